Context: an optimization exercise on an open-source flow, tuned for small area and a short achievable clock period. The choices shown serve that exercise and are no tape-out recipe. Where RTL was checked, it was by simulation tests only, not by an equivalence proof against the original. Order is by start time. A run may have started before the one above it ended, and the first run may already hold edits. The series may have gaps, and a smaller design here may also do less where the tests do not look. Only the layout flow was run in runs 2 to 22, 24 to 26, 29 to 31, 36, 37, 39, 40, 43 to 56, 58, 76 to 78, 80, 83, 84 and 108; the RTL was not checked for function there. No driver is modelled on the clock port, so clocking that relies on it looks cheaper here than on a real chip. Power and IR drop assume default switching activity.

`design/flow/design.v`:
```
`timescale 1ns / 1ps
module top(
            input clk,input [15:0]x,y,
            output [31:0] Q_p
            );
 wire  [15:0]Q_x,Q_y;
 wire [31:0] p;
  RisingEdge_DFlipFlop_16 d_ff_x(x,clk,Q_x); 
  RisingEdge_DFlipFlop_16 d_ff_y(y,clk,Q_y);
  RisingEdge_DFlipFlop_32 d_ff_p(p,clk,Q_p);
 ROBA S_roba( Q_x,Q_y,p);
endmodule
module RisingEdge_DFlipFlop_16(D,clk,Q);
input [15:0]D;  
input clk;  
output reg [15:0]Q;  
always @(posedge clk) 
begin
 Q <= D; 
end 
endmodule 
module RisingEdge_DFlipFlop_32(D,clk,Q);
input [31:0]D;  
input clk;  
output reg [31:0]Q;  
always @(posedge clk) 
begin
 Q <= D; 
end 
endmodule
module ROBA(
    input [15:0] x,
    input [15:0] y,
    output [31:0] p
    );
wire [15:0] x_abs;
wire [15:0] y_abs;
wire x_sign;
wire y_sign;
assign x_sign = x[15];
assign y_sign = y[15];
sec_complement_w16 abs_X
        (
         .data_in(x),
         .sign(x[15]),
         .data_out(x_abs)
         );
sec_complement_w16 abs_Y
        (
         .data_in(y),
         .sign(y[15]),
         .data_out(y_abs)
         ); 
wire [15:0] x_round;
rounding_mod RoundX(x_abs,x_round);
wire [15:0] y_round;
rounding_mod RoundY(y_abs,y_round);
wire [3:0] x_enc;
PriorityEncoder_16 EncX(x_round,x_enc);
wire [3:0] y_enc;
PriorityEncoder_16 EncY(y_round,y_enc);
wire [31:0] xr_Y;
Barrel32L XRtimesY( y_abs, x_enc, xr_Y);
wire [31:0] yr_X;
Barrel32L YRtimesX( x_abs, y_enc, yr_X);
wire [31:0] yr_yx;
Barrel32L YRtimesXR( x_round, y_enc, yr_yx);
wire [31:0] P;
wire carry_out;
cpu_wb_cla_adder CLA(xr_Y, yr_X, 1'b0, P, carry_out);
wire [31:0] prod_abs;
wire [31:0] Z;
assign Z = yr_yx;
wire [31:0] tmp;
wire [31:0] tmp1;
wire [31:0] tmp2;
assign tmp = (P ^ Z);
assign tmp1 = (Z << 1);
assign tmp2 = (P & Z) << 1;
assign prod_abs = tmp & ((tmp1 ^ tmp) | tmp2);
wire prod_sign;
assign prod_sign = x_sign ^ y_sign;
wire zero_op;
assign zero_op = ~(|x) | ~(|y);
assign p =  zero_op ? 32'd0 : ((prod_sign ==1) ?  (~prod_abs) : prod_abs) ;
endmodule
module rounding_mod(
    input [15:0] data_in,
    output [15:0] data_out
);
    wire [15:0] tmp;
    genvar i;
    generate
    for (i=3; i<14; i=i+1) 
      begin
        assign tmp[i] = &(~data_in[15:i+1]);
        assign data_out[i] = ((~(data_in[i]) & data_in[i-1] & data_in[i-2]) | (data_in[i] & ~data_in[i-1])) & tmp[i];
      end
    endgenerate
    assign data_out[15] = (~data_in[15] & data_in[14] & data_in[13]) | (data_in[15] & ~data_in[14]);
    assign data_out[14] = ((~data_in[14] & data_in[13] & data_in[12]) | (data_in[14] & ~data_in[13])) & ~data_in[15];
    assign data_out[2] = data_in[2] & ~data_in[1] & (&(~data_in[15:3]));
    assign data_out[1] = data_in[1] & (&(~data_in[15:2]));
    assign data_out[0] = data_in[0] & (&(~data_in[15:1]));
endmodule
module PriorityEncoder_16(
    input [15:0] data_i,
    output reg [3:0] code_o
    );
	always @*
		case (data_i)
	 16'b0000000000000001 : code_o = 4'b0000;
         16'b0000000000000010 : code_o = 4'b0001;
         16'b0000000000000100 : code_o = 4'b0010;
         16'b0000000000001000 : code_o = 4'b0011;
         16'b0000000000010000 : code_o = 4'b0100;
         16'b0000000000100000 : code_o = 4'b0101;
         16'b0000000001000000 : code_o = 4'b0110;
         16'b0000000010000000 : code_o = 4'b0111;
         16'b0000000100000000 : code_o = 4'b1000;
         16'b0000001000000000 : code_o = 4'b1001;
         16'b0000010000000000 : code_o = 4'b1010;
         16'b0000100000000000 : code_o = 4'b1011;
         16'b0001000000000000 : code_o = 4'b1100;
         16'b0010000000000000 : code_o = 4'b1101;
         16'b0100000000000000 : code_o = 4'b1110;
         16'b1000000000000000 : code_o = 4'b1111;
	 default     : code_o = 4'b0000;
	        endcase
endmodule
module Barrel32L(
    input [15:0] data_i,
    input [3:0] shift_i,
    output reg [31:0] data_o
    );
   always @*
      case (shift_i)
         4'b0000: data_o = data_i;
         4'b0001: data_o = data_i << 1;
         4'b0010: data_o = data_i << 2;
         4'b0011: data_o = data_i << 3;
         4'b0100: data_o = data_i << 4;
         4'b0101: data_o = data_i << 5;
         4'b0110: data_o = data_i << 6;
         4'b0111: data_o = data_i << 7;
         4'b1000: data_o = data_i << 8;
         4'b1001: data_o = data_i << 9;
         4'b1010: data_o = data_i << 10;
         4'b1011: data_o = data_i << 11;
         4'b1100: data_o = data_i << 12;
         4'b1101: data_o = data_i << 13;
         4'b1110: data_o = data_i << 14;
         default: data_o = data_i << 15;
      endcase
endmodule
module sec_complement_w16 (          
    input [15:0] data_in,
    input sign,
    output [15:0] data_out
);
    wire [15:0] inverted_data;
    wire [15:0] sum;
    wire carry_out;
    assign inverted_data = sign ? ~data_in : data_in;
    assign {carry_out, sum} = inverted_data + sign;
    assign data_out = sum;
endmodule
module cpu_wb_cla_adder (in1, in2, carry_in, sum, carry_out);  
parameter DATA_WID = 32;
input [DATA_WID - 1:0] in1;
input [DATA_WID - 1:0] in2;
input carry_in;
output [DATA_WID - 1:0] sum;
output carry_out;
wire [DATA_WID - 1:0] gen;
wire [DATA_WID - 1:0] pro;
wire [DATA_WID:0] carry_tmp;
genvar j, i;
generate
 assign carry_tmp[0] = carry_in;
 for(j = 0; j < DATA_WID; j = j + 1) begin: carry_generator
 assign gen[j] = in1[j] & in2[j];
 assign pro[j] = in1[j] | in2[j];
 assign carry_tmp[j+1] = gen[j] | pro[j] & carry_tmp[j];
 end
 assign carry_out = carry_tmp[DATA_WID];
 for(i = 0; i < DATA_WID; i = i+1) begin: sum_without_carry
 assign sum[i] = in1[i] ^ in2[i] ^ carry_tmp[i];
 end 
endgenerate 
endmodule
```
`design/flow/run.sh`:
```
#!/bin/bash
# synth_recipe.tcl (not shown) runs the flow's synth.tcl, then flattens the netlist and writes it again
# the make line also repeats each setting of config.mk as NAME=value (left out here)
make -C /OpenROAD-flow-scripts/flow DESIGN_CONFIG=/design/flow/config.mk WORK_HOME=/design/flow/orfs CLKGATE_MAP_FILE= SYNTH_SCRIPT=/design/flow/synth_recipe.tcl finish
```
`design/flow/config.mk`:
```
export PLATFORM = sky130hd
export DESIGN_NAME = top
export DESIGN_NICKNAME = top
export VERILOG_FILES = /design/flow/design.v
export SDC_FILE = /design/flow/constraint.sdc
export NUM_CORES = 8
export LEC_CHECK = 0
export CAP_MARGIN = 20
export CORE_MARGIN = 2
export CORE_UTILIZATION = 40
export SLEW_MARGIN = 20
```
`design/flow/constraint.sdc`:
```
create_clock -name core_clock -period 14.0 [get_ports {clk}]
set_input_delay 2.8000 -clock core_clock [delete_from_list [all_inputs] [get_ports {clk}]]
set_output_delay 2.8000 -clock core_clock [all_outputs]
set_load 0.01 [all_outputs]
```
==> results.sh, run 1 <==
export IMPL_floorplan_core_area_mm2=0.02606
export IMPL_p_per_area_mw_per_mm2=91.15
export IMPL_area_sequential_mm2=0.001294
export IMPL_cpLargestDelayFamily="adder cells"
export IMPL_met1_usage=0.4566
export IMPL_crit_buf_inv=7
export IMPL_worst_setup_path_start_kind="flop"
export IMPL_drv_slew=0
export IMPL_layout_commonest_cell="o22ai_1"
export IMPL_crit_arrival_ns=13.76
export IMPL_dp_hpwl_um=35370
export IMPL_grt_usage=0.3602
export IMPL_grt_overflow=0
export IMPL_gp_congestion=1.032
export IMPL_multi_input_area_mm2=0.008782
export IMPL_post_place_ws_ns=0.3279
export IMPL_fin_util=0.4840
export IMPL_fmax_mhz=73.91
export IMPL_cts_root_buffer="clkbuf_16"
export IMPL_ys_flop_type="dfxtp_1"
export IMPL_grt_util_met2=0.5486
export IMPL_p_total_mw=1.150
export IMPL_layoutNonFillerInstCount=1799
export IMPL_wirelength_um=52170
export IMPL_initial_core_util=0.4083
export IMPL_crit_required_ns=14.23
export IMPL_critical_path_class="flop to flop"
export IMPL_cap_violations=0
export IMPL_final_cell_mix="186 x o22ai_1, 130 x buf_4, 91 x nor2_1, 64 x clkdlybuf4s50_1, 62 x a21oi_1"
export IMPL_clockBufferDepth=2
export IMPL_fin_ws_ns=0.4697
export IMPL_status="no timing/DRC/antenna violations"
export IMPL_slowest_delay_ns=0.49
export IMPL_wl_per_cell_um=29.00
export IMPL_seq_area_frac_synth=0.1204
export IMPL_slew_headroom=0.2686
export IMPL_cts_buffers_inserted=9
export IMPL_cts_sinks=64
export IMPL_synth_area_per_cell_um2=7.435
export IMPL_hold_viol=0
export IMPL_worstSetupEndpointType="flop"
export IMPL_fillCellCount=2578
export IMPL_rsz0062_at_grt="no"
export IMPL_tns_ns=0
export IMPL_die_x_um=167.1
export IMPL_critical_path_max_fanout=7
export IMPL_via_per_inst=7.479
export IMPL_fp_dieH_um=167.1
export IMPL_port_buffer_count=64
export IMPL_rows=59
export IMPL_post_route_period_util=0.9664
export IMPL_synth_warnings=4
export IMPL_hold_class="flop to flop"
export IMPL_async_flop_share=0
export IMPL_die_area_mm2=0.02792
export IMPL_netlist_instances=1431
export IMPL_layout_drive_gt1_share=0.1955
export IMPL_p_leak_nw=4.551
export IMPL_grt_busiest_layer="met2"
export IMPL_vias=13450
export IMPL_skew_ns=0.01046
export IMPL_placedCellCount=1779
export IMPL_drc=0
export IMPL_grt_pass1_vias=12620
export IMPL_holdBufCountCts=0
export IMPL_areaGrowthSynthToFinish_pct=18.55
export IMPL_grt_pass1_wl_um=78190
export IMPL_antenna_found_initial=1
export IMPL_drt_iter0_markers=2294
export IMPL_drtAntennaViolNets=0
export IMPL_ys_types=104
export IMPL_synth_edf_count=0
export IMPL_setup_violations=0
export IMPL_grt_max_degree=38
export IMPL_grt_util_met3=0.1112
export IMPL_cts_htree_levels=3
export IMPL_clk_pin_slew_ns=0.06
export IMPL_cpMostUsedCell="fa_2"
export IMPL_num_io_pins=65
export IMPL_fin_nets=1562
export IMPL_insertion_delay_ns=0.34
export IMPL_cp_slowest_cell="or4b_4"
export IMPL_firstDrtPassIters=7
export IMPL_tightest_slew_ns=1.092
export IMPL_ir_drop_mv=0.07851
export IMPL_final_min_clock_period_ns=13.53
export IMPL_syn_area_mm2=0.01064
export IMPL_cts_tree="yes"
export IMPL_synth_seq_cells=64
==> cells by family (layout without fill, tap and decap cells) <==
kind of cell | Yosys count | in the layout | share of synthesized area
buf+inv | 231 | 263 | 0.09338
fa+ha+maj | 68 | 68 | 0.1011
xor+xnor | 41 | 41 | 0.03587
mux | 26 | 26 | 0.02458
compound gates | 571 | 571 | 0.3940
flops | 64 | 64 | 0.1204
simple gates | 430 | 430 | 0.2306
other cells | 0 | 1 | 0
==> layer usage <==
metal  up-vias  wire length [um]
met4         0              3716
met2      1160             21840
li1       5723                 -
met1      6259             19680
met5         -                 0
met3       312              6929
==> sequential cells by signal (all words and copies together) (netlist names) <==
register  cells
d_ff_p.Q     32
d_ff_x.Q     16
d_ff_y.Q     16
==> layout make-up <==
class                   instances  area share
multi-input cells            1136      0.6963
repair buffers                197      0.1309
flip-flops and latches         64      0.1026
well taps                     335     0.03323
clock buffers                  12     0.02034
inverters                      53     0.01607
clock inverters                 1   0.0003968
diodes                          1   0.0001984
==> report_power, final <==
part | switching [mW] | total [mW] | internal [mW]
registers | 0.0224 | 0.247 | 0.224
logic | 0.396 | 0.694 | 0.298
clock network | 0.0828 | 0.209 | 0.126
total | 0.502 | 1.15 | 0.648
==> stage by stage <==
step / cell area [um^2] / hold WS (ns)
finish: 12610 / 0.8769
global route: 12610 / 0.9526
CTS: 12270 / 0.8626
detailed placement: 12010 / 0.8502
global placement: 12010 / 0.8695
floorplan: 10780 / 0.6754
==> cells in the mapped netlist (all sizes together), types with 6 or more instances <==
cell,number,area (um^2)
nand2b,27,171.4
or4,15,120.1
a221oi,33,289.0
xor2,21,198.9
o21ai,39,198.9
or2,11,68.81
nand3,36,185.2
o221ai,53,470.5
or3,16,100.1
nor3,49,271.5
o31ai,7,57.55
nor2b,10,62.56
nand2,57,216.5
dfxtp,64,1281
mux2i,25,250.2
and4,6,52.55
ha,38,475.5
and2,16,100.1
a21o,8,60.06
xnor2,20,182.7
o2111ai,11,96.34
nor2,94,365.3
nand4,20,143.9
and3,16,100.1
o22ai,188,1182
a21oi,64,320.3
a222oi,19,190.2
fa,30,600.6
a211oi,36,302.8
o211ai,11,87.58
a2111oi,13,138.9
inv,51,191.4
a22oi,21,157.7
buf,79,422.9
a21bo,6,60.06
clkbuf,99,371.6
nor3b,10,85.08
nor4,22,173.9
==> worst min-delay path, stage by stage (launching register included) <==
cell	delay, ns
dfxtp_1	0.32
inv_1	0.06
nand4_1	0.10
o41ai_1	0.07
buf_4	0.18
nor2_1	0.10
==> worst paths after layout <==
path / from / to / slack, ns / cells past startpoint
max: d_ff_y.Q[15]$_DFF_P_ / d_ff_p.Q[30]$_SDFF_PP0_ / 0.47 / 54
min: d_ff_x.Q[0]$_DFF_P_ / d_ff_p.Q[0]$_SDFF_PP0_ / 0.88 / 5
max reg2reg: d_ff_y.Q[15]$_DFF_P_ / d_ff_p.Q[30]$_SDFF_PP0_ / 0.47 / 54
min reg2reg: d_ff_x.Q[0]$_DFF_P_ / d_ff_p.Q[0]$_SDFF_PP0_ / 0.88 / 5
==> what timing repair did <==
| action | CTS | global route |
|---|---|---|
| resized for setup | 0 | 56 |
| endpoints found under the setup margin | 0 | 2 |
| buffers inserted | 0 | 6 |
==> run 2, diff against run 1 <==
==> design/flow/design.v (replaced) <==
`timescale 1ns / 1ps
module top (
    input         clk,
    input  [15:0] x,
    input  [15:0] y,
    output reg [31:0] Q_p
);
  wire        nzx = |x;
  wire        nzy = |y;
  wire [15:0] ax  = x[15] ? (~x + 16'd1) : x;
  wire [15:0] ay  = y[15] ? (~y + 16'd1) : y;
  reg  [15:0] ax_r, ay_r;
  reg         s_r;
  always @(posedge clk) begin
    ax_r <= nzy ? ax : 16'd0;
    ay_r <= nzx ? ay : 16'd0;
    s_r  <= (x[15] ^ y[15]) & nzx & nzy;
  end
  wire [3:0]  ex, ey;
  wire [15:0] dx;
  roba_round rx (.a(ax_r), .e(ex), .d(dx));
  roba_round ry (.a(ay_r), .e(ey), .d());
  wire [31:0] A = {16'd0, ay_r} << ex;
  wire [31:0] B = {{16{dx[15]}}, dx} << ey;
  wire [31:0] P = A + B;
  always @(posedge clk)
    Q_p <= P ^ {32{s_r}};
endmodule
module roba_round (
    input      [15:0] a,
    output reg [3:0]  e,
    output     [15:0] d
);
  wire [15:0] m;
  assign m[15] = 1'b0;
  genvar j;
  generate
    for (j = 0; j < 15; j = j + 1) begin : g_m
      assign m[j] = |a[15:j+1];
    end
  endgenerate
  wire [15:0] oh = a & ~m;            
  wire up = |(oh[15:2] & a[14:1]);    
  assign d = (a & m) | ({16{up}} & ~m);
  integer i;
  always @* begin
    e = 4'd0;
    for (i = 0; i < 16; i = i + 1)
      if (oh[i]) e = i;
    e = e + up;
  end
endmodule
==> results.sh, run 2 <==
export IMPL_topRoutingLayerUsed="met4"
export IMPL_p_per_area_mw_per_mm2=184.2
export IMPL_holdBufCountCts=0
export IMPL_p_comb_frac=0.645
export IMPL_fmax_mhz=150.2
export IMPL_dp_hpwl_um=13140
export IMPL_insertion_delay_ns=0.35
export IMPL_r2r_end="Q_p[31]$_DFF_P_"
export IMPL_clock_net_power_mw=0.221
export IMPL_cts_sinks=65
export IMPL_status="no timing/DRC/antenna violations"
export IMPL_largest_register_ffs=32
export IMPL_synth_seq_cells=65
export IMPL_via_per_inst=5.539
export IMPL_cpLargestDelayFamily="simple AND/OR/NAND/NOR gates"
export IMPL_grt_util_met2=0.3045
export IMPL_crit_start="ax_r[13]$_SDFF_PN0_"
export IMPL_cap_violations=0
export IMPL_clockBufferDepth=2
export IMPL_synth_most_common_cell="nor2_1"
export IMPL_drv_slew=0
export IMPL_p_switching_mw=0.5913
export IMPL_multi_input_area_mm2=0.004957
export IMPL_layout_drive_gt1_share=0.06328
export IMPL_grt_pass1_vias=5380
export IMPL_cts_resized=0
export IMPL_wl_per_cell_um=15.16
export IMPL_worst_setup_path_start_kind="flop"
export IMPL_drc=0
export IMPL_hold_viol=0
export IMPL_switching_share=0.4232
export IMPL_cts_root_buffer="clkbuf_16"
export IMPL_p_seq_mw=0.275
export IMPL_slowest_delay_ns=0.63
## run 2: logic make-up (layout without fill, tap and decap cells)
logic type	after synthesis	after routing	share of synthesized area
adder cells (fa/ha/maj)	38	38	0.07432
AND/OR/NAND/NOR	297	297	0.2278
buffers and inverters	66	108	0.03889
AO/OA/AOI/OAI	231	231	0.2357
flip-flops	65	65	0.2002
multiplexers	53	53	0.09665
XOR/XNOR	93	93	0.1265
## run 2: through the flow
step                      worst slack (ns)  hold slack (ns)  utilization
after floorplan                      8.522           0.7224            -
after global placement               7.530           0.9656       0.4587
after detailed placement             7.476           0.9547       0.4587
after CTS                            7.455           0.9780       0.4770
after global routing                 6.861            1.025       0.4775
final                                7.340           0.9339       0.4775
## run 2: area by class of cell
cell class | instances | area share
Tap cell | 216 | 0.03563
Sequential cell | 65 | 0.1717
Multi-Input combinational cell | 712 | 0.6536
Timing Repair Buffer | 69 | 0.08941
Clock buffer | 13 | 0.03299
Inverter | 23 | 0.01138
Clock inverter | 3 | 0.005279
--- run 3: outline of the changes from run 2 ---
design/flow/design.v: 52 -> 77 lines; modules unchanged: 0
  top: edited, 27 -> 27 lines, not shown
  roba_abs: new, 16 lines
  roba_round: edited, 24 -> 33 lines, shown in part
==> module roba_abs as of run 3 <==
module roba_abs (
    input  [15:0] v,
    output [15:0] a,
    output        nz
);
  wire [15:0] c;
  assign c[0] = 1'b0;
  genvar j;
  generate
    for (j = 1; j < 16; j = j + 1) begin : g_c
      assign c[j] = |v[j-1:0];
    end
  endgenerate
  assign a  = v ^ (c & {16{v[15]}});
  assign nz = c[15] | v[15];
endmodule
==> module roba_round, changes in run 3, first 34 of 37 lines <==
@@ -1,6 +1,6 @@
 module roba_round (
-    input      [15:0] a,
-    output reg [3:0]  e,
-    output     [15:0] d
+    input  [15:0] a,
+    output [3:0]  e,
+    output [15:0] d
 );
   wire [15:0] m;
@@ -15,10 +15,19 @@
   wire up = |(oh[15:2] & a[14:1]);    
   assign d = (a & m) | ({16{up}} & ~m);
-  integer i;
-  always @* begin
-    e = 4'd0;
-    for (i = 0; i < 16; i = i + 1)
-      if (oh[i]) e = i;
-    e = e + up;
-  end
+  wire [15:0] r;
+  assign r[0] = oh[0];
+  assign r[1] = oh[1] | oh[0] & 1'b0;
+  generate
+    for (j = 2; j < 16; j = j + 1) begin : g_r
+      if (j == 2) begin : g2
+        assign r[j] = oh[j] & ~a[j-1] | oh[j-1] & 1'b0;
+      end else begin : gn
+        assign r[j] = oh[j] & ~a[j-1] | oh[j-1] & a[j-2];
+      end
+    end
+  endgenerate
+  assign e[0] = r[1] | r[3] | r[5] | r[7] | r[9] | r[11] | r[13] | r[15];
+  assign e[1] = r[2] | r[3] | r[6] | r[7] | r[10] | r[11] | r[14] | r[15];
removed: design/flow/run.sh
==> design/flow/flow/run.sh (new file) <==
#!/bin/bash
# Own layout flow: the standard ORFS flow with a different ABC mapping script for synthesis,
# smaller port buffers and timing repair aimed below the clock period (a setup margin).
# Every tool's output goes to a log file in the work folder (and ORFS's own logs under orfs/logs).
set -euo pipefail
WORK=$(pwd)
FLOWDIR=$WORK/flow
source $FLOWDIR/settings.sh

cp config.mk my_config.mk
cat >> my_config.mk <<EOC
export SETUP_SLACK_MARGIN = ${SETUP_MARGIN}
export TNS_END_PERCENT = 100
export BUFFER_PORTS_ARGS = -buffer_cell ${PORT_BUF}
EOC
[ -n "${EXTRA_MK:-}" ] && printf '%s\n' "$EXTRA_MK" >> my_config.mk

# synthesis script: the standard flow's, with abc's script replaced
{
  echo "proc abc {args} {"
  echo "  set i [lsearch -exact \$args -script]"
  echo "  if {\$i >= 0} { lset args [expr {\$i + 1}] $FLOWDIR/${ABC_SCRIPT} }"
  echo "  yosys abc {*}\$args"
  echo "}"
  cat synth_recipe.tcl
} > my_synth.tcl

make -C "$FLOW_HOME" DESIGN_CONFIG=$WORK/my_config.mk WORK_HOME=$WORK/orfs CLKGATE_MAP_FILE= \
  SYNTH_SCRIPT=$WORK/my_synth.tcl finish > $WORK/make_finish.log 2>&1

RES=$WORK/orfs/results/$FLOW_PLATFORM/top/base
: # left out here: write the final layout as DEF
==> design/flow/flow/area.abc (new file) <==
strash; dch -f; map -D 3000; topo; stime -p
==> design/flow/flow/settings.sh (new file) <==
SETUP_MARGIN=9
PORT_BUF=sky130_fd_sc_hd__buf_1
ABC_SCRIPT=area.abc
==> design/flow/standard.sh (new file) <==
#!/bin/bash
# synth_recipe.tcl (not shown) runs the flow's synth.tcl, then flattens the netlist and writes it again
# the make line also repeats each setting of config.mk as NAME=value (left out here)
make -C /OpenROAD-flow-scripts/flow DESIGN_CONFIG=/design/flow/config.mk WORK_HOME=/design/flow/orfs CLKGATE_MAP_FILE= SYNTH_SCRIPT=/design/flow/synth_recipe.tcl "${@:-finish}"
==> results.sh, run 3 <==
export IMPL_status="no timing/DRC/antenna violations"
export IMPL_cap_violations=0
export IMPL_hold_viol=0
export IMPL_synth_seq_cells=65
export IMPL_synth_adder_area_share=0.06836
export IMPL_switching_share=0.4566
export IMPL_num_clock_buffers=10
export IMPL_clockBufferDepth=2
export IMPL_inv_count=120
export IMPL_p_per_area_mw_per_mm2=173.8
export IMPL_synthSimpleGateAreaFrac=0.2973
export IMPL_wl_per_cell_um=14.11
export IMPL_largest_register_ffs=32
export IMPL_drc=0
export IMPL_nWellTaps=184
export IMPL_post_place_ws_ns=7.634
export IMPL_seq_share=0.1539
export IMPL_clock_net_power_mw=0.226
export IMPL_p_comb_frac=0.661
export IMPL_p_seq_mw=0.274
export IMPL_cts_root_buffer="clkbuf_16"
export IMPL_synth_edf_count=0
export IMPL_layout_drive_gt1_share=0.2627
export IMPL_n_all_buffers=169
export IMPL_seq_cells=65
export IMPL_muxShareOfSynthArea=0.02516
export IMPL_synth_compound_area_share=0.1877
export IMPL_buf_share=0.1290
export IMPL_grt_util_met2=0.3827
export IMPL_grt_pass1_vias=6134
export IMPL_synth_top_family_by_area="simple AND/OR/NAND/NOR gates"
export IMPL_area_sequential_mm2=0.001308
export IMPL_fin_util=0.5845
export IMPL_fmax_mhz=192.3
export IMPL_final_cell_mix="173 x nand2_1, 121 x nor2_1, 94 x buf_4, 86 x clkinv_1, 64 x buf_1"
export IMPL_fin_ws_ns=8.799
export IMPL_cts_sinks=65
export IMPL_timing_hold_ws_ns=0.9113
export IMPL_drv_slew=0
export IMPL_synth_most_common_cell="nand2_1"
export IMPL_multi_input_cells=774
export IMPL_insertion_delay_ns=0.36
export IMPL_ir_drop_mv=0.07662
export IMPL_multi_input_area_mm2=0.005064
export IMPL_cpLargestDelayFamily="simple AND/OR/NAND/NOR gates"
export IMPL_cts_resized=103
export IMPL_topRoutingLayerUsed="met4"
export IMPL_slowest_delay_ns=0.43
export IMPL_holdBufCountCts=0
==> run 3: cell types whose count changed in the layout (fill, tap and decap cells not counted), sizes merged, moves of 15 or more <==
cell and delta:
mux2i -23, buf +164, xnor2 -23, a21o -15, clkdlybuf4s50 -64, o21ai +53, nor2 +38, nand2 +136
nor3 +18, xor2 +18, clkinv +100
==> run 3: cell families (layout without fill, tap and decap cells) <==
group | after synthesis | after routing
xor gates and xnor gates | 88 | 88
muxes | 15 | 15
adders and majority gates | 32 | 32
buffers and inverters | 118 | 303
AOI/OAI and AO/OA | 202 | 202
DFF | 65 | 65
other | 0 | 1
and+or+nand+nor | 431 | 437
==> run 3: worst paths after layout <==
kind,end,slack [ns],depth (start not counted)
worst max-delay path,Q_p[30]$_DFF_P_,8.80,35
worst min-delay path,Q_p[0]$_DFF_P_,0.91,1
worst max register to register,Q_p[30]$_DFF_P_,8.80,35
worst min register to register,Q_p[0]$_DFF_P_,0.91,1
==> run 4, diff against run 3 <==
==> design/flow/flow/s_area.abc (new file) <==
strash; dch -f; map -a; topo; stime -p
==> design/flow/flow/settings.sh (replaced) <==
SETUP_MARGIN=6
PORT_BUF=sky130_fd_sc_hd__buf_1
ABC_SCRIPT=s_area.abc
==> results.sh, run 4 <==
export IMPL_r2r_cells=42
export IMPL_hold_viol=0
export IMPL_multi_input_area_mm2=0.004257
export IMPL_p_per_area_mw_per_mm2=176.9
export IMPL_clock_net_power_mw=0.230
export IMPL_clkPwrFrac=0.191
export IMPL_via_per_inst=5.117
export IMPL_cts_root_buffer="clkbuf_16"
export IMPL_timing_hold_ws_ns=0.9084
export IMPL_p_seq_mw=0.271
export IMPL_muxShareOfSynthArea=0.02857
export IMPL_synth_top_family_by_area="simple AND/OR/NAND/NOR gates"
export IMPL_switching_share=0.4632
export IMPL_fmax_mhz=146.7
export IMPL_crit_path_end="Q_p[30]$_DFF_P_"
export IMPL_slowest_delay_ns=0.35
export IMPL_synth_compound_area_share=0.1863
export IMPL_status="no timing/DRC/antenna violations"
export IMPL_top_power_group="combinational logic"
export IMPL_synth_warnings=1
export IMPL_p_comb_frac=0.584
export IMPL_drv_slew=0
export IMPL_tightest_slew_ns=1.014
export IMPL_grt_pass1_vias=5620
export IMPL_synth_xor_area_frac=0.1294
export IMPL_insertion_delay_ns=0.35
export IMPL_synth_most_common_cell="nand2_1"
export IMPL_async_flop_share=0
export IMPL_area_sequential_mm2=0.001303
export IMPL_r2r_end="Q_p[30]$_DFF_P_"
export IMPL_ir_drop_mv=0.06841
export IMPL_rows=44
export IMPL_clockBufferDepth=2
export IMPL_p_switching_mw=0.5582
export IMPL_cap_violations=0
export IMPL_min_path_cells=1
export IMPL_fin_ws_ns=7.182
export IMPL_clk_pin_slew_ns=0.06
export IMPL_fin_util=0.4687
export IMPL_wl_per_cell_um=12.99
export IMPL_r2r_slack_ns=7.18
export IMPL_ys_top_cells_by_area="dfxtp_1 22%, nand2_1 11%, nor2_1 9.5%, o21ai_0 8.6%, xor2_1 8.5%"
export IMPL_synthSimpleGateAreaFrac=0.2956
export IMPL_synth_edf_count=0
export IMPL_drc=0
export IMPL_hold_end="Q_p[1]$_DFF_P_"
export IMPL_synth_seq_cells=65
export IMPL_layout_drive_gt1_share=0.03779
export IMPL_post_place_ws_ns=7.009
[run 4: per-layer routing]
layer,track usage,part of all wire,vias to the layer above
met5,0,0,-
li1,-,-,3349
met4,0.08791,0.028,0
met2,0.3242,0.44,127
met3,0.02591,0.039,34
met1,0.2745,0.49,2712
[run 4: final cells by class]
type                    count  area share
repair buffers             71     0.04298
multi-input cells         765      0.6249
well taps                 184     0.03380
inverters                 115     0.06337
flip-flops and latches     65      0.1912
clock inverters             5    0.008082
clock buffers              11     0.03564
[run 4: what timing repair did]
item / 4_1_cts / 5_1_grt
resized for setup: 0 / 1
hold buffers: 0 / 0
setup endpoints to repair: 0 / 2
buffers inserted: 0 / 0
[run 4: critical path, delay by kind of cell (launching register included)]
kind / cells / cell delay (ns)
AO/OA/AOI/OAI: 10 / 1.96
XOR/XNOR: 1 / 0.13
adder cells (fa/ha/maj): 1 / 0.35
AND/OR/NAND/NOR: 16 / 2.25
flip-flops: 1 / 0.32
buffers and inverters: 14 / 1.72
==> run 5, diff against run 4 <==
==> design/flow/flow/settings.sh (replaced) <==
SETUP_MARGIN=7
PORT_BUF=sky130_fd_sc_hd__buf_1
ABC_SCRIPT=area.abc
==> results.sh, run 5 <==
export IMPL_async_flop_share=0
export IMPL_nWellTaps=184
export IMPL_synth_warnings=1
export IMPL_area_sequential_mm2=0.001303
export IMPL_hold_end="Q_p[0]$_DFF_P_"
export IMPL_synth_xor_area_frac=0.1292
export IMPL_p_seq_mw=0.272
export IMPL_rsz0062_at_grt="no"
export IMPL_status="no timing/DRC/antenna violations"
export IMPL_p_comb_frac=0.600
export IMPL_drc=0
export IMPL_switching_share=0.4604
export IMPL_seq_share=0.1893
export IMPL_crit_required_ns=14.27
export IMPL_cts_root_buffer="clkbuf_16"
export IMPL_crit_buf_inv=14
export IMPL_synth_compound_area_share=0.1877
export IMPL_r2r_slack_ns=7.59
export IMPL_multi_input_cells=768
export IMPL_rows=44
export IMPL_fmax_mhz=156.1
export IMPL_synth_edf_count=0
export IMPL_crit_cells=43
export IMPL_p_switching_mw=0.5500
export IMPL_seq_cells=65
export IMPL_insertion_delay_ns=0.34
export IMPL_min_path_cells=1
export IMPL_largestClassByArea="multi-input combinational cells"
export IMPL_via_per_inst=5.051
export IMPL_grt_busiest_layer="met2"
export IMPL_final_clk_cell_share=0.03929
export IMPL_wl_per_cell_um=12.60
export IMPL_tightest_slew_ns=1.006
export IMPL_grt_util_met3=0.02846
export IMPL_grt_pass1_vias=5549
export IMPL_synth_most_common_cell="nand2_1"
export IMPL_buf_share=0.04693
export IMPL_cpLargestDelayFamily="simple AND/OR/NAND/NOR gates"
export IMPL_p_per_area_mw_per_mm2=173.6
export IMPL_clockBufferDepth=2
export IMPL_synth_top_family_by_area="simple AND/OR/NAND/NOR gates"
export IMPL_clkPwrFrac=0.172
export IMPL_num_clock_buffers=13
export IMPL_ys_top_cells_by_area="dfxtp_1 22%, nand2_1 12%, nor2_1 9.3%, o21ai_0 8.6%, xor2_1 8.5%"
export IMPL_hold_viol=0
export IMPL_hold_class="flop to flop"
export IMPL_synthSimpleGateAreaFrac=0.2973
export IMPL_muxShareOfSynthArea=0.02516
export IMPL_top_power_group="combinational logic"
==> run 5: cell count changes in the layout (fill, tap and decap cells not counted), sizes merged, moves of 2 or more <==
cell | previous run | this run
nand2 | 182 | 188
buf | 71 | 75
a31oi | 12 | 10
clkbuf | 11 | 13
clkinvlp | 2 | 0
mux2i | 17 | 15
nor2 | 150 | 148
==> run 5: metrics by stage <==
| step | setup WS, ns | total power [mW] | utilization |
|---|---|---|---|
| floorplan | 7.590 | 0.8018 | - |
| global placement | 7.373 | 0.9719 | 0.4490 |
| detailed placement | 7.177 | 0.9747 | 0.4490 |
| CTS | 7.083 | 1.186 | 0.4676 |
| global route | 6.935 | 1.306 | 0.4733 |
| finish | 7.592 | 1.195 | 0.4733 |
==> run 5: what timing repair did <==
action	CTS	global route
gates resized for setup	0	21
buffers inserted	0	3
hold endpoints to repair	0	0
endpoints found under the setup margin	0	17
==> run 5: layer usage <==
metal	wire length, um	part of all wire
met5	0	0
met4	335	0.022
met3	680	0.044
met2	6872	0.45
met1	7527	0.49
==> run 6, diff against run 5 <==
==> design/flow/flow/settings.sh (replaced) <==
SETUP_MARGIN=0
PORT_BUF=sky130_fd_sc_hd__buf_1
ABC_SCRIPT=s_area.abc
==> results.sh, run 6 <==
export IMPL_clockBufferDepth=2
export IMPL_fin_util=0.4683
export IMPL_via_per_inst=5.124
export IMPL_ir_drop_mv=0.06834
export IMPL_p_comb_frac=0.584
export IMPL_p_total_mw=1.205
export IMPL_wl_per_cell_um=12.97
export IMPL_met2_wirelength_um=6947
export IMPL_switching_share=0.4631
export IMPL_firstDrtPassIters=6
export IMPL_ys_top_cells_by_area="dfxtp_1 22%, nand2_1 11%, nor2_1 9.5%, o21ai_0 8.6%, xor2_1 8.5%"
export IMPL_hold_class="flop to flop"
export IMPL_synth_edf_count=0
export IMPL_m1WireLength_um=7724
export IMPL_fin_ws_ns=7.037
export IMPL_status="no timing/DRC/antenna violations"
export IMPL_r2r_slack_ns=7.04
export IMPL_clkPwrFrac=0.191
export IMPL_async_flop_share=0
export IMPL_synth_top_family_by_area="simple AND/OR/NAND/NOR gates"
export IMPL_cts_root_buffer="clkbuf_16"
export IMPL_min_path_cells=1
export IMPL_r2r_end="Q_p[30]$_DFF_P_"
export IMPL_synth_most_common_cell="nand2_1"
export IMPL_rows=44
export IMPL_rsz0062_at_grt="no"
export IMPL_synth_warnings=1
export IMPL_top_power_group="combinational logic"
export IMPL_synth_xor_area_frac=0.1294
export IMPL_post_place_ws_ns=7.009
export IMPL_cts_setup_buffers=0
export IMPL_insertion_delay_ns=0.35
export IMPL_hold_viol=0
export IMPL_slowest_delay_ns=0.35
export IMPL_synth_compound_area_share=0.1863
export IMPL_synthSimpleGateAreaFrac=0.2956
export IMPL_hold_end="Q_p[1]$_DFF_P_"
export IMPL_crit_required_ns=14.28
export IMPL_wl_met3_um=657
export IMPL_p_switching_mw=0.5581
export IMPL_grt_pass1_vias=5620
export IMPL_num_io_pins=65
export IMPL_grt_util_met3=0.02591
export IMPL_p_seq_mw=0.271
export IMPL_p_per_area_mw_per_mm2=177.0
export IMPL_cts_resized=0
export IMPL_tightest_slew_ns=1.029
export IMPL_fmax_mhz=143.6
export IMPL_skew_ns=0.01178
run 6: cell count changes after synthesis, moves of 2 or more:
cell / delta
nand2_1: -6
nor2_1: +2
a31oi_1: +2
mux2i_1: +2
clkinv_1: -3
run 6: area by class of cell:
type / count / area (um^2)
fillers: 1578 / 7727
multi-input cells: 765 / 4252
flip-flops and latches: 65 / 1303
inverters: 115 / 431.7
repair buffers: 71 / 292.8
clock buffers: 11 / 242.7
well taps: 184 / 230.2
clock inverters: 5 / 55.05
run 6: worst max-delay path, delay by kind of cell (launching register included):
kind                       cells  cell delay, ns
and+or+nand+nor               16            2.39
AOI/OAI and AO/OA             10            1.96
buffers and inverters         14            1.74
adders and majority gates      1            0.35
DFF                            1            0.32
xor gates and xnor gates       1            0.13
run 6: through the flow:
step           hold slack (ns)  std cells  area (um^2)
2_1_floorplan           0.8223        946         5956
3_3_place_gp            0.9292       1200         6504
3_5_place_dp            0.9294       1200         6504
4_1_cts                 0.9258       1216         6802
5_1_grt                 0.9492       1216         6807
6_report                0.9099       1216         6807
==> run 7, diff against run 6 <==
removed: design/flow/flow/s_area.abc
==> design/flow/design.v (replaced) <==
`timescale 1ns / 1ps
module top (
    input             clk,
    input      [15:0] x,
    input      [15:0] y,
    output reg [31:0] Q_p
);
  wire [15:0] ax, ay;
  wire        nzx, nzy;
  roba_abs absx (.v(x), .a(ax), .nz(nzx));
  roba_abs absy (.v(y), .a(ay), .nz(nzy));
  reg  [15:0] ax_r, ay_r;
  reg         s_r;
  always @(posedge clk) begin
    ax_r <= ax & {16{nzy}};
    ay_r <= ay & {16{nzx}};
    s_r  <= (x[15] ^ y[15]) & nzx & nzy;
  end
  wire [3:0]  ex, ey;
  wire [13:0] dx;
  roba_exp rx (.a(ax_r), .e(ex), .d(dx));
  roba_exp ry (.a(ay_r), .e(ey), .d());
  wire [30:0] a0 = {15'd0, ay_r};
  wire [30:0] a1 = ex[3] ? {a0[22:0], 8'd0} : a0;
  wire [30:0] a2 = ex[2] ? {a1[26:0], 4'd0} : a1;
  wire [30:0] a3 = ex[1] ? {a2[28:0], 2'd0} : a2;
  wire [30:0] A  = ex[0] ? {a3[29:0], 1'd0} : a3;
  wire [30:0] b0 = {{17{dx[13]}}, dx};
  wire [30:0] b1 = ey[3] ? {b0[22:0], 8'd0} : b0;
  wire [30:0] b2 = ey[2] ? {b1[26:0], 4'd0} : b1;
  wire [30:0] b3 = ey[1] ? {b2[28:0], 2'd0} : b2;
  wire [30:0] B  = ey[0] ? {b3[29:0], 1'd0} : b3;
  wire [30:0] P = A + B;
  always @(posedge clk)
    Q_p <= {s_r, P ^ {31{s_r}}};
endmodule
module roba_abs (
    input  [15:0] v,
    output [15:0] a,
    output        nz
);
  wire [15:0] c;
  assign c[0] = 1'b0;
  genvar j;
  generate
    for (j = 1; j < 16; j = j + 1) begin : g_c
      assign c[j] = |v[j-1:0];
    end
  endgenerate
  assign a  = v ^ (c & {16{v[15]}});
  assign nz = c[15] | v[15];
endmodule
module roba_exp (
    input  [15:0] a,
    output [3:0]  e,
    output [13:0] d
);
  wire [15:0] m;
  assign m[15] = 1'b0;
  genvar j;
  generate
    for (j = 0; j < 15; j = j + 1) begin : g_m
      assign m[j] = |a[15:j+1];
    end
  endgenerate
  wire [16:1] ge;
  assign ge[1]  = m[0];
  assign ge[2]  = m[1];
  generate
    for (j = 3; j < 16; j = j + 1) begin : g_ge
      assign ge[j] = m[j-1] | (a[j-1] & a[j-2]);
    end
  endgenerate
  assign ge[16] = 1'b0;
  assign e[3] = ge[8];
  assign e[2] = ge[4] & ~ge[8] | ge[12];
  assign e[1] = ge[2] & ~ge[4] | ge[6] & ~ge[8] | ge[10] & ~ge[12] | ge[14];
  assign e[0] = ge[1] & ~ge[2] | ge[3] & ~ge[4] | ge[5] & ~ge[6] | ge[7] & ~ge[8]
              | ge[9] & ~ge[10] | ge[11] & ~ge[12] | ge[13] & ~ge[14] | ge[15];
  wire [15:3] upt;
  generate
    for (j = 3; j < 16; j = j + 1) begin : g_up
      assign upt[j] = a[j-1] & a[j-2] & ~m[j-1];
    end
  endgenerate
  wire up = |upt;
  generate
    for (j = 0; j < 14; j = j + 1) begin : g_d
      assign d[j] = m[j] ? a[j] : up;
    end
  endgenerate
endmodule
==> design/flow/flow/settings.sh (replaced) <==
SETUP_MARGIN=8
PORT_BUF=sky130_fd_sc_hd__buf_1
ABC_SCRIPT=area.abc
==> results.sh, run 7 <==
export IMPL_status="no timing/DRC/antenna violations"
export IMPL_cts_resized=13
export IMPL_skew_ns=0.008728
export IMPL_clockBufferDepth=2
export IMPL_cts_setup_buffers=6
export IMPL_cts_root_buffer="clkbuf_16"
export IMPL_fin_ws_ns=8.526
export IMPL_num_io_pins=65
export IMPL_hold_start="s_r$_DFF_P_"
export IMPL_p_total_mw=1.003
export IMPL_cpLargestDelayFamily="simple AND/OR/NAND/NOR gates"
export IMPL_ir_drop_mv=0.07060
export IMPL_vias=6369
export IMPL_p_per_area_mw_per_mm2=141.3
export IMPL_fp_dieH_um=127.0
export IMPL_crit_buf_inv=8
export IMPL_crit_cells=36
export IMPL_hold_end="Q_p[31]$_DFF_P_"
export IMPL_grt_pass1_vias=5790
export IMPL_rows=44
export IMPL_hold_viol=0
export IMPL_layoutNonFillerInstCount=1231
export IMPL_placedCellCount=1204
export IMPL_hold_class="flop to flop"
export IMPL_fin_util=0.4845
export IMPL_rsz0062_at_grt="yes"
export IMPL_r2r_slack_ns=8.53
export IMPL_grt_util_met3=0.02806
export IMPL_stdcell_area_mm2=0.007096
export IMPL_synth_warnings=1
export IMPL_m1WireLength_um=7967
export IMPL_p_leak_nw=2.839
export IMPL_wl_met3_um=588
export IMPL_tightest_slew_ns=1.033
export IMPL_firstDrtPassIters=5
export IMPL_async_flop_share=0
export IMPL_min_path_cells=0
export IMPL_synth_most_common_cell="nand2_1"
export IMPL_slowest_delay_ns=0.45
export IMPL_met2_wirelength_um=7630
export IMPL_fmax_mhz=182.7
export IMPL_post_place_ws_ns=7.121
export IMPL_synth_edf_count=0
export IMPL_r2r_end="Q_p[28]$_DFF_P_"
export IMPL_place_area_mm2=0.006600
export IMPL_timing_hold_ws_ns=0.8754
export IMPL_insertion_delay_ns=0.35
export IMPL_crit_required_ns=14.23
export IMPL_ys_top_cells_by_area="dfxtp_1 21%, nand2_1 12%, o21ai_0 11%, nor2_1 8.6%, xor2_1 8.5%"
[run 7: changes by cell type in the layout (fill, tap and decap cells not counted), moves of 7 or more]
cell and change:
a21oi_1 +22, a31oi_1 -7, nor3_1 -16, o21ai_0 +24, mux2i_1 +15, nand2_1 +11
clkinv_1 -39, nor2_1 -18
[run 7: logic make-up after synthesis]
logic type,share of synthesized area
buf+inv,0.05393
fa+ha+maj,0.06529
simple gates,0.2688
mux,0.05289
xor+xnor,0.1244
compound gates,0.2198
flops,0.2149
[run 7: area by class of cell]
class | instances | area [um^2] | area share
multi-input combinational | 805 | 4588 | 0.6466
sequential | 65 | 1303 | 0.1836
inverter | 87 | 351.6 | 0.04955
timing repair buffer | 74 | 315.3 | 0.04444
clock buffer | 12 | 256.5 | 0.03615
tap | 184 | 230.2 | 0.03245
clock inverter | 4 | 51.30 | 0.007230
[run 7: report_power, final]
part           total [mW]  internal (mW)  switching, mW
registers           0.261          0.237         0.0237
clock network       0.231          0.147         0.0840
logic               0.510          0.195          0.315
total                1.00          0.579          0.423
==> run 8, diff against run 7 <==
==> design/flow/flow/settings.sh (replaced) <==
SETUP_MARGIN=10
PORT_BUF=sky130_fd_sc_hd__buf_1
ABC_SCRIPT=area.abc
==> results.sh, run 8 <==
export IMPL_largestClassByArea="multi-input combinational cells"
export IMPL_grt_util_met3=0.03099
export IMPL_cts_resized=124
export IMPL_multi_input_cells=805
export IMPL_power_combinational_mw=0.635
export IMPL_place_area_mm2=0.006869
export IMPL_post_place_ws_ns=7.833
export IMPL_clock_net_power_mw=0.226
export IMPL_final_clk_cell_share=0.03199
export IMPL_ir_drop_mv=0.06850
export IMPL_vias=7210
export IMPL_area_sequential_mm2=0.001306
export IMPL_skew_ns=0.004326
export IMPL_placedCellCount=1204
export IMPL_stdcell_area_mm2=0.009270
export IMPL_grt_pass1_vias=6361
export IMPL_layoutNonFillerInstCount=1369
export IMPL_met2_wirelength_um=9136
export IMPL_buf_share=0.1840
export IMPL_wl_met3_um=812
export IMPL_insertion_delay_ns=0.34
export IMPL_cpLargestDelayFamily="buffers and inverters"
export IMPL_status="no timing/DRC/antenna violations"
export IMPL_rows=44
export IMPL_hold_class="flop to flop"
export IMPL_multi_input_area_mm2=0.005305
export IMPL_rsz0062_at_grt="yes"
export IMPL_p_per_area_mw_per_mm2=121.2
export IMPL_crit_required_ns=14.22
export IMPL_num_io_pins=65
export IMPL_cts_root_buffer="clkbuf_16"
export IMPL_synth_most_common_cell="nand2_1"
export IMPL_fin_ws_ns=8.959
export IMPL_top_power_group="combinational logic"
export IMPL_seq_share=0.1409
export IMPL_clkPwrFrac=0.201
export IMPL_num_clock_buffers=12
export IMPL_ys_top_cells_by_area="dfxtp_1 21%, nand2_1 12%, o21ai_0 11%, nor2_1 8.6%, xor2_1 8.5%"
export IMPL_crit_buf_inv=20
export IMPL_p_switching_mw=0.4704
export IMPL_seq_cells=65
export IMPL_synth_warnings=1
export IMPL_clockBufferDepth=2
export IMPL_firstDrtPassIters=5
export IMPL_slowest_delay_ns=0.33
export IMPL_power_frac_seq=0.234
export IMPL_timing_hold_ws_ns=0.8878
export IMPL_n_all_buffers=212
export IMPL_synth_edf_count=0
## run 8: cell families (layout without fill, tap and decap cells)
logic type / Yosys count / after routing / synth area share
AND/OR/NAND/NOR: 403 / 405 / 0.2688
AO/OA/AOI/OAI: 249 / 251 / 0.2198
buffers and inverters: 87 / 315 / 0.05393
XOR/XNOR: 86 / 86 / 0.1244
flip-flops: 65 / 65 / 0.2149
multiplexers: 32 / 32 / 0.05289
adder cells (fa/ha/maj): 31 / 31 / 0.06529
## run 8: final timing paths
| check | from | endpoint | slack (ns) |
|---|---|---|---|
| hold / removal | s_r$_DFF_P_ | Q_p[31]$_DFF_P_ | 0.89 |
| setup / recovery | ax_r[15]$_DFF_P_ | Q_p[14]$_DFF_P_ | 8.96 |
| hold reg to reg | s_r$_DFF_P_ | Q_p[31]$_DFF_P_ | 0.89 |
| setup reg to reg | ax_r[15]$_DFF_P_ | Q_p[14]$_DFF_P_ | 8.96 |
==> run 9, diff against run 8 <==
--- a/design/flow/design.v
+++ b/design/flow/design.v
@@ -31,7 +31,8 @@
   wire [30:0] b3 = ey[1] ? {b2[28:0], 2'd0} : b2;
   wire [30:0] B  = ey[0] ? {b3[29:0], 1'd0} : b3;
-  wire [30:0] P = A + B;
+  wire [30:0] Pn;
+  roba_add #(.N(31)) add (.a(A), .b(B), .inv(s_r), .s(Pn));
   always @(posedge clk)
-    Q_p <= {s_r, P ^ {31{s_r}}};
+    Q_p <= {s_r, Pn};
 endmodule
 module roba_abs (
@@ -41,11 +42,7 @@
 );
   wire [15:0] c;
-  assign c[0] = 1'b0;
-  genvar j;
-  generate
-    for (j = 1; j < 16; j = j + 1) begin : g_c
-      assign c[j] = |v[j-1:0];
-    end
-  endgenerate
+  wire [15:0] o;    
+  roba_por #(.N(16)) por (.i(v), .o(o));
+  assign c = {o[14:0], 1'b0};
   assign a  = v ^ (c & {16{v[15]}});
   assign nz = c[15] | v[15];
@@ -57,11 +54,13 @@
 );
   wire [15:0] m;
-  assign m[15] = 1'b0;
+  wire [15:0] ar, orr;    
   genvar j;
   generate
-    for (j = 0; j < 15; j = j + 1) begin : g_m
-      assign m[j] = |a[15:j+1];
+    for (j = 0; j < 16; j = j + 1) begin : g_r
+      assign ar[j] = a[15-j];
+      assign m[15-j] = (j == 0) ? 1'b0 : orr[j-1];
     end
   endgenerate
+  roba_por #(.N(16)) por (.i(ar), .o(orr));
   wire [16:1] ge;
   assign ge[1]  = m[0];
@@ -91,2 +90,50 @@
   endgenerate
 endmodule
+module roba_por #(parameter N = 16) (
+    input  [N-1:0] i,
+    output [N-1:0] o
+);
+  localparam L = $clog2(N);
+  wire [N-1:0] t [0:L];
+  assign t[0] = i;
+  genvar l, k;
+  generate
+    for (l = 0; l < L; l = l + 1) begin : lv
+      for (k = 0; k < N; k = k + 1) begin : bt
+        if ((k >> l) & 1) begin : op
+          assign t[l+1][k] = t[l][k] | t[l][((k >> l) << l) - 1];
+        end else begin : pass
+          assign t[l+1][k] = t[l][k];
+        end
+      end
+    end
+  endgenerate
+  assign o = t[L];
+endmodule
+module roba_add #(parameter N = 31) (
+    input  [N-1:0] a,
+    input  [N-1:0] b,
+    input          inv,
+    output [N-1:0] s
+);
+  localparam L = $clog2(N);
+  wire [N-1:0] G [0:L];
+  wire [N-1:0] P [0:L];
+  assign G[0] = a & b;
+  assign P[0] = a ^ b;
+  genvar l, i;
+  generate
+    for (l = 0; l < L; l = l + 1) begin : lv
+      for (i = 0; i < N; i = i + 1) begin : bt
+        if ((i >> l) & 1) begin : op
+          assign G[l+1][i] = G[l][i] | (P[l][i] & G[l][((i >> l) << l) - 1]);
+          assign P[l+1][i] = P[l][i] & P[l][((i >> l) << l) - 1];
+        end else begin : pass
+          assign G[l+1][i] = G[l][i];
+          assign P[l+1][i] = P[l][i];
+        end
+      end
+    end
+  endgenerate
+  assign s = (P[0] ^ {N{inv}}) ^ {G[L][N-2:0], 1'b0};
+endmodule
==> design/flow/flow/p2.abc (new file) <==
strash; map -a
==> design/flow/flow/settings.sh (replaced) <==
SETUP_MARGIN=8.5
PORT_BUF=sky130_fd_sc_hd__buf_1
ABC_SCRIPT=area.abc
==> results.sh, run 9 <==
export IMPL_status="no timing/DRC/antenna violations"
export IMPL_fin_util=0.5234
export IMPL_fin_ws_ns=8.618
export IMPL_p_per_area_mw_per_mm2=136.4
export IMPL_seq_cells=65
export IMPL_clockBufferDepth=2
export IMPL_synthSimpleGateAreaFrac=0.2351
export IMPL_seq_share=0.1782
export IMPL_cpLargestDelayFamily="simple AND/OR/NAND/NOR gates"
export IMPL_synth_xor_area_frac=0.1336
export IMPL_placedCellCount=1132
export IMPL_top_power_group="combinational logic"
export IMPL_skew_ns=0.006027
export IMPL_power_frac_seq=0.263
export IMPL_power_combinational_mw=0.531
export IMPL_muxShareOfSynthArea=0.06940
export IMPL_synth_compound_area_share=0.2088
export IMPL_slowest_delay_ns=0.33
export IMPL_cts_root_buffer="clkbuf_16"
export IMPL_multi_input_cells=730
export IMPL_grt_pass1_vias=5267
export IMPL_p_switching_mw=0.4185
export IMPL_firstDrtPassIters=5
export IMPL_num_io_pins=65
export IMPL_synth_edf_count=0
export IMPL_num_clock_buffers=13
export IMPL_timing_hold_ws_ns=0.8363
export IMPL_crit_buf_inv=12
export IMPL_cts_resized=16
export IMPL_synth_warnings=3
export IMPL_place_area_mm2=0.006466
export IMPL_synth_adder_area_share=0.06506
export IMPL_clock_net_power_mw=0.205
export IMPL_rows=43
export IMPL_synth_most_common_cell="nand2_1"
export IMPL_vias=6116
export IMPL_clkPwrFrac=0.205
export IMPL_synth_top_family_by_area="simple AND/OR/NAND/NOR gates"
export IMPL_crit_required_ns=14.27
export IMPL_stdcell_area_mm2=0.007322
export IMPL_ys_types=28
export IMPL_area_sequential_mm2=0.001305
export IMPL_hold_class="flop to flop"
export IMPL_cts_setup_buffers=15
export IMPL_largestClassByArea="multi-input combinational cells"
export IMPL_buf_share=0.07843
export IMPL_gp_congestion=0.9080
export IMPL_multi_input_area_mm2=0.004531
export IMPL_rsz0062_at_grt="yes"
run 9: cell types whose count changed in the layout (fill, tap and decap cells not counted), sizes merged, moves of 3 or more:
cell and change:
xor2 -3, nor3 -3, o21ai -21, xnor2 +5
a211oi +5, mux2i +8, nand2 -31, buf -103
nand3 -10, clkinv +9, a21oi +4, o31ai -4
nor2 -14
run 9: worst paths after layout:
path | slack (ns) | from | endpoint
hold reg to reg | 0.84 | s_r$_DFF_P_ | Q_p[31]$_DFF_P_
hold / removal | 0.84 | s_r$_DFF_P_ | Q_p[31]$_DFF_P_
setup / recovery | 8.62 | ax_r[14]$_DFF_P_ | Q_p[30]$_DFF_P_
setup reg to reg | 8.62 | ax_r[14]$_DFF_P_ | Q_p[30]$_DFF_P_
run 9: layer usage:
layer  vias up  part of all wire  GRT usage
met1      2665              0.48     0.2919
met5         -                 0          0
li1       3242                 -          -
met4         0             0.027    0.08848
met2       179              0.44     0.3313
met3        30             0.049    0.03205
==> run 10, diff against run 9 <==
==> design/flow/flow/settings.sh (replaced) <==
SETUP_MARGIN=7
PORT_BUF=sky130_fd_sc_hd__buf_1
ABC_SCRIPT=p2.abc
==> results.sh, run 10 <==
export IMPL_p_per_area_mw_per_mm2=152.2
export IMPL_rsz0062_at_grt="no"
export IMPL_muxShareOfSynthArea=0.1035
export IMPL_rows=45
export IMPL_power_frac_seq=0.255
export IMPL_synth_warnings=3
export IMPL_clock_net_power_mw=0.207
export IMPL_gp_congestion=0.9368
export IMPL_timing_hold_ws_ns=0.8709
export IMPL_m1WireLength_um=7831
export IMPL_grt_busiest_layer="met2"
export IMPL_skew_ns=0.007594
export IMPL_num_clock_buffers=13
export IMPL_clkPwrFrac=0.194
export IMPL_area_sequential_mm2=0.001303
export IMPL_grt_util_met2=0.2992
export IMPL_cts_resized=4
export IMPL_cts_setup_buffers=0
export IMPL_slowest_delay_ns=0.44
export IMPL_synthSimpleGateAreaFrac=0.2139
export IMPL_crit_buf_inv=8
export IMPL_firstDrtPassIters=5
export IMPL_num_io_pins=65
export IMPL_place_area_mm2=0.006638
export IMPL_multi_input_cells=736
export IMPL_status="no timing/DRC/antenna violations"
export IMPL_clockBufferDepth=2
export IMPL_met2_wirelength_um=6405
export IMPL_wl_met3_um=584
export IMPL_placedCellCount=1167
export IMPL_synth_adder_area_share=0.06159
export IMPL_topRoutingLayerUsed="met4"
export IMPL_crit_required_ns=14.23
export IMPL_hold_class="flop to flop"
export IMPL_buf_share=0.04610
export IMPL_vias=6031
export IMPL_cts_root_buffer="clkbuf_16"
export IMPL_multi_input_area_mm2=0.004444
export IMPL_ys_types=30
export IMPL_fin_ws_ns=7.754
export IMPL_p_switching_mw=0.4594
export IMPL_cpLargestDelayFamily="compound AO/OA/AOI/OAI gates"
export IMPL_power_combinational_mw=0.588
export IMPL_grt_util_met3=0.03308
export IMPL_synth_compound_area_share=0.2110
export IMPL_grt_pass1_vias=5471
export IMPL_seq_cells=65
export IMPL_stdcell_area_mm2=0.007002
export IMPL_synth_top_family_by_area="simple AND/OR/NAND/NOR gates"
[run 10: cell types whose count changed after synthesis, moves of 4 or more]
cell	change
nand2_1	-84
nor2_1	+68
mux2i_1	+23
o21ai_0	-15
xor2_1	+14
clkinv_1	+13
xnor2_1	-12
a21oi_1	-7
nand3_1	-6
a221oi_1	+5
nand4_1	+5
o211ai_1	+4
o31ai_1	+4
[run 10: final timing paths]
| check | depth (start not counted) | from | slack, ns | end |
|---|---|---|---|---|
| worst max-delay path | 27 | ax_r[14]$_DFF_P_ | 7.75 | Q_p[29]$_DFF_P_ |
| worst min-delay path | 0 | s_r$_DFF_P_ | 0.87 | Q_p[31]$_DFF_P_ |
| worst max register to register | 27 | ax_r[14]$_DFF_P_ | 7.75 | Q_p[29]$_DFF_P_ |
| worst min register to register | 0 | s_r$_DFF_P_ | 0.87 | Q_p[31]$_DFF_P_ |
==> run 11, diff against run 10 <==
==> design/flow/flow/settings.sh (replaced) <==
SETUP_MARGIN=8.5
PORT_BUF=sky130_fd_sc_hd__buf_1
ABC_SCRIPT=p2.abc
==> results.sh, run 11 <==
export IMPL_status="no timing/DRC/antenna violations"
export IMPL_wirelength_um=16570
export IMPL_cts_resized=17
export IMPL_hold_class="flop to flop"
export IMPL_rows=45
export IMPL_slowest_delay_ns=0.72
export IMPL_gp_congestion=0.9249
export IMPL_ys_top_cells_by_area="dfxtp_1 21%, nor2_1 12%, mux2i_1 10%, xor2_1 10%, o21ai_0 7.7%"
export IMPL_fin_ws_ns=8.899
export IMPL_topRoutingLayerUsed="met4"
export IMPL_ys_types=30
export IMPL_cts_sinks=65
export IMPL_r2r_start="ay_r[14]$_DFF_P_"
export IMPL_rsz0062_at_grt="no"
export IMPL_crit_required_ns=14.22
export IMPL_hold_start="s_r$_DFF_P_"
export IMPL_cts_tree="yes"
export IMPL_antenna_found_initial=0
export IMPL_synth_warnings=3
export IMPL_r2r_end="Q_p[27]$_DFF_P_"
export IMPL_grt_util_met3=0.02806
export IMPL_r2r_cells=20
export IMPL_firstDrtPassIters=6
export IMPL_insertion_delay_ns=0.35
export IMPL_cts_root_buffer="clkbuf_16"
export IMPL_crit_cells=20
export IMPL_vias=6226
export IMPL_grt_pass1_vias=5422
export IMPL_skew_ns=0.007388
export IMPL_placedCellCount=1163
export IMPL_place_area_mm2=0.006653
export IMPL_seq_area_frac_synth=0.2135
export IMPL_crit_start="ay_r[14]$_DFF_P_"
export IMPL_multi_input_area_mm2=0.004608
export IMPL_min_path_cells=0
export IMPL_grt_busiest_layer="met2"
export IMPL_p_per_area_mw_per_mm2=157.6
export IMPL_timing_hold_ws_ns=0.8672
export IMPL_floorplan_core_area_mm2=0.01503
export IMPL_stdcell_area_mm2=0.007375
export IMPL_area_sequential_mm2=0.001303
export IMPL_crit_path_end="Q_p[27]$_DFF_P_"
export IMPL_cts_setup_buffers=11
export IMPL_grt_util_met2=0.3202
export IMPL_dp_hpwl_um=12320
export IMPL_clockBufferDepth=2
export IMPL_m1WireLength_um=8330
export IMPL_crit_buf_inv=5
export IMPL_r2r_slack_ns=8.90
run 11: cell counts after synthesis:
Identical to the previous run, type by type.
run 11: kinds of logic (layout without fill, tap and decap cells):
group	Yosys count	count (layout)	share of synthesized area
XOR/XNOR	90	90	0.1293
buffers and inverters	109	216	0.06713
flip-flops	65	65	0.2135
multiplexers	63	63	0.1035
adder cells (fa/ha/maj)	30	30	0.06159
AND/OR/NAND/NOR	322	325	0.2139
AO/OA/AOI/OAI	229	230	0.2110
run 11: layout make-up:
| type | count | share of cell area |
|---|---|---|
| clock buffers | 13 | 0.03665 |
| clock inverters | 2 | 0.008144 |
| inverters | 109 | 0.05803 |
| multi-input cells | 738 | 0.6249 |
| flip-flops and latches | 65 | 0.1766 |
| well taps | 188 | 0.03190 |
| repair buffers | 92 | 0.06379 |
run 11: power breakdown:
part           switching (mW)  internal (mW)
logic                   0.385          0.255
registers              0.0253          0.247
clock network          0.0802          0.169
total                   0.491          0.672
==> run 12, diff against run 11 <==
==> design/flow/flow/settings.sh (replaced) <==
SETUP_MARGIN=7
PORT_BUF=sky130_fd_sc_hd__buf_1
ABC_SCRIPT=area.abc
==> results.sh, run 12 <==
export IMPL_status="no timing/DRC/antenna violations"
export IMPL_gp_congestion=0.9021
export IMPL_clockBufferDepth=2
export IMPL_p_comb_frac=0.502
export IMPL_top_power_group="combinational logic"
export IMPL_antenna_cells=0
export IMPL_insertion_delay_ns=0.34
export IMPL_vias=5756
export IMPL_ys_types=28
export IMPL_rows=43
export IMPL_floorplan_core_area_mm2=0.01399
export IMPL_p_switching_mw=0.3821
export IMPL_cts_tree="yes"
export IMPL_seq_area_frac_synth=0.2255
export IMPL_port_buffer_count=64
export IMPL_r2r_start="ay_r[13]$_DFF_P_"
export IMPL_place_area_mm2=0.006296
export IMPL_slowest_delay_ns=0.41
export IMPL_grt_pass1_vias=5048
export IMPL_stdcell_area_mm2=0.006719
export IMPL_crit_start="ay_r[13]$_DFF_P_"
export IMPL_clkPwrFrac=0.218
export IMPL_cts_setup_buffers=1
export IMPL_p_seq_mw=0.262
export IMPL_hold_start="s_r$_DFF_P_"
export IMPL_clock_net_power_mw=0.205
export IMPL_timing_hold_ws_ns=0.8454
export IMPL_m1WireLength_um=6969
export IMPL_power_frac_seq=0.279
export IMPL_cts_resized=11
export IMPL_r2r_end="Q_p[30]$_DFF_P_"
export IMPL_topRoutingLayerUsed="met4"
export IMPL_grt_busiest_layer="met2"
export IMPL_min_path_cells=0
export IMPL_cts_root_buffer="clkbuf_16"
export IMPL_crit_buf_inv=9
export IMPL_crit_path_end="Q_p[30]$_DFF_P_"
export IMPL_synth_warnings=3
export IMPL_ys_top_cells_by_area="dfxtp_1 23%, nand2_1 10%, o21ai_0 9.5%, xor2_1 8.5%, a21oi_1 8.1%"
export IMPL_fin_ws_ns=7.646
export IMPL_antenna_found_initial=0
export IMPL_cts_sinks=65
export IMPL_placedCellCount=1134
export IMPL_p_int_mw=0.5564
export IMPL_wirelength_um=14280
export IMPL_grt_util_met3=0.04304
export IMPL_hold_class="flop to flop"
export IMPL_skew_ns=0.006523
export IMPL_firstDrtPassIters=5
## run 12: changes by cell type in the layout (fill, tap and decap cells not counted), sizes merged, moves of 6 or more
| cell | delta |
|---|---|
| xor2 | -14 |
| clkinv | -12 |
| buf | -18 |
| nor2 | -70 |
| mux2i | -23 |
| nand2 | +85 |
| o21ai | +14 |
| xnor2 | +12 |
| a21oi | +7 |
| nand3 | +6 |
## run 12: layout make-up
class                           instances  area (um^2)  share of cell area
Clock buffer                           13        270.3             0.04022
Inverter                               96        375.4             0.05587
Multi-Input combinational cell        726         4227              0.6291
Sequential cell                        65         1303              0.1939
Tap cell                              180        225.2             0.03352
Timing Repair Buffer                   73        319.1             0.04749
## run 12: cells by family after synthesis
group	after synthesis	synth area share
compound gates	228	0.2089
xor+xnor	88	0.1336
fa+ha+maj	30	0.06506
buf+inv	96	0.06246
flops	65	0.2255
mux	40	0.06940
simple gates	338	0.2351
==> run 13, diff against run 12 <==
==> design/flow/flow/amap.abc (new file) <==
strash; dch -f; amap
==> design/flow/flow/settings.sh (replaced) <==
SETUP_MARGIN=8.5
PORT_BUF=sky130_fd_sc_hd__buf_1
ABC_SCRIPT=amap.abc
==> results.sh, run 13 <==
export IMPL_status="no timing/DRC/antenna violations"
export IMPL_power_frac_seq=0.276
export IMPL_antenna_cells=0
export IMPL_final_min_clock_period_ns=5.779
export IMPL_clockBufferDepth=2
export IMPL_ys_top_cells_by_area="dfxtp_1 24%, o22ai_1 11%, nor2_1 11%, o22a_1 9.9%, ha_1 7.0%"
export IMPL_insertion_delay_ns=0.35
export IMPL_floorplan_core_area_mm2=0.01319
export IMPL_timing_hold_ws_ns=0.6633
export IMPL_synth_warnings=3
export IMPL_stdcell_area_mm2=0.007383
export IMPL_multi_input_area_mm2=0.004447
export IMPL_cts_tree="yes"
export IMPL_antenna_found_initial=0
export IMPL_p_int_mw=0.5174
export IMPL_post_route_period_util=0.4128
export IMPL_vias=6757
export IMPL_place_area_mm2=0.006145
export IMPL_p_comb_frac=0.482
export IMPL_min_path_cells=1
export IMPL_r2r_start="ax_r[14]$_DFF_P_"
export IMPL_synth_top_family_by_area="compound AO/OA/AOI/OAI gates"
export IMPL_crit_buf_inv=13
export IMPL_skew_ns=0.009237
export IMPL_fin_ws_ns=8.221
export IMPL_area_sequential_mm2=0.001308
export IMPL_crit_path_end="Q_p[28]$_DFF_P_"
export IMPL_cts_root_buffer="clkbuf_16"
export IMPL_slowest_delay_ns=0.34
export IMPL_synth_adder_area_share=0.06962
export IMPL_synthSimpleGateAreaFrac=0.2168
export IMPL_hold_start="s_r$_DFF_P_"
export IMPL_muxShareOfSynthArea=0
export IMPL_seq_area_frac_synth=0.2414
export IMPL_synth_compound_area_share=0.4187
export IMPL_rows=42
export IMPL_critical_path_max_fanout=5
export IMPL_p_seq_mw=0.242
export IMPL_port_buffer_count=64
export IMPL_firstDrtPassIters=6
export IMPL_p_switching_mw=0.3594
export IMPL_hold_class="flop to flop"
export IMPL_cts_sinks=65
export IMPL_r2r_end="Q_p[28]$_DFF_P_"
export IMPL_gp_congestion=0.9552
export IMPL_synth_xor_area_frac=0
export IMPL_grt_usage=0.2623
export IMPL_drc=0
export IMPL_clock_net_power_mw=0.212
[run 13: cell count changes after synthesis, sizes merged, moves of 26 or more]
cell / previous run / this run
mux2i: 40 / 0
nand2: 158 / 57
o22ai: 0 / 93
o22a: 0 / 61
xnor2: 32 / 0
o21ai: 109 / 55
xor2: 56 / 0
a21oi: 93 / 67
nor2: 124 / 151
[run 13: final cells by class]
class	instances	share of cell area
multi-input cells	655	0.6023
flip-flops and latches	65	0.1771
repair buffers	129	0.1035
inverters	77	0.04728
clock buffers	13	0.03525
well taps	176	0.02983
repair inverters	4	0.002711
clock inverters	3	0.002034
[run 13: layer usage]
layer  GRT usage  vias to the layer above  part of all wire
met4      0.1184                        0             0.039
li1            -                     3350                 -
met5           0                        -                 0
met3     0.05608                       54             0.069
met2      0.4354                      253              0.47
met1      0.3248                     3100              0.43
[run 13: what timing repair did]
item,4_1_cts,5_1_grt
pin swaps,17,16
buffers inserted,47,16
endpoints found under the setup margin,56,53
resized for setup,59,34
gates cloned,11,0
==> run 14, diff against run 13 <==
==> design/flow/flow/settings.sh (replaced) <==
SETUP_MARGIN=7
PORT_BUF=sky130_fd_sc_hd__buf_1
ABC_SCRIPT=amap.abc
==> results.sh, run 14 <==
export IMPL_floorplan_core_area_mm2=0.01319
export IMPL_multi_input_area_share=0.6163
export IMPL_port_buffer_count=64
export IMPL_p_switching_mw=0.3258
export IMPL_slowest_delay_ns=0.53
export IMPL_clock_net_power_mw=0.242
export IMPL_multi_input_area_mm2=0.004084
export IMPL_vias=6258
export IMPL_seq_cells=65
export IMPL_cts_setup_buffers=12
export IMPL_synth_warnings=3
export IMPL_switching_share=0.3893
export IMPL_cts_sinks=65
export IMPL_insertion_delay_ns=0.34
export IMPL_place_area_mm2=0.005973
export IMPL_gp_congestion=0.9505
export IMPL_status="no timing/DRC/antenna violations"
export IMPL_final_cell_mix="147 x nor2_1, 91 x o22ai_1, 66 x clkinv_1, 65 x dfxtp_1, 64 x buf_1"
export IMPL_largestClassByArea="multi-input combinational cells"
export IMPL_final_min_clock_period_ns=6.482
export IMPL_clockBufferDepth=2
export IMPL_grt_util_met3=0.04373
export IMPL_fin_ws_ns=7.518
export IMPL_cap_violations=0
export IMPL_final_clk_cell_share=0.04834
export IMPL_slew_headroom=0.4579
export IMPL_hold_class="flop to flop"
export IMPL_p_seq_mw=0.241
export IMPL_crit_buf_inv=6
export IMPL_ys_top_cells_by_area="dfxtp_1 24%, o22ai_1 11%, nor2_1 11%, o22a_1 9.9%, ha_1 7.0%"
export IMPL_critical_path_max_fanout=28
export IMPL_grt_usage=0.2325
export IMPL_num_clock_buffers=9
export IMPL_multi_input_cells=652
export IMPL_timing_hold_ws_ns=0.6634
export IMPL_post_route_period_util=0.4630
export IMPL_cts_root_buffer="clkbuf_16"
export IMPL_firstDrtPassIters=5
export IMPL_buf_share=0.05608
export IMPL_antenna_found_initial=0
export IMPL_ys_flop_type="dfxtp_1"
export IMPL_grt_util_met2=0.3810
export IMPL_netlist_instances=790
export IMPL_cts_resized=20
export IMPL_stdcell_area_mm2=0.006626
export IMPL_area_sequential_mm2=0.001301
export IMPL_rows=42
export IMPL_nWellTaps=176
export IMPL_power_frac_seq=0.288
[run 14: cell counts after synthesis]
Identical to the previous run, type by type.
[run 14: kinds of logic after synthesis]
logic type                 count (synthesis)  share of synthesized area
AOI/OAI and AO/OA                        342                     0.4187
adders and majority gates                 30                    0.06962
buffers and inverters                     77                    0.05361
DFF                                       65                     0.2414
and+or+nand+nor                          276                     0.2168
[run 14: worst paths after layout]
| path | startpoint | to | slack (ns) |
|---|---|---|---|
| max | ay_r[15]$_DFF_P_ | Q_p[30]$_DFF_P_ | 7.52 |
| min reg2reg | s_r$_DFF_P_ | Q_p[31]$_DFF_P_ | 0.66 |
| max reg2reg | ay_r[15]$_DFF_P_ | Q_p[30]$_DFF_P_ | 7.52 |
| min | s_r$_DFF_P_ | Q_p[31]$_DFF_P_ | 0.66 |
[run 14: layer usage]
layer  share of wire  vias to the layer above  routed length, um
met3           0.059                       37                994
met2            0.46                      176               7703
met1            0.45                     2813               7564
met4           0.030                        0                506
li1                -                     3232                  -
met5               0                        -                  0
==> run 15, diff against run 14 <==
==> design/flow/flow/settings.sh (replaced) <==
SETUP_MARGIN=8.5
PORT_BUF=sky130_fd_sc_hd__buf_1
ABC_SCRIPT=amap.abc
EXTRA_MK='export ADDER_MAP_FILE ='
==> results.sh, run 15 <==
export IMPL_synth_top_family_by_area="compound AO/OA/AOI/OAI gates"
export IMPL_firstDrtPassIters=6
export IMPL_final_cell_mix="176 x nor2_1, 87 x nand2_1, 80 x o21ai_0, 75 x o22ai_1, 65 x dfxtp_1"
export IMPL_grt_util_met2=0.3569
export IMPL_ys_top_cells_by_area="dfxtp_1 24%, nor2_1 13%, o22ai_1 9.4%, o22a_1 8.6%, o21ai_0 8.0%"
export IMPL_clockBufferDepth=2
export IMPL_topRoutingLayerUsed="met4"
export IMPL_vias=6477
export IMPL_met2_wirelength_um=7277
export IMPL_cts_sinks=65
export IMPL_synthSimpleGateAreaFrac=0.2581
export IMPL_status="no timing/DRC/antenna violations"
export IMPL_post_route_period_util=0.3763
export IMPL_r2r_end="Q_p[27]$_DFF_P_"
export IMPL_insertion_delay_ns=0.35
export IMPL_crit_path_end="ax_r[2]$_DFF_P_"
export IMPL_grt_usage=0.2331
export IMPL_final_min_clock_period_ns=5.268
export IMPL_synth_adder_area_share=0
export IMPL_gp_congestion=0.9037
export IMPL_muxShareOfSynthArea=0
export IMPL_r2r_start="ax_r[14]$_DFF_P_"
export IMPL_port_buffer_count=64
export IMPL_wl_met3_um=935
export IMPL_r2r_slack_ns=8.83
export IMPL_m1WireLength_um=8066
export IMPL_grt_util_met3=0.04230
export IMPL_crit_buf_inv=2
export IMPL_antenna_found_initial=0
export IMPL_netlist_instances=843
export IMPL_hold_end="Q_p[31]$_DFF_P_"
export IMPL_synth_xor_area_frac=0.001628
export IMPL_p_seq_mw=0.241
export IMPL_p_switching_mw=0.3240
==> run 15: per-stage QoR <==
stage,hold slack (ns),cells,utilization,instance area [um^2]
2_1_floorplan,0.6240,843,-,5472
3_3_place_gp,0.6233,1088,0.4526,5969
3_5_place_dp,0.6210,1088,0.4530,5976
4_1_cts,0.6315,1112,0.4889,6449
5_1_grt,0.6576,1121,0.5078,6698
6_report,0.6333,1121,0.5078,6698
==> run 15: layout make-up <==
cell class | count | area, um^2
Fill cell | 1381 | 6492
Multi-Input combinational cell | 715 | 4188
Sequential cell | 65 | 1301
Timing Repair Buffer | 81 | 400.4
Inverter | 67 | 282.8
Clock buffer | 10 | 229.0
Tap cell | 176 | 220.2
Clock inverter | 6 | 68.82
Timing Repair inverter | 1 | 7.507
==> run 15: timing repair <==
item	CTS	global route
endpoints found under the setup margin	56	56
resized for setup	22	43
setup buffers	6	6
cloned	2	3
pin swaps	5	9
==> run 16, diff against run 15 <==
==> design/flow/flow/settings.sh (replaced) <==
SETUP_MARGIN=8.5
PORT_BUF=sky130_fd_sc_hd__buf_1
ABC_SCRIPT=u2500.abc
EXTRA_MK='export ADDER_MAP_FILE ='
==> design/flow/flow/u2500.abc (new file) <==
strash; dch -f; map -D 2500 -f; topo; buffer -N 8; upsize -D 2500; dnsize -D 2500; stime -p
==> design/flow/flow/u3000.abc (new file) <==
strash; dch -f; map -D 3000 -f; topo; buffer -N 8; upsize -D 3000; dnsize -D 3000; stime -p
==> results.sh, run 16 <==
export IMPL_insertion_delay_ns=0.35
export IMPL_stdcell_area_mm2=0.008109
export IMPL_final_min_clock_period_ns=4.847
export IMPL_final_cell_mix="510 x nand2_1, 209 x nor2_1, 131 x inv_1, 83 x nand3_1, 69 x o21ai_0"
export IMPL_place_area_mm2=0.007766
export IMPL_cts_setup_buffers=0
export IMPL_synthSimpleGateAreaFrac=0.4816
export IMPL_p_seq_mw=0.257
export IMPL_placedCellCount=1632
export IMPL_synth_xor_area_frac=0.07129
export IMPL_met2_wirelength_um=8742
export IMPL_grt_usage=0.2109
export IMPL_critical_path_max_fanout=27
export IMPL_firstDrtPassIters=5
export IMPL_antenna_found_initial=0
export IMPL_vias=8156
export IMPL_topRoutingLayerUsed="met4"
export IMPL_wl_met3_um=773
export IMPL_fin_util=0.4379
export IMPL_cts_sinks=65
export IMPL_status="no timing/DRC/antenna violations"
export IMPL_synth_top_family_by_area="simple AND/OR/NAND/NOR gates"
export IMPL_grt_util_met2=0.3291
export IMPL_cts_resized=0
export IMPL_muxShareOfSynthArea=0.006678
export IMPL_layoutNonFillerInstCount=1647
export IMPL_p_switching_mw=0.5517
export IMPL_drtAntennaViolNets=0
export IMPL_post_route_period_util=0.3462
export IMPL_crit_buf_inv=3
export IMPL_ys_top_cells_by_area="nand2_1 26%, dfxtp_1 17%, nor2_1 11%, xor2_1 6.7%, inv_1 6.6%"
export IMPL_r2r_slack_ns=9.15
export IMPL_m1WireLength_um=10260
export IMPL_timing_hold_ws_ns=0.6107
==> run 16: cell count changes in the layout (fill, tap and decap cells not counted), sizes merged, moves of 9 or more <==
cell    previous run  this run
xor2               0        57
a22oi             13         1
nand2             88       518
a211oi            29         2
inv               12       134
o22ai             81         5
nor2             184       228
nor3              19        10
clkinv            58         2
buf               81        70
nand3              7        88
nor2b              9         0
o22a              53         0
==> run 16: final cells by class <==
cell class / instances / area (um^2) / share of cell area
clock buffer: 11 / 252.7 / 0.03117
clock inverter: 4 / 76.32 / 0.009412
inverter: 136 / 515.5 / 0.06357
multi-input combinational: 1127 / 5385 / 0.6641
sequential: 65 / 1301 / 0.1605
tap: 234 / 292.8 / 0.03611
timing repair buffer: 70 / 285.3 / 0.03518
==> run 16: worst paths after layout <==
check | endpoint | cells after the start
setup / recovery | Q_p[19]$_DFF_P_ | 24
hold / removal | Q_p[31]$_DFF_P_ | 1
hold reg to reg | Q_p[31]$_DFF_P_ | 1
setup reg to reg | Q_p[19]$_DFF_P_ | 24
==> run 17, diff against run 16 <==
==> design/flow/flow/settings.sh (replaced) <==
SETUP_MARGIN=8
PORT_BUF=sky130_fd_sc_hd__buf_1
ABC_SCRIPT=u3000.abc
EXTRA_MK='export ADDER_MAP_FILE ='
==> results.sh, run 17 <==
export IMPL_status="no timing/DRC/antenna violations"
export IMPL_num_clock_buffers=12
export IMPL_cts_sinks=65
export IMPL_r2r_end="Q_p[22]$_DFF_P_"
export IMPL_r2r_cells=23
export IMPL_buf_share=0.03500
export IMPL_antenna_found_initial=0
export IMPL_r2r_slack_ns=8.92
export IMPL_synth_top_family_by_area="simple AND/OR/NAND/NOR gates"
export IMPL_grt_util_met2=0.3043
export IMPL_n_all_buffers=68
export IMPL_cts_setup_buffers=0
export IMPL_insertion_delay_ns=0.35
export IMPL_multi_input_area_mm2=0.005107
export IMPL_final_clk_cell_share=0.04034
export IMPL_seq_cells=65
export IMPL_p_switching_mw=0.4864
export IMPL_topRoutingLayerUsed="met4"
export IMPL_muxShareOfSynthArea=0.004200
export IMPL_wl_met3_um=731
export IMPL_min_path_cells=0
export IMPL_area_sequential_mm2=0.001301
export IMPL_multi_input_area_share=0.6614
export IMPL_drtAntennaViolNets=0
export IMPL_cts_resized=0
export IMPL_post_route_period_util=0.3643
export IMPL_crit_path_end="ax_r[13]$_DFF_P_"
export IMPL_crit_cells=15
export IMPL_synthSimpleGateAreaFrac=0.4753
export IMPL_inv_count=120
export IMPL_ys_top_cells_by_area="nand2_1 23%, dfxtp_1 18%, nor2_1 11%, xor2_1 9.1%, inv_1 5.7%"
export IMPL_grt_usage=0.1960
export IMPL_m1WireLength_um=9243
export IMPL_crit_buf_inv=1
==> run 17: cell types whose count changed in the layout (fill, tap and decap cells not counted), sizes merged, moves of 15 or more <==
cell and delta:
nand2 -63, nand3 -42, a21oi -19, or2 +19
xor2 +18, inv -15
==> run 17: through the flow <==
| step | util | setup slack [ns] | cells | power [mW] | cell area [um^2] |
|---|---|---|---|---|---|
| CTS | 0.4449 | 8.893 | 1537 | 1.105 | 7722 |
| global route | 0.4449 | 8.337 | 1537 | 1.204 | 7722 |
| finish | 0.4449 | 8.899 | 1537 | 1.096 | 7722 |
| global placement | 0.4270 | 8.667 | 1522 | 0.8550 | 7411 |
| detailed placement | 0.4270 | 8.548 | 1522 | 0.8610 | 7411 |
| floorplan | - | 9.359 | 1293 | 0.7459 | 7149 |
==> run 17: power groups by stage <==
stage	sequential [mW]	clock, mW	combinational, mW
finish	0.259	0.241	0.596
detailed placement	0.263	0	0.598
CTS	0.259	0.246	0.600
floorplan	0.284	0	0.462
global route	0.266	0.255	0.683
global placement	0.262	0	0.592
==> run 18, diff against run 17 <==
==> design/flow/flow/settings.sh (replaced) <==
SETUP_MARGIN=9.5
PORT_BUF=sky130_fd_sc_hd__buf_1
ABC_SCRIPT=amap.abc
EXTRA_MK='export ADDER_MAP_FILE ='
==> results.sh, run 18 <==
export IMPL_status="no timing/DRC/antenna violations"
export IMPL_fin_ws_ns=8.968
export IMPL_post_place_ws_ns=7.622
export IMPL_grt_util_met2=0.4421
export IMPL_tns_ns=0
export IMPL_crit_arrival_ns=5.30
export IMPL_place_area_mm2=0.006141
export IMPL_critical_path_class="flop to flop"
export IMPL_cp_slowest_cell="or3_4"
export IMPL_synthSimpleGateAreaFrac=0.2581
export IMPL_cap_violations=0
export IMPL_drtAntennaViolNets=0
export IMPL_p_switching_mw=0.4091
export IMPL_grt_usage=0.2697
export IMPL_m1WireLength_um=8895
export IMPL_placedCellCount=1087
export IMPL_muxShareOfSynthArea=0
export IMPL_stdcell_area_mm2=0.009245
export IMPL_cts_tree="yes"
export IMPL_cts_setup_buffers=97
export IMPL_p_seq_mw=0.240
export IMPL_layoutNonFillerInstCount=1258
export IMPL_synth_most_common_cell="nor2_1"
export IMPL_antenna_found_initial=0
export IMPL_synth_top_area_frac=0.2419
export IMPL_topRoutingLayerUsed="met4"
export IMPL_p_total_mw=1.007
export IMPL_crit_buf_inv=7
export IMPL_layout_commonest_cell="nor2_1"
export IMPL_cts_resized=209
export IMPL_vias=7571
export IMPL_insertion_delay_ns=0.34
export IMPL_synth_top_family_by_area="compound AO/OA/AOI/OAI gates"
export IMPL_power_combinational_mw=0.529
export IMPL_rsz0062_at_grt="yes"
export IMPL_cts_sinks=65
export IMPL_top_power_group="combinational logic"
export IMPL_wl_met3_um=1489
export IMPL_fin_nets=1110
export IMPL_cpLargestDelayFamily="simple AND/OR/NAND/NOR gates"
export IMPL_synth_area_per_cell_um2=6.382
export IMPL_ys_top_cells_by_area="dfxtp_1 24%, nor2_1 13%, o22ai_1 9.4%, o22a_1 8.6%, o21ai_0 8.0%"
export IMPL_fin_util=0.7009
export IMPL_clock_net_power_mw=0.238
export IMPL_ys_types=40
export IMPL_synth_seq_cells=65
export IMPL_post_route_period_util=0.3594
export IMPL_grt_util_met3=0.04040
export IMPL_p_per_area_mw_per_mm2=108.9
run 18: cell count changes after synthesis, moves of 26 or more:
cell      change
nand2_1     -354
inv_1       -109
o22ai_1      +80
xor2_1       -74
clkinv_1     +66
o22a_1       +53
clkbuf_1     -44
nand3_1      -38
o21ai_0      +26
o21ai_1      -26
run 18: final timing paths:
path / from / cells past startpoint / slack [ns] / to
setup / recovery: ax_r[15]$_DFF_P_ / 33 / 8.97 / Q_p[27]$_DFF_P_
hold reg to reg: s_r$_DFF_P_ / 1 / 0.63 / Q_p[31]$_DFF_P_
setup reg to reg: ax_r[15]$_DFF_P_ / 33 / 8.97 / Q_p[27]$_DFF_P_
hold / removal: s_r$_DFF_P_ / 1 / 0.63 / Q_p[31]$_DFF_P_
run 18: final cells by class:
cell class	count	area, um^2
fillers	1019	3945
multi-input cells	717	5393
well taps	176	220.2
inverters	67	345.3
clock buffers	13	240.2
repair buffers	214	1647
flip-flops and latches	65	1306
clock inverters	3	65.06
repair inverters	3	28.78
--- run 19: outline of the changes from run 18 ---
design/flow/design.v: 139 -> 170 lines; modules unchanged: 2
  top: edited, 36 -> 21 lines, not shown
  roba_in: new, 15 lines, not shown
  roba_abs: edited, 12 -> 10 lines
  roba_mid: new, 22 lines, not shown
  roba_add: edited, 27 -> 38 lines, shown in part
==> module roba_abs as of run 19 <==
module roba_abs (
    input  [15:0] v,
    output [15:0] a,
    output        nz
);
  wire [15:0] o;    
  roba_por #(.N(16)) por (.i(v), .o(o));
  assign a  = v ^ ({o[14:0], 1'b0} & {16{v[15]}});
  assign nz = o[15];
endmodule
==> module roba_add, changes in run 19, first 22 of 40 lines <==
@@ -6,15 +6,15 @@
 );
   localparam L = $clog2(N);
-  wire [N-1:0] G [0:L];
-  wire [N-1:0] P [0:L];
+  wire [N-1:0] G [0:2*L-1];
+  wire [N-1:0] P [0:2*L-1];
   assign G[0] = a & b;
   assign P[0] = a ^ b;
   genvar l, i;
   generate
-    for (l = 0; l < L; l = l + 1) begin : lv
+    for (l = 0; l < L; l = l + 1) begin : up
       for (i = 0; i < N; i = i + 1) begin : bt
-        if ((i >> l) & 1) begin : op
-          assign G[l+1][i] = G[l][i] | (P[l][i] & G[l][((i >> l) << l) - 1]);
-          assign P[l+1][i] = P[l][i] & P[l][((i >> l) << l) - 1];
+        if (((i + 1) % (1 << (l + 1))) == 0) begin : op
+          assign G[l+1][i] = G[l][i] | (P[l][i] & G[l][i-(1<<l)]);
+          assign P[l+1][i] = P[l][i] & P[l][i-(1<<l)];
         end else begin : pass
           assign G[l+1][i] = G[l][i];
removed: design/flow/flow/area.abc
removed: design/flow/flow/p2.abc
==> design/flow/flow/run.sh (replaced) <==
#!/bin/bash
# Own layout flow: the standard ORFS flow with these changes:
#  - synthesis keeps the modules named in KEEP (flattened again at the end, as the standard flow's script
#    does) so that ABC maps each with a script of its own (ABC_PLAN: module:script pairs);
#  - ports get PORT_BUF buffers;
#  - timing repair aims SETUP_MARGIN ns below the clock period.
# Every tool's output goes to a log file in the work folder (and ORFS's own logs under orfs/logs).
set -euo pipefail
WORK=$(pwd)
FLOWDIR=$WORK/flow
source $FLOWDIR/settings.sh

cp config.mk my_config.mk
cat >> my_config.mk <<EOC
export SETUP_SLACK_MARGIN = ${SETUP_MARGIN}
export TNS_END_PERCENT = 100
export BUFFER_PORTS_ARGS = -buffer_cell ${PORT_BUF}
export SYNTH_KEEP_MODULES = ${KEEP:-}
EOC
[ -n "${EXTRA_MK:-}" ] && printf '%b\n' "$EXTRA_MK" >> my_config.mk

# synthesis script: the standard flow's, with abc run once per module of ABC_PLAN, each with its own script
{
  echo "proc abc {args} {"
  echo "  set i [lsearch -exact \$args -script]"
  echo "  foreach {mod scr} {${ABC_PLAN}} {"
  echo "    set a \$args"
  echo "    lset a [expr {\$i + 1}] $FLOWDIR/\$scr"
  echo "    yosys abc {*}\$a \$mod"
  echo "  }"
  echo "}"
  cat synth_recipe.tcl
} > my_synth.tcl

make -C "$FLOW_HOME" DESIGN_CONFIG=$WORK/my_config.mk WORK_HOME=$WORK/orfs CLKGATE_MAP_FILE= \
  SYNTH_SCRIPT=$WORK/my_synth.tcl finish > $WORK/make_finish.log 2>&1

RES=$WORK/orfs/results/$FLOW_PLATFORM/top/base
: # left out here: write the final layout as DEF
==> design/flow/flow/fast.abc (new file) <==
strash; dch -f; map -D 700; topo; buffer -N 6; upsize -D 700; dnsize -D 700; stime -p
==> design/flow/flow/mid.abc (new file) <==
strash; dch -f; map -D 2600 -f; topo; buffer -N 8; upsize -D 2600; dnsize -D 2600; stime -p
==> design/flow/flow/settings.sh (replaced) <==
SETUP_MARGIN=8
PORT_BUF=sky130_fd_sc_hd__buf_1
KEEP="roba_in roba_mid"
ABC_PLAN="roba_in fast.abc roba_mid mid.abc top amap.abc"
EXTRA_MK='export ADDER_MAP_FILE ='
==> results.sh, run 19 <==
export IMPL_grt_util_met2=0.3116
export IMPL_ys_types=61
export IMPL_insertion_delay_ns=0.35
export IMPL_critical_path_class="flop to flop"
export IMPL_fin_nets=1167
export IMPL_layout_commonest_cell="nand2_1"
export IMPL_grt_usage=0.1927
export IMPL_seq_share=0.1829
export IMPL_r2r_cells=24
export IMPL_place_area_mm2=0.006805
export IMPL_p_total_mw=0.8663
export IMPL_layoutNonFillerInstCount=1355
export IMPL_multi_input_cells=898
export IMPL_synth_area_per_cell_um2=5.910
export IMPL_num_clock_buffers=12
export IMPL_final_clk_cell_share=0.04327
export IMPL_hold_start="s_r$_DFF_P_"
export IMPL_crit_arrival_ns=5.34
export IMPL_ys_top_cells_by_area="nand2_1 22%, dfxtp_1 20%, xor2_1 7.2%, nor2_1 6.8%, inv_1 4.8%"
export IMPL_status="no timing/DRC/antenna violations"
export IMPL_placedCellCount=1339
export IMPL_tns_ns=0
export IMPL_synth_seq_cells=65
export IMPL_seq_cells=65
export IMPL_synth_most_common_cell="nand2_1"
export IMPL_synth_top_area_frac=0.2238
export IMPL_crit_path_end="Q_p[27]$_DFF_P_"
export IMPL_stdcell_area_mm2=0.007113
export IMPL_cap_violations=0
export IMPL_hold_end="Q_p[31]$_DFF_P_"
export IMPL_min_path_cells=1
export IMPL_drtAntennaViolNets=0
export IMPL_fillCellCount=1787
export IMPL_topRoutingLayerUsed="met4"
export IMPL_inv_count=94
export IMPL_p_per_area_mw_per_mm2=121.8
export IMPL_m1WireLength_um=8162
export IMPL_largestClassByArea="multi-input combinational cells"
export IMPL_post_route_period_util=0.3642
export IMPL_buf_share=0.03588
export IMPL_post_place_ws_ns=8.940
export IMPL_cts_setup_buffers=0
export IMPL_fin_util=0.4462
export IMPL_rsz0062_at_grt="no"
export IMPL_vias=6545
export IMPL_cp_slowest_cell="nor2_2"
export IMPL_nWellTaps=216
export IMPL_cts_sinks=65
export IMPL_grt_util_met3=0.02922
==> run 19: cell types whose count changed in the layout (fill, tap and decap cells not counted), sizes merged, moves of 53 or more <==
cell and delta:
nand2 +313, buf -144, inv +87, o22ai -71
clkinv -62, xor2 +58, o22a -53
==> run 19: cell families (layout without fill, tap and decap cells) <==
group,Yosys count,after routing,synth area share
compound gates,172,172,0.1605
buf+inv,144,176,0.09447
flops,65,65,0.1989
simple gates,661,661,0.4525
xor+xnor,65,65,0.09371
==> run 19: critical path, delay by kind of cell, from the launching register on <==
| kind | cells | cell delay (ns) |
|---|---|---|
| and+or+nand+nor | 17 | 3.16 |
| buffers and inverters | 4 | 1.08 |
| AOI/OAI and AO/OA | 3 | 0.42 |
| DFF | 1 | 0.33 |
==> run 19: power by group <==
group / total (mW) / switching, mW / internal (mW)
clock network: 0.234 / 0.0866 / 0.148
registers: 0.239 / 0.0130 / 0.226
logic: 0.393 / 0.257 / 0.136
==> run 20, diff against run 19 <==
==> design/flow/flow/settings.sh (replaced) <==
SETUP_MARGIN=9
PORT_BUF=sky130_fd_sc_hd__buf_1
KEEP="roba_in roba_mid"
ABC_PLAN="roba_in fast.abc roba_mid mid.abc top amap.abc"
EXTRA_MK='export ADDER_MAP_FILE ='
==> results.sh, run 20 <==
export IMPL_synth_area_per_cell_um2=5.910
export IMPL_critical_path_class="flop to flop"
export IMPL_crit_cells=24
export IMPL_rsz0062_at_grt="no"
export IMPL_insertion_delay_ns=0.35
export IMPL_tns_ns=0
export IMPL_synth_seq_cells=65
export IMPL_fin_util=0.4476
export IMPL_grt_util_met3=0.02922
export IMPL_synth_warnings=3
export IMPL_seq_share=0.1824
export IMPL_cpLargestDelayFamily="simple AND/OR/NAND/NOR gates"
export IMPL_drtAntennaViolNets=0
export IMPL_ys_types=61
export IMPL_wl_met3_um=628
export IMPL_post_place_ws_ns=8.940
export IMPL_hold_class="flop to flop"
export IMPL_grt_pass1_vias=5922
export IMPL_crit_buf_inv=4
export IMPL_fin_nets=1167
export IMPL_p_per_area_mw_per_mm2=121.5
export IMPL_cp_slowest_cell="nor2_4"
export IMPL_r2r_cells=24
export IMPL_inv_count=94
export IMPL_cap_violations=0
export IMPL_stdcell_area_mm2=0.007136
export IMPL_hold_end="Q_p[31]$_DFF_P_"
export IMPL_topRoutingLayerUsed="met4"
export IMPL_cts_setup_buffers=0
export IMPL_layout_commonest_cell="nand2_1"
export IMPL_buf_share=0.03577
export IMPL_synth_most_common_cell="nand2_1"
export IMPL_ys_top_cells_by_area="nand2_1 22%, dfxtp_1 20%, xor2_1 7.2%, nor2_1 6.8%, inv_1 4.8%"
export IMPL_m1WireLength_um=8155
export IMPL_post_route_period_util=0.3203
export IMPL_crit_path_end="Q_p[27]$_DFF_P_"
export IMPL_grt_util_met2=0.3116
export IMPL_min_path_cells=1
export IMPL_crit_arrival_ns=4.73
export IMPL_fillCellCount=1789
export IMPL_grt_usage=0.1927
export IMPL_seq_cells=65
export IMPL_synth_top_area_frac=0.2238
export IMPL_hold_start="s_r$_DFF_P_"
export IMPL_cts_sinks=65
export IMPL_drt_iter0_markers=322
export IMPL_vias=6568
export IMPL_status="no timing/DRC/antenna violations"
export IMPL_num_clock_buffers=12
run 20: logic make-up after synthesis:
kind of cell,share of synthesized area
compound gates,0.1605
flops,0.1989
buf+inv,0.09447
simple gates,0.4525
xor+xnor,0.09371
run 20: Yosys stat by module (local to each module, per instance):
module	flip-flops and latches	cells inside	cell area [um^2]
roba_in	0	169	953.4
roba_mid	0	873	4288
top	65	65	1301
run 20: metrics by stage:
stage	instances	total power, mW
after detailed placement	1339	0.6351
after CTS	1355	0.8747
after floorplan	1107	0.5509
after global placement	1339	0.6338
final	1355	0.8668
after global routing	1355	0.9375
run 20: where the power goes:
part / internal (mW) / switching, mW / total [mW] / leakage (nW)
clock network: 0.148 / 0.0868 / 0.234 / 0.149
registers: 0.226 / 0.0131 / 0.239 / 0.547
logic: 0.137 / 0.256 / 0.393 / 2.71
run 20: worst register-to-register path: cells and delay by family (launching register included):
family | cells | cell delay (ns)
simple gates | 17 | 2.82
flops | 1 | 0.33
buf+inv | 4 | 0.83
compound gates | 3 | 0.42
==> run 21, diff against run 20 <==
--- a/design/flow/design.v
+++ b/design/flow/design.v
@@ -56,15 +56,30 @@
   roba_exp rx (.a(ax), .e(ex), .d(dx));
   roba_exp ry (.a(ay), .e(ey), .d());
-  wire [30:0] a0 = {15'd0, ay};
-  wire [30:0] a1 = ex[0] ? {a0[29:0], 1'd0} : a0;
-  wire [30:0] a2 = ex[1] ? {a1[28:0], 2'd0} : a1;
-  wire [30:0] a3 = ex[2] ? {a2[26:0], 4'd0} : a2;
-  wire [30:0] A  = ex[3] ? {a3[22:0], 8'd0} : a3;
-  wire [30:0] b0 = {{17{dx[13]}}, dx};
-  wire [30:0] b1 = ey[0] ? {b0[29:0], 1'd0} : b0;
-  wire [30:0] b2 = ey[1] ? {b1[28:0], 2'd0} : b1;
-  wire [30:0] b3 = ey[2] ? {b2[26:0], 4'd0} : b2;
-  wire [30:0] B  = ey[3] ? {b3[22:0], 8'd0} : b3;
-  roba_add #(.N(31)) add (.a(A), .b(B), .inv(s), .s(p));
+  wire [30:0] A, B;
+  roba_shl_a sha (.d(ay), .e(ex), .o(A));    
+  roba_shl_b shb (.d(dx), .e(ey), .o(B));    
+  roba_add add (.a(A), .b(B), .inv(s), .s(p));
+endmodule
+module roba_shl_a (
+    input  [15:0] d,
+    input  [3:0]  e,
+    output [30:0] o
+);
+  wire [30:0] a0 = {15'd0, d};
+  wire [30:0] a1 = e[0] ? {a0[29:0], 1'd0} : a0;
+  wire [30:0] a2 = e[1] ? {a1[28:0], 2'd0} : a1;
+  wire [30:0] a3 = e[2] ? {a2[26:0], 4'd0} : a2;
+  assign o = e[3] ? {a3[22:0], 8'd0} : a3;
+endmodule
+module roba_shl_b (
+    input  [13:0] d,
+    input  [3:0]  e,
+    output [30:0] o
+);
+  wire [30:0] b0 = {{17{d[13]}}, d};
+  wire [30:0] b1 = e[0] ? {b0[29:0], 1'd0} : b0;
+  wire [30:0] b2 = e[1] ? {b1[28:0], 2'd0} : b1;
+  wire [30:0] b3 = e[2] ? {b2[26:0], 4'd0} : b2;
+  assign o = e[3] ? {b3[22:0], 8'd0} : b3;
 endmodule
 module roba_exp (
@@ -131,11 +146,12 @@
   assign o = t[L];
 endmodule
-module roba_add #(parameter N = 31) (
-    input  [N-1:0] a,
-    input  [N-1:0] b,
-    input          inv,
-    output [N-1:0] s
+module roba_add (
+    input  [30:0] a,
+    input  [30:0] b,
+    input         inv,
+    output [30:0] s
 );
-  localparam L = $clog2(N);
+  localparam N = 31;
+  localparam L = 5;
   wire [N-1:0] G [0:2*L-1];
   wire [N-1:0] P [0:2*L-1];
==> design/flow/flow/add.abc (new file) <==
strash; dch -f; map -D 1300; topo; buffer -N 8; upsize -D 1300; dnsize -D 1300; stime -p
==> design/flow/flow/exp.abc (new file) <==
strash; dch -f; map -D 900; topo; buffer -N 8; upsize -D 900; dnsize -D 900; stime -p
==> design/flow/flow/settings.sh (replaced) <==
SETUP_MARGIN=9
PORT_BUF=sky130_fd_sc_hd__buf_1
KEEP="roba_in roba_exp roba_shl_a roba_shl_b roba_add"
ABC_PLAN="roba_in fast.abc roba_exp exp.abc roba_shl_a amap.abc roba_shl_b amap.abc roba_add add.abc top amap.abc"
EXTRA_MK='export ADDER_MAP_FILE ='
==> results.sh, run 21 <==
export IMPL_r2r_cells=25
export IMPL_power_frac_seq=0.281
export IMPL_grt_pass1_wl_um=26570
export IMPL_vias=6032
export IMPL_initial_core_util=0.4081
export IMPL_grt_util_met3=0.03653
export IMPL_critical_path_max_fanout=24
export IMPL_crit_path_end="Q_p[30]$_DFF_P_"
export IMPL_tns_ns=0
export IMPL_hold_start="s_r$_DFF_P_"
export IMPL_crit_cells=25
export IMPL_p_switching_mw=0.3354
export IMPL_p_per_area_mw_per_mm2=128.9
export IMPL_fillCellCount=1549
export IMPL_cts_sinks=65
export IMPL_synth_area_per_cell_um2=6.717
export IMPL_drtAntennaViolNets=0
export IMPL_cpLargestDelayFamily="compound AO/OA/AOI/OAI gates"
export IMPL_largest_register_ffs=32
export IMPL_p_int_mw=0.5354
export IMPL_insertion_delay_ns=0.34
export IMPL_dp_hpwl_um=12400
export IMPL_power_combinational_mw=0.378
export IMPL_p_comb_frac=0.433
export IMPL_drt_iter0_markers=461
export IMPL_cp_slowest_cell="dfxtp_1"
export IMPL_cts_setup_buffers=1
export IMPL_fin_nets=984
export IMPL_hold_class="flop to flop"
export IMPL_stdcell_area_mm2=0.006756
export IMPL_crit_arrival_ns=4.81
export IMPL_p_seq_mw=0.245
export IMPL_crit_buf_inv=6
export IMPL_grt_util_met2=0.3320
export IMPL_p_total_mw=0.8708
export IMPL_synth_warnings=3
export IMPL_grt_pass1_vias=5514
export IMPL_post_route_period_util=0.3273
export IMPL_gp_congestion=0.8856
export IMPL_layout_commonest_cell="nor2_1"
export IMPL_hold_end="Q_p[31]$_DFF_P_"
export IMPL_status="no timing/DRC/antenna violations"
export IMPL_top_power_group="combinational logic"
export IMPL_clockBufferDepth=2
export IMPL_min_path_cells=1
export IMPL_clock_net_power_mw=0.248
export IMPL_clkPwrFrac=0.285
export IMPL_rsz0062_at_grt="no"
export IMPL_switching_share=0.3852
-- run 21: per-stage QoR --
step	cells	utilization	worst slack [ns]
final	1140	0.4649	9.418
after global placement	1114	0.4348	8.525
after floorplan	883	-	9.134
after global routing	1140	0.4649	8.955
after CTS	1131	0.4591	9.008
after detailed placement	1114	0.4353	8.566
-- run 21: final cells by class --
| cell class | instances | area [um^2] | share of cell area |
|---|---|---|---|
| Clock buffer | 11 | 252.7 | 0.03741 |
| Clock inverter | 5 | 77.57 | 0.01148 |
| Inverter | 94 | 364.1 | 0.05389 |
| Multi-Input combinational cell | 702 | 4178 | 0.6183 |
| Sequential cell | 65 | 1301 | 0.1926 |
| Tap cell | 184 | 230.2 | 0.03407 |
| Timing Repair Buffer | 78 | 345.3 | 0.05111 |
| Timing Repair inverter | 1 | 7.507 | 0.001111 |
-- run 21: per-layer routing --
metal,wire [um],part of all wire,up-vias
li1,-,-,3190
met1,7602,0.48,2680
met2,7175,0.46,147
met3,708,0.045,15
met4,212,0.014,0
met5,0,0,-
==> run 22, diff against run 21 <==
--- a/design/flow/flow/settings.sh
+++ b/design/flow/flow/settings.sh
@@ -1,3 +1,3 @@
-SETUP_MARGIN=9
+SETUP_MARGIN=9.5
 PORT_BUF=sky130_fd_sc_hd__buf_1
 KEEP="roba_in roba_exp roba_shl_a roba_shl_b roba_add"
==> results.sh, run 22 <==
export IMPL_cts_sinks=65
export IMPL_gp_congestion=0.9153
export IMPL_p_per_area_mw_per_mm2=121.0
export IMPL_cts_setup_buffers=7
export IMPL_placedCellCount=1111
export IMPL_insertion_delay_ns=0.35
export IMPL_drt_iter0_markers=357
export IMPL_synth_area_per_cell_um2=6.717
export IMPL_fin_nets=999
export IMPL_setup_violations=0
export IMPL_cts_tree="yes"
export IMPL_p_total_mw=0.8550
export IMPL_hold_start="s_r$_DFF_P_"
export IMPL_fin_util=0.4862
export IMPL_areaGrowthSynthToFinish_pct=19.16
export IMPL_post_place_ws_ns=8.488
export IMPL_slew_headroom=0.3818
export IMPL_layout_commonest_cell="nor2_1"
export IMPL_drtAntennaViolNets=0
export IMPL_initial_core_util=0.4081
export IMPL_holdBufCountCts=0
export IMPL_clockBufferDepth=2
export IMPL_min_path_cells=1
export IMPL_cp_slowest_cell="dfxtp_1"
export IMPL_grt_pass1_wl_um=26000
export IMPL_crit_arrival_ns=4.55
export IMPL_clk_pin_slew_ns=0.06
export IMPL_rsz0062_at_grt="no"
export IMPL_critical_path_max_fanout=16
export IMPL_grt_max_degree=28
export IMPL_synth_warnings=3
export IMPL_grt_overflow=0
export IMPL_netlist_instances=883
export IMPL_vias=6227
export IMPL_grt_pass1_vias=5438
export IMPL_post_route_period_util=0.3080
export IMPL_tns_ns=0
export IMPL_hold_class="flop to flop"
export IMPL_stdcell_area_mm2=0.007067
export IMPL_layoutNonFillerInstCount=1154
export IMPL_hold_end="Q_p[31]$_DFF_P_"
export IMPL_rows=44
export IMPL_fin_ws_ns=9.689
export IMPL_r2r_cells=27
export IMPL_dp_hpwl_um=12350
export IMPL_status="no timing/DRC/antenna violations"
export IMPL_largest_register_ffs=32
export IMPL_fillCellCount=1539
export IMPL_crit_path_end="Q_p[30]$_DFF_P_"
[run 22: final cells by class]
type | instances | area [um^2] | area share
clock buffers | 13 | 270.3 | 0.03824
clock inverters | 2 | 12.51 | 0.001771
inverters | 94 | 380.4 | 0.05382
multi-input cells | 703 | 4409 | 0.6239
flip-flops and latches | 65 | 1305 | 0.1847
well taps | 184 | 230.2 | 0.03258
repair buffers | 92 | 451.7 | 0.06392
repair inverters | 1 | 7.507 | 0.001062
[run 22: critical path, delay by kind of cell (launching register included)]
kind            cells  cell delay [ns]
compound gates     11             1.92
simple gates       11             1.21
buf+inv             5             0.70
flops               1             0.39
[run 22: routing by layer]
layer	global-route usage	vias to the layer above	share of wire
met4	0.07757	0	0.024
met2	0.3161	206	0.45
met3	0.03951	38	0.058
met1	0.2674	2766	0.47
met5	0	-	0
li1	-	3217	-
[run 22: where the power goes]
part           switching, mW  total, mW  internal, mW
registers             0.0201      0.247         0.227
clock network         0.0804      0.213         0.133
logic                  0.242      0.395         0.153
total                  0.343      0.855         0.512
==> run 23, diff against run 22 <==
--- a/design/flow/design.v
+++ b/design/flow/design.v
@@ -125,9 +125,8 @@
   endgenerate
 endmodule
-module roba_por #(parameter N = 16) (
+module roba_por #(parameter N = 16, parameter L = 4) (
     input  [N-1:0] i,
     output [N-1:0] o
 );
-  localparam L = $clog2(N);
   wire [N-1:0] t [0:L];
   assign t[0] = i;
==> results.sh, run 23 <==
export IMPL_clock_net_power_mw=0.213
export IMPL_hold_class="flop to flop"
export IMPL_post_route_period_util=0.3080
export IMPL_gp_congestion=0.9153
export IMPL_power_frac_seq=0.289
export IMPL_layout_commonest_cell="nor2_1"
export IMPL_p_total_mw=0.8550
export IMPL_insertion_delay_ns=0.35
export IMPL_largest_register_ffs=32
export IMPL_fin_ws_ns=9.689
export IMPL_stdcell_area_mm2=0.007067
export IMPL_fin_nets=999
export IMPL_crit_buf_inv=5
export IMPL_setup_violations=0
export IMPL_p_seq_mw=0.247
export IMPL_switching_share=0.4009
export IMPL_post_place_ws_ns=8.488
export IMPL_top_power_group="combinational logic"
export IMPL_cpLargestDelayFamily="compound AO/OA/AOI/OAI gates"
export IMPL_rsz0062_at_grt="no"
export IMPL_drtAntennaViolNets=0
export IMPL_min_path_cells=1
export IMPL_slew_headroom=0.3818
export IMPL_fillCellCount=1539
export IMPL_critical_path_max_fanout=16
export IMPL_grt_max_degree=28
export IMPL_netlist_instances=883
export IMPL_cts_sinks=65
export IMPL_tns_ns=0
export IMPL_areaGrowthSynthToFinish_pct=19.16
export IMPL_p_per_area_mw_per_mm2=121.0
export IMPL_grt_pass1_vias=5438
export IMPL_power_combinational_mw=0.395
export IMPL_fin_util=0.4862
export IMPL_synth_area_per_cell_um2=6.717
export IMPL_drt_iter0_markers=357
export IMPL_clkPwrFrac=0.249
export IMPL_grt_overflow=0
export IMPL_clockBufferDepth=2
export IMPL_layoutNonFillerInstCount=1154
export IMPL_dp_hpwl_um=12350
export IMPL_clk_pin_slew_ns=0.06
export IMPL_initial_core_util=0.4081
export IMPL_cp_slowest_cell="dfxtp_1"
export IMPL_status="no timing/DRC/antenna violations"
export IMPL_p_switching_mw=0.3428
export IMPL_grt_pass1_wl_um=26000
export IMPL_vias=6227
export IMPL_r2r_cells=27
==> run 23: area by class of cell <==
class | instances | area (um^2) | share of cell area
multi-input cells | 703 | 4409 | 0.6239
flip-flops and latches | 65 | 1305 | 0.1847
repair buffers | 92 | 451.7 | 0.06392
inverters | 94 | 380.4 | 0.05382
clock buffers | 13 | 270.3 | 0.03824
well taps | 184 | 230.2 | 0.03258
clock inverters | 2 | 12.51 | 0.001771
repair inverters | 1 | 7.507 | 0.001062
==> run 23: repair_timing <==
action | in CTS | in global routing
cloned | 0 | 3
hold buffers | 0 | 0
pin swaps | 3 | 13
gates resized for setup | 10 | 49
endpoints found under the setup margin | 27 | 20
buffers inserted | 7 | 18
==> run 23: layer usage <==
layer / global-route usage / vias to the layer above / share of wire
met3: 0.03951 / 38 / 0.058
met1: 0.2674 / 2766 / 0.47
li1: - / 3217 / -
met4: 0.07757 / 0 / 0.024
met5: 0 / - / 0
met2: 0.3161 / 206 / 0.45
## Run 24: large edit since run 23, in outline
design/flow/design.v: 185 -> 693 lines; modules unchanged: 5
  roba_mid: edited, 15 -> 15 lines, not shown
  roba_sha: new, 132 lines, not shown
  roba_shb: new, 121 lines, not shown
  roba_add: edited, 39 -> 308 lines, shown in part
  g_inv: new, 1 line
  g_nand2: new, 1 line
  g_nor2: new, 1 line
  g_xor2: new, 1 line
  g_xnor2: new, 1 line
  g_a21oi: new, 1 line
  g_o21ai: new, 1 line
  g_o22ai: new, 1 line
  removed: roba_shl_a, roba_shl_b
==> module roba_add as of run 24, first 6 of 308 lines <==
module roba_add (
    input  [30:0] a,
    input  [30:0] b,
    input         inv,
    output [30:0] s
);
==> module g_inv as of run 24 <==
module g_inv   (input a, output y);                   assign y = ~a;                      endmodule
==> module g_nand2 as of run 24 <==
module g_nand2 (input a, input b, output y);          assign y = ~(a & b);                endmodule
==> module g_nor2 as of run 24 <==
module g_nor2  (input a, input b, output y);          assign y = ~(a | b);                endmodule
==> module g_xor2 as of run 24 <==
module g_xor2  (input a, input b, output y);          assign y = a ^ b;                   endmodule
==> module g_xnor2 as of run 24 <==
module g_xnor2 (input a, input b, output y);          assign y = ~(a ^ b);                endmodule
==> module g_a21oi as of run 24 <==
module g_a21oi (input a1, input a2, input b1, output y); assign y = ~((a1 & a2) | b1);    endmodule
==> module g_o21ai as of run 24 <==
module g_o21ai (input a1, input a2, input b1, output y); assign y = ~((a1 | a2) & b1);    endmodule
==> module g_o22ai as of run 24 <==
module g_o22ai (input a1, input a2, input b1, input b2, output y); assign y = ~((a1 | a2) & (b1 | b2)); endmodule
removed: design/flow/flow/add.abc
removed: design/flow/flow/mid.abc
removed: design/flow/flow/u2500.abc
removed: design/flow/flow/u3000.abc
==> design/flow/flow/gate.abc (new file) <==
strash; map -a
==> design/flow/flow/settings.sh (replaced) <==
SETUP_MARGIN=9
PORT_BUF=sky130_fd_sc_hd__buf_1
KEEP="roba_in roba_exp g_inv g_nand2 g_nor2 g_xor2 g_xnor2 g_a21oi g_o21ai g_o22ai"
ABC_PLAN="roba_in fast.abc roba_exp exp.abc g_* gate.abc top amap.abc"
EXTRA_MK='export ADDER_MAP_FILE ='
==> results.sh, run 24 <==
export IMPL_slew_headroom=0.3449
export IMPL_grt_max_degree=33
export IMPL_clk_pin_slew_ns=0.05
export IMPL_n_all_buffers=73
export IMPL_multi_input_cells=656
export IMPL_seq_cells=65
export IMPL_seq_share=0.2024
export IMPL_status="no timing/DRC/antenna violations"
export IMPL_initial_core_util=0.4066
export IMPL_clockBufferDepth=2
export IMPL_crit_buf_inv=3
export IMPL_layout_commonest_cell="o22ai_1"
export IMPL_nWellTaps=180
export IMPL_grt_pass1_wl_um=24270
export IMPL_buf_share=0.04783
export IMPL_grt_busiest_layer="met2"
export IMPL_rsz0062_at_grt="no"
export IMPL_met1_usage=0.2645
export IMPL_vias=5837
export IMPL_critical_path_max_fanout=27
export IMPL_topRoutingLayerUsed="met4"
export IMPL_stdcell_area_mm2=0.006435
export IMPL_fin_ws_ns=9.423
export IMPL_gp_congestion=0.9453
export IMPL_inv_count=87
export IMPL_met2_wirelength_um=6429
export IMPL_m1WireLength_um=6872
export IMPL_areaGrowthSynthToFinish_pct=14.47
export IMPL_multi_input_area_mm2=0.003974
export IMPL_num_clock_buffers=13
export IMPL_largest_register_ffs=32
export IMPL_wl_met3_um=919
export IMPL_final_clk_cell_share=0.04511
export IMPL_cts_sinks=65
export IMPL_post_place_ws_ns=7.713
export IMPL_tns_ns=0
export IMPL_fillCellCount=1446
export IMPL_multi_input_area_share=0.6175
export IMPL_p_total_mw=0.8622
export IMPL_grt_util_met3=0.04507
export IMPL_grt_util_met2=0.3181
export IMPL_area_sequential_mm2=0.001303
export IMPL_cp_slowest_cell="dfxtp_1"
export IMPL_cpLargestDelayFamily="compound AO/OA/AOI/OAI gates"
export IMPL_netlist_instances=823
export IMPL_r2r_cells=21
export IMPL_fin_nets=925
export IMPL_grt_overflow=0
export IMPL_insertion_delay_ns=0.34
-- run 24: worst min path at each step --
stage / to / cells after the start / start / slack, ns
final: Q_p[1]$_DFF_P_ / 6 / ay_r[0]$_DFF_P_ / 0.79
after global routing: Q_p[31]$_DFF_P_ / 0 / s_r$_DFF_P_ / 0.88
after CTS: Q_p[1]$_DFF_P_ / 6 / ay_r[0]$_DFF_P_ / 0.80
after detailed placement: Q_p[1]$_DFF_P_ / 6 / ay_r[0]$_DFF_P_ / 0.80
after global placement: Q_p[1]$_DFF_P_ / 6 / ay_r[0]$_DFF_P_ / 0.80
after floorplan: Q_p[1]$_DFF_P_ / 6 / ay_r[0]$_DFF_P_ / 0.72
-- run 24: repair_timing --
action / CTS / global route
pin swaps: 3 / 0
setup endpoints to repair: 23 / 19
resized for setup: 9 / 9
buffers inserted: 2 / 4
-- run 24: report_power, final --
part	internal [mW]	switching (mW)	total, mW
clock network	0.142	0.0754	0.217
registers	0.228	0.0217	0.250
logic	0.156	0.239	0.395
total	0.526	0.336	0.862
==> run 25, diff against run 24 <==
--- a/design/flow/flow/settings.sh
+++ b/design/flow/flow/settings.sh
@@ -1,3 +1,3 @@
-SETUP_MARGIN=9
+SETUP_MARGIN=9.5
 PORT_BUF=sky130_fd_sc_hd__buf_1
 KEEP="roba_in roba_exp g_inv g_nand2 g_nor2 g_xor2 g_xnor2 g_a21oi g_o21ai g_o22ai"
==> results.sh, run 25 <==
export IMPL_status="no timing/DRC/antenna violations"
export IMPL_cts_sinks=65
export IMPL_met2_wirelength_um=7380
export IMPL_netlist_instances=823
export IMPL_power_frac_seq=0.271
export IMPL_topRoutingLayerUsed="met4"
export IMPL_grt_util_met3=0.02370
export IMPL_insertion_delay_ns=0.34
export IMPL_layout_commonest_cell="nand2_1"
export IMPL_grt_overflow=0
export IMPL_buf_share=0.05438
export IMPL_final_clk_cell_share=0.04500
export IMPL_clk_pin_slew_ns=0.06
export IMPL_m1WireLength_um=7359
export IMPL_fin_ws_ns=9.797
export IMPL_fin_nets=938
export IMPL_n_all_buffers=83
export IMPL_rsz0062_at_grt="no"
export IMPL_area_sequential_mm2=0.001304
export IMPL_power_combinational_mw=0.431
export IMPL_seq_cells=65
export IMPL_grt_max_degree=33
export IMPL_post_place_ws_ns=8.289
export IMPL_p_comb_frac=0.465
export IMPL_p_seq_mw=0.251
export IMPL_inv_count=88
export IMPL_clockBufferDepth=2
export IMPL_nWellTaps=180
export IMPL_grt_pass1_wl_um=24870
export IMPL_clkPwrFrac=0.264
export IMPL_p_int_mw=0.5655
export IMPL_critical_path_max_fanout=16
export IMPL_initial_core_util=0.4066
export IMPL_slew_headroom=0.3334
export IMPL_areaGrowthSynthToFinish_pct=25.64
export IMPL_p_switching_mw=0.3617
export IMPL_multi_input_cells=658
export IMPL_vias=6076
export IMPL_num_clock_buffers=11
export IMPL_cts_resized=16
export IMPL_switching_share=0.3901
export IMPL_wl_met3_um=777
export IMPL_gp_congestion=0.9140
export IMPL_clock_net_power_mw=0.245
export IMPL_fillCellCount=1374
export IMPL_cts_setup_buffers=5
export IMPL_multi_input_area_share=0.6328
export IMPL_multi_input_area_mm2=0.004469
export IMPL_grt_util_met2=0.3253
## run 25: changes by cell type in the layout (fill, tap and decap cells not counted), sizes merged
cell      change
clkinvlp      +4
o21ai         +1
nand2         +1
clkinv        -5
buf          +10
clkbuf        -2
bufinv        +1
inv           +1
## run 25: final timing paths
kind,startpoint,end,cells past startpoint,slack [ns]
setup / recovery,ax_r[15]$_DFF_P_,Q_p[30]$_DFF_P_,23,9.80
hold / removal,s_r$_DFF_P_,Q_p[31]$_DFF_P_,0,0.85
setup reg to reg,ax_r[15]$_DFF_P_,Q_p[30]$_DFF_P_,23,9.80
hold reg to reg,s_r$_DFF_P_,Q_p[31]$_DFF_P_,0,0.85
## run 25: per-stage QoR
step | power [mW] | instance area [um^2]
5_1_grt | 0.9900 | 7063
4_1_cts | 0.8858 | 6471
3_3_place_gp | 0.6322 | 6038
3_5_place_dp | 0.6315 | 6038
2_1_floorplan | 0.5432 | 5652
6_report | 0.9272 | 7063
==> run 26, diff against run 25 <==
==> design/flow/flow/settings.sh (replaced) <==
SETUP_MARGIN=10
PORT_BUF=sky130_fd_sc_hd__buf_1
KEEP="roba_in roba_exp g_inv g_nand2 g_nor2 g_xor2 g_xnor2 g_a21oi g_o21ai g_o22ai"
ABC_PLAN="roba_in fast.abc roba_exp exp.abc g_* gate.abc top amap.abc"
EXTRA_MK='export ADDER_MAP_FILE ='
==> results.sh, run 26 <==
export IMPL_multi_input_cells=659
export IMPL_grt_max_degree=33
export IMPL_place_area_mm2=0.006097
export IMPL_synth_area_per_cell_um2=6.831
export IMPL_crit_start="ax_r[12]$_DFF_P_"
export IMPL_status="no timing/DRC/antenna violations"
export IMPL_final_clk_cell_share=0.03369
export IMPL_clk_pin_slew_ns=0.05
export IMPL_crit_path_end="Q_p[28]$_DFF_P_"
export IMPL_insertion_delay_ns=0.34
export IMPL_multi_input_area_share=0.6497
export IMPL_r2r_end="Q_p[28]$_DFF_P_"
export IMPL_cts_sinks=65
export IMPL_vias=6456
export IMPL_rsz0062_at_grt="yes"
export IMPL_slew_headroom=0.3147
export IMPL_fin_nets=979
export IMPL_multi_input_area_mm2=0.005477
export IMPL_layout_commonest_cell="nand2_1"
export IMPL_buf_share=0.08654
export IMPL_cpLargestDelayFamily="simple AND/OR/NAND/NOR gates"
export IMPL_crit_cells=24
export IMPL_post_place_ws_ns=9.122
export IMPL_hold_start="s_r$_DFF_P_"
export IMPL_seq_cells=65
export IMPL_initial_core_util=0.4066
export IMPL_n_all_buffers=123
export IMPL_grt_overflow=0
export IMPL_area_sequential_mm2=0.001324
export IMPL_inv_count=88
export IMPL_r2r_start="ax_r[12]$_DFF_P_"
export IMPL_clockBufferDepth=2
export IMPL_synth_warnings=2
export IMPL_fin_ws_ns=10.03
export IMPL_wirelength_um=18330
export IMPL_nWellTaps=180
export IMPL_stdcell_area_mm2=0.008429
export IMPL_critical_path_max_fanout=8
export IMPL_p_leak_nw=2.916
export IMPL_gp_congestion=0.9293
export IMPL_r2r_slack_ns=10.03
export IMPL_r2r_cells=24
export IMPL_min_path_cells=0
export IMPL_netlist_instances=823
export IMPL_areaGrowthSynthToFinish_pct=49.94
export IMPL_die_x_um=122.6
export IMPL_grt_pass1_wl_um=26340
export IMPL_num_clock_buffers=10
export IMPL_fillCellCount=1206
[run 26: timing repair]
item	in CTS	in global routing
setup endpoints to repair	29	44
pin swaps	20	41
setup buffers	28	31
gates cloned	3	1
resized for setup	85	215
[run 26: worst reg2reg max path, delay by kind of cell, from the launching register on]
kind | cells | cell delay, ns
compound gates | 7 | 1.01
xor+xnor | 2 | 0.31
buf+inv | 6 | 0.88
flops | 1 | 0.40
simple gates | 9 | 1.26
[run 26: layer usage]
| layer | vias up | track usage | part of all wire |
|---|---|---|---|
| met5 | - | 0 | 0 |
| met1 | 2935 | 0.2733 | 0.42 |
| met2 | 260 | 0.3556 | 0.48 |
| met4 | 0 | 0.1178 | 0.050 |
| li1 | 3182 | - | - |
| met3 | 79 | 0.03253 | 0.047 |
[run 26: power breakdown]
| part | internal [mW] | switching [mW] |
|---|---|---|
| clock network | 0.139 | 0.0768 |
| registers | 0.229 | 0.0278 |
| logic | 0.241 | 0.316 |
--- run 27: outline of the changes from run 26 ---
design/flow/design.v: 693 -> 835 lines; modules unchanged: 14
  roba_in: edited, 15 -> 139 lines, not shown
  roba_sha: edited, 132 -> 155 lines, not shown
  g_nor3: new, 1 line
  g_nor4: new, 1 line
  g_and4: new, 1 line
  g_a31oi: new, 1 line
  g_a41oi: new, 1 line
  removed: roba_abs
==> module g_nor3 as of run 27 <==
module g_nor3  (input a, input b, input c, output y); assign y = ~(a | b | c);          endmodule
==> module g_nor4 as of run 27 <==
module g_nor4  (input a, input b, input c, input d, output y); assign y = ~(a | b | c | d); endmodule
==> module g_and4 as of run 27 <==
module g_and4  (input a, input b, input c, input d, output y); assign y = a & b & c & d;  endmodule
==> module g_a31oi as of run 27 <==
module g_a31oi (input a1, input a2, input a3, input b1, output y); assign y = ~((a1 & a2 & a3) | b1); endmodule
==> module g_a41oi as of run 27 <==
module g_a41oi (input a1, input a2, input a3, input a4, input b1, output y); assign y = ~((a1 & a2 & a3 & a4) | b1); endmodule
==> design/flow/flow/settings.sh (replaced) <==
SETUP_MARGIN=9
PORT_BUF=sky130_fd_sc_hd__buf_1
KEEP="roba_exp g_inv g_nand2 g_nor2 g_xor2 g_xnor2 g_a21oi g_o21ai g_o22ai g_nor3 g_nor4 g_and4 g_a31oi g_a41oi"
ABC_PLAN="roba_exp exp.abc g_* gate.abc top amap.abc"
EXTRA_MK='export ADDER_MAP_FILE ='
==> results.sh, run 27 <==
export IMPL_fmax_mhz=217.2
export IMPL_critical_path_max_fanout=28
export IMPL_grt_pass1_wl_um=24140
export IMPL_cts_sinks=65
export IMPL_met2_wirelength_um=6448
export IMPL_wl_met3_um=992
export IMPL_post_place_ws_ns=7.878
export IMPL_p_leak_nw=2.212
export IMPL_fin_nets=934
export IMPL_clkPwrFrac=0.257
export IMPL_initial_core_util=0.4056
export IMPL_r2r_slack_ns=9.39
export IMPL_r2r_cells=20
export IMPL_clk_pin_slew_ns=0.06
export IMPL_wirelength_um=15080
export IMPL_p_comb_frac=0.472
export IMPL_grt_overflow=0
export IMPL_switching_share=0.3946
export IMPL_die_x_um=121.9
export IMPL_min_path_cells=6
export IMPL_rsz0062_at_grt="no"
export IMPL_m1WireLength_um=7236
export IMPL_netlist_instances=811
export IMPL_power_combinational_mw=0.461
export IMPL_status="no timing/DRC/antenna violations"
export IMPL_p_seq_mw=0.265
export IMPL_crit_path_end="Q_p[19]$_DFF_P_"
export IMPL_insertion_delay_ns=0.35
export IMPL_r2r_end="Q_p[19]$_DFF_P_"
export IMPL_antenna_cells=0
export IMPL_timing_hold_ws_ns=0.8040
export IMPL_power_frac_seq=0.271
export IMPL_p_int_mw=0.5913
export IMPL_grt_util_met3=0.03324
export IMPL_vias=5907
export IMPL_clockBufferDepth=2
export IMPL_slew_headroom=0.3428
export IMPL_grt_max_degree=33
export IMPL_crit_cells=20
export IMPL_grt_util_met2=0.3125
export IMPL_top_power_group="combinational logic"
export IMPL_r2r_start="ax_r[15]$_DFF_P_"
export IMPL_grt_busiest_layer="met2"
export IMPL_synth_area_per_cell_um2=6.861
export IMPL_fin_ws_ns=9.395
export IMPL_layout_commonest_cell="o22ai_1"
export IMPL_met1_usage=0.2738
export IMPL_gp_congestion=0.8950
export IMPL_cpLargestDelayFamily="compound AO/OA/AOI/OAI gates"
run 27: cell type report:
| type | instances | area (um^2) | area share |
|---|---|---|---|
| clock buffer | 13 | 270.3 | 0.04104 |
| clock inverter | 2 | 60.06 | 0.009120 |
| inverter | 80 | 322.8 | 0.04902 |
| multi-input combinational | 665 | 4044 | 0.6141 |
| sequential | 65 | 1303 | 0.1978 |
| tap | 180 | 225.2 | 0.03420 |
| timing repair buffer | 80 | 360.3 | 0.05472 |
run 27: per-stage QoR:
step / power, mW / instance area [um^2] / instances
after floorplan: 0.6107 / 5593 / 811
after global placement: 0.7161 / 6085 / 1058
after detailed placement: 0.7160 / 6085 / 1058
after CTS: 0.9789 / 6511 / 1078
after global routing: 1.045 / 6585 / 1085
final: 0.9767 / 6585 / 1085
run 27: timing repair:
item / 4_1_cts / 5_1_grt
setup buffers: 3 / 7
endpoints found under the setup margin: 23 / 22
gates resized for setup: 12 / 8
cloned: 2 / 0
pin swaps: 4 / 2
==> run 28, diff against run 27 <==
==> design/flow/flow/settings.sh (replaced) <==
SETUP_MARGIN=9.5
PORT_BUF=sky130_fd_sc_hd__buf_1
KEEP="roba_exp g_inv g_nand2 g_nor2 g_xor2 g_xnor2 g_a21oi g_o21ai g_o22ai g_nor3 g_nor4 g_and4 g_a31oi g_a41oi"
ABC_PLAN="roba_exp exp.abc g_* gate.abc top amap.abc"
EXTRA_MK='export ADDER_MAP_FILE ='
==> results.sh, run 28 <==
export IMPL_areaGrowthSynthToFinish_pct=21.57
export IMPL_largestClassByArea="multi-input combinational cells"
export IMPL_slew_headroom=0.3276
export IMPL_cts_setup_buffers=3
export IMPL_vias=5943
export IMPL_layout_commonest_cell="o22ai_1"
export IMPL_fmax_mhz=234.3
export IMPL_largestRegisters="Q_p x32, ax_r x16, ay_r x16"
export IMPL_r2r_start="ay_r[14]$_DFF_P_"
export IMPL_largest_register="Q_p"
export IMPL_multi_input_area_share=0.6258
export IMPL_seq_cells=65
export IMPL_layoutNonFillerInstCount=1083
export IMPL_status="no timing/DRC/antenna violations"
export IMPL_multi_input_area_mm2=0.004233
export IMPL_crit_path_end="ax_r[12]$_DFF_P_"
export IMPL_cts_buffers_inserted=9
export IMPL_synth_area_per_cell_um2=6.861
export IMPL_fin_nets=931
export IMPL_grt_pass1_wl_um=24220
export IMPL_layout_drive_gt1_share=0.1107
export IMPL_grt_max_degree=33
export IMPL_gp_congestion=0.9122
export IMPL_cts_sinks=65
export IMPL_drv_slew=0
export IMPL_rsz0062_at_grt="no"
export IMPL_grt_overflow=0
export IMPL_p_total_mw=0.9774
export IMPL_wirelength_um=15280
export IMPL_min_path_cells=6
export IMPL_skew_ns=0.009790
export IMPL_insertion_delay_ns=0.35
export IMPL_placedCellCount=1055
export IMPL_num_clock_buffers=12
export IMPL_critical_path_max_fanout=17
export IMPL_nWellTaps=180
export IMPL_final_clk_cell_share=0.04680
export IMPL_seq_share=0.1927
export IMPL_p_leak_nw=2.232
export IMPL_buf_share=0.05124
export IMPL_initial_core_util=0.4056
export IMPL_clockBufferDepth=2
export IMPL_antenna_cells=0
export IMPL_die_x_um=121.9
export IMPL_r2r_end="Q_p[18]$_DFF_P_"
export IMPL_clk_pin_slew_ns=0.05
export IMPL_netlist_instances=811
export IMPL_r2r_slack_ns=9.79
export IMPL_multi_input_cells=665
run 28: through the flow:
| stage | hold WS [ns] | worst slack (ns) | instance area, um^2 |
|---|---|---|---|
| 3_3_place_gp | 0.8255 | 8.725 | 6116 |
| 2_1_floorplan | 0.7180 | 9.525 | 5647 |
| 4_1_cts | 0.8037 | 9.547 | 6540 |
| 5_1_grt | 0.8661 | 9.532 | 6764 |
| 6_report | 0.8063 | 9.733 | 6764 |
| 3_5_place_dp | 0.7890 | 8.692 | 6116 |
run 28: worst max-delay path, cell delays in order:
cell	delay, ns
buf_1	0.13
nor4_2	0.69
nand3_1	0.19
nor2_2	0.51
nor2_1	0.13
run 28: routing by layer:
layer  track usage  part of all wire
met1        0.2746              0.47
met2        0.3115              0.43
met3       0.03418             0.064
met4       0.09267             0.029
met5             0                 0
run 28: power breakdown:
| group | internal [mW] | switching (mW) |
|---|---|---|
| Combinational | 0.193 | 0.280 |
| Clock | 0.152 | 0.0855 |
| Sequential | 0.236 | 0.0298 |
## Run 29: large edit since run 28, in outline
design/flow/design.v: 835 -> 980 lines; modules unchanged: 18
  roba_mid: edited, 15 -> 15 lines
  roba_expx: new, 132 lines, not shown
  roba_expy: new, 72 lines, not shown
  g_nand3: new, 1 line
  g_nand4: new, 1 line
  g_a22o: new, 1 line
  removed: roba_exp, roba_por
==> module roba_mid as of run 29 <==
module roba_mid (
    input  [15:0] ax,
    input  [15:0] ay,
    input         s,
    output [30:0] p
);
  wire [3:0]  ex, ey;
  wire [13:0] dx;
  roba_expx rx (.a(ax), .e(ex), .d(dx));
  roba_expy ry (.a(ay), .e(ey));
  wire [30:0] A, B;
  roba_sha sha (.d(ay), .e(ex), .o(A));    
  roba_shb shb (.d(dx), .e(ey), .o(B));    
  roba_add add (.a(A), .b(B), .inv(s), .s(p));
endmodule
==> module g_nand3 as of run 29 <==
module g_nand3 (input a, input b, input c, output y); assign y = ~(a & b & c);          endmodule
==> module g_nand4 as of run 29 <==
module g_nand4 (input a, input b, input c, input d, output y); assign y = ~(a & b & c & d); endmodule
==> module g_a22o as of run 29 <==
module g_a22o  (input a1, input a2, input b1, input b2, output y); assign y = (a1 & a2) | (b1 & b2); endmodule
removed: design/flow/flow/exp.abc
removed: design/flow/flow/fast.abc
==> design/flow/flow/settings.sh (replaced) <==
SETUP_MARGIN=9
PORT_BUF=sky130_fd_sc_hd__buf_1
KEEP="g_inv g_nand2 g_nor2 g_xor2 g_xnor2 g_a21oi g_o21ai g_o22ai g_nor3 g_nor4 g_and4 g_nand3 g_nand4 g_a22o g_a31oi g_a41oi "
ABC_PLAN="g_* gate.abc top amap.abc"
EXTRA_MK='export ADDER_MAP_FILE ='
EXTRA_MK='export ADDER_MAP_FILE =
export CTS_BUF_LIST = sky130_fd_sc_hd__clkbuf_8
export CTS_CLUSTER_SIZE = 32
export CTS_CLUSTER_DIAMETER = 60'
==> results.sh, run 29 <==
export IMPL_grt_util_met3=0.02622
export IMPL_vias=6093
export IMPL_fin_nets=953
export IMPL_status="no timing/DRC/antenna violations"
export IMPL_p_total_mw=0.8568
export IMPL_cpMostUsedCell="o22ai_1"
export IMPL_layoutNonFillerInstCount=1102
export IMPL_clockBufferDepth=2
export IMPL_grt_max_degree=33
export IMPL_skew_ns=0.007427
export IMPL_r2r_slack_ns=9.26
export IMPL_clkPwrFrac=0.153
export IMPL_netlist_instances=826
export IMPL_slew_headroom=0.3113
export IMPL_slowest_delay_ns=0.41
export IMPL_insertion_delay_ns=0.36
export IMPL_crit_cells=21
export IMPL_drv_slew=0
export IMPL_largest_register="Q_p"
export IMPL_wl_met3_um=766
export IMPL_grt_util_met2=0.3206
export IMPL_r2r_start="ay_r[11]$_DFF_P_"
export IMPL_p_comb_frac=0.532
export IMPL_synth_area_per_cell_um2=6.710
export IMPL_wirelength_um=15290
export IMPL_p_leak_nw=2.067
export IMPL_initial_core_util=0.4040
export IMPL_largestRegisters="Q_p x32, ax_r x16, ay_r x16"
export IMPL_met1_usage=0.2815
export IMPL_p_int_mw=0.4870
export IMPL_grt_pass1_wl_um=24670
export IMPL_topRoutingLayerUsed="met4"
export IMPL_r2r_end="Q_p[17]$_DFF_P_"
export IMPL_gp_congestion=0.9279
[run 29: changes by cell type in the layout (fill, tap and decap cells not counted), sizes merged, moves of 4 or more]
| cell | before | now |
|---|---|---|
| a21oi | 58 | 62 |
| a22o | 0 | 14 |
| a41oi | 16 | 6 |
| buf | 76 | 81 |
| clkinv | 41 | 85 |
| inv | 38 | 4 |
| nand2 | 90 | 80 |
| nand3 | 2 | 23 |
| nand4 | 4 | 9 |
| nor2 | 125 | 114 |
| nor4 | 8 | 14 |
| o21ai | 60 | 50 |
| o22ai | 146 | 154 |
[run 29: layout make-up]
type                    count  area (um^2)
clock buffers              10        137.6
flip-flops and latches     65         1303
repair buffers             81        367.9
well taps                 180        225.2
fillers                  1454         7204
inverters                  88        364.1
clock inverters             3        12.51
multi-input cells         674         4100
repair inverters            1        5.005
[run 29: what timing repair did]
item,CTS,global route
setup endpoints to repair,23,22
gates cloned,1,1
pin swaps,4,5
gates resized for setup,19,17
setup buffers,7,5
==> run 30, diff against run 29 <==
--- a/design/flow/flow/settings.sh
+++ b/design/flow/flow/settings.sh
@@ -1,3 +1,3 @@
-SETUP_MARGIN=9
+SETUP_MARGIN=9.5
 PORT_BUF=sky130_fd_sc_hd__buf_1
 KEEP="g_inv g_nand2 g_nor2 g_xor2 g_xnor2 g_a21oi g_o21ai g_o22ai g_nor3 g_nor4 g_and4 g_nand3 g_nand4 g_a22o g_a31oi g_a41oi "
==> results.sh, run 30 <==
export IMPL_status="no timing/DRC/antenna violations"
export IMPL_grt_pass1_wl_um=24950
export IMPL_synth_area_per_cell_um2=6.710
export IMPL_post_place_ws_ns=8.494
export IMPL_insertion_delay_ns=0.37
export IMPL_topRoutingLayerUsed="met4"
export IMPL_holdBufCountCts=0
export IMPL_antenna_found_initial=0
export IMPL_largestRegisters="Q_p x32, ax_r x16, ay_r x16"
export IMPL_ys_flop_type="dfxtp_1"
export IMPL_largest_register_ffs=32
export IMPL_cts_setup_buffers=12
export IMPL_met1_usage=0.2835
export IMPL_stdcell_area_mm2=0.007005
export IMPL_floorplan_core_area_mm2=0.01372
export IMPL_skew_ns=0.005713
export IMPL_cts_resized=26
export IMPL_crit_cells=20
export IMPL_r2r_start="ay_r[9]$_DFF_P_"
export IMPL_crit_buf_inv=3
export IMPL_cts_buffers_inserted=9
export IMPL_largest_register="Q_p"
export IMPL_grt_util_met3=0.02622
export IMPL_grt_usage=0.2050
export IMPL_grt_max_degree=33
export IMPL_netlist_instances=826
export IMPL_p_total_mw=0.9081
export IMPL_r2r_end="Q_p[29]$_DFF_P_"
export IMPL_fin_nets=958
export IMPL_slew_headroom=0.3199
export IMPL_cpMostUsedCell="o22ai_1"
export IMPL_synth_warnings=1
export IMPL_slowest_delay_ns=0.42
export IMPL_fillCellCount=1401
export IMPL_layoutNonFillerInstCount=1110
export IMPL_wl_met3_um=655
export IMPL_clockBufferDepth=2
export IMPL_drv_slew=0
export IMPL_worstSetupEndpointType="flop"
export IMPL_ir_drop_mv=0.05269
export IMPL_initial_core_util=0.4040
export IMPL_areaGrowthSynthToFinish_pct=26.39
export IMPL_fmax_mhz=234.9
export IMPL_gp_congestion=0.9371
export IMPL_p_leak_nw=2.230
export IMPL_vias=6083
export IMPL_wirelength_um=15130
export IMPL_setup_violations=0
export IMPL_die_x_um=121.7
-- run 30: cell counts after synthesis --
No cell type changed its count.
-- run 30: cells by family (layout without fill, tap and decap cells) --
family,count (synthesis),in the layout,share of synthesized area
AOI/OAI and AO/OA,293,294,0.3178
and+or+nand+nor,257,257,0.1935
xor gates and xnor gates,123,123,0.1944
buffers and inverters,88,191,0.05959
DFF,65,65,0.2348
-- run 30: cell type report --
| type | instances | area, um^2 | area share |
|---|---|---|---|
| clock buffers | 11 | 151.4 | 0.02161 |
| clock inverters | 5 | 22.52 | 0.003215 |
| inverters | 88 | 376.6 | 0.05376 |
| multi-input cells | 674 | 4502 | 0.6426 |
| flip-flops and latches | 65 | 1305 | 0.1863 |
| well taps | 180 | 225.2 | 0.03215 |
| repair buffers | 86 | 417.9 | 0.05965 |
| repair inverters | 1 | 5.005 | 0.0007144 |
-- run 30: power by group --
part	internal (mW)	switching [mW]
clock	0.0716	0.0706
sequential	0.236	0.0346
combinational	0.208	0.287
==> run 31, diff against run 30 <==
--- a/design/flow/flow/settings.sh
+++ b/design/flow/flow/settings.sh
@@ -1,3 +1,3 @@
-SETUP_MARGIN=9.5
+SETUP_MARGIN=10
 PORT_BUF=sky130_fd_sc_hd__buf_1
 KEEP="g_inv g_nand2 g_nor2 g_xor2 g_xnor2 g_a21oi g_o21ai g_o22ai g_nor3 g_nor4 g_and4 g_nand3 g_nand4 g_a22o g_a31oi g_a41oi "
==> results.sh, run 31 <==
export IMPL_holdBufCountCts=0
export IMPL_die_x_um=121.7
export IMPL_largestRegisters="Q_p x32, ax_r x16, ay_r x16"
export IMPL_wl_met3_um=768
export IMPL_stdcell_area_mm2=0.008133
export IMPL_largest_register="Q_p"
export IMPL_grt_util_met3=0.03043
export IMPL_drv_slew=0
export IMPL_slowest_delay_ns=0.42
export IMPL_vias=6585
export IMPL_antenna_found_initial=0
export IMPL_p_leak_nw=2.667
export IMPL_topRoutingLayerUsed="met4"
export IMPL_largest_register_ffs=32
export IMPL_cts_resized=84
export IMPL_wirelength_um=17510
export IMPL_n_all_buffers=129
export IMPL_fin_nets=1006
export IMPL_fmax_mhz=250.2
export IMPL_floorplan_core_area_mm2=0.01372
export IMPL_insertion_delay_ns=0.37
export IMPL_grt_pass1_wl_um=26390
export IMPL_area_sequential_mm2=0.001320
export IMPL_gp_congestion=0.9033
export IMPL_grt_usage=0.2182
export IMPL_post_place_ws_ns=9.062
export IMPL_status="no timing/DRC/antenna violations"
export IMPL_seq_cells=65
export IMPL_inv_count=92
export IMPL_synth_warnings=1
export IMPL_fillCellCount=1272
export IMPL_seq_share=0.1623
export IMPL_ys_flop_type="dfxtp_1"
export IMPL_buf_share=0.09415
export IMPL_multi_input_area_mm2=0.005189
export IMPL_clockBufferDepth=2
export IMPL_final_clk_cell_share=0.02415
export IMPL_nWellTaps=180
export IMPL_initial_core_util=0.4040
export IMPL_setup_violations=0
export IMPL_multi_input_area_share=0.6380
export IMPL_multi_input_cells=676
export IMPL_layoutNonFillerInstCount=1158
export IMPL_largestClassByArea="multi-input combinational cells"
export IMPL_synth_area_per_cell_um2=6.710
export IMPL_cts_setup_buffers=38
export IMPL_met1_usage=0.2855
export IMPL_worstSetupEndpointType="flop"
export IMPL_slew_headroom=0.3105
-- run 31: logic make-up (layout without fill, tap and decap cells) --
| kind of cell | Yosys count | in the layout | share of synthesized area |
|---|---|---|---|
| compound gates | 293 | 295 | 0.3178 |
| simple gates | 257 | 258 | 0.1935 |
| xor+xnor | 123 | 123 | 0.1944 |
| buf+inv | 88 | 237 | 0.05959 |
| flops | 65 | 65 | 0.2348 |
-- run 31: where the power goes --
group | switching, mW | internal (mW)
clock | 0.0745 | 0.0856
combinational | 0.346 | 0.273
sequential | 0.0368 | 0.237
total | 0.457 | 0.595
-- run 31: worst paths after layout --
path | from | endpoint | depth (start not counted)
worst max-delay path | ay_r[11]$_DFF_P_ | Q_p[19]$_DFF_P_ | 21
worst min-delay path | s_r$_DFF_P_ | Q_p[31]$_DFF_P_ | 0
worst max register to register | ay_r[11]$_DFF_P_ | Q_p[19]$_DFF_P_ | 21
worst min register to register | s_r$_DFF_P_ | Q_p[31]$_DFF_P_ | 0
==> run 32, diff against run 31 <==
==> design/flow/design.v: back to that of run 27 <==
==> design/flow/flow/exp.abc (new file) <==
strash; dch -f; map -D 900; topo; buffer -N 8; upsize -D 900; dnsize -D 900; stime -p
==> design/flow/flow/fast.abc (new file) <==
strash; dch -f; map -D 700; topo; buffer -N 6; upsize -D 700; dnsize -D 700; stime -p
==> design/flow/flow/settings.sh (replaced) <==
SETUP_MARGIN=9.75
PORT_BUF=sky130_fd_sc_hd__buf_1
KEEP="roba_exp g_inv g_nand2 g_nor2 g_xor2 g_xnor2 g_a21oi g_o21ai g_o22ai g_nor3 g_nor4 g_and4 g_a31oi g_a41oi"
ABC_PLAN="roba_exp exp.abc g_* gate.abc top amap.abc"
EXTRA_MK='export ADDER_MAP_FILE =
export CTS_BUF_LIST = sky130_fd_sc_hd__clkbuf_8
export CTS_CLUSTER_SIZE = 32
export CTS_CLUSTER_DIAMETER = 60'
==> results.sh, run 32 <==
export IMPL_status="no timing/DRC/antenna violations"
export IMPL_multi_input_cells=666
export IMPL_grt_usage=0.2042
export IMPL_inv_count=82
export IMPL_wl_met3_um=923
export IMPL_power_combinational_mw=0.510
export IMPL_multi_input_area_share=0.6446
export IMPL_p_seq_mw=0.266
export IMPL_area_sequential_mm2=0.001308
export IMPL_final_clk_cell_share=0.02285
export IMPL_grt_util_met3=0.03792
export IMPL_synth_warnings=2
export IMPL_nWellTaps=180
export IMPL_die_x_um=121.9
export IMPL_fillCellCount=1387
export IMPL_antenna_found_initial=0
export IMPL_largestRegisters="Q_p x32, ax_r x16, ay_r x16"
export IMPL_power_frac_seq=0.291
export IMPL_p_int_mw=0.5158
export IMPL_r2r_end="Q_p[18]$_DFF_P_"
export IMPL_top_power_group="combinational logic"
export IMPL_layoutNonFillerInstCount=1100
export IMPL_largest_register="Q_p"
export IMPL_clock_net_power_mw=0.140
export IMPL_floorplan_core_area_mm2=0.01372
export IMPL_grt_pass1_wl_um=24670
export IMPL_buf_share=0.06732
export IMPL_r2r_start="ay_r[10]$_DFF_P_"
export IMPL_seq_share=0.1837
export IMPL_switching_share=0.4370
export IMPL_r2r_cells=24
export IMPL_hold_end="Q_p[1]$_DFF_P_"
export IMPL_wirelength_um=15660
export IMPL_stdcell_area_mm2=0.007118
export IMPL_multi_input_area_mm2=0.004588
export IMPL_clockBufferDepth=2
export IMPL_p_leak_nw=2.357
export IMPL_initial_core_util=0.4056
export IMPL_holdBufCountCts=0
export IMPL_slew_headroom=0.3402
export IMPL_setup_violations=0
export IMPL_fmax_mhz=247.8
export IMPL_met1_usage=0.2776
export IMPL_synth_area_per_cell_um2=6.861
export IMPL_fin_nets=949
export IMPL_p_switching_mw=0.4003
export IMPL_post_place_ws_ns=8.809
export IMPL_worstSetupEndpointType="flop"
export IMPL_insertion_delay_ns=0.37
## run 32: worst max-delay path by stage
| stage | start | endpoint | slack (ns) | cells past startpoint |
|---|---|---|---|---|
| floorplan | ax_r[13]$_DFF_P_ | Q_p[25]$_DFF_P_ | 9.78 | 19 |
| global placement | ay_r[13]$_DFF_P_ | Q_p[30]$_DFF_P_ | 8.85 | 22 |
| detailed placement | ay_r[11]$_DFF_P_ | Q_p[19]$_DFF_P_ | 8.81 | 22 |
| CTS | ax_r[13]$_DFF_P_ | Q_p[29]$_DFF_P_ | 9.75 | 21 |
| global route | ay_r[10]$_DFF_P_ | Q_p[30]$_DFF_P_ | 9.72 | 23 |
| finish | y[1] | ax_r[10]$_DFF_P_ | 9.96 | 5 |
## run 32: worst min-delay path, stage by stage, from the launching register on
cell	delay, ns
dfxtp_1	0.33
nand2_1	0.08
nor2_1	0.06
nand2_1	0.07
nor2_1	0.06
nand2_1	0.11
xnor2_1	0.07
==> run 33, diff against run 32 <==
--- a/design/flow/flow/settings.sh
+++ b/design/flow/flow/settings.sh
@@ -1,3 +1,3 @@
-SETUP_MARGIN=9.75
+SETUP_MARGIN=9.25
 PORT_BUF=sky130_fd_sc_hd__buf_1
 KEEP="roba_exp g_inv g_nand2 g_nor2 g_xor2 g_xnor2 g_a21oi g_o21ai g_o22ai g_nor3 g_nor4 g_and4 g_a31oi g_a41oi"
==> results.sh, run 33 <==
export IMPL_wirelength_um=14820
export IMPL_wl_met3_um=791
export IMPL_synth_warnings=2
export IMPL_antenna_found_initial=0
export IMPL_die_x_um=121.9
export IMPL_multi_input_cells=665
export IMPL_power_frac_seq=0.299
export IMPL_clockBufferDepth=2
export IMPL_grt_usage=0.2010
export IMPL_critical_path_max_fanout=32
export IMPL_p_leak_nw=2.160
export IMPL_grt_pass1_wl_um=24210
export IMPL_fillCellCount=1460
export IMPL_floorplan_core_area_mm2=0.01372
export IMPL_p_switching_mw=0.3762
export IMPL_worstSetupEndpointType="flop"
export IMPL_synth_area_per_cell_um2=6.861
export IMPL_r2r_start="ay_r[13]$_DFF_P_"
export IMPL_stdcell_area_mm2=0.006500
export IMPL_multi_input_area_mm2=0.004098
export IMPL_switching_share=0.4231
export IMPL_met1_usage=0.2782
export IMPL_initial_core_util=0.4056
export IMPL_area_sequential_mm2=0.001303
export IMPL_setup_violations=0
export IMPL_fmax_mhz=222.2
export IMPL_cts_resized=7
export IMPL_multi_input_area_share=0.6304
export IMPL_final_clk_cell_share=0.03003
export IMPL_status="no timing/DRC/antenna violations"
export IMPL_areaGrowthSynthToFinish_pct=16.82
export IMPL_nWellTaps=180
export IMPL_largest_register_ffs=32
export IMPL_fin_nets=933
export IMPL_r2r_cells=23
export IMPL_largest_register="Q_p"
export IMPL_n_all_buffers=79
export IMPL_post_place_ws_ns=8.261
export IMPL_holdBufCountCts=0
export IMPL_crit_path_end="Q_p[18]$_DFF_P_"
export IMPL_layout_drive_gt1_share=0.08960
export IMPL_largestRegisters="Q_p x32, ax_r x16, ay_r x16"
export IMPL_insertion_delay_ns=0.38
export IMPL_layoutNonFillerInstCount=1084
export IMPL_grt_util_met3=0.02903
export IMPL_buf_share=0.05428
export IMPL_r2r_end="Q_p[18]$_DFF_P_"
export IMPL_crit_start="ay_r[13]$_DFF_P_"
export IMPL_seq_share=0.2004
run 33: worst min-delay path by stage:
stage	start	endpoint	cells after the start
3_5_place_dp	ay_r[0]$_DFF_P_	Q_p[1]$_DFF_P_	6
4_1_cts	ay_r[0]$_DFF_P_	Q_p[1]$_DFF_P_	6
5_1_grt	s_r$_DFF_P_	Q_p[31]$_DFF_P_	0
6_report	ay_r[0]$_DFF_P_	Q_p[1]$_DFF_P_	6
2_1_floorplan	ay_r[0]$_DFF_P_	Q_p[1]$_DFF_P_	6
3_3_place_gp	ay_r[0]$_DFF_P_	Q_p[1]$_DFF_P_	6
run 33: power by group through the flow:
stage | combinational [mW] | sequential (mW) | clock (mW)
after CTS | 0.454 | 0.267 | 0.167
after floorplan | 0.328 | 0.284 | 0
after global placement | 0.445 | 0.269 | 0
final | 0.462 | 0.266 | 0.162
after global routing | 0.516 | 0.272 | 0.174
after detailed placement | 0.446 | 0.271 | 0
==> run 34, diff against run 33 <==
==> design/flow/flow/settings.sh (replaced) <==
SETUP_MARGIN=9.5
PORT_BUF=sky130_fd_sc_hd__buf_1
KEEP="roba_exp g_inv g_nand2 g_nor2 g_xor2 g_xnor2 g_a21oi g_o21ai g_o22ai g_nor3 g_nor4 g_and4 g_a31oi g_a41oi"
ABC_PLAN="roba_exp exp.abc g_* gate.abc top amap.abc"
EXTRA_MK='export ADDER_MAP_FILE =
export CTS_BUF_LIST = sky130_fd_sc_hd__clkbuf_8
export CTS_CLUSTER_SIZE = 32
export CTS_CLUSTER_DIAMETER = 60
export GPL_TIMING_DRIVEN = 1'
==> results.sh, run 34 <==
export IMPL_power_combinational_mw=0.473
export IMPL_antenna_found_initial=0
export IMPL_stdcell_area_mm2=0.006673
export IMPL_layout_drive_gt1_share=0.1127
export IMPL_port_buffer_count=64
export IMPL_fin_nets=933
export IMPL_die_x_um=121.9
export IMPL_floorplan_core_area_mm2=0.01372
export IMPL_area_sequential_mm2=0.001304
export IMPL_crit_start="y[5]"
export IMPL_r2r_end="Q_p[19]$_DFF_P_"
export IMPL_clockBufferDepth=2
export IMPL_p_switching_mw=0.3880
export IMPL_top_power_group="combinational logic"
export IMPL_power_frac_seq=0.290
export IMPL_r2r_start="ay_r[15]$_DFF_P_"
export IMPL_crit_path_end="ax_r[12]$_DFF_P_"
export IMPL_insertion_delay_ns=0.38
export IMPL_slowest_delay_ns=0.69
export IMPL_largest_register="Q_p"
export IMPL_critical_path_max_fanout=17
export IMPL_areaGrowthSynthToFinish_pct=19.92
export IMPL_p_seq_mw=0.265
export IMPL_via_per_inst=5.486
export IMPL_min_path_cells=6
export IMPL_largest_register_ffs=32
export IMPL_status="no timing/DRC/antenna violations"
export IMPL_grt_pass1_wl_um=24140
export IMPL_r2r_cells=23
export IMPL_worstSetupEndpointType="flop"
export IMPL_layoutNonFillerInstCount=1085
export IMPL_multi_input_area_mm2=0.004228
export IMPL_met1_usage=0.2741
export IMPL_post_place_ws_ns=8.692
export IMPL_grt_usage=0.1998
export IMPL_hold_class="flop to flop"
export IMPL_hold_end="Q_p[1]$_DFF_P_"
export IMPL_wirelength_um=15110
export IMPL_switching_share=0.4244
export IMPL_clock_net_power_mw=0.176
export IMPL_initial_core_util=0.4056
export IMPL_largestRegisters="Q_p x32, ax_r x16, ay_r x16"
export IMPL_holdBufCountCts=0
export IMPL_rsz0062_at_grt="no"
export IMPL_synth_area_per_cell_um2=6.861
export IMPL_fillCellCount=1414
export IMPL_p_leak_nw=2.195
export IMPL_setup_violations=0
export IMPL_grt_util_met3=0.03558
-- run 34: cell count changes in the layout (fill, tap and decap cells not counted), sizes merged --
cell	change
buf	-1
clkinvlp	+2
clkinv	-1
clkbuf	+1
-- run 34: timing repair --
action,in CTS,in global routing
resized for setup,15,34
pin swaps,4,5
setup endpoints to repair,40,51
cloned,3,0
buffers inserted,3,8
-- run 34: layer usage --
layer / up-vias / part of all wire
li1: 3102 / -
met1: 2580 / 0.48
met2: 233 / 0.43
met3: 37 / 0.065
met4: 0 / 0.027
met5: - / 0
-- run 34: layout make-up --
cell class | count | share of cell area
multi-input combinational | 665 | 0.6336
sequential | 65 | 0.1954
timing repair buffer | 78 | 0.05419
inverter | 80 | 0.04988
tap | 180 | 0.03375
clock buffer | 12 | 0.02475
clock inverter | 4 | 0.007500
timing repair inverter | 1 | 0.0009376
==> run 35, diff against run 34 <==
--- a/design/flow/flow/settings.sh
+++ b/design/flow/flow/settings.sh
@@ -7,3 +7,3 @@
 export CTS_CLUSTER_SIZE = 32
 export CTS_CLUSTER_DIAMETER = 60
-export GPL_TIMING_DRIVEN = 1'
+export CORE_UTILIZATION = 65'
==> results.sh, run 35 <==
export IMPL_layoutNonFillerInstCount=1005
export IMPL_hold_class="flop to flop"
export IMPL_slowest_delay_ns=0.34
export IMPL_grt_usage=0.3340
export IMPL_synth_area_per_cell_um2=6.861
export IMPL_wl_met3_um=1325
export IMPL_multi_input_area_share=0.6473
export IMPL_r2r_start="ay_r[11]$_DFF_P_"
export IMPL_status="no timing/DRC/antenna violations"
export IMPL_worstSetupEndpointType="flop"
export IMPL_antenna_found_initial=0
export IMPL_largestClassByArea="multi-input combinational cells"
export IMPL_largest_register_ffs=32
export IMPL_final_clk_cell_share=0.03479
export IMPL_buf_share=0.04734
export IMPL_num_io_pins=65
export IMPL_setup_violations=0
export IMPL_floorplan_core_area_mm2=0.008258
export IMPL_hold_start="s_r$_DFF_P_"
export IMPL_wirelength_um=16160
export IMPL_topRoutingLayerUsed="met4"
export IMPL_grt_util_met3=0.04577
export IMPL_drt_iter0_markers=911
export IMPL_p_leak_nw=2.180
export IMPL_grt_pass1_wl_um=24940
export IMPL_inv_count=82
export IMPL_met1_usage=0.4087
export IMPL_m1WireLength_um=6470
export IMPL_initial_core_util=0.6738
export IMPL_areaGrowthSynthToFinish_pct=18.28
export IMPL_multi_input_cells=665
export IMPL_met2_wirelength_um=7539
export IMPL_nWellTaps=105
export IMPL_rsz0062_at_grt="yes"
export IMPL_crit_start="ay_r[11]$_DFF_P_"
export IMPL_multi_input_area_mm2=0.004260
export IMPL_cts_resized=16
export IMPL_n_all_buffers=73
export IMPL_port_buffer_count=64
export IMPL_largestRegisters="Q_p x32, ax_r x16, ay_r x16"
export IMPL_seq_cells=65
export IMPL_insertion_delay_ns=0.36
export IMPL_num_clock_buffers=12
export IMPL_seq_share=0.1979
export IMPL_area_sequential_mm2=0.001303
export IMPL_critical_path_max_fanout=32
export IMPL_syn_area_mm2=0.005564
export IMPL_layout_drive_gt1_share=0.1078
export IMPL_fin_nets=929
==> run 35: where the power goes <==
part	switching [mW]	total [mW]	internal [mW]
clock network	0.0696	0.183	0.113
logic	0.297	0.490	0.193
registers	0.0297	0.266	0.236
total	0.397	0.939	0.542
==> run 35: metrics by stage <==
| stage | worst slack (ns) | hold slack, ns | area (um^2) | util |
|---|---|---|---|---|
| floorplan | 9.525 | 0.7180 | 5647 | - |
| CTS | 9.507 | 0.8313 | 6345 | 0.7683 |
| finish | 9.590 | 0.8661 | 6581 | 0.7970 |
| global route | 9.287 | 0.8783 | 6581 | 0.7970 |
| detailed placement | 8.581 | 0.8145 | 6007 | 0.7274 |
| global placement | 8.869 | 0.8029 | 6007 | 0.7274 |
==> run 35: worst paths after layout <==
check	cells past startpoint	end	slack (ns)
worst min-delay path	0	Q_p[31]$_DFF_P_	0.87
worst min register to register	0	Q_p[31]$_DFF_P_	0.87
worst max register to register	23	Q_p[21]$_DFF_P_	9.59
worst max-delay path	23	Q_p[21]$_DFF_P_	9.59
## Run 36: large edit since run 35, in outline
design/flow/design.v: 835 -> 916 lines; modules unchanged: 18
  roba_mid: edited, 15 -> 17 lines
  roba_expx: new, 43 lines, not shown
  roba_expy: new, 29 lines, not shown
  roba_in: edited, 139 -> 185 lines, not shown
  g_nand3: new, 1 line
  g_nand4: new, 1 line
  g_a22o: new, 1 line
  removed: roba_exp
==> module roba_mid as of run 36 <==
module roba_mid (
    input  [15:0] ax,
    input  [15:0] ay,
    input         s,
    output [30:0] p
);
  wire        nzx = |ax;
  wire        nzy = |ay;
  wire [3:0]  ex, ey;
  wire [13:0] dx;
  roba_expx rx (.a(ax), .nz(nzy), .e(ex), .d(dx));
  roba_expy ry (.a(ay), .e(ey));
  wire [30:0] A, B;
  roba_sha sha (.d(ay & {16{nzx}}), .e(ex), .o(A));    
  roba_shb shb (.d(dx), .e(ey), .o(B));                 
  roba_add add (.a(A), .b(B), .inv(s), .s(p));
endmodule
==> module g_nand3 as of run 36 <==
module g_nand3 (input a, input b, input c, output y); assign y = ~(a & b & c);          endmodule
==> module g_nand4 as of run 36 <==
module g_nand4 (input a, input b, input c, input d, output y); assign y = ~(a & b & c & d); endmodule
==> module g_a22o as of run 36 <==
module g_a22o  (input a1, input a2, input b1, input b2, output y); assign y = (a1 & a2) | (b1 & b2); endmodule
removed: design/flow/flow/fast.abc
==> design/flow/flow/settings.sh (replaced) <==
SETUP_MARGIN=9.75
PORT_BUF=sky130_fd_sc_hd__buf_1
KEEP="roba_expx roba_expy g_inv g_nand2 g_nor2 g_xor2 g_xnor2 g_a21oi g_o21ai g_o22ai g_nor3 g_nor4 g_and4 g_nand3 g_nand4 g_a22o g_a31oi g_a41oi "
ABC_PLAN="roba_expx exp.abc roba_expy exp.abc g_* gate.abc top amap.abc"
EXTRA_MK='export ADDER_MAP_FILE =
export CTS_BUF_LIST = sky130_fd_sc_hd__clkbuf_8
export CTS_CLUSTER_SIZE = 32
export CTS_CLUSTER_DIAMETER = 60'
==> results.sh, run 36 <==
export IMPL_status="aborted with a tool error"
export IMPL_synth_warnings=2
export IMPL_stop_error="ERROR: No such module: g_nor4"
export IMPL_haltStage="1_2_yosys"
==> run 37, diff against run 36 <==
--- a/design/flow/flow/settings.sh
+++ b/design/flow/flow/settings.sh
@@ -1,3 +1,3 @@
-SETUP_MARGIN=9.75
+SETUP_MARGIN=9.5
 PORT_BUF=sky130_fd_sc_hd__buf_1
 KEEP="roba_expx roba_expy g_inv g_nand2 g_nor2 g_xor2 g_xnor2 g_a21oi g_o21ai g_o22ai g_nor3 g_nor4 g_and4 g_nand3 g_nand4 g_a22o g_a31oi g_a41oi "
==> results.sh, run 37 <==
export IMPL_status="aborted with a tool error"
export IMPL_haltStage="1_2_yosys"
export IMPL_stop_error="ERROR: No such module: g_nor4"
export IMPL_synth_warnings=2
==> run 38, diff against run 37 <==
==> design/flow/design.v: back to that of run 27 <==
==> design/flow/flow/fast.abc (new file) <==
strash; dch -f; map -D 700; topo; buffer -N 6; upsize -D 700; dnsize -D 700; stime -p
==> design/flow/flow/settings.sh (replaced) <==
SETUP_MARGIN=9.5
PORT_BUF=sky130_fd_sc_hd__buf_1
KEEP="roba_exp g_inv g_nand2 g_nor2 g_xor2 g_xnor2 g_a21oi g_o21ai g_o22ai g_nor3 g_nor4 g_and4 g_a31oi g_a41oi"
ABC_PLAN="roba_exp exp.abc g_* gate.abc top amap.abc"
EXTRA_MK='export ADDER_MAP_FILE =
export CTS_BUF_LIST = sky130_fd_sc_hd__clkbuf_8
export CTS_CLUSTER_SIZE = 32
export CTS_CLUSTER_DIAMETER = 60'
==> results.sh, run 38 <==
export IMPL_rsz0062_at_grt="no"
export IMPL_cts_tree="yes"
export IMPL_skew_ns=0.01914
export IMPL_ir_drop_mv=0.05500
export IMPL_synth_warnings=2
export IMPL_r2r_cells=23
export IMPL_grt_util_met2=0.3111
export IMPL_drc=0
export IMPL_syn_area_mm2=0.005564
export IMPL_clockBufferDepth=2
export IMPL_hold_viol=0
export IMPL_grt_busiest_layer="met2"
export IMPL_cap_violations=0
export IMPL_wl_per_cell_um=13.93
export IMPL_fillCellCount=1414
export IMPL_tns_ns=0
export IMPL_largestRegisters="Q_p x32, ax_r x16, ay_r x16"
export IMPL_grt_util_met3=0.03558
export IMPL_fin_nets=933
export IMPL_insertion_delay_ns=0.38
export IMPL_port_buffer_count=64
export IMPL_hold_start="ay_r[0]$_DFF_P_"
export IMPL_initial_core_util=0.4056
export IMPL_die_x_um=121.9
export IMPL_post_route_period_util=0.3028
export IMPL_holdBufCountCts=0
export IMPL_via_per_inst=5.486
export IMPL_status="no timing/DRC/antenna violations"
export IMPL_placedCellCount=1055
export IMPL_layoutNonFillerInstCount=1085
export IMPL_worstSetupEndpointType="flop"
export IMPL_met2_wirelength_um=6470
export IMPL_p_per_area_mw_per_mm2=137.0
export IMPL_multi_input_cells=665
export IMPL_grt_pass1_vias=5084
export IMPL_critical_path_class="input pin to flop"
export IMPL_antenna_cells=0
export IMPL_fmax_mhz=235.9
export IMPL_areaGrowthSynthToFinish_pct=19.92
export IMPL_cts_htree_levels=3
export IMPL_worst_setup_path_start_kind="input pin"
export IMPL_fin_util=0.4864
export IMPL_synth_area_per_cell_um2=6.861
export IMPL_rows=43
export IMPL_seq_share=0.1954
export IMPL_grt_usage=0.1998
export IMPL_min_path_cells=6
export IMPL_largest_register_ffs=32
export IMPL_met1_usage=0.2741
run 38: worst max-delay path by stage:
| stage | end | slack (ns) | start |
|---|---|---|---|
| 6_report | ax_r[12]$_DFF_P_ | 9.76 | y[5] |
| 5_1_grt | Q_p[19]$_DFF_P_ | 9.47 | ax_r[13]$_DFF_P_ |
| 4_1_cts | ax_r[12]$_DFF_P_ | 9.51 | y[5] |
| 3_5_place_dp | Q_p[21]$_DFF_P_ | 8.69 | ax_r[11]$_DFF_P_ |
| 3_3_place_gp | Q_p[28]$_DFF_P_ | 8.73 | ax_r[15]$_DFF_P_ |
| 2_1_floorplan | s_r$_DFF_P_ | 9.53 | x[1] |
run 38: power breakdown:
group / total [mW] / switching, mW / internal (mW)
Clock: 0.176 / 0.0793 / 0.0964
Sequential: 0.265 / 0.0293 / 0.236
Combinational: 0.473 / 0.279 / 0.194
Total: 0.914 / 0.388 / 0.526
run 38: critical path, stage by stage:
cell	delay (ns)
buf_1	0.13
nor4_2	0.69
nand3_1	0.19
nor2_2	0.51
nor2_1	0.14
==> run 39, diff against run 38 <==
==> design/flow/design.v: back to that of run 36 <==
==> design/flow/flow/settings.sh (replaced) <==
SETUP_MARGIN=9.5
PORT_BUF=sky130_fd_sc_hd__buf_1
KEEP="roba_expx roba_expy g_a21oi g_inv g_nand2 g_nor2 g_nor3 g_o21ai g_o22ai g_xnor2 g_xor2 "
ABC_PLAN="roba_expx exp.abc roba_expy exp.abc g_* gate.abc top amap.abc"
EXTRA_MK='export ADDER_MAP_FILE =
export CTS_BUF_LIST = sky130_fd_sc_hd__clkbuf_8
export CTS_CLUSTER_SIZE = 32
export CTS_CLUSTER_DIAMETER = 60'
removed: design/flow/flow/fast.abc
==> results.sh, run 39 <==
export IMPL_skew_ns=0.02297
export IMPL_antenna_cells=0
export IMPL_port_buffer_count=64
export IMPL_synth_warnings=2
export IMPL_grt_usage=0.2088
export IMPL_crit_buf_inv=3
export IMPL_cap_violations=0
export IMPL_p_int_mw=0.5112
export IMPL_largestRegisters="Q_p x32, ax_r x16, ay_r x16"
export IMPL_layoutNonFillerInstCount=1111
export IMPL_power_combinational_mw=0.470
export IMPL_areaGrowthSynthToFinish_pct=17.58
export IMPL_fin_util=0.4788
export IMPL_clockBufferDepth=2
export IMPL_hold_viol=0
export IMPL_syn_area_mm2=0.005609
export IMPL_insertion_delay_ns=0.38
export IMPL_post_route_period_util=0.3021
export IMPL_clkPwrFrac=0.183
export IMPL_switching_share=0.4316
export IMPL_holdBufCountCts=0
export IMPL_fin_nets=959
export IMPL_tns_ns=0
export IMPL_power_frac_seq=0.294
export IMPL_synth_area_per_cell_um2=6.709
export IMPL_r2r_cells=20
export IMPL_p_switching_mw=0.3882
export IMPL_worst_setup_path_start_kind="flop"
export IMPL_cpMostUsedCell="o22ai_1"
export IMPL_status="no timing/DRC/antenna violations"
export IMPL_p_seq_mw=0.265
export IMPL_top_power_group="combinational logic"
export IMPL_wl_per_cell_um=14.10
export IMPL_initial_core_util=0.4072
==> run 39: final cells by class <==
class | instances | area (um^2)
well taps | 180 | 225.2
multi-input cells | 696 | 4204
repair buffers | 79 | 352.8
flip-flops and latches | 65 | 1303
clock inverters | 6 | 58.81
inverters | 74 | 306.5
fillers | 1504 | 7178
repair inverters | 1 | 7.507
clock buffers | 10 | 137.6
==> run 39: path summary, 6_finish.rpt <==
kind | from | endpoint | slack, ns
setup / recovery | ax_r[13]$_DFF_P_ | Q_p[29]$_DFF_P_ | 9.77
hold / removal | s_r$_DFF_P_ | Q_p[31]$_DFF_P_ | 0.87
setup reg to reg | ax_r[13]$_DFF_P_ | Q_p[29]$_DFF_P_ | 9.77
hold reg to reg | s_r$_DFF_P_ | Q_p[31]$_DFF_P_ | 0.87
==> run 39: layer usage <==
layer  up-vias  global-route usage  share of wire
li1       3168                   -              -
met1      2771              0.2844           0.47
met2       256              0.3257           0.44
met3        31             0.03020          0.060
met4         0             0.09483          0.029
met5         -                   0              0
==> run 40, diff against run 39 <==
--- a/design/flow/flow/settings.sh
+++ b/design/flow/flow/settings.sh
@@ -1,3 +1,3 @@
-SETUP_MARGIN=9.5
+SETUP_MARGIN=9.75
 PORT_BUF=sky130_fd_sc_hd__buf_1
 KEEP="roba_expx roba_expy g_a21oi g_inv g_nand2 g_nor2 g_nor3 g_o21ai g_o22ai g_xnor2 g_xor2 "
==> results.sh, run 40 <==
export IMPL_antenna_cells=0
export IMPL_cpMostUsedCell="o22ai_1"
export IMPL_cap_violations=0
export IMPL_syn_area_mm2=0.005609
export IMPL_areaGrowthSynthToFinish_pct=27.30
export IMPL_holdBufCountCts=0
export IMPL_multi_input_area_mm2=0.004653
export IMPL_p_per_area_mw_per_mm2=129.7
export IMPL_fin_util=0.5184
export IMPL_m1WireLength_um=7324
export IMPL_hold_viol=0
export IMPL_status="no timing/DRC/antenna violations"
export IMPL_cts_root_buffer="clkbuf_8"
export IMPL_multi_input_cells=696
export IMPL_tns_ns=0
export IMPL_fin_ws_ns=9.925
export IMPL_largestRegisters="Q_p x32, ax_r x16, ay_r x16"
export IMPL_buf_share=0.06413
export IMPL_hold_end="Q_p[31]$_DFF_P_"
export IMPL_n_all_buffers=87
export IMPL_r2r_slack_ns=9.92
export IMPL_fin_nets=967
export IMPL_grt_usage=0.2056
export IMPL_num_clock_buffers=11
export IMPL_wl_per_cell_um=14.10
export IMPL_r2r_cells=20
export IMPL_clockBufferDepth=2
export IMPL_wl_met3_um=967
export IMPL_die_area_mm2=0.01499
export IMPL_seq_cells=65
export IMPL_synth_area_per_cell_um2=6.709
export IMPL_grt_util_met2=0.3292
export IMPL_grt_util_met3=0.04043
export IMPL_area_sequential_mm2=0.001304
export IMPL_hold_start="s_r$_DFF_P_"
export IMPL_multi_input_area_share=0.6517
export IMPL_met1_usage=0.2738
export IMPL_largestClassByArea="multi-input combinational cells"
export IMPL_grt_busiest_layer="met2"
export IMPL_inv_count=75
export IMPL_topRoutingLayerUsed="met4"
export IMPL_r2r_start="ax_r[15]$_DFF_P_"
export IMPL_worst_setup_path_start_kind="flop"
export IMPL_r2r_end="Q_p[20]$_DFF_P_"
export IMPL_insertion_delay_ns=0.37
export IMPL_skew_ns=0.01124
export IMPL_synth_warnings=2
export IMPL_final_clk_cell_share=0.02541
export IMPL_nWellTaps=180
==> run 40: worst max-delay path by stage <==
stage                      end             start  slack (ns)  depth (start not counted)
2_1_floorplan  Q_p[24]$_DFF_P_  ax_r[13]$_DFF_P_        9.80                         19
3_3_place_gp   Q_p[24]$_DFF_P_  ay_r[15]$_DFF_P_        8.68                         18
3_5_place_dp   Q_p[30]$_DFF_P_  ay_r[15]$_DFF_P_        8.72                         18
4_1_cts        Q_p[30]$_DFF_P_  ax_r[15]$_DFF_P_        9.76                         20
5_1_grt        Q_p[28]$_DFF_P_  ax_r[15]$_DFF_P_        9.67                         20
6_report       Q_p[20]$_DFF_P_  ax_r[15]$_DFF_P_        9.92                         20
==> run 40: power breakdown <==
group          internal (mW)  leakage [nW]  total, mW  switching, mW
clock network         0.0727        0.0911      0.146         0.0737
registers              0.236         0.549      0.264         0.0281
logic                  0.217          1.76      0.516          0.298
total                  0.526          2.40      0.926          0.400
==> run 41, diff against run 40 <==
==> design/flow/design.v: back to that of run 27 <==
==> design/flow/flow/fast.abc (new file) <==
strash; dch -f; map -D 700; topo; buffer -N 6; upsize -D 700; dnsize -D 700; stime -p
==> design/flow/flow/settings.sh (replaced) <==
SETUP_MARGIN=9.5
PORT_BUF=sky130_fd_sc_hd__buf_1
KEEP="roba_exp g_inv g_nand2 g_nor2 g_xor2 g_xnor2 g_a21oi g_o21ai g_o22ai g_nor3 g_nor4 g_and4 g_a31oi g_a41oi"
ABC_PLAN="roba_exp exp.abc g_* gate.abc top amap.abc"
EXTRA_MK='export ADDER_MAP_FILE =
export CTS_BUF_LIST = sky130_fd_sc_hd__clkbuf_8
export CTS_CLUSTER_SIZE = 64
export CTS_CLUSTER_DIAMETER = 200'
==> results.sh, run 41 <==
export IMPL_syn_area_mm2=0.005564
export IMPL_wl_met3_um=988
export IMPL_r2r_slack_ns=9.80
export IMPL_wl_per_cell_um=13.93
export IMPL_tns_ns=0
export IMPL_hold_end="Q_p[1]$_DFF_P_"
export IMPL_insertion_delay_ns=0.38
export IMPL_antenna_cells=0
export IMPL_fin_nets=933
export IMPL_n_all_buffers=78
export IMPL_r2r_end="Q_p[19]$_DFF_P_"
export IMPL_m1WireLength_um=7249
export IMPL_largestRegisters="Q_p x32, ax_r x16, ay_r x16"
export IMPL_crit_cells=5
export IMPL_power_frac_seq=0.290
export IMPL_areaGrowthSynthToFinish_pct=19.92
export IMPL_area_sequential_mm2=0.001304
export IMPL_r2r_cells=23
export IMPL_inv_count=81
export IMPL_clockBufferDepth=2
export IMPL_multi_input_area_mm2=0.004228
export IMPL_crit_path_end="ax_r[12]$_DFF_P_"
export IMPL_skew_ns=0.01914
export IMPL_largestClassByArea="multi-input combinational cells"
export IMPL_multi_input_area_share=0.6336
export IMPL_grt_usage=0.1998
export IMPL_fin_util=0.4864
export IMPL_cap_violations=0
export IMPL_p_int_mw=0.5261
export IMPL_num_clock_buffers=12
export IMPL_p_comb_frac=0.517
export IMPL_r2r_start="ay_r[15]$_DFF_P_"
export IMPL_holdBufCountCts=0
export IMPL_met1_usage=0.2741
export IMPL_synth_area_per_cell_um2=6.861
export IMPL_buf_share=0.05419
export IMPL_status="no timing/DRC/antenna violations"
export IMPL_nWellTaps=180
export IMPL_topRoutingLayerUsed="met4"
export IMPL_crit_start="y[5]"
export IMPL_hold_viol=0
export IMPL_switching_share=0.4244
export IMPL_worst_setup_path_start_kind="input pin"
export IMPL_final_clk_cell_share=0.03225
export IMPL_cts_root_buffer="clkbuf_8"
export IMPL_fin_ws_ns=9.761
export IMPL_p_switching_mw=0.3880
export IMPL_synth_warnings=2
export IMPL_p_per_area_mw_per_mm2=137.0
[run 41: cell count changes in the layout (fill, tap and decap cells not counted), moves of 16 or more]
cell | before | now
a41oi_1 | 0 | 16
nand2_1 | 122 | 82
nor2b_1 | 16 | 0
o22ai_1 | 108 | 144
o22ai_2 | 38 | 2
xnor2_1 | 81 | 98
xor2_1 | 31 | 15
[run 41: timing repair]
action,CTS,global route
setup buffers,3,8
cloned,3,0
endpoints found under the setup margin,40,51
pin swaps,4,5
resized for setup,15,34
[run 41: tightest hold or removal path, stage by stage (launching register included)]
cell     delay, ns
dfxtp_1       0.32
nand2_1       0.08
nor2_1        0.06
nand2_1       0.07
nor2_1        0.06
nand2_1       0.09
xnor2_1       0.07
[run 41: power by group through the flow]
stage / clock network, mW / logic, mW / registers (mW)
global placement: 0 / 0.445 / 0.268
CTS: 0.179 / 0.452 / 0.266
finish: 0.176 / 0.473 / 0.265
floorplan: 0 / 0.328 / 0.284
global route: 0.189 / 0.526 / 0.272
detailed placement: 0 / 0.445 / 0.270
==> run 42, diff against run 41 <==
--- a/design/flow/flow/settings.sh
+++ b/design/flow/flow/settings.sh
@@ -4,5 +4,5 @@
 ABC_PLAN="roba_exp exp.abc g_* gate.abc top amap.abc"
 EXTRA_MK='export ADDER_MAP_FILE =
-export CTS_BUF_LIST = sky130_fd_sc_hd__clkbuf_8
+export CTS_BUF_LIST = sky130_fd_sc_hd__clkbuf_16
 export CTS_CLUSTER_SIZE = 64
 export CTS_CLUSTER_DIAMETER = 200'
==> results.sh, run 42 <==
export IMPL_status="no timing/DRC/antenna violations"
export IMPL_n_all_buffers=80
export IMPL_p_switching_mw=0.3934
export IMPL_cts_resized=16
export IMPL_p_int_mw=0.5639
export IMPL_path_cells="buf_1, nor4_2, nand3_1, nor2_2, nor2_1"
export IMPL_hold_viol=0
export IMPL_power_frac_seq=0.278
export IMPL_buf_share=0.05393
export IMPL_cts_tree="yes"
export IMPL_p_per_area_mw_per_mm2=141.8
export IMPL_top_power_group="combinational logic"
export IMPL_fin_nets=935
export IMPL_r2r_cells=23
export IMPL_multi_input_area_share=0.6264
export IMPL_cts_root_buffer="clkbuf_16"
export IMPL_switching_share=0.4110
export IMPL_areaGrowthSynthToFinish_pct=21.34
export IMPL_power_combinational_mw=0.470
export IMPL_holdBufCountCts=0
export IMPL_grt_usage=0.2017
export IMPL_fin_ws_ns=9.732
export IMPL_inv_count=81
export IMPL_area_sequential_mm2=0.001304
export IMPL_syn_area_mm2=0.005564
export IMPL_cts_setup_buffers=3
export IMPL_crit_cells=5
export IMPL_synth_warnings=2
export IMPL_num_io_pins=65
export IMPL_worst_setup_path_start_kind="input pin"
export IMPL_largestClassByArea="multi-input combinational cells"
export IMPL_insertion_delay_ns=0.35
export IMPL_multi_input_area_mm2=0.004229
export IMPL_rsz0062_at_grt="no"
export IMPL_cap_violations=0
export IMPL_nWellTaps=180
export IMPL_final_clk_cell_share=0.04244
export IMPL_place_area_mm2=0.006116
export IMPL_largestRegisters="Q_p x32, ax_r x16, ay_r x16"
export IMPL_num_clock_buffers=9
export IMPL_clk_pin_slew_ns=0.05
export IMPL_antenna_cells=0
export IMPL_initial_core_util=0.4056
export IMPL_wl_per_cell_um=13.93
export IMPL_skew_ns=0.01139
export IMPL_drtAntennaViolNets=0
export IMPL_p_seq_mw=0.266
export IMPL_clockBufferDepth=2
export IMPL_clock_net_power_mw=0.221
[run 42: metrics by stage]
step | hold WS, ns | utilization
after floorplan | 0.7180 | -
after global placement | 0.8255 | 0.4458
after detailed placement | 0.7890 | 0.4458
after CTS | 0.8037 | 0.4745
after global routing | 0.8662 | 0.4921
final | 0.8065 | 0.4921
[run 42: per-layer routing]
metal	global-route usage	up-vias	part of all wire
met5	0	-	0
met4	0.07830	0	0.025
met3	0.04307	32	0.067
met2	0.3101	220	0.43
met1	0.2758	2574	0.48
li1	-	3108	-
[run 42: path summary, 6_finish.rpt]
check | startpoint | endpoint | slack, ns
max | y[5] | ax_r[12]$_DFF_P_ | 9.73
min | ay_r[0]$_DFF_P_ | Q_p[1]$_DFF_P_ | 0.81
max reg2reg | ay_r[14]$_DFF_P_ | Q_p[26]$_DFF_P_ | 9.80
min reg2reg | ay_r[0]$_DFF_P_ | Q_p[1]$_DFF_P_ | 0.81
## Run 43: large edit since run 42, in outline
design/flow/design.v: 835 -> 947 lines; modules unchanged: 17
  roba_mid: edited, 15 -> 17 lines
  roba_expx: new, 43 lines, not shown
  roba_expy: new, 29 lines, not shown
  roba_in: edited, 139 -> 185 lines, not shown
  roba_add: edited, 308 -> 339 lines, shown in part
  g_nand3: new, 1 line
  g_nand4: new, 1 line
  g_a22o: new, 1 line
  removed: roba_exp
==> module roba_mid as of run 43 <==
module roba_mid (
    input  [15:0] ax,
    input  [15:0] ay,
    input         s,
    output [30:0] p
);
  wire        nzx = |ax;
  wire        nzy = |ay;
  wire [3:0]  ex, ey;
  wire [13:0] dx;
  roba_expx rx (.a(ax), .nz(nzy), .e(ex), .d(dx));
  roba_expy ry (.a(ay), .e(ey));
  wire [30:0] A, B;
  roba_sha sha (.d(ay & {16{nzx}}), .e(ex), .o(A));    
  roba_shb shb (.d(dx), .e(ey), .o(B));                 
  roba_add add (.a(A), .b(B), .inv(s), .s(p));
endmodule
==> module roba_add as of run 43, first 6 of 339 lines <==
module roba_add (
    input  [30:0] a,
    input  [30:0] b,
    input         inv,
    output [30:0] s
);
==> module g_nand3 as of run 43 <==
module g_nand3 (input a, input b, input c, output y); assign y = ~(a & b & c);          endmodule
==> module g_nand4 as of run 43 <==
module g_nand4 (input a, input b, input c, input d, output y); assign y = ~(a & b & c & d); endmodule
==> module g_a22o as of run 43 <==
module g_a22o  (input a1, input a2, input b1, input b2, output y); assign y = (a1 & a2) | (b1 & b2); endmodule
removed: design/flow/flow/fast.abc
==> design/flow/flow/settings.sh (replaced) <==
SETUP_MARGIN=9.5
PORT_BUF=sky130_fd_sc_hd__buf_1
KEEP="roba_expx roba_expy g_a21oi g_inv g_nand2 g_nor2 g_nor3 g_o21ai g_o22ai g_xnor2 g_xor2 "
ABC_PLAN="roba_expx exp.abc roba_expy exp.abc g_* gate.abc top amap.abc"
EXTRA_MK='export ADDER_MAP_FILE =
export CTS_BUF_LIST = sky130_fd_sc_hd__clkbuf_8
export CTS_CLUSTER_SIZE = 32
export CTS_CLUSTER_DIAMETER = 60'
==> results.sh, run 43 <==
export IMPL_hold_viol=0
export IMPL_synth_warnings=2
export IMPL_fin_nets=983
export IMPL_initial_core_util=0.4103
export IMPL_status="no timing/DRC/antenna violations"
export IMPL_fin_util=0.4777
export IMPL_met1_usage=0.2783
export IMPL_clock_net_power_mw=0.163
export IMPL_cts_tree="yes"
export IMPL_grt_busiest_layer="met2"
export IMPL_holdBufCountCts=0
export IMPL_cap_violations=0
export IMPL_p_per_area_mw_per_mm2=136.1
export IMPL_crit_cells=20
export IMPL_m1WireLength_um=7506
export IMPL_multi_input_area_mm2=0.004284
export IMPL_p_seq_mw=0.265
export IMPL_wl_met3_um=879
export IMPL_antenna_cells=0
export IMPL_r2r_cells=20
export IMPL_largestRegisters="Q_p x32, ax_r x16, ay_r x16"
export IMPL_place_area_mm2=0.006220
export IMPL_areaGrowthSynthToFinish_pct=16.41
export IMPL_clk_pin_slew_ns=0.07
export IMPL_grt_usage=0.2024
export IMPL_top_power_group="combinational logic"
export IMPL_path_cells="nor2_4, nand2_2, inv_4, nand2_4, inv_2, o2111ai_2, a41oi_1, buf_4, o22ai_1, o22ai_1, o22ai_1, o22ai_1, nor2_1, o21ai_1, a21oi_1, o21ai_2, clkinv_1, o21ai_0, a21oi_1, xnor2_1"
export IMPL_p_int_mw=0.5208
export IMPL_rsz0062_at_grt="no"
export IMPL_power_combinational_mw=0.479
export IMPL_power_frac_seq=0.292
export IMPL_area_sequential_mm2=0.001303
export IMPL_fin_ws_ns=9.738
export IMPL_clockBufferDepth=2
[run 43: area by class of cell]
| cell class | instances | share of cell area |
|---|---|---|
| multi-input cells | 725 | 0.6436 |
| clock inverters | 4 | 0.006579 |
| flip-flops and latches | 65 | 0.1957 |
| inverters | 74 | 0.04662 |
| repair inverters | 1 | 0.001128 |
| clock buffers | 11 | 0.02274 |
| repair buffers | 74 | 0.04981 |
| well taps | 180 | 0.03383 |
[run 43: worst paths after layout]
path,end,start,slack [ns]
hold / removal,Q_p[31]$_DFF_P_,s_r$_DFF_P_,0.85
setup / recovery,Q_p[30]$_DFF_P_,ax_r[15]$_DFF_P_,9.74
setup reg to reg,Q_p[30]$_DFF_P_,ax_r[15]$_DFF_P_,9.74
hold reg to reg,Q_p[31]$_DFF_P_,s_r$_DFF_P_,0.85
[run 43: timing repair]
| item | CTS | global route |
|---|---|---|
| pin swaps | 2 | 5 |
| gates cloned | 1 | 3 |
| resized for setup | 11 | 27 |
| buffers inserted | 1 | 5 |
| setup endpoints to repair | 23 | 20 |
--- run 44: outline of the changes from run 43 ---
design/flow/design.v: 947 -> 1123 lines; modules unchanged: 22
  roba_expx: edited, 43 -> 179 lines, shown in part
  roba_expy: edited, 29 -> 89 lines, not shown
  removed: roba_por
==> module roba_expx as of run 44, first 28 of 179 lines <==
module roba_expx (
    input  [15:0] a,
    input         nz,
    output [3:0]  e,
    output [13:0] d
);
  wire o_1, o_2, o_3, o_4, o_5, o_6, o_7, o_8, i_9, o_10, o_11, i_12, o_13, o_14, i_15, o_16, o_17, i_18, o_19, o_20, o_21, i_22, o_23, o_24, o_25, o_26, i_27, o_28, o_29, o_30, i_31, o_32, o_33, o_34, o_35, o_36, o_37, o_38, o_39, gn_40, ab_41, ge_42, gn_43, gn_44, ab_45, ge_46, ab_47, ge_48, gn_49, gn_50, ab_51, ge_52, gn_53, ab_54, ge_55, ab_56, ge_57, gn_58, i_59, e_60, e_61, i_62, i_63, e_64, e_65, e_66, i_67, e_68, i_69, i_70, e_71, i_72, i_73, e_74, i_75, e_76, e_77, e_78, e_79, i_80, tn_81, tn_82, i_83, tn_84, i_85, tn_86, tn_87, tn_88, i_89, tn_90, i_91, tn_92, tn_93, tn_94, tn_95, tn_96, i_97, tn_98, up_99, up_100, up_101, up_102, nzn_103, up_104, up_105, up_106, i_107, ag_108, i_109, d_110, i_111, ag_112, d_113, i_114, ag_115, d_116, i_117, ag_118, i_119, d_120, i_121, ag_122, d_123, i_124, ag_125, d_126, i_127, ag_128, i_129, d_130, i_131, ag_132, d_133, i_134, ag_135, d_136, i_137, ag_138, d_139, i_140, ag_141, i_142, d_143, i_144, ag_145, d_146, i_147, ag_148, i_149, d_150, i_151, ag_152, d_153;
  g_nor2 u1 (a[14], a[15], o_1);
  g_nor2 u2 (a[12], a[13], o_2);
  g_nor2 u3 (a[10], a[11], o_3);
  g_nor2 u4 (a[8], a[9], o_4);
  g_nor2 u5 (a[6], a[7], o_5);
  g_nor2 u6 (a[4], a[5], o_6);
  g_nor2 u7 (a[2], a[3], o_7);
  g_nor2 u8 (a[0], a[1], o_8);
  g_inv u9 (o_1, i_9);
  g_nor2 u10 (a[13], i_9, o_10);
  g_nand2 u11 (o_2, o_1, o_11);
  g_inv u12 (o_3, i_12);
  g_nor2 u13 (a[9], i_12, o_13);
  g_nand2 u14 (o_4, o_3, o_14);
  g_inv u15 (o_5, i_15);
  g_nor2 u16 (a[5], i_15, o_16);
  g_nand2 u17 (o_6, o_5, o_17);
  g_inv u18 (o_7, i_18);
  g_nor2 u19 (a[1], i_18, o_19);
  g_nand2 u20 (o_8, o_7, o_20);
  g_nor2 u21 (a[11], o_11, o_21);
removed: design/flow/flow/exp.abc
==> design/flow/flow/settings.sh (replaced) <==
SETUP_MARGIN=9.75
PORT_BUF=sky130_fd_sc_hd__buf_1
KEEP="g_a21oi g_a22o g_inv g_nand2 g_nand3 g_nand4 g_nor2 g_nor3 g_o21ai g_o22ai g_xnor2 g_xor2 "
ABC_PLAN="g_* gate.abc top amap.abc"
EXTRA_MK='export ADDER_MAP_FILE =
export CTS_BUF_LIST = sky130_fd_sc_hd__clkbuf_8
export CTS_CLUSTER_SIZE = 32
export CTS_CLUSTER_DIAMETER = 60'
==> results.sh, run 44 <==
export IMPL_status="no timing/DRC/antenna violations"
export IMPL_clock_net_power_mw=0.132
export IMPL_slowest_delay_ns=0.42
export IMPL_fin_nets=1085
export IMPL_antenna_cells=0
export IMPL_clockBufferDepth=2
export IMPL_fin_util=0.5164
export IMPL_path_cells="nor2_4, nand2_2, nor2_4, buf_4, nand2_1, clkinv_1, nand3_1, nand4_1, nor2_2, a21oi_4, buf_4, a22o_2, o22ai_2, o22ai_2, o22ai_2, nor2_2, nor2_1, o21ai_1, a21oi_1, o21ai_4, a21oi_4, buf_4, o21ai_1, xor2_1"
export IMPL_synth_warnings=1
export IMPL_grt_busiest_layer="met2"
export IMPL_clk_pin_slew_ns=0.06
export IMPL_met1_usage=0.2619
export IMPL_fp_dieH_um=125.5
export IMPL_cts_setup_buffers=7
export IMPL_initial_core_util=0.4081
export IMPL_p_seq_mw=0.266
export IMPL_synth_commonest_cells="191 x nor2_1, 154 x o22ai_1, 153 x nand2_1"
export IMPL_top_power_group="combinational logic"
export IMPL_power_combinational_mw=0.542
export IMPL_cap_violations=0
export IMPL_p_int_mw=0.5302
export IMPL_grt_usage=0.1966
export IMPL_rsz0062_at_grt="no"
export IMPL_place_area_mm2=0.006432
export IMPL_hold_viol=0
export IMPL_fin_ws_ns=9.884
export IMPL_cts_tree="yes"
export IMPL_post_route_period_util=0.2940
export IMPL_antenna_found_initial=0
export IMPL_grt_util_met3=0.03766
export IMPL_power_frac_seq=0.283
export IMPL_wl_met3_um=906
export IMPL_holdBufCountCts=0
export IMPL_largestRegisters="Q_p x32, ax_r x16, ay_r x16"
[run 44: cell type report]
cell class,count,area (um^2)
Sequential cell,65,1314
Tap cell,184,230.2
Inverter,112,459.2
Timing Repair Buffer,92,454.2
Multi-Input combinational cell,772,4870
Clock inverter,3,12.51
Fill cell,1487,7002
Clock buffer,10,137.6
[run 44: path summary, 6_finish.rpt]
path | depth (start not counted) | endpoint | from | slack (ns)
max reg2reg | 24 | Q_p[29]$_DFF_P_ | ax_r[14]$_DFF_P_ | 9.88
min reg2reg | 0 | Q_p[31]$_DFF_P_ | s_r$_DFF_P_ | 0.86
min | 0 | Q_p[31]$_DFF_P_ | s_r$_DFF_P_ | 0.86
max | 24 | Q_p[29]$_DFF_P_ | ax_r[14]$_DFF_P_ | 9.88
[run 44: logic make-up after synthesis]
kind of cell              after synthesis  share of synthesized area
AOI/OAI and AO/OA                     260                     0.2647
buffers and inverters                 112                    0.07116
DFF                                    65                     0.2202
and+or+nand+nor                       387                     0.2615
xor gates and xnor gates              123                     0.1823
==> run 45, diff against run 44 <==
--- a/design/flow/flow/settings.sh
+++ b/design/flow/flow/settings.sh
@@ -1,3 +1,3 @@
-SETUP_MARGIN=9.75
+SETUP_MARGIN=9.5
 PORT_BUF=sky130_fd_sc_hd__buf_1
 KEEP="g_a21oi g_a22o g_inv g_nand2 g_nand3 g_nand4 g_nor2 g_nor3 g_o21ai g_o22ai g_xnor2 g_xor2 "
==> results.sh, run 45 <==
export IMPL_status="no timing/DRC/antenna violations"
export IMPL_area_sequential_mm2=0.001308
export IMPL_power_combinational_mw=0.512
export IMPL_hold_end="Q_p[31]$_DFF_P_"
export IMPL_top_power_group="combinational logic"
export IMPL_clockBufferDepth=2
export IMPL_muxShareOfSynthArea=0
export IMPL_r2r_slack_ns=9.74
export IMPL_cap_violations=0
export IMPL_hold_viol=0
export IMPL_fin_nets=1072
export IMPL_post_route_period_util=0.3040
export IMPL_r2r_end="Q_p[18]$_DFF_P_"
export IMPL_grt_usage=0.1957
export IMPL_cts_tree="yes"
export IMPL_fin_ws_ns=9.745
export IMPL_p_int_mw=0.5198
export IMPL_clock_net_power_mw=0.143
export IMPL_cts_setup_buffers=2
export IMPL_antenna_cells=0
export IMPL_hold_start="s_r$_DFF_P_"
export IMPL_fp_dieH_um=125.5
export IMPL_place_area_mm2=0.006409
export IMPL_slowest_delay_ns=0.33
export IMPL_power_frac_seq=0.288
export IMPL_grt_util_met3=0.02781
export IMPL_initial_core_util=0.4081
export IMPL_r2r_cells=22
export IMPL_grt_busiest_layer="met2"
export IMPL_wl_met3_um=773
export IMPL_min_path_cells=0
export IMPL_layout_commonest_cell="nor2_1"
export IMPL_fillCellCount=1533
export IMPL_rsz0062_at_grt="yes"
export IMPL_synthSimpleGateAreaFrac=0.2615
export IMPL_p_seq_mw=0.264
export IMPL_ys_flop_type="dfxtp_1"
export IMPL_crit_buf_inv=4
export IMPL_largest_register_ffs=32
export IMPL_antenna_found_initial=0
export IMPL_crit_cells=22
export IMPL_crit_path_end="Q_p[18]$_DFF_P_"
export IMPL_holdBufCountCts=0
export IMPL_synth_commonest_cells="191 x nor2_1, 154 x o22ai_1, 153 x nand2_1"
export IMPL_critical_path_class="flop to flop"
export IMPL_met1_usage=0.2630
export IMPL_crit_start="ay_r[15]$_DFF_P_"
export IMPL_synth_xor_area_frac=0.1823
export IMPL_r2r_start="ay_r[15]$_DFF_P_"
[run 45: cell counts after synthesis]
Identical to the previous run, type by type.
[run 45: Yosys stat by module (local to each module, per instance), a selection]
module,cells,flops+latches
g_nor3,1,0
g_a22o,1,0
g_nor2,1,0
g_nand2,1,0
g_nand3,1,0
g_a21oi,1,0
[run 45: layout make-up]
class | instances | area share
sequential | 65 | 0.1824
clock buffer | 11 | 0.02112
multi-input combinational | 772 | 0.6477
tap | 184 | 0.03212
timing repair buffer | 78 | 0.04818
clock inverter | 5 | 0.003142
timing repair inverter | 1 | 0.0006983
inverter | 112 | 0.06460
[run 45: stage by stage]
step | utilization | power, mW
4_1_cts | 0.4641 | 0.8839
5_1_grt | 0.4950 | 0.9888
3_5_place_dp | 0.4426 | 0.7261
6_report | 0.4950 | 0.9196
3_3_place_gp | 0.4426 | 0.7239
2_1_floorplan | - | 0.6221
==> run 46, diff against run 45 <==
==> design/flow/design.v: back to that of run 36 <==
==> design/flow/flow/exp.abc (new file) <==
strash; dch -f; map -D 900; topo; buffer -N 8; upsize -D 900; dnsize -D 900; stime -p
==> design/flow/flow/settings.sh (replaced) <==
SETUP_MARGIN=9.5
PORT_BUF=sky130_fd_sc_hd__buf_1
KEEP="roba_expx roba_expy g_a21oi g_inv g_nand2 g_nor2 g_nor3 g_o21ai g_o22ai g_xnor2 g_xor2 "
ABC_PLAN="roba_expx exp.abc roba_expy exp.abc g_* gate.abc top amap.abc"
EXTRA_MK='export ADDER_MAP_FILE =
export CTS_BUF_LIST = sky130_fd_sc_hd__clkbuf_8
export CTS_CLUSTER_SIZE = 32
export CTS_CLUSTER_DIAMETER = 60'
EXTRA_MK='export ADDER_MAP_FILE =
export CTS_ARGS = -sink_clustering_enable -repair_clock_nets -buf_list sky130_fd_sc_hd__clkbuf_8 -sink_clustering_buffer sky130_fd_sc_hd__clkbuf_4 -sink_clustering_size 12 -sink_clustering_max_diameter 50'
==> results.sh, run 46 <==
export IMPL_status="no timing/DRC/antenna violations"
export IMPL_clockBufferDepth=2
export IMPL_p_seq_mw=0.265
export IMPL_crit_path_end="Q_p[29]$_DFF_P_"
export IMPL_fin_ws_ns=9.770
export IMPL_inv_count=75
export IMPL_critical_path_class="flop to flop"
export IMPL_min_path_cells=0
export IMPL_synthSimpleGateAreaFrac=0.2199
export IMPL_r2r_slack_ns=9.77
export IMPL_p_total_mw=0.8993
export IMPL_crit_start="ax_r[13]$_DFF_P_"
export IMPL_r2r_end="Q_p[29]$_DFF_P_"
export IMPL_fillCellCount=1504
export IMPL_rsz0062_at_grt="no"
export IMPL_multi_input_cells=696
export IMPL_clock_net_power_mw=0.165
export IMPL_n_all_buffers=79
export IMPL_synth_xor_area_frac=0.1921
export IMPL_seq_share=0.1975
export IMPL_hold_viol=0
export IMPL_largest_register_ffs=32
export IMPL_synth_commonest_cells="146 x o22ai_1, 124 x nand2_1, 119 x nor2_1"
export IMPL_hold_end="Q_p[31]$_DFF_P_"
export IMPL_nWellTaps=180
export IMPL_hold_start="s_r$_DFF_P_"
export IMPL_fin_nets=959
export IMPL_cap_violations=0
export IMPL_top_power_group="combinational logic"
export IMPL_fp_dieH_um=122.4
export IMPL_die_area_mm2=0.01499
export IMPL_ys_flop_type="dfxtp_1"
export IMPL_fin_util=0.4788
export IMPL_multi_input_area_mm2=0.004204
export IMPL_r2r_start="ax_r[13]$_DFF_P_"
export IMPL_cts_tree="yes"
export IMPL_grt_usage=0.2088
export IMPL_post_route_period_util=0.3021
export IMPL_place_area_mm2=0.006116
export IMPL_buf_share=0.05350
export IMPL_p_int_mw=0.5112
export IMPL_layout_commonest_cell="o22ai_1"
export IMPL_power_frac_seq=0.294
export IMPL_power_combinational_mw=0.470
export IMPL_antenna_found_initial=0
export IMPL_holdBufCountCts=0
export IMPL_initial_core_util=0.4072
export IMPL_antenna_cells=0
export IMPL_cts_setup_buffers=4
==> run 46: cell count changes after synthesis, moves of 3 or more <==
cell	previous run	this run
nor2_1	191	119
clkinv_1	112	51
nand2_1	153	124
inv_1	0	19
o21ai_0	49	67
a22o_2	14	0
a41oi_1	0	11
nand3_1	13	5
o22ai_1	154	146
a21oi_1	43	46
a22oi_1	0	3
inv_2	0	3
nand4_1	4	1
nor3_1	1	4
==> run 46: routing by layer <==
| layer | global-route usage | vias to the layer above | part of all wire |
|---|---|---|---|
| met5 | 0 | - | 0 |
| met4 | 0.09483 | 0 | 0.029 |
| met3 | 0.03020 | 31 | 0.060 |
| met2 | 0.3257 | 256 | 0.44 |
| met1 | 0.2844 | 2771 | 0.47 |
| li1 | - | 3168 | - |
==> run 46: critical path: cells and delay by family (launching register included) <==
family	cells	cell delay, ns
xor+xnor	2	0.50
simple gates	4	0.43
flops	1	0.43
buf+inv	3	0.47
compound gates	11	2.24
==> run 47, diff against run 46 <==
==> design/flow/flow/settings.sh (replaced) <==
SETUP_MARGIN=9.75
PORT_BUF=sky130_fd_sc_hd__buf_1
KEEP="roba_expx roba_expy g_a21oi g_inv g_nand2 g_nor2 g_nor3 g_o21ai g_o22ai g_xnor2 g_xor2 "
ABC_PLAN="roba_expx exp.abc roba_expy exp.abc g_* gate.abc top amap.abc"
EXTRA_MK='export ADDER_MAP_FILE =
export CTS_BUF_LIST = sky130_fd_sc_hd__clkbuf_8
export CTS_CLUSTER_SIZE = 32
export CTS_CLUSTER_DIAMETER = 60
export TNS_END_PERCENT = 0'
==> results.sh, run 47 <==
export IMPL_cpLargestDelayFamily="compound AO/OA/AOI/OAI gates"
export IMPL_grt_max_degree=33
export IMPL_antenna_cells=0
export IMPL_netlist_instances=836
export IMPL_holdBufCountCts=0
export IMPL_cap_violations=0
export IMPL_hold_start="s_r$_DFF_P_"
export IMPL_status="no timing/DRC/antenna violations"
export IMPL_rsz0062_at_grt="yes"
export IMPL_crit_path_end="Q_p[20]$_DFF_P_"
export IMPL_crit_start="ax_r[15]$_DFF_P_"
export IMPL_synth_commonest_cells="146 x o22ai_1, 124 x nand2_1, 119 x nor2_1"
export IMPL_initial_core_util=0.4072
export IMPL_crit_buf_inv=3
export IMPL_cts_root_buffer="clkbuf_8"
export IMPL_r2r_cells=20
export IMPL_fp_dieH_um=122.4
export IMPL_multi_input_area_mm2=0.004639
export IMPL_grt_usage=0.2056
export IMPL_antenna_found_initial=0
export IMPL_stdcell_area_mm2=0.007127
export IMPL_die_area_mm2=0.01499
export IMPL_r2r_slack_ns=9.92
export IMPL_largest_register_ffs=32
export IMPL_r2r_start="ax_r[15]$_DFF_P_"
export IMPL_fin_ws_ns=9.918
export IMPL_hold_viol=0
export IMPL_r2r_end="Q_p[20]$_DFF_P_"
export IMPL_post_route_period_util=0.2915
export IMPL_p_total_mw=0.9234
export IMPL_fin_util=0.5174
export IMPL_crit_cells=20
export IMPL_critical_path_max_fanout=8
export IMPL_area_sequential_mm2=0.001304
export IMPL_hold_end="Q_p[31]$_DFF_P_"
export IMPL_slowest_delay_ns=0.43
export IMPL_place_area_mm2=0.006122
export IMPL_min_path_cells=0
export IMPL_ir_drop_mv=0.05131
export IMPL_clockBufferDepth=2
export IMPL_layout_commonest_cell="nand2_1"
export IMPL_fillCellCount=1470
export IMPL_ys_flop_type="dfxtp_1"
export IMPL_cts_setup_buffers=6
export IMPL_cts_tree="yes"
export IMPL_synthSimpleGateAreaFrac=0.2199
export IMPL_wl_per_cell_um=14.03
export IMPL_synth_xor_area_frac=0.1921
export IMPL_synth_most_common_cell="o22ai_1"
[run 47: cell counts after synthesis]
Identical to the previous run, type by type.
[run 47: layer usage]
| metal | vias to the layer above | GRT usage | share of wire |
|---|---|---|---|
| met2 | 231 | 0.3292 | 0.45 |
| met3 | 46 | 0.04043 | 0.064 |
| met5 | - | 0 | 0 |
| met4 | 0 | 0.07543 | 0.027 |
| met1 | 2735 | 0.2738 | 0.46 |
| li1 | 3179 | - | - |
[run 47: final cells by class]
class,instances,area share
Sequential cell,65,0.1829
Tap cell,180,0.03160
Timing Repair Buffer,87,0.06426
Clock buffer,11,0.02124
Inverter,74,0.04389
Clock inverter,5,0.004213
Timing Repair inverter,1,0.0008778
Multi-Input combinational cell,696,0.6510
[run 47: power by group]
group | total, mW | leakage (nW) | internal, mW | switching, mW
combinational | 0.513 | 1.76 | 0.217 | 0.297
sequential | 0.264 | 0.549 | 0.236 | 0.0282
clock | 0.146 | 0.0911 | 0.0727 | 0.0733
==> run 48, diff against run 47 <==
--- a/design/flow/flow/settings.sh
+++ b/design/flow/flow/settings.sh
@@ -7,3 +7,3 @@
 export CTS_CLUSTER_SIZE = 32
 export CTS_CLUSTER_DIAMETER = 60
-export TNS_END_PERCENT = 0'
+export TNS_END_PERCENT = 30'
==> results.sh, run 48 <==
export IMPL_status="no timing/DRC/antenna violations"
export IMPL_fillCellCount=1472
export IMPL_multi_input_area_share=0.6517
export IMPL_hold_start="s_r$_DFF_P_"
export IMPL_clkPwrFrac=0.158
export IMPL_ir_drop_mv=0.05259
export IMPL_stdcell_area_mm2=0.007141
export IMPL_grt_usage=0.2056
export IMPL_p_int_mw=0.5261
export IMPL_seq_share=0.1826
export IMPL_grt_max_degree=33
export IMPL_fin_util=0.5184
export IMPL_post_route_period_util=0.2911
export IMPL_nWellTaps=180
export IMPL_ys_flop_type="dfxtp_1"
export IMPL_layout_commonest_cell="nand2_1"
export IMPL_cap_violations=0
export IMPL_switching_share=0.4320
export IMPL_r2r_slack_ns=9.92
export IMPL_num_clock_buffers=11
export IMPL_place_area_mm2=0.006122
export IMPL_crit_buf_inv=3
export IMPL_largestClassByArea="multi-input combinational cells"
export IMPL_min_path_cells=0
export IMPL_clockBufferDepth=2
export IMPL_crit_cells=20
export IMPL_cts_tree="yes"
export IMPL_holdBufCountCts=0
export IMPL_crit_start="ax_r[15]$_DFF_P_"
export IMPL_fin_ws_ns=9.925
export IMPL_antenna_found_initial=0
export IMPL_synth_commonest_cells="146 x o22ai_1, 124 x nand2_1, 119 x nor2_1"
export IMPL_p_total_mw=0.9262
export IMPL_synth_most_common_cell="o22ai_1"
export IMPL_power_combinational_mw=0.516
export IMPL_buf_share=0.06413
export IMPL_r2r_start="ax_r[15]$_DFF_P_"
export IMPL_seq_cells=65
export IMPL_p_comb_frac=0.557
export IMPL_multi_input_cells=696
export IMPL_hold_viol=0
export IMPL_clock_net_power_mw=0.146
export IMPL_cpLargestDelayFamily="compound AO/OA/AOI/OAI gates"
export IMPL_synthSimpleGateAreaFrac=0.2199
export IMPL_rsz0062_at_grt="yes"
export IMPL_cts_root_buffer="clkbuf_8"
export IMPL_power_frac_seq=0.285
export IMPL_area_sequential_mm2=0.001304
export IMPL_antenna_cells=0
-- run 48: cell counts after synthesis --
Identical to the previous run, type by type.
-- run 48: per-layer routing --
| layer | up-vias | part of all wire | track usage |
|---|---|---|---|
| met5 | - | 0 | 0 |
| met4 | 0 | 0.024 | 0.07543 |
| met1 | 2743 | 0.46 | 0.2738 |
| li1 | 3176 | - | - |
| met2 | 235 | 0.45 | 0.3292 |
| met3 | 44 | 0.061 | 0.04043 |
-- run 48: worst register-to-register path, stage by stage, from the launching register on --
cell and delay (ns):
dfxtp_1 0.36, nor2_4 0.19, nand2_2 0.13, inv_4 0.11
nand2_4 0.12, nor3_4 0.25, a221oi_4 0.13, buf_4 0.20
a41oi_4 0.32, o22ai_1 0.18, o22ai_1 0.31, o22ai_2 0.14
o22ai_1 0.30, xnor2_2 0.19, nor2_1 0.09, a21oi_1 0.14
o21ai_1 0.11, a21oi_4 0.21, buf_4 0.17, o21ai_0 0.11
xor2_1 0.18
==> run 49, diff against run 48 <==
==> design/flow/flow/settings.sh (replaced) <==
SETUP_MARGIN=10
PORT_BUF=sky130_fd_sc_hd__buf_1
KEEP="roba_expx roba_expy g_a21oi g_inv g_nand2 g_nor2 g_nor3 g_o21ai g_o22ai g_xnor2 g_xor2 "
ABC_PLAN="roba_expx exp.abc roba_expy exp.abc g_* gate.abc top amap.abc"
EXTRA_MK='export ADDER_MAP_FILE =
export CTS_BUF_LIST = sky130_fd_sc_hd__clkbuf_8
export CTS_CLUSTER_SIZE = 32
export CTS_CLUSTER_DIAMETER = 60
export TNS_END_PERCENT = 0'
==> results.sh, run 49 <==
export IMPL_grt_max_degree=33
export IMPL_crit_cells=21
export IMPL_clkPwrFrac=0.160
export IMPL_nWellTaps=180
export IMPL_ir_drop_mv=0.05964
export IMPL_fillCellCount=1366
export IMPL_crit_buf_inv=5
export IMPL_multi_input_area_share=0.6515
export IMPL_hold_start="s_r$_DFF_P_"
export IMPL_seq_cells=65
export IMPL_hold_viol=0
export IMPL_m1WireLength_um=7639
export IMPL_switching_share=0.4379
export IMPL_synth_commonest_cells="146 x o22ai_1, 124 x nand2_1, 119 x nor2_1"
export IMPL_p_comb_frac=0.576
export IMPL_met2_wirelength_um=7853
export IMPL_clockBufferDepth=2
export IMPL_met1_usage=0.2815
export IMPL_holdBufCountCts=0
export IMPL_seq_share=0.1702
export IMPL_wl_met3_um=1007
export IMPL_p_int_mw=0.5620
export IMPL_fin_ws_ns=10.03
export IMPL_layout_commonest_cell="nand2_1"
export IMPL_status="no timing/DRC/antenna violations"
export IMPL_r2r_slack_ns=10.03
export IMPL_stdcell_area_mm2=0.007676
export IMPL_ys_flop_type="dfxtp_1"
export IMPL_area_sequential_mm2=0.001306
export IMPL_grt_busiest_layer="met2"
export IMPL_rsz0062_at_grt="yes"
export IMPL_p_total_mw=0.9998
export IMPL_timing_hold_ws_ns=0.8527
export IMPL_via_per_inst=5.652
export IMPL_min_path_cells=0
export IMPL_place_area_mm2=0.006142
export IMPL_multi_input_cells=697
export IMPL_synth_most_common_cell="o22ai_1"
export IMPL_grt_util_met3=0.03903
export IMPL_post_route_period_util=0.2834
export IMPL_power_frac_seq=0.265
export IMPL_antenna_cells=0
export IMPL_topRoutingLayerUsed="met4"
export IMPL_fin_util=0.5573
export IMPL_num_clock_buffers=9
export IMPL_r2r_start="ax_r[15]$_DFF_P_"
export IMPL_cts_root_buffer="clkbuf_8"
export IMPL_largestClassByArea="multi-input combinational cells"
export IMPL_final_min_clock_period_ns=3.967
## run 49: logic make-up (layout without fill, tap and decap cells)
family | after synthesis | in the layout | share of synthesized area
flops | 65 | 65 | 0.2320
xor+xnor | 123 | 123 | 0.1921
compound gates | 282 | 285 | 0.3018
buf+inv | 78 | 204 | 0.05420
simple gates | 288 | 289 | 0.2199
## run 49: what timing repair did
item,in CTS,in global routing
endpoints found under the setup margin,25,31
resized for setup,58,119
pin swaps,14,26
buffers inserted,15,34
cloned,4,0
## run 49: power by group through the flow
stage / sequential [mW] / combinational [mW] / clock [mW]
after global routing: 0.272 / 0.628 / 0.173
after floorplan: 0.283 / 0.329 / 0
after CTS: 0.265 / 0.480 / 0.164
after detailed placement: 0.268 / 0.446 / 0
final: 0.265 / 0.576 / 0.159
after global placement: 0.268 / 0.446 / 0
==> run 50, diff against run 49 <==
--- a/design/flow/flow/settings.sh
+++ b/design/flow/flow/settings.sh
@@ -1,3 +1,3 @@
-SETUP_MARGIN=10
+SETUP_MARGIN=9.5
 PORT_BUF=sky130_fd_sc_hd__buf_1
 KEEP="roba_expx roba_expy g_a21oi g_inv g_nand2 g_nor2 g_nor3 g_o21ai g_o22ai g_xnor2 g_xor2 "
@@ -7,3 +7,3 @@
 export CTS_CLUSTER_SIZE = 32
 export CTS_CLUSTER_DIAMETER = 60
-export TNS_END_PERCENT = 0'
+export SKIP_GATE_CLONING = 1'
==> results.sh, run 50 <==
export IMPL_status="no timing/DRC/antenna violations"
export IMPL_crit_buf_inv=4
export IMPL_rsz0062_at_grt="no"
export IMPL_min_path_cells=0
export IMPL_holdBufCountCts=0
export IMPL_crit_cells=21
export IMPL_final_min_clock_period_ns=4.240
export IMPL_grt_max_degree=33
export IMPL_insertion_delay_ns=0.38
export IMPL_synth_commonest_cells="146 x o22ai_1, 124 x nand2_1, 119 x nor2_1"
export IMPL_topRoutingLayerUsed="met4"
export IMPL_synth_most_common_cell="o22ai_1"
export IMPL_ir_drop_mv=0.04807
export IMPL_crit_arrival_ns=4.50
export IMPL_met2_wirelength_um=6712
export IMPL_p_total_mw=0.8958
export IMPL_r2r_start="ax_r[15]$_DFF_P_"
export IMPL_timing_hold_ws_ns=0.8756
export IMPL_hold_end="Q_p[31]$_DFF_P_"
export IMPL_largest_register_ffs=32
export IMPL_grt_busiest_layer="met2"
export IMPL_cpLargestDelayFamily="compound AO/OA/AOI/OAI gates"
export IMPL_place_area_mm2=0.006116
export IMPL_hold_viol=0
export IMPL_m1WireLength_um=7286
export IMPL_r2r_cells=21
export IMPL_ys_flop_type="dfxtp_1"
export IMPL_clockBufferDepth=2
export IMPL_layout_drive_gt1_share=0.08602
export IMPL_fin_ws_ns=9.760
export IMPL_layout_commonest_cell="o22ai_1"
export IMPL_fin_util=0.4771
export IMPL_r2r_slack_ns=9.76
export IMPL_wl_met3_um=912
-- run 50: final cells by class --
type | instances | area (um^2)
inverter | 74 | 305.3
clock inverter | 6 | 58.81
fill | 1501 | 7202
clock buffer | 10 | 137.6
sequential | 65 | 1303
timing repair buffer | 82 | 372.9
multi-input combinational | 693 | 4169
tap | 180 | 225.2
-- run 50: logic make-up after synthesis --
kind of cell           after synthesis  synth area share
XOR/XNOR                           123            0.1921
flip-flops                          65            0.2320
buffers and inverters               78           0.05420
AO/OA/AOI/OAI                      282            0.3018
AND/OR/NAND/NOR                    288            0.2199
-- run 50: timing repair --
| item | in CTS | in global routing |
|---|---|---|
| endpoints found under the setup margin | 23 | 19 |
| buffers inserted | 4 | 11 |
| pin swaps | 3 | 4 |
| gates resized for setup | 14 | 22 |
-- run 50: where the power goes --
group          switching, mW  leakage (nW)  internal (mW)  total, mW
Sequential            0.0286         0.549          0.236      0.265
Combinational          0.278          1.56          0.189      0.467
Clock                 0.0785        0.0995         0.0857      0.164
Total                  0.385          2.21          0.511      0.896
## Run 51: large edit since run 50, in outline
design/flow/design.v: 916 -> 883 lines; modules unchanged: 24
  roba_add: edited, 308 -> 275 lines, shown in part
==> module roba_add as of run 51, first 10 of 275 lines <==
module roba_add (
    input  [30:0] a,
    input  [30:0] b,
    input         inv,
    output [30:0] s
);
  wire g_1, h_2, p_3, g_4, h_5, p_6, g_7, h_8, p_9, g_10, h_11, p_12, g_13, h_14, p_15, g_16, h_17, p_18, g_19, h_20, p_21, g_22, h_23, p_24, g_25, h_26, p_27, g_28, h_29, p_30, g_31, h_32, p_33, g_34, h_35, p_36, g_37, h_38, p_39, g_40, h_41, p_42, g_43, h_44, p_45, g_46, h_47, p_48, g_49, h_50, p_51, g_52, h_53, p_54, g_55, h_56, p_57, g_58, h_59, p_60, g_61, h_62, p_63, g_64, h_65, p_66, g_67, h_68, p_69, g_70, h_71, p_72, g_73, h_74, p_75, g_76, h_77, p_78, g_79, h_80, p_81, g_82, h_83, p_84, g_85, h_86, p_87, g_88, h_89, p_90, g_91, h_92, p_93, G_94, G_95, P_96, G_97, P_98, G_99, P_100, G_101, P_102, G_103, P_104, G_105, P_106, G_107, P_108, G_109, P_110, G_111, P_112, G_113, P_114, G_115, P_116, G_117, P_118, G_119, P_120, G_121, P_122, G_123, G_124, P_125, G_126, P_127, G_128, P_129, G_130, P_131, G_132, P_133, G_134, P_135, G_136, G_137, P_138, G_139, P_140, G_141, i_142, G_143, i_144, G_145, G_146, G_147, i_148, G_149, G_150, G_151, G_152, G_153, i_154, G_155, G_156, i_157, G_158, G_159, G_160, G_161, G_162, i_163, G_164, G_165, G_166, G_167, i_168, G_169, G_170, G_171, G_172, i_173, G_174, G_175, hs_176, hs_177, o_178, hs_179, o_180, hs_181, o_182, hs_183, o_184, hs_185, o_186, hs_187, o_188, hs_189, o_190, hs_191, o_192, hs_193, o_194, hs_195, o_196, hs_197, o_198, hs_199, o_200, hs_201, o_202, hs_203, o_204, hs_205, o_206, hs_207, o_208, hs_209, o_210, hs_211, o_212, hs_213, o_214, hs_215, o_216, hs_217, o_218, hs_219, o_220, hs_221, o_222, hs_223, o_224, hs_225, o_226, hs_227, o_228, hs_229, o_230, hs_231, o_232, hs_233, o_234, hs_235, o_236;
  g_nand2 u1 (a[0], b[0], g_1);
  g_xnor2 u2 (a[0], b[0], h_2);
  g_nor2 u3 (a[0], b[0], p_3);
==> results.sh, run 51 <==
export IMPL_status="no timing/DRC/antenna violations"
export IMPL_num_io_pins=65
export IMPL_p_total_mw=0.8910
export IMPL_ys_types=37
export IMPL_rsz0062_at_grt="yes"
export IMPL_holdBufCountCts=0
export IMPL_crit_cells=24
export IMPL_timing_hold_ws_ns=0.8623
export IMPL_ir_drop_mv=0.04886
export IMPL_fin_ws_ns=9.661
export IMPL_largest_register_ffs=32
export IMPL_setup_violations=0
export IMPL_fin_util=0.5184
export IMPL_layout_drive_gt1_share=0.1584
export IMPL_min_path_cells=0
export IMPL_final_min_clock_period_ns=4.339
export IMPL_r2r_cells=24
export IMPL_wl_met3_um=899
export IMPL_r2r_start="ax_r[12]$_DFF_P_"
export IMPL_synth_commonest_cells="146 x o22ai_1, 136 x nor2_1, 116 x nand2_1"
export IMPL_synth_most_common_cell="o22ai_1"
export IMPL_cts_htree_levels=3
export IMPL_crit_path_end="Q_p[27]$_DFF_P_"
export IMPL_netlist_instances=809
export IMPL_layout_commonest_cell="nor2_1"
export IMPL_topRoutingLayerUsed="met4"
export IMPL_met2_wirelength_um=6863
export IMPL_place_area_mm2=0.005995
export IMPL_r2r_slack_ns=9.66
export IMPL_hold_viol=0
export IMPL_grt_max_degree=33
export IMPL_hold_end="Q_p[31]$_DFF_P_"
export IMPL_slew_headroom=0.3231
export IMPL_insertion_delay_ns=0.36
export IMPL_via_per_inst=5.485
export IMPL_cts_setup_buffers=5
export IMPL_fillCellCount=1360
export IMPL_rows=42
export IMPL_cp_slowest_cell="dfxtp_1"
export IMPL_clockBufferDepth=2
export IMPL_cts_resized=18
export IMPL_worst_setup_path_start_kind="flop"
export IMPL_m1WireLength_um=7128
export IMPL_cpLargestDelayFamily="compound AO/OA/AOI/OAI gates"
export IMPL_async_flop_share=0
export IMPL_ys_flop_type="dfxtp_1"
export IMPL_crit_buf_inv=5
export IMPL_areaGrowthSynthToFinish_pct=25.70
export IMPL_crit_arrival_ns=4.58
[run 51: logic make-up after synthesis]
logic type	count (synthesis)	share of synthesized area
buffers and inverters	62	0.04450
AOI/OAI and AO/OA	262	0.2905
DFF	65	0.2373
xor gates and xnor gates	123	0.1965
and+or+nand+nor	297	0.2312
[run 51: report_power, final]
group	switching (mW)	internal [mW]	total, mW
clock network	0.0693	0.0788	0.148
logic	0.273	0.205	0.478
registers	0.0284	0.236	0.265
total	0.371	0.520	0.891
[run 51: metal layers]
metal | vias to the layer above | track usage
met1 | 2680 | 0.2765
met5 | - | 0
met2 | 217 | 0.3255
met3 | 26 | 0.02303
li1 | 3100 | -
met4 | 0 | 0.07195
[run 51: area by class of cell]
class / instances / area, um^2 / share of cell area
clock inverter: 6 / 52.55 / 0.007625
clock buffer: 9 / 123.9 / 0.01797
multi-input combinational: 682 / 4387 / 0.6365
inverter: 58 / 261.5 / 0.03794
timing repair buffer: 102 / 539.3 / 0.07825
sequential: 65 / 1308 / 0.1897
tap: 176 / 220.2 / 0.03195
==> run 52: too many edits to list; what changed since run 51 <==
design/flow/design.v: 883 -> 831 lines; modules unchanged: 24
  roba_add: edited, 275 -> 223 lines, shown in part
==> module roba_add as of run 52, first 21 of 223 lines <==
module roba_add (
    input  [30:0] a,
    input  [30:0] b,
    input         inv,
    output [30:0] s
);
  wire g_1, h_2, p_3, g_4, h_5, p_6, g_7, h_8, p_9, g_10, h_11, p_12, g_13, h_14, p_15, g_16, h_17, p_18, g_19, h_20, p_21, g_22, h_23, p_24, g_25, h_26, p_27, g_28, h_29, p_30, g_31, h_32, p_33, g_34, h_35, p_36, g_37, h_38, p_39, g_40, h_41, p_42, g_43, h_44, p_45, g_46, h_47, p_48, g_49, h_50, p_51, g_52, h_53, p_54, g_55, h_56, p_57, g_58, h_59, p_60, g_61, h_62, p_63, g_64, h_65, p_66, g_67, h_68, p_69, g_70, h_71, p_72, g_73, h_74, p_75, g_76, h_77, p_78, g_79, h_80, p_81, g_82, h_83, p_84, g_85, h_86, p_87, g_88, h_89, p_90, g_91, h_92, p_93, G_94, G_95, G_96, G_97, G_98, G_99, G_100, G_101, G_102, G_103, G_104, G_105, G_106, G_107, G_108, G_109, G_110, G_111, G_112, G_113, G_114, G_115, G_116, G_117, G_118, G_119, G_120, G_121, G_122, G_123, hs_124, hs_125, o_126, hs_127, o_128, hs_129, o_130, hs_131, o_132, hs_133, o_134, hs_135, o_136, hs_137, o_138, hs_139, o_140, hs_141, o_142, hs_143, o_144, hs_145, o_146, hs_147, o_148, hs_149, o_150, hs_151, o_152, hs_153, o_154, hs_155, o_156, hs_157, o_158, hs_159, o_160, hs_161, o_162, hs_163, o_164, hs_165, o_166, hs_167, o_168, hs_169, o_170, hs_171, o_172, hs_173, o_174, hs_175, o_176, hs_177, o_178, hs_179, o_180, hs_181, o_182, hs_183, o_184;
  g_nand2 u1 (a[0], b[0], g_1);
  g_xnor2 u2 (a[0], b[0], h_2);
  g_nor2 u3 (a[0], b[0], p_3);
  g_nand2 u4 (a[1], b[1], g_4);
  g_xnor2 u5 (a[1], b[1], h_5);
  g_nor2 u6 (a[1], b[1], p_6);
  g_nand2 u7 (a[2], b[2], g_7);
  g_xnor2 u8 (a[2], b[2], h_8);
  g_nor2 u9 (a[2], b[2], p_9);
  g_nand2 u10 (a[3], b[3], g_10);
  g_xnor2 u11 (a[3], b[3], h_11);
  g_nor2 u12 (a[3], b[3], p_12);
  g_nand2 u13 (a[4], b[4], g_13);
  g_xnor2 u14 (a[4], b[4], h_14);
==> design/flow/flow/settings.sh (replaced) <==
SETUP_MARGIN=9.5
PORT_BUF=sky130_fd_sc_hd__buf_1
KEEP="roba_expx roba_expy g_inv g_nand2 g_nor2 g_nor3 g_o21ai g_o22ai g_xnor2 g_xor2 "
ABC_PLAN="roba_expx exp.abc roba_expy exp.abc g_* gate.abc top amap.abc"
EXTRA_MK='export ADDER_MAP_FILE =
export CTS_BUF_LIST = sky130_fd_sc_hd__clkbuf_8
export CTS_CLUSTER_SIZE = 32
export CTS_CLUSTER_DIAMETER = 60
export SKIP_GATE_CLONING = 1'
==> results.sh, run 52 <==
export IMPL_status="no timing/DRC/antenna violations"
export IMPL_power_frac_seq=0.330
export IMPL_rsz0062_at_grt="no"
export IMPL_switching_share=0.3976
export IMPL_grt_util_met3=0.02027
export IMPL_met1_usage=0.2548
export IMPL_crit_arrival_ns=4.15
export IMPL_areaGrowthSynthToFinish_pct=13.11
export IMPL_cts_setup_buffers=0
export IMPL_insertion_delay_ns=0.36
export IMPL_hold_viol=0
export IMPL_synth_adder_area_share=0
export IMPL_layout_drive_gt1_share=0.04529
export IMPL_ir_drop_mv=0.03942
export IMPL_synth_most_common_cell="o22ai_1"
export IMPL_hold_end="Q_p[31]$_DFF_P_"
export IMPL_grt_busiest_layer="met2"
export IMPL_synth_compound_area_share=0.2819
export IMPL_p_total_mw=0.7951
export IMPL_p_comb_frac=0.460
export IMPL_synth_xor_area_frac=0.2048
export IMPL_cts_htree_levels=3
export IMPL_muxShareOfSynthArea=0
export IMPL_crit_buf_inv=2
export IMPL_cpLargestDelayFamily="simple AND/OR/NAND/NOR gates"
export IMPL_layout_commonest_cell="o22ai_1"
export IMPL_clkPwrFrac=0.210
export IMPL_synth_top_family_by_area="compound AO/OA/AOI/OAI gates"
export IMPL_worst_setup_path_start_kind="input pin"
export IMPL_ys_types=37
export IMPL_place_area_mm2=0.005744
export IMPL_rows=41
export IMPL_synthSimpleGateAreaFrac=0.2253
export IMPL_largest_register_ffs=32
export IMPL_p_switching_mw=0.3161
export IMPL_r2r_slack_ns=10.12
export IMPL_netlist_instances=757
export IMPL_fin_util=0.4676
export IMPL_holdBufCountCts=0
export IMPL_topRoutingLayerUsed="met4"
export IMPL_wl_met3_um=634
export IMPL_ys_flop_type="dfxtp_1"
export IMPL_r2r_cells=15
export IMPL_clockBufferDepth=2
export IMPL_via_per_inst=5.490
export IMPL_fillCellCount=1362
export IMPL_cp_slowest_cell="nor2_1"
export IMPL_r2r_start="ax_r[15]$_DFF_P_"
export IMPL_num_io_pins=65
[run 52: power by group through the flow]
stage	combinational [mW]	sequential, mW	clock, mW
floorplan	0.261	0.282	0
global placement	0.359	0.266	0
detailed placement	0.363	0.267	0
CTS	0.364	0.263	0.172
global route	0.406	0.269	0.179
finish	0.366	0.262	0.167
[run 52: how the worst max path moves through the flow]
stage,startpoint,endpoint,slack [ns],depth (start not counted)
global route,ax_r[11]$_DFF_P_,Q_p[15]$_DFF_P_,9.63,15
floorplan,ax_r[13]$_DFF_P_,Q_p[28]$_DFF_P_,9.68,10
detailed placement,x[0],ax_r[15]$_DFF_P_,9.69,8
global placement,y[0],ay_r[15]$_DFF_P_,9.81,8
finish,x[0],ax_r[15]$_DFF_P_,10.06,8
CTS,x[0],ax_r[15]$_DFF_P_,10.05,8
[run 52: final cells by class]
cell class	count	area share
clock buffers	11	0.02545
multi-input cells	638	0.6305
repair buffers	70	0.04795
well taps	172	0.03617
inverters	50	0.03197
flip-flops and latches	65	0.2189
clock inverters	5	0.009043
==> run 53: too many edits to list; what changed since run 52 <==
design/flow/design.v: 831 -> 1027 lines; modules unchanged: 24
  roba_add: edited, 223 -> 419 lines, shown in part
==> module roba_add as of run 53, first 6 of 419 lines <==
module roba_add (
    input  [30:0] a,
    input  [30:0] b,
    input         inv,
    output [30:0] s
);
==> design/flow/flow/settings.sh (replaced) <==
SETUP_MARGIN=9.5
PORT_BUF=sky130_fd_sc_hd__buf_1
KEEP="roba_expx roba_expy g_a21oi g_inv g_nand2 g_nor2 g_nor3 g_o21ai g_o22ai g_xnor2 g_xor2 "
ABC_PLAN="roba_expx exp.abc roba_expy exp.abc g_* gate.abc top amap.abc"
EXTRA_MK='export ADDER_MAP_FILE =
export CTS_BUF_LIST = sky130_fd_sc_hd__clkbuf_8
export CTS_CLUSTER_SIZE = 32
export CTS_CLUSTER_DIAMETER = 60
export SKIP_GATE_CLONING = 1'
==> results.sh, run 53 <==
export IMPL_place_area_mm2=0.006583
export IMPL_cpLargestDelayFamily="compound AO/OA/AOI/OAI gates"
export IMPL_crit_arrival_ns=4.52
export IMPL_ir_drop_mv=0.04923
export IMPL_synth_xor_area_frac=0.1772
export IMPL_synth_top_family_by_area="compound AO/OA/AOI/OAI gates"
export IMPL_layout_commonest_cell="nor2_1"
export IMPL_synth_adder_area_share=0
export IMPL_cts_htree_levels=3
export IMPL_hold_viol=0
export IMPL_p_total_mw=0.9829
export IMPL_via_per_inst=5.607
export IMPL_r2r_slack_ns=9.78
export IMPL_met1_usage=0.2932
export IMPL_cts_setup_buffers=1
export IMPL_grt_util_met3=0.03141
export IMPL_worst_setup_path_start_kind="flop"
export IMPL_layout_drive_gt1_share=0.05258
export IMPL_netlist_instances=945
export IMPL_status="no timing/DRC/antenna violations"
export IMPL_synth_most_common_cell="nor2_1"
export IMPL_hold_end="Q_p[31]$_DFF_P_"
export IMPL_holdBufCountCts=0
export IMPL_r2r_cells=19
export IMPL_synth_compound_area_share=0.3180
export IMPL_grt_busiest_layer="met2"
export IMPL_crit_buf_inv=4
export IMPL_insertion_delay_ns=0.38
export IMPL_crit_path_end="Q_p[22]$_DFF_P_"
export IMPL_topRoutingLayerUsed="met4"
export IMPL_crit_start="ax_r[15]$_DFF_P_"
export IMPL_muxShareOfSynthArea=0
export IMPL_clockBufferDepth=2
export IMPL_fin_util=0.4590
-- run 53: Yosys stat by module (local to each module, per instance), excerpt --
module / area (um^2) / flops+latches
roba_expy: 198.9 / 0
g_nand2: 3.754 / 0
top: 1466 / 65
g_xnor2: 8.758 / 0
g_a21oi: 5.005 / 0
g_xor2: 8.758 / 0
g_nor2: 3.754 / 0
-- run 53: area by class of cell --
type	count	area, um^2
clock buffer	9	123.9
sequential	65	1303
tap	188	235.2
timing repair buffer	71	292.8
fill	1625	8133
multi-input combinational	818	4597
inverter	58	241.5
clock inverter	6	107.6
-- run 53: report_power, final --
part | internal [mW] | total, mW | switching, mW | leakage [nW]
clock | 0.117 | 0.198 | 0.0815 | 0.115
sequential | 0.236 | 0.264 | 0.0282 | 0.549
combinational | 0.196 | 0.521 | 0.325 | 1.62
-- run 53: kinds of logic (layout without fill, tap and decap cells) --
family	Yosys count	count (layout)
AND/OR/NAND/NOR	365	365
AO/OA/AOI/OAI	330	330
buffers and inverters	62	144
flip-flops	65	65
XOR/XNOR	123	123
## Run 54: large edit since run 53, in outline
design/flow/design.v: 1027 -> 1045 lines; modules unchanged: 22
  roba_mid: edited, 17 -> 19 lines
  roba_expx: edited, 43 -> 31 lines, not shown
  roba_upd: new, 107 lines, not shown
  roba_add: edited, 419 -> 339 lines, shown in part
  g_and2: new, 1 line
==> module roba_mid, changes in run 54 <==
@@ -9,5 +9,7 @@
   wire [3:0]  ex, ey;
   wire [13:0] dx;
-  roba_expx rx (.a(ax), .nz(nzy), .e(ex), .d(dx));
+  wire [13:0] mx;
+  roba_expx rx (.a(ax), .e(ex), .m(mx));
+  roba_upd  ux (.a(ax), .m(mx), .nz(nzy), .d(dx));
   roba_expy ry (.a(ay), .e(ey));
   wire [30:0] A, B;
==> module roba_add as of run 54, first 6 of 339 lines <==
module roba_add (
    input  [30:0] a,
    input  [30:0] b,
    input         inv,
    output [30:0] s
);
==> module g_and2 as of run 54 <==
module g_and2  (input a, input b, output y);          assign y = a & b;                   endmodule
==> design/flow/flow/settings.sh (replaced) <==
SETUP_MARGIN=9.5
PORT_BUF=sky130_fd_sc_hd__buf_1
KEEP="roba_expx roba_expy g_a21oi g_a22o g_and2 g_inv g_nand2 g_nor2 g_nor3 g_o21ai g_o22ai g_xnor2 g_xor2 "
ABC_PLAN="roba_expx exp.abc roba_expy exp.abc g_* gate.abc top amap.abc"
EXTRA_MK='export ADDER_MAP_FILE =
export CTS_BUF_LIST = sky130_fd_sc_hd__clkbuf_8
export CTS_CLUSTER_SIZE = 32
export CTS_CLUSTER_DIAMETER = 60
export SKIP_GATE_CLONING = 1'
==> results.sh, run 54 <==
export IMPL_synth_most_common_cell="nor2_1"
export IMPL_ir_drop_mv=0.05316
export IMPL_antenna_found_initial=0
export IMPL_cts_htree_levels=3
export IMPL_hold_viol=0
export IMPL_via_per_inst=5.287
export IMPL_cts_buffers_inserted=9
export IMPL_crit_start="ay_r[15]$_DFF_P_"
export IMPL_status="no timing/DRC/antenna violations"
export IMPL_cpLargestDelayFamily="compound AO/OA/AOI/OAI gates"
export IMPL_clockBufferDepth=2
export IMPL_hold_end="Q_p[31]$_DFF_P_"
export IMPL_met1_usage=0.2557
export IMPL_r2r_cells=22
export IMPL_topRoutingLayerUsed="met4"
export IMPL_crit_arrival_ns=4.50
export IMPL_muxShareOfSynthArea=0
export IMPL_crit_path_end="Q_p[17]$_DFF_P_"
export IMPL_cts_setup_buffers=2
export IMPL_synth_xor_area_frac=0.1817
export IMPL_worst_setup_path_start_kind="flop"
export IMPL_syn_area_mm2=0.005928
export IMPL_place_area_mm2=0.006452
export IMPL_synth_adder_area_share=0
export IMPL_holdBufCountCts=0
export IMPL_r2r_slack_ns=9.79
export IMPL_crit_buf_inv=6
export IMPL_synth_top_family_by_area="compound AO/OA/AOI/OAI gates"
export IMPL_netlist_instances=903
export IMPL_layout_commonest_cell="nor2_1"
export IMPL_grt_busiest_layer="met2"
export IMPL_synth_seq_cells=65
export IMPL_layout_drive_gt1_share=0.09557
export IMPL_p_per_area_mw_per_mm2=133.0
[run 54: metrics by stage]
| step | setup WS, ns | total power [mW] |
|---|---|---|
| floorplan | 9.520 | 0.6328 |
| global placement | 8.358 | 0.7399 |
| detailed placement | 8.368 | 0.7401 |
| CTS | 9.516 | 0.9020 |
| global route | 9.457 | 0.9803 |
| finish | 9.790 | 0.9073 |
[run 54: power by group]
| part | switching [mW] | internal (mW) | leakage, nW |
|---|---|---|---|
| Sequential | 0.0288 | 0.236 | 0.549 |
| Clock | 0.0691 | 0.0840 | 0.0954 |
| Combinational | 0.286 | 0.203 | 1.71 |
| Total | 0.384 | 0.523 | 2.36 |
[run 54: area by class of cell]
| class | instances | area, um^2 |
|---|---|---|
| fillers | 1555 | 7710 |
| multi-input cells | 753 | 4424 |
| flip-flops and latches | 65 | 1304 |
| inverters | 85 | 349.1 |
| repair buffers | 77 | 332.8 |
| well taps | 184 | 230.2 |
| clock buffers | 10 | 137.6 |
| clock inverters | 4 | 46.29 |
## Run 55: large edit since run 54, in outline
design/flow/design.v: 1045 -> 1068 lines; modules unchanged: 26
  roba_shb: edited, 121 -> 144 lines, shown in part
==> module roba_shb, changes in run 55, first 18 of 250 lines <==
@@ -4,116 +4,139 @@
     output [30:0] o
 );
-  wire en_1, en_2, en_3, en_4, sn_5, sh_6, sh_7, sh_8, sh_9, sh_10, sh_11, sh_12, sh_13, sh_14, sh_15, sh_16, sh_17, sh_18, sh_19, sh_20, sh_21, sh_22, sh_23, sh_24, sh_25, sh_26, sh_27, sh_28, sh_29, sh_30, sh_31, sh_32, sh_33, sh_34, sh_35, sh_36, sh_37, sh_38, sh_39, sh_40, sh_41, sh_42, sh_43, sh_44, sh_45, sh_46, sh_47, sh_48, sh_49, sh_50, sh_51, sh_52, sh_53, sh_54, sh_55, sh_56, sh_57, sh_58, sh_59, sh_60, sh_61, sh_62, sh_63, sh_64, sh_65, sh_66, sh_67, sh_68, sh_69, sh_70, sh_71, sh_72, sh_73, sh_74, sh_75, sh_76, sh_77, sh_78, sh_79, sh_80, sh_81, sh_82, sh_83;
-  g_inv u1 (e[0], en_1);
-  g_inv u2 (e[1], en_2);
-  g_inv u3 (e[2], en_3);
-  g_inv u4 (e[3], en_4);
+  wire en_1, en_2, en_3, en_4, sn_5, sh_6, sh_7, sh_8, sh_9, sh_10, sh_11, sh_12, sh_13, sh_14, sh_15, sh_16, sh_17, sh_18, sh_19, sh_20, sh_21, sh_22, sh_23, sh_24, sh_25, sh_26, sh_27, sh_28, sh_29, sh_30, sh_31, sh_32, sh_33, sh_34, sh_35, sh_36, sh_37, sh_38, sh_39, sh_40, sh_41, sh_42, sh_43, sh_44, sh_45, sh_46, sh_47, sh_48, sh_49, sh_50, sh_51, sh_52, sh_53, sh_54, sh_55, sh_56, sh_57, sh_58, sh_59, sh_60, sh_61, sh_62, sh_63, sh_64, sh_65, sh_66, sh_67, sh_68, sh_69, sh_70, sh_71, sh_72, sh_73, sh_74, sh_75, sh_76, sh_77, sh_78, sh_79, sh_80, sh_81, sh_82, sh_83, sh_84, sh_85, sh_86, sh_87, sh_88, sh_89, sh_90, sh_91, sh_92, sh_93, sh_94, sh_95, sh_96, sh_97, sh_98, sh_99, sh_100, sh_101, sh_102, sh_103, sh_104, sh_105, sh_106;
+  g_inv u1 (e[3], en_1);
+  g_inv u2 (e[2], en_2);
+  g_inv u3 (e[1], en_3);
+  g_inv u4 (e[0], en_4);
   g_inv u5 (d[13], sn_5);
   g_nand2 u6 (en_1, d[0], sh_6);
-  g_o22ai u7 (d[0], en_1, d[1], e[0], sh_7);
-  g_o22ai u8 (d[1], en_1, d[2], e[0], sh_8);
-  g_o22ai u9 (d[2], en_1, d[3], e[0], sh_9);
==> results.sh, run 55 <==
export IMPL_status="no timing/DRC/antenna violations"
export IMPL_final_cell_mix="180 x o22ai_1, 159 x nor2_1, 132 x nand2_1, 92 x xnor2_1"
export IMPL_p_int_mw=0.5518
export IMPL_synth_most_common_cell="o22ai_1"
export IMPL_clkPwrFrac=0.174
export IMPL_r2r_cells=21
export IMPL_synth_adder_area_share=0
export IMPL_area_sequential_mm2=0.001303
export IMPL_p_switching_mw=0.3974
export IMPL_multi_input_area_mm2=0.004566
export IMPL_clock_net_power_mw=0.165
export IMPL_cts_setup_buffers=5
export IMPL_hold_end="Q_p[31]$_DFF_P_"
export IMPL_synth_xor_area_frac=0.1774
export IMPL_cts_htree_levels=3
export IMPL_crit_buf_inv=2
export IMPL_cts_buffers_inserted=9
export IMPL_netlist_instances=926
export IMPL_inv_count=85
export IMPL_met1_usage=0.2798
export IMPL_syn_area_mm2=0.006072
export IMPL_ir_drop_mv=0.04990
export IMPL_p_per_area_mw_per_mm2=135.3
export IMPL_multi_input_cells=776
export IMPL_n_all_buffers=80
export IMPL_muxShareOfSynthArea=0
export IMPL_die_area_mm2=0.01618
export IMPL_top_power_group="combinational logic"
export IMPL_cpLargestDelayFamily="compound AO/OA/AOI/OAI gates"
export IMPL_worst_setup_path_start_kind="flop"
export IMPL_nWellTaps=188
export IMPL_antenna_found_initial=0
export IMPL_num_clock_buffers=12
export IMPL_seq_share=0.1856
export IMPL_seq_cells=65
export IMPL_synth_top_family_by_area="compound AO/OA/AOI/OAI gates"
export IMPL_fillCellCount=1603
export IMPL_p_comb_frac=0.541
export IMPL_crit_arrival_ns=4.54
export IMPL_synth_seq_cells=65
export IMPL_final_clk_cell_share=0.02889
export IMPL_crit_path_end="Q_p[26]$_DFF_P_"
export IMPL_power_combinational_mw=0.513
export IMPL_power_frac_seq=0.286
export IMPL_buf_share=0.05153
export IMPL_holdBufCountCts=0
export IMPL_clockBufferDepth=2
export IMPL_grt_busiest_layer="met2"
export IMPL_largestClassByArea="multi-input combinational cells"
[run 55: cell count changes after synthesis]
| cell | change |
|---|---|
| o22ai_1 | +23 |
| nand2_1 | +5 |
| nor2_1 | -5 |
[run 55: per-module statistics from Yosys (local to each module, per instance)]
module     area, um^2  copies in the design  cells  flops+latches
g_a21oi         5.005                    28      1              0
g_a22o          10.01                    14      1              0
g_and2          7.507                    14      1              0
g_inv           3.754                    65      1              0
g_nand2         3.754                   115      1              0
g_nor2          3.754                   151      1              0
g_nor3          5.005                     1      1              0
g_o21ai         5.005                    43      1              0
g_o22ai         6.256                   182      1              0
g_xnor2         8.758                    92      1              0
g_xor2          8.758                    31      1              0
roba_expx       342.8                     1     56              0
roba_expy       198.9                     1     43              0
top              1466                     1     91             65
--- run 56: outline of the changes from run 55 ---
design/flow/design.v: 1068 -> 1141 lines; modules unchanged: 25
  roba_sha: edited, 155 -> 190 lines, shown in part
  roba_shb: edited, 144 -> 182 lines, not shown
==> module roba_sha as of run 56, first 23 of 190 lines <==
module roba_sha (
    input  [15:0] d,
    input  [3:0]  e,
    output [30:0] o
);
  wire sn_1, sh_2, sh_3, sh_4, sh_5, sh_6, sh_7, sh_8, sh_9, sn_10, sb_11, s_12, sh_13, sh_14, sh_15, sh_16, sh_17, sh_18, sh_19, sh_20, sb_21, s_22, sh_23, sh_24, sh_25, sh_26, sh_27, sh_28, sh_29, sh_30, sb_31, s_32, sh_33, sh_34, sh_35, sh_36, sn_37, sh_38, sh_39, sh_40, sh_41, sb_42, s_43, sh_44, sh_45, sh_46, sh_47, sn_48, sh_49, sh_50, sh_51, sh_52, sb_53, s_54, sh_55, sh_56, sh_57, sh_58, sn_59, sh_60, sh_61, sh_62, sh_63, sh_64, sh_65, sh_66, sh_67, sn_68, sh_69, sh_70, sb_71, s_72, sh_73, sh_74, sh_75, sh_76, sh_77, sh_78, sn_79, sh_80, sh_81, sb_82, s_83, sh_84, sh_85, sh_86, sh_87, sh_88, sh_89, sn_90, sh_91, sh_92, sb_93, s_94, sh_95, sh_96, sh_97, sh_98, sh_99, sh_100, sn_101, sh_102, sh_103, sb_104, s_105, sh_106, sh_107, sh_108, sh_109, sb_110, s_111, sh_112, sn_113, sh_114, sh_115, sh_116, sh_117, sh_118, sh_119, sh_120, sb_121, s_122, sh_123, sn_124, sh_125, sh_126, sh_127, sh_128, sh_129, sh_130, sh_131, sb_132, s_133, sh_134, sn_135, sh_136, sh_137, sh_138, sh_139, sh_140, sh_141, sh_142, sb_143, s_144, sh_145, sn_146, sh_147, sh_148, sh_149, sh_150, sh_151, sh_152;
  g_inv u1 (e[3], sn_1);
  g_nand2 u2 (sn_1, d[0], sh_2);
  g_nand2 u3 (sn_1, d[1], sh_3);
  g_nand2 u4 (sn_1, d[2], sh_4);
  g_nand2 u5 (sn_1, d[3], sh_5);
  g_nand2 u6 (sn_1, d[4], sh_6);
  g_nand2 u7 (sn_1, d[5], sh_7);
  g_nand2 u8 (sn_1, d[6], sh_8);
  g_nand2 u9 (sn_1, d[7], sh_9);
  g_inv u10 (e[3], sn_10);
  g_inv u11 (e[3], sb_11);
  g_inv u12 (sb_11, s_12);
  g_o22ai u13 (d[0], sn_10, d[8], s_12, sh_13);
  g_o22ai u14 (d[1], sn_10, d[9], s_12, sh_14);
  g_o22ai u15 (d[2], sn_10, d[10], s_12, sh_15);
  g_o22ai u16 (d[3], sn_10, d[11], s_12, sh_16);
  g_o22ai u17 (d[4], sn_10, d[12], s_12, sh_17);
==> results.sh, run 56 <==
export IMPL_status="no timing/DRC/antenna violations"
export IMPL_cts_buffers_inserted=9
export IMPL_num_clock_buffers=11
export IMPL_ir_drop_mv=0.04419
export IMPL_area_sequential_mm2=0.001303
export IMPL_crit_start="ax_r[13]$_DFF_P_"
export IMPL_synth_seq_cells=65
export IMPL_antenna_found_initial=0
export IMPL_buf_share=0.03760
export IMPL_final_cell_mix="182 x o22ai_1, 160 x nor2_1, 133 x clkinv_1, 133 x nand2_1, 92 x xnor2_1"
export IMPL_clkPwrFrac=0.191
export IMPL_synth_most_common_cell="o22ai_1"
export IMPL_met1_usage=0.2756
export IMPL_p_per_area_mw_per_mm2=134.8
export IMPL_cts_htree_levels=3
export IMPL_grt_util_met2=0.3228
export IMPL_worst_setup_path_start_kind="flop"
export IMPL_synth_top_area_frac=0.2050
export IMPL_fillCellCount=1681
export IMPL_crit_path_end="Q_p[18]$_DFF_P_"
export IMPL_seq_share=0.1812
export IMPL_power_frac_seq=0.280
export IMPL_cts_setup_buffers=0
export IMPL_inv_count=158
export IMPL_hold_end="Q_p[31]$_DFF_P_"
export IMPL_die_area_mm2=0.01689
export IMPL_cpLargestDelayFamily="compound AO/OA/AOI/OAI gates"
export IMPL_p_int_mw=0.5624
export IMPL_crit_buf_inv=6
export IMPL_cts_tree="yes"
export IMPL_seq_cells=65
export IMPL_synth_edf_count=0
export IMPL_netlist_instances=999
export IMPL_crit_arrival_ns=4.34
export IMPL_fp_dieH_um=130.0
export IMPL_nWellTaps=216
export IMPL_final_clk_cell_share=0.03186
export IMPL_multi_input_area_mm2=0.004516
export IMPL_clockBufferDepth=2
export IMPL_ys_types=38
export IMPL_largestClassByArea="multi-input combinational cells"
export IMPL_holdBufCountCts=0
export IMPL_r2r_start="ax_r[13]$_DFF_P_"
export IMPL_cp_slowest_cell="dfxtp_1"
export IMPL_port_buffer_count=64
export IMPL_p_switching_mw=0.4067
export IMPL_syn_area_mm2=0.006346
export IMPL_grt_busiest_layer="met2"
export IMPL_p_comb_frac=0.528
run 56: power by group through the flow:
stage | sequential (mW) | clock, mW | combinational, mW
after floorplan | 0.295 | 0 | 0.374
after global placement | 0.276 | 0 | 0.503
after detailed placement | 0.277 | 0 | 0.505
after CTS | 0.272 | 0.191 | 0.507
after global routing | 0.280 | 0.199 | 0.580
final | 0.272 | 0.186 | 0.512
run 56: stage by stage:
step	setup slack, ns	instances	total power, mW	area (um^2)
floorplan	10.02	999	0.6688	6346
global placement	9.084	1281	0.7793	6873
detailed placement	8.917	1281	0.7815	6879
CTS	9.554	1297	0.9713	7124
global route	9.501	1299	1.059	7187
finish	9.911	1299	0.9690	7187
run 56: cells by family after synthesis:
kind of cell | synth area share
flip-flops | 0.2050
AND/OR/NAND/NOR | 0.2417
buffers and inverters | 0.09345
XOR/XNOR | 0.1698
AO/OA/AOI/OAI | 0.2900
--- run 57: outline of the changes from run 56 ---
design/flow/design.v: 1141 -> 925 lines; modules unchanged: 22
  roba_mid: edited, 19 -> 17 lines
  roba_expx: edited, 31 -> 43 lines, not shown
  roba_sha: edited, 190 -> 132 lines, shown in part
  roba_shb: edited, 182 -> 121 lines, not shown
  removed: roba_upd
==> module roba_mid, changes in run 57 <==
@@ -9,7 +9,5 @@
   wire [3:0]  ex, ey;
   wire [13:0] dx;
-  wire [13:0] mx;
-  roba_expx rx (.a(ax), .e(ex), .m(mx));
-  roba_upd  ux (.a(ax), .m(mx), .nz(nzy), .d(dx));
+  roba_expx rx (.a(ax), .nz(nzy), .e(ex), .d(dx));
   roba_expy ry (.a(ay), .e(ey));
   wire [30:0] A, B;
==> module roba_sha as of run 57, first 31 of 132 lines <==
module roba_sha (
    input  [15:0] d,
    input  [3:0]  e,
    output [30:0] o
);
  wire en_1, en_2, en_3, en_4, sh_5, sh_6, sh_7, sh_8, sh_9, sh_10, sh_11, sh_12, sh_13, sh_14, sh_15, sh_16, sh_17, sh_18, sh_19, sh_20, sh_21, sh_22, sh_23, sh_24, sh_25, sh_26, sh_27, sh_28, sh_29, sh_30, sh_31, sh_32, sh_33, sh_34, sh_35, sh_36, sh_37, sh_38, sh_39, sh_40, sh_41, sh_42, sh_43, sh_44, sh_45, sh_46, sh_47, sh_48, sh_49, sh_50, sh_51, sh_52, sh_53, sh_54, sh_55, sh_56, sh_57, sh_58, sh_59, sh_60, sh_61, sh_62, sh_63, sh_64, sh_65, sh_66, sh_67, sh_68, sh_69, sh_70, sh_71, sh_72, sh_73, sh_74, sh_75, sh_76, sh_77, sh_78, sh_79, sh_80, sh_81, sh_82, sh_83, sh_84, sh_85, sh_86, sh_87, sh_88, sh_89, sh_90, sh_91, sh_92, sh_93, sh_94;
  g_inv u1 (e[0], en_1);
  g_inv u2 (e[1], en_2);
  g_inv u3 (e[2], en_3);
  g_inv u4 (e[3], en_4);
  g_nand2 u5 (en_1, d[0], sh_5);
  g_o22ai u6 (d[0], en_1, d[1], e[0], sh_6);
  g_o22ai u7 (d[1], en_1, d[2], e[0], sh_7);
  g_o22ai u8 (d[2], en_1, d[3], e[0], sh_8);
  g_o22ai u9 (d[3], en_1, d[4], e[0], sh_9);
  g_o22ai u10 (d[4], en_1, d[5], e[0], sh_10);
  g_o22ai u11 (d[5], en_1, d[6], e[0], sh_11);
  g_o22ai u12 (d[6], en_1, d[7], e[0], sh_12);
  g_o22ai u13 (d[7], en_1, d[8], e[0], sh_13);
  g_o22ai u14 (d[8], en_1, d[9], e[0], sh_14);
  g_o22ai u15 (d[9], en_1, d[10], e[0], sh_15);
  g_o22ai u16 (d[10], en_1, d[11], e[0], sh_16);
  g_o22ai u17 (d[11], en_1, d[12], e[0], sh_17);
  g_o22ai u18 (d[12], en_1, d[13], e[0], sh_18);
  g_o22ai u19 (d[13], en_1, d[14], e[0], sh_19);
  g_o22ai u20 (d[14], en_1, d[15], e[0], sh_20);
  g_nand2 u21 (e[0], d[15], sh_21);
  g_nor2 u22 (e[1], sh_5, sh_22);
  g_nor2 u23 (e[1], sh_6, sh_23);
  g_o22ai u24 (sh_5, en_2, sh_7, e[1], sh_24);
  g_o22ai u25 (sh_6, en_2, sh_8, e[1], sh_25);
==> design/flow/flow/settings.sh (replaced) <==
SETUP_MARGIN=9.5
PORT_BUF=sky130_fd_sc_hd__buf_1
KEEP="roba_expx roba_expy g_a21oi g_inv g_nand2 g_nor2 g_nor3 g_o21ai g_o22ai g_xnor2 g_xor2 "
ABC_PLAN="roba_expx exp.abc roba_expy exp.abc g_* gate.abc top amap.abc"
EXTRA_MK='export ADDER_MAP_FILE =
export CTS_BUF_LIST = sky130_fd_sc_hd__clkbuf_8
export CTS_CLUSTER_SIZE = 32
export CTS_CLUSTER_DIAMETER = 60
export SKIP_GATE_CLONING = 1'
==> results.sh, run 57 <==
export IMPL_cts_tree="yes"
export IMPL_crit_path_end="Q_p[17]$_DFF_P_"
export IMPL_p_per_area_mw_per_mm2=136.7
export IMPL_cpLargestDelayFamily="compound AO/OA/AOI/OAI gates"
export IMPL_ys_types=37
export IMPL_syn_area_mm2=0.005574
export IMPL_fin_ws_ns=9.778
export IMPL_synth_xor_area_frac=0.1933
export IMPL_cts_htree_levels=3
export IMPL_switching_share=0.4187
export IMPL_p_switching_mw=0.3737
export IMPL_status="no timing/DRC/antenna violations"
export IMPL_layoutNonFillerInstCount=1108
export IMPL_synthSimpleGateAreaFrac=0.2409
export IMPL_fillCellCount=1458
export IMPL_crit_arrival_ns=4.51
export IMPL_synth_edf_count=0
export IMPL_crit_start="ax_r[7]$_DFF_P_"
export IMPL_final_cell_mix="153 x nor2_1, 112 x nand2_1, 110 x o22ai_1, 92 x xnor2_1"
export IMPL_grt_busiest_layer="met2"
export IMPL_p_seq_mw=0.258
export IMPL_clock_net_power_mw=0.173
export IMPL_synth_top_area_frac=0.2334
export IMPL_netlist_instances=842
export IMPL_antenna_found_initial=0
export IMPL_ir_drop_mv=0.05329
export IMPL_post_place_ws_ns=8.424
export IMPL_port_buffer_count=64
export IMPL_power_combinational_mw=0.461
export IMPL_place_area_mm2=0.006055
export IMPL_synth_top_family_by_area="compound AO/OA/AOI/OAI gates"
export IMPL_cp_slowest_cell="dfxtp_1"
export IMPL_die_x_um=122.0
export IMPL_cts_buffers_inserted=9
export IMPL_stdcell_area_mm2=0.006528
export IMPL_clkPwrFrac=0.194
export IMPL_met1_usage=0.2669
export IMPL_grt_util_met3=0.02949
export IMPL_grt_pass1_vias=5022
export IMPL_crit_buf_inv=3
export IMPL_synth_compound_area_share=0.2779
export IMPL_synth_most_common_cell="nor2_1"
export IMPL_top_power_group="combinational logic"
export IMPL_placedCellCount=1085
export IMPL_power_frac_seq=0.289
export IMPL_fp_dieH_um=122.0
export IMPL_grt_util_met2=0.3118
export IMPL_r2r_start="ax_r[7]$_DFF_P_"
export IMPL_synth_adder_area_share=0
-- run 57: cell count changes in the layout (fill, tap and decap cells not counted), moves of 5 or more --
cell and delta:
clkinv_1 -89, o22ai_1 -72, nand2_1 -21, o21ai_0 +15
and2_2 -14, a22o_2 -13, o22ai_2 +13, a41oi_1 +11
nor2_1 -7, a21oi_1 +5
-- run 57: repair_timing --
| action | 4_1_cts | 5_1_grt |
|---|---|---|
| cloned | 0 | 0 |
| setup buffers | 2 | 5 |
| gates resized for setup | 12 | 34 |
| pin swaps | 1 | 1 |
| hold buffers | 0 | 0 |
| endpoints found under the setup margin | 23 | 19 |
-- run 57: final cells by class --
class	instances	area, um^2	area share
multi-input combinational	699	4168	0.6385
sequential	65	1303	0.1995
timing repair buffer	74	322.8	0.04945
inverter	74	299.0	0.04581
tap	180	225.2	0.03450
clock buffer	9	123.9	0.01898
clock inverter	7	86.33	0.01323
==> run 58: too many edits to list; what changed since run 57 <==
design/flow/design.v: 925 -> 930 lines; modules unchanged: 25
  roba_sha: edited, 132 -> 137 lines, shown in part
==> module roba_sha, changes in run 58, first 17 of 257 lines <==
@@ -4,129 +4,134 @@
     output [30:0] o
 );
-  wire en_1, en_2, en_3, en_4, sh_5, sh_6, sh_7, sh_8, sh_9, sh_10, sh_11, sh_12, sh_13, sh_14, sh_15, sh_16, sh_17, sh_18, sh_19, sh_20, sh_21, sh_22, sh_23, sh_24, sh_25, sh_26, sh_27, sh_28, sh_29, sh_30, sh_31, sh_32, sh_33, sh_34, sh_35, sh_36, sh_37, sh_38, sh_39, sh_40, sh_41, sh_42, sh_43, sh_44, sh_45, sh_46, sh_47, sh_48, sh_49, sh_50, sh_51, sh_52, sh_53, sh_54, sh_55, sh_56, sh_57, sh_58, sh_59, sh_60, sh_61, sh_62, sh_63, sh_64, sh_65, sh_66, sh_67, sh_68, sh_69, sh_70, sh_71, sh_72, sh_73, sh_74, sh_75, sh_76, sh_77, sh_78, sh_79, sh_80, sh_81, sh_82, sh_83, sh_84, sh_85, sh_86, sh_87, sh_88, sh_89, sh_90, sh_91, sh_92, sh_93, sh_94;
-  g_inv u1 (e[0], en_1);
-  g_inv u2 (e[1], en_2);
-  g_inv u3 (e[2], en_3);
-  g_inv u4 (e[3], en_4);
+  wire en_1, en_2, en_3, en_4, sh_5, sh_6, sh_7, sh_8, sh_9, sh_10, sh_11, sh_12, sh_13, sh_14, sh_15, sh_16, sh_17, sh_18, sh_19, sh_20, sh_21, sh_22, sh_23, sh_24, sh_25, sh_26, sh_27, sh_28, sh_29, sh_30, sh_31, sh_32, sh_33, sh_34, sh_35, sh_36, sh_37, sh_38, sh_39, sh_40, sh_41, sh_42, sh_43, sh_44, sh_45, sh_46, sh_47, sh_48, sh_49, sh_50, sh_51, sh_52, sh_53, sh_54, sh_55, sh_56, sh_57, sh_58, sh_59, sh_60, sh_61, sh_62, sh_63, sh_64, sh_65, sh_66, sh_67, sh_68, sh_69, sh_70, sh_71, sh_72, sh_73, sh_74, sh_75, sh_76, sh_77, sh_78, sh_79, sh_80, sh_81, sh_82, sh_83, sh_84, sh_85, sh_86, sh_87, sh_88, sh_89, sh_90, sh_91, sh_92, sh_93, sh_94, sh_95, sh_96, sh_97, sh_98, sh_99;
+  g_inv u1 (e[1], en_1);
+  g_inv u2 (e[0], en_2);
+  g_inv u3 (e[3], en_3);
+  g_inv u4 (e[2], en_4);
   g_nand2 u5 (en_1, d[0], sh_5);
-  g_o22ai u6 (d[0], en_1, d[1], e[0], sh_6);
-  g_o22ai u7 (d[1], en_1, d[2], e[0], sh_7);
-  g_o22ai u8 (d[2], en_1, d[3], e[0], sh_8);
==> results.sh, run 58 <==
export IMPL_grt_busiest_layer="met2"
export IMPL_p_per_area_mw_per_mm2=133.0
export IMPL_cts_tree="yes"
export IMPL_cts_htree_levels=3
export IMPL_p_seq_mw=0.259
export IMPL_top_power_group="combinational logic"
export IMPL_place_area_mm2=0.006085
export IMPL_ir_drop_mv=0.05177
export IMPL_met1_usage=0.2636
export IMPL_synth_compound_area_share=0.2819
export IMPL_cpLargestDelayFamily="compound AO/OA/AOI/OAI gates"
export IMPL_holdBufCountCts=0
export IMPL_synthSimpleGateAreaFrac=0.2395
export IMPL_clkPwrFrac=0.181
export IMPL_p_switching_mw=0.3723
export IMPL_synth_edf_count=0
export IMPL_ys_types=37
export IMPL_status="no timing/DRC/antenna violations"
export IMPL_fp_dieH_um=122.4
export IMPL_antenna_found_initial=0
export IMPL_netlist_instances=847
export IMPL_multi_input_area_mm2=0.004228
export IMPL_crit_buf_inv=3
export IMPL_area_sequential_mm2=0.001304
export IMPL_cts_resized=19
export IMPL_port_buffer_count=64
export IMPL_cp_slowest_cell="nor4_4"
export IMPL_synth_top_area_frac=0.2321
export IMPL_fillCellCount=1509
export IMPL_grt_util_met2=0.3229
export IMPL_synth_top_family_by_area="compound AO/OA/AOI/OAI gates"
export IMPL_crit_arrival_ns=4.48
export IMPL_stdcell_area_mm2=0.006606
export IMPL_die_x_um=122.4
==> run 58: worst paths after layout <==
kind / slack, ns / startpoint / to
min: 0.86 / s_r$_DFF_P_ / Q_p[31]$_DFF_P_
min reg2reg: 0.86 / s_r$_DFF_P_ / Q_p[31]$_DFF_P_
max reg2reg: 9.81 / ax_r[6]$_DFF_P_ / Q_p[18]$_DFF_P_
max: 9.81 / ax_r[6]$_DFF_P_ / Q_p[18]$_DFF_P_
==> run 58: stage by stage <==
stage,cells,setup WS [ns],utilization,hold WS [ns]
6_report,1116,9.812,0.4797,0.8638
5_1_grt,1116,9.476,0.4797,0.9008
4_1_cts,1108,9.567,0.4616,0.8802
3_5_place_dp,1090,8.457,0.4418,0.8755
3_3_place_gp,1090,8.333,0.4418,0.8745
2_1_floorplan,847,9.509,-,0.8128
==> run 58: final cells by class <==
class,instances,area share
clock inverters,6,0.008712
repair buffers,77,0.05341
flip-flops and latches,65,0.1973
clock buffers,10,0.02083
multi-input cells,704,0.6400
well taps,180,0.03409
inverters,74,0.04564
==> run 59, diff against run 58 <==
==> design/flow/design.v: back to that of run 57 <==
==> design/flow/flow/exp.abc (replaced) <==
strash; dch -f; map -D 900; topo; stime -p
==> results.sh, run 59 <==
export IMPL_met1_usage=0.2523
export IMPL_cts_tree="yes"
export IMPL_crit_buf_inv=5
export IMPL_p_seq_mw=0.258
export IMPL_fin_util=0.5229
export IMPL_cp_slowest_cell="dfxtp_1"
export IMPL_crit_arrival_ns=4.52
export IMPL_crit_path_end="Q_p[25]$_DFF_P_"
export IMPL_holdBufCountCts=0
export IMPL_placedCellCount=1083
export IMPL_fillCellCount=1377
export IMPL_p_per_area_mw_per_mm2=134.0
export IMPL_antenna_found_initial=0
export IMPL_multi_input_area_share=0.6325
export IMPL_stdcell_area_mm2=0.006952
export IMPL_status="no timing/DRC/antenna violations"
export IMPL_fp_dieH_um=120.9
export IMPL_netlist_instances=838
export IMPL_post_place_ws_ns=8.428
export IMPL_n_all_buffers=100
export IMPL_p_switching_mw=0.3840
export IMPL_synth_compound_area_share=0.2791
export IMPL_buf_share=0.07217
export IMPL_layoutNonFillerInstCount=1130
export IMPL_crit_start="ax_r[15]$_DFF_P_"
export IMPL_multi_input_area_mm2=0.004397
export IMPL_top_power_group="combinational logic"
export IMPL_r2r_end="Q_p[25]$_DFF_P_"
export IMPL_synth_top_area_frac=0.2381
export IMPL_grt_util_met2=0.3202
export IMPL_timing_hold_ws_ns=0.8596
export IMPL_num_clock_buffers=11
export IMPL_area_sequential_mm2=0.001304
export IMPL_final_clk_cell_share=0.03204
export IMPL_clkPwrFrac=0.189
export IMPL_die_x_um=120.9
export IMPL_hold_start="s_r$_DFF_P_"
export IMPL_hold_end="Q_p[31]$_DFF_P_"
export IMPL_synth_top_family_by_area="compound AO/OA/AOI/OAI gates"
export IMPL_largestClassByArea="multi-input combinational cells"
export IMPL_cts_htree_levels=3
export IMPL_clk_pin_slew_ns=0.07
export IMPL_inv_count=74
export IMPL_cts_resized=24
export IMPL_nWellTaps=176
export IMPL_grt_busiest_layer="met2"
export IMPL_ys_types=23
export IMPL_synthSimpleGateAreaFrac=0.2347
export IMPL_seq_share=0.1875
[run 59: cell types whose count changed in the layout (fill, tap and decap cells not counted), moves of 5 or more]
| cell | delta |
|---|---|
| o22ai_1 | -33 |
| o22ai_2 | +28 |
| buf_4 | +21 |
| clkinv_1 | +20 |
| inv_1 | -15 |
| nand2_1 | -9 |
| a21oi_1 | -7 |
| a21oi_2 | +7 |
| nor2_2 | +7 |
| clkinv_2 | -5 |
[run 59: modules after synthesis (local to each module, per instance), a selection]
| module | cells | flops+latches | area (um^2) | times used |
|---|---|---|---|---|
| top | 91 | 65 | 1466 | 1 |
| g_inv | 1 | 0 | 3.754 | 51 |
| g_o22ai | 1 | 0 | 6.256 | 123 |
| roba_expy | 43 | 0 | 201.4 | 1 |
| g_nor2 | 1 | 0 | 3.754 | 143 |
| g_nand2 | 1 | 0 | 3.754 | 97 |
| g_o21ai | 1 | 0 | 5.005 | 43 |
| g_a21oi | 1 | 0 | 5.005 | 28 |
| g_nor3 | 1 | 0 | 5.005 | 1 |
==> run 60, diff against run 59 <==
==> design/flow/flow/exp.abc (replaced) <==
strash; dch -f; amap; topo
==> results.sh, run 60 <==
export IMPL_cts_resized=134
export IMPL_hold_start="s_r$_DFF_P_"
export IMPL_crit_path_end="Q_p[26]$_DFF_P_"
export IMPL_wirelength_um=17430
export IMPL_synth_compound_area_share=0.2604
export IMPL_holdBufCountCts=0
export IMPL_final_clk_cell_share=0.02492
export IMPL_clk_pin_slew_ns=0.07
export IMPL_grt_busiest_layer="met2"
export IMPL_multi_input_area_share=0.6437
export IMPL_synthSimpleGateAreaFrac=0.2523
export IMPL_antenna_cells=0
export IMPL_die_x_um=120.8
export IMPL_status="no timing/DRC/antenna violations"
export IMPL_synth_top_family_by_area="compound AO/OA/AOI/OAI gates"
export IMPL_seq_area_frac_synth=0.2384
export IMPL_cts_htree_levels=3
export IMPL_buf_share=0.1081
export IMPL_hold_viol=0
export IMPL_n_all_buffers=141
export IMPL_r2r_end="Q_p[26]$_DFF_P_"
export IMPL_inv_count=75
export IMPL_largestClassByArea="multi-input combinational cells"
export IMPL_met1_usage=0.2716
export IMPL_p_per_area_mw_per_mm2=133.0
export IMPL_p_leak_nw=2.792
export IMPL_p_total_mw=1.108
export IMPL_seq_share=0.1584
export IMPL_fillCellCount=1133
export IMPL_timing_hold_ws_ns=0.8588
export IMPL_syn_area_mm2=0.005459
export IMPL_stdcell_area_mm2=0.008334
export IMPL_antenna_found_initial=0
export IMPL_multi_input_area_mm2=0.005365
export IMPL_fp_dieH_um=120.8
export IMPL_cts_setup_buffers=35
export IMPL_synth_top_area_frac=0.2384
export IMPL_cp_slowest_cell="dfxtp_4"
export IMPL_crit_arrival_ns=4.89
export IMPL_grt_max_degree=33
export IMPL_num_clock_buffers=12
export IMPL_crit_start="ax_r[15]$_DFF_P_"
export IMPL_drtAntennaViolNets=0
export IMPL_grt_util_met2=0.3659
export IMPL_ys_types=28
export IMPL_synth_area_leader_cell="dfxtp_1"
export IMPL_hold_end="Q_p[31]$_DFF_P_"
export IMPL_cts_tree="yes"
export IMPL_area_sequential_mm2=0.001320
run 60: changes by cell type after synthesis, moves of 4 or more:
cell     previous run  this run
nor2_1            159       182
o21a_1              0         4
o22ai_1           123       131
a41oi_1            11         0
nor3_1              7        14
a21oi_1            46        38
o21ai_0            68        51
nand3_1             5         0
nand2_1           117       105
run 60: metrics by stage:
step	utilization	setup slack, ns	cells
finish	0.6269	9.366	1172
global route	0.6269	9.100	1172
CTS	0.5480	9.503	1131
detailed placement	0.4643	8.536	1080
global placement	0.4642	8.573	1080
floorplan	-	9.462	839
run 60: critical path, delay by kind of cell (launching register included):
kind	cells	cell delay [ns]
xor+xnor	1	0.17
simple gates	9	1.47
flops	1	0.36
compound gates	10	1.41
buf+inv	8	1.09
run 60: report_power, final:
group	total, mW	internal, mW	leakage [nW]	switching [mW]
sequential	0.259	0.232	0.550	0.0263
combinational	0.682	0.307	2.13	0.375
clock	0.168	0.0952	0.115	0.0732
total	1.11	0.634	2.79	0.474
==> run 61, diff against run 60 <==
==> design/flow/flow/exp.abc (replaced) <==
strash; dch -f; map -D 1200; topo; buffer -N 8; upsize -D 1200; dnsize -D 1200; stime -p
==> results.sh, run 61 <==
export IMPL_status="no timing/DRC/antenna violations"
export IMPL_holdBufCountCts=0
export IMPL_cp_slowest_cell="a2111oi_4"
export IMPL_ys_types=37
export IMPL_switching_share=0.4215
export IMPL_placedCellCount=1082
export IMPL_r2r_start="ax_r[14]$_DFF_P_"
export IMPL_p_comb_frac=0.569
export IMPL_die_x_um=121.4
export IMPL_clk_pin_slew_ns=0.07
export IMPL_cts_tree="yes"
export IMPL_fp_dieH_um=121.4
export IMPL_cts_setup_buffers=6
export IMPL_drtAntennaViolNets=0
export IMPL_synth_top_area_frac=0.2362
export IMPL_fin_util=0.5479
export IMPL_wl_per_cell_um=13.70
export IMPL_top_power_group="combinational logic"
export IMPL_antenna_found_initial=0
export IMPL_p_total_mw=0.9706
export IMPL_crit_path_end="Q_p[21]$_DFF_P_"
export IMPL_p_seq_mw=0.258
export IMPL_stdcell_area_mm2=0.007313
export IMPL_syn_area_mm2=0.005509
export IMPL_power_combinational_mw=0.552
export IMPL_r2r_end="Q_p[21]$_DFF_P_"
export IMPL_power_frac_seq=0.265
export IMPL_netlist_instances=841
export IMPL_p_switching_mw=0.4092
export IMPL_cts_resized=29
export IMPL_p_per_area_mw_per_mm2=132.7
export IMPL_crit_arrival_ns=4.70
export IMPL_wirelength_um=15470
export IMPL_antenna_cells=0
export IMPL_clock_net_power_mw=0.161
export IMPL_p_leak_nw=2.500
export IMPL_post_place_ws_ns=8.699
export IMPL_hold_start="s_r$_DFF_P_"
export IMPL_clkPwrFrac=0.166
export IMPL_crit_start="ax_r[14]$_DFF_P_"
export IMPL_cts_htree_levels=3
export IMPL_tns_ns=0
export IMPL_layoutNonFillerInstCount=1129
export IMPL_hold_end="Q_p[31]$_DFF_P_"
export IMPL_fin_ws_ns=9.586
export IMPL_timing_hold_ws_ns=0.8491
export IMPL_synth_area_leader_cell="dfxtp_1"
export IMPL_hold_viol=0
export IMPL_seq_area_frac_synth=0.2362
## run 61: area by class of cell
class	count	area (um^2)
Clock buffer	11	151.4
Clock inverter	4	43.79
Fill cell	1332	6035
Inverter	72	292.8
Multi-Input combinational cell	702	4796
Sequential cell	65	1305
Tap cell	176	220.2
Timing Repair Buffer	99	504.2
## run 61: cells by family (layout without fill, tap and decap cells)
kind of cell	after synthesis	after routing	share of synthesized area
AO/OA/AOI/OAI	242	242	0.2591
XOR/XNOR	123	123	0.1955
buffers and inverters	74	186	0.05178
flip-flops	65	65	0.2362
AND/OR/NAND/NOR	337	337	0.2573
## run 61: layer usage
layer,track usage,vias to the layer above,routed length (um)
met5,0,-,0
met4,0.1027,0,464
met3,0.03102,38,759
met2,0.3097,165,7252
met1,0.2649,2695,6995
li1,-,3131,-
## run 61: critical path, delay by kind of cell, from the launching register on
kind                      cells  cell delay [ns]
AOI/OAI and AO/OA             9             1.91
xor gates and xnor gates      1             0.13
buffers and inverters         4             0.62
DFF                           1             0.35
and+or+nand+nor               8             1.31
==> run 62: too many edits to list; what changed since run 61 <==
design/flow/design.v: 925 -> 907 lines; modules unchanged: 25
  roba_in: edited, 185 -> 167 lines, shown in part
==> module roba_in as of run 62, first 36 of 167 lines <==
module roba_in (
    input  [15:0] x,
    input  [15:0] y,
    output [15:0] ax,
    output [15:0] ay,
    output        s
);
  wire o_1, o_2, o_3, o_4, o_5, o_6, o_7, o_8, o_9, o_10, o_11, o_12, o_13, o_14, o_15, i_16, o_17, i_18, o_19, o_20, o_21, i_22, o_23, o_24, o_25, o_26, o_27, i_28, o_29, o_30, t_31, a_32, i_33, t_34, a_35, t_36, a_37, t_38, a_39, t_40, a_41, t_42, a_43, t_44, a_45, t_46, a_47, t_48, a_49, t_50, a_51, t_52, a_53, t_54, a_55, t_56, a_57, t_58, a_59, t_60, a_61, o_62, o_63, o_64, o_65, o_66, o_67, o_68, o_69, o_70, o_71, o_72, o_73, o_74, o_75, o_76, i_77, o_78, i_79, o_80, o_81, o_82, i_83, o_84, o_85, o_86, o_87, o_88, i_89, o_90, o_91, t_92, a_93, i_94, t_95, a_96, t_97, a_98, t_99, a_100, t_101, a_102, t_103, a_104, t_105, a_106, t_107, a_108, t_109, a_110, t_111, a_112, t_113, a_114, t_115, a_116, t_117, a_118, t_119, a_120, t_121, a_122, sx_123, i_124, i_125;
  g_nor2 u1 (x[1], x[0], o_1);
  g_nor2 u2 (x[3], x[2], o_2);
  g_nor2 u3 (x[5], x[4], o_3);
  g_nor2 u4 (x[7], x[6], o_4);
  g_nor2 u5 (x[9], x[8], o_5);
  g_nor2 u6 (x[11], x[10], o_6);
  g_nor2 u7 (x[13], x[12], o_7);
  g_nor2 u8 (x[15], x[14], o_8);
  g_nand2 u9 (o_2, o_1, o_9);
  g_nand2 u10 (o_4, o_3, o_10);
  g_nand2 u11 (o_6, o_5, o_11);
  g_nand2 u12 (o_8, o_7, o_12);
  g_nor2 u13 (o_10, o_9, o_13);
  g_nor2 u14 (o_12, o_11, o_14);
  g_nand2 u15 (o_14, o_13, o_15);
  g_inv u16 (o_13, i_16);
  g_nor2 u17 (o_11, i_16, o_17);
  g_inv u18 (o_9, i_18);
  g_nand2 u19 (o_3, i_18, o_19);
  g_nand2 u20 (o_5, o_13, o_20);
  g_nand2 u21 (o_7, o_17, o_21);
  g_inv u22 (o_1, i_22);
  g_nor2 u23 (x[2], i_22, o_23);
  g_nor2 u24 (x[4], o_9, o_24);
  g_nor2 u25 (x[6], o_19, o_25);
  g_nor2 u26 (x[8], i_16, o_26);
  g_nor2 u27 (x[10], o_20, o_27);
  g_inv u28 (o_17, i_28);
==> design/flow/flow/exp.abc (replaced) <==
strash; dch -f; map -D 900; topo; buffer -N 8; upsize -D 900; dnsize -D 900; stime -p
==> results.sh, run 62 <==
export IMPL_multi_input_area_mm2=0.004161
export IMPL_grt_busiest_layer="met2"
export IMPL_met1_usage=0.2633
export IMPL_netlist_instances=824
export IMPL_clk_pin_slew_ns=0.07
export IMPL_stdcell_area_mm2=0.006579
export IMPL_top_power_group="combinational logic"
export IMPL_crit_buf_inv=5
export IMPL_synth_adder_area_share=0
export IMPL_status="no timing/DRC/antenna violations"
export IMPL_crit_start="ax_r[13]$_DFF_P_"
export IMPL_multi_input_area_share=0.6326
export IMPL_seq_cells=65
export IMPL_switching_share=0.4219
export IMPL_timing_hold_ws_ns=0.8613
export IMPL_muxShareOfSynthArea=0
export IMPL_seq_share=0.1980
export IMPL_m1WireLength_um=6894
export IMPL_cpLargestDelayFamily="compound AO/OA/AOI/OAI gates"
export IMPL_n_all_buffers=85
export IMPL_synth_compound_area_share=0.2813
export IMPL_p_total_mw=0.8838
export IMPL_final_clk_cell_share=0.02872
export IMPL_met2_wirelength_um=6729
export IMPL_seq_area_frac_synth=0.2363
export IMPL_wl_met3_um=881
export IMPL_p_leak_nw=2.270
export IMPL_cts_htree_levels=3
export IMPL_crit_path_end="Q_p[18]$_DFF_P_"
export IMPL_synth_top_family_by_area="compound AO/OA/AOI/OAI gates"
export IMPL_p_per_area_mw_per_mm2=134.3
export IMPL_power_combinational_mw=0.470
export IMPL_wirelength_um=14880
export IMPL_p_switching_mw=0.3729
export IMPL_wl_per_cell_um=13.57
export IMPL_cts_tree="yes"
export IMPL_drtAntennaViolNets=0
export IMPL_hold_viol=0
export IMPL_multi_input_cells=687
export IMPL_synthSimpleGateAreaFrac=0.2356
export IMPL_fin_ws_ns=9.766
export IMPL_p_seq_mw=0.259
export IMPL_crit_cells=23
export IMPL_grt_util_met2=0.3220
export IMPL_clkPwrFrac=0.176
export IMPL_die_x_um=121.3
export IMPL_holdBufCountCts=0
export IMPL_synth_xor_area_frac=0.1956
export IMPL_power_frac_seq=0.293
==> run 62: cell count changes in the layout (fill, tap and decap cells not counted), sizes merged, moves of 4 or more <==
| cell | before | now |
|---|---|---|
| a211oi | 7 | 2 |
| a41oi | 0 | 11 |
| buf | 98 | 81 |
| nand2 | 117 | 105 |
| nor2 | 171 | 159 |
| nor3 | 12 | 7 |
| o21ai | 52 | 68 |
| xnor2 | 92 | 88 |
| xor2 | 31 | 35 |
==> run 62: Yosys stat by module (local to each module, per instance), a selection <==
| module | copies in the design | flops+latches |
|---|---|---|
| g_nand2 | 85 | 0 |
| g_a21oi | 28 | 0 |
| g_nor3 | 1 | 0 |
| g_o21ai | 43 | 0 |
| g_nor2 | 143 | 0 |
| roba_expy | 1 | 0 |
| g_xnor2 | 88 | 0 |
| g_inv | 45 | 0 |
==> run 62: repair_timing <==
action,CTS,global route
cloned,0,0
pin swaps,1,5
setup endpoints to repair,23,22
resized for setup,14,39
setup buffers,5,13
==> run 63, diff against run 62 <==
==> design/flow/design.v: back to that of run 57 <==
--- a/design/flow/flow/run.sh
+++ b/design/flow/flow/run.sh
@@ -27,4 +27,5 @@
   echo "    set a \$args"
   echo "    lset a [expr {\$i + 1}] $FLOWDIR/\$scr"
+  echo "    if {[string match roba_exp* \$mod]} { foreach c {${EXP_DU:-}} { lappend a -dont_use \$c } }"
   echo "    yosys abc {*}\$a \$mod"
   echo "  }"
--- a/design/flow/flow/settings.sh
+++ b/design/flow/flow/settings.sh
@@ -8,2 +8,3 @@
 export CTS_CLUSTER_DIAMETER = 60
 export SKIP_GATE_CLONING = 1'
+EXP_DU="sky130_fd_sc_hd__nor4_* sky130_fd_sc_hd__nor3_* sky130_fd_sc_hd__or4_* sky130_fd_sc_hd__or3_* sky130_fd_sc_hd__a211oi_* sky130_fd_sc_hd__a2111oi_* sky130_fd_sc_hd__o2111ai_* sky130_fd_sc_hd__a311oi_* sky130_fd_sc_hd__o311ai_* sky130_fd_sc_hd__a41oi_* sky130_fd_sc_hd__o41ai_* sky130_fd_sc_hd__nor4b_* sky130_fd_sc_hd__nor3b_* sky130_fd_sc_hd__or2_* sky130_fd_sc_hd__and4_* sky130_fd_sc_hd__a221oi_* sky130_fd_sc_hd__o221ai_*"
==> results.sh, run 63 <==
export IMPL_multi_input_area_mm2=0.004076
export IMPL_clkPwrFrac=0.164
export IMPL_muxShareOfSynthArea=0
export IMPL_m1WireLength_um=7076
export IMPL_p_switching_mw=0.3624
export IMPL_cts_htree_levels=3
export IMPL_stdcell_area_mm2=0.006431
export IMPL_crit_start="ax_r[9]$_DFF_P_"
export IMPL_drt_iter0_markers=351
export IMPL_p_total_mw=0.8547
export IMPL_crit_path_end="Q_p[19]$_DFF_P_"
export IMPL_seq_share=0.2025
export IMPL_multi_input_area_share=0.6339
export IMPL_multi_input_cells=705
export IMPL_fillCellCount=1478
export IMPL_area_sequential_mm2=0.001303
export IMPL_antenna_found_initial=0
export IMPL_p_leak_nw=2.234
export IMPL_synthSimpleGateAreaFrac=0.2426
export IMPL_power_frac_seq=0.301
export IMPL_grt_busiest_layer="met2"
export IMPL_n_all_buffers=80
export IMPL_switching_share=0.4240
export IMPL_synth_xor_area_frac=0.1941
export IMPL_synth_compound_area_share=0.2759
export IMPL_timing_hold_ws_ns=0.8561
export IMPL_wl_per_cell_um=12.85
export IMPL_power_combinational_mw=0.457
export IMPL_status="no timing/DRC/antenna violations"
export IMPL_holdBufCountCts=0
export IMPL_wl_met3_um=610
export IMPL_final_clk_cell_share=0.02724
export IMPL_inv_count=73
export IMPL_worstSetupEndpointType="flop"
export IMPL_p_int_mw=0.4923
export IMPL_dp_hpwl_um=11280
export IMPL_p_seq_mw=0.257
export IMPL_fin_ws_ns=9.756
export IMPL_met2_wirelength_um=6320
export IMPL_top_power_group="combinational logic"
export IMPL_grt_util_met2=0.3066
export IMPL_met1_usage=0.2600
export IMPL_hold_viol=0
export IMPL_ir_drop_mv=0.04365
export IMPL_cts_tree="yes"
export IMPL_clk_pin_slew_ns=0.07
export IMPL_die_x_um=121.8
export IMPL_synth_adder_area_share=0
export IMPL_seq_area_frac_synth=0.2344
run 63: cell types whose count changed in the layout (fill, tap and decap cells not counted), moves of 4 or more:
cell	change
a41oi_1	-11
clkinv_2	+4
clkinv_1	+6
xnor2_1	+4
o22ai_2	-9
nand2_1	+16
nor2_1	+5
xor2_1	-4
a31oi_1	+12
o22ai_1	+9
run 63: what timing repair did:
action,in CTS,in global routing
endpoints found under the setup margin,23,19
cloned,0,0
setup buffers,4,8
pin swaps,2,3
resized for setup,17,21
run 63: critical path, stage by stage, from the launching register on:
cell and delay (ns):
dfxtp_1 0.45, inv_1 0.15, nand3_1 0.13, nor2_2 0.07
o21ai_2 0.06, buf_6 0.24, o21ai_0 0.13, a2111o_2 0.47
buf_4 0.17, o22ai_1 0.19, o22ai_1 0.14, o22ai_1 0.25
o22ai_1 0.16, nor2_1 0.21, nor2_1 0.10, a21oi_2 0.21
o21ai_0 0.14, a21oi_2 0.33, clkinv_2 0.20, a21oi_1 0.19
xnor2_1 0.15
==> run 64, diff against run 63 <==
--- a/design/flow/flow/settings.sh
+++ b/design/flow/flow/settings.sh
@@ -1,3 +1,3 @@
-SETUP_MARGIN=9.5
+SETUP_MARGIN=9.6
 PORT_BUF=sky130_fd_sc_hd__buf_1
 KEEP="roba_expx roba_expy g_a21oi g_inv g_nand2 g_nor2 g_nor3 g_o21ai g_o22ai g_xnor2 g_xor2 "
==> results.sh, run 64 <==
export IMPL_wl_per_cell_um=13.29
export IMPL_ir_drop_mv=0.04787
export IMPL_grt_busiest_layer="met2"
export IMPL_cpLargestDelayFamily="compound AO/OA/AOI/OAI gates"
export IMPL_cts_resized=19
export IMPL_drt_iter0_markers=457
export IMPL_synth_area_leader_cell="dfxtp_1"
export IMPL_stdcell_area_mm2=0.006635
export IMPL_inv_count=73
export IMPL_status="no timing/DRC/antenna violations"
export IMPL_met1_usage=0.2672
export IMPL_grt_util_met2=0.3352
export IMPL_crit_buf_inv=4
export IMPL_hold_viol=0
export IMPL_clk_pin_slew_ns=0.07
export IMPL_area_sequential_mm2=0.001306
export IMPL_cts_htree_levels=3
export IMPL_fillCellCount=1514
export IMPL_cts_tree="yes"
export IMPL_worstSetupEndpointType="flop"
export IMPL_rows=43
export IMPL_final_clk_cell_share=0.02715
export IMPL_fmax_mhz=236.1
export IMPL_slowest_delay_ns=0.51
export IMPL_dp_hpwl_um=11360
export IMPL_p_total_mw=0.8850
export IMPL_grt_usage=0.2027
export IMPL_seq_share=0.1969
export IMPL_multi_input_area_share=0.6444
export IMPL_timing_hold_ws_ns=0.8404
export IMPL_p_leak_nw=2.282
export IMPL_netlist_instances=846
export IMPL_synth_top_area_frac=0.2344
export IMPL_fin_ws_ns=9.764
export IMPL_path_cells="inv_1, nand3_4, nor2_4, o21ai_2, buf_12, o21ai_0, a2111o_2, clkbuf_2, o22ai_1, o22ai_1, o22ai_2, o22ai_2, nor2_2, nor2_1, a21oi_2, o21ai_0, a21oi_2, clkinv_2, a21oi_1, xnor2_1"
export IMPL_slew_headroom=0.3304
export IMPL_n_all_buffers=78
export IMPL_die_x_um=121.8
export IMPL_m1WireLength_um=7005
export IMPL_multi_input_cells=705
export IMPL_areaGrowthSynthToFinish_pct=19.54
export IMPL_holdBufCountCts=0
export IMPL_multi_input_area_mm2=0.004275
export IMPL_firstDrtPassIters=6
export IMPL_cts_setup_buffers=6
export IMPL_drv_slew=0
export IMPL_critical_path_class="flop to flop"
export IMPL_wl_met3_um=731
export IMPL_layout_drive_gt1_share=0.1100
run 64: cell counts after synthesis:
Identical to the previous run, type by type.
run 64: cells by family after synthesis:
family	count (synthesis)	share of synthesized area
and+or+nand+nor	321	0.2426
buffers and inverters	76	0.05297
xor gates and xnor gates	123	0.1941
DFF	65	0.2344
AOI/OAI and AO/OA	261	0.2759
run 64: final timing paths:
check	startpoint	to	slack, ns	cells past startpoint
worst min-delay path	s_r$_DFF_P_	Q_p[31]$_DFF_P_	0.84	0
worst max register to register	ax_r[13]$_DFF_P_	Q_p[21]$_DFF_P_	9.76	20
worst min register to register	s_r$_DFF_P_	Q_p[31]$_DFF_P_	0.84	0
worst max-delay path	ax_r[13]$_DFF_P_	Q_p[21]$_DFF_P_	9.76	20
run 64: power breakdown:
part	switching [mW]	internal, mW
logic	0.284	0.199
clock network	0.0676	0.0767
registers	0.0257	0.232
total	0.377	0.508
==> run 65, diff against run 64 <==
--- a/design/flow/flow/settings.sh
+++ b/design/flow/flow/settings.sh
@@ -1,3 +1,3 @@
-SETUP_MARGIN=9.6
+SETUP_MARGIN=9.75
 PORT_BUF=sky130_fd_sc_hd__buf_1
 KEEP="roba_expx roba_expy g_a21oi g_inv g_nand2 g_nor2 g_nor3 g_o21ai g_o22ai g_xnor2 g_xor2 "
==> results.sh, run 65 <==
export IMPL_areaGrowthSynthToFinish_pct=26.17
export IMPL_status="no timing/DRC/antenna violations"
export IMPL_ir_drop_mv=0.04606
export IMPL_stdcell_area_mm2=0.007003
export IMPL_crit_path_end="Q_p[27]$_DFF_P_"
export IMPL_die_x_um=121.8
export IMPL_cpLargestDelayFamily="compound AO/OA/AOI/OAI gates"
export IMPL_multi_input_cells=705
export IMPL_timing_hold_ws_ns=0.8749
export IMPL_r2r_end="Q_p[27]$_DFF_P_"
export IMPL_fin_ws_ns=9.933
export IMPL_multi_input_area_mm2=0.004559
export IMPL_p_total_mw=0.9139
export IMPL_wl_per_cell_um=13.83
export IMPL_drt_iter0_markers=418
export IMPL_cts_tree="yes"
export IMPL_slew_headroom=0.3056
export IMPL_inv_count=73
export IMPL_r2r_start="ax_r[14]$_DFF_P_"
export IMPL_p_leak_nw=2.397
export IMPL_synth_area_leader_cell="dfxtp_1"
export IMPL_synth_top_area_frac=0.2344
export IMPL_min_path_cells=0
export IMPL_cts_htree_levels=3
export IMPL_firstDrtPassIters=5
export IMPL_path_cells="nor2_4, nand3_4, inv_2, nand4_4, nor2_4, nand2_1, a2111o_2, buf_4, o22ai_2, o22ai_2, o22ai_2, o22ai_2, nor2_2, o21ai_2, a21oi_2, o21ai_2, a21oi_4, buf_4, o21ai_0, xor2_1"
export IMPL_layout_drive_gt1_share=0.1728
export IMPL_hold_viol=0
export IMPL_r2r_slack_ns=9.93
export IMPL_cts_setup_buffers=10
export IMPL_multi_input_area_share=0.6511
export IMPL_crit_cells=20
export IMPL_rows=43
export IMPL_holdBufCountCts=0
run 65: cell counts after synthesis:
Identical to the previous run, type by type.
run 65: report_power, final:
group | total (mW) | switching, mW | internal (mW)
combinational | 0.512 | 0.296 | 0.216
sequential | 0.258 | 0.0257 | 0.232
clock | 0.144 | 0.0762 | 0.0676
total | 0.914 | 0.398 | 0.515
run 65: routing by layer:
layer / vias to the layer above / track usage / routed length [um]
li1: 3136 / - / -
met1: 2719 / 0.2697 / 7129
met2: 178 / 0.3369 / 7262
met3: 38 / 0.03511 / 725
met4: 0 / 0.08693 / 495
met5: - / 0 / 0
run 65: logic make-up (layout without fill, tap and decap cells):
group / after synthesis / count (layout) / share of synthesized area
compound gates: 261 / 261 / 0.2759
xor+xnor: 123 / 123 / 0.1941
buf+inv: 76 / 179 / 0.05297
flops: 65 / 65 / 0.2344
simple gates: 321 / 321 / 0.2426
==> run 66, diff against run 65 <==
==> design/flow/flow/settings.sh (replaced) <==
SETUP_MARGIN=9.5
PORT_BUF=sky130_fd_sc_hd__buf_1
KEEP="roba_expx roba_expy g_a21oi g_inv g_nand2 g_nor2 g_nor3 g_o21ai g_o22ai g_xnor2 g_xor2 "
ABC_PLAN="roba_expx exp.abc roba_expy exp.abc g_* gate.abc top amap.abc"
EXTRA_MK='export ADDER_MAP_FILE =
export CTS_BUF_LIST = sky130_fd_sc_hd__clkbuf_8
export CTS_CLUSTER_SIZE = 32
export CTS_CLUSTER_DIAMETER = 60
export SKIP_GATE_CLONING = 1
export REMOVE_ABC_BUFFERS = 1'
EXP_DU="sky130_fd_sc_hd__nor4_* sky130_fd_sc_hd__nor3_* sky130_fd_sc_hd__or4_* sky130_fd_sc_hd__or3_* sky130_fd_sc_hd__a211oi_* sky130_fd_sc_hd__a2111oi_* sky130_fd_sc_hd__o2111ai_* sky130_fd_sc_hd__a311oi_* sky130_fd_sc_hd__o311ai_* sky130_fd_sc_hd__a41oi_* sky130_fd_sc_hd__o41ai_* sky130_fd_sc_hd__nor4b_* sky130_fd_sc_hd__nor3b_* sky130_fd_sc_hd__or2_* sky130_fd_sc_hd__and4_* sky130_fd_sc_hd__a221oi_* sky130_fd_sc_hd__o221ai_*"
==> results.sh, run 66 <==
export IMPL_cpLargestDelayFamily="compound AO/OA/AOI/OAI gates"
export IMPL_status="no timing/DRC/antenna violations"
export IMPL_switching_share=0.4261
export IMPL_slew_headroom=0.3322
export IMPL_wl_met3_um=792
export IMPL_grt_busiest_layer="met2"
export IMPL_synth_xor_area_frac=0.1941
export IMPL_synthSimpleGateAreaFrac=0.2426
export IMPL_crit_cells=18
export IMPL_synth_top_family_by_area="compound AO/OA/AOI/OAI gates"
export IMPL_rows=43
export IMPL_p_switching_mw=0.3616
export IMPL_met1_usage=0.2572
export IMPL_muxShareOfSynthArea=0
export IMPL_r2r_start="ax_r[7]$_DFF_P_"
export IMPL_holdBufCountCts=0
export IMPL_p_int_mw=0.4870
export IMPL_hold_viol=0
export IMPL_die_x_um=121.8
export IMPL_clkPwrFrac=0.153
export IMPL_grt_util_met2=0.3188
export IMPL_synth_top_area_frac=0.2344
export IMPL_met2_wirelength_um=6392
export IMPL_drt_iter0_markers=404
export IMPL_wl_per_cell_um=13.01
export IMPL_m1WireLength_um=6847
export IMPL_cts_htree_levels=3
export IMPL_synth_area_leader_cell="dfxtp_1"
export IMPL_cts_tree="yes"
export IMPL_firstDrtPassIters=6
export IMPL_power_frac_seq=0.304
export IMPL_synth_compound_area_share=0.2759
export IMPL_r2r_slack_ns=9.81
export IMPL_grt_util_met3=0.02903
run 66: through the flow:
step / area [um^2] / hold WS [ns] / power (mW)
after floorplan: 5530 / 0.8200 / 0.5956
after global placement: 6038 / 0.8843 / 0.6956
after detailed placement: 6038 / 0.8748 / 0.6987
after CTS: 6254 / 0.8750 / 0.8419
after global routing: 6419 / 0.8762 / 0.9213
final: 6419 / 0.8382 / 0.8487
run 66: power by group through the flow:
stage	Combinational, mW	Sequential (mW)	Clock (mW)
finish	0.461	0.258	0.130
global placement	0.433	0.263	0
global route	0.514	0.263	0.144
detailed placement	0.436	0.262	0
CTS	0.447	0.258	0.136
floorplan	0.321	0.274	0
run 66: final cells by class:
class | count | area (um^2)
fill | 1500 | 7301
clock inverter | 3 | 12.51
clock buffer | 10 | 137.6
timing repair buffer | 78 | 352.8
tap | 180 | 225.2
inverter | 73 | 285.3
multi-input combinational | 705 | 4103
sequential | 65 | 1303
==> run 67, diff against run 66 <==
==> design/flow/flow/settings.sh (replaced) <==
SETUP_MARGIN=9.4
PORT_BUF=sky130_fd_sc_hd__buf_1
KEEP="roba_expx roba_expy g_a21oi g_inv g_nand2 g_nor2 g_nor3 g_o21ai g_o22ai g_xnor2 g_xor2 "
ABC_PLAN="roba_expx exp.abc roba_expy exp.abc g_* gate.abc top amap.abc"
EXTRA_MK='export ADDER_MAP_FILE =
export CTS_BUF_LIST = sky130_fd_sc_hd__clkbuf_8
export CTS_CLUSTER_SIZE = 32
export CTS_CLUSTER_DIAMETER = 60
export SKIP_GATE_CLONING = 1'
EXP_DU="sky130_fd_sc_hd__nor4_* sky130_fd_sc_hd__nor3_* sky130_fd_sc_hd__or4_* sky130_fd_sc_hd__or3_* sky130_fd_sc_hd__a211oi_* sky130_fd_sc_hd__a2111oi_* sky130_fd_sc_hd__o2111ai_* sky130_fd_sc_hd__a311oi_* sky130_fd_sc_hd__o311ai_* sky130_fd_sc_hd__a41oi_* sky130_fd_sc_hd__o41ai_* sky130_fd_sc_hd__nor4b_* sky130_fd_sc_hd__nor3b_* sky130_fd_sc_hd__or2_* sky130_fd_sc_hd__and4_* sky130_fd_sc_hd__a221oi_* sky130_fd_sc_hd__o221ai_*"
==> results.sh, run 67 <==
export IMPL_place_area_mm2=0.006040
export IMPL_synth_area_leader_cell="dfxtp_1"
export IMPL_ys_top_cells_by_area="dfxtp_1 23%, xnor2_1 15%, o22ai_1 14%, nor2_1 11%, nand2_1 7.8%"
export IMPL_r2r_start="ax_r[9]$_DFF_P_"
export IMPL_setup_violations=0
export IMPL_slew_headroom=0.3139
export IMPL_crit_arrival_ns=4.61
export IMPL_p_int_mw=0.4905
export IMPL_synthSimpleGateAreaFrac=0.2426
export IMPL_clock_net_power_mw=0.140
export IMPL_top_power_group="combinational logic"
export IMPL_gp_congestion=0.9258
export IMPL_stdcell_area_mm2=0.006364
export IMPL_power_frac_seq=0.302
export IMPL_crit_start="ax_r[9]$_DFF_P_"
export IMPL_grt_busiest_layer="met2"
export IMPL_wl_met3_um=694
export IMPL_layout_drive_gt1_share=0.06197
export IMPL_m1WireLength_um=6986
export IMPL_fp_dieH_um=121.8
export IMPL_synth_area_per_cell_um2=6.561
export IMPL_timing_hold_ws_ns=0.8641
export IMPL_multi_input_area_mm2=0.004040
export IMPL_synth_seq_cells=65
export IMPL_topRoutingLayerUsed="met4"
export IMPL_firstDrtPassIters=5
export IMPL_rows=43
export IMPL_power_combinational_mw=0.454
export IMPL_synth_xor_area_frac=0.1941
export IMPL_switching_share=0.4244
export IMPL_r2r_slack_ns=9.69
export IMPL_status="no timing/DRC/antenna violations"
export IMPL_p_switching_mw=0.3617
export IMPL_grt_util_met2=0.3062
export IMPL_hold_viol=0
export IMPL_drt_iter0_markers=420
export IMPL_wl_per_cell_um=12.84
export IMPL_cts_htree_levels=3
export IMPL_muxShareOfSynthArea=0
export IMPL_synth_top_family_by_area="compound AO/OA/AOI/OAI gates"
export IMPL_die_x_um=121.8
export IMPL_clkPwrFrac=0.165
export IMPL_grt_util_met3=0.02903
export IMPL_met2_wirelength_um=6282
export IMPL_fillCellCount=1474
export IMPL_cts_tree="yes"
export IMPL_p_total_mw=0.8522
export IMPL_p_seq_mw=0.257
export IMPL_synth_top_area_frac=0.2344
## run 67: cells by family after synthesis
group | count (synthesis)
AOI/OAI and AO/OA | 261
xor gates and xnor gates | 123
buffers and inverters | 76
DFF | 65
and+or+nand+nor | 321
## run 67: layout make-up
cell class                      instances  area share
Multi-Input combinational cell        705      0.6349
Sequential cell                        65      0.2047
Timing Repair Buffer                   77     0.05309
Inverter                               73     0.04444
Tap cell                              180     0.03539
Clock buffer                           11     0.02379
Clock inverter                          5    0.003736
## run 67: worst max-delay path, delay by kind of cell, from the launching register on
kind	cells	cell delay (ns)
AO/OA/AOI/OAI	11	2.12
buffers and inverters	5	0.94
AND/OR/NAND/NOR	4	0.56
flip-flops	1	0.45
XOR/XNOR	1	0.16
## run 67: what timing repair did
action / CTS / global route
hold endpoints to repair: 0 / 0
setup endpoints to repair: 22 / 18
hold buffers: 0 / 0
pin swaps: 2 / 2
gates resized for setup: 16 / 11
setup buffers: 4 / 5
==> run 68, diff against run 67 <==
==> design/flow/flow/settings.sh (replaced) <==
SETUP_MARGIN=9.6
PORT_BUF=sky130_fd_sc_hd__buf_1
KEEP="roba_expx roba_expy g_a21oi g_inv g_nand2 g_nor2 g_nor3 g_o21ai g_o22ai g_xnor2 g_xor2 "
ABC_PLAN="roba_expx exp.abc roba_expy exp.abc g_* gate.abc top amap.abc"
EXTRA_MK='export ADDER_MAP_FILE =
export CTS_BUF_LIST = sky130_fd_sc_hd__clkbuf_8
export CTS_CLUSTER_SIZE = 32
export CTS_CLUSTER_DIAMETER = 60
export SKIP_GATE_CLONING = 1
export REMOVE_ABC_BUFFERS = 1'
EXP_DU="sky130_fd_sc_hd__nor4_* sky130_fd_sc_hd__nor3_* sky130_fd_sc_hd__or4_* sky130_fd_sc_hd__or3_* sky130_fd_sc_hd__a211oi_* sky130_fd_sc_hd__a2111oi_* sky130_fd_sc_hd__o2111ai_* sky130_fd_sc_hd__a311oi_* sky130_fd_sc_hd__o311ai_* sky130_fd_sc_hd__a41oi_* sky130_fd_sc_hd__o41ai_* sky130_fd_sc_hd__nor4b_* sky130_fd_sc_hd__nor3b_* sky130_fd_sc_hd__or2_* sky130_fd_sc_hd__and4_* sky130_fd_sc_hd__a221oi_* sky130_fd_sc_hd__o221ai_*"
==> results.sh, run 68 <==
export IMPL_multi_input_area_share=0.6429
export IMPL_status="no timing/DRC/antenna violations"
export IMPL_setup_violations=0
export IMPL_crit_arrival_ns=4.40
export IMPL_slew_headroom=0.3257
export IMPL_multi_input_area_mm2=0.004224
export IMPL_grt_util_met2=0.3188
export IMPL_synth_area_leader_cell="dfxtp_1"
export IMPL_nWellTaps=180
export IMPL_seq_cells=65
export IMPL_hold_viol=0
export IMPL_ys_top_cells_by_area="dfxtp_1 23%, xnor2_1 15%, o22ai_1 14%, nor2_1 11%, nand2_1 7.8%"
export IMPL_synth_seq_cells=65
export IMPL_cts_tree="yes"
export IMPL_clkPwrFrac=0.150
export IMPL_fp_dieH_um=121.8
export IMPL_final_clk_cell_share=0.02285
export IMPL_r2r_start="ax_r[14]$_DFF_P_"
export IMPL_clock_net_power_mw=0.130
export IMPL_switching_share=0.4281
export IMPL_crit_start="ax_r[14]$_DFF_P_"
export IMPL_p_seq_mw=0.258
export IMPL_timing_hold_ws_ns=0.8482
export IMPL_seq_share=0.1982
export IMPL_die_x_um=121.8
export IMPL_top_power_group="combinational logic"
export IMPL_largestClassByArea="multi-input combinational cells"
export IMPL_cpLargestDelayFamily="compound AO/OA/AOI/OAI gates"
export IMPL_p_switching_mw=0.3697
export IMPL_crit_buf_inv=2
export IMPL_fillCellCount=1477
export IMPL_stdcell_area_mm2=0.006570
export IMPL_wl_per_cell_um=13.22
export IMPL_p_total_mw=0.8635
export IMPL_topRoutingLayerUsed="met4"
export IMPL_p_int_mw=0.4938
export IMPL_m1WireLength_um=6961
export IMPL_n_all_buffers=81
export IMPL_synth_top_area_frac=0.2344
export IMPL_buf_share=0.05675
export IMPL_power_frac_seq=0.298
export IMPL_power_combinational_mw=0.476
export IMPL_drt_iter0_markers=385
export IMPL_wl_met3_um=705
export IMPL_multi_input_cells=705
export IMPL_grt_busiest_layer="met2"
export IMPL_crit_cells=20
export IMPL_cts_htree_levels=3
export IMPL_rows=43
==> run 68: cell counts after synthesis <==
Identical to the previous run, type by type.
==> run 68: cells by family (layout without fill, tap and decap cells) <==
kind of cell / count (synthesis) / count (layout) / share of synthesized area
buffers and inverters: 76 / 167 / 0.05297
XOR/XNOR: 123 / 123 / 0.1941
flip-flops: 65 / 65 / 0.2344
AO/OA/AOI/OAI: 261 / 261 / 0.2759
AND/OR/NAND/NOR: 321 / 321 / 0.2426
==> run 68: timing repair <==
| item | 4_1_cts | 5_1_grt |
|---|---|---|
| pin swaps | 2 | 3 |
| hold buffers | 0 | 0 |
| endpoints found under the hold margin | 0 | 0 |
| buffers inserted | 4 | 8 |
| resized for setup | 17 | 57 |
| endpoints found under the setup margin | 22 | 20 |
==> run 69, diff against run 68 <==
--- a/design/flow/flow/settings.sh
+++ b/design/flow/flow/settings.sh
@@ -1,3 +1,3 @@
-SETUP_MARGIN=9.6
+SETUP_MARGIN=9.7
 PORT_BUF=sky130_fd_sc_hd__buf_1
 KEEP="roba_expx roba_expy g_a21oi g_inv g_nand2 g_nor2 g_nor3 g_o21ai g_o22ai g_xnor2 g_xor2 "
==> results.sh, run 69 <==
export IMPL_synth_seq_cells=65
export IMPL_hold_viol=0
export IMPL_muxShareOfSynthArea=0
export IMPL_ys_top_cells_by_area="dfxtp_1 23%, xnor2_1 15%, o22ai_1 14%, nor2_1 11%, nand2_1 7.8%"
export IMPL_grt_util_met2=0.3198
export IMPL_synth_compound_area_share=0.2759
export IMPL_synth_area_leader_cell="dfxtp_1"
export IMPL_cts_tree="yes"
export IMPL_p_switching_mw=0.3790
export IMPL_holdBufCountCts=0
export IMPL_crit_buf_inv=4
export IMPL_top_power_group="combinational logic"
export IMPL_cts_htree_levels=3
export IMPL_drt_iter0_markers=326
export IMPL_m1WireLength_um=7095
export IMPL_synth_adder_area_share=0
export IMPL_fillCellCount=1448
export IMPL_setup_violations=0
export IMPL_wl_per_cell_um=13.29
export IMPL_synth_top_area_frac=0.2344
export IMPL_clkPwrFrac=0.147
export IMPL_p_int_mw=0.5047
export IMPL_multi_input_area_mm2=0.004412
export IMPL_die_x_um=121.8
export IMPL_rows=43
export IMPL_grt_busiest_layer="met2"
export IMPL_r2r_start="ax_r[7]$_DFF_P_"
export IMPL_crit_arrival_ns=4.36
export IMPL_status="no timing/DRC/antenna violations"
export IMPL_slew_headroom=0.3210
export IMPL_wl_met3_um=615
export IMPL_power_frac_seq=0.292
export IMPL_p_total_mw=0.8838
export IMPL_cpLargestDelayFamily="compound AO/OA/AOI/OAI gates"
==> run 69: cell count changes in the layout (fill, tap and decap cells not counted), moves of 2 or more <==
cell | previous run | this run
o22ai_1 | 95 | 72
o22ai_2 | 28 | 51
buf_4 | 13 | 20
nor2_1 | 151 | 144
nor2_2 | 12 | 19
dfxtp_1 | 64 | 60
dfxtp_2 | 1 | 5
a21oi_1 | 38 | 36
a21oi_2 | 4 | 6
inv_6 | 0 | 2
o21ai_4 | 0 | 2
==> run 69: final cells by class <==
class | instances | area share
multi-input cells | 705 | 0.6472
flip-flops and latches | 65 | 0.1918
repair buffers | 87 | 0.06167
inverters | 73 | 0.04424
well taps | 180 | 0.03304
clock buffers | 10 | 0.02019
clock inverters | 3 | 0.001836
==> run 69: repair_timing <==
action                                  in CTS  in global routing
endpoints found under the setup margin      23                 19
resized for setup                           22                 95
pin swaps                                    5                  3
setup buffers                                7                 11
==> run 70, diff against run 69 <==
--- a/design/flow/flow/settings.sh
+++ b/design/flow/flow/settings.sh
@@ -1,3 +1,3 @@
-SETUP_MARGIN=9.7
+SETUP_MARGIN=9.5
 PORT_BUF=sky130_fd_sc_hd__buf_1
 KEEP="roba_expx roba_expy g_a21oi g_inv g_nand2 g_nor2 g_nor3 g_o21ai g_o22ai g_xnor2 g_xor2 "
@@ -8,4 +8,5 @@
 export CTS_CLUSTER_DIAMETER = 60
 export SKIP_GATE_CLONING = 1
-export REMOVE_ABC_BUFFERS = 1'
+export REMOVE_ABC_BUFFERS = 1
+export SKIP_CTS_REPAIR_TIMING = 1'
 EXP_DU="sky130_fd_sc_hd__nor4_* sky130_fd_sc_hd__nor3_* sky130_fd_sc_hd__or4_* sky130_fd_sc_hd__or3_* sky130_fd_sc_hd__a211oi_* sky130_fd_sc_hd__a2111oi_* sky130_fd_sc_hd__o2111ai_* sky130_fd_sc_hd__a311oi_* sky130_fd_sc_hd__o311ai_* sky130_fd_sc_hd__a41oi_* sky130_fd_sc_hd__o41ai_* sky130_fd_sc_hd__nor4b_* sky130_fd_sc_hd__nor3b_* sky130_fd_sc_hd__or2_* sky130_fd_sc_hd__and4_* sky130_fd_sc_hd__a221oi_* sky130_fd_sc_hd__o221ai_*"
==> results.sh, run 70 <==
export IMPL_ir_drop_mv=0.05218
export IMPL_n_all_buffers=87
export IMPL_multi_input_area_mm2=0.004163
export IMPL_multi_input_cells=705
export IMPL_multi_input_area_share=0.6346
export IMPL_synth_area_leader_cell="dfxtp_1"
export IMPL_drt_iter0_markers=327
export IMPL_critical_path_class="flop to flop"
export IMPL_m1WireLength_um=7064
export IMPL_nWellTaps=180
export IMPL_p_int_mw=0.4986
export IMPL_synth_compound_area_share=0.2759
export IMPL_seq_cells=65
export IMPL_final_clk_cell_share=0.02289
export IMPL_largestClassByArea="multi-input combinational cells"
export IMPL_r2r_end="Q_p[21]$_DFF_P_"
export IMPL_p_switching_mw=0.3720
export IMPL_top_power_group="combinational logic"
export IMPL_grt_util_met2=0.3156
export IMPL_setup_violations=0
export IMPL_power_frac_seq=0.296
export IMPL_grt_busiest_layer="met2"
export IMPL_fillCellCount=1488
export IMPL_crit_arrival_ns=4.55
export IMPL_status="no timing/DRC/antenna violations"
export IMPL_cts_tree="yes"
export IMPL_r2r_cells=20
export IMPL_inv_count=73
export IMPL_hold_viol=0
export IMPL_rows=43
export IMPL_muxShareOfSynthArea=0
export IMPL_cts_htree_levels=3
export IMPL_grt_max_degree=33
export IMPL_ys_top_cells_by_area="dfxtp_1 23%, xnor2_1 15%, o22ai_1 14%, nor2_1 11%, nand2_1 7.8%"
export IMPL_synth_top_area_frac=0.2344
export IMPL_synth_seq_cells=65
export IMPL_r2r_start="ax_r[14]$_DFF_P_"
export IMPL_wl_met3_um=590
export IMPL_slew_headroom=0.3206
export IMPL_seq_share=0.1986
export IMPL_final_cell_mix="154 x nor2_1, 116 x nand2_1, 107 x o22ai_1, 92 x xnor2_1"
export IMPL_buf_share=0.06389
export IMPL_critical_path_max_fanout=10
export IMPL_p_seq_mw=0.258
export IMPL_synth_adder_area_share=0
export IMPL_num_clock_buffers=10
export IMPL_clkPwrFrac=0.150
export IMPL_die_x_um=121.8
export IMPL_insertion_delay_ns=0.36
==> run 70: cell counts after synthesis <==
No cell type changed its count.
==> run 70: metrics by stage <==
stage | util | power, mW | hold slack, ns | cells | setup WS, ns
2_1_floorplan | - | 0.5956 | 0.8200 | 843 | 8.102
3_3_place_gp | 0.4401 | 0.6956 | 0.8843 | 1092 | 8.692
3_5_place_dp | 0.4401 | 0.6987 | 0.8748 | 1092 | 8.480
4_1_cts | 0.4511 | 0.8325 | 0.8750 | 1105 | 8.474
5_1_grt | 0.4782 | 0.9402 | 0.8743 | 1123 | 9.381
6_report | 0.4782 | 0.8705 | 0.8494 | 1123 | 9.739
==> run 70: critical path: cells and delay by family, from the launching register on <==
family	cells	cell delay (ns)
XOR/XNOR	1	0.14
flip-flops	1	0.37
AND/OR/NAND/NOR	6	0.77
AO/OA/AOI/OAI	11	2.50
buffers and inverters	2	0.42
==> run 71, diff against run 70 <==
==> design/flow/flow/settings.sh (replaced) <==
SETUP_MARGIN=9.2
PORT_BUF=sky130_fd_sc_hd__buf_1
KEEP="roba_expx roba_expy g_a21oi g_inv g_nand2 g_nor2 g_nor3 g_o21ai g_o22ai g_xnor2 g_xor2 "
ABC_PLAN="roba_expx exp.abc roba_expy exp.abc g_* gate.abc top amap.abc"
EXTRA_MK='export ADDER_MAP_FILE =
export CTS_BUF_LIST = sky130_fd_sc_hd__clkbuf_8
export CTS_CLUSTER_SIZE = 32
export CTS_CLUSTER_DIAMETER = 60
export SKIP_GATE_CLONING = 1
export REMOVE_ABC_BUFFERS = 1'
EXP_DU="sky130_fd_sc_hd__nor4_* sky130_fd_sc_hd__nor3_* sky130_fd_sc_hd__or4_* sky130_fd_sc_hd__or3_* sky130_fd_sc_hd__a211oi_* sky130_fd_sc_hd__a2111oi_* sky130_fd_sc_hd__o2111ai_* sky130_fd_sc_hd__a311oi_* sky130_fd_sc_hd__o311ai_* sky130_fd_sc_hd__a41oi_* sky130_fd_sc_hd__o41ai_* sky130_fd_sc_hd__nor4b_* sky130_fd_sc_hd__nor3b_* sky130_fd_sc_hd__or2_* sky130_fd_sc_hd__and4_* sky130_fd_sc_hd__a221oi_* sky130_fd_sc_hd__o221ai_*"
==> results.sh, run 71 <==
export IMPL_status="no timing/DRC/antenna violations"
export IMPL_inv_count=73
export IMPL_critical_path_max_fanout=17
export IMPL_grt_busiest_layer="met2"
export IMPL_multi_input_area_share=0.6366
export IMPL_n_all_buffers=76
export IMPL_power_frac_seq=0.307
export IMPL_synth_area_leader_cell="dfxtp_1"
export IMPL_wl_met3_um=570
export IMPL_ys_top_cells_by_area="dfxtp_1 23%, xnor2_1 15%, o22ai_1 14%, nor2_1 11%, nand2_1 7.8%"
export IMPL_multi_input_cells=705
export IMPL_ir_drop_mv=0.05195
export IMPL_p_int_mw=0.4816
export IMPL_placedCellCount=1092
export IMPL_synth_top_area_frac=0.2344
export IMPL_clkPwrFrac=0.155
export IMPL_critical_path_class="flop to flop"
export IMPL_worst_setup_path_start_kind="flop"
export IMPL_hold_viol=0
export IMPL_rows=43
export IMPL_cts_tree="yes"
export IMPL_seq_cells=65
export IMPL_slew_headroom=0.3317
export IMPL_timing_hold_ws_ns=0.8414
export IMPL_synth_seq_cells=65
export IMPL_setup_violations=0
export IMPL_insertion_delay_ns=0.36
export IMPL_synth_adder_area_share=0
export IMPL_r2r_cells=20
export IMPL_layoutNonFillerInstCount=1112
export IMPL_num_clock_buffers=10
export IMPL_grt_util_met2=0.3170
export IMPL_nWellTaps=180
export IMPL_seq_share=0.2070
export IMPL_m1WireLength_um=7021
export IMPL_fillCellCount=1501
export IMPL_die_x_um=121.8
export IMPL_buf_share=0.05249
export IMPL_p_total_mw=0.8381
export IMPL_grt_max_degree=33
export IMPL_largestClassByArea="multi-input combinational cells"
export IMPL_cts_htree_levels=3
export IMPL_switching_share=0.4254
export IMPL_synth_compound_area_share=0.2759
export IMPL_fin_util=0.4587
export IMPL_r2r_start="ax_r[14]$_DFF_P_"
export IMPL_crit_arrival_ns=4.62
export IMPL_multi_input_area_mm2=0.004006
export IMPL_p_seq_mw=0.257
[run 71: cell counts after synthesis]
No cell type changed its count.
[run 71: critical path, stage by stage (launching register included)]
cell and delay [ns]:
dfxtp_1 0.37, nor2_4 0.15, nand3_4 0.12, inv_2 0.11, nand4_4 0.12, nor2_1 0.27
nand2_1 0.09, a2111o_2 0.57, clkinv_2 0.21, o22ai_1 0.14, o22ai_1 0.25, o22ai_1 0.15
o22ai_1 0.39, nor2_1 0.13, nor2_1 0.24, nand2_1 0.12, nor2_1 0.30, clkinv_1 0.19
nor2_1 0.14, a21oi_1 0.08, xnor2_1 0.12
[run 71: Yosys stat by module, one instance, submodules excluded, a selection]
module | cell area [um^2] | cells inside
g_inv | 3.754 | 1
g_nand2 | 3.754 | 1
g_nor2 | 3.754 | 1
g_o21ai | 5.005 | 1
g_xnor2 | 8.758 | 1
g_xor2 | 8.758 | 1
top | 1466 | 91
==> run 72, diff against run 71 <==
--- a/design/flow/flow/settings.sh
+++ b/design/flow/flow/settings.sh
@@ -1,3 +1,3 @@
-SETUP_MARGIN=9.2
+SETUP_MARGIN=9.3
 PORT_BUF=sky130_fd_sc_hd__buf_1
 KEEP="roba_expx roba_expy g_a21oi g_inv g_nand2 g_nor2 g_nor3 g_o21ai g_o22ai g_xnor2 g_xor2 "
==> results.sh, run 72 <==
export IMPL_status="no timing/DRC/antenna violations"
export IMPL_crit_buf_inv=2
export IMPL_hold_viol=0
export IMPL_grt_util_met2=0.3195
export IMPL_cts_htree_levels=3
export IMPL_rows=43
export IMPL_placedCellCount=1092
export IMPL_fin_util=0.4583
export IMPL_cpLargestDelayFamily="compound AO/OA/AOI/OAI gates"
export IMPL_setup_violations=0
export IMPL_path_cells="nor2_4, nand3_4, nor2_1, nand2_1, a22oi_1, o211ai_1, a2111o_2, inv_4, o22ai_1, o22ai_1, o22ai_1, o22ai_1, nor2_1, nor2_1, nand2_1, nor2_1, clkinv_1, nor2_1, a21oi_1, xnor2_1"
export IMPL_slew_headroom=0.3245
export IMPL_synth_adder_area_share=0
export IMPL_crit_cells=20
export IMPL_layoutNonFillerInstCount=1109
export IMPL_slowest_delay_ns=0.58
export IMPL_insertion_delay_ns=0.35
export IMPL_wl_met3_um=535
export IMPL_p_total_mw=0.8374
export IMPL_m1WireLength_um=7024
export IMPL_synth_seq_cells=65
export IMPL_ys_top_cells_by_area="dfxtp_1 23%, xnor2_1 15%, o22ai_1 14%, nor2_1 11%, nand2_1 7.8%"
export IMPL_r2r_start="ax_r[14]$_DFF_P_"
export IMPL_grt_max_degree=33
export IMPL_critical_path_max_fanout=17
export IMPL_grt_busiest_layer="met2"
export IMPL_die_x_um=121.8
export IMPL_synth_area_leader_cell="dfxtp_1"
export IMPL_synth_top_area_frac=0.2344
export IMPL_crit_arrival_ns=4.58
export IMPL_synth_compound_area_share=0.2759
export IMPL_worst_setup_path_start_kind="flop"
export IMPL_ir_drop_mv=0.05137
export IMPL_cpMostUsedCell="nor2_1"
-- run 72: cell counts after synthesis --
Identical to the previous run, type by type.
-- run 72: what timing repair did --
item,4_1_cts,5_1_grt
setup buffers,3,1
gates resized for setup,9,16
endpoints found under the setup margin,19,19
pin swaps,2,1
-- run 72: layout make-up --
type | instances | area, um^2 | area share
clock buffers | 10 | 137.6 | 0.02189
multi-input cells | 705 | 4021 | 0.6396
flip-flops and latches | 65 | 1303 | 0.2072
well taps | 180 | 225.2 | 0.03582
repair buffers | 73 | 307.8 | 0.04896
inverters | 73 | 280.3 | 0.04458
clock inverters | 3 | 12.51 | 0.001990
-- run 72: through the flow --
stage	area, um^2	hold slack (ns)
3_5_place_dp	6038	0.8748
3_3_place_gp	6038	0.8843
4_1_cts	6226	0.8750
5_1_grt	6287	0.8758
2_1_floorplan	5530	0.8200
6_report	6287	0.8468
-- run 72: power by group --
group | switching, mW | internal (mW)
clock | 0.0653 | 0.0644
combinational | 0.266 | 0.184
sequential | 0.0257 | 0.232
total | 0.357 | 0.481
==> run 73, diff against run 72 <==
--- a/design/flow/flow/settings.sh
+++ b/design/flow/flow/settings.sh
@@ -1,3 +1,3 @@
-SETUP_MARGIN=9.3
+SETUP_MARGIN=9.0
 PORT_BUF=sky130_fd_sc_hd__buf_1
 KEEP="roba_expx roba_expy g_a21oi g_inv g_nand2 g_nor2 g_nor3 g_o21ai g_o22ai g_xnor2 g_xor2 "
==> results.sh, run 73 <==
export IMPL_status="no timing/DRC/antenna violations"
export IMPL_seq_share=0.2079
export IMPL_synth_area_leader_cell="dfxtp_1"
export IMPL_insertion_delay_ns=0.35
export IMPL_worst_setup_path_start_kind="flop"
export IMPL_die_x_um=121.8
export IMPL_n_all_buffers=75
export IMPL_cts_htree_levels=3
export IMPL_areaGrowthSynthToFinish_pct=12.89
export IMPL_grt_pass1_wl_um=23470
export IMPL_p_seq_mw=0.258
export IMPL_num_clock_buffers=10
export IMPL_fin_util=0.4567
export IMPL_p_total_mw=0.8347
export IMPL_slowest_delay_ns=0.39
export IMPL_hold_viol=0
export IMPL_final_clk_cell_share=0.02396
export IMPL_multi_input_area_mm2=0.003984
export IMPL_multi_input_cells=705
export IMPL_setup_violations=0
export IMPL_netlist_instances=846
export IMPL_area_sequential_mm2=0.001303
export IMPL_synth_top_area_frac=0.2344
export IMPL_wirelength_um=14260
export IMPL_p_comb_frac=0.536
export IMPL_clkPwrFrac=0.155
export IMPL_crit_arrival_ns=4.69
export IMPL_synth_compound_area_share=0.2759
export IMPL_synth_edf_count=0
export IMPL_synth_seq_cells=65
export IMPL_buf_share=0.05152
export IMPL_inv_count=73
export IMPL_nWellTaps=180
export IMPL_power_frac_seq=0.309
export IMPL_cts_resized=5
export IMPL_top_power_group="combinational logic"
export IMPL_ys_flop_type="dfxtp_1"
export IMPL_dp_hpwl_um=11420
export IMPL_p_int_mw=0.4794
export IMPL_ir_drop_mv=0.05136
export IMPL_clock_net_power_mw=0.130
export IMPL_largestClassByArea="multi-input combinational cells"
export IMPL_critical_path_max_fanout=26
export IMPL_grt_max_degree=33
export IMPL_rows=43
export IMPL_multi_input_area_share=0.6358
export IMPL_crit_buf_inv=3
export IMPL_synth_adder_area_share=0
export IMPL_cpMostUsedCell="o22ai_1"
## run 73: final timing paths
check	start	endpoint	cells after the start
worst max-delay path	ax_r[11]$_DFF_P_	Q_p[17]$_DFF_P_	20
worst min-delay path	s_r$_DFF_P_	Q_p[31]$_DFF_P_	0
worst max register to register	ax_r[11]$_DFF_P_	Q_p[17]$_DFF_P_	20
worst min register to register	s_r$_DFF_P_	Q_p[31]$_DFF_P_	0
## run 73: stage by stage
| stage | cell area, um^2 | std cells |
|---|---|---|
| final | 6266 | 1111 |
| after CTS | 6211 | 1107 |
| after detailed placement | 6038 | 1092 |
| after global placement | 6038 | 1092 |
| after global routing | 6266 | 1111 |
| after floorplan | 5530 | 843 |
## run 73: per-layer routing
metal | up-vias | part of all wire | global-route usage
met3 | 28 | 0.045 | 0.02856
met5 | - | 0 | 0
met1 | 2510 | 0.49 | 0.2569
met4 | 0 | 0.031 | 0.09339
met2 | 146 | 0.44 | 0.3170
li1 | 3108 | - | -
==> run 74, diff against run 73 <==
--- a/design/flow/flow/settings.sh
+++ b/design/flow/flow/settings.sh
@@ -1,3 +1,3 @@
-SETUP_MARGIN=9.0
+SETUP_MARGIN=9.45
 PORT_BUF=sky130_fd_sc_hd__buf_1
 KEEP="roba_expx roba_expy g_a21oi g_inv g_nand2 g_nor2 g_nor3 g_o21ai g_o22ai g_xnor2 g_xor2 "
==> results.sh, run 74 <==
export IMPL_crit_path_end="Q_p[27]$_DFF_P_"
export IMPL_worst_setup_path_start_kind="flop"
export IMPL_synth_seq_cells=65
export IMPL_insertion_delay_ns=0.36
export IMPL_ir_drop_mv=0.05172
export IMPL_synth_top_area_frac=0.2344
export IMPL_synth_compound_area_share=0.2759
export IMPL_crit_buf_inv=3
export IMPL_grt_pass1_wl_um=23560
export IMPL_critical_path_max_fanout=16
export IMPL_place_area_mm2=0.006038
export IMPL_r2r_cells=21
export IMPL_power_frac_seq=0.305
export IMPL_synth_area_leader_cell="dfxtp_1"
export IMPL_crit_cells=21
export IMPL_synth_adder_area_share=0
export IMPL_rows=43
export IMPL_antenna_found_initial=0
export IMPL_min_path_cells=0
export IMPL_areaGrowthSynthToFinish_pct=14.65
export IMPL_grt_max_degree=33
export IMPL_stdcell_area_mm2=0.006364
export IMPL_synth_warnings=2
export IMPL_cts_htree_levels=3
export IMPL_synth_edf_count=0
export IMPL_switching_share=0.4262
export IMPL_cpMostUsedCell="o22ai_1"
export IMPL_largest_register="Q_p"
export IMPL_status="no timing/DRC/antenna violations"
export IMPL_cts_resized=13
export IMPL_cts_root_buffer="clkbuf_8"
export IMPL_hold_viol=0
export IMPL_cts_tree="yes"
export IMPL_placedCellCount=1092
export IMPL_cp_slowest_cell="a2111o_2"
export IMPL_slowest_delay_ns=0.56
export IMPL_hold_end="Q_p[31]$_DFF_P_"
export IMPL_die_x_um=121.8
export IMPL_setup_violations=0
export IMPL_r2r_start="ax_r[14]$_DFF_P_"
export IMPL_crit_start="ax_r[14]$_DFF_P_"
export IMPL_r2r_end="Q_p[27]$_DFF_P_"
export IMPL_p_comb_frac=0.541
export IMPL_p_int_mw=0.4835
export IMPL_wirelength_um=14350
export IMPL_p_total_mw=0.8427
export IMPL_hold_start="s_r$_DFF_P_"
export IMPL_holdBufCountCts=0
export IMPL_netlist_instances=846
run 74: power by group through the flow:
stage	clock [mW]	combinational [mW]	sequential [mW]
finish	0.130	0.455	0.257
floorplan	0	0.321	0.274
detailed placement	0	0.436	0.262
global route	0.144	0.509	0.263
CTS	0.136	0.445	0.258
global placement	0	0.433	0.263
run 74: per-layer routing:
| metal | part of all wire | vias up | global-route usage |
|---|---|---|---|
| met4 | 0.034 | 0 | 0.09339 |
| met5 | 0 | - | 0 |
| met2 | 0.44 | 145 | 0.3198 |
| met1 | 0.48 | 2515 | 0.2572 |
| li1 | - | 3108 | - |
| met3 | 0.045 | 28 | 0.02856 |
run 74: layout make-up:
cell class	instances	area, um^2	area share
multi-input combinational	705	4066	0.6390
sequential	65	1303	0.2047
timing repair buffer	76	334.1	0.05250
inverter	73	285.3	0.04483
tap	180	225.2	0.03539
clock buffer	10	137.6	0.02163
clock inverter	3	12.51	0.001966
==> run 75, diff against run 74 <==
--- a/design/flow/flow/settings.sh
+++ b/design/flow/flow/settings.sh
@@ -1,3 +1,3 @@
-SETUP_MARGIN=9.45
+SETUP_MARGIN=9.4
 PORT_BUF=sky130_fd_sc_hd__buf_1
 KEEP="roba_expx roba_expy g_a21oi g_inv g_nand2 g_nor2 g_nor3 g_o21ai g_o22ai g_xnor2 g_xor2 "
==> results.sh, run 75 <==
export IMPL_status="no timing/DRC/antenna violations"
export IMPL_crit_path_end="Q_p[25]$_DFF_P_"
export IMPL_num_clock_buffers=10
export IMPL_ir_drop_mv=0.05206
export IMPL_areaGrowthSynthToFinish_pct=13.68
export IMPL_multi_input_area_share=0.6351
export IMPL_area_sequential_mm2=0.001303
export IMPL_multi_input_cells=705
export IMPL_cp_slowest_cell="a2111o_2"
export IMPL_synth_top_area_frac=0.2344
export IMPL_p_total_mw=0.8403
export IMPL_clock_net_power_mw=0.130
export IMPL_p_seq_mw=0.257
export IMPL_multi_input_area_mm2=0.004008
export IMPL_placedCellCount=1092
export IMPL_setup_violations=0
export IMPL_die_x_um=121.8
export IMPL_crit_start="ax_r[9]$_DFF_P_"
export IMPL_slowest_delay_ns=0.45
export IMPL_grt_max_degree=33
export IMPL_antenna_found_initial=0
export IMPL_place_area_mm2=0.006038
export IMPL_switching_share=0.4258
export IMPL_synth_warnings=2
export IMPL_final_clk_cell_share=0.02380
export IMPL_p_comb_frac=0.539
export IMPL_synth_edf_count=0
export IMPL_cts_resized=12
export IMPL_r2r_cells=20
export IMPL_synth_area_leader_cell="dfxtp_1"
export IMPL_seq_cells=65
export IMPL_stdcell_area_mm2=0.006310
export IMPL_min_path_cells=0
export IMPL_seq_share=0.2064
export IMPL_hold_viol=0
export IMPL_r2r_end="Q_p[25]$_DFF_P_"
export IMPL_top_power_group="combinational logic"
export IMPL_n_all_buffers=75
export IMPL_critical_path_max_fanout=26
export IMPL_hold_start="s_r$_DFF_P_"
export IMPL_wirelength_um=14290
export IMPL_r2r_start="ax_r[9]$_DFF_P_"
export IMPL_cts_htree_levels=3
export IMPL_power_combinational_mw=0.453
export IMPL_hold_end="Q_p[31]$_DFF_P_"
export IMPL_holdBufCountCts=0
export IMPL_synth_seq_cells=65
export IMPL_power_frac_seq=0.306
export IMPL_buf_share=0.05314
[run 75: cell counts after synthesis]
No cell type changed its count.
[run 75: logic make-up (layout without fill, tap and decap cells)]
group | Yosys count | in the layout | share of synthesized area
compound gates | 261 | 261 | 0.2759
xor+xnor | 123 | 123 | 0.1941
buf+inv | 76 | 161 | 0.05297
flops | 65 | 65 | 0.2344
simple gates | 321 | 321 | 0.2426
[run 75: critical path: cells and delay by family, from the launching register on]
kind	cells	cell delay [ns]
buffers and inverters	4	0.78
DFF	1	0.44
and+or+nand+nor	7	1.13
AOI/OAI and AO/OA	8	1.65
xor gates and xnor gates	1	0.12
[run 75: per-layer routing]
| layer | track usage | vias to the layer above | wire, um |
|---|---|---|---|
| li1 | - | 3106 | - |
| met1 | 0.2572 | 2512 | 6907 |
| met2 | 0.3198 | 166 | 6251 |
| met3 | 0.02856 | 33 | 643 |
| met4 | 0.09339 | 0 | 490 |
| met5 | 0 | - | 0 |
==> run 76, diff against run 75 <==
==> design/flow/design.v: back to that of run 44 <==
--- a/design/flow/flow/settings.sh
+++ b/design/flow/flow/settings.sh
@@ -1,6 +1,6 @@
 SETUP_MARGIN=9.4
 PORT_BUF=sky130_fd_sc_hd__buf_1
-KEEP="roba_expx roba_expy g_a21oi g_inv g_nand2 g_nor2 g_nor3 g_o21ai g_o22ai g_xnor2 g_xor2 "
-ABC_PLAN="roba_expx exp.abc roba_expy exp.abc g_* gate.abc top amap.abc"
+KEEP=" g_a21oi g_a22o g_inv g_nand2 g_nand3 g_nand4 g_nor2 g_nor3 g_o21ai g_o22ai g_xnor2 g_xor2 "
+ABC_PLAN="g_* gate.abc top amap.abc"
 EXTRA_MK='export ADDER_MAP_FILE =
 export CTS_BUF_LIST = sky130_fd_sc_hd__clkbuf_8
==> results.sh, run 76 <==
export IMPL_grt_util_met2=0.3065
export IMPL_final_clk_cell_share=0.02733
export IMPL_status="no timing/DRC/antenna violations"
export IMPL_multi_input_cells=770
export IMPL_num_clock_buffers=10
export IMPL_placedCellCount=1198
export IMPL_wl_met3_um=542
export IMPL_cp_slowest_cell="dfxtp_1"
export IMPL_synth_top_area_frac=0.2202
export IMPL_seq_share=0.1884
export IMPL_met2_wirelength_um=6758
export IMPL_switching_share=0.4244
export IMPL_area_sequential_mm2=0.001303
export IMPL_multi_input_area_mm2=0.004420
export IMPL_stdcell_area_mm2=0.006913
export IMPL_grt_util_met3=0.02439
export IMPL_buf_share=0.04579
export IMPL_met1_usage=0.2598
export IMPL_die_x_um=125.5
export IMPL_power_frac_seq=0.292
export IMPL_topRoutingLayerUsed="met4"
export IMPL_m1WireLength_um=7635
export IMPL_critical_path_max_fanout=14
export IMPL_synth_compound_area_share=0.2647
export IMPL_cts_htree_levels=3
export IMPL_r2r_cells=23
export IMPL_top_power_group="combinational logic"
export IMPL_synth_seq_cells=65
export IMPL_crit_buf_inv=3
export IMPL_synth_xor_area_frac=0.1823
export IMPL_clock_net_power_mw=0.154
export IMPL_setup_violations=0
export IMPL_crit_start="ax_r[11]$_DFF_P_"
export IMPL_multi_input_area_share=0.6395
export IMPL_wirelength_um=15250
export IMPL_p_total_mw=0.9078
export IMPL_synth_warnings=1
export IMPL_r2r_end="Q_p[30]$_DFF_P_"
export IMPL_muxShareOfSynthArea=0
export IMPL_antenna_found_initial=0
export IMPL_place_area_mm2=0.006402
export IMPL_crit_path_end="Q_p[30]$_DFF_P_"
export IMPL_seq_cells=65
export IMPL_grt_busiest_layer="met2"
export IMPL_slowest_delay_ns=0.38
export IMPL_synth_adder_area_share=0
export IMPL_synth_edf_count=0
export IMPL_power_combinational_mw=0.489
export IMPL_synthSimpleGateAreaFrac=0.2615
-- run 76: cell count changes after synthesis, moves of 8 or more --
cell / change
a31oi_1: -12
o22ai_1: +31
nor2_1: +28
inv_1: -20
nand3_1: +8
a22o_2: +14
clkinv_1: +61
nand2_1: +37
o21ai_0: -23
-- run 76: what timing repair did --
action / 4_1_cts / 5_1_grt
setup endpoints to repair: 29 / 23
cloned: 0 / 0
gates resized for setup: 30 / 47
pin swaps: 1 / 2
buffers inserted: 5 / 2
-- run 76: modules after synthesis (local to each module, per instance) --
module   copies in the design  cells inside
g_nand2                   153             1
g_xor2                     31             1
g_a21oi                    43             1
g_nor2                    191             1
g_o21ai                    49             1
g_nor3                      1             1
g_inv                     112             1
g_xnor2                    92             1
top                         1            91
g_nand4                     3             1
g_o22ai                   154             1
g_a22o                     14             1
g_nand3                    13             1
==> run 77, diff against run 76 <==
==> design/flow/design.v: back to that of run 36 <==
--- a/design/flow/flow/settings.sh
+++ b/design/flow/flow/settings.sh
@@ -1,6 +1,6 @@
 SETUP_MARGIN=9.4
 PORT_BUF=sky130_fd_sc_hd__buf_1
-KEEP=" g_a21oi g_a22o g_inv g_nand2 g_nand3 g_nand4 g_nor2 g_nor3 g_o21ai g_o22ai g_xnor2 g_xor2 "
-ABC_PLAN="g_* gate.abc top amap.abc"
+KEEP="roba_expx roba_expy g_a21oi g_inv g_nand2 g_nor2 g_nor3 g_o21ai g_o22ai g_xnor2 g_xor2 "
+ABC_PLAN="roba_expx exp.abc roba_expy exp.abc g_* gate.abc top amap.abc"
 EXTRA_MK='export ADDER_MAP_FILE =
 export CTS_BUF_LIST = sky130_fd_sc_hd__clkbuf_8
==> results.sh, run 77 <==
export IMPL_nWellTaps=180
export IMPL_final_min_clock_period_ns=4.193
export IMPL_num_clock_buffers=11
export IMPL_crit_buf_inv=6
export IMPL_power_frac_seq=0.296
export IMPL_antenna_found_initial=0
export IMPL_p_total_mw=0.8863
export IMPL_met1_usage=0.2643
export IMPL_area_sequential_mm2=0.001303
export IMPL_seq_share=0.2002
export IMPL_hold_viol=0
export IMPL_grt_pass1_wl_um=23670
export IMPL_wirelength_um=14630
export IMPL_grt_util_met3=0.02949
export IMPL_grt_busiest_layer="met2"
export IMPL_cp_slowest_cell="xnor2_1"
export IMPL_multi_input_area_share=0.6381
export IMPL_slowest_delay_ns=0.35
export IMPL_synth_adder_area_share=0
export IMPL_multi_input_area_mm2=0.004151
export IMPL_synth_edf_count=0
export IMPL_muxShareOfSynthArea=0
export IMPL_clock_net_power_mw=0.159
export IMPL_areaGrowthSynthToFinish_pct=16.49
export IMPL_setup_violations=0
export IMPL_top_power_group="combinational logic"
export IMPL_synth_warnings=2
export IMPL_synth_top_area_frac=0.2330
export IMPL_drt_iter0_markers=388
export IMPL_largest_register_ffs=32
export IMPL_final_cell_mix="142 x o22ai_1, 126 x nand2_1, 121 x nor2_1, 85 x xnor2_1, 66 x o21ai_0"
export IMPL_grt_util_met2=0.3062
export IMPL_die_x_um=122.2
export IMPL_multi_input_cells=699
export IMPL_buf_share=0.05077
export IMPL_seq_cells=65
export IMPL_status="no timing/DRC/antenna violations"
export IMPL_synth_xor_area_frac=0.1929
export IMPL_critical_path_max_fanout=32
export IMPL_final_clk_cell_share=0.03000
export IMPL_tns_ns=0
export IMPL_largest_register="Q_p"
export IMPL_num_io_pins=65
export IMPL_cts_htree_levels=3
export IMPL_switching_share=0.4191
export IMPL_synth_compound_area_share=0.3000
export IMPL_power_combinational_mw=0.464
export IMPL_synth_seq_cells=65
export IMPL_synthSimpleGateAreaFrac=0.2216
-- run 77: worst paths after layout --
path | cells past startpoint | from | end
max | 20 | ay_r[15]$_DFF_P_ | Q_p[18]$_DFF_P_
min | 0 | s_r$_DFF_P_ | Q_p[31]$_DFF_P_
max reg2reg | 20 | ay_r[15]$_DFF_P_ | Q_p[18]$_DFF_P_
min reg2reg | 0 | s_r$_DFF_P_ | Q_p[31]$_DFF_P_
-- run 77: repair_timing --
action,in CTS,in global routing
setup endpoints to repair,28,19
pin swaps,1,6
setup buffers,1,6
resized for setup,16,28
-- run 77: metrics by stage --
stage                     std cells  hold WS [ns]    util  cell area (um^2)
after global placement         1085        0.8762  0.4404              6066
after global routing           1107        0.8897  0.4724              6506
final                          1107        0.8452  0.4724              6506
after floorplan                 837        0.8201       -              5565
after detailed placement       1085        0.8801  0.4404              6066
after CTS                      1101        0.8826  0.4585              6315
-- run 77: metal layers --
layer,share of wire,up-vias
li1,-,3139
met1,0.49,2552
met2,0.44,162
met3,0.043,38
met4,0.030,0
met5,0,-
==> run 78, diff against run 77 <==
==> design/flow/design.v: back to that of run 54 <==
--- a/design/flow/flow/settings.sh
+++ b/design/flow/flow/settings.sh
@@ -1,5 +1,5 @@
 SETUP_MARGIN=9.4
 PORT_BUF=sky130_fd_sc_hd__buf_1
-KEEP="roba_expx roba_expy g_a21oi g_inv g_nand2 g_nor2 g_nor3 g_o21ai g_o22ai g_xnor2 g_xor2 "
+KEEP="roba_expx roba_expy g_a21oi g_a22o g_and2 g_inv g_nand2 g_nor2 g_nor3 g_o21ai g_o22ai g_xnor2 g_xor2 "
 ABC_PLAN="roba_expx exp.abc roba_expy exp.abc g_* gate.abc top amap.abc"
 EXTRA_MK='export ADDER_MAP_FILE =
==> results.sh, run 78 <==
export IMPL_largest_register="Q_p"
export IMPL_buf_share=0.04806
export IMPL_critical_path_max_fanout=32
export IMPL_min_path_cells=0
export IMPL_r2r_cells=21
export IMPL_synth_edf_count=0
export IMPL_hold_viol=0
export IMPL_r2r_start="ay_r[13]$_DFF_P_"
export IMPL_status="no timing/DRC/antenna violations"
export IMPL_final_clk_cell_share=0.02589
export IMPL_layoutNonFillerInstCount=1186
export IMPL_placedCellCount=1164
export IMPL_timing_hold_ws_ns=0.8325
export IMPL_cp_slowest_cell="dfxtp_1"
export IMPL_crit_path_end="Q_p[25]$_DFF_P_"
export IMPL_num_io_pins=65
export IMPL_synth_seq_cells=65
export IMPL_crit_buf_inv=4
export IMPL_largest_register_ffs=32
export IMPL_crit_start="ay_r[13]$_DFF_P_"
export IMPL_drt_iter0_markers=469
export IMPL_crit_required_ns=14.26
export IMPL_place_area_mm2=0.006422
export IMPL_multi_input_cells=754
export IMPL_wirelength_um=14890
export IMPL_antenna_found_initial=0
export IMPL_cts_resized=12
export IMPL_nWellTaps=184
export IMPL_slowest_delay_ns=0.39
export IMPL_stdcell_area_mm2=0.006716
export IMPL_fp_dieH_um=125.5
export IMPL_hold_end="Q_p[31]$_DFF_P_"
export IMPL_final_cell_mix="170 x nor2_1, 155 x o22ai_1, 128 x nand2_1, 92 x xnor2_1"
export IMPL_crit_cells=21
export IMPL_num_clock_buffers=11
export IMPL_synth_warnings=2
export IMPL_die_x_um=125.5
export IMPL_area_sequential_mm2=0.001303
export IMPL_cts_htree_levels=3
export IMPL_inv_count=92
export IMPL_initial_core_util=0.4081
export IMPL_multi_input_area_mm2=0.004332
export IMPL_final_min_clock_period_ns=4.196
export IMPL_grt_pass1_wl_um=25170
export IMPL_areaGrowthSynthToFinish_pct=13.66
export IMPL_post_place_ws_ns=8.205
export IMPL_p_total_mw=0.8902
export IMPL_cts_setup_buffers=4
export IMPL_multi_input_area_share=0.6449
[run 78: per-module statistics from Yosys (local to each module, per instance), excerpt]
module	times used	cells inside	flip-flops and latches
g_nor3	1	1	0
g_nor2	156	1	0
g_xor2	31	1	0
g_a21oi	28	1	0
g_o22ai	159	1	0
g_and2	14	1	0
roba_expy	1	44	0
g_xnor2	92	1	0
g_inv	65	1	0
g_o21ai	43	1	0
g_nand2	110	1	0
g_a22o	14	1	0
[run 78: where the power goes]
part	total, mW	switching, mW	internal [mW]
clock network	0.145	0.0732	0.0717
registers	0.264	0.0277	0.236
logic	0.481	0.281	0.201
[run 78: logic make-up after synthesis]
family                    after synthesis  synth area share
DFF                                    65            0.2202
xor gates and xnor gates              123            0.1823
buffers and inverters                  92           0.05844
and+or+nand+nor                       353            0.2541
AOI/OAI and AO/OA                     278            0.2850
[run 78: layer usage]
metal  wire length (um)  vias up  GRT usage
li1                   -     3349          -
met5                  0        -          0
met1               7476     2625     0.2629
met3                615       24    0.02567
met4                320        0    0.06732
met2               6472      146     0.3033
==> run 79, diff against run 78 <==
==> design/flow/design.v: back to that of run 57 <==
==> design/flow/flow/settings.sh (replaced) <==
SETUP_MARGIN=9.4
PORT_BUF=sky130_fd_sc_hd__buf_1
KEEP="roba_expx roba_expy g_a21oi g_inv g_nand2 g_nor2 g_nor3 g_o21ai g_o22ai g_xnor2 g_xor2 "
ABC_PLAN="roba_expx exp.abc roba_expy exp.abc g_* gate.abc top amap.abc"
EXTRA_MK='export ADDER_MAP_FILE =
export CTS_BUF_LIST = sky130_fd_sc_hd__clkbuf_8
export CTS_CLUSTER_SIZE = 32
export CTS_CLUSTER_DIAMETER = 60
export SKIP_GATE_CLONING = 1
export REMOVE_ABC_BUFFERS = 1'
EXP_DU="sky130_fd_sc_hd__nor4_* sky130_fd_sc_hd__nor3_* sky130_fd_sc_hd__or4_* sky130_fd_sc_hd__or3_* sky130_fd_sc_hd__or2_* sky130_fd_sc_hd__a211oi_* sky130_fd_sc_hd__a2111oi_* sky130_fd_sc_hd__o2111ai_* sky130_fd_sc_hd__a311oi_* sky130_fd_sc_hd__o311ai_* sky130_fd_sc_hd__a41oi_* sky130_fd_sc_hd__o41ai_* sky130_fd_sc_hd__nor4b_* sky130_fd_sc_hd__nor3b_* sky130_fd_sc_hd__and4_* sky130_fd_sc_hd__and3_* sky130_fd_sc_hd__a221oi_* sky130_fd_sc_hd__o221ai_* sky130_fd_sc_hd__a2111o_* sky130_fd_sc_hd__o2111a_* sky130_fd_sc_hd__a211o_* sky130_fd_sc_hd__o211a_* sky130_fd_sc_hd__a311o_* sky130_fd_sc_hd__o311a_* sky130_fd_sc_hd__a41o_* sky130_fd_sc_hd__o41a_* sky130_fd_sc_hd__a221o_* sky130_fd_sc_hd__o221a_* sky130_fd_sc_hd__a222oi_* sky130_fd_sc_hd__a32o_* sky130_fd_sc_hd__o32a_* sky130_fd_sc_hd__a32oi_* sky130_fd_sc_hd__o32ai_* sky130_fd_sc_hd__a31o_* sky130_fd_sc_hd__o31a_* sky130_fd_sc_hd__a2bb2o_* sky130_fd_sc_hd__o2bb2a_* sky130_fd_sc_hd__a2bb2oi_* sky130_fd_sc_hd__o2bb2ai_* sky130_fd_sc_hd__and4b_* sky130_fd_sc_hd__and4bb_* sky130_fd_sc_hd__or4b_* sky130_fd_sc_hd__or4bb_* sky130_fd_sc_hd__nand4b_* sky130_fd_sc_hd__nand4bb_* sky130_fd_sc_hd__and3b_* sky130_fd_sc_hd__or3b_* sky130_fd_sc_hd__nand3b_* sky130_fd_sc_hd__o21ba_* sky130_fd_sc_hd__o21bai_* sky130_fd_sc_hd__a21bo_* sky130_fd_sc_hd__a21boi_* "
==> results.sh, run 79 <==
export IMPL_crit_start="ay_r[7]$_DFF_P_"
export IMPL_clock_net_power_mw=0.165
export IMPL_largest_register="Q_p"
export IMPL_placedCellCount=1093
export IMPL_die_x_um=122.0
export IMPL_synth_edf_count=0
export IMPL_die_area_mm2=0.01489
export IMPL_top_power_group="combinational logic"
export IMPL_place_area_mm2=0.006076
export IMPL_crit_cells=24
export IMPL_clkPwrFrac=0.190
export IMPL_cp_slowest_cell="dfxtp_1"
export IMPL_grt_pass1_wl_um=23750
export IMPL_p_comb_frac=0.515
export IMPL_p_switching_mw=0.3591
export IMPL_power_frac_seq=0.295
export IMPL_grt_util_met3=0.03137
export IMPL_initial_core_util=0.4062
export IMPL_synth_seq_cells=65
export IMPL_timing_hold_ws_ns=0.8373
export IMPL_status="no timing/DRC/antenna violations"
export IMPL_topRoutingLayerUsed="met4"
export IMPL_wl_met3_um=681
export IMPL_fp_dieH_um=122.0
export IMPL_min_path_cells=0
export IMPL_p_seq_mw=0.257
export IMPL_crit_buf_inv=5
export IMPL_hold_end="Q_p[31]$_DFF_P_"
export IMPL_slowest_delay_ns=0.35
export IMPL_areaGrowthSynthToFinish_pct=14.91
export IMPL_hold_viol=0
export IMPL_cts_resized=7
export IMPL_final_min_clock_period_ns=4.210
export IMPL_power_combinational_mw=0.448
export IMPL_stdcell_area_mm2=0.006404
export IMPL_critical_path_max_fanout=14
export IMPL_layoutNonFillerInstCount=1113
export IMPL_met1_usage=0.2601
export IMPL_grt_busiest_layer="met2"
export IMPL_p_total_mw=0.8705
export IMPL_largest_register_ffs=32
export IMPL_cts_htree_levels=3
export IMPL_crit_required_ns=14.25
export IMPL_p_int_mw=0.5114
export IMPL_crit_path_end="Q_p[18]$_DFF_P_"
export IMPL_switching_share=0.4125
export IMPL_r2r_cells=24
export IMPL_wirelength_um=14200
export IMPL_post_place_ws_ns=9.027
run 79: cell count changes in the layout (fill, tap and decap cells not counted), moves of 11 or more:
cell	previous run	this run
and2_2	14	1
o21ai_0	46	57
o22ai_1	155	117
clkinv_1	59	45
nor2_1	170	159
a22o_2	14	0
run 79: layout make-up:
class	instances	area [um^2]	share of cell area
clock buffers	12	165.2	0.02579
clock inverters	4	42.54	0.006643
inverters	71	281.5	0.04396
multi-input cells	706	4063	0.6344
flip-flops and latches	65	1303	0.2034
well taps	180	225.2	0.03517
repair buffers	75	324.1	0.05061
run 79: logic make-up after synthesis:
logic type,synth area share
flops,0.2335
xor+xnor,0.1933
buf+inv,0.05141
compound gates,0.2721
simple gates,0.2497
run 79: modules after synthesis, one instance, submodules excluded, a selection:
module / flops+latches / copies in the design
g_a21oi: 0 / 28
g_xor2: 0 / 31
g_o22ai: 0 / 123
roba_expx: 0 / 1
g_xnor2: 0 / 92
g_inv: 0 / 51
==> run 80: too many edits to list; what changed since run 79 <==
design/flow/design.v: 925 -> 894 lines; modules unchanged: 25
  roba_add: edited, 339 -> 308 lines, shown in part
==> module roba_add as of run 80, first 6 of 308 lines <==
module roba_add (
    input  [30:0] a,
    input  [30:0] b,
    input         inv,
    output [30:0] s
);
==> design/flow/flow/settings.sh (replaced) <==
SETUP_MARGIN=9.4
PORT_BUF=sky130_fd_sc_hd__buf_1
KEEP="roba_expx roba_expy g_a21oi g_inv g_nand2 g_nor2 g_nor3 g_o21ai g_o22ai g_xnor2 g_xor2 "
ABC_PLAN="roba_expx exp.abc roba_expy exp.abc g_* gate.abc top amap.abc"
EXTRA_MK='export ADDER_MAP_FILE =
export CTS_BUF_LIST = sky130_fd_sc_hd__clkbuf_8
export CTS_CLUSTER_SIZE = 32
export CTS_CLUSTER_DIAMETER = 60
export SKIP_GATE_CLONING = 1
export REMOVE_ABC_BUFFERS = 1'
EXP_DU="sky130_fd_sc_hd__nor4_* sky130_fd_sc_hd__nor3_* sky130_fd_sc_hd__or4_* sky130_fd_sc_hd__or3_* sky130_fd_sc_hd__a211oi_* sky130_fd_sc_hd__a2111oi_* sky130_fd_sc_hd__o2111ai_* sky130_fd_sc_hd__a311oi_* sky130_fd_sc_hd__o311ai_* sky130_fd_sc_hd__a41oi_* sky130_fd_sc_hd__o41ai_* sky130_fd_sc_hd__nor4b_* sky130_fd_sc_hd__nor3b_* sky130_fd_sc_hd__or2_* sky130_fd_sc_hd__and4_* sky130_fd_sc_hd__a221oi_* sky130_fd_sc_hd__o221ai_*"
==> results.sh, run 80 <==
export IMPL_slowest_delay_ns=0.54
export IMPL_seq_cells=65
export IMPL_areaGrowthSynthToFinish_pct=18.85
export IMPL_critical_path_max_fanout=16
export IMPL_area_sequential_mm2=0.001303
export IMPL_muxShareOfSynthArea=0
export IMPL_p_switching_mw=0.3695
export IMPL_initial_core_util=0.4109
export IMPL_grt_pass1_wl_um=23180
export IMPL_synth_top_family_by_area="compound AO/OA/AOI/OAI gates"
export IMPL_synth_compound_area_share=0.2814
export IMPL_final_clk_cell_share=0.03328
export IMPL_p_int_mw=0.5186
export IMPL_p_total_mw=0.8880
export IMPL_power_frac_seq=0.290
export IMPL_buf_share=0.04991
export IMPL_multi_input_area_mm2=0.004121
export IMPL_top_power_group="combinational logic"
export IMPL_die_area_mm2=0.01455
export IMPL_p_comb_frac=0.522
export IMPL_p_seq_mw=0.257
export IMPL_wl_met3_um=629
export IMPL_largest_register_ffs=32
export IMPL_met1_usage=0.2587
export IMPL_clock_net_power_mw=0.167
export IMPL_multi_input_area_share=0.6373
export IMPL_stdcell_area_mm2=0.006467
export IMPL_hold_viol=0
export IMPL_seq_share=0.2014
export IMPL_nWellTaps=176
export IMPL_synth_xor_area_frac=0.1980
export IMPL_timing_hold_ws_ns=0.8527
export IMPL_crit_buf_inv=2
export IMPL_status="no timing/DRC/antenna violations"
export IMPL_synth_seq_cells=65
export IMPL_crit_required_ns=14.28
export IMPL_cp_slowest_cell="a2111o_2"
export IMPL_inv_count=73
export IMPL_power_combinational_mw=0.464
export IMPL_layoutNonFillerInstCount=1081
export IMPL_post_place_ws_ns=8.099
export IMPL_switching_share=0.4161
export IMPL_die_x_um=120.6
export IMPL_synth_edf_count=0
export IMPL_clkPwrFrac=0.188
export IMPL_n_all_buffers=75
export IMPL_grt_util_met3=0.03349
export IMPL_largestClassByArea="multi-input combinational cells"
export IMPL_num_clock_buffers=12
-- run 80: path summary, 6_finish.rpt --
| kind | start | endpoint | slack [ns] | cells past startpoint |
|---|---|---|---|---|
| setup reg to reg | ax_r[14]$_DFF_P_ | Q_p[29]$_DFF_P_ | 9.69 | 20 |
| hold reg to reg | s_r$_DFF_P_ | Q_p[31]$_DFF_P_ | 0.85 | 0 |
| hold / removal | s_r$_DFF_P_ | Q_p[31]$_DFF_P_ | 0.85 | 0 |
| setup / recovery | ax_r[14]$_DFF_P_ | Q_p[29]$_DFF_P_ | 9.69 | 20 |
-- run 80: what timing repair did --
action / CTS / global route
gates resized for setup: 16 / 51
gates cloned: 0 / 0
pin swaps: 2 / 4
setup buffers: 3 / 5
endpoints found under the setup margin: 23 / 21
-- run 80: cells by family after synthesis --
| group | Yosys count |
|---|---|
| AO/OA/AOI/OAI | 261 |
| XOR/XNOR | 123 |
| buffers and inverters | 76 |
| flip-flops | 65 |
| AND/OR/NAND/NOR | 292 |
==> run 81, diff against run 80 <==
==> design/flow/design.v: back to that of run 57 <==
--- a/design/flow/flow/settings.sh
+++ b/design/flow/flow/settings.sh
@@ -4,5 +4,5 @@
 ABC_PLAN="roba_expx exp.abc roba_expy exp.abc g_* gate.abc top amap.abc"
 EXTRA_MK='export ADDER_MAP_FILE =
-export CTS_BUF_LIST = sky130_fd_sc_hd__clkbuf_8
+export CTS_BUF_LIST = sky130_fd_sc_hd__clkbuf_4 sky130_fd_sc_hd__clkbuf_8
 export CTS_CLUSTER_SIZE = 32
 export CTS_CLUSTER_DIAMETER = 60
==> results.sh, run 81 <==
export IMPL_hold_end="Q_p[31]$_DFF_P_"
export IMPL_min_path_cells=0
export IMPL_hold_start="s_r$_DFF_P_"
export IMPL_stdcell_area_mm2=0.006317
export IMPL_dp_hpwl_um=11420
export IMPL_initial_core_util=0.4046
export IMPL_crit_buf_inv=4
export IMPL_layoutNonFillerInstCount=1111
export IMPL_grt_overflow=0
export IMPL_synth_commonest_cells="163 x nor2_1, 123 x o22ai_1, 116 x nand2_1"
export IMPL_placedCellCount=1092
export IMPL_grt_pass1_wl_um=23570
export IMPL_grt_usage=0.1970
export IMPL_num_io_pins=65
export IMPL_areaGrowthSynthToFinish_pct=13.82
export IMPL_r2r_start="ax_r[9]$_DFF_P_"
export IMPL_drtAntennaViolNets=0
export IMPL_synth_warnings=2
export IMPL_synth_seq_cells=65
export IMPL_cts_htree_levels=3
export IMPL_cap_violations=0
export IMPL_slowest_delay_ns=0.45
export IMPL_insertion_delay_ns=0.35
export IMPL_crit_cells=20
export IMPL_hold_viol=0
export IMPL_grt_util_met3=0.02856
export IMPL_crit_start="ax_r[9]$_DFF_P_"
export IMPL_met1_usage=0.2560
export IMPL_r2r_slack_ns=9.73
export IMPL_p_total_mw=0.8451
export IMPL_r2r_end="Q_p[25]$_DFF_P_"
export IMPL_post_place_ws_ns=8.480
export IMPL_fp_dieH_um=121.8
export IMPL_met2_wirelength_um=6299
export IMPL_largest_register_ffs=32
export IMPL_cp_slowest_cell="a2111o_2"
export IMPL_wl_met3_um=717
export IMPL_critical_path_max_fanout=26
export IMPL_worst_setup_path_start_kind="flop"
export IMPL_timing_hold_ws_ns=0.8452
export IMPL_layout_commonest_cell="nor2_1"
export IMPL_drc=0
export IMPL_ys_types=34
export IMPL_die_area_mm2=0.01483
export IMPL_cts_tree="yes"
export IMPL_die_x_um=121.8
export IMPL_crit_required_ns=14.24
export IMPL_r2r_cells=20
export IMPL_status="no timing/DRC/antenna violations"
run 81: kinds of logic after synthesis:
logic type      after synthesis  share of synthesized area
flops                        65                     0.2344
simple gates                321                     0.2426
xor+xnor                    123                     0.1941
compound gates              261                     0.2759
buf+inv                      76                    0.05297
run 81: cell type report:
type                       instances  area, um^2
clock buffer                      12       152.6
clock inverter                     1       5.005
fill                            1505        7402
inverter                          73       289.0
multi-input combinational        705        4008
sequential                        65        1303
tap                              180       225.2
timing repair buffer              75       335.3
run 81: repair_timing:
item,in CTS,in global routing
gates cloned,0,0
hold endpoints to repair,0,0
resized for setup,12,13
setup buffers,3,3
endpoints found under the setup margin,19,22
pin swaps,2,1
run 81: power breakdown:
| part | total [mW] | leakage, nW | internal (mW) | switching (mW) |
|---|---|---|---|---|
| Sequential | 0.258 | 0.549 | 0.232 | 0.0258 |
| Combinational | 0.452 | 1.53 | 0.186 | 0.266 |
| Clock | 0.135 | 0.0850 | 0.0697 | 0.0654 |
| Total | 0.845 | 2.17 | 0.488 | 0.357 |
==> run 82, diff against run 81 <==
--- a/design/flow/flow/settings.sh
+++ b/design/flow/flow/settings.sh
@@ -4,5 +4,5 @@
 ABC_PLAN="roba_expx exp.abc roba_expy exp.abc g_* gate.abc top amap.abc"
 EXTRA_MK='export ADDER_MAP_FILE =
-export CTS_BUF_LIST = sky130_fd_sc_hd__clkbuf_4 sky130_fd_sc_hd__clkbuf_8
+export CTS_BUF_LIST = sky130_fd_sc_hd__clkbuf_4 sky130_fd_sc_hd__clkbuf_16
 export CTS_CLUSTER_SIZE = 32
 export CTS_CLUSTER_DIAMETER = 60
==> results.sh, run 82 <==
export IMPL_status="no timing/DRC/antenna violations"
export IMPL_synth_compound_area_share=0.2759
export IMPL_inv_count=73
export IMPL_timing_hold_ws_ns=0.8516
export IMPL_area_sequential_mm2=0.001303
export IMPL_fillCellCount=1489
export IMPL_areaGrowthSynthToFinish_pct=16.01
export IMPL_met2_wirelength_um=6452
export IMPL_synth_warnings=2
export IMPL_p_int_mw=0.5376
export IMPL_clkPwrFrac=0.212
export IMPL_largest_register_ffs=32
export IMPL_num_clock_buffers=11
export IMPL_ys_types=34
export IMPL_grt_pass1_wl_um=23670
export IMPL_synthSimpleGateAreaFrac=0.2426
export IMPL_p_switching_mw=0.3697
export IMPL_synth_seq_cells=65
export IMPL_post_place_ws_ns=8.480
export IMPL_final_clk_cell_share=0.03867
export IMPL_seq_cells=65
export IMPL_buf_share=0.05111
export IMPL_largestClassByArea="multi-input combinational cells"
export IMPL_hold_viol=0
export IMPL_crit_buf_inv=2
export IMPL_worst_setup_path_start_kind="flop"
export IMPL_drc=0
export IMPL_muxShareOfSynthArea=0
export IMPL_placedCellCount=1092
export IMPL_switching_share=0.4075
export IMPL_layout_commonest_cell="nor2_1"
export IMPL_wl_met3_um=692
export IMPL_multi_input_area_share=0.6288
export IMPL_num_io_pins=65
export IMPL_synth_adder_area_share=0
export IMPL_cap_violations=0
export IMPL_multi_input_area_mm2=0.004049
export IMPL_stdcell_area_mm2=0.006439
export IMPL_die_area_mm2=0.01483
export IMPL_grt_usage=0.1982
export IMPL_p_comb_frac=0.503
export IMPL_nWellTaps=180
export IMPL_cp_slowest_cell="a2111o_2"
export IMPL_p_total_mw=0.9073
export IMPL_grt_overflow=0
export IMPL_power_frac_seq=0.285
export IMPL_clock_net_power_mw=0.193
export IMPL_drtAntennaViolNets=0
export IMPL_grt_util_met3=0.03090
## run 82: cell types whose count changed in the layout (fill, tap and decap cells not counted), sizes merged
cell and change:
buf -1, clkbuf -1, clkdlybuf4s18 +1, clkinv +1, clkinvlp -1, inv +1
## run 82: final timing paths
path                          end              from  cells past startpoint  slack, ns
setup / recovery  Q_p[25]$_DFF_P_  ax_r[14]$_DFF_P_                     20       9.76
hold / removal    Q_p[31]$_DFF_P_       s_r$_DFF_P_                      0       0.85
setup reg to reg  Q_p[25]$_DFF_P_  ax_r[14]$_DFF_P_                     20       9.76
hold reg to reg   Q_p[31]$_DFF_P_       s_r$_DFF_P_                      0       0.85
## run 82: timing repair
| action | in CTS | in global routing |
|---|---|---|
| setup endpoints to repair | 19 | 19 |
| resized for setup | 12 | 22 |
| setup buffers | 2 | 4 |
| cloned | 0 | 0 |
| pin swaps | 2 | 2 |
==> run 83, diff against run 82 <==
==> design/flow/design.v: back to that of run 53 <==
--- a/design/flow/flow/settings.sh
+++ b/design/flow/flow/settings.sh
@@ -1,8 +1,8 @@
-SETUP_MARGIN=9.4
+SETUP_MARGIN=10
 PORT_BUF=sky130_fd_sc_hd__buf_1
 KEEP="roba_expx roba_expy g_a21oi g_inv g_nand2 g_nor2 g_nor3 g_o21ai g_o22ai g_xnor2 g_xor2 "
 ABC_PLAN="roba_expx exp.abc roba_expy exp.abc g_* gate.abc top amap.abc"
 EXTRA_MK='export ADDER_MAP_FILE =
-export CTS_BUF_LIST = sky130_fd_sc_hd__clkbuf_4 sky130_fd_sc_hd__clkbuf_16
+export CTS_BUF_LIST = sky130_fd_sc_hd__clkbuf_8
 export CTS_CLUSTER_SIZE = 32
 export CTS_CLUSTER_DIAMETER = 60
==> results.sh, run 83 <==
export IMPL_synth_compound_area_share=0.3164
export IMPL_cts_tree="yes"
export IMPL_fmax_mhz=261.5
export IMPL_cp_slowest_cell="dfxtp_1"
export IMPL_cap_violations=0
export IMPL_hold_end="Q_p[31]$_DFF_P_"
export IMPL_ys_types=34
export IMPL_worst_setup_path_start_kind="flop"
export IMPL_crit_path_end="Q_p[25]$_DFF_P_"
export IMPL_placedCellCount=1198
export IMPL_rsz0062_at_grt="yes"
export IMPL_crit_start="ax_r[14]$_DFF_P_"
export IMPL_muxShareOfSynthArea=0
export IMPL_timing_hold_ws_ns=0.8508
export IMPL_min_path_cells=0
export IMPL_layout_commonest_cell="nand2_1"
export IMPL_grt_util_met3=0.03434
export IMPL_drtAntennaViolNets=0
export IMPL_synth_seq_cells=65
export IMPL_grt_overflow=0
export IMPL_hold_viol=0
export IMPL_critical_path_max_fanout=28
export IMPL_areaGrowthSynthToFinish_pct=27.34
export IMPL_synth_area_per_cell_um2=6.380
export IMPL_wl_met3_um=1005
export IMPL_largest_register_ffs=32
export IMPL_cts_setup_buffers=4
export IMPL_synthSimpleGateAreaFrac=0.2521
export IMPL_cts_resized=32
export IMPL_tightest_slew_ns=1.007
export IMPL_grt_usage=0.2271
export IMPL_grt_pass1_wl_um=29310
export IMPL_cts_sinks=65
export IMPL_post_place_ws_ns=8.635
export IMPL_synth_commonest_cells="175 x nor2_1, 152 x nand2_1, 146 x o22ai_1"
export IMPL_num_io_pins=65
export IMPL_vias=7018
export IMPL_crit_cells=18
export IMPL_crit_buf_inv=2
export IMPL_antenna_found_initial=0
export IMPL_synth_adder_area_share=0
export IMPL_drc=0
export IMPL_hold_start="s_r$_DFF_P_"
export IMPL_synth_warnings=2
export IMPL_r2r_end="Q_p[25]$_DFF_P_"
export IMPL_status="no timing/DRC/antenna violations"
export IMPL_met2_wirelength_um=9076
export IMPL_r2r_slack_ns=10.18
export IMPL_stdcell_area_mm2=0.007710
run 83: area by class of cell:
class	count	area (um^2)
Fill cell	1482	6934
Multi-Input combinational cell	824	5304
Sequential cell	65	1304
Timing Repair Buffer	81	407.9
Inverter	57	244.0
Tap cell	184	230.2
Clock buffer	10	137.6
Clock inverter	6	82.58
run 83: modules after synthesis, one instance, submodules excluded:
module     area (um^2)  flip-flops and latches  cells  copies in the design
g_nor3           5.005                       0      1                     1
roba_expy        203.9                       0     44                     1
g_o21ai          5.005                       0      1                    69
g_nand2          3.754                       0      1                   133
roba_expx        580.6                       0    102                     1
g_o22ai          6.256                       0      1                   146
g_a21oi          5.005                       0      1                    50
top               1466                      65     91                     1
g_inv            3.754                       0      1                    35
g_xor2           8.758                       0      1                    35
g_xnor2          8.758                       0      1                    88
g_nor2           3.754                       0      1                   155
run 83: where the power goes:
group,internal (mW),switching [mW]
sequential,0.236,0.0268
clock,0.104,0.0752
combinational,0.232,0.363
total,0.572,0.465
==> run 84, diff against run 83 <==
--- a/design/flow/flow/settings.sh
+++ b/design/flow/flow/settings.sh
@@ -1,3 +1,3 @@
-SETUP_MARGIN=10
+SETUP_MARGIN=9.75
 PORT_BUF=sky130_fd_sc_hd__buf_1
 KEEP="roba_expx roba_expy g_a21oi g_inv g_nand2 g_nor2 g_nor3 g_o21ai g_o22ai g_xnor2 g_xor2 "
==> results.sh, run 84 <==
export IMPL_post_place_ws_ns=8.635
export IMPL_synth_area_per_cell_um2=6.380
export IMPL_timing_hold_ws_ns=0.8542
export IMPL_cap_violations=0
export IMPL_grt_overflow=0
export IMPL_synth_warnings=2
export IMPL_seq_cells=65
export IMPL_largestClassByArea="multi-input combinational cells"
export IMPL_grt_usage=0.2260
export IMPL_synth_seq_cells=65
export IMPL_final_clk_cell_share=0.03119
export IMPL_drc=0
export IMPL_buf_share=0.04874
export IMPL_min_path_cells=0
export IMPL_multi_input_cells=824
export IMPL_inv_count=57
export IMPL_largest_register_ffs=32
export IMPL_wl_met3_um=1010
export IMPL_grt_pass1_wl_um=29120
export IMPL_cts_sinks=65
export IMPL_crit_start="ay_r[13]$_DFF_P_"
export IMPL_hold_end="Q_p[31]$_DFF_P_"
export IMPL_tightest_slew_ns=1.009
export IMPL_worst_setup_path_start_kind="flop"
export IMPL_slowest_delay_ns=0.41
export IMPL_layout_commonest_cell="nor2_1"
export IMPL_num_clock_buffers=10
export IMPL_crit_cells=21
export IMPL_cts_tree="yes"
export IMPL_hold_start="s_r$_DFF_P_"
export IMPL_fmax_mhz=248.0
export IMPL_drtAntennaViolNets=0
export IMPL_seq_share=0.1845
export IMPL_cp_slowest_cell="dfxtp_1"
export IMPL_n_all_buffers=76
export IMPL_multi_input_area_mm2=0.004727
export IMPL_vias=6892
export IMPL_areaGrowthSynthToFinish_pct=16.59
export IMPL_ys_types=34
export IMPL_fillCellCount=1571
export IMPL_crit_path_end="Q_p[26]$_DFF_P_"
export IMPL_cts_htree_levels=3
export IMPL_nWellTaps=184
export IMPL_largestRegisters="Q_p x32, ax_r x16, ay_r x16"
export IMPL_r2r_end="Q_p[26]$_DFF_P_"
export IMPL_r2r_slack_ns=9.97
export IMPL_status="no timing/DRC/antenna violations"
export IMPL_num_io_pins=65
export IMPL_synth_commonest_cells="175 x nor2_1, 152 x nand2_1, 146 x o22ai_1"
run 84: cell counts after synthesis:
Identical to the previous run, type by type.
run 84: metrics by stage:
step / power (mW) / cell area, um^2 / instances
2_1_floorplan: 0.6429 / 6035 / 946
3_3_place_gp: 0.7769 / 6540 / 1198
3_5_place_dp: 0.7770 / 6544 / 1198
4_1_cts: 0.9615 / 6815 / 1216
5_1_grt: 1.050 / 7059 / 1222
6_report: 0.9762 / 7059 / 1222
run 84: logic make-up after synthesis:
kind of cell              count (synthesis)  synth area share
buffers and inverters                    60           0.03864
xor gates and xnor gates                123            0.1779
DFF                                      65            0.2149
AOI/OAI and AO/OA                       332            0.3164
and+or+nand+nor                         369            0.2521
run 84: power breakdown:
part	leakage [nW]	internal [mW]	switching, mW
Sequential	0.549	0.236	0.0267
Combinational	1.70	0.203	0.332
Clock	0.117	0.104	0.0743
run 84: repair_timing:
action | CTS | global route
endpoints found under the setup margin | 29 | 25
pin swaps | 1 | 2
gates resized for setup | 16 | 54
buffers inserted | 2 | 6
==> run 85, diff against run 84 <==
==> design/flow/design.v: back to that of run 57 <==
--- a/design/flow/flow/settings.sh
+++ b/design/flow/flow/settings.sh
@@ -1,3 +1,3 @@
-SETUP_MARGIN=9.75
+SETUP_MARGIN=9.4
 PORT_BUF=sky130_fd_sc_hd__buf_1
 KEEP="roba_expx roba_expy g_a21oi g_inv g_nand2 g_nor2 g_nor3 g_o21ai g_o22ai g_xnor2 g_xor2 "
@@ -8,4 +8,5 @@
 export CTS_CLUSTER_DIAMETER = 60
 export SKIP_GATE_CLONING = 1
-export REMOVE_ABC_BUFFERS = 1'
+export REMOVE_ABC_BUFFERS = 1
+export PLACE_DENSITY = 0.75'
 EXP_DU="sky130_fd_sc_hd__nor4_* sky130_fd_sc_hd__nor3_* sky130_fd_sc_hd__or4_* sky130_fd_sc_hd__or3_* sky130_fd_sc_hd__a211oi_* sky130_fd_sc_hd__a2111oi_* sky130_fd_sc_hd__o2111ai_* sky130_fd_sc_hd__a311oi_* sky130_fd_sc_hd__o311ai_* sky130_fd_sc_hd__a41oi_* sky130_fd_sc_hd__o41ai_* sky130_fd_sc_hd__nor4b_* sky130_fd_sc_hd__nor3b_* sky130_fd_sc_hd__or2_* sky130_fd_sc_hd__and4_* sky130_fd_sc_hd__a221oi_* sky130_fd_sc_hd__o221ai_*"
==> results.sh, run 85 <==
export IMPL_fmax_mhz=232.8
export IMPL_crit_path_end="Q_p[17]$_DFF_P_"
export IMPL_largest_register_ffs=32
export IMPL_slowest_delay_ns=0.50
export IMPL_vias=5926
export IMPL_num_clock_buffers=12
export IMPL_grt_overflow=0
export IMPL_synthSimpleGateAreaFrac=0.2426
export IMPL_cap_violations=0
export IMPL_clock_net_power_mw=0.163
export IMPL_largestRegisters="Q_p x32, ax_r x16, ay_r x16"
export IMPL_synth_warnings=2
export IMPL_seq_share=0.2024
export IMPL_cts_resized=15
export IMPL_multi_input_area_mm2=0.004090
export IMPL_cts_htree_levels=3
export IMPL_drc=0
export IMPL_buf_share=0.05075
export IMPL_status="no timing/DRC/antenna violations"
export IMPL_clkPwrFrac=0.186
export IMPL_placedCellCount=1090
export IMPL_r2r_slack_ns=9.70
export IMPL_hold_start="s_r$_DFF_P_"
export IMPL_synth_area_per_cell_um2=6.561
export IMPL_power_combinational_mw=0.455
export IMPL_synth_compound_area_share=0.2759
export IMPL_nWellTaps=180
export IMPL_cp_slowest_cell="a2111o_2"
export IMPL_fillCellCount=1430
export IMPL_grt_usage=0.1927
export IMPL_r2r_end="Q_p[17]$_DFF_P_"
export IMPL_synth_adder_area_share=0
export IMPL_cts_setup_buffers=1
export IMPL_synth_seq_cells=65
export IMPL_layout_commonest_cell="nor2_1"
export IMPL_p_seq_mw=0.257
export IMPL_final_clk_cell_share=0.03228
export IMPL_top_power_group="combinational logic"
export IMPL_num_io_pins=65
export IMPL_n_all_buffers=74
export IMPL_muxShareOfSynthArea=0
export IMPL_drtAntennaViolNets=0
export IMPL_wl_met3_um=990
export IMPL_p_comb_frac=0.520
export IMPL_inv_count=73
export IMPL_cts_sinks=65
export IMPL_p_total_mw=0.8750
export IMPL_ys_types=34
export IMPL_p_switching_mw=0.3612
-- run 85: changes by cell type in the layout (fill, tap and decap cells not counted), moves of 10 or more --
cell,previous run,this run
o22ai_1,130,113
o21ai_0,79,64
o21ai_1,13,3
nand2_1,152,116
clkinv_1,29,45
a21oi_1,59,40
-- run 85: worst max-delay path: cells and delay by family (launching register included) --
kind,cells,cell delay [ns]
flip-flops,1,0.36
XOR/XNOR,1,0.17
AO/OA/AOI/OAI,8,2.06
buffers and inverters,3,0.48
AND/OR/NAND/NOR,8,1.16
-- run 85: per-module statistics from Yosys, one instance, submodules excluded, excerpt --
module     cells inside  copies in the design  cell area, um^2  flops+latches
roba_expy            44                     1            203.9              0
g_nor2                1                   143            3.754              0
top                  91                     1             1466             65
roba_expx           102                     1            580.6              0
g_inv                 1                    51            3.754              0
g_nand2               1                    97            3.754              0
g_nor3                1                     1            5.005              0
g_a21oi               1                    28            5.005              0
g_o22ai               1                   123            6.256              0
g_o21ai               1                    43            5.005              0
g_xor2                1                    31            8.758              0
==> run 86, diff against run 85 <==
--- a/design/flow/flow/settings.sh
+++ b/design/flow/flow/settings.sh
@@ -9,4 +9,4 @@
 export SKIP_GATE_CLONING = 1
 export REMOVE_ABC_BUFFERS = 1
-export PLACE_DENSITY = 0.75'
+export PLACE_DENSITY = 0.45'
 EXP_DU="sky130_fd_sc_hd__nor4_* sky130_fd_sc_hd__nor3_* sky130_fd_sc_hd__or4_* sky130_fd_sc_hd__or3_* sky130_fd_sc_hd__a211oi_* sky130_fd_sc_hd__a2111oi_* sky130_fd_sc_hd__o2111ai_* sky130_fd_sc_hd__a311oi_* sky130_fd_sc_hd__o311ai_* sky130_fd_sc_hd__a41oi_* sky130_fd_sc_hd__o41ai_* sky130_fd_sc_hd__nor4b_* sky130_fd_sc_hd__nor3b_* sky130_fd_sc_hd__or2_* sky130_fd_sc_hd__and4_* sky130_fd_sc_hd__a221oi_* sky130_fd_sc_hd__o221ai_*"
==> results.sh, run 86 <==
export IMPL_vias=6004
export IMPL_drtAntennaViolNets=0
export IMPL_final_min_clock_period_ns=4.294
export IMPL_crit_required_ns=14.30
export IMPL_via_per_inst=5.366
export IMPL_p_switching_mw=0.3940
export IMPL_rows=43
export IMPL_cts_htree_levels=3
export IMPL_cpLargestDelayFamily="compound AO/OA/AOI/OAI gates"
export IMPL_synth_area_per_cell_um2=6.561
export IMPL_crit_buf_inv=4
export IMPL_layout_commonest_cell="nor2_1"
export IMPL_grt_usage=0.2184
export IMPL_hold_start="s_r$_DFF_P_"
export IMPL_port_buffer_count=64
export IMPL_slowest_delay_ns=0.53
export IMPL_r2r_end="Q_p[28]$_DFF_P_"
export IMPL_synthSimpleGateAreaFrac=0.2426
export IMPL_num_io_pins=65
export IMPL_crit_cells=20
export IMPL_cp_slowest_cell="a2111o_2"
export IMPL_synth_warnings=2
export IMPL_synth_adder_area_share=0
export IMPL_power_frac_seq=0.267
export IMPL_fmax_mhz=232.9
export IMPL_grt_overflow=0
export IMPL_r2r_slack_ns=9.71
export IMPL_multi_input_area_mm2=0.004199
export IMPL_crit_start="ax_r[9]$_DFF_P_"
export IMPL_muxShareOfSynthArea=0
export IMPL_largestRegisters="Q_p x32, ax_r x16, ay_r x16"
export IMPL_p_comb_frac=0.499
export IMPL_status="no timing/DRC/antenna violations"
export IMPL_synth_most_common_cell="nor2_1"
export IMPL_crit_path_end="Q_p[28]$_DFF_P_"
export IMPL_fillCellCount=1455
export IMPL_fp_dieH_um=121.8
export IMPL_cts_setup_buffers=3
export IMPL_p_leak_nw=2.302
export IMPL_synth_seq_cells=65
export IMPL_cts_resized=13
export IMPL_cts_sinks=65
export IMPL_ys_types=34
export IMPL_drc=0
export IMPL_wl_met3_um=684
export IMPL_cap_violations=0
export IMPL_largest_register_ffs=32
export IMPL_largest_register="Q_p"
export IMPL_topRoutingLayerUsed="met4"
-- run 86: cell counts after synthesis --
Identical to the previous run, type by type.
-- run 86: power by group through the flow --
stage | clock network, mW | registers, mW | logic, mW
2_1_floorplan | 0 | 0.274 | 0.321
3_3_place_gp | 0 | 0.261 | 0.442
3_5_place_dp | 0 | 0.263 | 0.444
4_1_cts | 0.230 | 0.258 | 0.454
5_1_grt | 0.238 | 0.264 | 0.533
6_report | 0.225 | 0.257 | 0.482
-- run 86: kinds of logic (layout without fill, tap and decap cells) --
family                 after synthesis  in the layout
AO/OA/AOI/OAI                      261            261
XOR/XNOR                           123            123
buffers and inverters               76            169
flip-flops                          65             65
AND/OR/NAND/NOR                    321            321
-- run 86: final cells by class --
class	instances	share of cell area
clock buffers	10	0.02068
clock inverters	6	0.02068
inverters	73	0.04286
multi-input cells	705	0.6308
flip-flops and latches	65	0.1959
well taps	180	0.03383
repair buffers	80	0.05526
--- run 87: outline of the changes from run 86 ---
new, not shown: design/flow/flow/dnsize.tcl
--- a/design/flow/flow/run.sh
+++ b/design/flow/flow/run.sh
@@ -19,4 +19,8 @@
 EOC
 [ -n "${EXTRA_MK:-}" ] && printf '%b\n' "$EXTRA_MK" >> my_config.mk
+# area recovery after global routing (see post_grt.tcl)
+if [ -f $FLOWDIR/post_grt.tcl ]; then
+  echo "export POST_GLOBAL_ROUTE_TCL = $FLOWDIR/post_grt.tcl" >> my_config.mk
+fi
 
 # synthesis script: the standard flow's, with abc run once per module of ABC_PLAN, each with its own script
==> design/flow/flow/post_grt.tcl (new file) <==
# After global routing's timing repair: give back area by downsizing cells that do not set the
# worst slack, then legalize and re-route what moved (as global_route.tcl does after its repairs).
source [file join [file dirname [info script]] dnsize.tcl]
roba_dnsize $::env(ROBA_DN_TOL)
log_cmd global_route -start_incremental
log_cmd detailed_placement
log_cmd global_route -end_incremental
log_cmd estimate_parasitics -global_routing
write_guides $::env(RESULTS_DIR)/route.guide
--- a/design/flow/flow/settings.sh
+++ b/design/flow/flow/settings.sh
@@ -9,4 +9,4 @@
 export SKIP_GATE_CLONING = 1
 export REMOVE_ABC_BUFFERS = 1
-export PLACE_DENSITY = 0.45'
+export ROBA_DN_TOL = 0.0'
 EXP_DU="sky130_fd_sc_hd__nor4_* sky130_fd_sc_hd__nor3_* sky130_fd_sc_hd__or4_* sky130_fd_sc_hd__or3_* sky130_fd_sc_hd__a211oi_* sky130_fd_sc_hd__a2111oi_* sky130_fd_sc_hd__o2111ai_* sky130_fd_sc_hd__a311oi_* sky130_fd_sc_hd__o311ai_* sky130_fd_sc_hd__a41oi_* sky130_fd_sc_hd__o41ai_* sky130_fd_sc_hd__nor4b_* sky130_fd_sc_hd__nor3b_* sky130_fd_sc_hd__or2_* sky130_fd_sc_hd__and4_* sky130_fd_sc_hd__a221oi_* sky130_fd_sc_hd__o221ai_*"
==> results.sh, run 87 <==
export IMPL_grt_overflow=0
export IMPL_wl_met3_um=677
export IMPL_multi_input_area_share=0.6345
export IMPL_nWellTaps=180
export IMPL_top_power_group="combinational logic"
export IMPL_p_comb_frac=0.534
export IMPL_power_frac_seq=0.310
export IMPL_largestRegisters="Q_p x32, ax_r x16, ay_r x16"
export IMPL_ys_types=34
export IMPL_status="no timing/DRC/antenna violations"
export IMPL_crit_path_end="Q_p[24]$_DFF_P_"
export IMPL_p_switching_mw=0.3533
export IMPL_slowest_delay_ns=0.35
export IMPL_grt_usage=0.1971
export IMPL_fmax_mhz=207.9
export IMPL_p_leak_nw=2.130
export IMPL_drc=0
export IMPL_buf_share=0.04922
export IMPL_p_seq_mw=0.257
export IMPL_cap_violations=0
export IMPL_inv_count=73
export IMPL_power_combinational_mw=0.443
export IMPL_n_all_buffers=75
export IMPL_vias=5812
export IMPL_via_per_inst=5.231
export IMPL_fp_dieH_um=121.8
export IMPL_cts_resized=12
export IMPL_seq_cells=65
export IMPL_final_clk_cell_share=0.02421
export IMPL_topRoutingLayerUsed="met4"
export IMPL_crit_cells=21
export IMPL_r2r_slack_ns=9.19
export IMPL_multi_input_cells=705
export IMPL_cpLargestDelayFamily="simple AND/OR/NAND/NOR gates"
export IMPL_port_buffer_count=64
export IMPL_synth_most_common_cell="nor2_1"
export IMPL_crit_buf_inv=4
export IMPL_rows=43
export IMPL_seq_share=0.2100
export IMPL_crit_required_ns=14.28
export IMPL_synth_seq_cells=65
export IMPL_num_io_pins=65
export IMPL_fillCellCount=1518
export IMPL_largestClassByArea="multi-input combinational cells"
export IMPL_layout_commonest_cell="nor2_1"
export IMPL_cts_setup_buffers=3
export IMPL_synth_warnings=2
export IMPL_drtAntennaViolNets=0
export IMPL_r2r_end="Q_p[24]$_DFF_P_"
run 87: cell types whose count changed in the layout (fill, tap and decap cells not counted), sizes merged:
| cell | previous run | this run |
|---|---|---|
| buf | 79 | 75 |
| bufinv | 4 | 0 |
| clkbuf | 11 | 10 |
| inv | 24 | 25 |
run 87: kinds of logic (layout without fill, tap and decap cells):
family | Yosys count | in the layout | share of synthesized area
XOR/XNOR | 123 | 123 | 0.1941
buffers and inverters | 76 | 161 | 0.05297
AND/OR/NAND/NOR | 321 | 321 | 0.2426
AO/OA/AOI/OAI | 261 | 261 | 0.2759
flip-flops | 65 | 65 | 0.2344
run 87: metrics by stage:
step	total power [mW]	instances	setup WS, ns	hold slack, ns	area (um^2)
after floorplan	0.5956	843	8.102	0.8200	5530
after global placement	0.6956	1092	8.692	0.8843	6038
after detailed placement	0.6987	1092	8.480	0.8748	6038
after CTS	0.8395	1108	9.401	0.8750	6236
final	0.8297	1111	9.189	0.8412	6202
==> run 88, diff against run 87 <==
--- a/design/flow/flow/dnsize.tcl
+++ b/design/flow/flow/dnsize.tcl
@@ -10,5 +10,6 @@
   return [lsort -integer -index 0 $sizes]
 }
-proc roba_dnsize { {tol 0.0} } {
+proc roba_dnsize { {tol 0.0} {est "-placement"} } {
+  estimate_parasitics {*}$est
   set ws0 [sta::worst_slack_cmd max]
   set a0 [rsz::design_area]
@@ -43,7 +44,9 @@
       if { $smaller eq "" } { break }
       if { [catch { replace_cell $inst $smaller }] } { break }
+      estimate_parasitics {*}$est
       set ws [sta::worst_slack_cmd max]
       if { $ws < $ws0 - $tol } {
         replace_cell $inst $mn
+        estimate_parasitics {*}$est
         set done 1
       } else {
--- a/design/flow/flow/post_grt.tcl
+++ b/design/flow/flow/post_grt.tcl
@@ -2,5 +2,5 @@
 # worst slack, then legalize and re-route what moved (as global_route.tcl does after its repairs).
 source [file join [file dirname [info script]] dnsize.tcl]
-roba_dnsize $::env(ROBA_DN_TOL)
+roba_dnsize $::env(ROBA_DN_TOL) -global_routing
 log_cmd global_route -start_incremental
 log_cmd detailed_placement
==> results.sh, run 88 <==
export IMPL_p_leak_nw=2.141
export IMPL_post_place_ws_ns=8.480
export IMPL_power_combinational_mw=0.449
export IMPL_synth_adder_area_share=0
export IMPL_synth_seq_cells=65
export IMPL_violatedChecks="capacitance limit, slew limit"
export IMPL_ys_types=34
export IMPL_layout_commonest_cell="nor2_1"
export IMPL_clkPwrFrac=0.155
export IMPL_p_total_mw=0.8358
export IMPL_fmax_mhz=236.8
export IMPL_crit_cells=20
export IMPL_crit_required_ns=14.24
export IMPL_cap_violations=1
export IMPL_synthSimpleGateAreaFrac=0.2426
export IMPL_grt_pass1_wl_um=23560
export IMPL_fp_dieH_um=121.8
export IMPL_port_buffer_count=64
export IMPL_cts_resized=12
export IMPL_synth_warnings=2
export IMPL_grt_overflow=0
export IMPL_place_area_mm2=0.006038
export IMPL_grt_usage=0.1971
export IMPL_stdcell_area_mm2=0.006257
export IMPL_synth_xor_area_frac=0.1941
export IMPL_synth_compound_area_share=0.2759
export IMPL_crit_buf_inv=3
export IMPL_p_switching_mw=0.3570
export IMPL_drc=0
export IMPL_status="finished with violations"
export IMPL_cpLargestDelayFamily="simple AND/OR/NAND/NOR gates"
export IMPL_muxShareOfSynthArea=0
export IMPL_fin_ws_ns=9.777
export IMPL_placedCellCount=1092
export IMPL_r2r_end="Q_p[25]$_DFF_P_"
export IMPL_num_io_pins=65
export IMPL_cts_setup_buffers=3
export IMPL_synth_top_family_by_area="compound AO/OA/AOI/OAI gates"
export IMPL_drtAntennaViolNets=0
export IMPL_timing_hold_ws_ns=0.9837
export IMPL_die_area_mm2=0.01483
export IMPL_rows=43
export IMPL_top_power_group="combinational logic"
export IMPL_drv_slew=33
export IMPL_fillCellCount=1509
export IMPL_power_frac_seq=0.308
export IMPL_largestRegisters="Q_p x32, ax_r x16, ay_r x16"
export IMPL_synth_most_common_cell="nor2_1"
export IMPL_slowest_delay_ns=0.50
-- run 88: cell types whose count changed in the layout (fill, tap and decap cells not counted), moves of 2 or more --
cell / before / now
buf_2: 1 / 3
nand3_4: 0 / 2
nor2_4: 1 / 3
o21ai_2: 1 / 3
-- run 88: layer usage --
layer  GRT usage  vias up  routed length (um)  share of wire
met5           0        -                   0              0
met4     0.09339        0                 462          0.032
met3     0.02856       25                 598          0.042
met2      0.3198      164                6297           0.44
met1      0.2572     2520                6976           0.49
li1            -     3106                   -              -
-- run 88: area by class of cell --
cell class	instances	area, um^2	area share
Multi-Input combinational cell	705	3989	0.6375
Sequential cell	65	1301	0.2080
Timing Repair Buffer	75	304.0	0.04859
Inverter	73	287.8	0.04599
Tap cell	180	225.2	0.03599
Clock buffer	10	137.6	0.02200
Clock inverter	3	12.51	0.002000
==> run 89, diff against run 88 <==
--- a/design/flow/flow/dnsize.tcl
+++ b/design/flow/flow/dnsize.tcl
@@ -58,5 +58,6 @@
 }
 
-proc roba_dnsize_adp { period } {
+proc roba_dnsize_adp { period {est "-placement"} } {
+  estimate_parasitics {*}$est
   set ws [expr {[sta::worst_slack_cmd max] * 1e9}]
   set a [expr {[rsz::design_area] * 1e12}]
@@ -90,8 +91,10 @@
       if { $smaller eq "" } { break }
       if { [catch { replace_cell $inst $smaller }] } { break }
+      estimate_parasitics {*}$est
       set ws1 [expr {[sta::worst_slack_cmd max] * 1e9}]
       set a1 [expr {[rsz::design_area] * 1e12}]
       if { $a1 * ($period - $ws1) > $a * ($period - $ws) } {
         replace_cell $inst $mn
+        estimate_parasitics {*}$est
         break
       }
--- a/design/flow/flow/post_grt.tcl
+++ b/design/flow/flow/post_grt.tcl
@@ -2,5 +2,5 @@
 # worst slack, then legalize and re-route what moved (as global_route.tcl does after its repairs).
 source [file join [file dirname [info script]] dnsize.tcl]
-roba_dnsize $::env(ROBA_DN_TOL) -global_routing
+roba_dnsize_adp 14.0 -global_routing
 log_cmd global_route -start_incremental
 log_cmd detailed_placement
--- a/design/flow/flow/settings.sh
+++ b/design/flow/flow/settings.sh
@@ -1,3 +1,3 @@
-SETUP_MARGIN=9.4
+SETUP_MARGIN=10
 PORT_BUF=sky130_fd_sc_hd__buf_1
 KEEP="roba_expx roba_expy g_a21oi g_inv g_nand2 g_nor2 g_nor3 g_o21ai g_o22ai g_xnor2 g_xor2 "
==> results.sh, run 89 <==
export IMPL_ir_drop_mv=0.05687
export IMPL_inv_count=73
export IMPL_multi_input_cells=705
export IMPL_largestClassByArea="multi-input combinational cells"
export IMPL_crit_cells=8
export IMPL_n_all_buffers=99
export IMPL_largestRegisters="Q_p x32, ax_r x16, ay_r x16"
export IMPL_power_frac_seq=0.286
export IMPL_synth_compound_area_share=0.2759
export IMPL_p_leak_nw=2.373
export IMPL_final_clk_cell_share=0.02155
export IMPL_synth_warnings=2
export IMPL_timing_hold_ws_ns=0.8514
export IMPL_met2_wirelength_um=7308
export IMPL_seq_cells=65
export IMPL_cpLargestDelayFamily="simple AND/OR/NAND/NOR gates"
export IMPL_layout_commonest_cell="nor2_1"
export IMPL_buf_share=0.06411
export IMPL_fmax_mhz=252.4
export IMPL_synth_xor_area_frac=0.1941
export IMPL_grt_busiest_layer="met2"
export IMPL_fin_ws_ns=10.04
export IMPL_synth_adder_area_share=0
export IMPL_wl_met3_um=697
export IMPL_crit_required_ns=14.21
export IMPL_cts_setup_buffers=9
export IMPL_muxShareOfSynthArea=0
export IMPL_fillCellCount=1482
export IMPL_nWellTaps=180
export IMPL_ys_types=34
export IMPL_port_buffer_count=64
export IMPL_drc=0
export IMPL_crit_buf_inv=2
export IMPL_synthSimpleGateAreaFrac=0.2426
export IMPL_num_io_pins=65
export IMPL_area_sequential_mm2=0.001314
export IMPL_synth_most_common_cell="nor2_1"
export IMPL_status="no timing/DRC/antenna violations"
export IMPL_slowest_delay_ns=0.36
export IMPL_post_place_ws_ns=8.480
export IMPL_synth_seq_cells=65
export IMPL_fp_dieH_um=121.8
export IMPL_clkPwrFrac=0.143
export IMPL_drv_slew=0
export IMPL_p_switching_mw=0.3912
export IMPL_rows=43
export IMPL_seq_share=0.1901
export IMPL_synth_top_family_by_area="compound AO/OA/AOI/OAI gates"
export IMPL_grt_pass1_wl_um=24160
[run 89: per-stage QoR]
| step | util | area, um^2 | std cells | power [mW] |
|---|---|---|---|---|
| 2_1_floorplan | - | 5530 | 843 | 0.5956 |
| 3_3_place_gp | 0.4401 | 6038 | 1092 | 0.6956 |
| 3_5_place_dp | 0.4401 | 6038 | 1092 | 0.6987 |
| 4_1_cts | 0.4699 | 6446 | 1114 | 0.8570 |
| 6_report | 0.5036 | 6909 | 1135 | 0.9018 |
[run 89: power groups by stage]
| stage | Sequential (mW) | Clock (mW) | Combinational (mW) |
|---|---|---|---|
| 2_1_floorplan | 0.274 | 0 | 0.321 |
| 3_3_place_gp | 0.263 | 0 | 0.433 |
| 3_5_place_dp | 0.262 | 0 | 0.436 |
| 4_1_cts | 0.258 | 0.136 | 0.463 |
| 6_report | 0.258 | 0.129 | 0.514 |
==> run 90, diff against run 89 <==
--- a/design/flow/flow/settings.sh
+++ b/design/flow/flow/settings.sh
@@ -1,3 +1,3 @@
-SETUP_MARGIN=10
+SETUP_MARGIN=9.7
 PORT_BUF=sky130_fd_sc_hd__buf_1
 KEEP="roba_expx roba_expy g_a21oi g_inv g_nand2 g_nor2 g_nor3 g_o21ai g_o22ai g_xnor2 g_xor2 "
==> results.sh, run 90 <==
export IMPL_status="finished with violations"
export IMPL_violatedChecks="capacitance limit, slew limit"
export IMPL_top_power_group="combinational logic"
export IMPL_synth_compound_area_share=0.2759
export IMPL_synthSimpleGateAreaFrac=0.2426
export IMPL_synth_warnings=2
export IMPL_met2_wirelength_um=6701
export IMPL_p_leak_nw=2.261
export IMPL_final_clk_cell_share=0.02247
export IMPL_ys_types=34
export IMPL_min_path_cells=7
export IMPL_drc=0
export IMPL_synth_top_family_by_area="compound AO/OA/AOI/OAI gates"
export IMPL_port_buffer_count=64
export IMPL_fin_util=0.4830
export IMPL_seq_share=0.1971
export IMPL_slowest_delay_ns=0.53
export IMPL_p_int_mw=0.4941
export IMPL_inv_count=73
export IMPL_muxShareOfSynthArea=0
export IMPL_largestRegisters="Q_p x32, ax_r x16, ay_r x16"
export IMPL_p_seq_mw=0.258
export IMPL_power_frac_seq=0.297
export IMPL_synth_xor_area_frac=0.1941
export IMPL_cpLargestDelayFamily="compound AO/OA/AOI/OAI gates"
export IMPL_buf_share=0.05532
export IMPL_drv_slew=33
export IMPL_synth_adder_area_share=0
export IMPL_num_clock_buffers=10
export IMPL_ir_drop_mv=0.05208
export IMPL_n_all_buffers=87
export IMPL_cts_setup_buffers=7
export IMPL_layout_commonest_cell="nor2_1"
export IMPL_clkPwrFrac=0.149
export IMPL_synth_seq_cells=65
export IMPL_p_switching_mw=0.3736
export IMPL_fp_dieH_um=121.8
export IMPL_wl_met3_um=620
export IMPL_rows=43
export IMPL_nWellTaps=180
export IMPL_largestClassByArea="multi-input combinational cells"
export IMPL_p_total_mw=0.8677
export IMPL_clock_net_power_mw=0.129
export IMPL_area_sequential_mm2=0.001306
export IMPL_cap_violations=1
export IMPL_fillCellCount=1477
export IMPL_num_io_pins=65
export IMPL_grt_busiest_layer="met2"
export IMPL_crit_buf_inv=4
==> run 90: cell count changes in the layout (fill, tap and decap cells not counted), moves of 3 or more <==
cell and change:
buf_6 -3, dfxtp_1 +4, o21ai_2 -5, dfxtp_2 -3
o22ai_1 +26, o21ai_0 +13, buf_1 -7, o21ai_1 -9
o22ai_2 -26, nor2_4 -3
==> run 90: metrics by stage <==
step	instance area [um^2]	instances	hold WS, ns	setup WS [ns]
2_1_floorplan	5530	843	0.8200	8.102
3_3_place_gp	6038	1092	0.8843	8.692
3_5_place_dp	6038	1092	0.8748	8.480
4_1_cts	6305	1112	0.8750	9.814
6_report	6626	1123	1.034	9.891
==> run 90: per-module statistics from Yosys, one instance, submodules excluded, a selection <==
| module | cells | cell area (um^2) | flops+latches |
|---|---|---|---|
| g_o21ai | 1 | 5.005 | 0 |
| g_xnor2 | 1 | 8.758 | 0 |
| roba_expx | 102 | 580.6 | 0 |
| g_nor2 | 1 | 3.754 | 0 |
| roba_expy | 44 | 203.9 | 0 |
| top | 91 | 1466 | 65 |
==> run 91, diff against run 90 <==
--- a/design/flow/flow/settings.sh
+++ b/design/flow/flow/settings.sh
@@ -1,3 +1,3 @@
-SETUP_MARGIN=9.7
+SETUP_MARGIN=9.3
 PORT_BUF=sky130_fd_sc_hd__buf_1
 KEEP="roba_expx roba_expy g_a21oi g_inv g_nand2 g_nor2 g_nor3 g_o21ai g_o22ai g_xnor2 g_xor2 "
==> results.sh, run 91 <==
export IMPL_ir_drop_mv=0.05175
export IMPL_power_frac_seq=0.308
export IMPL_p_total_mw=0.8347
export IMPL_drc=0
export IMPL_synth_area_leader_cell="dfxtp_1"
export IMPL_muxShareOfSynthArea=0
export IMPL_antenna_cells=0
export IMPL_met2_wirelength_um=6202
export IMPL_port_buffer_count=64
export IMPL_wl_met3_um=696
export IMPL_slowest_delay_ns=0.58
export IMPL_synth_seq_cells=65
export IMPL_fp_dieH_um=121.8
export IMPL_ys_types=34
export IMPL_cpLargestDelayFamily="compound AO/OA/AOI/OAI gates"
export IMPL_p_seq_mw=0.257
export IMPL_rows=43
export IMPL_synth_compound_area_share=0.2759
export IMPL_min_path_cells=0
export IMPL_p_leak_nw=2.154
export IMPL_synth_adder_area_share=0
export IMPL_status="no timing/DRC/antenna violations"
export IMPL_synth_xor_area_frac=0.1941
export IMPL_largestRegisters="Q_p x32, ax_r x16, ay_r x16"
export IMPL_power_combinational_mw=0.447
export IMPL_cts_root_buffer="clkbuf_8"
export IMPL_crit_buf_inv=2
export IMPL_tns_ns=0
export IMPL_largest_register="Q_p"
export IMPL_p_int_mw=0.4791
export IMPL_grt_busiest_layer="met2"
export IMPL_layout_commonest_cell="nor2_1"
export IMPL_num_io_pins=65
export IMPL_synth_top_family_by_area="compound AO/OA/AOI/OAI gates"
export IMPL_synth_edf_count=0
export IMPL_fin_util=0.4558
export IMPL_clkPwrFrac=0.156
export IMPL_post_place_ws_ns=8.480
export IMPL_grt_util_met2=0.3195
export IMPL_cap_violations=0
export IMPL_fin_ws_ns=9.666
export IMPL_insertion_delay_ns=0.36
export IMPL_largest_register_ffs=32
export IMPL_synthSimpleGateAreaFrac=0.2426
export IMPL_cts_setup_buffers=3
export IMPL_crit_required_ns=14.25
export IMPL_p_switching_mw=0.3556
export IMPL_synth_warnings=2
export IMPL_timing_hold_ws_ns=0.8405
==> run 91: changes by cell type in the layout (fill, tap and decap cells not counted), sizes merged <==
cell and delta:
clkbuf -1, buf -13, clkinvlp -3, clkinv +5, inv -2
==> run 91: metrics by stage <==
stage / cell area (um^2) / instances
6_report: 6254 / 1109
4_1_cts: 6226 / 1108
3_5_place_dp: 6038 / 1092
3_3_place_gp: 6038 / 1092
2_1_floorplan: 5530 / 843
==> run 91: final cells by class <==
class	instances	area, um^2
Fill cell	1509	7466
Tap cell	180	225.2
Timing Repair Buffer	73	300.3
Multi-Input combinational cell	705	3996
Clock inverter	3	12.51
Clock buffer	10	137.6
Sequential cell	65	1303
Inverter	73	279.0
==> run 91: modules after synthesis, one instance, submodules excluded, a selection <==
module | cells | times used
top | 91 | 1
roba_expx | 102 | 1
g_xnor2 | 1 | 92
g_xor2 | 1 | 31
g_o22ai | 1 | 123
g_nor3 | 1 | 1
g_a21oi | 1 | 28
g_o21ai | 1 | 43
g_inv | 1 | 51
g_nand2 | 1 | 97
==> run 92, diff against run 91 <==
--- a/design/flow/flow/settings.sh
+++ b/design/flow/flow/settings.sh
@@ -1,3 +1,3 @@
-SETUP_MARGIN=9.3
+SETUP_MARGIN=9.5
 PORT_BUF=sky130_fd_sc_hd__buf_1
 KEEP="roba_expx roba_expy g_a21oi g_inv g_nand2 g_nor2 g_nor3 g_o21ai g_o22ai g_xnor2 g_xor2 "
==> results.sh, run 92 <==
export IMPL_nWellTaps=180
export IMPL_min_path_cells=0
export IMPL_drc=0
export IMPL_fin_util=0.4624
export IMPL_seq_cells=65
export IMPL_cap_violations=0
export IMPL_fin_ws_ns=9.794
export IMPL_r2r_slack_ns=9.79
export IMPL_placedCellCount=1092
export IMPL_synth_seq_cells=65
export IMPL_place_area_mm2=0.006038
export IMPL_seq_share=0.2053
export IMPL_n_all_buffers=78
export IMPL_p_leak_nw=2.171
export IMPL_cpLargestDelayFamily="compound AO/OA/AOI/OAI gates"
export IMPL_synth_area_leader_cell="dfxtp_1"
export IMPL_slowest_delay_ns=0.61
export IMPL_ir_drop_mv=0.05186
export IMPL_largest_register="Q_p"
export IMPL_r2r_end="Q_p[25]$_DFF_P_"
export IMPL_final_clk_cell_share=0.02367
export IMPL_fp_dieH_um=121.8
export IMPL_cts_setup_buffers=4
export IMPL_multi_input_area_mm2=0.004066
export IMPL_tns_ns=0
export IMPL_crit_required_ns=14.25
export IMPL_multi_input_area_share=0.6410
export IMPL_rows=43
export IMPL_synth_warnings=2
export IMPL_inv_count=73
export IMPL_setup_violations=0
export IMPL_insertion_delay_ns=0.36
export IMPL_ys_types=34
export IMPL_port_buffer_count=64
export IMPL_timing_hold_ws_ns=0.8456
export IMPL_synth_edf_count=0
export IMPL_status="no timing/DRC/antenna violations"
export IMPL_area_sequential_mm2=0.001303
export IMPL_num_clock_buffers=10
export IMPL_largestRegisters="Q_p x32, ax_r x16, ay_r x16"
export IMPL_buf_share=0.04951
export IMPL_largest_register_ffs=32
export IMPL_crit_buf_inv=3
export IMPL_layoutNonFillerInstCount=1114
export IMPL_num_io_pins=65
export IMPL_multi_input_cells=705
export IMPL_stdcell_area_mm2=0.006344
export IMPL_skew_ns=0.007582
export IMPL_fillCellCount=1515
## run 92: changes by cell type in the layout (fill, tap and decap cells not counted), sizes merged
cell,previous run,this run
inv,26,25
buf,73,78
clkinvlp,0,1
## run 92: power by group
part | switching [mW] | internal, mW | total, mW
combinational | 0.270 | 0.185 | 0.455
clock | 0.0654 | 0.0644 | 0.130
sequential | 0.0258 | 0.232 | 0.258
total | 0.361 | 0.481 | 0.843
## run 92: logic make-up (layout without fill, tap and decap cells)
kind of cell / after synthesis / in the layout / synth area share
buffers and inverters: 76 / 164 / 0.05297
xor gates and xnor gates: 123 / 123 / 0.1941
and+or+nand+nor: 321 / 321 / 0.2426
AOI/OAI and AO/OA: 261 / 261 / 0.2759
DFF: 65 / 65 / 0.2344
## run 92: routing by layer
metal	global-route usage	part of all wire	vias up
li1	-	-	3114
met2	0.3188	0.44	154
met1	0.2572	0.48	2528
met5	0	0	-
met3	0.02903	0.043	29
met4	0.09555	0.034	0
==> run 93, diff against run 92 <==
--- a/design/flow/flow/run.sh
+++ b/design/flow/flow/run.sh
@@ -20,4 +20,7 @@
 [ -n "${EXTRA_MK:-}" ] && printf '%b\n' "$EXTRA_MK" >> my_config.mk
 # area recovery after global routing (see post_grt.tcl)
+if [ -f $FLOWDIR/post_cts.tcl ]; then
+  echo "export POST_CTS_TCL = $FLOWDIR/post_cts.tcl" >> my_config.mk
+fi
 if [ -f $FLOWDIR/post_grt.tcl ]; then
   echo "export POST_GLOBAL_ROUTE_TCL = $FLOWDIR/post_grt.tcl" >> my_config.mk
==> design/flow/flow/post_cts.tcl (new file) <==
source [file join [file dirname [info script]] dnsize.tcl]
roba_dnsize_adp 14.0 -placement
log_cmd detailed_placement
--- a/design/flow/flow/settings.sh
+++ b/design/flow/flow/settings.sh
@@ -1,3 +1,3 @@
-SETUP_MARGIN=9.5
+SETUP_MARGIN=9.4
 PORT_BUF=sky130_fd_sc_hd__buf_1
 KEEP="roba_expx roba_expy g_a21oi g_inv g_nand2 g_nor2 g_nor3 g_o21ai g_o22ai g_xnor2 g_xor2 "
==> results.sh, run 93 <==
export IMPL_multi_input_area_share=0.6312
export IMPL_power_frac_seq=0.303
export IMPL_nWellTaps=180
export IMPL_drc=0
export IMPL_n_all_buffers=88
export IMPL_fillCellCount=1509
export IMPL_rows=43
export IMPL_clock_net_power_mw=0.129
export IMPL_slowest_delay_ns=0.53
export IMPL_seq_share=0.2057
export IMPL_synth_edf_count=0
export IMPL_met2_wirelength_um=6650
export IMPL_place_area_mm2=0.006038
export IMPL_synth_xor_area_frac=0.1941
export IMPL_setup_violations=0
export IMPL_num_io_pins=65
export IMPL_largest_register_ffs=32
export IMPL_synth_seq_cells=65
export IMPL_wl_met3_um=680
export IMPL_synth_top_family_by_area="compound AO/OA/AOI/OAI gates"
export IMPL_skew_ns=0.008298
export IMPL_fp_dieH_um=121.8
export IMPL_r2r_slack_ns=9.63
export IMPL_synth_compound_area_share=0.2759
export IMPL_clkPwrFrac=0.153
export IMPL_synth_adder_area_share=0
export IMPL_grt_util_met3=0.02856
export IMPL_p_seq_mw=0.255
export IMPL_synth_warnings=2
export IMPL_grt_busiest_layer="met2"
export IMPL_p_leak_nw=2.162
export IMPL_fin_ws_ns=9.634
export IMPL_largest_register="Q_p"
export IMPL_timing_hold_ws_ns=0.8404
export IMPL_seq_cells=65
export IMPL_status="no timing/DRC/antenna violations"
export IMPL_crit_buf_inv=2
export IMPL_area_sequential_mm2=0.001301
export IMPL_switching_share=0.4290
export IMPL_met1_usage=0.2572
export IMPL_m1WireLength_um=7026
export IMPL_stdcell_area_mm2=0.006327
export IMPL_insertion_delay_ns=0.36
export IMPL_cap_violations=0
export IMPL_placedCellCount=1092
export IMPL_layoutNonFillerInstCount=1124
export IMPL_r2r_end="Q_p[24]$_DFF_P_"
export IMPL_tns_ns=0
export IMPL_synth_area_leader_cell="dfxtp_1"
run 93: worst min path at each step:
stage,startpoint,endpoint,slack [ns],cells past startpoint
2_1_floorplan,ax_r[0]$_DFF_P_,Q_p[1]$_DFF_P_,0.82,7
3_3_place_gp,s_r$_DFF_P_,Q_p[31]$_DFF_P_,0.88,0
3_5_place_dp,s_r$_DFF_P_,Q_p[31]$_DFF_P_,0.87,0
6_report,s_r$_DFF_P_,Q_p[0]$_DFF_P_,0.84,1
run 93: Yosys stat by module (local to each module, per instance), a selection:
module	cells	flops+latches	cell area, um^2	copies in the design
g_xnor2	1	0	8.758	92
top	91	65	1466	1
g_a21oi	1	0	5.005	28
g_nand2	1	0	3.754	97
g_xor2	1	0	8.758	31
g_inv	1	0	3.754	51
g_o22ai	1	0	6.256	123
g_nor3	1	0	5.005	1
roba_expx	102	0	580.6	1
g_o21ai	1	0	5.005	43
g_nor2	1	0	3.754	143
==> run 94, diff against run 93 <==
--- a/design/flow/flow/run.sh
+++ b/design/flow/flow/run.sh
@@ -20,7 +20,4 @@
 [ -n "${EXTRA_MK:-}" ] && printf '%b\n' "$EXTRA_MK" >> my_config.mk
 # area recovery after global routing (see post_grt.tcl)
-if [ -f $FLOWDIR/post_cts.tcl ]; then
-  echo "export POST_CTS_TCL = $FLOWDIR/post_cts.tcl" >> my_config.mk
-fi
 if [ -f $FLOWDIR/post_grt.tcl ]; then
   echo "export POST_GLOBAL_ROUTE_TCL = $FLOWDIR/post_grt.tcl" >> my_config.mk
removed: design/flow/flow/post_cts.tcl
==> results.sh, run 94 <==
export IMPL_status="no timing/DRC/antenna violations"
export IMPL_grt_max_degree=33
export IMPL_synth_warnings=2
export IMPL_clkPwrFrac=0.155
export IMPL_skew_ns=0.008856
export IMPL_drc=0
export IMPL_wl_met3_um=665
export IMPL_num_io_pins=65
export IMPL_place_area_mm2=0.006038
export IMPL_p_seq_mw=0.257
export IMPL_slowest_delay_ns=0.50
export IMPL_fin_ws_ns=9.793
export IMPL_antenna_found_initial=0
export IMPL_fillCellCount=1511
export IMPL_synth_top_area_frac=0.2344
export IMPL_synth_edf_count=0
export IMPL_wirelength_um=14300
export IMPL_largest_register_ffs=32
export IMPL_antenna_cells=0
export IMPL_rows=43
export IMPL_m1WireLength_um=6894
export IMPL_synth_commonest_cells="163 x nor2_1, 123 x o22ai_1, 116 x nand2_1"
export IMPL_switching_share=0.4268
export IMPL_clock_net_power_mw=0.129
export IMPL_met2_wirelength_um=6278
export IMPL_power_frac_seq=0.308
export IMPL_met1_usage=0.2572
export IMPL_tns_ns=0
export IMPL_placedCellCount=1092
export IMPL_p_leak_nw=2.146
export IMPL_fp_dieH_um=121.8
export IMPL_stdcell_area_mm2=0.006265
export IMPL_grt_pass1_vias=5033
export IMPL_drtAntennaViolNets=0
export IMPL_synth_seq_cells=65
export IMPL_cts_sinks=65
export IMPL_grt_util_met3=0.02856
export IMPL_largest_register="Q_p"
export IMPL_setup_violations=0
export IMPL_synth_area_leader_cell="dfxtp_1"
export IMPL_dp_hpwl_um=11420
export IMPL_layout_commonest_cell="nor2_1"
export IMPL_ir_drop_mv=0.05190
export IMPL_insertion_delay_ns=0.36
export IMPL_top_power_group="combinational logic"
export IMPL_cap_violations=0
export IMPL_hold_viol=0
export IMPL_timing_hold_ws_ns=0.8387
export IMPL_grt_busiest_layer="met2"
[run 94: cell families after synthesis]
kind of cell / after synthesis / share of synthesized area
simple gates: 321 / 0.2426
buf+inv: 76 / 0.05297
compound gates: 261 / 0.2759
flops: 65 / 0.2344
xor+xnor: 123 / 0.1941
[run 94: final timing paths]
kind | slack [ns] | endpoint | depth (start not counted) | startpoint
max | 9.79 | Q_p[25]$_DFF_P_ | 20 | ax_r[14]$_DFF_P_
min | 0.84 | Q_p[31]$_DFF_P_ | 0 | s_r$_DFF_P_
max reg2reg | 9.79 | Q_p[25]$_DFF_P_ | 20 | ax_r[14]$_DFF_P_
min reg2reg | 0.84 | Q_p[31]$_DFF_P_ | 0 | s_r$_DFF_P_
[run 94: area by class of cell]
type,count,share of cell area
inverter,73,0.04594
multi-input combinational,705,0.6373
timing repair buffer,75,0.04913
clock inverter,3,0.001797
sequential,65,0.2079
clock buffer,10,0.02197
tap,180,0.03595
==> run 95, diff against run 94 <==
==> design/flow/flow/exp.abc (replaced) <==
strash; dch -f; map -D 700; topo; buffer -N 8; upsize -D 700; dnsize -D 700; stime -p
==> results.sh, run 95 <==
export IMPL_wirelength_um=14580
export IMPL_hold_viol=0
export IMPL_setup_violations=0
export IMPL_min_path_cells=0
export IMPL_timing_hold_ws_ns=0.8598
export IMPL_seq_cells=65
export IMPL_met1_usage=0.2644
export IMPL_r2r_start="ax_r[13]$_DFF_P_"
export IMPL_grt_pass1_vias=5144
export IMPL_r2r_cells=21
export IMPL_synth_edf_count=0
export IMPL_crit_path_end="Q_p[18]$_DFF_P_"
export IMPL_drc=0
export IMPL_synth_area_leader_cell="dfxtp_1"
export IMPL_synthSimpleGateAreaFrac=0.2419
export IMPL_fillCellCount=1481
export IMPL_layout_commonest_cell="nor2_1"
export IMPL_buf_share=0.04795
export IMPL_seq_share=0.2054
export IMPL_drtAntennaViolNets=0
export IMPL_slowest_delay_ns=0.51
export IMPL_status="no timing/DRC/antenna violations"
export IMPL_ir_drop_mv=0.05409
export IMPL_grt_busiest_layer="met2"
export IMPL_nWellTaps=180
export IMPL_largestClassByArea="multi-input combinational cells"
export IMPL_multi_input_area_share=0.6377
export IMPL_stdcell_area_mm2=0.006341
export IMPL_rows=43
export IMPL_r2r_end="Q_p[18]$_DFF_P_"
export IMPL_synth_compound_area_share=0.2779
export IMPL_switching_share=0.4261
export IMPL_final_clk_cell_share=0.02703
export IMPL_largest_register="Q_p"
export IMPL_fp_dieH_um=122.0
export IMPL_placedCellCount=1093
export IMPL_multi_input_cells=705
export IMPL_hold_start="s_r$_DFF_P_"
export IMPL_clkPwrFrac=0.166
export IMPL_met2_wirelength_um=6348
export IMPL_synth_seq_cells=65
export IMPL_insertion_delay_ns=0.37
export IMPL_r2r_slack_ns=9.79
export IMPL_power_frac_seq=0.304
export IMPL_num_clock_buffers=11
export IMPL_largest_register_ffs=32
export IMPL_skew_ns=0.009645
export IMPL_antenna_found_initial=0
export IMPL_crit_cells=21
==> run 95: cell count changes after synthesis, moves of 2 or more <==
| cell | previous run | this run |
|---|---|---|
| a21oi_1 | 42 | 40 |
| a21oi_2 | 0 | 2 |
| and3_1 | 3 | 1 |
| inv_1 | 20 | 23 |
| inv_2 | 2 | 0 |
| nand2_1 | 116 | 118 |
| nand3_1 | 5 | 7 |
| nor2_1 | 163 | 157 |
| nor2_2 | 0 | 4 |
| o21a_1 | 1 | 3 |
| o21ai_0 | 72 | 66 |
| o21ai_1 | 0 | 2 |
| o22ai_1 | 123 | 125 |
==> run 95: power by group through the flow <==
| stage | Sequential, mW | Combinational, mW | Clock (mW) |
|---|---|---|---|
| finish | 0.258 | 0.450 | 0.141 |
| detailed placement | 0.263 | 0.437 | 0 |
| global placement | 0.262 | 0.437 | 0 |
| floorplan | 0.275 | 0.324 | 0 |
| CTS | 0.258 | 0.441 | 0.149 |
==> run 96, diff against run 95 <==
==> design/flow/flow/exp.abc (replaced) <==
strash; dch -f; map -D 1100; topo; buffer -N 8; upsize -D 1100; dnsize -D 1100; stime -p
==> results.sh, run 96 <==
export IMPL_seq_cells=65
export IMPL_p_seq_mw=0.257
export IMPL_clock_net_power_mw=0.141
export IMPL_power_combinational_mw=0.459
export IMPL_synth_edf_count=0
export IMPL_synth_seq_cells=65
export IMPL_synth_area_leader_cell="dfxtp_1"
export IMPL_fmax_mhz=238.7
export IMPL_met1_usage=0.2573
export IMPL_setup_violations=0
export IMPL_nWellTaps=180
export IMPL_skew_ns=0.01876
export IMPL_seq_share=0.2032
export IMPL_multi_input_area_share=0.6381
export IMPL_final_clk_cell_share=0.02671
export IMPL_cp_slowest_cell="dfxtp_1"
export IMPL_dp_hpwl_um=11250
export IMPL_met2_wirelength_um=6449
export IMPL_rows=43
export IMPL_synth_commonest_cells="156 x nor2_1, 124 x o22ai_1, 119 x nand2_1"
export IMPL_clkPwrFrac=0.164
export IMPL_ys_types=38
export IMPL_synthSimpleGateAreaFrac=0.2444
export IMPL_largest_register_ffs=32
export IMPL_drtAntennaViolNets=0
export IMPL_hold_start="s_r$_DFF_P_"
export IMPL_drc=0
export IMPL_crit_buf_inv=4
export IMPL_critical_path_max_fanout=17
export IMPL_fillCellCount=1468
export IMPL_top_power_group="combinational logic"
export IMPL_ir_drop_mv=0.05258
export IMPL_synth_compound_area_share=0.2750
export IMPL_wirelength_um=14420
export IMPL_r2r_start="ax_r[15]$_DFF_P_"
export IMPL_slowest_delay_ns=0.36
export IMPL_final_min_clock_period_ns=4.189
export IMPL_crit_required_ns=14.28
export IMPL_fp_dieH_um=121.9
export IMPL_grt_pass1_vias=5037
export IMPL_status="no timing/DRC/antenna violations"
export IMPL_multi_input_cells=700
export IMPL_stdcell_area_mm2=0.006417
export IMPL_synth_top_area_frac=0.2341
export IMPL_insertion_delay_ns=0.37
export IMPL_hold_viol=0
export IMPL_power_frac_seq=0.300
export IMPL_layout_commonest_cell="nor2_1"
export IMPL_switching_share=0.4273
run 96: worst register-to-register path, delay by kind of cell (launching register included):
kind	cells	cell delay (ns)
and+or+nand+nor	8	1.11
AOI/OAI and AO/OA	11	1.86
xor gates and xnor gates	1	0.14
buffers and inverters	4	0.63
DFF	1	0.36
run 96: stage by stage:
stage          setup slack [ns]  hold WS (ns)  cells
2_1_floorplan             8.140        0.8200    839
6_report                  9.811        0.8594   1111
4_1_cts                   9.437        0.8702   1107
3_5_place_dp              8.741        0.8637   1090
3_3_place_gp              8.706        0.8921   1090
run 96: path summary, 6_finish.rpt:
| kind | end | slack, ns | cells after the start |
|---|---|---|---|
| max | Q_p[19]$_DFF_P_ | 9.81 | 24 |
| min | Q_p[31]$_DFF_P_ | 0.86 | 0 |
| max reg2reg | Q_p[19]$_DFF_P_ | 9.81 | 24 |
| min reg2reg | Q_p[31]$_DFF_P_ | 0.86 | 0 |
==> run 97, diff against run 96 <==
==> design/flow/flow/exp.abc (replaced) <==
strash; dch -f; map -D 1400; topo; buffer -N 8; upsize -D 1400; dnsize -D 1400; stime -p
==> results.sh, run 97 <==
export IMPL_dp_hpwl_um=11030
export IMPL_clock_net_power_mw=0.136
export IMPL_wirelength_um=14790
export IMPL_drc=0
export IMPL_hold_viol=0
export IMPL_slowest_delay_ns=0.35
export IMPL_crit_required_ns=14.29
export IMPL_ys_types=29
export IMPL_nWellTaps=176
export IMPL_cp_slowest_cell="dfxtp_2"
export IMPL_switching_share=0.4249
export IMPL_status="no timing/DRC/antenna violations"
export IMPL_power_frac_seq=0.298
export IMPL_skew_ns=0.01171
export IMPL_seq_cells=65
export IMPL_placedCellCount=1082
export IMPL_largest_register_ffs=32
export IMPL_rows=42
export IMPL_synth_commonest_cells="165 x nor2_1, 125 x o22ai_1, 115 x nand2_1"
export IMPL_insertion_delay_ns=0.36
export IMPL_synth_edf_count=0
export IMPL_r2r_slack_ns=9.76
export IMPL_layoutNonFillerInstCount=1114
export IMPL_r2r_start="ax_r[15]$_DFF_P_"
export IMPL_top_power_group="combinational logic"
export IMPL_setup_violations=0
export IMPL_layout_commonest_cell="nor2_1"
export IMPL_fmax_mhz=236.1
export IMPL_synth_top_area_frac=0.2392
export IMPL_min_path_cells=0
export IMPL_synth_area_leader_cell="dfxtp_1"
export IMPL_fillCellCount=1464
export IMPL_stdcell_area_mm2=0.006460
export IMPL_power_combinational_mw=0.469
export IMPL_r2r_end="Q_p[29]$_DFF_P_"
export IMPL_critical_path_max_fanout=11
export IMPL_crit_path_end="Q_p[29]$_DFF_P_"
export IMPL_drtAntennaViolNets=0
export IMPL_post_place_ws_ns=8.665
export IMPL_synth_most_common_cell="nor2_1"
export IMPL_fin_ws_ns=9.765
export IMPL_multi_input_area_share=0.6368
export IMPL_p_seq_mw=0.257
export IMPL_fp_dieH_um=120.6
export IMPL_clkPwrFrac=0.158
export IMPL_crit_buf_inv=5
export IMPL_r2r_cells=25
export IMPL_ir_drop_mv=0.05098
export IMPL_grt_pass1_vias=5039
-- run 97: changes by cell type in the layout (fill, tap and decap cells not counted), moves of 3 or more --
cell,delta
nand2_1,-5
o21ai_2,+3
o22ai_2,+6
inv_1,-4
buf_1,+7
o22ai_1,-5
nor2_2,+5
nor2_1,+4
buf_2,+5
dfxtp_1,-3
-- run 97: metal layers --
metal,share of wire,wire length (um),up-vias,global-route usage
met3,0.041,603,16,0.02783
met1,0.47,6931,2634,0.2627
met5,0,0,-,0
met4,0.016,241,0,0.07994
met2,0.47,7018,162,0.3294
li1,-,-,3101,-
-- run 97: cell families after synthesis --
kind of cell / after synthesis / share of synthesized area
xor+xnor: 123 / 0.1980
simple gates: 317 / 0.2364
flops: 65 / 0.2392
buf+inv: 73 / 0.05060
compound gates: 261 / 0.2758
==> run 98, diff against run 97 <==
==> design/flow/design.v: back to that of run 62 <==
==> design/flow/flow/exp.abc (replaced) <==
strash; dch -f; map -D 900; topo; buffer -N 8; upsize -D 900; dnsize -D 900; stime -p
==> results.sh, run 98 <==
export IMPL_skew_ns=0.009723
export IMPL_crit_path_end="Q_p[30]$_DFF_P_"
export IMPL_fillCellCount=1449
export IMPL_inv_count=67
export IMPL_met1_usage=0.2589
export IMPL_synth_top_family_by_area="compound AO/OA/AOI/OAI gates"
export IMPL_met2_wirelength_um=6220
export IMPL_hold_start="s_r$_DFF_P_"
export IMPL_synth_adder_area_share=0
export IMPL_synth_commonest_cells="163 x nor2_1, 123 x o22ai_1, 104 x nand2_1"
export IMPL_grt_busiest_layer="met2"
export IMPL_ys_types=34
export IMPL_grt_pass1_vias=5125
export IMPL_insertion_delay_ns=0.36
export IMPL_drc=0
export IMPL_grt_util_met2=0.3241
export IMPL_r2r_cells=21
export IMPL_synth_edf_count=0
export IMPL_drtAntennaViolNets=0
export IMPL_ir_drop_mv=0.04171
export IMPL_rows=42
export IMPL_cts_setup_buffers=5
export IMPL_muxShareOfSynthArea=0
export IMPL_r2r_slack_ns=9.82
export IMPL_largest_register_ffs=32
export IMPL_critical_path_max_fanout=13
export IMPL_dp_hpwl_um=11140
export IMPL_synth_xor_area_frac=0.1965
export IMPL_r2r_end="Q_p[30]$_DFF_P_"
export IMPL_r2r_start="ax_r[15]$_DFF_P_"
export IMPL_min_path_cells=0
export IMPL_multi_input_area_share=0.6335
export IMPL_topRoutingLayerUsed="met4"
export IMPL_fmax_mhz=239.4
export IMPL_synth_area_leader_cell="dfxtp_1"
export IMPL_m1WireLength_um=6962
export IMPL_fp_dieH_um=121.1
export IMPL_grt_pass1_wl_um=23690
export IMPL_synth_most_common_cell="nor2_1"
export IMPL_synth_compound_area_share=0.2793
export IMPL_crit_required_ns=14.29
export IMPL_layout_commonest_cell="nor2_1"
export IMPL_seq_cells=65
export IMPL_setup_violations=0
export IMPL_stdcell_area_mm2=0.006261
export IMPL_antenna_cells=0
export IMPL_nWellTaps=176
export IMPL_hold_viol=0
export IMPL_status="no timing/DRC/antenna violations"
run 98: critical path, cell delays in order (launching register included):
cell      delay, ns
dfxtp_1        0.36
nor2_4         0.16
nand3_4        0.12
inv_2          0.11
nand4_4        0.12
nor2_4         0.15
inv_1          0.07
o221a_1        0.35
a31oi_1        0.19
buf_4          0.22
clkinv_1       0.26
o22ai_1        0.28
o22ai_1        0.15
o22ai_1        0.33
nor2_1         0.13
nor2_1         0.16
nand2_1        0.11
o21ai_2        0.26
clkinv_1       0.15
o21ai_0        0.18
a21oi_1        0.07
xnor2_1        0.18
run 98: per-stage QoR:
stage          worst slack, ns  instances    util
4_1_cts                  9.424       1091  0.4666
6_report                 9.822       1098  0.4709
3_5_place_dp             8.557       1070  0.4487
3_3_place_gp             8.669       1070  0.4487
2_1_floorplan            8.102        825       -
run 98: report_power, final:
part / internal [mW] / switching (mW)
clock network: 0.0710 / 0.0694
registers: 0.232 / 0.0256
logic: 0.185 / 0.265
total: 0.488 / 0.360
==> run 99, diff against run 98 <==
==> design/flow/design.v: back to that of run 57 <==
--- a/design/flow/flow/settings.sh
+++ b/design/flow/flow/settings.sh
@@ -9,4 +9,5 @@
 export SKIP_GATE_CLONING = 1
 export REMOVE_ABC_BUFFERS = 1
-export ROBA_DN_TOL = 0.0'
+export ROBA_DN_TOL = 0.0
+export CTS_ARGS = -sink_clustering_enable -repair_clock_nets -buf_list sky130_fd_sc_hd__clkbuf_8 -sink_clustering_size 32 -sink_clustering_max_diameter 100 -sink_buffer_max_cap_derate 1.0'
 EXP_DU="sky130_fd_sc_hd__nor4_* sky130_fd_sc_hd__nor3_* sky130_fd_sc_hd__or4_* sky130_fd_sc_hd__or3_* sky130_fd_sc_hd__a211oi_* sky130_fd_sc_hd__a2111oi_* sky130_fd_sc_hd__o2111ai_* sky130_fd_sc_hd__a311oi_* sky130_fd_sc_hd__o311ai_* sky130_fd_sc_hd__a41oi_* sky130_fd_sc_hd__o41ai_* sky130_fd_sc_hd__nor4b_* sky130_fd_sc_hd__nor3b_* sky130_fd_sc_hd__or2_* sky130_fd_sc_hd__and4_* sky130_fd_sc_hd__a221oi_* sky130_fd_sc_hd__o221ai_*"
==> results.sh, run 99 <==
export IMPL_layout_commonest_cell="nor2_1"
export IMPL_ir_drop_mv=0.05190
export IMPL_insertion_delay_ns=0.36
export IMPL_cts_setup_buffers=3
export IMPL_crit_required_ns=14.25
export IMPL_r2r_slack_ns=9.79
export IMPL_antenna_cells=0
export IMPL_dp_hpwl_um=11420
export IMPL_r2r_cells=20
export IMPL_min_path_cells=0
export IMPL_clkPwrFrac=0.155
export IMPL_clock_net_power_mw=0.129
export IMPL_post_place_ws_ns=8.480
export IMPL_top_power_group="combinational logic"
export IMPL_stdcell_area_mm2=0.006265
export IMPL_synth_edf_count=0
export IMPL_p_comb_frac=0.537
export IMPL_fillCellCount=1511
export IMPL_cpMostUsedCell="nor2_1"
export IMPL_critical_path_max_fanout=16
export IMPL_drtAntennaViolNets=0
export IMPL_crit_cells=20
export IMPL_fmax_mhz=237.7
export IMPL_cpLargestDelayFamily="simple AND/OR/NAND/NOR gates"
export IMPL_hold_viol=0
export IMPL_path_cells="nor2_4, nand3_4, inv_2, nand4_4, nor2_1, nand2_1, a2111o_2, inv_4, o22ai_1, o22ai_1, o22ai_1, o22ai_1, nor2_1, nor2_1, nand2_1, nor2_1, clkinv_1, nor2_1, a21oi_1, xnor2_1"
export IMPL_slowest_delay_ns=0.50
export IMPL_status="no timing/DRC/antenna violations"
export IMPL_grt_pass1_vias=5033
export IMPL_grt_pass1_wl_um=23560
export IMPL_r2r_start="ax_r[14]$_DFF_P_"
export IMPL_synth_commonest_cells="163 x nor2_1, 123 x o22ai_1, 116 x nand2_1"
export IMPL_synth_area_leader_cell="dfxtp_1"
export IMPL_synth_most_common_cell="nor2_1"
-- run 99: cell types whose count changed in the layout (fill, tap and decap cells not counted), sizes merged --
cell / delta
buf: -6
clkbuf: -1
clkinv: +3
clkinvlp: +1
nand2: +12
xnor2: +4
xor2: -4
-- run 99: routing by layer --
metal	track usage	up-vias	wire, um
met2	0.3198	165	6278
met5	0	-	0
met3	0.02856	27	665
met4	0.09339	0	465
met1	0.2572	2525	6894
li1	-	3103	-
-- run 99: kinds of logic after synthesis --
| kind of cell | share of synthesized area |
|---|---|
| and+or+nand+nor | 0.2426 |
| xor gates and xnor gates | 0.1941 |
| DFF | 0.2344 |
| AOI/OAI and AO/OA | 0.2759 |
| buffers and inverters | 0.05297 |
-- run 99: cell type report --
cell class	instances	area, um^2	area share
clock buffers	10	137.6	0.02197
clock inverters	3	11.26	0.001797
inverters	73	287.8	0.04594
multi-input cells	705	3993	0.6373
flip-flops and latches	65	1303	0.2079
well taps	180	225.2	0.03595
repair buffers	75	307.8	0.04913
==> run 100, diff against run 99 <==
--- a/design/flow/flow/settings.sh
+++ b/design/flow/flow/settings.sh
@@ -10,4 +10,4 @@
 export REMOVE_ABC_BUFFERS = 1
 export ROBA_DN_TOL = 0.0
-export CTS_ARGS = -sink_clustering_enable -repair_clock_nets -buf_list sky130_fd_sc_hd__clkbuf_8 -sink_clustering_size 32 -sink_clustering_max_diameter 100 -sink_buffer_max_cap_derate 1.0'
+export CTS_ARGS = -repair_clock_nets -buf_list sky130_fd_sc_hd__clkbuf_8'
 EXP_DU="sky130_fd_sc_hd__nor4_* sky130_fd_sc_hd__nor3_* sky130_fd_sc_hd__or4_* sky130_fd_sc_hd__or3_* sky130_fd_sc_hd__a211oi_* sky130_fd_sc_hd__a2111oi_* sky130_fd_sc_hd__o2111ai_* sky130_fd_sc_hd__a311oi_* sky130_fd_sc_hd__o311ai_* sky130_fd_sc_hd__a41oi_* sky130_fd_sc_hd__o41ai_* sky130_fd_sc_hd__nor4b_* sky130_fd_sc_hd__nor3b_* sky130_fd_sc_hd__or2_* sky130_fd_sc_hd__and4_* sky130_fd_sc_hd__a221oi_* sky130_fd_sc_hd__o221ai_*"
==> results.sh, run 100 <==
export IMPL_insertion_delay_ns=0.36
export IMPL_cts_setup_buffers=3
export IMPL_synth_area_leader_cell="dfxtp_1"
export IMPL_num_clock_buffers=10
export IMPL_cpLargestDelayFamily="simple AND/OR/NAND/NOR gates"
export IMPL_synth_adder_area_share=0
export IMPL_ir_drop_mv=0.05190
export IMPL_multi_input_area_share=0.6373
export IMPL_seq_cells=65
export IMPL_met2_wirelength_um=6278
export IMPL_largestClassByArea="multi-input combinational cells"
export IMPL_antenna_cells=0
export IMPL_nWellTaps=180
export IMPL_r2r_start="ax_r[14]$_DFF_P_"
export IMPL_synth_most_common_cell="nor2_1"
export IMPL_synthSimpleGateAreaFrac=0.2426
export IMPL_grt_pass1_wl_um=23560
export IMPL_multi_input_cells=705
export IMPL_grt_pass1_vias=5033
export IMPL_muxShareOfSynthArea=0
export IMPL_n_all_buffers=75
export IMPL_synth_edf_count=0
export IMPL_multi_input_area_mm2=0.003993
export IMPL_stdcell_area_mm2=0.006265
export IMPL_area_sequential_mm2=0.001303
export IMPL_synth_top_family_by_area="compound AO/OA/AOI/OAI gates"
export IMPL_inv_count=73
export IMPL_cpMostUsedCell="nor2_1"
export IMPL_synth_xor_area_frac=0.1941
export IMPL_status="no timing/DRC/antenna violations"
export IMPL_post_place_ws_ns=8.480
export IMPL_synth_commonest_cells="163 x nor2_1, 123 x o22ai_1, 116 x nand2_1"
export IMPL_fmax_mhz=237.7
export IMPL_drtAntennaViolNets=0
==> run 100: cell counts in the layout (fill, tap and decap cells not counted) <==
No cell type changed its count.
==> run 100: where the power goes <==
| group | internal, mW | switching, mW |
|---|---|---|
| clock | 0.0641 | 0.0653 |
| combinational | 0.183 | 0.266 |
| sequential | 0.232 | 0.0256 |
| total | 0.479 | 0.357 |
==> run 100: path summary, 6_finish.rpt <==
path	end	slack, ns	depth (start not counted)
min reg2reg	Q_p[31]$_DFF_P_	0.84	0
min	Q_p[31]$_DFF_P_	0.84	0
max reg2reg	Q_p[25]$_DFF_P_	9.79	20
max	Q_p[25]$_DFF_P_	9.79	20
==> run 100: Yosys stat by module, one instance, submodules excluded <==
module	cells inside	cell area, um^2
g_a21oi	1	5.005
g_nor2	1	3.754
g_xor2	1	8.758
g_nand2	1	3.754
g_nor3	1	5.005
g_xnor2	1	8.758
g_inv	1	3.754
g_o21ai	1	5.005
g_o22ai	1	6.256
roba_expy	44	203.9
roba_expx	102	580.6
top	91	1466
==> run 101, diff against run 100 <==
==> design/flow/design.v: back to that of run 62 <==
==> design/flow/flow/settings.sh (replaced) <==
SETUP_MARGIN=9.35
PORT_BUF=sky130_fd_sc_hd__buf_1
KEEP="roba_expx roba_expy g_a21oi g_inv g_nand2 g_nor2 g_nor3 g_o21ai g_o22ai g_xnor2 g_xor2 "
ABC_PLAN="roba_expx exp.abc roba_expy exp.abc g_* gate.abc top amap.abc"
EXTRA_MK='export ADDER_MAP_FILE =
export CTS_BUF_LIST = sky130_fd_sc_hd__clkbuf_8
export CTS_CLUSTER_SIZE = 32
export CTS_CLUSTER_DIAMETER = 60
export SKIP_GATE_CLONING = 1
export REMOVE_ABC_BUFFERS = 1
export ROBA_DN_TOL = 0.0'
EXP_DU="sky130_fd_sc_hd__nor4_* sky130_fd_sc_hd__nor3_* sky130_fd_sc_hd__or4_* sky130_fd_sc_hd__or3_* sky130_fd_sc_hd__a211oi_* sky130_fd_sc_hd__a2111oi_* sky130_fd_sc_hd__o2111ai_* sky130_fd_sc_hd__a311oi_* sky130_fd_sc_hd__o311ai_* sky130_fd_sc_hd__a41oi_* sky130_fd_sc_hd__o41ai_* sky130_fd_sc_hd__nor4b_* sky130_fd_sc_hd__nor3b_* sky130_fd_sc_hd__or2_* sky130_fd_sc_hd__and4_* sky130_fd_sc_hd__a221oi_* sky130_fd_sc_hd__o221ai_*"
==> results.sh, run 101 <==
export IMPL_status="finished with violations"
export IMPL_violatedChecks="capacitance limit, slew limit"
export IMPL_cap_violations=1
export IMPL_synth_commonest_cells="163 x nor2_1, 123 x o22ai_1, 104 x nand2_1"
export IMPL_synth_area_leader_cell="dfxtp_1"
export IMPL_rows=42
export IMPL_m1WireLength_um=6902
export IMPL_switching_share=0.4243
export IMPL_antenna_cells=0
export IMPL_stdcell_area_mm2=0.006235
export IMPL_areaGrowthSynthToFinish_pct=13.72
export IMPL_drtAntennaViolNets=0
export IMPL_cts_setup_buffers=5
export IMPL_synth_edf_count=0
export IMPL_hold_end="Q_p[1]$_DFF_P_"
export IMPL_met2_wirelength_um=6202
export IMPL_die_x_um=121.1
export IMPL_dp_hpwl_um=11140
export IMPL_r2r_end="Q_p[30]$_DFF_P_"
export IMPL_place_area_mm2=0.005966
export IMPL_p_int_mw=0.4873
export IMPL_top_power_group="combinational logic"
export IMPL_ir_drop_mv=0.04144
export IMPL_min_path_cells=7
export IMPL_crit_path_end="Q_p[30]$_DFF_P_"
export IMPL_grt_pass1_wl_um=23680
export IMPL_grt_util_met3=0.03008
export IMPL_r2r_cells=20
export IMPL_fmax_mhz=235.9
export IMPL_insertion_delay_ns=0.36
export IMPL_clkPwrFrac=0.166
export IMPL_p_comb_frac=0.530
export IMPL_drv_slew=33
export IMPL_met1_usage=0.2589
export IMPL_hold_viol=0
export IMPL_p_seq_mw=0.257
export IMPL_p_switching_mw=0.3592
export IMPL_grt_pass1_vias=5119
export IMPL_crit_arrival_ns=4.52
export IMPL_largestRegisters="Q_p x32, ax_r x16, ay_r x16"
export IMPL_synth_most_common_cell="nor2_1"
export IMPL_grt_overflow=0
export IMPL_clock_net_power_mw=0.140
export IMPL_power_combinational_mw=0.449
export IMPL_r2r_start="ax_r[9]$_DFF_P_"
export IMPL_r2r_slack_ns=9.76
export IMPL_post_place_ws_ns=8.557
export IMPL_via_per_inst=5.191
export IMPL_cpMostUsedCell="o22ai_1"
run 101: changes by cell type after synthesis, sizes merged:
cell	change
nand2	-12
clkinv	-6
xnor2	-4
xor2	+4
run 101: cells by family (layout without fill, tap and decap cells):
kind of cell | after synthesis | count (layout) | share of synthesized area
buffers and inverters | 70 | 163 | 0.04952
and+or+nand+nor | 309 | 309 | 0.2373
AOI/OAI and AO/OA | 261 | 261 | 0.2793
xor gates and xnor gates | 123 | 123 | 0.1965
DFF | 65 | 65 | 0.2373
run 101: final cells by class:
class                      count  area, um^2  share of cell area
clock buffer                  11       151.4             0.02428
tap                          176       220.2             0.03532
multi-input combinational    693        3950              0.6336
clock inverter                 5       20.02            0.003211
inverter                      67       259.0             0.04154
sequential                    65        1301              0.2087
timing repair buffer          80       332.8             0.05338
run 101: critical path, delay by kind of cell (launching register included):
kind | cells | cell delay (ns)
flops | 1 | 0.44
simple gates | 5 | 0.68
buf+inv | 4 | 0.68
xor+xnor | 1 | 0.18
compound gates | 10 | 2.17
==> run 102, diff against run 101 <==
--- a/design/flow/flow/settings.sh
+++ b/design/flow/flow/settings.sh
@@ -1,3 +1,3 @@
-SETUP_MARGIN=9.35
+SETUP_MARGIN=9.45
 PORT_BUF=sky130_fd_sc_hd__buf_1
 KEEP="roba_expx roba_expy g_a21oi g_inv g_nand2 g_nor2 g_nor3 g_o21ai g_o22ai g_xnor2 g_xor2 "
==> results.sh, run 102 <==
export IMPL_status="no timing/DRC/antenna violations"
export IMPL_hold_end="Q_p[31]$_DFF_P_"
export IMPL_power_combinational_mw=0.450
export IMPL_synth_edf_count=0
export IMPL_m1WireLength_um=6985
export IMPL_synth_compound_area_share=0.2793
export IMPL_r2r_cells=21
export IMPL_met1_usage=0.2589
export IMPL_drtAntennaViolNets=0
export IMPL_r2r_start="ax_r[15]$_DFF_P_"
export IMPL_dp_hpwl_um=11140
export IMPL_r2r_end="Q_p[30]$_DFF_P_"
export IMPL_cts_setup_buffers=5
export IMPL_fmax_mhz=238.8
export IMPL_p_comb_frac=0.531
export IMPL_via_per_inst=5.220
export IMPL_synth_top_family_by_area="compound AO/OA/AOI/OAI gates"
export IMPL_p_int_mw=0.4878
export IMPL_hold_viol=0
export IMPL_antenna_cells=0
export IMPL_met2_wirelength_um=6232
export IMPL_grt_pass1_vias=5125
export IMPL_cap_violations=0
export IMPL_p_seq_mw=0.257
export IMPL_r2r_slack_ns=9.81
export IMPL_cpLargestDelayFamily="compound AO/OA/AOI/OAI gates"
export IMPL_largestRegisters="Q_p x32, ax_r x16, ay_r x16"
export IMPL_synth_adder_area_share=0
export IMPL_grt_util_met3=0.03008
export IMPL_drv_slew=0
export IMPL_crit_cells=21
export IMPL_grt_pass1_wl_um=23690
export IMPL_rows=42
export IMPL_ir_drop_mv=0.04178
==> run 102: cell types whose count changed in the layout (fill, tap and decap cells not counted) <==
cell	delta
buf_2	+2
a21oi_1	-1
a21oi_2	+1
buf_1	-1
dfxtp_1	-1
dfxtp_2	+1
nand3_2	-1
nand3_4	+1
nor2_1	-1
nor2_4	+1
o22ai_1	-1
o22ai_2	+1
==> run 102: metrics by stage <==
step           hold WS, ns  std cells  instance area (um^2)  worst slack [ns]  utilization
2_1_floorplan       0.8200        825                  5463             8.102            -
3_3_place_gp        0.8597       1070                  5966             8.669       0.4487
3_5_place_dp        0.8551       1070                  5966             8.557       0.4487
4_1_cts             0.8593       1091                  6203             9.424       0.4666
6_report            0.8530       1098                  6267             9.813       0.4714
==> run 102: final cells by class <==
cell class,instances,area (um^2),area share
tap,176,220.2,0.03514
sequential,65,1303,0.2078
clock inverter,5,20.02,0.003194
timing repair buffer,81,339.1,0.05410
multi-input combinational,693,3975,0.6343
inverter,67,259.0,0.04133
clock buffer,11,151.4,0.02416
==> run 103, diff against run 102 <==
--- a/design/flow/flow/settings.sh
+++ b/design/flow/flow/settings.sh
@@ -1,3 +1,3 @@
-SETUP_MARGIN=9.45
+SETUP_MARGIN=9.5
 PORT_BUF=sky130_fd_sc_hd__buf_1
 KEEP="roba_expx roba_expy g_a21oi g_inv g_nand2 g_nor2 g_nor3 g_o21ai g_o22ai g_xnor2 g_xor2 "
==> results.sh, run 103 <==
export IMPL_cts_setup_buffers=5
export IMPL_cts_resized=13
export IMPL_r2r_start="ax_r[15]$_DFF_P_"
export IMPL_timing_hold_ws_ns=0.9772
export IMPL_drv_slew=33
export IMPL_post_place_ws_ns=8.557
export IMPL_fin_util=0.4721
export IMPL_hold_viol=0
export IMPL_dp_hpwl_um=11140
export IMPL_grt_pass1_vias=5125
export IMPL_r2r_cells=21
export IMPL_drtAntennaViolNets=0
export IMPL_antenna_cells=0
export IMPL_placedCellCount=1070
export IMPL_worst_setup_path_start_kind="flop"
export IMPL_status="finished with violations"
export IMPL_r2r_slack_ns=9.83
export IMPL_grt_pass1_wl_um=23690
export IMPL_synth_seq_cells=65
export IMPL_r2r_end="Q_p[30]$_DFF_P_"
export IMPL_violatedChecks="capacitance limit, slew limit"
export IMPL_synth_edf_count=0
export IMPL_rows=42
export IMPL_met2_wirelength_um=6326
export IMPL_drt_iter0_markers=428
export IMPL_fillCellCount=1448
export IMPL_worstSetupEndpointType="flop"
export IMPL_crit_cells=21
export IMPL_largest_register_ffs=32
export IMPL_grt_overflow=0
export IMPL_m1WireLength_um=6923
export IMPL_cap_violations=1
export IMPL_wirelength_um=14250
export IMPL_final_min_clock_period_ns=4.175
export IMPL_via_per_inst=5.264
export IMPL_grt_util_met3=0.03008
export IMPL_antenna_found_initial=0
export IMPL_hold_end="Q_p[1]$_DFF_P_"
export IMPL_layoutNonFillerInstCount=1098
export IMPL_place_area_mm2=0.005966
export IMPL_fmax_mhz=239.5
export IMPL_met1_usage=0.2589
export IMPL_fin_ws_ns=9.825
export IMPL_largestRegisters="Q_p x32, ax_r x16, ay_r x16"
export IMPL_wl_per_cell_um=12.98
export IMPL_p_comb_frac=0.532
export IMPL_p_int_mw=0.4880
export IMPL_cpLargestDelayFamily="compound AO/OA/AOI/OAI gates"
export IMPL_stdcell_area_mm2=0.006277
## run 103: cell counts after synthesis
No cell type changed its count.
## run 103: tightest hold or removal path, stage by stage, from the launching register on
cell	delay, ns
dfxtp_1	0.31
nor2b_1	0.14
nand2_1	0.09
nor2_1	0.06
nand2_1	0.09
nor2_1	0.07
nand2_1	0.10
xnor2_1	0.07
## run 103: cell type report
class,instances,area [um^2],area share
clock buffer,11,151.4,0.02412
clock inverter,5,20.02,0.003189
inverter,67,259.0,0.04126
multi-input combinational,693,3988,0.6352
sequential,65,1301,0.2073
tap,176,220.2,0.03508
timing repair buffer,81,337.8,0.05382
## run 103: power by group through the flow
stage	Clock [mW]	Combinational [mW]	Sequential [mW]
3_3_place_gp	0	0.432	0.262
4_1_cts	0.148	0.444	0.258
6_report	0.140	0.452	0.257
3_5_place_dp	0	0.433	0.262
2_1_floorplan	0	0.320	0.274
## run 103: cells by family after synthesis
logic type      synth area share
compound gates            0.2793
xor+xnor                  0.1965
buf+inv                  0.04952
flops                     0.2373
simple gates              0.2373
==> run 104, diff against run 103 <==
--- a/design/flow/flow/settings.sh
+++ b/design/flow/flow/settings.sh
@@ -1,3 +1,3 @@
-SETUP_MARGIN=9.5
+SETUP_MARGIN=9.55
 PORT_BUF=sky130_fd_sc_hd__buf_1
 KEEP="roba_expx roba_expy g_a21oi g_inv g_nand2 g_nor2 g_nor3 g_o21ai g_o22ai g_xnor2 g_xor2 "
==> results.sh, run 104 <==
export IMPL_status="no timing/DRC/antenna violations"
export IMPL_via_per_inst=5.241
export IMPL_synth_seq_cells=65
export IMPL_rows=42
export IMPL_synth_edf_count=0
export IMPL_hold_viol=0
export IMPL_fin_util=0.4835
export IMPL_fmax_mhz=244.9
export IMPL_grt_pass1_vias=5132
export IMPL_top_power_group="combinational logic"
export IMPL_gp_congestion=0.9013
export IMPL_met1_usage=0.2581
export IMPL_post_place_ws_ns=8.557
export IMPL_largest_register_ffs=32
export IMPL_stdcell_area_mm2=0.006429
export IMPL_largestRegisters="Q_p x32, ax_r x16, ay_r x16"
export IMPL_timing_hold_ws_ns=0.8502
export IMPL_cts_setup_buffers=5
export IMPL_p_seq_mw=0.257
export IMPL_m1WireLength_um=6873
export IMPL_met2_wirelength_um=6366
export IMPL_cts_resized=14
export IMPL_wirelength_um=14230
export IMPL_placedCellCount=1070
export IMPL_p_comb_frac=0.539
export IMPL_synth_top_area_frac=0.2373
export IMPL_p_int_mw=0.4940
export IMPL_cpLargestDelayFamily="compound AO/OA/AOI/OAI gates"
export IMPL_grt_overflow=0
export IMPL_place_area_mm2=0.005966
export IMPL_drv_slew=0
export IMPL_antenna_cells=0
export IMPL_grt_pass1_wl_um=23740
export IMPL_cap_violations=0
export IMPL_layoutNonFillerInstCount=1098
export IMPL_worst_setup_path_start_kind="flop"
export IMPL_drtAntennaViolNets=0
export IMPL_final_min_clock_period_ns=4.083
export IMPL_wl_per_cell_um=12.96
export IMPL_grt_usage=0.1995
export IMPL_fin_ws_ns=9.917
export IMPL_r2r_slack_ns=9.92
export IMPL_grt_util_met3=0.03008
export IMPL_drt_iter0_markers=464
export IMPL_worstSetupEndpointType="flop"
export IMPL_r2r_end="Q_p[30]$_DFF_P_"
export IMPL_r2r_cells=21
export IMPL_power_combinational_mw=0.464
export IMPL_cp_slowest_cell="dfxtp_1"
-- run 104: changes by cell type in the layout (fill, tap and decap cells not counted), moves of 2 or more --
cell	change
buf_4	+2
clkinvlp_4	+2
dfxtp_1	-2
dfxtp_2	+2
nor2_1	-2
nor2_4	+2
o21ai_0	-4
o21ai_1	+2
o22ai_1	-15
o22ai_2	+15
-- run 104: cell type report --
cell class | count | area (um^2)
clock buffers | 11 | 151.4
clock inverters | 5 | 18.77
fillers | 1409 | 6867
inverters | 67 | 266.5
multi-input cells | 693 | 4124
flip-flops and latches | 65 | 1304
well taps | 176 | 220.2
repair buffers | 81 | 344.1
-- run 104: kinds of logic after synthesis --
group | synth area share
XOR/XNOR | 0.1965
buffers and inverters | 0.04952
AO/OA/AOI/OAI | 0.2793
flip-flops | 0.2373
AND/OR/NAND/NOR | 0.2373
==> run 105, diff against run 104 <==
--- a/design/flow/flow/settings.sh
+++ b/design/flow/flow/settings.sh
@@ -1,3 +1,3 @@
-SETUP_MARGIN=9.55
+SETUP_MARGIN=9.4
 PORT_BUF=sky130_fd_sc_hd__buf_1
 KEEP="roba_expx roba_expy g_a21oi g_inv g_nand2 g_nor2 g_nor3 g_o21ai g_o22ai g_xnor2 g_xor2 "
@@ -9,4 +9,5 @@
 export SKIP_GATE_CLONING = 1
 export REMOVE_ABC_BUFFERS = 1
-export ROBA_DN_TOL = 0.0'
+export ROBA_DN_TOL = 0.0
+export SETUP_MOVE_SEQUENCE = unbuffer,sizeup,swap'
 EXP_DU="sky130_fd_sc_hd__nor4_* sky130_fd_sc_hd__nor3_* sky130_fd_sc_hd__or4_* sky130_fd_sc_hd__or3_* sky130_fd_sc_hd__a211oi_* sky130_fd_sc_hd__a2111oi_* sky130_fd_sc_hd__o2111ai_* sky130_fd_sc_hd__a311oi_* sky130_fd_sc_hd__o311ai_* sky130_fd_sc_hd__a41oi_* sky130_fd_sc_hd__o41ai_* sky130_fd_sc_hd__nor4b_* sky130_fd_sc_hd__nor3b_* sky130_fd_sc_hd__or2_* sky130_fd_sc_hd__and4_* sky130_fd_sc_hd__a221oi_* sky130_fd_sc_hd__o221ai_*"
==> results.sh, run 105 <==
export IMPL_place_area_mm2=0.005966
export IMPL_power_combinational_mw=0.470
export IMPL_worst_setup_path_start_kind="flop"
export IMPL_largestRegisters="Q_p x32, ax_r x16, ay_r x16"
export IMPL_worstSetupEndpointType="flop"
export IMPL_synth_edf_count=0
export IMPL_fin_util=0.4841
export IMPL_synth_top_family_by_area="compound AO/OA/AOI/OAI gates"
export IMPL_synthSimpleGateAreaFrac=0.2373
export IMPL_timing_hold_ws_ns=0.8511
export IMPL_p_comb_frac=0.542
export IMPL_post_place_ws_ns=8.557
export IMPL_drt_iter0_markers=391
export IMPL_fin_ws_ns=9.555
export IMPL_synth_adder_area_share=0
export IMPL_fillCellCount=1413
export IMPL_wirelength_um=14280
export IMPL_r2r_slack_ns=9.56
export IMPL_cap_violations=0
export IMPL_p_seq_mw=0.257
export IMPL_via_per_inst=5.245
export IMPL_rows=42
export IMPL_synth_top_area_frac=0.2373
export IMPL_drtAntennaViolNets=0
export IMPL_synth_compound_area_share=0.2793
export IMPL_antenna_cells=0
export IMPL_crit_path_end="Q_p[30]$_DFF_P_"
export IMPL_synth_seq_cells=65
export IMPL_r2r_cells=21
export IMPL_cpLargestDelayFamily="compound AO/OA/AOI/OAI gates"
export IMPL_hold_viol=0
export IMPL_r2r_end="Q_p[30]$_DFF_P_"
export IMPL_layout_drive_gt1_share=0.09341
export IMPL_p_int_mw=0.4959
export IMPL_largest_register="Q_p"
export IMPL_muxShareOfSynthArea=0
export IMPL_largest_register_ffs=32
export IMPL_cts_resized=17
export IMPL_grt_overflow=0
export IMPL_gp_congestion=0.9013
export IMPL_clock_net_power_mw=0.140
export IMPL_status="no timing/DRC/antenna violations"
export IMPL_grt_pass1_wl_um=23670
export IMPL_grt_usage=0.1988
export IMPL_cts_setup_buffers=0
export IMPL_cp_slowest_cell="dfxtp_1"
export IMPL_top_power_group="combinational logic"
export IMPL_layoutNonFillerInstCount=1086
export IMPL_fmax_mhz=225.0
[run 105: layout make-up]
cell class | instances | area (um^2) | share of cell area
multi-input combinational | 693 | 4194 | 0.6516
sequential | 65 | 1305 | 0.2028
timing repair buffer | 69 | 285.3 | 0.04432
inverter | 67 | 260.3 | 0.04044
tap | 176 | 220.2 | 0.03421
clock buffer | 11 | 151.4 | 0.02352
clock inverter | 5 | 20.02 | 0.003110
[run 105: metal layers]
metal / vias up / share of wire / GRT usage / routed length, um
li1: 3046 / - / - / -
met1: 2474 / 0.49 / 0.2589 / 6986
met2: 146 / 0.44 / 0.3227 / 6269
met3: 30 / 0.040 / 0.03008 / 566
met4: 0 / 0.032 / 0.09084 / 459
met5: - / 0 / 0 / 0
[run 105: logic make-up (layout without fill, tap and decap cells)]
group,count (synthesis),count (layout)
compound gates,261,261
xor+xnor,123,123
simple gates,309,309
buf+inv,70,152
flops,65,65
==> run 106, diff against run 105 <==
--- a/design/flow/flow/settings.sh
+++ b/design/flow/flow/settings.sh
@@ -10,4 +10,4 @@
 export REMOVE_ABC_BUFFERS = 1
 export ROBA_DN_TOL = 0.0
-export SETUP_MOVE_SEQUENCE = unbuffer,sizeup,swap'
+export SETUP_MOVE_SEQUENCE = sizeup,swap,buffer'
 EXP_DU="sky130_fd_sc_hd__nor4_* sky130_fd_sc_hd__nor3_* sky130_fd_sc_hd__or4_* sky130_fd_sc_hd__or3_* sky130_fd_sc_hd__a211oi_* sky130_fd_sc_hd__a2111oi_* sky130_fd_sc_hd__o2111ai_* sky130_fd_sc_hd__a311oi_* sky130_fd_sc_hd__o311ai_* sky130_fd_sc_hd__a41oi_* sky130_fd_sc_hd__o41ai_* sky130_fd_sc_hd__nor4b_* sky130_fd_sc_hd__nor3b_* sky130_fd_sc_hd__or2_* sky130_fd_sc_hd__and4_* sky130_fd_sc_hd__a221oi_* sky130_fd_sc_hd__o221ai_*"
==> results.sh, run 106 <==
export IMPL_place_area_mm2=0.005966
export IMPL_grt_overflow=0
export IMPL_fin_ws_ns=9.739
export IMPL_multi_input_area_mm2=0.003973
export IMPL_met2_wirelength_um=6207
export IMPL_rows=42
export IMPL_synth_edf_count=0
export IMPL_cp_slowest_cell="a2111o_2"
export IMPL_cts_resized=11
export IMPL_synth_top_family_by_area="compound AO/OA/AOI/OAI gates"
export IMPL_multi_input_area_share=0.6346
export IMPL_layoutNonFillerInstCount=1097
export IMPL_synth_compound_area_share=0.2793
export IMPL_area_sequential_mm2=0.001303
export IMPL_seq_share=0.2081
export IMPL_grt_usage=0.1991
export IMPL_wirelength_um=14120
export IMPL_muxShareOfSynthArea=0
export IMPL_fin_util=0.4708
export IMPL_status="no timing/DRC/antenna violations"
export IMPL_multi_input_cells=693
export IMPL_fmax_mhz=234.7
export IMPL_final_clk_cell_share=0.02738
export IMPL_worst_setup_path_start_kind="flop"
export IMPL_r2r_cells=20
export IMPL_num_clock_buffers=11
export IMPL_drt_iter0_markers=434
export IMPL_synth_adder_area_share=0
export IMPL_grt_util_met3=0.03008
export IMPL_antenna_cells=0
export IMPL_largestRegisters="Q_p x32, ax_r x16, ay_r x16"
export IMPL_timing_hold_ws_ns=0.8527
export IMPL_wl_met3_um=558
export IMPL_layout_drive_gt1_share=0.05646
run 106: kinds of logic (layout without fill, tap and decap cells):
logic type                after synthesis  count (layout)
buffers and inverters                  70             163
DFF                                    65              65
AOI/OAI and AO/OA                     261             261
xor gates and xnor gates              123             123
and+or+nand+nor                       309             309
run 106: path summary, 6_finish.rpt:
| kind | endpoint | slack [ns] | startpoint |
|---|---|---|---|
| max reg2reg | Q_p[22]$_DFF_P_ | 9.74 | ax_r[9]$_DFF_P_ |
| min | Q_p[31]$_DFF_P_ | 0.85 | s_r$_DFF_P_ |
| min reg2reg | Q_p[31]$_DFF_P_ | 0.85 | s_r$_DFF_P_ |
| max | Q_p[22]$_DFF_P_ | 9.74 | ax_r[9]$_DFF_P_ |
run 106: where the power goes:
| part | leakage, nW | switching [mW] | total [mW] | internal [mW] |
|---|---|---|---|---|
| combinational | 1.52 | 0.265 | 0.450 | 0.185 |
| sequential | 0.549 | 0.0256 | 0.257 | 0.232 |
| clock | 0.0968 | 0.0696 | 0.141 | 0.0710 |
==> run 107, diff against run 106 <==
--- a/design/flow/flow/settings.sh
+++ b/design/flow/flow/settings.sh
@@ -10,4 +10,4 @@
 export REMOVE_ABC_BUFFERS = 1
 export ROBA_DN_TOL = 0.0
-export SETUP_MOVE_SEQUENCE = sizeup,swap,buffer'
+export SETUP_MOVE_SEQUENCE = unbuffer,sizeup,swap,buffer,split'
 EXP_DU="sky130_fd_sc_hd__nor4_* sky130_fd_sc_hd__nor3_* sky130_fd_sc_hd__or4_* sky130_fd_sc_hd__or3_* sky130_fd_sc_hd__a211oi_* sky130_fd_sc_hd__a2111oi_* sky130_fd_sc_hd__o2111ai_* sky130_fd_sc_hd__a311oi_* sky130_fd_sc_hd__o311ai_* sky130_fd_sc_hd__a41oi_* sky130_fd_sc_hd__o41ai_* sky130_fd_sc_hd__nor4b_* sky130_fd_sc_hd__nor3b_* sky130_fd_sc_hd__or2_* sky130_fd_sc_hd__and4_* sky130_fd_sc_hd__a221oi_* sky130_fd_sc_hd__o221ai_*"
==> results.sh, run 107 <==
export IMPL_status="no timing/DRC/antenna violations"
export IMPL_r2r_cells=21
export IMPL_grt_usage=0.1991
export IMPL_hold_end="Q_p[31]$_DFF_P_"
export IMPL_grt_overflow=0
export IMPL_drv_slew=0
export IMPL_synth_top_area_frac=0.2373
export IMPL_antenna_found_initial=0
export IMPL_final_clk_cell_share=0.02738
export IMPL_synth_edf_count=0
export IMPL_clock_net_power_mw=0.140
export IMPL_rows=42
export IMPL_antenna_cells=0
export IMPL_cts_resized=11
export IMPL_p_int_mw=0.4881
export IMPL_hold_start="s_r$_DFF_P_"
export IMPL_power_combinational_mw=0.450
export IMPL_switching_share=0.4246
export IMPL_initial_core_util=0.4124
export IMPL_p_seq_mw=0.257
export IMPL_n_all_buffers=81
export IMPL_multi_input_cells=693
export IMPL_cp_slowest_cell="dfxtp_1"
export IMPL_area_sequential_mm2=0.001303
export IMPL_wirelength_um=14190
export IMPL_ir_drop_mv=0.04171
export IMPL_r2r_end="Q_p[30]$_DFF_P_"
export IMPL_r2r_start="ax_r[15]$_DFF_P_"
export IMPL_largestRegisters="Q_p x32, ax_r x16, ay_r x16"
export IMPL_clkPwrFrac=0.166
export IMPL_die_area_mm2=0.01466
export IMPL_p_comb_frac=0.531
export IMPL_crit_start="ax_r[15]$_DFF_P_"
export IMPL_hold_class="flop to flop"
export IMPL_post_route_period_util=0.2984
export IMPL_worst_setup_path_start_kind="flop"
export IMPL_multi_input_area_share=0.6335
export IMPL_synth_warnings=2
export IMPL_layout_drive_gt1_share=0.05315
export IMPL_r2r_slack_ns=9.82
export IMPL_p_switching_mw=0.3601
export IMPL_num_clock_buffers=11
export IMPL_top_power_group="combinational logic"
export IMPL_place_area_mm2=0.005966
export IMPL_crit_buf_inv=5
export IMPL_fmax_mhz=239.4
export IMPL_crit_path_end="Q_p[30]$_DFF_P_"
export IMPL_multi_input_area_mm2=0.003966
export IMPL_drt_iter0_markers=414
-- run 107: cell counts after synthesis --
No cell type changed its count.
-- run 107: logic make-up (layout without fill, tap and decap cells) --
| logic type | after synthesis | in the layout | share of synthesized area |
|---|---|---|---|
| simple gates | 309 | 309 | 0.2373 |
| compound gates | 261 | 261 | 0.2793 |
| xor+xnor | 123 | 123 | 0.1965 |
| buf+inv | 70 | 164 | 0.04952 |
| flops | 65 | 65 | 0.2373 |
-- run 107: metrics by stage --
stage	hold WS [ns]	util	instances	setup slack, ns
final	0.8542	0.4709	1098	9.822
after floorplan	0.8200	-	825	8.102
after detailed placement	0.8551	0.4487	1070	8.557
after global placement	0.8597	0.4487	1070	8.669
after CTS	0.8593	0.4666	1091	9.424
-- run 107: routing by layer --
metal,share of wire,GRT usage
met1,0.49,0.2589
met3,0.039,0.03008
met2,0.44,0.3241
met4,0.031,0.09084
met5,0,0
--- run 108: outline of the changes from run 107 ---
design/flow/design.v: 907 -> 903 lines; modules unchanged: 22
  top: edited, 21 -> 29 lines, not shown
  roba_mid: edited, 17 -> 18 lines
  roba_expe: new, 37 lines, shown in part
  roba_dx: new, 22 lines, not shown
  removed: roba_expx, roba_expy
==> module roba_mid as of run 108 <==
module roba_mid (
    input  [15:0] ax,
    input  [15:0] ay,
    input  [3:0]  ex,
    input  [3:0]  ey,
    input         up,
    input         s,
    output [30:0] p
);
  wire        nzx = |ax;
  wire        nzy = |ay;
  wire [13:0] dx;
  roba_dx rdx (.a(ax), .up(up), .nz(nzy), .d(dx));
  wire [30:0] A, B;
  roba_sha sha (.d(ay & {16{nzx}}), .e(ex), .o(A));    
  roba_shb shb (.d(dx), .e(ey), .o(B));                 
  roba_add add (.a(A), .b(B), .inv(s), .s(p));
endmodule
==> module roba_expe as of run 108, first 32 of 37 lines <==
module roba_expe (
    input  [15:0] a,
    output [3:0]  e,
    output        up
);
  wire [15:0] m;
  wire [15:0] ar, orr;
  genvar j;
  generate
    for (j = 0; j < 16; j = j + 1) begin : g_r
      assign ar[j] = a[15-j];
      assign m[15-j] = (j == 0) ? 1'b0 : orr[j-1];
    end
  endgenerate
  roba_por #(.N(16)) por (.i(ar), .o(orr));
  wire [16:1] ge;
  assign ge[1]  = m[0];
  assign ge[2]  = m[1];
  generate
    for (j = 3; j < 16; j = j + 1) begin : g_ge
      assign ge[j] = m[j-1] | (a[j-1] & a[j-2]);
    end
  endgenerate
  assign ge[16] = 1'b0;
  assign e[3] = ge[8];
  assign e[2] = ge[4] & ~ge[8] | ge[12];
  assign e[1] = ge[2] & ~ge[4] | ge[6] & ~ge[8] | ge[10] & ~ge[12] | ge[14];
  assign e[0] = ge[1] & ~ge[2] | ge[3] & ~ge[4] | ge[5] & ~ge[6] | ge[7] & ~ge[8]
              | ge[9] & ~ge[10] | ge[11] & ~ge[12] | ge[13] & ~ge[14] | ge[15];
  wire [15:3] upt;
  generate
    for (j = 3; j < 16; j = j + 1) begin : g_up
--- a/design/flow/flow/run.sh
+++ b/design/flow/flow/run.sh
@@ -31,5 +31,5 @@
   echo "    set a \$args"
   echo "    lset a [expr {\$i + 1}] $FLOWDIR/\$scr"
-  echo "    if {[string match roba_exp* \$mod]} { foreach c {${EXP_DU:-}} { lappend a -dont_use \$c } }"
+  echo "    if {[string match roba_* \$mod]} { foreach c {${EXP_DU:-}} { lappend a -dont_use \$c } }"
   echo "    yosys abc {*}\$a \$mod"
   echo "  }"
==> design/flow/flow/settings.sh (replaced) <==
SETUP_MARGIN=9.4
PORT_BUF=sky130_fd_sc_hd__buf_1
KEEP="roba_expe roba_dx g_a21oi g_inv g_nand2 g_nor2 g_nor3 g_o21ai g_o22ai g_xnor2 g_xor2 "
ABC_PLAN="roba_expe exp.abc roba_dx exp.abc g_* gate.abc top amap.abc"
EXTRA_MK='export ADDER_MAP_FILE =
export CTS_BUF_LIST = sky130_fd_sc_hd__clkbuf_8
export CTS_CLUSTER_SIZE = 32
export CTS_CLUSTER_DIAMETER = 60
export SKIP_GATE_CLONING = 1
export REMOVE_ABC_BUFFERS = 1
export ROBA_DN_TOL = 0.0'
EXP_DU="sky130_fd_sc_hd__nor4_* sky130_fd_sc_hd__nor3_* sky130_fd_sc_hd__or4_* sky130_fd_sc_hd__or3_* sky130_fd_sc_hd__a211oi_* sky130_fd_sc_hd__a2111oi_* sky130_fd_sc_hd__o2111ai_* sky130_fd_sc_hd__a311oi_* sky130_fd_sc_hd__o311ai_* sky130_fd_sc_hd__a41oi_* sky130_fd_sc_hd__o41ai_* sky130_fd_sc_hd__nor4b_* sky130_fd_sc_hd__nor3b_* sky130_fd_sc_hd__or2_* sky130_fd_sc_hd__and4_* sky130_fd_sc_hd__a221oi_* sky130_fd_sc_hd__o221ai_*"
==> results.sh, run 108 <==
export IMPL_status="finished with violations"
export IMPL_violatedChecks="capacitance limit, slew limit"
export IMPL_cap_violations=1
export IMPL_hold_class="flop to flop"
export IMPL_r2r_start="ax_r[15]$_DFF_P_"
export IMPL_p_comb_frac=0.496
export IMPL_top_power_group="combinational logic"
export IMPL_p_int_mw=0.5337
export IMPL_fmax_mhz=222.8
export IMPL_grt_usage=0.1807
export IMPL_r2r_end="Q_p[28]$_DFF_P_"
export IMPL_holdBufCountCts=0
export IMPL_synth_warnings=2
export IMPL_layoutNonFillerInstCount=1146
export IMPL_m1WireLength_um=7103
export IMPL_crit_buf_inv=3
export IMPL_crit_path_end="ex_r[1]$_DFF_P_"
export IMPL_fin_ws_ns=9.511
export IMPL_cts_resized=12
export IMPL_wirelength_um=14410
export IMPL_post_place_ws_ns=8.618
export IMPL_drv_slew=33
export IMPL_antenna_cells=0
export IMPL_p_seq_mw=0.286
export IMPL_grt_busiest_layer="met2"
export IMPL_die_area_mm2=0.01545
export IMPL_timing_hold_ws_ns=0.9654
export IMPL_clkPwrFrac=0.184
export IMPL_grt_util_met2=0.2967
export IMPL_layout_drive_gt1_share=0.07143
export IMPL_cp_slowest_cell="xor2_1"
export IMPL_ir_drop_mv=0.04924
export IMPL_r2r_cells=20
export IMPL_fin_util=0.4753
export IMPL_initial_core_util=0.4138
export IMPL_drt_iter0_markers=374
export IMPL_crit_start="x[1]"
export IMPL_grt_util_met3=0.02792
export IMPL_clock_net_power_mw=0.165
export IMPL_worst_setup_path_start_kind="input pin"
export IMPL_switching_share=0.4036
export IMPL_largestRegisters="Q_p x32, ax_r x16, ay_r x16"
export IMPL_p_switching_mw=0.3611
export IMPL_power_combinational_mw=0.444
export IMPL_met2_wirelength_um=6432
export IMPL_r2r_slack_ns=9.75
export IMPL_hold_end="Q_p[1]$_DFF_P_"
export IMPL_wl_met3_um=600
export IMPL_placedCellCount=1115
run 108: area by class of cell:
cell class | count | area, um^2
Fill cell | 1523 | 7340
Multi-Input combinational cell | 707 | 4063
Sequential cell | 74 | 1481
Timing Repair Buffer | 81 | 342.8
Inverter | 88 | 335.3
Tap cell | 180 | 225.2
Clock buffer | 10 | 137.6
Clock inverter | 6 | 63.81
run 108: worst reg2reg max path: stages, from the launching register on:
cell and delay [ns]:
dfxtp_1 0.32, nor2_1 0.14, inv_1 0.12, nor2_4 0.16
nand4_4 0.11, nor2_1 0.27, nand4_1 0.16, a21oi_1 0.26
o22ai_1 0.13, nor2_1 0.20, nand2_1 0.13, nor2_1 0.23
nor2_1 0.07, o21ai_0 0.38, a21oi_1 0.25, o21ai_1 0.47
a21oi_1 0.12, buf_4 0.19, clkinv_1 0.14, a21oi_1 0.11
xnor2_1 0.14

[separate check: timing with driven ports]
How much do the figures lean on ideal ports? The routed layouts below were timed once more, with nothing changed but the port constraints.
Step 1, drivers: a clkbuf_16 drives clk and a buf_2 each remaining input, both assumed.
Step 2 times the ports against the registers' clock, not the clock port: input delays grow and output delays shrink by t, the midpoint of the rising clock arrivals with the driver on.
a / b / c = no drivers / after step 1 / after step 2; a / b = the first two.
run	shift t [ns]	setup slack, ns	slew at the worst register clock pin (ns)
run 1	0.386	0.470 / 0.470 / 0.470	0.06 / 0.06
run 2	0.389	7.340 / 7.340 / 7.340	0.05 / 0.05
run 3	0.392	8.799 / 8.799 / 8.799	0.06 / 0.06
run 4	0.382	7.182 / 7.182 / 7.182	0.06 / 0.06
run 5	0.379	7.592 / 7.592 / 7.592	0.05 / 0.05
run 6	0.382	7.037 / 7.037 / 7.037	0.06 / 0.06
run 7	0.388	8.526 / 8.526 / 8.382	0.06 / 0.06
run 8	0.380	8.959 / 8.959 / 8.959	0.05 / 0.05
run 9	0.372	8.618 / 8.618 / 8.618	0.05 / 0.05
run 10	0.379	7.754 / 7.754 / 7.754	0.05 / 0.05
run 11	0.383	8.899 / 8.899 / 8.747	0.06 / 0.06
run 12	0.380	7.646 / 7.646 / 7.646	0.05 / 0.05
run 13	0.387	8.221 / 8.221 / 8.221	0.06 / 0.06
run 14	0.384	7.518 / 7.518 / 7.518	0.06 / 0.06
run 15	0.386	8.732 / 8.750 / 8.364	0.06 / 0.06
run 16	0.389	9.153 / 9.153 / 8.829	0.06 / 0.06
run 17	0.383	8.899 / 8.918 / 8.539	0.07 / 0.07
run 18	0.373	8.968 / 8.968 / 8.647	0.06 / 0.06
run 19	0.383	8.902 / 8.902 / 8.902	0.06 / 0.06
run 20	0.384	9.516 / 9.516 / 9.516	0.06 / 0.06
run 21	0.380	9.418 / 9.418 / 9.418	0.05 / 0.05
run 22	0.387	9.689 / 9.689 / 9.612	0.06 / 0.06
run 23	0.387	9.689 / 9.689 / 9.612	0.06 / 0.06
run 24	0.372	9.423 / 9.423 / 9.423	0.05 / 0.05
run 25	0.375	9.797 / 9.797 / 9.565	0.06 / 0.06
run 26	0.379	10.034 / 10.034 / 9.822	0.05 / 0.05
run 27	0.386	9.395 / 9.395 / 9.090	0.06 / 0.06
run 28	0.384	9.733 / 9.756 / 9.372	0.06 / 0.06
run 29	0.389	9.261 / 9.261 / 9.189	0.07 / 0.07
run 30	0.399	9.744 / 9.744 / 9.422	0.07 / 0.07
run 31	0.402	10.003 / 10.003 / 9.804	0.07 / 0.07
run 32	0.399	9.964 / 9.980 / 9.581	0.09 / 0.09
run 33	0.404	9.500 / 9.500 / 9.170	0.08 / 0.08
run 34	0.405	9.761 / 9.776 / 9.371	0.09 / 0.09
run 35	0.389	9.590 / 9.590 / 9.410	0.07 / 0.07
run 38	0.405	9.761 / 9.776 / 9.371	0.09 / 0.09
run 39	0.407	9.770 / 9.770 / 9.644	0.09 / 0.09
run 40	0.402	9.925 / 9.925 / 9.697	0.08 / 0.08
run 41	0.405	9.761 / 9.776 / 9.371	0.09 / 0.09
run 42	0.386	9.732 / 9.755 / 9.370	0.06 / 0.06
run 43	0.396	9.738 / 9.738 / 9.673	0.08 / 0.08
run 44	0.395	9.884 / 9.884 / 9.676	0.07 / 0.07
run 45	0.401	9.745 / 9.745 / 9.698	0.07 / 0.07
run 46	0.407	9.770 / 9.770 / 9.644	0.09 / 0.09
run 47	0.400	9.918 / 9.918 / 9.695	0.08 / 0.08
run 48	0.402	9.925 / 9.925 / 9.697	0.08 / 0.08
run 49	0.406	10.032 / 10.032 / 9.708	0.09 / 0.09
run 50	0.401	9.760 / 9.760 / 9.640	0.09 / 0.09
run 51	0.393	9.661 / 9.661 / 9.661	0.07 / 0.07
run 52	0.381	10.057 / 10.070 / 9.690	0.09 / 0.09
run 53	0.410	9.782 / 9.782 / 9.653	0.09 / 0.09
run 54	0.384	9.790 / 9.790 / 9.676	0.07 / 0.07
run 55	0.396	9.757 / 9.757 / 9.687	0.07 / 0.07
run 56	0.403	9.911 / 9.911 / 9.687	0.08 / 0.08
run 57	0.404	9.778 / 9.778 / 9.669	0.08 / 0.08
run 58	0.403	9.812 / 9.812 / 9.687	0.08 / 0.08
run 59	0.390	9.724 / 9.724 / 9.662	0.07 / 0.07
run 60	0.407	9.366 / 9.366 / 9.366	0.07 / 0.07
run 61	0.400	9.586 / 9.586 / 9.586	0.08 / 0.08
run 62	0.397	9.766 / 9.766 / 9.582	0.07 / 0.07
run 63	0.392	9.756 / 9.756 / 9.656	0.07 / 0.07
run 64	0.386	9.764 / 9.764 / 9.678	0.07 / 0.07
run 65	0.409	9.933 / 9.933 / 9.679	0.09 / 0.09
run 66	0.388	9.805 / 9.805 / 9.683	0.07 / 0.07
run 67	0.391	9.688 / 9.688 / 9.658	0.07 / 0.07
run 68	0.390	9.843 / 9.843 / 9.683	0.07 / 0.07
run 69	0.391	9.918 / 9.918 / 9.688	0.07 / 0.07
run 70	0.391	9.739 / 9.739 / 9.682	0.07 / 0.07
run 71	0.391	9.628 / 9.628 / 9.628	0.07 / 0.07
run 72	0.388	9.665 / 9.665 / 9.665	0.07 / 0.07
run 73	0.389	9.555 / 9.555 / 9.555	0.07 / 0.07
run 74	0.389	9.753 / 9.753 / 9.689	0.07 / 0.07
run 75	0.392	9.761 / 9.761 / 9.682	0.07 / 0.07
run 76	0.392	9.730 / 9.730 / 9.639	0.07 / 0.07
run 77	0.397	9.807 / 9.807 / 9.683	0.07 / 0.07
run 78	0.397	9.804 / 9.804 / 9.692	0.07 / 0.07
run 79	0.393	9.790 / 9.790 / 9.710	0.07 / 0.07
run 80	0.389	9.690 / 9.690 / 9.668	0.07 / 0.07
run 81	0.387	9.733 / 9.733 / 9.675	0.07 / 0.07
run 82	0.379	9.762 / 9.762 / 9.679	0.05 / 0.05
run 83	0.400	10.176 / 10.176 / 9.807	0.07 / 0.07
run 84	0.400	9.968 / 9.968 / 9.675	0.07 / 0.07
run 85	0.389	9.705 / 9.705 / 9.660	0.07 / 0.07
run 86	0.407	9.706 / 9.706 / 9.639	0.09 / 0.09
run 87	0.390	9.189 / 9.189 / 9.189	0.07 / 0.07
run 88	0.390	9.777 / 9.777 / 9.677	0.07 / 0.07
run 89	0.392	10.038 / 10.043 / 9.665	0.07 / 0.07
run 90	0.393	9.891 / 9.891 / 9.689	0.07 / 0.07
run 91	0.390	9.666 / 9.666 / 9.666	0.07 / 0.07
run 92	0.390	9.794 / 9.794 / 9.682	0.07 / 0.07
run 93	0.390	9.634 / 9.634 / 9.634	0.07 / 0.07
run 94	0.392	9.793 / 9.793 / 9.689	0.07 / 0.07
run 95	0.399	9.791 / 9.791 / 9.678	0.07 / 0.07
run 96	0.398	9.811 / 9.811 / 9.665	0.08 / 0.08
run 97	0.393	9.765 / 9.765 / 9.628	0.07 / 0.07
run 98	0.392	9.822 / 9.822 / 9.555	0.07 / 0.07
run 99	0.392	9.793 / 9.793 / 9.689	0.07 / 0.07
run 100	0.392	9.793 / 9.793 / 9.689	0.07 / 0.07
run 101	0.392	9.760 / 9.760 / 9.562	0.07 / 0.07
run 102	0.392	9.813 / 9.813 / 9.557	0.07 / 0.07
run 103	0.393	9.825 / 9.825 / 9.561	0.07 / 0.07
run 104	0.394	9.917 / 9.917 / 9.555	0.07 / 0.07
run 105	0.393	9.555 / 9.555 / 9.555	0.07 / 0.07
run 106	0.392	9.739 / 9.739 / 9.556	0.07 / 0.07
run 107	0.392	9.822 / 9.822 / 9.555	0.07 / 0.07
run 108	0.390	9.511 / 9.525 / 9.136	0.08 / 0.08
